This design comes from an exercise in tuning for small area, a short achievable clock period and few clock cycles on the open sky130 flow, not from production work.
RTL that was checked went through simulation tests only; none was proved equivalent to the original.
The runs stand in the order in which they began. Some may have run side by side, so a run need not build on the results above it, and the first need not be the original design.
Not every run is shown, and edits may drop behaviour that the tests do not exercise.
For runs 2 to 5, 13 to 15, 20, 22 and 26, only the layout was checked, not whether the RTL still works.
Power is estimated from default activity; no workload was simulated.

### design/flow/design.v
`default_nettype none
module mac_array_32x32 #(
    parameter int ROWS = 32,
    parameter int COLS = 32
) (
    input  logic        clk,
    input  logic        rst_n,
    input  logic        valid,            
    input  logic        clear_acc,        
    input  wire  [COLS*8-1:0]  act_in_flat,       
    input  wire  [ROWS*COLS*8-1:0] w_in_flat,    
    output wire  [ROWS*32-1:0] acc_out_flat,          
    output logic        done                          
);
    reg signed [31:0] acc [0:ROWS-1];
    integer r, c;
    logic signed [31:0] partial;
    logic signed [15:0] prod16;
    always_ff @(posedge clk or negedge rst_n) begin
        if (!rst_n) begin
            for (r = 0; r < ROWS; r = r + 1)
                acc[r] <= 32'sd0;
            done <= 1'b0;
        end else begin
            done <= valid;
            if (valid) begin
                for (r = 0; r < ROWS; r = r + 1) begin
                    partial = 32'sd0;
                    for (c = 0; c < COLS; c = c + 1) begin
                        prod16 = $signed(w_in_flat[(r * COLS + c)*8 +: 8]) * $signed(act_in_flat[c*8 +: 8]);
                        partial = partial + {{16{prod16[15]}}, prod16};
                    end
                    if (clear_acc)
                        acc[r] <= partial;
                    else
                        acc[r] <= acc[r] + partial;
                end
            end
        end
    end
    genvar gi;
    generate
        for (gi = 0; gi < ROWS; gi = gi + 1) begin : gen_pack
            assign acc_out_flat[gi*32 +: 32] = acc[gi];
        end
    endgenerate
endmodule
`default_nettype wire
`default_nettype none
module post_process_array #(
    parameter int LANES   = 32,
    parameter int SCALE_Q = 16
) (
    input  logic        clk,
    input  logic        rst_n,
    input  logic        valid,
    input  wire  [LANES*32-1:0] acc_in_flat,    
    input  wire  [LANES*32-1:0] bias_flat,      
    input  logic [15:0]        scale,
    input  logic               skip_relu,       
    output wire  [LANES*8-1:0] result_flat,     
    output wire  [LANES*32-1:0] result_int32_flat,  
    output reg                 done
);
    reg v1, v2, v3;
    reg signed [31:0] biased_r [0:LANES-1];
    reg signed [31:0] relu_r [0:LANES-1];
    reg signed [7:0] result_int [0:LANES-1];
    wire signed [47:0] prod_w  [0:LANES-1];
    wire signed [31:0] rnd_w   [0:LANES-1];
    wire signed [7:0]  clamp_w [0:LANES-1];
    genvar gi;
    generate
        for (gi = 0; gi < LANES; gi = gi + 1) begin : gen_pp
            assign prod_w[gi]  = relu_r[gi] * $signed({1'b0, scale});
            assign rnd_w[gi]   = prod_w[gi] >>> SCALE_Q;
            assign clamp_w[gi] = (rnd_w[gi] > 32'sd127)  ? 8'sd127  :
                                 (rnd_w[gi] < -32'sd128) ? -8'sd128 :
                                 rnd_w[gi][7:0];
            assign result_flat[gi*8 +: 8] = result_int[gi];
            assign result_int32_flat[gi*32 +: 32] = relu_r[gi];
        end
    endgenerate
    integer i;
    always @(posedge clk or negedge rst_n) begin
        if (!rst_n) begin
            v1 <= 1'b0;
            v2 <= 1'b0;
            v3 <= 1'b0;
            done <= 1'b0;
            for (i = 0; i < LANES; i = i + 1) begin
                biased_r[i]   <= 32'sd0;
                relu_r[i]     <= 32'sd0;
                result_int[i] <= 8'sd0;
            end
        end else begin
            v1 <= valid;
            v2 <= v1;
            v3 <= v2;
            done <= v3;
            if (valid) begin
                for (i = 0; i < LANES; i = i + 1)
                    biased_r[i] <= $signed(acc_in_flat[i*32 +: 32]) + $signed(bias_flat[i*32 +: 32]);
            end
            if (v1) begin
                for (i = 0; i < LANES; i = i + 1)
                    relu_r[i] <= skip_relu ? biased_r[i] :
                                 ((biased_r[i][31] == 1'b0) ? biased_r[i] : ((biased_r[i] >>> 3) - (biased_r[i] >>> 5)));
            end
            if (v2) begin
                for (i = 0; i < LANES; i = i + 1)
                    result_int[i] <= clamp_w[i];
            end
        end
    end
endmodule
`default_nettype wire
`default_nettype none
module conv_engine_array #(
    parameter int ROWS    = 4,
    parameter int COLS    = 4,
    parameter int SCALE_Q = 16
) (
    input  logic        clk,
    input  logic        rst_n,
    input  logic        start,
    input  logic [10:0] c_in,
    input  logic [10:0] c_out,
    input  logic [3:0]  kernel_size,      
    output logic [12:0] patch_rd_addr,
    input  logic [COLS*8-1:0] patch_rd_data_wide,   
    output logic [21:0] weight_rd_addr,
    input  logic [COLS*8-1:0] weight_rd_data_wide,  
    output logic [8:0]  bias_rd_ch,
    input  logic signed [31:0] bias_rd_data,
    input  logic [15:0] scale,
    input  logic        skip_relu,      
    output logic        out_valid,
    output logic [8:0]  out_ch_base,
    output logic [5:0]  out_count,        
    output wire  [ROWS*8-1:0] out_data_flat,    
    output wire  [ROWS*32-1:0] out_int32_flat,  
    output logic        done
);
    reg signed [7:0] act_reg  [0:COLS-1];
    reg signed [7:0] w_reg    [0:ROWS*COLS-1];    
    reg signed [31:0] bias_reg [0:ROWS-1];
    logic        arr_valid, arr_clear, arr_done;
    wire [ROWS*32-1:0] acc_flat;
    wire [COLS*8-1:0]  act_flat;
    wire [ROWS*COLS*8-1:0] w_flat;
    wire [ROWS*32-1:0] bias_flat;
    wire [ROWS*32-1:0] arr_acc_flat;
    mac_array_32x32 #(.ROWS(ROWS), .COLS(COLS)) u_mac_array (
        .clk(clk), .rst_n(rst_n),
        .valid(arr_valid), .clear_acc(arr_clear),
        .act_in_flat(act_flat), .w_in_flat(w_flat),
        .acc_out_flat(acc_flat), .done(arr_done)
    );
    reg signed [31:0] arr_acc [0:ROWS-1];
    logic        pp_valid, pp_done;
    wire [ROWS*8-1:0] pp_result_flat;
    wire [ROWS*32-1:0] pp_result_int32_flat;
    post_process_array #(.LANES(ROWS), .SCALE_Q(SCALE_Q)) u_post (
        .clk(clk), .rst_n(rst_n),
        .valid(pp_valid),
        .acc_in_flat(arr_acc_flat), .bias_flat(bias_flat), .scale(scale),
        .skip_relu(skip_relu),
        .result_flat(pp_result_flat),
        .result_int32_flat(pp_result_int32_flat),
        .done(pp_done)
    );
    reg signed [7:0] pp_result [0:ROWS-1];
    reg signed [31:0] pp_result_int32 [0:ROWS-1];
    reg signed [7:0] out_data_int [0:ROWS-1];
    reg signed [31:0] out_data_int32 [0:ROWS-1];
    genvar gk;
    generate
        for (gk = 0; gk < COLS; gk = gk + 1) begin : gen_act_pack
            assign act_flat[gk*8 +: 8] = act_reg[gk];
        end
        for (gk = 0; gk < ROWS*COLS; gk = gk + 1) begin : gen_w_pack
            assign w_flat[gk*8 +: 8] = w_reg[gk];
        end
        for (gk = 0; gk < ROWS; gk = gk + 1) begin : gen_acc_pack
            assign bias_flat[gk*32 +: 32] = bias_reg[gk];
            assign arr_acc_flat[gk*32 +: 32] = arr_acc[gk];
        end
        for (gk = 0; gk < ROWS; gk = gk + 1) begin : gen_out_pack
            assign out_data_flat[gk*8 +: 8] = out_data_int[gk];
            assign out_int32_flat[gk*32 +: 32] = out_data_int32[gk];
        end
    endgenerate
    logic [10:0] k_sq;            
    logic [20:0] macs_per_ch;     
    typedef enum logic [3:0] {
        S_IDLE,
        S_INIT,
        S_BIAS_REQ,
        S_BIAS_LATCH,
        S_WLOAD_ROW,
        S_WLOAD_LATCH,
        S_ALOAD,
        S_ALOAD_LATCH,
        S_MAC_FIRE,
        S_MAC_WAIT,
        S_POST_PROCESS,
        S_PP_WAIT,
        S_OUTPUT,
        S_DONE
    } state_t;
    state_t state;
    integer cout_base;
    integer cin_base;
    integer kpos;
    logic   first_mac;            
    integer ld_r;                
    integer ld_b;                
    integer active_rows;         
    integer cin_actual;          
    integer ii, jj;              
    always_ff @(posedge clk or negedge rst_n) begin
        if (!rst_n) begin
            state       <= S_IDLE;
            arr_valid   <= 1'b0;
            arr_clear   <= 1'b0;
            pp_valid    <= 1'b0;
            out_valid   <= 1'b0;
            done        <= 1'b0;
            patch_rd_addr  <= 13'd0;
            weight_rd_addr <= 22'd0;
            bias_rd_ch     <= 9'd0;
            out_ch_base    <= 9'd0;
            out_count      <= 6'd0;
            cout_base <= 0; cin_base <= 0; kpos <= 0;
            first_mac <= 1'b0;
            ld_r <= 0; ld_b <= 0;
            for (ii = 0; ii < ROWS; ii = ii + 1) begin
                arr_acc[ii]          <= 32'sd0;
                pp_result[ii]        <= 8'sd0;
                pp_result_int32[ii]  <= 32'sd0;
                out_data_int[ii]     <= 8'sd0;
                out_data_int32[ii]   <= 32'sd0;
            end
        end else begin
            arr_valid <= 1'b0;
            pp_valid  <= 1'b0;
            out_valid <= 1'b0;
            done      <= 1'b0;
            case (state)
                S_IDLE: begin
                    if (start) state <= S_INIT;
                end
                S_INIT: begin
                    k_sq        <= (kernel_size == 4'd3) ? 11'd9 : 11'd1;
                    macs_per_ch <= (kernel_size == 4'd3) ? (c_in * 21'd9) : {10'd0, c_in};
                    cout_base   <= 0;
                    for (ii = 0; ii < ROWS; ii = ii + 1) begin
                        act_reg[ii]  <= 8'sd0;
                        bias_reg[ii] <= 32'sd0;
                        for (jj = 0; jj < COLS; jj = jj + 1)
                            w_reg[ii*COLS+jj] <= 8'sd0;
                    end
                    ld_b  <= 0;
                    state <= S_BIAS_REQ;
                end
                S_BIAS_REQ: begin
                    active_rows = (cout_base + ROWS <= c_out) ? ROWS : (c_out - cout_base);
                    if (ld_b < active_rows) begin
                        bias_rd_ch <= (cout_base + ld_b);
                        state      <= S_BIAS_LATCH;
                    end else begin
                        for (ii = 0; ii < ROWS; ii = ii + 1)
                            if (ii >= active_rows) bias_reg[ii] <= 32'sd0;
                        kpos      <= 0;
                        cin_base  <= 0;
                        first_mac <= 1'b1;
                        ld_r      <= 0;
                        for (ii = 0; ii < ROWS; ii = ii + 1) begin
                            act_reg[ii] <= 8'sd0;
                            for (jj = 0; jj < COLS; jj = jj + 1)
                                w_reg[ii*COLS+jj] <= 8'sd0;
                        end
                        state <= S_WLOAD_ROW;
                    end
                end
                S_BIAS_LATCH: begin
                    bias_reg[ld_b] <= bias_rd_data;
                    ld_b  <= ld_b + 1;
                    state <= S_BIAS_REQ;
                end
                S_WLOAD_ROW: begin
                    active_rows = (cout_base + ROWS <= c_out) ? ROWS : (c_out - cout_base);
                    if (ld_r < active_rows) begin
                        weight_rd_addr <= (cout_base + ld_r) * macs_per_ch +
                                         kpos * c_in + cin_base;
                        state <= S_WLOAD_LATCH;
                    end else begin
                        state <= S_ALOAD;
                    end
                end
                S_WLOAD_LATCH: begin
                    cin_actual = (cin_base + COLS <= c_in) ? COLS : (c_in - cin_base);
                    for (jj = 0; jj < COLS; jj = jj + 1) begin
                        if (jj < cin_actual)
                            w_reg[ld_r*COLS+jj] <= $signed(weight_rd_data_wide[jj*8 +: 8]);
                        else
                            w_reg[ld_r*COLS+jj] <= 8'sd0;
                    end
                    ld_r  <= ld_r + 1;
                    state <= S_WLOAD_ROW;
                end
                S_ALOAD: begin
                    patch_rd_addr <= kpos * c_in + cin_base;
                    state <= S_ALOAD_LATCH;
                end
                S_ALOAD_LATCH: begin
                    cin_actual = (cin_base + COLS <= c_in) ? COLS : (c_in - cin_base);
                    for (jj = 0; jj < COLS; jj = jj + 1) begin
                        if (jj < cin_actual)
                            act_reg[jj] <= $signed(patch_rd_data_wide[jj*8 +: 8]);
                        else
                            act_reg[jj] <= 8'sd0;
                    end
                    state <= S_MAC_FIRE;
                end
                S_MAC_FIRE: begin
                    arr_valid <= 1'b1;
                    arr_clear <= first_mac;
                    first_mac <= 1'b0;
                    state     <= S_MAC_WAIT;
                end
                S_MAC_WAIT: begin
                    if (arr_done) begin
                        if (cin_base + COLS < c_in) begin
                            cin_base <= cin_base + COLS;
                            ld_r <= 0;
                            state <= S_WLOAD_ROW;
                        end
                        else if (kpos + 1 < k_sq) begin
                            kpos     <= kpos + 1;
                            cin_base <= 0;
                            ld_r <= 0;
                            state <= S_WLOAD_ROW;
                        end
                        else begin
                            for (ii = 0; ii < ROWS; ii = ii + 1)
                                arr_acc[ii] <= $signed(acc_flat[ii*32 +: 32]);
                            state <= S_POST_PROCESS;
                        end
                    end
                end
                S_POST_PROCESS: begin
                    pp_valid <= 1'b1;
                    state    <= S_PP_WAIT;
                end
                S_PP_WAIT: begin
                    if (pp_done) begin
                        for (ii = 0; ii < ROWS; ii = ii + 1) begin
                            pp_result[ii] <= $signed(pp_result_flat[ii*8 +: 8]);
                            pp_result_int32[ii] <= $signed(pp_result_int32_flat[ii*32 +: 32]);
                        end
                        state <= S_OUTPUT;
                    end
                end
                S_OUTPUT: begin
                    active_rows = (cout_base + ROWS <= c_out) ? ROWS : (c_out - cout_base);
                    out_valid   <= 1'b1;
                    out_ch_base <= cout_base[8:0];
                    out_count   <= active_rows[5:0];
                    for (ii = 0; ii < ROWS; ii = ii + 1) begin
                        out_data_int[ii]   <= pp_result[ii];
                        out_data_int32[ii] <= pp_result_int32[ii];
                    end
                    if (cout_base + ROWS < c_out) begin
                        cout_base <= cout_base + ROWS;
                        ld_b      <= 0;
                        state     <= S_BIAS_REQ;
                    end else begin
                        state <= S_DONE;
                    end
                end
                S_DONE: begin
                    done  <= 1'b1;
                    state <= S_IDLE;
                end
                default: state <= S_IDLE;
            endcase
        end
    end
endmodule
`default_nettype wire
### design/flow/run.sh
#!/bin/bash
# synth_recipe.tcl (not shown) runs the flow's synth.tcl, then flattens the netlist and writes it again
# the make line also repeats each setting of config.mk as NAME=value (left out here)
make -C /OpenROAD-flow-scripts/flow DESIGN_CONFIG=/design/flow/config.mk WORK_HOME=/design/flow/orfs CLKGATE_MAP_FILE= SYNTH_SCRIPT=/design/flow/synth_recipe.tcl finish
### design/flow/config.mk
export PLATFORM = sky130hd
export DESIGN_NAME = conv_engine_array
export DESIGN_NICKNAME = conv_engine_array
export VERILOG_FILES = /design/flow/design.v
export SDC_FILE = /design/flow/constraint.sdc
export NUM_CORES = 4
export LEC_CHECK = 0
export CAP_MARGIN = 20
export CORE_MARGIN = 2
export CORE_UTILIZATION = 45
export PLACE_DENSITY = 0.6
export SLEW_MARGIN = 20
### design/flow/constraint.sdc
create_clock -name core_clock -period 13.5 [get_ports {clk}]
set_input_delay 2.7000 -clock core_clock [delete_from_list [all_inputs] [get_ports {clk}]]
set_output_delay 2.7000 -clock core_clock [all_outputs]
set_load 0.01 [all_outputs]
==> results of run 1 <==
## metrics by stage
stage	util	hold slack, ns	total power (W)	area, sq um	setup slack (ns)
CTS	0.488	0.424	0.0322	219000	0.121
floorplan	-	0.331	0.0216	202000	0.150
global placement	0.475	0.445	0.0266	213000	-0.876
finish	0.489	0.430	0.0321	219000	0.595
global route	0.488	0.467	0.0353	219000	0.0586
detailed placement	0.475	0.448	0.0268	213000	-0.883
## layer usage
metal | global-route usage | vias up
met4 | 0.0667 | 12
met5 | 0 | -
met2 | 0.416 | 3419
met3 | 0.0311 | 693
met1 | 0.344 | 74165
li1 | - | 67578
## Yosys cell counts (39+ instances only)
master / n
inv_1: 4190
fa_1: 3352
nand2_1: 2862
and2_1: 1704
ha_1: 1581
dfrtp_1: 1092
a21oi_1: 939
nor2_1: 826
clkbuf_1: 805
xnor2_1: 674
o21ai_0: 497
edfxtp_1: 304
mux2_2: 259
xor2_1: 232
a21o_1: 229
nor3_1: 204
nand3_1: 200
o21bai_1: 188
nand2b_1: 183
nor2b_1: 101
and3_1: 94
a31oi_1: 92
nand4_1: 90
o21a_1: 87
mux2_1: 78
or3_1: 78
mux2i_1: 73
o211ai_1: 61
a211oi_1: 58
buf_1: 52
o31ai_1: 49
nor4_1: 39
## worst register-to-register path, delay by kind of cell, from the launching register on
kind / cells / cell delay, ns
AOI/OAI and AO/OA: 15 / 3.23
xor gates and xnor gates: 3 / 1.17
and+or+nand+nor: 6 / 1.62
adders and majority gates: 10 / 4.60
buffers and inverters: 5 / 0.38
DFF: 1 / 0.94
## cells by family after synthesis
group,count (synthesis),synth area share
AND/OR/NAND/NOR,6529,0.155
buffers and inverters,5079,0.0946
adder cells (fa/ha/maj),4933,0.430
AO/OA/AOI/OAI,2539,0.0775
flip-flops,1396,0.180
XOR/XNOR,912,0.0400
multiplexers,411,0.0225
other,2,0.0000372
## layout make-up
type	instances	area, sq um
tap	5952	7450
inverter	4195	15800
timing repair buffer	711	6340
sequential	1396	36500
multi-input combinational	15333	147000
fill	42756	229000
antenna	16	40.0
clock inverter	78	1050
clock buffer	251	5140
## report_power, final
group          internal [W]  switching, W
Clock               0.00299       0.00214
Sequential          0.00430    0.00000398
Combinational       0.00965        0.0130
Total                0.0169        0.0151
## worst paths after layout
path | to | slack, ns | from
setup / recovery | weight_rd_addr[21] | 0.59 | c_in[5]
hold / removal | out_data_int32[3][17] | 0.43 | pp_result_int32[3][17]
setup reg to reg | u_mac_array.acc[1][29] | 1.42 | act_reg[1][0]
hold reg to reg | out_data_int32[3][17] | 0.43 | pp_result_int32[3][17]
max in group asynchronous | out_data_int32[3][2] | 8.15 | rst_n
min in group asynchronous | patch_rd_addr[5] | 1.70 | rst_n
## what timing repair did
action | in CTS | in global routing
hold endpoints to repair | 0 | 0
gates resized for setup | 0 | 11
setup buffers | 0 | 0
setup endpoints to repair | 0 | 1
hold buffers | 0 | 0
==> results.json, run 1 <==
{
  "outcome": "complete, no violations",
  "h-tree-depth": 4,
  "drc": 0,
  "finalCritPeriodShare": 0.956,
  "initial_core_util": 0.451,
  "cp.buffers_inverters": 9,
  "cts_tree": "built",
  "yosys_warnings": 15,
  "layout_common_cells": "4189 x inv_1, 3352 x fa_1, 2862 x nand2_1",
  "syn_inst": 21801,
  "setup_violations": 0,
  "layout-drive-gt1-share": 0.0464,
  "cpPeakStageDelay_ns": 0.62,
  "cp.required_ns": 14.30,
  "die_w_um": 674,
  "clock.fmax_mhz": 77.5,
  "critical_path_arrival_ns": 13.70,
  "globalRouteOverflowTotal": 0,
  "final-hold-violation-count": 0,
  "die_height_um": 674,
  "drt-met1-wl_mm": 247,
  "drt_iter0_drc": 9116,
  "antenna_found_initial": 36,
  "synth_edf_count": 304,
  "finalWirelength_mm": 555,
  "power_density_nw_per_um2": 147,
  "ys_seq_area_frac": 0.180,
  "min_path_cells": 2,
  "ys.flop_type": "dfrtp_1",
  "slew_headroom": 0.201,
  "rows": 246,
  "routed.top_layer": "met5",
  "clock_path_buffers": 4,
  "wl_per_cell_um": 19.9,
  "crit_slowest_cell": "a2111oi_0",
  "cts_sinks": 1396,
  "yosys.area.top_type_share": 0.332,
  "worstSetupPathType": "in2reg",
  "gp_congestion": 0.888,
  "drtAntennaViolNets": 0,
  "clk_pin_slew_ns": 0.06,
  "syn2layout_area_growth_pct": 8.36,
  "period_minus_slack_ns": 12.91,
  "finalClockSkew_ns": 0.0900,
  "grt_setup_unrepaired": "false",
  "grt_usage": 0.249,
  "maxCapViolations": 0,
  "dpl.cell_count": 27586,
  "worstSetupPathDepth": 41,
  "async_flop_share": 0.782,
  "slew_violations": 0,
  "cts_buffers": 181,
  "grt_pass1_wl_mm": 885,
  "clockRootBuffer": "clkbuf_16",
  "crit_family": "adder cells",
  "vias": 145867,
  "tns_ns": 0,
  "dp_hpwl_mm": 440,
  "wl_met3_mm": 29.5,
  "synth.avg_cell_area_sq_um": 9.27,
  "yosysTopAreaCell": "fa_1",
  "first_pass_iters": 6,
  "layout.cells.non_filler": 27932,
  "viasPerCell": 5.22,
  "worstSetupStartpointType": "input pin",
  "crit_path_max_fanout": 6,
  "p_leak_nw": 108,
  "ys_ff_latch": 1396,
  "ios": 363,
  "io_buffers": 360,
  "die_area_sq_um": 454000,
  "worstHoldPathType": "reg2reg",
  "layout_commonest_cell": "inv_1",
  "worstRegToRegCells": 39,
  "core_sq_um": 448000,
  "netlist_area_sq_um": 202000,
  "peakVddDrop_mv": 0.433,
  "worst_pin_slew_ns": 1.20,
  "grt_max_degree": 167,
  "route.met2.wl_mm": 262,
  "clk_latency_ns": 0.95,
  "synth_area_leaders": "fa_1 33%, dfrtp_1 14%, ha_1 9.8%",
  "first_global_vias": 151674,
  "nets": 26893,
  "ys_types": 105,
  "cp-end-kind": "flop"
}
Testbench counts, summed over its fixed seeds: cycles 56,830.
==> inputs of run 2 (changes only) <==
==> design/flow/design.v (replaced) <==
`default_nettype none
module mac_array_32x32 (
    input  wire [31:0]        w,
    input  wire [31:0]        a,
    output wire signed [17:0] y
);
    assign y = $signed(w[7:0])   * $signed(a[7:0])   +
               $signed(w[15:8])  * $signed(a[15:8])  +
               $signed(w[23:16]) * $signed(a[23:16]) +
               $signed(w[31:24]) * $signed(a[31:24]);
endmodule
`default_nettype wire
`default_nettype none
module post_process_array (
    input  wire signed [31:0] r,
    input  wire        [15:0] scale,
    output wire signed [7:0]  q
);
    wire big_pos = ~r[31] & (|r[30:23]);
    wire big_neg =  r[31] & ~(&r[30:23]);
    wire snz     = |scale;
    wire signed [39:0] p = $signed(r[23:0]) * $signed({1'b0, scale});
    wire signed [23:0] m = p[39:16];
    wire hi = ~m[23] & (|m[22:7]);
    wire lo =  m[23] & ~(&m[22:7]);
    wire big     = big_pos | big_neg;
    assign q = (snz & big_pos) | (~big & hi) ? 8'sd127  :
               (snz & big_neg) | (~big & lo) ? -8'sd128 :
               big ? 8'sd0 : m[7:0];
endmodule
`default_nettype wire
`default_nettype none
module conv_engine_array #(
    parameter int ROWS    = 4,
    parameter int COLS    = 4,
    parameter int SCALE_Q = 16
) (
    input  logic        clk,
    input  logic        rst_n,
    input  logic        start,
    input  logic [10:0] c_in,
    input  logic [10:0] c_out,
    input  logic [3:0]  kernel_size,
    output logic [12:0] patch_rd_addr,
    input  logic [COLS*8-1:0] patch_rd_data_wide,
    output logic [21:0] weight_rd_addr,
    input  logic [COLS*8-1:0] weight_rd_data_wide,
    output logic [8:0]  bias_rd_ch,
    input  logic signed [31:0] bias_rd_data,
    input  logic [15:0] scale,
    input  logic        skip_relu,
    output logic        out_valid,
    output logic [8:0]  out_ch_base,
    output logic [5:0]  out_count,
    output wire  [ROWS*8-1:0] out_data_flat,
    output wire  [ROWS*32-1:0] out_int32_flat,
    output logic        done
);
    logic [8:0]  cin_q;
    logic        k3_q;
    logic [8:0]  coutm1_q;       
    logic [15:0] scale_q;
    logic        skip_q;
    logic [10:0] lastq_q;        
    logic [1:0]  rlast_q;        
    wire  [13:0] nm1 = (k3_q ? ({cin_q, 3'b000} + {5'd0, cin_q}) : {5'd0, cin_q}) - 14'd1;
    always_ff @(posedge clk) begin
        cin_q    <= c_in[8:0];
        k3_q     <= (kernel_size == 4'd3);
        coutm1_q <= c_out[8:0] - 9'd1;
        scale_q  <= scale;
        skip_q   <= skip_relu;
        lastq_q  <= nm1[12:2];
        rlast_q  <= nm1[1:0];
    end
    logic        st1, run;
    logic [10:0] pos;            
    logic [8:0]  och;            
    logic [21:0] waddr;
    wire f_last   = (pos == lastq_q);
    wire f_lastch = (och == coutm1_q);
    assign weight_rd_addr = waddr;
    assign patch_rd_addr  = {pos, 2'b00};
    always_ff @(posedge clk or negedge rst_n) begin
        if (!rst_n) begin
            st1 <= 1'b0;
            run <= 1'b0;
        end else begin
            st1 <= start;
            if (st1)
                run <= 1'b1;
            else if (run && f_last && f_lastch)
                run <= 1'b0;
        end
    end
    always_ff @(posedge clk) begin
        if (st1) begin
            pos   <= 11'd0;
            och   <= 9'd0;
            waddr <= 22'd0;
        end else if (run) begin
            if (f_last) begin
                pos   <= 11'd0;
                och   <= och + 9'd1;
                waddr <= waddr + {19'd0, {1'b0, rlast_q} + 3'd1};
            end else begin
                pos   <= pos + 11'd1;
                waddr <= waddr + 22'd4;
            end
        end
    end
    logic        d_v, d_first, d_last, d_end;
    logic [31:0] d_w, d_a;
    always_ff @(posedge clk or negedge rst_n) begin
        if (!rst_n) d_v <= 1'b0;
        else        d_v <= run;
    end
    always_ff @(posedge clk) begin
        d_first <= (pos == 11'd0);
        d_last  <= f_last;
        d_end   <= f_last & f_lastch;
        d_w     <= weight_rd_data_wide;
        for (int j = 0; j < 4; j++)
            d_a[j*8 +: 8] <= (!f_last || j <= rlast_q) ? patch_rd_data_wide[j*8 +: 8] : 8'd0;
    end
    logic        s_v, s_first, s_last, s_end;
    logic signed [17:0] s_sum;
    wire  signed [17:0] dot;
    mac_array_32x32 u_dot (.w(d_w), .a(d_a), .y(dot));
    always_ff @(posedge clk or negedge rst_n) begin
        if (!rst_n) s_v <= 1'b0;
        else        s_v <= d_v;
    end
    always_ff @(posedge clk) begin
        s_first <= d_first;
        s_last  <= d_last;
        s_end   <= d_end;
        s_sum   <= dot;
    end
    logic        a_v, a_end;
    logic [8:0]  ach;            
    logic [1:0]  a_lane;
    logic signed [31:0] acc;
    assign bias_rd_ch = ach;
    always_ff @(posedge clk or negedge rst_n) begin
        if (!rst_n) a_v <= 1'b0;
        else        a_v <= s_v & s_last;
    end
    always_ff @(posedge clk) begin
        if (st1)
            ach <= 9'd0;
        else if (s_v && s_last)
            ach <= ach + 9'd1;
        a_end  <= s_end;
        a_lane <= ach[1:0];
        if (s_v)
            acc <= (s_first ? bias_rd_data : acc) + {{14{s_sum[17]}}, s_sum};
    end
    logic        r_v, r_end;
    logic [1:0]  r_lane;
    logic signed [31:0] r;
    always_ff @(posedge clk or negedge rst_n) begin
        if (!rst_n) r_v <= 1'b0;
        else        r_v <= a_v;
    end
    always_ff @(posedge clk) begin
        r_end  <= a_end;
        r_lane <= a_lane;
        r      <= (skip_q || !acc[31]) ? acc : ((acc >>> 3) - (acc >>> 5));
    end
    wire signed [7:0] q;
    post_process_array u_q (.r(r), .scale(scale_q), .q(q));
    logic [7:0]  o8  [0:ROWS-1];
    logic [31:0] o32 [0:ROWS-1];
    logic [6:0]  tile;
    always_ff @(posedge clk or negedge rst_n) begin
        if (!rst_n) begin
            out_valid <= 1'b0;
            done      <= 1'b0;
        end else begin
            out_valid <= r_v & (r_end | (r_lane == 2'd3));
            done      <= r_v & r_end;
        end
    end
    always_ff @(posedge clk) begin
        if (start)
            tile <= 7'd0;
        else if (out_valid)
            tile <= tile + 7'd1;
        out_count <= r_end ? {3'd0, {1'b0, coutm1_q[1:0]} + 3'd1} : 6'd4;
        if (r_v)
            for (int l = 0; l < ROWS; l++)
                if (r_lane == l[1:0]) begin
                    o8[l]  <= q;
                    o32[l] <= r;
                end
    end
    assign out_ch_base = {tile, 2'b00};
    genvar gl;
    generate
        for (gl = 0; gl < ROWS; gl++) begin : g_out
            assign out_data_flat[gl*8 +: 8]   = o8[gl];
            assign out_int32_flat[gl*32 +: 32] = o32[gl];
        end
    endgenerate
endmodule
`default_nettype wire
==> run 2 against run 1 <==
- still clean
- core utilization up 3.9 points
- global-route usage decreased by 3.3 points
- final area is 78% lower
- synthesized cell count shrank 81%
- setup slack improved by 4.5 ns
- non-clock buffer count shrank 320
- clock-buffer cell count shrank 183
- clock skew is 0.041 ns lower
- flip-flop and latch count fell by 960
- critical endpoint is now o8[3][4]
==> results.json, run 2 <==
{
  "yosys-top-cells-count": "850 x inv_1, 627 x fa_1, 447 x nand2_1",
  "viasPerCell": 5.00,
  "finalClockSkew_ns": 0.0492,
  "vias": 28828,
  "dp_hpwl_mm": 76.7,
  "ctsHoldBuffers": 0,
  "dpl.cell_count": 5676,
  "post_cts_buffers": 0,
  "finalWirelength_mm": 99.5,
  "yosys.area_share.simple": 0.144,
  "worst_pin_slew_ns": 1.14,
  "h-tree-depth": 2,
  "synth_compound_area_frac": 0.0669,
  "setup_violations": 0,
  "cts_tree": "built",
  "ios": 363,
  "ys.flop_type": "dfxtp_1",
  "worstSetupStartpointType": "flop",
  "syn_inst": 4186,
  "largest_register": "o32",
  "grt_max_degree": 66,
  "grt_usage": 0.216,
  "min_path_cells": 0,
  "yosysMostFrequentCell": "inv_1",
  "clockRootBuffer": "clkbuf_16",
  "synthAdderAreaFrac": 0.394,
  "ys_ff_latch": 436,
  "first_global_vias": 30380,
  "finalCritPeriodShare": 0.621,
  "layout_common_cells": "850 x inv_1, 627 x fa_1, 447 x nand2_1",
  "slew_violations": 0,
  "worstSetupPathType": "reg2reg",
  "cp.required_ns": 13.90,
  "io_buffers": 351,
  "cts_buffers": 49,
  "cts_resized": 0,
  "clk_latency_ns": 0.66,
  "synth_edf_count": 192,
  "clock.fmax_mhz": 119,
  "final-hold-violation-count": 0,
  "grt_setup_unrepaired": "false",
  "layout.cells.non_filler": 5770,
  "yosys_warnings": 3,
  "largest_reg_flops": 128,
  "die_height_um": 308,
  "worstHoldPathType": "reg2reg",
  "critical_path_arrival_ns": 8.78,
  "synth_top_family_by_area": "adder cells",
  "period_minus_slack_ns": 8.38,
  "first_pass_iters": 5,
  "die_area_sq_um": 94800,
  "core_sq_um": 91500,
  "layout-drive-gt1-share": 0.0336,
  "clock_path_buffers": 3,
  "antenna_found_initial": 9,
  "ys_types": 79,
  "tns_ns": 0,
  "synth_mux_area_frac": 0.00373,
  "drt_iter0_drc": 1479,
  "cts_sinks": 436,
  "crit_path_max_fanout": 20,
  "slew_headroom": 0.236,
  "die_w_um": 308,
  "outcome": "complete, no violations",
  "gp_congestion": 0.856,
  "nets": 5615,
  "synth_xor_area_frac": 0.0483,
  "netlist_area_sq_um": 41600,
  "synth.avg_cell_area_sq_um": 9.93,
  "drtAntennaViolNets": 0,
  "initial_core_util": 0.454,
  "yosys.area.top_type_share": 0.302,
  "drc": 0,
  "ys_seq_area_frac": 0.257,
  "layout_commonest_cell": "inv_1",
  "async_flop_share": 0.0183,
  "yosysTopAreaCell": "fa_1",
  "syn2layout_area_growth_pct": 16.2,
  "globalRouteOverflowTotal": 0,
  "cp-end-kind": "flop",
  "worstRegToRegCells": 23,
  "maxCapViolations": 0,
  "rows": 111,
  "wl_per_cell_um": 17.2,
  "synth_area_leaders": "fa_1 30%, edfxtp_1 14%, dfxtp_1 11%",
  "rrSetupSlack_ns": 5.12,
  "grt_pass1_wl_mm": 162,
  "clk_pin_slew_ns": 0.06
}
## run 2: layout make-up
class / count / area, sq um
well taps: 1186 / 1480
clock buffers: 68 / 1460
diodes: 3 / 7.51
inverters: 850 / 3190
flip-flops and latches: 436 / 10700
fillers: 8351 / 43300
clock inverters: 23 / 295
multi-input cells: 2813 / 27300
repair buffers: 391 / 3810
## run 2: kinds of logic (layout without fill, tap and decap cells)
family                     count (synthesis)  in the layout
adders and majority gates                932            932
muxes                                     15             15
buffers and inverters                    943           1332
other                                      1             10
AOI/OAI and AO/OA                        438            438
xor gates and xnor gates                 229            229
DFF                                      436            436
and+or+nand+nor                         1192           1192
## run 2: worst paths after layout
kind                              to       from
hold / removal             r_lane[1]  a_lane[1]
min in group asynchronous        st1      rst_n
max in group asynchronous        s_v      rst_n
setup reg to reg            o8[3][4]       r[4]
setup / recovery            o8[3][4]       r[4]
hold reg to reg            r_lane[1]  a_lane[1]
## run 2: metrics by stage
step	utilization	worst slack, ns	hold slack, ns	cell area [sq um]
after global routing	0.527	4.87	0.334	48300
after floorplan	-	6.49	0.310	41600
after detailed placement	0.508	5.17	0.312	46500
after CTS	0.527	5.15	0.326	48300
after global placement	0.508	5.18	0.311	46500
final	0.527	5.12	0.325	48300
## run 2: metal layers
| layer | up-vias | global-route usage | wire length (um) |
|---|---|---|---|
| met5 | - | 0 | 64 |
| met4 | 12 | 0.0649 | 3080 |
| met3 | 162 | 0.0438 | 5740 |
| met2 | 633 | 0.365 | 47400 |
| met1 | 14263 | 0.281 | 43200 |
| li1 | 13758 | - | - |
## run 2: worst max-delay path, stage by stage (launching register included)
cell and delay [ns]:
dfxtp_1 1.00, nand2_1 0.17, fa_1 0.54, inv_1 0.06, fa_1 0.39, inv_1 0.09, fa_1 0.39, inv_1 0.08
fa_1 0.44, fa_1 0.56, inv_1 0.07, fa_1 0.54, inv_1 0.05, ha_1 0.31, o21ai_0 0.78, nor2_1 0.17
o211ai_2 0.27, a21oi_1 0.17, o311ai_1 0.52, nand2_1 0.12, or4_4 0.45, nor4_4 0.32, a41oi_4 0.21, o211ai_1 0.46
Power of run 2 is left out: the tool's default activity adds up to more than one toggle a clock period on the data nets, which glitch-free logic cannot reach.
==> inputs of run 3 (changes only) <==
==> design/flow/design.v (replaced) <==
`default_nettype none
module mac_array_32x32 (
    input  wire [31:0] w,
    input  wire [31:0] a,
    output wire [17:0] s,
    output wire [17:0] c
);
    dot4_csa u_csa (.w(w), .a(a), .s(s), .c(c));
endmodule
module dot4_csa (
    input  wire [31:0] w,
    input  wire [31:0] a,
    output wire [17:0] s,
    output wire [17:0] c
);
    wire pp0_0_0 = a[0] & w[0];
    wire pp0_0_1 = a[0] & w[1];
    wire pp0_0_2 = a[0] & w[2];
    wire pp0_0_3 = a[0] & w[3];
    wire pp0_0_4 = a[0] & w[4];
    wire pp0_0_5 = a[0] & w[5];
    wire pp0_0_6 = a[0] & w[6];
    wire pp0_0_7 = ~(a[0] & w[7]);
    wire pp0_1_0 = a[1] & w[0];
    wire pp0_1_1 = a[1] & w[1];
    wire pp0_1_2 = a[1] & w[2];
    wire pp0_1_3 = a[1] & w[3];
    wire pp0_1_4 = a[1] & w[4];
    wire pp0_1_5 = a[1] & w[5];
    wire pp0_1_6 = a[1] & w[6];
    wire pp0_1_7 = ~(a[1] & w[7]);
    wire pp0_2_0 = a[2] & w[0];
    wire pp0_2_1 = a[2] & w[1];
    wire pp0_2_2 = a[2] & w[2];
    wire pp0_2_3 = a[2] & w[3];
    wire pp0_2_4 = a[2] & w[4];
    wire pp0_2_5 = a[2] & w[5];
    wire pp0_2_6 = a[2] & w[6];
    wire pp0_2_7 = ~(a[2] & w[7]);
    wire pp0_3_0 = a[3] & w[0];
    wire pp0_3_1 = a[3] & w[1];
    wire pp0_3_2 = a[3] & w[2];
    wire pp0_3_3 = a[3] & w[3];
    wire pp0_3_4 = a[3] & w[4];
    wire pp0_3_5 = a[3] & w[5];
    wire pp0_3_6 = a[3] & w[6];
    wire pp0_3_7 = ~(a[3] & w[7]);
    wire pp0_4_0 = a[4] & w[0];
    wire pp0_4_1 = a[4] & w[1];
    wire pp0_4_2 = a[4] & w[2];
    wire pp0_4_3 = a[4] & w[3];
    wire pp0_4_4 = a[4] & w[4];
    wire pp0_4_5 = a[4] & w[5];
    wire pp0_4_6 = a[4] & w[6];
    wire pp0_4_7 = ~(a[4] & w[7]);
    wire pp0_5_0 = a[5] & w[0];
    wire pp0_5_1 = a[5] & w[1];
    wire pp0_5_2 = a[5] & w[2];
    wire pp0_5_3 = a[5] & w[3];
    wire pp0_5_4 = a[5] & w[4];
    wire pp0_5_5 = a[5] & w[5];
    wire pp0_5_6 = a[5] & w[6];
    wire pp0_5_7 = ~(a[5] & w[7]);
    wire pp0_6_0 = a[6] & w[0];
    wire pp0_6_1 = a[6] & w[1];
    wire pp0_6_2 = a[6] & w[2];
    wire pp0_6_3 = a[6] & w[3];
    wire pp0_6_4 = a[6] & w[4];
    wire pp0_6_5 = a[6] & w[5];
    wire pp0_6_6 = a[6] & w[6];
    wire pp0_6_7 = ~(a[6] & w[7]);
    wire pp0_7_0 = ~(a[7] & w[0]);
    wire pp0_7_1 = ~(a[7] & w[1]);
    wire pp0_7_2 = ~(a[7] & w[2]);
    wire pp0_7_3 = ~(a[7] & w[3]);
    wire pp0_7_4 = ~(a[7] & w[4]);
    wire pp0_7_5 = ~(a[7] & w[5]);
    wire pp0_7_6 = ~(a[7] & w[6]);
    wire pp0_7_7 = a[7] & w[7];
    wire pp1_0_0 = a[8] & w[8];
    wire pp1_0_1 = a[8] & w[9];
    wire pp1_0_2 = a[8] & w[10];
    wire pp1_0_3 = a[8] & w[11];
    wire pp1_0_4 = a[8] & w[12];
    wire pp1_0_5 = a[8] & w[13];
    wire pp1_0_6 = a[8] & w[14];
    wire pp1_0_7 = ~(a[8] & w[15]);
    wire pp1_1_0 = a[9] & w[8];
    wire pp1_1_1 = a[9] & w[9];
    wire pp1_1_2 = a[9] & w[10];
    wire pp1_1_3 = a[9] & w[11];
    wire pp1_1_4 = a[9] & w[12];
    wire pp1_1_5 = a[9] & w[13];
    wire pp1_1_6 = a[9] & w[14];
    wire pp1_1_7 = ~(a[9] & w[15]);
    wire pp1_2_0 = a[10] & w[8];
    wire pp1_2_1 = a[10] & w[9];
    wire pp1_2_2 = a[10] & w[10];
    wire pp1_2_3 = a[10] & w[11];
    wire pp1_2_4 = a[10] & w[12];
    wire pp1_2_5 = a[10] & w[13];
    wire pp1_2_6 = a[10] & w[14];
    wire pp1_2_7 = ~(a[10] & w[15]);
    wire pp1_3_0 = a[11] & w[8];
    wire pp1_3_1 = a[11] & w[9];
    wire pp1_3_2 = a[11] & w[10];
    wire pp1_3_3 = a[11] & w[11];
    wire pp1_3_4 = a[11] & w[12];
    wire pp1_3_5 = a[11] & w[13];
    wire pp1_3_6 = a[11] & w[14];
    wire pp1_3_7 = ~(a[11] & w[15]);
    wire pp1_4_0 = a[12] & w[8];
    wire pp1_4_1 = a[12] & w[9];
    wire pp1_4_2 = a[12] & w[10];
    wire pp1_4_3 = a[12] & w[11];
    wire pp1_4_4 = a[12] & w[12];
    wire pp1_4_5 = a[12] & w[13];
    wire pp1_4_6 = a[12] & w[14];
    wire pp1_4_7 = ~(a[12] & w[15]);
    wire pp1_5_0 = a[13] & w[8];
    wire pp1_5_1 = a[13] & w[9];
    wire pp1_5_2 = a[13] & w[10];
    wire pp1_5_3 = a[13] & w[11];
    wire pp1_5_4 = a[13] & w[12];
    wire pp1_5_5 = a[13] & w[13];
    wire pp1_5_6 = a[13] & w[14];
    wire pp1_5_7 = ~(a[13] & w[15]);
    wire pp1_6_0 = a[14] & w[8];
    wire pp1_6_1 = a[14] & w[9];
    wire pp1_6_2 = a[14] & w[10];
    wire pp1_6_3 = a[14] & w[11];
    wire pp1_6_4 = a[14] & w[12];
    wire pp1_6_5 = a[14] & w[13];
    wire pp1_6_6 = a[14] & w[14];
    wire pp1_6_7 = ~(a[14] & w[15]);
    wire pp1_7_0 = ~(a[15] & w[8]);
    wire pp1_7_1 = ~(a[15] & w[9]);
    wire pp1_7_2 = ~(a[15] & w[10]);
    wire pp1_7_3 = ~(a[15] & w[11]);
    wire pp1_7_4 = ~(a[15] & w[12]);
    wire pp1_7_5 = ~(a[15] & w[13]);
    wire pp1_7_6 = ~(a[15] & w[14]);
    wire pp1_7_7 = a[15] & w[15];
    wire pp2_0_0 = a[16] & w[16];
    wire pp2_0_1 = a[16] & w[17];
    wire pp2_0_2 = a[16] & w[18];
    wire pp2_0_3 = a[16] & w[19];
    wire pp2_0_4 = a[16] & w[20];
    wire pp2_0_5 = a[16] & w[21];
    wire pp2_0_6 = a[16] & w[22];
    wire pp2_0_7 = ~(a[16] & w[23]);
    wire pp2_1_0 = a[17] & w[16];
    wire pp2_1_1 = a[17] & w[17];
    wire pp2_1_2 = a[17] & w[18];
    wire pp2_1_3 = a[17] & w[19];
    wire pp2_1_4 = a[17] & w[20];
    wire pp2_1_5 = a[17] & w[21];
    wire pp2_1_6 = a[17] & w[22];
    wire pp2_1_7 = ~(a[17] & w[23]);
    wire pp2_2_0 = a[18] & w[16];
    wire pp2_2_1 = a[18] & w[17];
    wire pp2_2_2 = a[18] & w[18];
    wire pp2_2_3 = a[18] & w[19];
    wire pp2_2_4 = a[18] & w[20];
    wire pp2_2_5 = a[18] & w[21];
    wire pp2_2_6 = a[18] & w[22];
    wire pp2_2_7 = ~(a[18] & w[23]);
    wire pp2_3_0 = a[19] & w[16];
    wire pp2_3_1 = a[19] & w[17];
    wire pp2_3_2 = a[19] & w[18];
    wire pp2_3_3 = a[19] & w[19];
    wire pp2_3_4 = a[19] & w[20];
    wire pp2_3_5 = a[19] & w[21];
    wire pp2_3_6 = a[19] & w[22];
    wire pp2_3_7 = ~(a[19] & w[23]);
    wire pp2_4_0 = a[20] & w[16];
    wire pp2_4_1 = a[20] & w[17];
    wire pp2_4_2 = a[20] & w[18];
    wire pp2_4_3 = a[20] & w[19];
    wire pp2_4_4 = a[20] & w[20];
    wire pp2_4_5 = a[20] & w[21];
    wire pp2_4_6 = a[20] & w[22];
    wire pp2_4_7 = ~(a[20] & w[23]);
    wire pp2_5_0 = a[21] & w[16];
    wire pp2_5_1 = a[21] & w[17];
    wire pp2_5_2 = a[21] & w[18];
    wire pp2_5_3 = a[21] & w[19];
    wire pp2_5_4 = a[21] & w[20];
    wire pp2_5_5 = a[21] & w[21];
    wire pp2_5_6 = a[21] & w[22];
    wire pp2_5_7 = ~(a[21] & w[23]);
    wire pp2_6_0 = a[22] & w[16];
    wire pp2_6_1 = a[22] & w[17];
    wire pp2_6_2 = a[22] & w[18];
    wire pp2_6_3 = a[22] & w[19];
    wire pp2_6_4 = a[22] & w[20];
    wire pp2_6_5 = a[22] & w[21];
    wire pp2_6_6 = a[22] & w[22];
    wire pp2_6_7 = ~(a[22] & w[23]);
    wire pp2_7_0 = ~(a[23] & w[16]);
    wire pp2_7_1 = ~(a[23] & w[17]);
    wire pp2_7_2 = ~(a[23] & w[18]);
    wire pp2_7_3 = ~(a[23] & w[19]);
    wire pp2_7_4 = ~(a[23] & w[20]);
    wire pp2_7_5 = ~(a[23] & w[21]);
    wire pp2_7_6 = ~(a[23] & w[22]);
    wire pp2_7_7 = a[23] & w[23];
    wire pp3_0_0 = a[24] & w[24];
    wire pp3_0_1 = a[24] & w[25];
    wire pp3_0_2 = a[24] & w[26];
    wire pp3_0_3 = a[24] & w[27];
    wire pp3_0_4 = a[24] & w[28];
    wire pp3_0_5 = a[24] & w[29];
    wire pp3_0_6 = a[24] & w[30];
    wire pp3_0_7 = ~(a[24] & w[31]);
    wire pp3_1_0 = a[25] & w[24];
    wire pp3_1_1 = a[25] & w[25];
    wire pp3_1_2 = a[25] & w[26];
    wire pp3_1_3 = a[25] & w[27];
    wire pp3_1_4 = a[25] & w[28];
    wire pp3_1_5 = a[25] & w[29];
    wire pp3_1_6 = a[25] & w[30];
    wire pp3_1_7 = ~(a[25] & w[31]);
    wire pp3_2_0 = a[26] & w[24];
    wire pp3_2_1 = a[26] & w[25];
    wire pp3_2_2 = a[26] & w[26];
    wire pp3_2_3 = a[26] & w[27];
    wire pp3_2_4 = a[26] & w[28];
    wire pp3_2_5 = a[26] & w[29];
    wire pp3_2_6 = a[26] & w[30];
    wire pp3_2_7 = ~(a[26] & w[31]);
    wire pp3_3_0 = a[27] & w[24];
    wire pp3_3_1 = a[27] & w[25];
    wire pp3_3_2 = a[27] & w[26];
    wire pp3_3_3 = a[27] & w[27];
    wire pp3_3_4 = a[27] & w[28];
    wire pp3_3_5 = a[27] & w[29];
    wire pp3_3_6 = a[27] & w[30];
    wire pp3_3_7 = ~(a[27] & w[31]);
    wire pp3_4_0 = a[28] & w[24];
    wire pp3_4_1 = a[28] & w[25];
    wire pp3_4_2 = a[28] & w[26];
    wire pp3_4_3 = a[28] & w[27];
    wire pp3_4_4 = a[28] & w[28];
    wire pp3_4_5 = a[28] & w[29];
    wire pp3_4_6 = a[28] & w[30];
    wire pp3_4_7 = ~(a[28] & w[31]);
    wire pp3_5_0 = a[29] & w[24];
    wire pp3_5_1 = a[29] & w[25];
    wire pp3_5_2 = a[29] & w[26];
    wire pp3_5_3 = a[29] & w[27];
    wire pp3_5_4 = a[29] & w[28];
    wire pp3_5_5 = a[29] & w[29];
    wire pp3_5_6 = a[29] & w[30];
    wire pp3_5_7 = ~(a[29] & w[31]);
    wire pp3_6_0 = a[30] & w[24];
    wire pp3_6_1 = a[30] & w[25];
    wire pp3_6_2 = a[30] & w[26];
    wire pp3_6_3 = a[30] & w[27];
    wire pp3_6_4 = a[30] & w[28];
    wire pp3_6_5 = a[30] & w[29];
    wire pp3_6_6 = a[30] & w[30];
    wire pp3_6_7 = ~(a[30] & w[31]);
    wire pp3_7_0 = ~(a[31] & w[24]);
    wire pp3_7_1 = ~(a[31] & w[25]);
    wire pp3_7_2 = ~(a[31] & w[26]);
    wire pp3_7_3 = ~(a[31] & w[27]);
    wire pp3_7_4 = ~(a[31] & w[28]);
    wire pp3_7_5 = ~(a[31] & w[29]);
    wire pp3_7_6 = ~(a[31] & w[30]);
    wire pp3_7_7 = a[31] & w[31];
    wire fs0 = pp0_0_7 ^ pp0_1_6 ^ pp0_2_5;
    wire fc0 = (pp0_0_7 & pp0_1_6) | (pp0_0_7 & pp0_2_5) | (pp0_1_6 & pp0_2_5);
    wire fs1 = pp0_3_4 ^ pp0_4_3 ^ pp0_5_2;
    wire fc1 = (pp0_3_4 & pp0_4_3) | (pp0_3_4 & pp0_5_2) | (pp0_4_3 & pp0_5_2);
    wire fs2 = pp0_1_7 ^ pp0_2_6 ^ pp0_3_5;
    wire fc2 = (pp0_1_7 & pp0_2_6) | (pp0_1_7 & pp0_3_5) | (pp0_2_6 & pp0_3_5);
    wire hs3 = pp0_0_4 ^ pp0_1_3;
    wire hc3 = pp0_0_4 & pp0_1_3;
    wire fs4 = pp0_0_5 ^ pp0_1_4 ^ pp0_2_3;
    wire fc4 = (pp0_0_5 & pp0_1_4) | (pp0_0_5 & pp0_2_3) | (pp0_1_4 & pp0_2_3);
    wire fs5 = pp0_3_2 ^ pp0_4_1 ^ pp0_5_0;
    wire fc5 = (pp0_3_2 & pp0_4_1) | (pp0_3_2 & pp0_5_0) | (pp0_4_1 & pp0_5_0);
    wire fs6 = pp1_0_5 ^ pp1_1_4 ^ pp1_2_3;
    wire fc6 = (pp1_0_5 & pp1_1_4) | (pp1_0_5 & pp1_2_3) | (pp1_1_4 & pp1_2_3);
    wire fs7 = pp0_0_6 ^ pp0_1_5 ^ pp0_2_4;
    wire fc7 = (pp0_0_6 & pp0_1_5) | (pp0_0_6 & pp0_2_4) | (pp0_1_5 & pp0_2_4);
    wire fs8 = pp0_3_3 ^ pp0_4_2 ^ pp0_5_1;
    wire fc8 = (pp0_3_3 & pp0_4_2) | (pp0_3_3 & pp0_5_1) | (pp0_4_2 & pp0_5_1);
    wire fs9 = pp0_6_0 ^ pp1_0_6 ^ pp1_1_5;
    wire fc9 = (pp0_6_0 & pp1_0_6) | (pp0_6_0 & pp1_1_5) | (pp1_0_6 & pp1_1_5);
    wire fs10 = pp1_2_4 ^ pp1_3_3 ^ pp1_4_2;
    wire fc10 = (pp1_2_4 & pp1_3_3) | (pp1_2_4 & pp1_4_2) | (pp1_3_3 & pp1_4_2);
    wire fs11 = pp1_5_1 ^ pp1_6_0 ^ pp2_0_6;
    wire fc11 = (pp1_5_1 & pp1_6_0) | (pp1_5_1 & pp2_0_6) | (pp1_6_0 & pp2_0_6);
    wire fs12 = pp2_1_5 ^ pp2_2_4 ^ pp2_3_3;
    wire fc12 = (pp2_1_5 & pp2_2_4) | (pp2_1_5 & pp2_3_3) | (pp2_2_4 & pp2_3_3);
    wire fs13 = fs0 ^ fs1 ^ pp0_6_1;
    wire fc13 = (fs0 & fs1) | (fs0 & pp0_6_1) | (fs1 & pp0_6_1);
    wire fs14 = pp0_7_0 ^ pp1_0_7 ^ pp1_1_6;
    wire fc14 = (pp0_7_0 & pp1_0_7) | (pp0_7_0 & pp1_1_6) | (pp1_0_7 & pp1_1_6);
    wire fs15 = pp1_2_5 ^ pp1_3_4 ^ pp1_4_3;
    wire fc15 = (pp1_2_5 & pp1_3_4) | (pp1_2_5 & pp1_4_3) | (pp1_3_4 & pp1_4_3);
    wire fs16 = pp1_5_2 ^ pp1_6_1 ^ pp1_7_0;
    wire fc16 = (pp1_5_2 & pp1_6_1) | (pp1_5_2 & pp1_7_0) | (pp1_6_1 & pp1_7_0);
    wire fs17 = pp2_0_7 ^ pp2_1_6 ^ pp2_2_5;
    wire fc17 = (pp2_0_7 & pp2_1_6) | (pp2_0_7 & pp2_2_5) | (pp2_1_6 & pp2_2_5);
    wire fs18 = pp2_3_4 ^ pp2_4_3 ^ pp2_5_2;
    wire fc18 = (pp2_3_4 & pp2_4_3) | (pp2_3_4 & pp2_5_2) | (pp2_4_3 & pp2_5_2);
    wire fs19 = pp2_6_1 ^ pp2_7_0 ^ pp3_0_7;
    wire fc19 = (pp2_6_1 & pp2_7_0) | (pp2_6_1 & pp3_0_7) | (pp2_7_0 & pp3_0_7);
    wire hs20 = pp3_1_6 ^ pp3_2_5;
    wire hc20 = pp3_1_6 & pp3_2_5;
    wire fs21 = fc0 ^ fc1 ^ fs2;
    wire fc21 = (fc0 & fc1) | (fc0 & fs2) | (fc1 & fs2);
    wire fs22 = pp0_4_4 ^ pp0_5_3 ^ pp0_6_2;
    wire fc22 = (pp0_4_4 & pp0_5_3) | (pp0_4_4 & pp0_6_2) | (pp0_5_3 & pp0_6_2);
    wire fs23 = pp0_7_1 ^ pp1_1_7 ^ pp1_2_6;
    wire fc23 = (pp0_7_1 & pp1_1_7) | (pp0_7_1 & pp1_2_6) | (pp1_1_7 & pp1_2_6);
    wire fs24 = pp1_3_5 ^ pp1_4_4 ^ pp1_5_3;
    wire fc24 = (pp1_3_5 & pp1_4_4) | (pp1_3_5 & pp1_5_3) | (pp1_4_4 & pp1_5_3);
    wire fs25 = pp1_6_2 ^ pp1_7_1 ^ pp2_1_7;
    wire fc25 = (pp1_6_2 & pp1_7_1) | (pp1_6_2 & pp2_1_7) | (pp1_7_1 & pp2_1_7);
    wire fs26 = pp2_2_6 ^ pp2_3_5 ^ pp2_4_4;
    wire fc26 = (pp2_2_6 & pp2_3_5) | (pp2_2_6 & pp2_4_4) | (pp2_3_5 & pp2_4_4);
    wire fs27 = pp2_5_3 ^ pp2_6_2 ^ pp2_7_1;
    wire fc27 = (pp2_5_3 & pp2_6_2) | (pp2_5_3 & pp2_7_1) | (pp2_6_2 & pp2_7_1);
    wire fs28 = pp3_1_7 ^ pp3_2_6 ^ pp3_3_5;
    wire fc28 = (pp3_1_7 & pp3_2_6) | (pp3_1_7 & pp3_3_5) | (pp3_2_6 & pp3_3_5);
    wire hs29 = pp3_4_4 ^ pp3_5_3;
    wire hc29 = pp3_4_4 & pp3_5_3;
    wire fs30 = fc2 ^ pp0_2_7 ^ pp0_3_6;
    wire fc30 = (fc2 & pp0_2_7) | (fc2 & pp0_3_6) | (pp0_2_7 & pp0_3_6);
    wire fs31 = pp0_4_5 ^ pp0_5_4 ^ pp0_6_3;
    wire fc31 = (pp0_4_5 & pp0_5_4) | (pp0_4_5 & pp0_6_3) | (pp0_5_4 & pp0_6_3);
    wire fs32 = pp0_7_2 ^ pp1_2_7 ^ pp1_3_6;
    wire fc32 = (pp0_7_2 & pp1_2_7) | (pp0_7_2 & pp1_3_6) | (pp1_2_7 & pp1_3_6);
    wire fs33 = pp1_4_5 ^ pp1_5_4 ^ pp1_6_3;
    wire fc33 = (pp1_4_5 & pp1_5_4) | (pp1_4_5 & pp1_6_3) | (pp1_5_4 & pp1_6_3);
    wire fs34 = pp1_7_2 ^ pp2_2_7 ^ pp2_3_6;
    wire fc34 = (pp1_7_2 & pp2_2_7) | (pp1_7_2 & pp2_3_6) | (pp2_2_7 & pp2_3_6);
    wire fs35 = pp2_4_5 ^ pp2_5_4 ^ pp2_6_3;
    wire fc35 = (pp2_4_5 & pp2_5_4) | (pp2_4_5 & pp2_6_3) | (pp2_5_4 & pp2_6_3);
    wire fs36 = pp2_7_2 ^ pp3_2_7 ^ pp3_3_6;
    wire fc36 = (pp2_7_2 & pp3_2_7) | (pp2_7_2 & pp3_3_6) | (pp3_2_7 & pp3_3_6);
    wire hs37 = pp3_4_5 ^ pp3_5_4;
    wire hc37 = pp3_4_5 & pp3_5_4;
    wire fs38 = pp0_3_7 ^ pp0_4_6 ^ pp0_5_5;
    wire fc38 = (pp0_3_7 & pp0_4_6) | (pp0_3_7 & pp0_5_5) | (pp0_4_6 & pp0_5_5);
    wire fs39 = pp0_6_4 ^ pp0_7_3 ^ pp1_3_7;
    wire fc39 = (pp0_6_4 & pp0_7_3) | (pp0_6_4 & pp1_3_7) | (pp0_7_3 & pp1_3_7);
    wire fs40 = pp1_4_6 ^ pp1_5_5 ^ pp1_6_4;
    wire fc40 = (pp1_4_6 & pp1_5_5) | (pp1_4_6 & pp1_6_4) | (pp1_5_5 & pp1_6_4);
    wire fs41 = pp1_7_3 ^ pp2_3_7 ^ pp2_4_6;
    wire fc41 = (pp1_7_3 & pp2_3_7) | (pp1_7_3 & pp2_4_6) | (pp2_3_7 & pp2_4_6);
    wire fs42 = pp2_5_5 ^ pp2_6_4 ^ pp2_7_3;
    wire fc42 = (pp2_5_5 & pp2_6_4) | (pp2_5_5 & pp2_7_3) | (pp2_6_4 & pp2_7_3);
    wire fs43 = pp0_4_7 ^ pp0_5_6 ^ pp0_6_5;
    wire fc43 = (pp0_4_7 & pp0_5_6) | (pp0_4_7 & pp0_6_5) | (pp0_5_6 & pp0_6_5);
    wire fs44 = pp0_0_3 ^ pp0_1_2 ^ pp0_2_1;
    wire fc44 = (pp0_0_3 & pp0_1_2) | (pp0_0_3 & pp0_2_1) | (pp0_1_2 & pp0_2_1);
    wire hs45 = pp0_3_0 ^ pp1_0_3;
    wire hc45 = pp0_3_0 & pp1_0_3;
    wire fs46 = hs3 ^ pp0_2_2 ^ pp0_3_1;
    wire fc46 = (hs3 & pp0_2_2) | (hs3 & pp0_3_1) | (pp0_2_2 & pp0_3_1);
    wire fs47 = pp0_4_0 ^ pp1_0_4 ^ pp1_1_3;
    wire fc47 = (pp0_4_0 & pp1_0_4) | (pp0_4_0 & pp1_1_3) | (pp1_0_4 & pp1_1_3);
    wire fs48 = pp1_2_2 ^ pp1_3_1 ^ pp1_4_0;
    wire fc48 = (pp1_2_2 & pp1_3_1) | (pp1_2_2 & pp1_4_0) | (pp1_3_1 & pp1_4_0);
    wire fs49 = pp2_0_4 ^ pp2_1_3 ^ pp2_2_2;
    wire fc49 = (pp2_0_4 & pp2_1_3) | (pp2_0_4 & pp2_2_2) | (pp2_1_3 & pp2_2_2);
    wire fs50 = hc3 ^ fs4 ^ fs5;
    wire fc50 = (hc3 & fs4) | (hc3 & fs5) | (fs4 & fs5);
    wire fs51 = fs6 ^ pp1_3_2 ^ pp1_4_1;
    wire fc51 = (fs6 & pp1_3_2) | (fs6 & pp1_4_1) | (pp1_3_2 & pp1_4_1);
    wire fs52 = pp1_5_0 ^ pp2_0_5 ^ pp2_1_4;
    wire fc52 = (pp1_5_0 & pp2_0_5) | (pp1_5_0 & pp2_1_4) | (pp2_0_5 & pp2_1_4);
    wire fs53 = pp2_2_3 ^ pp2_3_2 ^ pp2_4_1;
    wire fc53 = (pp2_2_3 & pp2_3_2) | (pp2_2_3 & pp2_4_1) | (pp2_3_2 & pp2_4_1);
    wire fs54 = pp2_5_0 ^ pp3_0_5 ^ pp3_1_4;
    wire fc54 = (pp2_5_0 & pp3_0_5) | (pp2_5_0 & pp3_1_4) | (pp3_0_5 & pp3_1_4);
    wire fs55 = fc4 ^ fc5 ^ fc6;
    wire fc55 = (fc4 & fc5) | (fc4 & fc6) | (fc5 & fc6);
    wire fs56 = fs7 ^ fs8 ^ fs9;
    wire fc56 = (fs7 & fs8) | (fs7 & fs9) | (fs8 & fs9);
    wire fs57 = fs10 ^ fs11 ^ fs12;
    wire fc57 = (fs10 & fs11) | (fs10 & fs12) | (fs11 & fs12);
    wire fs58 = pp2_4_2 ^ pp2_5_1 ^ pp2_6_0;
    wire fc58 = (pp2_4_2 & pp2_5_1) | (pp2_4_2 & pp2_6_0) | (pp2_5_1 & pp2_6_0);
    wire fs59 = pp3_0_6 ^ pp3_1_5 ^ pp3_2_4;
    wire fc59 = (pp3_0_6 & pp3_1_5) | (pp3_0_6 & pp3_2_4) | (pp3_1_5 & pp3_2_4);
    wire hs60 = pp3_3_3 ^ pp3_4_2;
    wire hc60 = pp3_3_3 & pp3_4_2;
    wire fs61 = fc7 ^ fc8 ^ fc9;
    wire fc61 = (fc7 & fc8) | (fc7 & fc9) | (fc8 & fc9);
    wire fs62 = fc10 ^ fc11 ^ fc12;
    wire fc62 = (fc10 & fc11) | (fc10 & fc12) | (fc11 & fc12);
    wire fs63 = fs13 ^ fs14 ^ fs15;
    wire fc63 = (fs13 & fs14) | (fs13 & fs15) | (fs14 & fs15);
    wire fs64 = fs16 ^ fs17 ^ fs18;
    wire fc64 = (fs16 & fs17) | (fs16 & fs18) | (fs17 & fs18);
    wire fs65 = fs19 ^ hs20 ^ pp3_3_4;
    wire fc65 = (fs19 & hs20) | (fs19 & pp3_3_4) | (hs20 & pp3_3_4);
    wire fs66 = pp3_4_3 ^ pp3_5_2 ^ pp3_6_1;
    wire fc66 = (pp3_4_3 & pp3_5_2) | (pp3_4_3 & pp3_6_1) | (pp3_5_2 & pp3_6_1);
    wire fs67 = fc13 ^ fc14 ^ fc15;
    wire fc67 = (fc13 & fc14) | (fc13 & fc15) | (fc14 & fc15);
    wire fs68 = fc16 ^ fc17 ^ fc18;
    wire fc68 = (fc16 & fc17) | (fc16 & fc18) | (fc17 & fc18);
    wire fs69 = fc19 ^ hc20 ^ fs21;
    wire fc69 = (fc19 & hc20) | (fc19 & fs21) | (hc20 & fs21);
    wire fs70 = fs22 ^ fs23 ^ fs24;
    wire fc70 = (fs22 & fs23) | (fs22 & fs24) | (fs23 & fs24);
    wire fs71 = fs25 ^ fs26 ^ fs27;
    wire fc71 = (fs25 & fs26) | (fs25 & fs27) | (fs26 & fs27);
    wire fs72 = fs28 ^ hs29 ^ pp3_6_2;
    wire fc72 = (fs28 & hs29) | (fs28 & pp3_6_2) | (hs29 & pp3_6_2);
    wire fs73 = fc21 ^ fc22 ^ fc23;
    wire fc73 = (fc21 & fc22) | (fc21 & fc23) | (fc22 & fc23);
    wire fs74 = fc24 ^ fc25 ^ fc26;
    wire fc74 = (fc24 & fc25) | (fc24 & fc26) | (fc25 & fc26);
    wire fs75 = fc27 ^ fc28 ^ hc29;
    wire fc75 = (fc27 & fc28) | (fc27 & hc29) | (fc28 & hc29);
    wire fs76 = fs30 ^ fs31 ^ fs32;
    wire fc76 = (fs30 & fs31) | (fs30 & fs32) | (fs31 & fs32);
    wire fs77 = fs33 ^ fs34 ^ fs35;
    wire fc77 = (fs33 & fs34) | (fs33 & fs35) | (fs34 & fs35);
    wire fs78 = fs36 ^ hs37 ^ pp3_6_3;
    wire fc78 = (fs36 & hs37) | (fs36 & pp3_6_3) | (hs37 & pp3_6_3);
    wire fs79 = fc30 ^ fc31 ^ fc32;
    wire fc79 = (fc30 & fc31) | (fc30 & fc32) | (fc31 & fc32);
    wire fs80 = fc33 ^ fc34 ^ fc35;
    wire fc80 = (fc33 & fc34) | (fc33 & fc35) | (fc34 & fc35);
    wire fs81 = fc36 ^ hc37 ^ fs38;
    wire fc81 = (fc36 & hc37) | (fc36 & fs38) | (hc37 & fs38);
    wire fs82 = fs39 ^ fs40 ^ fs41;
    wire fc82 = (fs39 & fs40) | (fs39 & fs41) | (fs40 & fs41);
    wire fs83 = fs42 ^ pp3_3_7 ^ pp3_4_6;
    wire fc83 = (fs42 & pp3_3_7) | (fs42 & pp3_4_6) | (pp3_3_7 & pp3_4_6);
    wire fs84 = pp3_5_5 ^ pp3_6_4 ^ pp3_7_3;
    wire fc84 = (pp3_5_5 & pp3_6_4) | (pp3_5_5 & pp3_7_3) | (pp3_6_4 & pp3_7_3);
    wire fs85 = fc38 ^ fc39 ^ fc40;
    wire fc85 = (fc38 & fc39) | (fc38 & fc40) | (fc39 & fc40);
    wire fs86 = fc41 ^ fc42 ^ fs43;
    wire fc86 = (fc41 & fc42) | (fc41 & fs43) | (fc42 & fs43);
    wire fs87 = pp0_7_4 ^ pp1_4_7 ^ pp1_5_6;
    wire fc87 = (pp0_7_4 & pp1_4_7) | (pp0_7_4 & pp1_5_6) | (pp1_4_7 & pp1_5_6);
    wire fs88 = pp1_6_5 ^ pp1_7_4 ^ pp2_4_7;
    wire fc88 = (pp1_6_5 & pp1_7_4) | (pp1_6_5 & pp2_4_7) | (pp1_7_4 & pp2_4_7);
    wire fs89 = pp2_5_6 ^ pp2_6_5 ^ pp2_7_4;
    wire fc89 = (pp2_5_6 & pp2_6_5) | (pp2_5_6 & pp2_7_4) | (pp2_6_5 & pp2_7_4);
    wire fs90 = pp3_4_7 ^ pp3_5_6 ^ pp3_6_5;
    wire fc90 = (pp3_4_7 & pp3_5_6) | (pp3_4_7 & pp3_6_5) | (pp3_5_6 & pp3_6_5);
    wire fs91 = fc43 ^ pp0_5_7 ^ pp0_6_6;
    wire fc91 = (fc43 & pp0_5_7) | (fc43 & pp0_6_6) | (pp0_5_7 & pp0_6_6);
    wire fs92 = pp0_7_5 ^ pp1_5_7 ^ pp1_6_6;
    wire fc92 = (pp0_7_5 & pp1_5_7) | (pp0_7_5 & pp1_6_6) | (pp1_5_7 & pp1_6_6);
    wire fs93 = pp1_7_5 ^ pp2_5_7 ^ pp2_6_6;
    wire fc93 = (pp1_7_5 & pp2_5_7) | (pp1_7_5 & pp2_6_6) | (pp2_5_7 & pp2_6_6);
    wire fs94 = pp0_0_2 ^ pp0_1_1 ^ pp0_2_0;
    wire fc94 = (pp0_0_2 & pp0_1_1) | (pp0_0_2 & pp0_2_0) | (pp0_1_1 & pp0_2_0);
    wire hs95 = pp1_0_2 ^ pp1_1_1;
    wire hc95 = pp1_0_2 & pp1_1_1;
    wire fs96 = fs44 ^ hs45 ^ pp1_1_2;
    wire fc96 = (fs44 & hs45) | (fs44 & pp1_1_2) | (hs45 & pp1_1_2);
    wire fs97 = pp1_2_1 ^ pp1_3_0 ^ pp2_0_3;
    wire fc97 = (pp1_2_1 & pp1_3_0) | (pp1_2_1 & pp2_0_3) | (pp1_3_0 & pp2_0_3);
    wire fs98 = pp2_1_2 ^ pp2_2_1 ^ pp2_3_0;
    wire fc98 = (pp2_1_2 & pp2_2_1) | (pp2_1_2 & pp2_3_0) | (pp2_2_1 & pp2_3_0);
    wire fs99 = fc44 ^ hc45 ^ fs46;
    wire fc99 = (fc44 & hc45) | (fc44 & fs46) | (hc45 & fs46);
    wire fs100 = fs47 ^ fs48 ^ fs49;
    wire fc100 = (fs47 & fs48) | (fs47 & fs49) | (fs48 & fs49);
    wire fs101 = pp2_3_1 ^ pp2_4_0 ^ pp3_0_4;
    wire fc101 = (pp2_3_1 & pp2_4_0) | (pp2_3_1 & pp3_0_4) | (pp2_4_0 & pp3_0_4);
    wire hs102 = pp3_1_3 ^ pp3_2_2;
    wire hc102 = pp3_1_3 & pp3_2_2;
    wire fs103 = fc46 ^ fc47 ^ fc48;
    wire fc103 = (fc46 & fc47) | (fc46 & fc48) | (fc47 & fc48);
    wire fs104 = fc49 ^ fs50 ^ fs51;
    wire fc104 = (fc49 & fs50) | (fc49 & fs51) | (fs50 & fs51);
    wire fs105 = fs52 ^ fs53 ^ fs54;
    wire fc105 = (fs52 & fs53) | (fs52 & fs54) | (fs53 & fs54);
    wire fs106 = pp3_2_3 ^ pp3_3_2 ^ pp3_4_1;
    wire fc106 = (pp3_2_3 & pp3_3_2) | (pp3_2_3 & pp3_4_1) | (pp3_3_2 & pp3_4_1);
    wire fs107 = fc50 ^ fc51 ^ fc52;
    wire fc107 = (fc50 & fc51) | (fc50 & fc52) | (fc51 & fc52);
    wire fs108 = fc53 ^ fc54 ^ fs55;
    wire fc108 = (fc53 & fc54) | (fc53 & fs55) | (fc54 & fs55);
    wire fs109 = fs56 ^ fs57 ^ fs58;
    wire fc109 = (fs56 & fs57) | (fs56 & fs58) | (fs57 & fs58);
    wire fs110 = fs59 ^ hs60 ^ pp3_5_1;
    wire fc110 = (fs59 & hs60) | (fs59 & pp3_5_1) | (hs60 & pp3_5_1);
    wire fs111 = fc55 ^ fc56 ^ fc57;
    wire fc111 = (fc55 & fc56) | (fc55 & fc57) | (fc56 & fc57);
    wire fs112 = fc58 ^ fc59 ^ hc60;
    wire fc112 = (fc58 & fc59) | (fc58 & hc60) | (fc59 & hc60);
    wire fs113 = fs61 ^ fs62 ^ fs63;
    wire fc113 = (fs61 & fs62) | (fs61 & fs63) | (fs62 & fs63);
    wire fs114 = fs64 ^ fs65 ^ fs66;
    wire fc114 = (fs64 & fs65) | (fs64 & fs66) | (fs65 & fs66);
    wire fs115 = fc61 ^ fc62 ^ fc63;
    wire fc115 = (fc61 & fc62) | (fc61 & fc63) | (fc62 & fc63);
    wire fs116 = fc64 ^ fc65 ^ fc66;
    wire fc116 = (fc64 & fc65) | (fc64 & fc66) | (fc65 & fc66);
    wire fs117 = fs67 ^ fs68 ^ fs69;
    wire fc117 = (fs67 & fs68) | (fs67 & fs69) | (fs68 & fs69);
    wire fs118 = fs70 ^ fs71 ^ fs72;
    wire fc118 = (fs70 & fs71) | (fs70 & fs72) | (fs71 & fs72);
    wire fs119 = fc67 ^ fc68 ^ fc69;
    wire fc119 = (fc67 & fc68) | (fc67 & fc69) | (fc68 & fc69);
    wire fs120 = fc70 ^ fc71 ^ fc72;
    wire fc120 = (fc70 & fc71) | (fc70 & fc72) | (fc71 & fc72);
    wire fs121 = fs73 ^ fs74 ^ fs75;
    wire fc121 = (fs73 & fs74) | (fs73 & fs75) | (fs74 & fs75);
    wire fs122 = fs76 ^ fs77 ^ fs78;
    wire fc122 = (fs76 & fs77) | (fs76 & fs78) | (fs77 & fs78);
    wire fs123 = fc73 ^ fc74 ^ fc75;
    wire fc123 = (fc73 & fc74) | (fc73 & fc75) | (fc74 & fc75);
    wire fs124 = fc76 ^ fc77 ^ fc78;
    wire fc124 = (fc76 & fc77) | (fc76 & fc78) | (fc77 & fc78);
    wire fs125 = fs79 ^ fs80 ^ fs81;
    wire fc125 = (fs79 & fs80) | (fs79 & fs81) | (fs80 & fs81);
    wire fs126 = fs82 ^ fs83 ^ fs84;
    wire fc126 = (fs82 & fs83) | (fs82 & fs84) | (fs83 & fs84);
    wire fs127 = fc79 ^ fc80 ^ fc81;
    wire fc127 = (fc79 & fc80) | (fc79 & fc81) | (fc80 & fc81);
    wire fs128 = fc82 ^ fc83 ^ fc84;
    wire fc128 = (fc82 & fc83) | (fc82 & fc84) | (fc83 & fc84);
    wire fs129 = fs85 ^ fs86 ^ fs87;
    wire fc129 = (fs85 & fs86) | (fs85 & fs87) | (fs86 & fs87);
    wire fs130 = fs88 ^ fs89 ^ fs90;
    wire fc130 = (fs88 & fs89) | (fs88 & fs90) | (fs89 & fs90);
    wire fs131 = fc85 ^ fc86 ^ fc87;
    wire fc131 = (fc85 & fc86) | (fc85 & fc87) | (fc86 & fc87);
    wire fs132 = fc88 ^ fc89 ^ fc90;
    wire fc132 = (fc88 & fc89) | (fc88 & fc90) | (fc89 & fc90);
    wire fs133 = fs91 ^ fs92 ^ fs93;
    wire fc133 = (fs91 & fs92) | (fs91 & fs93) | (fs92 & fs93);
    wire fs134 = pp2_7_5 ^ pp3_5_7 ^ pp3_6_6;
    wire fc134 = (pp2_7_5 & pp3_5_7) | (pp2_7_5 & pp3_6_6) | (pp3_5_7 & pp3_6_6);
    wire fs135 = fc91 ^ fc92 ^ fc93;
    wire fc135 = (fc91 & fc92) | (fc91 & fc93) | (fc92 & fc93);
    wire fs136 = pp0_6_7 ^ pp0_7_6 ^ pp1_6_7;
    wire fc136 = (pp0_6_7 & pp0_7_6) | (pp0_6_7 & pp1_6_7) | (pp0_7_6 & pp1_6_7);
    wire fs137 = pp1_7_6 ^ pp2_6_7 ^ pp2_7_6;
    wire fc137 = (pp1_7_6 & pp2_6_7) | (pp1_7_6 & pp2_7_6) | (pp2_6_7 & pp2_7_6);
    wire fs138 = pp0_0_1 ^ pp0_1_0 ^ pp1_0_1;
    wire fc138 = (pp0_0_1 & pp0_1_0) | (pp0_0_1 & pp1_0_1) | (pp0_1_0 & pp1_0_1);
    wire fs139 = fs94 ^ hs95 ^ pp1_2_0;
    wire fc139 = (fs94 & hs95) | (fs94 & pp1_2_0) | (hs95 & pp1_2_0);
    wire fs140 = pp2_0_2 ^ pp2_1_1 ^ pp2_2_0;
    wire fc140 = (pp2_0_2 & pp2_1_1) | (pp2_0_2 & pp2_2_0) | (pp2_1_1 & pp2_2_0);
    wire fs141 = fc94 ^ hc95 ^ fs96;
    wire fc141 = (fc94 & hc95) | (fc94 & fs96) | (hc95 & fs96);
    wire fs142 = fs97 ^ fs98 ^ pp3_0_3;
    wire fc142 = (fs97 & fs98) | (fs97 & pp3_0_3) | (fs98 & pp3_0_3);
    wire hs143 = pp3_1_2 ^ pp3_2_1;
    wire hc143 = pp3_1_2 & pp3_2_1;
    wire fs144 = fc96 ^ fc97 ^ fc98;
    wire fc144 = (fc96 & fc97) | (fc96 & fc98) | (fc97 & fc98);
    wire fs145 = fs99 ^ fs100 ^ fs101;
    wire fc145 = (fs99 & fs100) | (fs99 & fs101) | (fs100 & fs101);
    wire fs146 = hs102 ^ pp3_3_1 ^ pp3_4_0;
    wire fc146 = (hs102 & pp3_3_1) | (hs102 & pp3_4_0) | (pp3_3_1 & pp3_4_0);
    wire fs147 = fc99 ^ fc100 ^ fc101;
    wire fc147 = (fc99 & fc100) | (fc99 & fc101) | (fc100 & fc101);
    wire fs148 = hc102 ^ fs103 ^ fs104;
    wire fc148 = (hc102 & fs103) | (hc102 & fs104) | (fs103 & fs104);
    wire fs149 = fs105 ^ fs106 ^ pp3_5_0;
    wire fc149 = (fs105 & fs106) | (fs105 & pp3_5_0) | (fs106 & pp3_5_0);
    wire fs150 = fc103 ^ fc104 ^ fc105;
    wire fc150 = (fc103 & fc104) | (fc103 & fc105) | (fc104 & fc105);
    wire fs151 = fc106 ^ fs107 ^ fs108;
    wire fc151 = (fc106 & fs107) | (fc106 & fs108) | (fs107 & fs108);
    wire fs152 = fs109 ^ fs110 ^ pp3_6_0;
    wire fc152 = (fs109 & fs110) | (fs109 & pp3_6_0) | (fs110 & pp3_6_0);
    wire fs153 = fc107 ^ fc108 ^ fc109;
    wire fc153 = (fc107 & fc108) | (fc107 & fc109) | (fc108 & fc109);
    wire fs154 = fc110 ^ fs111 ^ fs112;
    wire fc154 = (fc110 & fs111) | (fc110 & fs112) | (fs111 & fs112);
    wire fs155 = fs113 ^ fs114 ^ pp3_7_0;
    wire fc155 = (fs113 & fs114) | (fs113 & pp3_7_0) | (fs114 & pp3_7_0);
    wire fs156 = fc111 ^ fc112 ^ fc113;
    wire fc156 = (fc111 & fc112) | (fc111 & fc113) | (fc112 & fc113);
    wire fs157 = fc114 ^ fs115 ^ fs116;
    wire fc157 = (fc114 & fs115) | (fc114 & fs116) | (fs115 & fs116);
    wire fs158 = fs117 ^ fs118 ^ pp3_7_1;
    wire fc158 = (fs117 & fs118) | (fs117 & pp3_7_1) | (fs118 & pp3_7_1);
    wire fs159 = fc115 ^ fc116 ^ fc117;
    wire fc159 = (fc115 & fc116) | (fc115 & fc117) | (fc116 & fc117);
    wire fs160 = fc118 ^ fs119 ^ fs120;
    wire fc160 = (fc118 & fs119) | (fc118 & fs120) | (fs119 & fs120);
    wire fs161 = fs121 ^ fs122 ^ pp3_7_2;
    wire fc161 = (fs121 & fs122) | (fs121 & pp3_7_2) | (fs122 & pp3_7_2);
    wire fs162 = fc119 ^ fc120 ^ fc121;
    wire fc162 = (fc119 & fc120) | (fc119 & fc121) | (fc120 & fc121);
    wire fs163 = fc122 ^ fs123 ^ fs124;
    wire fc163 = (fc122 & fs123) | (fc122 & fs124) | (fs123 & fs124);
    wire fs164 = fs125 ^ fs126 ^ 1'b1;
    wire fc164 = (fs125 & fs126) | (fs125 & 1'b1) | (fs126 & 1'b1);
    wire fs165 = fc123 ^ fc124 ^ fc125;
    wire fc165 = (fc123 & fc124) | (fc123 & fc125) | (fc124 & fc125);
    wire fs166 = fc126 ^ fs127 ^ fs128;
    wire fc166 = (fc126 & fs127) | (fc126 & fs128) | (fs127 & fs128);
    wire fs167 = fs129 ^ fs130 ^ pp3_7_4;
    wire fc167 = (fs129 & fs130) | (fs129 & pp3_7_4) | (fs130 & pp3_7_4);
    wire fs168 = fc127 ^ fc128 ^ fc129;
    wire fc168 = (fc127 & fc128) | (fc127 & fc129) | (fc128 & fc129);
    wire fs169 = fc130 ^ fs131 ^ fs132;
    wire fc169 = (fc130 & fs131) | (fc130 & fs132) | (fs131 & fs132);
    wire fs170 = fs133 ^ fs134 ^ pp3_7_5;
    wire fc170 = (fs133 & fs134) | (fs133 & pp3_7_5) | (fs134 & pp3_7_5);
    wire fs171 = fc131 ^ fc132 ^ fc133;
    wire fc171 = (fc131 & fc132) | (fc131 & fc133) | (fc132 & fc133);
    wire fs172 = fc134 ^ fs135 ^ fs136;
    wire fc172 = (fc134 & fs135) | (fc134 & fs136) | (fs135 & fs136);
    wire fs173 = fs137 ^ pp3_6_7 ^ pp3_7_6;
    wire fc173 = (fs137 & pp3_6_7) | (fs137 & pp3_7_6) | (pp3_6_7 & pp3_7_6);
    wire fs174 = fc135 ^ fc136 ^ fc137;
    wire fc174 = (fc135 & fc136) | (fc135 & fc137) | (fc136 & fc137);
    wire fs175 = pp0_7_7 ^ pp1_7_7 ^ pp2_7_7;
    wire fc175 = (pp0_7_7 & pp1_7_7) | (pp0_7_7 & pp2_7_7) | (pp1_7_7 & pp2_7_7);
    wire fs176 = fs138 ^ pp1_1_0 ^ pp2_0_1;
    wire fc176 = (fs138 & pp1_1_0) | (fs138 & pp2_0_1) | (pp1_1_0 & pp2_0_1);
    wire fs177 = fc138 ^ fs139 ^ fs140;
    wire fc177 = (fc138 & fs139) | (fc138 & fs140) | (fs139 & fs140);
    wire hs178 = pp3_0_2 ^ pp3_1_1;
    wire hc178 = pp3_0_2 & pp3_1_1;
    wire fs179 = fc139 ^ fc140 ^ fs141;
    wire fc179 = (fc139 & fc140) | (fc139 & fs141) | (fc140 & fs141);
    wire fs180 = fs142 ^ hs143 ^ pp3_3_0;
    wire fc180 = (fs142 & hs143) | (fs142 & pp3_3_0) | (hs143 & pp3_3_0);
    wire fs181 = fc141 ^ fc142 ^ hc143;
    wire fc181 = (fc141 & fc142) | (fc141 & hc143) | (fc142 & hc143);
    wire fs182 = fs144 ^ fs145 ^ fs146;
    wire fc182 = (fs144 & fs145) | (fs144 & fs146) | (fs145 & fs146);
    wire fs183 = fc144 ^ fc145 ^ fc146;
    wire fc183 = (fc144 & fc145) | (fc144 & fc146) | (fc145 & fc146);
    wire fs184 = fs147 ^ fs148 ^ fs149;
    wire fc184 = (fs147 & fs148) | (fs147 & fs149) | (fs148 & fs149);
    wire fs185 = fc147 ^ fc148 ^ fc149;
    wire fc185 = (fc147 & fc148) | (fc147 & fc149) | (fc148 & fc149);
    wire fs186 = fs150 ^ fs151 ^ fs152;
    wire fc186 = (fs150 & fs151) | (fs150 & fs152) | (fs151 & fs152);
    wire fs187 = fc150 ^ fc151 ^ fc152;
    wire fc187 = (fc150 & fc151) | (fc150 & fc152) | (fc151 & fc152);
    wire fs188 = fs153 ^ fs154 ^ fs155;
    wire fc188 = (fs153 & fs154) | (fs153 & fs155) | (fs154 & fs155);
    wire fs189 = fc153 ^ fc154 ^ fc155;
    wire fc189 = (fc153 & fc154) | (fc153 & fc155) | (fc154 & fc155);
    wire fs190 = fs156 ^ fs157 ^ fs158;
    wire fc190 = (fs156 & fs157) | (fs156 & fs158) | (fs157 & fs158);
    wire fs191 = fc156 ^ fc157 ^ fc158;
    wire fc191 = (fc156 & fc157) | (fc156 & fc158) | (fc157 & fc158);
    wire fs192 = fs159 ^ fs160 ^ fs161;
    wire fc192 = (fs159 & fs160) | (fs159 & fs161) | (fs160 & fs161);
    wire fs193 = fc159 ^ fc160 ^ fc161;
    wire fc193 = (fc159 & fc160) | (fc159 & fc161) | (fc160 & fc161);
    wire fs194 = fs162 ^ fs163 ^ fs164;
    wire fc194 = (fs162 & fs163) | (fs162 & fs164) | (fs163 & fs164);
    wire fs195 = fc162 ^ fc163 ^ fc164;
    wire fc195 = (fc162 & fc163) | (fc162 & fc164) | (fc163 & fc164);
    wire fs196 = fs165 ^ fs166 ^ fs167;
    wire fc196 = (fs165 & fs166) | (fs165 & fs167) | (fs166 & fs167);
    wire fs197 = fc165 ^ fc166 ^ fc167;
    wire fc197 = (fc165 & fc166) | (fc165 & fc167) | (fc166 & fc167);
    wire fs198 = fs168 ^ fs169 ^ fs170;
    wire fc198 = (fs168 & fs169) | (fs168 & fs170) | (fs169 & fs170);
    wire fs199 = fc168 ^ fc169 ^ fc170;
    wire fc199 = (fc168 & fc169) | (fc168 & fc170) | (fc169 & fc170);
    wire fs200 = fs171 ^ fs172 ^ fs173;
    wire fc200 = (fs171 & fs172) | (fs171 & fs173) | (fs172 & fs173);
    wire fs201 = fc171 ^ fc172 ^ fc173;
    wire fc201 = (fc171 & fc172) | (fc171 & fc173) | (fc172 & fc173);
    wire fs202 = fs174 ^ fs175 ^ pp3_7_7;
    wire fc202 = (fs174 & fs175) | (fs174 & pp3_7_7) | (fs175 & pp3_7_7);
    wire hs203 = pp0_0_0 ^ pp1_0_0;
    wire hc203 = pp0_0_0 & pp1_0_0;
    wire fs204 = fs176 ^ pp2_1_0 ^ pp3_0_1;
    wire fc204 = (fs176 & pp2_1_0) | (fs176 & pp3_0_1) | (pp2_1_0 & pp3_0_1);
    wire fs205 = fc176 ^ fs177 ^ hs178;
    wire fc205 = (fc176 & fs177) | (fc176 & hs178) | (fs177 & hs178);
    wire fs206 = fc177 ^ hc178 ^ fs179;
    wire fc206 = (fc177 & hc178) | (fc177 & fs179) | (hc178 & fs179);
    wire fs207 = fc179 ^ fc180 ^ fs181;
    wire fc207 = (fc179 & fc180) | (fc179 & fs181) | (fc180 & fs181);
    wire fs208 = fc181 ^ fc182 ^ fs183;
    wire fc208 = (fc181 & fc182) | (fc181 & fs183) | (fc182 & fs183);
    wire fs209 = fc183 ^ fc184 ^ fs185;
    wire fc209 = (fc183 & fc184) | (fc183 & fs185) | (fc184 & fs185);
    wire fs210 = fc185 ^ fc186 ^ fs187;
    wire fc210 = (fc185 & fc186) | (fc185 & fs187) | (fc186 & fs187);
    wire fs211 = fc187 ^ fc188 ^ fs189;
    wire fc211 = (fc187 & fc188) | (fc187 & fs189) | (fc188 & fs189);
    wire fs212 = fc189 ^ fc190 ^ fs191;
    wire fc212 = (fc189 & fc190) | (fc189 & fs191) | (fc190 & fs191);
    wire fs213 = fc191 ^ fc192 ^ fs193;
    wire fc213 = (fc191 & fc192) | (fc191 & fs193) | (fc192 & fs193);
    wire fs214 = fc193 ^ fc194 ^ fs195;
    wire fc214 = (fc193 & fc194) | (fc193 & fs195) | (fc194 & fs195);
    wire fs215 = fc195 ^ fc196 ^ fs197;
    wire fc215 = (fc195 & fc196) | (fc195 & fs197) | (fc196 & fs197);
    wire fs216 = fc197 ^ fc198 ^ fs199;
    wire fc216 = (fc197 & fc198) | (fc197 & fs199) | (fc198 & fs199);
    wire fs217 = fc199 ^ fc200 ^ fs201;
    wire fc217 = (fc199 & fc200) | (fc199 & fs201) | (fc200 & fs201);
    wire fs218 = fc201 ^ fc202 ^ fc174;
    wire fc218 = (fc201 & fc202) | (fc201 & fc174) | (fc202 & fc174);
    wire hs219 = hs203 ^ pp2_0_0;
    wire hc219 = hs203 & pp2_0_0;
    wire fs220 = hc203 ^ fs204 ^ pp3_1_0;
    wire fc220 = (hc203 & fs204) | (hc203 & pp3_1_0) | (fs204 & pp3_1_0);
    wire fs221 = fc204 ^ fs205 ^ pp3_2_0;
    wire fc221 = (fc204 & fs205) | (fc204 & pp3_2_0) | (fs205 & pp3_2_0);
    wire fs222 = fc205 ^ fs206 ^ fs180;
    wire fc222 = (fc205 & fs206) | (fc205 & fs180) | (fs206 & fs180);
    wire fs223 = fc206 ^ fs207 ^ fs182;
    wire fc223 = (fc206 & fs207) | (fc206 & fs182) | (fs207 & fs182);
    wire fs224 = fc207 ^ fs208 ^ fs184;
    wire fc224 = (fc207 & fs208) | (fc207 & fs184) | (fs208 & fs184);
    wire fs225 = fc208 ^ fs209 ^ fs186;
    wire fc225 = (fc208 & fs209) | (fc208 & fs186) | (fs209 & fs186);
    wire fs226 = fc209 ^ fs210 ^ fs188;
    wire fc226 = (fc209 & fs210) | (fc209 & fs188) | (fs210 & fs188);
    wire fs227 = fc210 ^ fs211 ^ fs190;
    wire fc227 = (fc210 & fs211) | (fc210 & fs190) | (fs211 & fs190);
    wire fs228 = fc211 ^ fs212 ^ fs192;
    wire fc228 = (fc211 & fs212) | (fc211 & fs192) | (fs212 & fs192);
    wire fs229 = fc212 ^ fs213 ^ fs194;
    wire fc229 = (fc212 & fs213) | (fc212 & fs194) | (fs213 & fs194);
    wire fs230 = fc213 ^ fs214 ^ fs196;
    wire fc230 = (fc213 & fs214) | (fc213 & fs196) | (fs214 & fs196);
    wire fs231 = fc214 ^ fs215 ^ fs198;
    wire fc231 = (fc214 & fs215) | (fc214 & fs198) | (fs215 & fs198);
    wire fs232 = fc215 ^ fs216 ^ fs200;
    wire fc232 = (fc215 & fs216) | (fc215 & fs200) | (fs216 & fs200);
    wire fs233 = fc216 ^ fs217 ^ fs202;
    wire fc233 = (fc216 & fs217) | (fc216 & fs202) | (fs217 & fs202);
    wire fs234 = fc217 ^ fs218 ^ fc175;
    wire fc234 = (fc217 & fs218) | (fc217 & fc175) | (fs218 & fc175);
    assign s = {1'b0, fc234, fc233, fc232, fc231, fc230, fc229, fc228, fc227, fc226, fc225, fc224, fc223, fc222, fc221, fc220, hc219, hs219};
    assign c = {1'b0, fc218, fs234, fs233, fs232, fs231, fs230, fs229, fs228, fs227, fs226, fs225, fs224, fs223, fs222, fs221, fs220, pp3_0_0};
endmodule
`default_nettype wire
`default_nettype none
module post_process_array (
    input  wire               clk,
    input  wire        [3:0]  qs,
    input  wire signed [31:0] r,
    input  wire        [15:0] scale,
    output wire signed [7:0]  q
);
    logic signed [23:0] t;
    wire [3:0] dig = ({4{qs[0]}} & scale[3:0])  | ({4{qs[1]}} & scale[7:4]) |
                     ({4{qs[2]}} & scale[11:8]) | ({4{qs[3]}} & scale[15:12]);
    wire [23:0] tin = qs[0] ? 24'd0 : t;
    wire [27:0] ps, pc;
    qmul_csa u_csa (.r(r[23:0]), .d(dig), .t(tin), .s(ps), .c(pc));
    wire [27:0] sum = ps + pc;       
    wire big_pos = ~r[31] & (|r[30:23]);
    wire big_neg =  r[31] & ~(&r[30:23]);
    logic bp, bn;
    always_ff @(posedge clk) begin
        t <= sum[27:4];
        if (qs[3]) begin
            bp <= big_pos;
            bn <= big_neg;
        end
    end
    wire signed [23:0] m = t;
    wire big     = bp | bn;
    wire snz     = |scale;
    wire hi = ~m[23] & (|m[22:7]);
    wire lo =  m[23] & ~(&m[22:7]);
    assign q = (snz & bp) | (~big & hi) ? 8'sd127  :
               (snz & bn) | (~big & lo) ? -8'sd128 :
               big ? 8'sd0 : m[7:0];
endmodule
module qmul_csa (
    input  wire [23:0] r,
    input  wire [3:0]  d,
    input  wire [23:0] t,
    output wire [27:0] s,
    output wire [27:0] c
);
    wire pq0_0 = d[0] & r[0];
    wire pq0_1 = d[0] & r[1];
    wire pq0_2 = d[0] & r[2];
    wire pq0_3 = d[0] & r[3];
    wire pq0_4 = d[0] & r[4];
    wire pq0_5 = d[0] & r[5];
    wire pq0_6 = d[0] & r[6];
    wire pq0_7 = d[0] & r[7];
    wire pq0_8 = d[0] & r[8];
    wire pq0_9 = d[0] & r[9];
    wire pq0_10 = d[0] & r[10];
    wire pq0_11 = d[0] & r[11];
    wire pq0_12 = d[0] & r[12];
    wire pq0_13 = d[0] & r[13];
    wire pq0_14 = d[0] & r[14];
    wire pq0_15 = d[0] & r[15];
    wire pq0_16 = d[0] & r[16];
    wire pq0_17 = d[0] & r[17];
    wire pq0_18 = d[0] & r[18];
    wire pq0_19 = d[0] & r[19];
    wire pq0_20 = d[0] & r[20];
    wire pq0_21 = d[0] & r[21];
    wire pq0_22 = d[0] & r[22];
    wire pq0_23 = ~(d[0] & r[23]);
    wire pq1_0 = d[1] & r[0];
    wire pq1_1 = d[1] & r[1];
    wire pq1_2 = d[1] & r[2];
    wire pq1_3 = d[1] & r[3];
    wire pq1_4 = d[1] & r[4];
    wire pq1_5 = d[1] & r[5];
    wire pq1_6 = d[1] & r[6];
    wire pq1_7 = d[1] & r[7];
    wire pq1_8 = d[1] & r[8];
    wire pq1_9 = d[1] & r[9];
    wire pq1_10 = d[1] & r[10];
    wire pq1_11 = d[1] & r[11];
    wire pq1_12 = d[1] & r[12];
    wire pq1_13 = d[1] & r[13];
    wire pq1_14 = d[1] & r[14];
    wire pq1_15 = d[1] & r[15];
    wire pq1_16 = d[1] & r[16];
    wire pq1_17 = d[1] & r[17];
    wire pq1_18 = d[1] & r[18];
    wire pq1_19 = d[1] & r[19];
    wire pq1_20 = d[1] & r[20];
    wire pq1_21 = d[1] & r[21];
    wire pq1_22 = d[1] & r[22];
    wire pq1_23 = ~(d[1] & r[23]);
    wire pq2_0 = d[2] & r[0];
    wire pq2_1 = d[2] & r[1];
    wire pq2_2 = d[2] & r[2];
    wire pq2_3 = d[2] & r[3];
    wire pq2_4 = d[2] & r[4];
    wire pq2_5 = d[2] & r[5];
    wire pq2_6 = d[2] & r[6];
    wire pq2_7 = d[2] & r[7];
    wire pq2_8 = d[2] & r[8];
    wire pq2_9 = d[2] & r[9];
    wire pq2_10 = d[2] & r[10];
    wire pq2_11 = d[2] & r[11];
    wire pq2_12 = d[2] & r[12];
    wire pq2_13 = d[2] & r[13];
    wire pq2_14 = d[2] & r[14];
    wire pq2_15 = d[2] & r[15];
    wire pq2_16 = d[2] & r[16];
    wire pq2_17 = d[2] & r[17];
    wire pq2_18 = d[2] & r[18];
    wire pq2_19 = d[2] & r[19];
    wire pq2_20 = d[2] & r[20];
    wire pq2_21 = d[2] & r[21];
    wire pq2_22 = d[2] & r[22];
    wire pq2_23 = ~(d[2] & r[23]);
    wire pq3_0 = d[3] & r[0];
    wire pq3_1 = d[3] & r[1];
    wire pq3_2 = d[3] & r[2];
    wire pq3_3 = d[3] & r[3];
    wire pq3_4 = d[3] & r[4];
    wire pq3_5 = d[3] & r[5];
    wire pq3_6 = d[3] & r[6];
    wire pq3_7 = d[3] & r[7];
    wire pq3_8 = d[3] & r[8];
    wire pq3_9 = d[3] & r[9];
    wire pq3_10 = d[3] & r[10];
    wire pq3_11 = d[3] & r[11];
    wire pq3_12 = d[3] & r[12];
    wire pq3_13 = d[3] & r[13];
    wire pq3_14 = d[3] & r[14];
    wire pq3_15 = d[3] & r[15];
    wire pq3_16 = d[3] & r[16];
    wire pq3_17 = d[3] & r[17];
    wire pq3_18 = d[3] & r[18];
    wire pq3_19 = d[3] & r[19];
    wire pq3_20 = d[3] & r[20];
    wire pq3_21 = d[3] & r[21];
    wire pq3_22 = d[3] & r[22];
    wire pq3_23 = ~(d[3] & r[23]);
    wire hs0 = pq0_3 ^ pq1_2;
    wire hc0 = pq0_3 & pq1_2;
    wire fs1 = pq0_4 ^ pq1_3 ^ pq2_2;
    wire fc1 = (pq0_4 & pq1_3) | (pq0_4 & pq2_2) | (pq1_3 & pq2_2);
    wire fs2 = pq0_5 ^ pq1_4 ^ pq2_3;
    wire fc2 = (pq0_5 & pq1_4) | (pq0_5 & pq2_3) | (pq1_4 & pq2_3);
    wire fs3 = pq0_6 ^ pq1_5 ^ pq2_4;
    wire fc3 = (pq0_6 & pq1_5) | (pq0_6 & pq2_4) | (pq1_5 & pq2_4);
    wire fs4 = pq0_7 ^ pq1_6 ^ pq2_5;
    wire fc4 = (pq0_7 & pq1_6) | (pq0_7 & pq2_5) | (pq1_6 & pq2_5);
    wire fs5 = pq0_8 ^ pq1_7 ^ pq2_6;
    wire fc5 = (pq0_8 & pq1_7) | (pq0_8 & pq2_6) | (pq1_7 & pq2_6);
    wire fs6 = pq0_9 ^ pq1_8 ^ pq2_7;
    wire fc6 = (pq0_9 & pq1_8) | (pq0_9 & pq2_7) | (pq1_8 & pq2_7);
    wire fs7 = pq0_10 ^ pq1_9 ^ pq2_8;
    wire fc7 = (pq0_10 & pq1_9) | (pq0_10 & pq2_8) | (pq1_9 & pq2_8);
    wire fs8 = pq0_11 ^ pq1_10 ^ pq2_9;
    wire fc8 = (pq0_11 & pq1_10) | (pq0_11 & pq2_9) | (pq1_10 & pq2_9);
    wire fs9 = pq0_12 ^ pq1_11 ^ pq2_10;
    wire fc9 = (pq0_12 & pq1_11) | (pq0_12 & pq2_10) | (pq1_11 & pq2_10);
    wire fs10 = pq0_13 ^ pq1_12 ^ pq2_11;
    wire fc10 = (pq0_13 & pq1_12) | (pq0_13 & pq2_11) | (pq1_12 & pq2_11);
    wire fs11 = pq0_14 ^ pq1_13 ^ pq2_12;
    wire fc11 = (pq0_14 & pq1_13) | (pq0_14 & pq2_12) | (pq1_13 & pq2_12);
    wire fs12 = pq0_15 ^ pq1_14 ^ pq2_13;
    wire fc12 = (pq0_15 & pq1_14) | (pq0_15 & pq2_13) | (pq1_14 & pq2_13);
    wire fs13 = pq0_16 ^ pq1_15 ^ pq2_14;
    wire fc13 = (pq0_16 & pq1_15) | (pq0_16 & pq2_14) | (pq1_15 & pq2_14);
    wire fs14 = pq0_17 ^ pq1_16 ^ pq2_15;
    wire fc14 = (pq0_17 & pq1_16) | (pq0_17 & pq2_15) | (pq1_16 & pq2_15);
    wire fs15 = pq0_18 ^ pq1_17 ^ pq2_16;
    wire fc15 = (pq0_18 & pq1_17) | (pq0_18 & pq2_16) | (pq1_17 & pq2_16);
    wire fs16 = pq0_19 ^ pq1_18 ^ pq2_17;
    wire fc16 = (pq0_19 & pq1_18) | (pq0_19 & pq2_17) | (pq1_18 & pq2_17);
    wire fs17 = pq0_20 ^ pq1_19 ^ pq2_18;
    wire fc17 = (pq0_20 & pq1_19) | (pq0_20 & pq2_18) | (pq1_19 & pq2_18);
    wire fs18 = pq0_21 ^ pq1_20 ^ pq2_19;
    wire fc18 = (pq0_21 & pq1_20) | (pq0_21 & pq2_19) | (pq1_20 & pq2_19);
    wire fs19 = pq0_22 ^ pq1_21 ^ pq2_20;
    wire fc19 = (pq0_22 & pq1_21) | (pq0_22 & pq2_20) | (pq1_21 & pq2_20);
    wire fs20 = pq0_23 ^ pq1_22 ^ pq2_21;
    wire fc20 = (pq0_23 & pq1_22) | (pq0_23 & pq2_21) | (pq1_22 & pq2_21);
    wire hs21 = pq0_2 ^ pq1_1;
    wire hc21 = pq0_2 & pq1_1;
    wire fs22 = hs0 ^ pq2_1 ^ pq3_0;
    wire fc22 = (hs0 & pq2_1) | (hs0 & pq3_0) | (pq2_1 & pq3_0);
    wire fs23 = hc0 ^ fs1 ^ pq3_1;
    wire fc23 = (hc0 & fs1) | (hc0 & pq3_1) | (fs1 & pq3_1);
    wire fs24 = fc1 ^ fs2 ^ pq3_2;
    wire fc24 = (fc1 & fs2) | (fc1 & pq3_2) | (fs2 & pq3_2);
    wire fs25 = fc2 ^ fs3 ^ pq3_3;
    wire fc25 = (fc2 & fs3) | (fc2 & pq3_3) | (fs3 & pq3_3);
    wire fs26 = fc3 ^ fs4 ^ pq3_4;
    wire fc26 = (fc3 & fs4) | (fc3 & pq3_4) | (fs4 & pq3_4);
    wire fs27 = fc4 ^ fs5 ^ pq3_5;
    wire fc27 = (fc4 & fs5) | (fc4 & pq3_5) | (fs5 & pq3_5);
    wire fs28 = fc5 ^ fs6 ^ pq3_6;
    wire fc28 = (fc5 & fs6) | (fc5 & pq3_6) | (fs6 & pq3_6);
    wire fs29 = fc6 ^ fs7 ^ pq3_7;
    wire fc29 = (fc6 & fs7) | (fc6 & pq3_7) | (fs7 & pq3_7);
    wire fs30 = fc7 ^ fs8 ^ pq3_8;
    wire fc30 = (fc7 & fs8) | (fc7 & pq3_8) | (fs8 & pq3_8);
    wire fs31 = fc8 ^ fs9 ^ pq3_9;
    wire fc31 = (fc8 & fs9) | (fc8 & pq3_9) | (fs9 & pq3_9);
    wire fs32 = fc9 ^ fs10 ^ pq3_10;
    wire fc32 = (fc9 & fs10) | (fc9 & pq3_10) | (fs10 & pq3_10);
    wire fs33 = fc10 ^ fs11 ^ pq3_11;
    wire fc33 = (fc10 & fs11) | (fc10 & pq3_11) | (fs11 & pq3_11);
    wire fs34 = fc11 ^ fs12 ^ pq3_12;
    wire fc34 = (fc11 & fs12) | (fc11 & pq3_12) | (fs12 & pq3_12);
    wire fs35 = fc12 ^ fs13 ^ pq3_13;
    wire fc35 = (fc12 & fs13) | (fc12 & pq3_13) | (fs13 & pq3_13);
    wire fs36 = fc13 ^ fs14 ^ pq3_14;
    wire fc36 = (fc13 & fs14) | (fc13 & pq3_14) | (fs14 & pq3_14);
    wire fs37 = fc14 ^ fs15 ^ pq3_15;
    wire fc37 = (fc14 & fs15) | (fc14 & pq3_15) | (fs15 & pq3_15);
    wire fs38 = fc15 ^ fs16 ^ pq3_16;
    wire fc38 = (fc15 & fs16) | (fc15 & pq3_16) | (fs16 & pq3_16);
    wire fs39 = fc16 ^ fs17 ^ pq3_17;
    wire fc39 = (fc16 & fs17) | (fc16 & pq3_17) | (fs17 & pq3_17);
    wire fs40 = fc17 ^ fs18 ^ pq3_18;
    wire fc40 = (fc17 & fs18) | (fc17 & pq3_18) | (fs18 & pq3_18);
    wire fs41 = fc18 ^ fs19 ^ pq3_19;
    wire fc41 = (fc18 & fs19) | (fc18 & pq3_19) | (fs19 & pq3_19);
    wire fs42 = fc19 ^ fs20 ^ pq3_20;
    wire fc42 = (fc19 & fs20) | (fc19 & pq3_20) | (fs20 & pq3_20);
    wire fs43 = fc20 ^ pq1_23 ^ pq2_22;
    wire fc43 = (fc20 & pq1_23) | (fc20 & pq2_22) | (pq1_23 & pq2_22);
    wire hs44 = pq0_1 ^ pq1_0;
    wire hc44 = pq0_1 & pq1_0;
    wire fs45 = hs21 ^ pq2_0 ^ t[2];
    wire fc45 = (hs21 & pq2_0) | (hs21 & t[2]) | (pq2_0 & t[2]);
    wire fs46 = hc21 ^ fs22 ^ t[3];
    wire fc46 = (hc21 & fs22) | (hc21 & t[3]) | (fs22 & t[3]);
    wire fs47 = fc22 ^ fs23 ^ t[4];
    wire fc47 = (fc22 & fs23) | (fc22 & t[4]) | (fs23 & t[4]);
    wire fs48 = fc23 ^ fs24 ^ t[5];
    wire fc48 = (fc23 & fs24) | (fc23 & t[5]) | (fs24 & t[5]);
    wire fs49 = fc24 ^ fs25 ^ t[6];
    wire fc49 = (fc24 & fs25) | (fc24 & t[6]) | (fs25 & t[6]);
    wire fs50 = fc25 ^ fs26 ^ t[7];
    wire fc50 = (fc25 & fs26) | (fc25 & t[7]) | (fs26 & t[7]);
    wire fs51 = fc26 ^ fs27 ^ t[8];
    wire fc51 = (fc26 & fs27) | (fc26 & t[8]) | (fs27 & t[8]);
    wire fs52 = fc27 ^ fs28 ^ t[9];
    wire fc52 = (fc27 & fs28) | (fc27 & t[9]) | (fs28 & t[9]);
    wire fs53 = fc28 ^ fs29 ^ t[10];
    wire fc53 = (fc28 & fs29) | (fc28 & t[10]) | (fs29 & t[10]);
    wire fs54 = fc29 ^ fs30 ^ t[11];
    wire fc54 = (fc29 & fs30) | (fc29 & t[11]) | (fs30 & t[11]);
    wire fs55 = fc30 ^ fs31 ^ t[12];
    wire fc55 = (fc30 & fs31) | (fc30 & t[12]) | (fs31 & t[12]);
    wire fs56 = fc31 ^ fs32 ^ t[13];
    wire fc56 = (fc31 & fs32) | (fc31 & t[13]) | (fs32 & t[13]);
    wire fs57 = fc32 ^ fs33 ^ t[14];
    wire fc57 = (fc32 & fs33) | (fc32 & t[14]) | (fs33 & t[14]);
    wire fs58 = fc33 ^ fs34 ^ t[15];
    wire fc58 = (fc33 & fs34) | (fc33 & t[15]) | (fs34 & t[15]);
    wire fs59 = fc34 ^ fs35 ^ t[16];
    wire fc59 = (fc34 & fs35) | (fc34 & t[16]) | (fs35 & t[16]);
    wire fs60 = fc35 ^ fs36 ^ t[17];
    wire fc60 = (fc35 & fs36) | (fc35 & t[17]) | (fs36 & t[17]);
    wire fs61 = fc36 ^ fs37 ^ t[18];
    wire fc61 = (fc36 & fs37) | (fc36 & t[18]) | (fs37 & t[18]);
    wire fs62 = fc37 ^ fs38 ^ t[19];
    wire fc62 = (fc37 & fs38) | (fc37 & t[19]) | (fs38 & t[19]);
    wire fs63 = fc38 ^ fs39 ^ t[20];
    wire fc63 = (fc38 & fs39) | (fc38 & t[20]) | (fs39 & t[20]);
    wire fs64 = fc39 ^ fs40 ^ t[21];
    wire fc64 = (fc39 & fs40) | (fc39 & t[21]) | (fs40 & t[21]);
    wire fs65 = fc40 ^ fs41 ^ t[22];
    wire fc65 = (fc40 & fs41) | (fc40 & t[22]) | (fs41 & t[22]);
    wire fs66 = fc41 ^ fs42 ^ ~t[23];
    wire fc66 = (fc41 & fs42) | (fc41 & ~t[23]) | (fs42 & ~t[23]);
    wire fs67 = fc42 ^ fs43 ^ pq3_21;
    wire fc67 = (fc42 & fs43) | (fc42 & pq3_21) | (fs43 & pq3_21);
    wire fs68 = fc43 ^ pq2_23 ^ pq3_22;
    wire fc68 = (fc43 & pq2_23) | (fc43 & pq3_22) | (pq2_23 & pq3_22);
    assign s = {1'b1, fc68, fc67, fc66, fc65, fc64, fc63, fc62, fc61, fc60, fc59, fc58, fc57, fc56, fc55, fc54, fc53, fc52, fc51, fc50, fc49, fc48, fc47, fc46, fc45, hc44, hs44, pq0_0};
    assign c = {1'b0, pq3_23, fs68, fs67, fs66, fs65, fs64, fs63, fs62, fs61, fs60, fs59, fs58, fs57, fs56, fs55, fs54, fs53, fs52, fs51, fs50, fs49, fs48, fs47, fs46, fs45, t[1], t[0]};
endmodule
`default_nettype wire
`default_nettype none
module conv_engine_array #(
    parameter int ROWS    = 4,
    parameter int COLS    = 4,
    parameter int SCALE_Q = 16
) (
    input  logic        clk,
    input  logic        rst_n,
    input  logic        start,
    input  logic [10:0] c_in,
    input  logic [10:0] c_out,
    input  logic [3:0]  kernel_size,
    output logic [12:0] patch_rd_addr,
    input  logic [COLS*8-1:0] patch_rd_data_wide,
    output logic [21:0] weight_rd_addr,
    input  logic [COLS*8-1:0] weight_rd_data_wide,
    output logic [8:0]  bias_rd_ch,
    input  logic signed [31:0] bias_rd_data,
    input  logic [15:0] scale,
    input  logic        skip_relu,
    output logic        out_valid,
    output logic [8:0]  out_ch_base,
    output logic [5:0]  out_count,
    output wire  [ROWS*8-1:0] out_data_flat,
    output wire  [ROWS*32-1:0] out_int32_flat,
    output logic        done
);
    logic [8:0]  cin_q;
    logic        k3_q;
    logic [8:0]  coutm1_q;       
    logic [15:0] scale_q;
    logic        skip_q;
    logic [10:0] lastq_q;        
    logic [1:0]  rlast_q;        
    wire  [13:0] nm1 = (k3_q ? ({cin_q, 3'b000} + {5'd0, cin_q}) : {5'd0, cin_q}) - 14'd1;
    always_ff @(posedge clk) begin
        cin_q    <= c_in[8:0];
        k3_q     <= (kernel_size == 4'd3);
        coutm1_q <= c_out[8:0] - 9'd1;
        scale_q  <= scale;
        skip_q   <= skip_relu;
        lastq_q  <= nm1[12:2];
        rlast_q  <= nm1[1:0];
    end
    logic        run;
    logic [10:0] pos;            
    logic [8:0]  och;            
    logic [21:0] waddr;
    logic [1:0]  gcnt;           
    logic        first_cyc;      
    wire f_last   = first_cyc ? (~k3_q & (cin_q <= 9'd4)) : (pos == lastq_q);
    wire f_lastch = (och == coutm1_q);
    wire f_go     = run & (~f_last | (&gcnt));    
    assign weight_rd_addr = waddr;
    assign patch_rd_addr  = {pos, 2'b00};
    always_ff @(posedge clk or negedge rst_n) begin
        if (!rst_n) begin
            run       <= 1'b0;
            first_cyc <= 1'b0;
        end else begin
            first_cyc <= start;
            if (start)
                run <= 1'b1;
            else if (f_go && f_last && f_lastch)
                run <= 1'b0;
        end
    end
    always_ff @(posedge clk) begin
        if (start) begin
            pos   <= 11'd0;
            och   <= 9'd0;
            waddr <= 22'd0;
            gcnt  <= 2'd0;
        end else if (f_go) begin
            if (f_last) begin
                pos   <= 11'd0;
                och   <= och + 9'd1;
                waddr <= waddr + {19'd0, {1'b0, rlast_q} + 3'd1};
                gcnt  <= 2'd0;
            end else begin
                pos   <= pos + 11'd1;
                waddr <= waddr + 22'd4;
                if (~&gcnt) gcnt <= gcnt + 2'd1;
            end
        end else if (~&gcnt) begin
            gcnt <= gcnt + 2'd1;
        end
    end
    logic        d_v, d_first, d_last, d_end;
    logic [31:0] d_w, d_a;
    always_ff @(posedge clk or negedge rst_n) begin
        if (!rst_n) d_v <= 1'b0;
        else        d_v <= f_go;
    end
    always_ff @(posedge clk) begin
        d_first <= f_go & (pos == 11'd0);
        d_last  <= f_last;
        d_end   <= f_last & f_lastch;
        d_w     <= weight_rd_data_wide;
        for (int j = 0; j < 4; j++)
            d_a[j*8 +: 8] <= (f_go && (!f_last || j <= rlast_q)) ? patch_rd_data_wide[j*8 +: 8] : 8'd0;
    end
    logic        s_v, s_first, s_last, s_end;
    logic [17:0] s_s, s_c;
    logic [8:0]  dch;            
    logic [31:0] bias_q;
    wire  [17:0] dot_s, dot_c;
    mac_array_32x32 u_dot (.w(d_w), .a(d_a), .s(dot_s), .c(dot_c));
    assign bias_rd_ch = dch;
    always_ff @(posedge clk or negedge rst_n) begin
        if (!rst_n) s_v <= 1'b0;
        else        s_v <= d_v;
    end
    always_ff @(posedge clk) begin
        if (start)
            dch <= 9'd0;
        else if (d_v && d_last)
            dch <= dch + 9'd1;
        s_first <= d_first;
        s_last  <= d_last;
        s_end   <= d_end;
        s_s     <= dot_s;
        s_c     <= dot_c;
        bias_q  <= bias_rd_data;
    end
    logic        a_v, a_end;
    logic [1:0]  alane, a_lane;
    logic signed [31:0] acc;
    always_ff @(posedge clk or negedge rst_n) begin
        if (!rst_n) a_v <= 1'b0;
        else        a_v <= s_v & s_last;
    end
    always_ff @(posedge clk) begin
        if (start)
            alane <= 2'd0;
        else if (s_v && s_last)
            alane <= alane + 2'd1;
        a_end  <= s_end;
        a_lane <= alane;
        acc <= (s_first ? bias_q : acc) + {14'd0, s_s} + {14'd0, s_c} - 32'd131072;
    end
    logic        r_end;
    logic [1:0]  r_lane;
    logic signed [31:0] r;
    logic [4:0]  qs;             
    always_ff @(posedge clk or negedge rst_n) begin
        if (!rst_n) qs <= 4'd0;
        else        qs <= {qs[3:0], a_v};
    end
    always_ff @(posedge clk) begin
        if (a_v) begin
            r_end  <= a_end;
            r_lane <= a_lane;
            r      <= (skip_q || !acc[31]) ? acc : ((acc >>> 3) - (acc >>> 5));
        end
    end
    wire signed [7:0] q;
    post_process_array u_q (.clk(clk), .qs(qs[3:0]), .r(r), .scale(scale_q), .q(q));
    logic [7:0]  o8  [0:ROWS-1];
    logic [31:0] o32 [0:ROWS-1];
    logic [6:0]  tile;
    logic        q_end;
    logic [1:0]  q_lane;
    always_ff @(posedge clk or negedge rst_n) begin
        if (!rst_n) begin
            out_valid <= 1'b0;
            done      <= 1'b0;
        end else begin
            out_valid <= qs[4] & (q_end | (q_lane == 2'd3));
            done      <= qs[4] & q_end;
        end
    end
    always_ff @(posedge clk) begin
        if (start)
            tile <= 7'd0;
        else if (out_valid)
            tile <= tile + 7'd1;
        if (qs[3]) begin
            q_end  <= r_end;
            q_lane <= r_lane;
        end
        out_count <= q_end ? {3'd0, {1'b0, coutm1_q[1:0]} + 3'd1} : 6'd4;
        for (int l = 0; l < ROWS; l++) begin
            if (qs[3] && r_lane == l[1:0]) o32[l] <= r;
            if (qs[4] && q_lane == l[1:0]) o8[l]  <= q;
        end
    end
    assign out_ch_base = {tile, 2'b00};
    genvar gl;
    generate
        for (gl = 0; gl < ROWS; gl++) begin : g_out
            assign out_data_flat[gl*8 +: 8]   = o8[gl];
            assign out_int32_flat[gl*32 +: 32] = o32[gl];
        end
    endgenerate
endmodule
`default_nettype wire
==> design/flow/flow/run.sh (new file) <==
#!/bin/bash
# The standard layout (standard.sh: unchanged synthesis, floorplan, place,
# CTS, route), with repair_timing asked for extra setup slack so that the
# achieved period is pushed below the constraint.
set -euo pipefail
bash standard.sh SETUP_SLACK_MARGIN=9 finish > standard_flow.log 2>&1
==> design/flow/standard.sh (new file) <==
#!/bin/bash
# synth_recipe.tcl (not shown) runs the flow's synth.tcl, then flattens the netlist and writes it again
# the make line also repeats each setting of config.mk as NAME=value (left out here)
make -C /OpenROAD-flow-scripts/flow DESIGN_CONFIG=/design/flow/config.mk WORK_HOME=/design/flow/orfs CLKGATE_MAP_FILE= SYNTH_SCRIPT=/design/flow/synth_recipe.tcl "${@:-finish}"
--- a/design/flow/config.mk
+++ b/design/flow/config.mk
@@ -8,5 +8,5 @@
 export CAP_MARGIN = 20
 export CORE_MARGIN = 2
-export CORE_UTILIZATION = 45
+export CORE_UTILIZATION = 35
 export PLACE_DENSITY = 0.6
 export SLEW_MARGIN = 20
removed: design/flow/run.sh
==> run 3 against run 2 <==
- worst hold slack got worse by 0.0011 ns
- sequential share of layout area increased by 11 points
- via count decreased by 32%
- final area decreased by 22%
- final cell count decreased by 27%
- synthesized area decreased by 29%
- first-iteration DRC count decreased by 42%
- die area decreased by 8.8%
- flip-flop and latch count increased by 85
- clock skew decreased by 0.015 ns
- setup slack improved by 3.6 ns
- synthesized cell count decreased by 37%
==> results.json, run 3 <==
{
  "outcome": "complete, no violations",
  "wl_per_cell_um": 17.6,
  "min_to": "a_end",
  "netlist_area_sq_um": 29500,
  "clk_pin_slew_ns": 0.06,
  "timing.rr.end": "u_q.t[21]",
  "total_power_w": 0.00721,
  "worstSetupPathType": "reg2reg",
  "ios": 363,
  "h-tree-depth": 2,
  "synth_area_leaders": "dfxtp_1 21%, fa_1 21%, edfxtp_1 20%",
  "clockRootBuffer": "clkbuf_16",
  "drtAntennaViolNets": 0,
  "die_height_um": 294,
  "rrSetupSlack_ns": 8.71,
  "worst_pin_slew_ns": 1.03,
  "fillCellCount": 7770,
  "synth_edf_count": 200,
  "cts_tree": "built",
  "largest_reg_flops": 128,
  "tns_ns": 0,
  "die_area_sq_um": 86500,
  "yosys-top-cells-count": "326 x inv_1, 309 x dfxtp_1, 309 x fa_1",
  "core_sq_um": 83400,
  "clock.fmax_mhz": 209,
  "initial_core_util": 0.353,
  "viasPerCell": 4.64,
  "slew_violations": 0,
  "drc": 0,
  "seqCellArea_sq_um": 12600,
  "dp_hpwl_mm": 56.1,
  "drt_iter0_drc": 859,
  "p_leak_nw": 15.6,
  "layout_commonest_cell": "clkdlybuf4s50_1",
  "min_path_cells": 0,
  "power_density_nw_per_um2": 193,
  "finalCritPeriodShare": 0.355,
  "finalWirelength_mm": 73.9,
  "layout_common_cells": "350 x clkdlybuf4s50_1, 311 x inv_1, 274 x fa_1",
  "r2r_start": "qs[0]",
  "ys_ff_latch": 521,
  "finalClockSkew_ns": 0.0339,
  "setup_violations": 0,
  "worstSetupStartpointType": "flop",
  "gp_congestion": 0.850,
  "layout-drive-gt1-share": 0.109,
  "period_minus_slack_ns": 4.79,
  "grt_usage": 0.171,
  "crit_chain": "a22oi_2, nand2_4, buf_12, and2_4, fa_2, fa_2, fa_1, ha_2, a21o_1, a21o_1, o211ai_1, o22ai_2, a31o_4, a41o_1, o211ai_1, buf_4, mux2i_1, nand2_1",
  "cts_sinks": 521,
  "ys_types": 69,
  "worstHoldStart": "s_end",
  "yosys_warnings": 4,
  "syn_inst": 2636,
  "first_global_vias": 20027,
  "yosysMostFrequentCell": "inv_1",
  "cp-end-kind": "flop",
  "crit_path_max_fanout": 7,
  "rows": 106,
  "slew_headroom": 0.317,
  "multi_input_area_sq_um": 16000,
  "critical_path_arrival_ns": 5.30,
  "final-hold-violation-count": 0,
  "cp.required_ns": 14.01,
  "maxCapViolations": 0,
  "ys.flop_type": "dfxtp_1",
  "worstHoldPathType": "reg2reg",
  "final_core_util": 0.449,
  "vias": 19495,
  "syn2layout_area_growth_pct": 27.1,
  "async_flop_share": 0.0230,
  "die_w_um": 294,
  "io_buffers": 351,
  "peakVddDrop_mv": 0.161,
  "clk_latency_ns": 0.64,
  "nets": 3636,
  "crit_slowest_cell": "fa_2",
  "cts_buffers": 60,
  "yosysTopAreaCell": "dfxtp_1",
  "cpPeakStageDelay_ns": 0.57,
  "grt_pass1_wl_mm": 114,
  "grt_setup_unrepaired": "true",
  "first_pass_iters": 5,
  "synth.avg_cell_area_sq_um": 11.2,
  "antenna_found_initial": 2,
  "worstRegToRegCells": 18,
  "largest_register": "o32",
  "clock_path_buffers": 3,
  "ys_seq_area_frac": 0.424,
  "globalRouteOverflowTotal": 0,
  "yosys.area.top_type_share": 0.210,
  "grt_max_degree": 66
}
run 3: logic make-up (layout without fill, tap and decap cells):
kind of cell    Yosys count  count (layout)  synth area share
other cells               1               9          0.000127
simple gates            836             839             0.149
fa+ha+maj               427             427             0.260
buf+inv                 373             846            0.0485
compound gates          322             322            0.0703
mux                      17              17           0.00591
flops                   521             521             0.424
xor+xnor                139             139            0.0413
run 3: area by class of cell:
cell class	count	area share
Antenna cell	2	0.000134
Clock inverter	33	0.0122
Tap cell	1080	0.0361
Clock buffer	80	0.0474
Sequential cell	521	0.336
Multi-Input combinational cell	1751	0.429
Inverter	326	0.0327
Timing Repair Buffer	407	0.106
run 3: power by group:
group	internal [W]	total, W	switching (W)	leakage [nW]
registers	0.00189	0.00203	0.000144	4.52
clock network	0.00110	0.00180	0.000699	1.10
logic	0.00152	0.00338	0.00185	9.94
total	0.00452	0.00721	0.00270	15.6
run 3: routing by layer:
metal	GRT usage	wire [um]
met5	0	0
met4	0.0528	1770
met3	0.0264	2990
met2	0.299	37100
met1	0.217	32000
run 3: how the worst max path moves through the flow:
stage	slack, ns	cells after the start	to	start
global route	8.53	18	u_q.t[21]	qs[0]
CTS	8.64	19	u_q.t[22]	qs[0]
floorplan	8.77	20	u_q.t[9]	qs[0]
finish	8.71	18	u_q.t[21]	qs[0]
global placement	7.41	16	u_q.t[22]	qs[0]
detailed placement	7.42	16	u_q.t[22]	qs[0]
run 3: critical path: cells and delay by family, from the launching register on:
family	cells	cell delay (ns)
AO/OA/AOI/OAI	8	1.59
adder cells (fa/ha/maj)	4	1.72
buffers and inverters	2	0.32
flip-flops	1	0.51
multiplexers	1	0.18
AND/OR/NAND/NOR	3	0.34
run 3: what timing repair did:
item,4_1_cts,5_1_grt
pin swaps,62,63
setup endpoints to repair,37,32
resized for setup,76,89
gates cloned,3,0
hold buffers,0,0
buffers inserted,41,6
run 3: through the flow:
stage	cells	hold slack [ns]	area [sq um]	setup slack (ns)
final	4200	0.324	37400	8.71
after global routing	4200	0.337	37400	8.53
after CTS	4192	0.330	37100	8.64
after detailed placement	4035	0.312	34300	7.42
after global placement	4035	0.313	34300	7.41
after floorplan	2642	0.310	29600	8.77
==> inputs of run 4 (changes only) <==
==> design/flow/run.sh (new file) <==
#!/bin/bash
# synth_recipe.tcl (not shown) runs the flow's synth.tcl, then flattens the netlist and writes it again
# the make line also repeats each setting of config.mk as NAME=value (left out here)
make -C /OpenROAD-flow-scripts/flow DESIGN_CONFIG=/design/flow/config.mk WORK_HOME=/design/flow/orfs CLKGATE_MAP_FILE= SYNTH_SCRIPT=/design/flow/synth_recipe.tcl finish
--- a/design/flow/config.mk
+++ b/design/flow/config.mk
@@ -10,3 +10,4 @@
 export CORE_UTILIZATION = 35
 export PLACE_DENSITY = 0.6
+export SETUP_SLACK_MARGIN = 5
 export SLEW_MARGIN = 20
removed: design/flow/flow/run.sh
removed: design/flow/standard.sh
==> run 4 against run 3 <==
- global-route usage fell by 0.79 points
- clock skew is 0.0047 ns higher
- via count is 0.88% lower
- synthesized area stayed put
- combinational power down 5%
- first-iteration DRC count shrank 4.4%
- sequential power about the same
- critical path depth stayed put
- non-clock buffer count down 47
- critical path type unchanged
- largest cell class unchanged
==> results.json, run 4 <==
{
  "largest_reg_flops": 128,
  "tns_ns": 0,
  "total_power_w": 0.00687,
  "antenna_found_initial": 3,
  "finalCritPeriodShare": 0.484,
  "yosys-top-cells-count": "326 x inv_1, 309 x dfxtp_1, 309 x fa_1",
  "cp.required_ns": 14.05,
  "yosys.area.top_type_share": 0.210,
  "finalClockSkew_ns": 0.0385,
  "h-tree-depth": 2,
  "power.share.clock": 0.238,
  "clk_pin_slew_ns": 0.06,
  "rows": 106,
  "crit_slowest_cell": "dfrtp_1",
  "cts_sinks": 521,
  "nets": 3584,
  "ys_types": 69,
  "first_global_vias": 19678,
  "crit_path_max_fanout": 29,
  "setup_violations": 0,
  "drtAntennaViolNets": 0,
  "globalRouteOverflowTotal": 0,
  "initial_core_util": 0.353,
  "crit_family": "compound AO/OA/AOI/OAI gates",
  "crit_chain": "a22oi_1, nand2_1, and2_1, fa_1, inv_1, fa_1, inv_1, fa_1, ha_1, o2111ai_1, a2111oi_2, a211oi_1, o22ai_1, a31o_2, a41o_1, o211ai_1, a21oi_1, xor2_1",
  "grt_pass1_wl_mm": 111,
  "netlist_area_sq_um": 29500,
  "ys.flop_type": "dfxtp_1",
  "yosysTopAreaCell": "dfxtp_1",
  "cts_resized": 0,
  "peakVddDrop_mv": 0.137,
  "yosysMostFrequentCell": "inv_1",
  "period_minus_slack_ns": 6.53,
  "io_buffers": 351,
  "power_density_nw_per_um2": 190,
  "cp.buffers_inverters": 2,
  "syn2layout_area_growth_pct": 23.0,
  "largest_register": "o32",
  "gp_congestion": 0.859,
  "ys_ff_latch": 521,
  "yosys_warnings": 4,
  "grt_max_degree": 66,
  "die_w_um": 294,
  "cp-end-kind": "flop",
  "worst_pin_slew_ns": 1.08,
  "clk_latency_ns": 0.63,
  "cpMostUsedCell": "fa_1",
  "synth.avg_cell_area_sq_um": 11.2,
  "die_area_sq_um": 86500,
  "post_cts_buffers": 0,
  "clock_path_buffers": 3,
  "slew_headroom": 0.280,
  "outcome": "complete, no violations",
  "worstSetupPathType": "reg2reg",
  "cts_buffers": 58,
  "cts_tree": "built",
  "wl_per_cell_um": 17.1,
  "layout_commonest_cell": "clkdlybuf4s50_1",
  "grt_setup_unrepaired": "false",
  "layout_common_cells": "350 x clkdlybuf4s50_1, 326 x inv_1, 309 x fa_1",
  "vias": 19324,
  "dp_hpwl_mm": 55.6,
  "clock.fmax_mhz": 153,
  "synth_edf_count": 200,
  "drt_iter0_drc": 821,
  "worstHoldPathType": "reg2reg",
  "internal-power_w": 0.00427,
  "critical_path_arrival_ns": 7.08,
  "p_switching_w": 0.00260,
  "final_core_util": 0.434,
  "slew_violations": 0,
  "maxCapViolations": 0,
  "final-hold-violation-count": 0,
  "first_pass_iters": 5,
  "finalWirelength_mm": 70.9,
  "ys_seq_area_frac": 0.424,
  "layout-drive-gt1-share": 0.0428,
  "core_sq_um": 83400,
  "viasPerCell": 4.66,
  "ctsHoldBuffers": 0,
  "cpPeakStageDelay_ns": 0.77,
  "async_flop_share": 0.0230,
  "seqPwrFrac": 0.296,
  "combPwrFrac": 0.466,
  "syn_inst": 2636,
  "drc": 0,
  "ios": 363,
  "grt_usage": 0.163,
  "p_leak_nw": 15.2,
  "switching_share": 0.378,
  "synth_area_leaders": "dfxtp_1 21%, fa_1 21%, edfxtp_1 20%",
  "clockRootBuffer": "clkbuf_16",
  "die_height_um": 294,
  "worstSetupStartpointType": "flop"
}
==> run 4: changes by cell type in the layout (fill, tap and decap cells not counted), sizes merged <==
cell      before  now
buf           57   10
bufinv         9    4
clkbuf        80   79
clkinv        14   16
clkinvlp       2    3
inv          334  333
nand2        219  216
==> run 4: area by class of cell <==
class / count / area, sq um
inverter: 326 / 1220
sequential: 521 / 12500
fill: 7981 / 47200
multi-input combinational: 1748 / 15600
antenna: 2 / 5.00
clock inverter: 30 / 329
tap: 1080 / 1350
clock buffer: 79 / 1680
timing repair buffer: 360 / 3580
==> run 4: power by group through the flow <==
stage	clock (W)	sequential, W	combinational [W]
6_report	0.00163	0.00203	0.00320
5_1_grt	0.00175	0.00206	0.00377
4_1_cts	0.00169	0.00204	0.00325
3_5_place_dp	0	0.00207	0.00324
3_3_place_gp	0	0.00207	0.00318
2_1_floorplan	0	0.00201	0.00252
==> run 4: cells by family after synthesis <==
| family | share of synthesized area |
|---|---|
| and+or+nand+nor | 0.149 |
| DFF | 0.424 |
| adders and majority gates | 0.260 |
| buffers and inverters | 0.0485 |
| AOI/OAI and AO/OA | 0.0703 |
| xor gates and xnor gates | 0.0413 |
| muxes | 0.00591 |
| other | 0.000127 |
==> run 4: worst paths after layout <==
path                            slack [ns]   endpoint   from  cells after the start
worst min-delay path                  0.33      a_end  s_end                      0
worst min register to register        0.33      a_end  s_end                      0
min in group asynchronous             2.49        run  rst_n                      1
max in group asynchronous            10.58      qs[0]  rst_n                      1
worst max-delay path                  6.97  u_q.t[22]  qs[0]                     18
worst max register to register        6.97  u_q.t[22]  qs[0]                     18
==> run 4: layer usage <==
layer / part of all wire / track usage / vias up / wire (um)
li1: - / - / 9385 / -
met3: 0.042 / 0.0230 / 94 / 2990
met4: 0.022 / 0.0441 / 0 / 1570
met1: 0.45 / 0.216 / 9437 / 31900
met5: 0 / 0 / - / 0
met2: 0.49 / 0.279 / 408 / 34500
==> run 4: worst reg2reg max path: cells and delay by family (launching register included) <==
kind	cells	cell delay (ns)
simple gates	2	1.02
buf+inv	2	0.12
flops	1	0.77
compound gates	9	2.55
fa+ha+maj	4	1.85
xor+xnor	1	0.16
==> run 4: through the flow <==
stage,std cells,cell area (sq um),hold slack [ns],setup slack (ns)
2_1_floorplan,2642,29500,0.310,8.48
3_3_place_gp,4035,34200,0.310,6.91
3_5_place_dp,4035,34200,0.314,6.79
4_1_cts,4144,36200,0.327,6.75
5_1_grt,4146,36200,0.337,6.56
6_report,4146,36200,0.327,6.97
## Run 5: large edit since run 4, in outline
design/flow/design.v: 1221 -> 1039 lines; modules unchanged: 0
  booth_enc4: new, 20 lines
  mac_array_32x32: edited, 8 -> 10 lines
  dot4_csa: edited, 735 -> 451 lines, shown in part
  post_process_array: edited, 33 -> 38 lines
  qmul_csa: edited, 244 -> 302 lines, not shown
  conv_engine_array: edited, 195 -> 212 lines
==> module booth_enc4 as of run 5 <==
module booth_enc4 (
    input  wire [31:0] a,
    output wire [15:0] one,
    output wire [15:0] two,
    output wire [15:0] neg
);
    genvar p, k;
    generate
        for (p = 0; p < 4; p++) begin : g_p
            for (k = 0; k < 4; k++) begin : g_k
                wire a2 = a[p*8 + 2*k + 1];
                wire a1 = a[p*8 + 2*k];
                wire a0 = (k == 0) ? 1'b0 : a[p*8 + 2*k - 1];
                assign one[p*4 + k] = a1 ^ a0;
                assign two[p*4 + k] = (a2 & ~a1 & ~a0) | (~a2 & a1 & a0);
                assign neg[p*4 + k] = a2;
            end
        end
    endgenerate
endmodule
==> module mac_array_32x32 as of run 5 <==
module mac_array_32x32 (
    input  wire [31:0] w,
    input  wire [15:0] one,
    input  wire [15:0] two,
    input  wire [15:0] neg,
    output wire [17:0] s,
    output wire [17:0] c
);
    dot4_csa u_csa (.w(w), .one(one), .two(two), .neg(neg), .s(s), .c(c));
endmodule
==> module dot4_csa as of run 5, first 34 of 451 lines <==
module dot4_csa (
    input  wire [31:0] w,
    input  wire [15:0] one,
    input  wire [15:0] two,
    input  wire [15:0] neg,
    output wire [17:0] s,
    output wire [17:0] c
);
    wire x0_0 = ((one[0] & w[0]) | (two[0] & 1'b0)) ^ neg[0];
    wire x0_1 = ((one[0] & w[1]) | (two[0] & w[0])) ^ neg[0];
    wire x0_2 = ((one[0] & w[2]) | (two[0] & w[1])) ^ neg[0];
    wire x0_3 = ((one[0] & w[3]) | (two[0] & w[2])) ^ neg[0];
    wire x0_4 = ((one[0] & w[4]) | (two[0] & w[3])) ^ neg[0];
    wire x0_5 = ((one[0] & w[5]) | (two[0] & w[4])) ^ neg[0];
    wire x0_6 = ((one[0] & w[6]) | (two[0] & w[5])) ^ neg[0];
    wire x0_7 = ((one[0] & w[7]) | (two[0] & w[6])) ^ neg[0];
    wire x0_8 = ((one[0] & w[7]) | (two[0] & w[7])) ^ neg[0];
    wire x1_0 = ((one[1] & w[0]) | (two[1] & 1'b0)) ^ neg[1];
    wire x1_1 = ((one[1] & w[1]) | (two[1] & w[0])) ^ neg[1];
    wire x1_2 = ((one[1] & w[2]) | (two[1] & w[1])) ^ neg[1];
    wire x1_3 = ((one[1] & w[3]) | (two[1] & w[2])) ^ neg[1];
    wire x1_4 = ((one[1] & w[4]) | (two[1] & w[3])) ^ neg[1];
    wire x1_5 = ((one[1] & w[5]) | (two[1] & w[4])) ^ neg[1];
    wire x1_6 = ((one[1] & w[6]) | (two[1] & w[5])) ^ neg[1];
    wire x1_7 = ((one[1] & w[7]) | (two[1] & w[6])) ^ neg[1];
    wire x1_8 = ((one[1] & w[7]) | (two[1] & w[7])) ^ neg[1];
    wire x2_0 = ((one[2] & w[0]) | (two[2] & 1'b0)) ^ neg[2];
    wire x2_1 = ((one[2] & w[1]) | (two[2] & w[0])) ^ neg[2];
    wire x2_2 = ((one[2] & w[2]) | (two[2] & w[1])) ^ neg[2];
    wire x2_3 = ((one[2] & w[3]) | (two[2] & w[2])) ^ neg[2];
    wire x2_4 = ((one[2] & w[4]) | (two[2] & w[3])) ^ neg[2];
    wire x2_5 = ((one[2] & w[5]) | (two[2] & w[4])) ^ neg[2];
    wire x2_6 = ((one[2] & w[6]) | (two[2] & w[5])) ^ neg[2];
    wire x2_7 = ((one[2] & w[7]) | (two[2] & w[6])) ^ neg[2];
==> module post_process_array as of run 5 <==
module post_process_array (
    input  wire               clk,
    input  wire        [3:0]  qs,
    input  wire        [3:0]  dig,
    input  wire signed [31:0] r,
    input  wire        [15:0] scale,
    output wire signed [7:0]  q
);
    logic [23:0] us, uc;
    logic        ui;
    wire [23:0] us_in = qs[0] ? 24'h800000 : us;
    wire [23:0] uc_in = qs[0] ? 24'h000000 : uc;
    wire        ui_in = ~qs[0] & ui;
    wire [27:0] ps, pc;
    qmul_csa u_csa (.r(r[23:0]), .d(dig), .us(us_in), .uc(uc_in), .ui(ui_in), .s(ps), .c(pc));
    wire [4:0] lo = {1'b0, ps[3:0]} + {1'b0, pc[3:0]};
    wire big_pos = ~r[31] & (|r[30:23]);
    wire big_neg =  r[31] & ~(&r[30:23]);
    logic bp, bn;
    always_ff @(posedge clk) begin
        us <= ps[27:4];
        uc <= pc[27:4];
        ui <= lo[4];
        if (qs[3]) begin
            bp <= big_pos;
            bn <= big_neg;
        end
    end
    wire [23:0] u = us + uc + {23'd0, ui};
    wire signed [23:0] m = {~u[23], u[22:0]};      
    wire big     = bp | bn;
    wire snz     = |scale;
    wire hi = ~m[23] & (|m[22:7]);
    wire lo_ = m[23] & ~(&m[22:7]);
    assign q = (snz & bp) | (~big & hi)  ? 8'sd127  :
               (snz & bn) | (~big & lo_) ? -8'sd128 :
               big ? 8'sd0 : m[7:0];
endmodule
==> module conv_engine_array, changes in run 5 <==
@@ -87,5 +87,16 @@
     end
     logic        d_v, d_first, d_last, d_end;
-    logic [31:0] d_w, d_a;
+    logic [31:0] d_w;
+    logic [15:0] d_one, d_two, d_neg;    
+    wire  [31:0] a_m;
+    wire  [15:0] e_one, e_two, e_neg;
+    genvar gj;
+    generate
+        for (gj = 0; gj < 4; gj++) begin : g_am
+            assign a_m[gj*8 +: 8] = (f_go && (!f_last || gj <= rlast_q)) ?
+                                    patch_rd_data_wide[gj*8 +: 8] : 8'd0;
+        end
+    endgenerate
+    booth_enc4 u_enc (.a(a_m), .one(e_one), .two(e_two), .neg(e_neg));
     always_ff @(posedge clk or negedge rst_n) begin
         if (!rst_n) d_v <= 1'b0;
@@ -97,6 +108,7 @@
         d_end   <= f_last & f_lastch;
         d_w     <= weight_rd_data_wide;
-        for (int j = 0; j < 4; j++)
-            d_a[j*8 +: 8] <= (f_go && (!f_last || j <= rlast_q)) ? patch_rd_data_wide[j*8 +: 8] : 8'd0;
+        d_one   <= e_one;
+        d_two   <= e_two;
+        d_neg   <= e_neg;
     end
     logic        s_v, s_first, s_last, s_end;
@@ -105,5 +117,5 @@
     logic [31:0] bias_q;
     wire  [17:0] dot_s, dot_c;
-    mac_array_32x32 u_dot (.w(d_w), .a(d_a), .s(dot_s), .c(dot_c));
+    mac_array_32x32 u_dot (.w(d_w), .one(d_one), .two(d_two), .neg(d_neg), .s(dot_s), .c(dot_c));
     assign bias_rd_ch = dch;
     always_ff @(posedge clk or negedge rst_n) begin
@@ -121,5 +133,5 @@
         s_s     <= dot_s;
         s_c     <= dot_c;
-        bias_q  <= bias_rd_data;
+        bias_q  <= bias_rd_data + {4'hf, ~lastq_q, 17'd0};
     end
     logic        a_v, a_end;
@@ -137,5 +149,5 @@
         a_end  <= s_end;
         a_lane <= alane;
-        acc <= (s_first ? bias_q : acc) + {14'd0, s_s} + {14'd0, s_c} - 32'd131072;
+        acc <= (s_first ? bias_q : acc) + {14'd0, s_s & {18{s_v}}} + {14'd0, s_c & {18{s_v}}};
     end
     logic        r_end;
@@ -155,5 +167,10 @@
     end
     wire signed [7:0] q;
-    post_process_array u_q (.clk(clk), .qs(qs[3:0]), .r(r), .scale(scale_q), .q(q));
+    logic [3:0]  dig;            
+    always_ff @(posedge clk)
+        dig <= a_v   ? scale_q[3:0]   :
+               qs[0] ? scale_q[7:4]   :
+               qs[1] ? scale_q[11:8]  : scale_q[15:12];
+    post_process_array u_q (.clk(clk), .qs(qs[3:0]), .dig(dig), .r(r), .scale(scale_q), .q(q));
     logic [7:0]  o8  [0:ROWS-1];
     logic [31:0] o32 [0:ROWS-1];
removed: design/flow/run.sh
==> design/flow/flow/run.sh (new file) <==
#!/bin/bash
# The standard layout (standard.sh: unchanged synthesis, floorplan, place,
# CTS, route), with repair_timing asked for extra setup slack so that the
# achieved period is pushed below the constraint.
set -euo pipefail
bash standard.sh SETUP_SLACK_MARGIN=9.5 finish > standard_flow.log 2>&1
==> design/flow/standard.sh (new file) <==
#!/bin/bash
# synth_recipe.tcl (not shown) runs the flow's synth.tcl, then flattens the netlist and writes it again
# the make line also repeats each setting of config.mk as NAME=value (left out here)
make -C /OpenROAD-flow-scripts/flow DESIGN_CONFIG=/design/flow/config.mk WORK_HOME=/design/flow/orfs CLKGATE_MAP_FILE= SYNTH_SCRIPT=/design/flow/synth_recipe.tcl "${@:-finish}"
--- a/design/flow/config.mk
+++ b/design/flow/config.mk
@@ -10,4 +10,3 @@
 export CORE_UTILIZATION = 35
 export PLACE_DENSITY = 0.6
-export SETUP_SLACK_MARGIN = 5
 export SLEW_MARGIN = 20
==> run 5 against run 4 <==
- register-to-register slack improved by 2.7 ns
- flip-flop and latch count rose by 44
- total power rose by 21%
- global-route usage rose by 0.68 points
- setup slack improved by 2.4 ns
- critical endpoint is now bias_q[27]
==> results.json, run 5 <==
{
  "wl_per_cell_um": 17.5,
  "yosysTopAreaCell": "dfxtp_1",
  "clock.fmax_mhz": 241,
  "die_w_um": 303,
  "worstSetupStartpointType": "input pin",
  "grt_setup_unrepaired": "true",
  "outcome": "complete, no violations",
  "worstHoldPathType": "reg2reg",
  "synth_compound_area_frac": 0.100,
  "critical_path_arrival_ns": 4.66,
  "antenna_found_initial": 10,
  "synthAdderAreaFrac": 0.201,
  "worst_pin_slew_ns": 1.07,
  "yosys.area.top_type_share": 0.226,
  "rrSetupSlack_ns": 9.62,
  "power_density_nw_per_um2": 214,
  "yosys-top-cells-count": "353 x dfxtp_1, 295 x inv_1, 234 x fa_1",
  "crit_path_max_fanout": 2,
  "largest_reg_flops": 128,
  "peakVddDrop_mv": 0.153,
  "synth_mux_area_frac": 0.0111,
  "die_height_um": 303,
  "ys_seq_area_frac": 0.427,
  "grt_max_degree": 68,
  "yosys.area_share.simple": 0.119,
  "antenna_cells": 0,
  "cts_tree": "built",
  "synth_top_family_by_area": "adder cells",
  "p_leak_nw": 15.7,
  "io_buffers": 351,
  "tns_ns": 0,
  "cts_buffers": 66,
  "finalClockSkew_ns": 0.0477,
  "vias": 21386,
  "initial_core_util": 0.354,
  "layout_common_cells": "290 x inv_1, 256 x dfxtp_1, 221 x fa_1",
  "synth.avg_cell_area_sq_um": 10.7,
  "setup_violations": 0,
  "clock_path_buffers": 3,
  "drt_iter0_drc": 823,
  "ios": 363,
  "globalRouteOverflowTotal": 0,
  "slew_violations": 0,
  "syn_inst": 2935,
  "synth_edf_count": 200,
  "ys_ff_latch": 565,
  "yosys_warnings": 4,
  "grt_usage": 0.170,
  "stdcell_area_sq_um": 38900,
  "clk_pin_slew_ns": 0.06,
  "synth_area_leaders": "dfxtp_1 23%, edfxtp_1 19%, fa_1 15%",
  "synth_xor_area_frac": 0.0884,
  "layout_commonest_cell": "inv_1",
  "dp_hpwl_mm": 60.6,
  "gp_congestion": 0.919,
  "maxCapViolations": 0,
  "placed_cell_area_sq_um": 35900,
  "first_global_vias": 21803,
  "core_sq_um": 88500,
  "drc": 0,
  "clockRootBuffer": "clkbuf_16",
  "yosysMostFrequentCell": "dfxtp_1",
  "slew_headroom": 0.286,
  "final-hold-violation-count": 0,
  "ctsHoldBuffers": 0,
  "syn2layout_area_growth_pct": 24.3,
  "rows": 109,
  "h-tree-depth": 3,
  "final_core_util": 0.440,
  "nets": 3777,
  "first_pass_iters": 5,
  "worstSetupPathType": "in2reg",
  "grt_pass1_wl_mm": 122,
  "finalCritPeriodShare": 0.307,
  "cts_sinks": 565,
  "async_flop_share": 0.0212,
  "ys_types": 85,
  "drtAntennaViolNets": 0,
  "die_area_sq_um": 91800,
  "cp.required_ns": 14.01,
  "largest_register": "o32",
  "layout-drive-gt1-share": 0.133,
  "clk_latency_ns": 0.63,
  "netlist_area_sq_um": 31300,
  "period_minus_slack_ns": 4.15,
  "finalWirelength_mm": 78.6,
  "ys.flop_type": "dfxtp_1",
  "viasPerCell": 4.76,
  "cp-end-kind": "flop"
}
-- run 5: cell count changes after synthesis, sizes merged, moves of 37 or more --
cell and delta:
a22oi +104, and2 -188, clkbuf +77, dfxtp +44, fa -75, nor2 +37
o21ai +38, xnor2 +92, xor2 +85
-- run 5: metrics by stage --
step | hold slack, ns | setup slack, ns | cells | power (W)
after global routing | 0.318 | 9.24 | 4489 | 0.00916
after global placement | 0.311 | 8.23 | 4337 | 0.00634
after CTS | 0.302 | 9.36 | 4476 | 0.00836
after detailed placement | 0.312 | 8.19 | 4337 | 0.00647
after floorplan | 0.310 | 8.84 | 2941 | 0.00540
final | 0.309 | 9.35 | 4489 | 0.00831
-- run 5: logic make-up after synthesis --
| kind of cell | Yosys count |
|---|---|
| other | 1 |
| DFF | 565 |
| buffers and inverters | 429 |
| muxes | 34 |
| and+or+nand+nor | 741 |
| AOI/OAI and AO/OA | 486 |
| adders and majority gates | 363 |
| xor gates and xnor gates | 316 |
-- run 5: path summary, 6_finish.rpt --
kind	cells past startpoint	end	start
worst max-delay path	15	bias_q[27]	bias_rd_data[17]
worst min-delay path	0	s_end	d_end
worst max register to register	9	s_c[5]	d_w[4]
worst min register to register	0	s_end	d_end
max in group asynchronous	1	s_v	rst_n
min in group asynchronous	1	qs[3]	rst_n
-- run 5: power breakdown --
| group | internal, W | total [W] | switching (W) |
|---|---|---|---|
| logic | 0.00188 | 0.00426 | 0.00238 |
| registers | 0.00207 | 0.00225 | 0.000181 |
| clock network | 0.00104 | 0.00180 | 0.000759 |
| total | 0.00499 | 0.00831 | 0.00332 |
-- run 5: per-layer routing --
| metal | global-route usage | part of all wire |
|---|---|---|
| met1 | 0.200 | 0.41 |
| met2 | 0.313 | 0.52 |
| met3 | 0.0305 | 0.051 |
| met4 | 0.0513 | 0.025 |
| met5 | 0 | 0.00088 |
-- run 5: timing repair --
item / 4_1_cts / 5_1_grt
endpoints found under the setup margin: 270 / 139
setup buffers: 18 / 12
cloned: 1 / 1
gates resized for setup: 556 / 173
pin swaps: 26 / 50
-- run 5: area by class of cell --
| class | count | area [sq um] |
|---|---|---|
| clock buffer | 84 | 1790 |
| multi-input combinational | 1947 | 16700 |
| sequential | 565 | 13600 |
| tap | 1165 | 1460 |
| clock inverter | 36 | 437 |
| fill | 8326 | 49600 |
| inverter | 297 | 1120 |
| timing repair buffer | 395 | 3780 |
-- run 5: worst max-delay path, cell delays in order --
cell and delay [ns]:
buf_6 0.09, ha_4 0.15, fa_2 0.34, a21o_1 0.17, a21oi_2 0.14, o21bai_1 0.11, a21oi_2 0.15, o21bai_1 0.10
a21oi_2 0.14, buf_4 0.13, buf_6 0.08, buf_6 0.10, nor2_4 0.03, o21ai_2 0.16, a21oi_2 0.07
==> inputs of run 6 (changes only) <==
--- a/design/flow/design.v
+++ b/design/flow/design.v
@@ -940,9 +940,8 @@
     logic        s_v, s_first, s_last, s_end;
     logic [17:0] s_s, s_c;
-    logic [8:0]  dch;            
-    logic [31:0] bias_q;
+    logic [31:0] bias_d, bias_q;
     wire  [17:0] dot_s, dot_c;
     mac_array_32x32 u_dot (.w(d_w), .one(d_one), .two(d_two), .neg(d_neg), .s(dot_s), .c(dot_c));
-    assign bias_rd_ch = dch;
+    assign bias_rd_ch = och;
     always_ff @(posedge clk or negedge rst_n) begin
         if (!rst_n) s_v <= 1'b0;
@@ -950,8 +949,4 @@
     end
     always_ff @(posedge clk) begin
-        if (start)
-            dch <= 9'd0;
-        else if (d_v && d_last)
-            dch <= dch + 9'd1;
         s_first <= d_first;
         s_last  <= d_last;
@@ -959,5 +954,6 @@
         s_s     <= dot_s;
         s_c     <= dot_c;
-        bias_q  <= bias_rd_data + {4'hf, ~lastq_q, 17'd0};
+        bias_d  <= bias_rd_data;
+        bias_q  <= bias_d + {4'hf, ~lastq_q, 17'd0};
     end
     logic        a_v, a_end;
==> design/flow/flow/run.sh (replaced) <==
#!/bin/bash
# The standard layout (standard.sh: unchanged synthesis, floorplan, place,
# CTS, route) with two changes to how it is made:
#  - repair_timing is asked for extra setup slack, so that the achieved period
#    is pushed below the constraint;
#  - the port buffers that buffer_ports inserts are plain buffers (buf_1,
#    which repair may upsize) rather than the delay cells it picks by default.
set -euo pipefail
bash standard.sh SETUP_SLACK_MARGIN=9.7 \
  "BUFFER_PORTS_ARGS=-buffer_cell sky130_fd_sc_hd__buf_1" finish > standard_flow.log 2>&1
--- a/design/flow/config.mk
+++ b/design/flow/config.mk
@@ -9,4 +9,5 @@
 export CORE_MARGIN = 2
 export CORE_UTILIZATION = 35
+export CTS_BUF_LIST = sky130_fd_sc_hd__clkbuf_4 sky130_fd_sc_hd__clkbuf_8
 export PLACE_DENSITY = 0.6
 export SLEW_MARGIN = 20
==> run 6 against run 5 <==
- synthesized cell count is 0.20% lower
- routed wire length is 3.5% higher
- final area is 0.12% higher
- combinational power is 6.3% higher
- critical path depth is 14 lower
- total power is 5.6% higher
- register-to-register slack worse by 0.06 ns
- clock-buffer cell count is 57 higher
==> results.json, run 6 <==
{
  "outcome": "complete, no violations",
  "layout-drive-gt1-share": 0.226,
  "p_leak_nw": 16.0,
  "clk_pin_slew_ns": 0.07,
  "globalRouteOverflowTotal": 0,
  "drc": 0,
  "synth_edf_count": 200,
  "finalWirelength_mm": 81.4,
  "ys_ff_latch": 588,
  "netlist_area_sq_um": 31600,
  "initial_core_util": 0.352,
  "grt_max_degree": 72,
  "core_sq_um": 89700,
  "syn2layout_area_growth_pct": 23.2,
  "ys_seq_area_frac": 0.437,
  "clock_path_buffers": 3,
  "clockRootBuffer": "clkbuf_8",
  "yosys.area.top_type_share": 0.238,
  "power_density_nw_per_um2": 225,
  "fillCellCount": 8558,
  "yosysMostFrequentCell": "dfxtp_1",
  "viasPerCell": 4.80,
  "ios": 363,
  "holdWs_ns": 0.305,
  "largest_register": "o32",
  "synth.avg_cell_area_sq_um": 10.8,
  "largest_reg_flops": 128,
  "worstHoldPathType": "reg2reg",
  "clk_latency_ns": 0.79,
  "finalCritPeriodShare": 0.299,
  "layout_common_cells": "283 x inv_1, 260 x dfxtp_1, 200 x edfxtp_1",
  "worst_pin_slew_ns": 1.09,
  "slew_violations": 0,
  "gp_congestion": 0.882,
  "cp-end-kind": "output pin",
  "r2r_start": "d_one[5]",
  "peakVddDrop_mv": 0.120,
  "first_pass_iters": 5,
  "rows": 110,
  "setup_violations": 0,
  "vias": 22186,
  "io_buffers": 351,
  "maxCapViolations": 0,
  "cp.buffers_inverters": 1,
  "drtAntennaViolNets": 0,
  "worstHoldStart": "d_last",
  "crit_slowest_cell": "edfxtp_1",
  "cts_sinks": 588,
  "clock.fmax_mhz": 248,
  "ys.flop_type": "dfxtp_1",
  "die_w_um": 305,
  "grt_setup_unrepaired": "true",
  "wl_per_cell_um": 17.6,
  "worstSetupStartpointType": "flop",
  "worstSetupPathType": "reg2out",
  "cp.required_ns": 10.80,
  "async_flop_share": 0.0204,
  "die_area_sq_um": 92800,
  "final_core_util": 0.434,
  "h-tree-depth": 3,
  "grt_pass1_wl_mm": 126,
  "cts_buffers": 103,
  "die_height_um": 305,
  "syn_inst": 2929,
  "yosys_warnings": 4,
  "drt_iter0_drc": 927,
  "crit_chain": "buf_1",
  "finalClockSkew_ns": 0.0870,
  "grt_usage": 0.173,
  "tns_ns": 0,
  "dp_hpwl_mm": 60.5,
  "yosysTopAreaCell": "dfxtp_1",
  "cp-startpoint": "o8[0][6]",
  "nets": 3864,
  "cpPeakStageDelay_ns": 0.42,
  "period_minus_slack_ns": 4.03,
  "first_global_vias": 22869,
  "layout_commonest_cell": "inv_1",
  "crit_family": "flip-flops",
  "yosys-top-cells-count": "376 x dfxtp_1, 302 x inv_1, 234 x fa_1",
  "slew_headroom": 0.271,
  "synth_area_leaders": "dfxtp_1 24%, edfxtp_1 19%, fa_1 15%",
  "cts_tree": "built",
  "ys_types": 84,
  "critical_path_arrival_ns": 1.33,
  "antenna_found_initial": 12,
  "crit_path_max_fanout": 1,
  "final-hold-violation-count": 0
}
[run 6: repair_timing]
item	4_1_cts	5_1_grt
hold buffers	0	0
resized for setup	381	216
buffers inserted	73	21
cloned	2	0
endpoints found under the setup margin	280	275
pin swaps	67	70
[run 6: per-stage QoR]
stage	instances	instance area [sq um]	worst slack (ns)	power, W
2_1_floorplan	2935	31800	9.69	0.00546
3_3_place_gp	4335	34100	8.74	0.00637
3_5_place_dp	4335	34100	8.71	0.00648
4_1_cts	4601	38200	9.36	0.00869
5_1_grt	4624	39000	9.39	0.00961
6_report	4624	39000	9.47	0.00878
[run 6: layout make-up]
type,count,area [sq um],share of cell area
multi-input cells,1904,16900,0.434
flip-flops and latches,588,14200,0.364
repair buffers,458,2810,0.0721
clock buffers,141,1780,0.0458
well taps,1176,1470,0.0378
inverters,305,1150,0.0295
clock inverters,50,661,0.0170
diodes,2,5.00,0.000128
[run 6: logic make-up after synthesis]
kind of cell,Yosys count,share of synthesized area
buffers and inverters,443,0.0535
flip-flops,588,0.437
XOR/XNOR,315,0.0873
multiplexers,31,0.0101
AND/OR/NAND/NOR,736,0.117
other,1,0.000119
adder cells (fa/ha/maj),362,0.199
AO/OA/AOI/OAI,453,0.0955
[run 6: final timing paths]
kind,end,slack (ns),cells after the start
worst max-delay path,out_data_flat[6],9.47,1
worst min-delay path,s_last,0.30,0
worst max register to register,s_c[8],9.56,10
worst min register to register,s_last,0.30,0
max in group asynchronous,s_v,10.79,1
min in group asynchronous,run,2.03,1
[run 6: power by group]
group,total (W),internal [W],switching [W]
combinational,0.00453,0.00202,0.00251
clock,0.00192,0.00113,0.000796
sequential,0.00233,0.00214,0.000184
total,0.00878,0.00529,0.00349
[run 6: layer usage]
layer	vias up	GRT usage	wire, um
met5	-	0	77
met4	12	0.0650	2430
met3	174	0.0332	3990
met2	580	0.312	42100
met1	10771	0.202	32800
li1	10649	-	-
Testbench counts for the RTL of run 6, summed over its fixed seeds: cycles 14,425.
==> inputs of run 7 (changes only) <==
--- a/design/flow/config.mk
+++ b/design/flow/config.mk
@@ -9,5 +9,4 @@
 export CORE_MARGIN = 2
 export CORE_UTILIZATION = 35
-export CTS_BUF_LIST = sky130_fd_sc_hd__clkbuf_4 sky130_fd_sc_hd__clkbuf_8
 export PLACE_DENSITY = 0.6
 export SLEW_MARGIN = 20
==> run 7 against run 6 <==
- final area decreased by 0.26%
- total power grew 0.62%
- largest power group unchanged
- core utilization is 0.11 points lower
- worst hold slack gained 0.020 ns
- maximum frequency grew 3.4%
- critical path type is now reg2reg
- largest cell class unchanged
- synthesized cell count is the same
- critical endpoint is now s_c[11]
==> results.json, run 7 <==
{
  "outcome": "complete, no violations",
  "critical_path_arrival_ns": 4.45,
  "rows": 110,
  "yosys-top-cells-count": "376 x dfxtp_1, 302 x inv_1, 234 x fa_1",
  "maxCapViolations": 0,
  "finalClockSkew_ns": 0.0280,
  "route.met2.wl_mm": 41.1,
  "die_w_um": 305,
  "dp_hpwl_mm": 60.5,
  "async_flop_share": 0.0204,
  "yosys_warnings": 4,
  "crit_path_max_fanout": 6,
  "period_minus_slack_ns": 3.90,
  "gp_congestion": 0.882,
  "cp-end-kind": "flop",
  "clk_pin_slew_ns": 0.06,
  "h-tree-depth": 3,
  "ys.flop_type": "dfxtp_1",
  "drtAntennaViolNets": 0,
  "layout_commonest_cell": "inv_1",
  "drt-met1-wl_mm": 32.9,
  "worstSetupPathType": "reg2reg",
  "largest_reg_flops": 128,
  "syn2layout_area_growth_pct": 22.9,
  "synth.avg_cell_area_sq_um": 10.8,
  "drc": 0,
  "layout-drive-gt1-share": 0.207,
  "clock.fmax_mhz": 257,
  "ys_seq_area_frac": 0.437,
  "initial_core_util": 0.352,
  "routed.top_layer": "met5",
  "ys_ff_latch": 588,
  "die_area_sq_um": 92800,
  "clock_path_buffers": 3,
  "yosys.area.top_type_share": 0.238,
  "first_global_vias": 22544,
  "vias": 21887,
  "finalWirelength_mm": 80.5,
  "antenna_found_initial": 12,
  "layout_common_cells": "279 x inv_1, 260 x dfxtp_1, 202 x fa_1",
  "netlist_area_sq_um": 31600,
  "final-hold-violation-count": 0,
  "grt_pass1_wl_mm": 125,
  "worstHoldPathType": "reg2reg",
  "rrSetupSlack_ns": 9.60,
  "globalRouteOverflowTotal": 0,
  "worst_pin_slew_ns": 1.07,
  "ios": 363,
  "p_leak_nw": 15.9,
  "cts_tree": "built",
  "synth_area_leaders": "dfxtp_1 24%, edfxtp_1 19%, fa_1 15%",
  "worstSetupStartpointType": "flop",
  "first_pass_iters": 5,
  "syn_inst": 2929,
  "grt_max_degree": 72,
  "core_sq_um": 89700,
  "io_buffers": 351,
  "nets": 3828,
  "synth_edf_count": 200,
  "largest_register": "o32",
  "wl_per_cell_um": 17.7,
  "cts_sinks": 588,
  "clk_latency_ns": 0.63,
  "power_density_nw_per_um2": 227,
  "slew_violations": 0,
  "die_height_um": 305,
  "holdWs_ns": 0.325,
  "slew_headroom": 0.289,
  "wl_met3_mm": 3.51,
  "cp.required_ns": 14.06,
  "viasPerCell": 4.80,
  "peakVddDrop_mv": 0.134,
  "yosysTopAreaCell": "dfxtp_1",
  "finalCritPeriodShare": 0.289,
  "drt_iter0_drc": 856,
  "ctsHoldBuffers": 0,
  "cts_buffers": 69,
  "grt_setup_unrepaired": "true",
  "yosysMostFrequentCell": "dfxtp_1",
  "ys_types": 84,
  "clockRootBuffer": "clkbuf_16",
  "tns_ns": 0,
  "setup_violations": 0,
  "grt_usage": 0.172
}
[run 7: timing repair]
item                       4_1_cts  5_1_grt
resized for setup              393      194
pin swaps                       75       59
setup endpoints to repair      281      274
buffers inserted                71       21
cloned                           2        0
[run 7: cells by family (layout without fill, tap and decap cells)]
family	count (synthesis)	count (layout)	synth area share
XOR/XNOR	315	315	0.0873
AO/OA/AOI/OAI	453	453	0.0955
AND/OR/NAND/NOR	736	736	0.117
multiplexers	31	31	0.0101
adder cells (fa/ha/maj)	362	362	0.199
flip-flops	588	588	0.437
other	1	10	0.000119
buffers and inverters	443	885	0.0535
[run 7: final timing paths]
check / startpoint / endpoint / depth (start not counted)
worst max-delay path: d_one[2] / s_c[11] / 12
worst min-delay path: bias_d[9] / bias_q[9] / 0
worst max register to register: d_one[2] / s_c[11] / 12
worst min register to register: bias_d[9] / bias_q[9] / 0
max in group asynchronous: rst_n / s_v / 1
min in group asynchronous: rst_n / s_v / 1
[run 7: power breakdown]
group          internal [W]  total [W]  switching [W]
Combinational       0.00201    0.00452        0.00251
Clock               0.00123    0.00199       0.000754
Sequential          0.00214    0.00233       0.000183
Total               0.00539    0.00883        0.00345
[run 7: critical path: stages (launching register included)]
cell and delay, ns:
dfxtp_4 0.37, buf_6 0.13, a22oi_2 0.17, xor2_1 0.20
fa_2 0.47, inv_2 0.07, fa_2 0.46, fa_2 0.56
inv_2 0.04, fa_2 0.33, fa_1 0.48, inv_1 0.05
fa_2 0.50
[run 7: layout make-up]
| class | instances | area [sq um] |
|---|---|---|
| antenna | 3 | 7.51 |
| timing repair buffer | 456 | 2780 |
| clock buffer | 94 | 2000 |
| inverter | 305 | 1150 |
| clock inverter | 30 | 444 |
| multi-input combinational | 1904 | 16800 |
| tap | 1176 | 1470 |
| fill | 8551 | 50900 |
| sequential | 588 | 14200 |
[run 7: per-layer routing]
layer	GRT usage	vias to the layer above
met1	0.202	10630
met5	0	-
met2	0.306	515
li1	-	10558
met3	0.0316	172
met4	0.0738	12
[run 7: per-stage QoR]
step                instances  cell area [sq um]  total power, W  utilization  worst slack (ns)
global route             4555              38800         0.00964        0.433              9.52
global placement         4335              34100         0.00637        0.379              8.74
detailed placement       4335              34100         0.00648        0.379              8.71
finish                   4556              38900         0.00883        0.433              9.60
floorplan                2935              31800         0.00546            -              9.69
CTS                      4532              38200         0.00878        0.426              9.55
==> inputs of run 8 (changes only) <==
--- a/design/flow/flow/run.sh
+++ b/design/flow/flow/run.sh
@@ -7,4 +7,4 @@
 #    which repair may upsize) rather than the delay cells it picks by default.
 set -euo pipefail
-bash standard.sh SETUP_SLACK_MARGIN=9.7 \
+bash standard.sh SETUP_SLACK_MARGIN=9.3 \
   "BUFFER_PORTS_ARGS=-buffer_cell sky130_fd_sc_hd__buf_1" finish > standard_flow.log 2>&1
==> run 8 against run 7 <==
- maximum frequency is 5.0% lower
- register-to-register slack lost 0.21 ns
- flip-flop and latch count did not move
- non-clock buffer count is 87 lower
==> results.json, run 8 <==
{
  "outcome": "complete, no violations",
  "synth.avg_cell_area_sq_um": 10.8,
  "globalRouteOverflowTotal": 0,
  "largest_register": "o32",
  "vias": 21352,
  "grt_setup_unrepaired": "true",
  "synth_edf_count": 200,
  "layout-drive-gt1-share": 0.0718,
  "yosys-top-cells-count": "376 x dfxtp_1, 302 x inv_1, 234 x fa_1",
  "worstHoldPathType": "reg2reg",
  "drt_iter0_drc": 1025,
  "io_buffers": 351,
  "wl_per_cell_um": 17.5,
  "fillCellCount": 8795,
  "drtAntennaViolNets": 0,
  "dp_hpwl_mm": 60.7,
  "ios": 363,
  "maxCapViolations": 0,
  "period_minus_slack_ns": 4.10,
  "cp-end-kind": "flop",
  "syn_inst": 2929,
  "clockRootBuffer": "clkbuf_16",
  "cts_sinks": 588,
  "ys_ff_latch": 588,
  "viasPerCell": 4.78,
  "seqPwrFrac": 0.279,
  "peakVddDrop_mv": 0.127,
  "slew_headroom": 0.200,
  "drc": 0,
  "power.share.clock": 0.224,
  "die_w_um": 305,
  "largest_reg_flops": 128,
  "first_global_vias": 21935,
  "switching_share": 0.395,
  "finalWirelength_mm": 78.3,
  "core_sq_um": 89700,
  "layout_common_cells": "349 x buf_1, 325 x dfxtp_1, 302 x inv_1",
  "netlist_area_sq_um": 31600,
  "die_height_um": 305,
  "worst_pin_slew_ns": 1.20,
  "ys_seq_area_frac": 0.437,
  "yosys_warnings": 4,
  "rows": 110,
  "p_leak_nw": 14.5,
  "power_density_nw_per_um2": 229,
  "clock.fmax_mhz": 244,
  "final-hold-violation-count": 0,
  "clk_pin_slew_ns": 0.06,
  "critical_path_arrival_ns": 4.47,
  "crit_path_max_fanout": 7,
  "synth_area_leaders": "dfxtp_1 24%, edfxtp_1 19%, fa_1 15%",
  "ys.flop_type": "dfxtp_1",
  "ctsHoldBuffers": 0,
  "grt_pass1_wl_mm": 122,
  "slew_violations": 0,
  "multi_input_area_sq_um": 16300,
  "die_area_sq_um": 92800,
  "clk_latency_ns": 0.63,
  "internal-power_w": 0.00506,
  "yosys.area.top_type_share": 0.238,
  "yosysMostFrequentCell": "dfxtp_1",
  "combPwrFrac": 0.497,
  "worstSetupStartpointType": "flop",
  "first_pass_iters": 5,
  "clock_path_buffers": 3,
  "antenna_found_initial": 13,
  "finalClockSkew_ns": 0.0386,
  "yosysTopAreaCell": "dfxtp_1",
  "layout_commonest_cell": "buf_1",
  "async_flop_share": 0.0204,
  "h-tree-depth": 3,
  "grt_usage": 0.167,
  "grt_max_degree": 72,
  "cp-startpoint": "u_q.ui",
  "ys_types": 84,
  "setup_violations": 0,
  "syn2layout_area_growth_pct": 15.6,
  "cts_buffers": 69,
  "worstHoldStart": "bias_d[10]",
  "final_core_util": 0.407,
  "gp_congestion": 0.893,
  "r2r_start": "u_q.ui",
  "cts_tree": "built",
  "finalCritPeriodShare": 0.304,
  "nets": 3741,
  "tns_ns": 0,
  "cp.required_ns": 13.87,
  "seqCellArea_sq_um": 13900,
  "p_switching_w": 0.00330,
  "initial_core_util": 0.352,
  "worstSetupPathType": "reg2reg"
}
[run 8: cell counts after synthesis]
Identical to the previous run, type by type.
[run 8: metal layers]
metal | vias to the layer above | GRT usage | routed length, um
met2 | 491 | 0.303 | 39900
met4 | 10 | 0.0558 | 2430
met5 | - | 0 | 54
met3 | 149 | 0.0323 | 3430
met1 | 10316 | 0.198 | 32500
li1 | 10386 | - | -
[run 8: power by group through the flow]
stage	combinational [W]	sequential [W]	clock [W]
2_1_floorplan	0.00317	0.00226	0
3_3_place_gp	0.00398	0.00237	0
3_5_place_dp	0.00410	0.00237	0
4_1_cts	0.00417	0.00233	0.00194
5_1_grt	0.00481	0.00236	0.00200
6_report	0.00416	0.00233	0.00187
[run 8: path summary, 6_finish.rpt]
path                               to  slack [ns]  cells past startpoint
max in group asynchronous         s_v       11.08                      1
min                        bias_q[10]        0.30                      0
min reg2reg                bias_q[10]        0.30                      0
max reg2reg                  o8[0][0]        9.40                     14
max                          o8[0][0]        9.40                     14
min in group asynchronous   out_valid        2.04                      1
[run 8: cell type report]
cell class	count	area share
clock inverter	32	0.0103
antenna	1	0.0000685
timing repair buffer	369	0.0410
clock buffer	89	0.0518
multi-input combinational	1904	0.445
tap	1176	0.0403
sequential	588	0.380
inverter	305	0.0314
[run 8: logic make-up (layout without fill, tap and decap cells)]
kind of cell,count (synthesis),in the layout,share of synthesized area
AOI/OAI and AO/OA,453,453,0.0955
xor gates and xnor gates,315,315,0.0873
adders and majority gates,362,362,0.199
buffers and inverters,443,795,0.0535
DFF,588,588,0.437
muxes,31,31,0.0101
other,1,8,0.000119
and+or+nand+nor,736,736,0.117
[run 8: per-stage QoR]
step | total power (W) | hold WS (ns) | instances | setup slack (ns) | instance area [sq um]
floorplan | 0.00543 | 0.310 | 2935 | 9.36 | 31600
global placement | 0.00634 | 0.312 | 4336 | 8.59 | 34000
detailed placement | 0.00646 | 0.312 | 4336 | 8.56 | 34000
CTS | 0.00844 | 0.303 | 4460 | 9.30 | 36400
global route | 0.00918 | 0.304 | 4464 | 9.24 | 36600
finish | 0.00836 | 0.305 | 4464 | 9.40 | 36600
[run 8: critical path, stage by stage (launching register included)]
cell	delay (ns)
dfxtp_1	0.33
inv_1	0.06
fa_1	0.47
fa_1	0.46
nand2b_1	0.19
a21o_1	0.21
a21o_2	0.22
mux2i_1	0.14
a2111oi_2	0.29
buf_4	0.18
nor4b_1	0.04
and4_1	0.26
a31oi_2	0.59
o32ai_2	0.18
buf_4	0.22
[run 8: what timing repair did]
| item | CTS | global route |
|---|---|---|
| setup endpoints to repair | 48 | 50 |
| cloned | 0 | 1 |
| gates resized for setup | 18 | 56 |
| pin swaps | 4 | 5 |
| setup buffers | 3 | 2 |
==> inputs of run 9 (changes only) <==
--- a/design/flow/flow/run.sh
+++ b/design/flow/flow/run.sh
@@ -7,4 +7,4 @@
 #    which repair may upsize) rather than the delay cells it picks by default.
 set -euo pipefail
-bash standard.sh SETUP_SLACK_MARGIN=9.3 \
+bash standard.sh SETUP_SLACK_MARGIN=9.5 \
   "BUFFER_PORTS_ARGS=-buffer_cell sky130_fd_sc_hd__buf_1" finish > standard_flow.log 2>&1
==> run 9 against run 8 <==
- critical path type is now reg2out
- maximum frequency grew 3.9%
- total power grew 3.2%
- largest power group unchanged
- die area is the same
- final cell count increased by 0.36%
- final area rose by 2.2%
- via count up 0.44%
- clock-buffer cell count down 8
- critical endpoint is now bias_rd_ch[1]
- combinational power is 2% higher
- first-iteration DRC count rose by 9.1%
- largest cell class unchanged
==> results.json, run 9 <==
{
  "outcome": "complete, no violations",
  "finalWirelength_mm": 78.9,
  "worstSetupStartpointType": "flop",
  "min_path_cells": 0,
  "crit_slowest_cell": "dfxtp_1",
  "vias": 21445,
  "worstSetupPathDepth": 1,
  "drc": 0,
  "yosysTopAreaCell": "dfxtp_1",
  "syn_inst": 2929,
  "grt_max_degree": 72,
  "antenna_found_initial": 12,
  "yosys.area.top_type_share": 0.238,
  "tns_ns": 0,
  "clock_path_buffers": 3,
  "syn2layout_area_growth_pct": 18.1,
  "rows": 110,
  "fillCellCount": 8702,
  "crit_path_max_fanout": 5,
  "nets": 3750,
  "ys_seq_area_frac": 0.437,
  "worstRegToRegCells": 11,
  "io_buffers": 351,
  "power_density_nw_per_um2": 231,
  "initial_core_util": 0.352,
  "cts_sinks": 588,
  "clock.fmax_mhz": 253,
  "clk_latency_ns": 0.65,
  "setup_violations": 0,
  "worstHoldPathType": "reg2reg",
  "period_minus_slack_ns": 3.95,
  "worst_pin_slew_ns": 1.06,
  "slew_headroom": 0.292,
  "cts_buffers": 69,
  "largest_reg_flops": 128,
  "finalClockSkew_ns": 0.0375,
  "cp.required_ns": 10.80,
  "p_leak_nw": 14.9,
  "cts_tree": "built",
  "core_sq_um": 89700,
  "layout_commonest_cell": "buf_1",
  "worstSetupPathType": "reg2out",
  "synth_top_family_by_area": "adder cells",
  "synth_area_leaders": "dfxtp_1 24%, edfxtp_1 19%, fa_1 15%",
  "synth_compound_area_frac": 0.0955,
  "yosys-top-cells-count": "376 x dfxtp_1, 302 x inv_1, 234 x fa_1",
  "stdcell_area_sq_um": 37300,
  "maxCapViolations": 0,
  "globalRouteOverflowTotal": 0,
  "drtAntennaViolNets": 0,
  "synth_xor_area_frac": 0.0873,
  "die_height_um": 305,
  "ys_types": 84,
  "cp.buffers_inverters": 1,
  "first_pass_iters": 5,
  "crit_family": "flip-flops",
  "layout-drive-gt1-share": 0.105,
  "layout_common_cells": "337 x buf_1, 298 x inv_1, 296 x dfxtp_1",
  "synth_mux_area_frac": 0.0101,
  "dp_hpwl_mm": 60.8,
  "wl_per_cell_um": 17.6,
  "async_flop_share": 0.0204,
  "final-hold-violation-count": 0,
  "grt_usage": 0.170,
  "cpPeakStageDelay_ns": 0.43,
  "crit_chain": "buf_1",
  "yosys.area_share.simple": 0.117,
  "clk_pin_slew_ns": 0.06,
  "grt_pass1_wl_mm": 124,
  "ys.flop_type": "dfxtp_1",
  "synth.avg_cell_area_sq_um": 10.8,
  "finalCritPeriodShare": 0.293,
  "netlist_area_sq_um": 31600,
  "yosys_warnings": 4,
  "seqCellArea_sq_um": 14000,
  "drt_iter0_drc": 1118,
  "cp-end-kind": "output pin",
  "largest_register": "o32",
  "slew_violations": 0,
  "multi_input_area_sq_um": 16500,
  "first_global_vias": 21925,
  "synth_edf_count": 200,
  "grt_setup_unrepaired": "true",
  "placed_cell_area_sq_um": 34000,
  "yosysMostFrequentCell": "dfxtp_1",
  "gp_congestion": 0.878,
  "viasPerCell": 4.79,
  "ys_ff_latch": 588,
  "die_area_sq_um": 92800,
  "ios": 363,
  "critical_path_arrival_ns": 1.25,
  "h-tree-depth": 3,
  "die_w_um": 305,
  "clockRootBuffer": "clkbuf_16",
  "ctsHoldBuffers": 0,
  "peakVddDrop_mv": 0.156,
  "synthAdderAreaFrac": 0.199
}
==> run 9: cell counts after synthesis <==
Identical to the previous run, type by type.
==> run 9: power by group <==
part	internal (W)	switching [W]	total (W)
Sequential	0.00215	0.000184	0.00233
Combinational	0.00185	0.00240	0.00425
Clock	0.00125	0.000796	0.00204
Total	0.00525	0.00338	0.00863
==> run 9: metrics by stage <==
stage	power, W	util	std cells	hold WS, ns	setup slack, ns
floorplan	0.00543	-	2935	0.310	9.50
global placement	0.00635	0.379	4337	0.313	8.58
detailed placement	0.00645	0.379	4337	0.312	8.60
CTS	0.00864	0.412	4469	0.326	9.50
global route	0.00945	0.416	4479	0.330	9.48
finish	0.00863	0.416	4480	0.317	9.55
==> run 9: worst paths after layout <==
path	startpoint	endpoint	slack, ns
max reg2reg	d_one[1]	s_c[12]	9.61
min	bias_d[14]	bias_q[14]	0.32
min in group asynchronous	rst_n	run	2.00
min reg2reg	bias_d[14]	bias_q[14]	0.32
max in group asynchronous	rst_n	s_v	11.14
max	och[1]	bias_rd_ch[1]	9.55
==> run 9: metal layers <==
metal | GRT usage | share of wire | up-vias | wire [um]
li1 | - | - | 10404 | -
met2 | 0.302 | 0.50 | 512 | 39700
met5 | 0 | 0.00086 | - | 68
met4 | 0.0664 | 0.030 | 10 | 2390
met3 | 0.0331 | 0.051 | 140 | 4030
met1 | 0.202 | 0.41 | 10379 | 32700
==> run 9: area by class of cell <==
cell class | count | share of cell area
Clock inverter | 45 | 0.0184
Tap cell | 1176 | 0.0394
Clock buffer | 81 | 0.0496
Sequential cell | 588 | 0.375
Timing Repair Buffer | 378 | 0.0430
Inverter | 305 | 0.0308
Antenna cell | 3 | 0.000201
Multi-Input combinational cell | 1904 | 0.443
==> run 9: cell families after synthesis <==
kind of cell	count (synthesis)
muxes	31
and+or+nand+nor	736
buffers and inverters	443
other	1
AOI/OAI and AO/OA	453
adders and majority gates	362
DFF	588
xor gates and xnor gates	315
==> run 9: repair_timing <==
| item | 4_1_cts | 5_1_grt |
|---|---|---|
| gates cloned | 1 | 1 |
| pin swaps | 7 | 33 |
| resized for setup | 123 | 81 |
| buffers inserted | 5 | 7 |
| endpoints found under the setup margin | 86 | 64 |
==> inputs of run 10 (changes only) <==
==> design/flow/flow/run.sh (replaced) <==
#!/bin/bash
# The standard layout (standard.sh: unchanged synthesis, floorplan, place,
# CTS, route) with these changes to how it is made:
#  - repair_timing is asked for extra setup slack, so that the achieved period
#    is pushed below the constraint;
#  - the port buffers that buffer_ports inserts are plain buffers (buf_1,
#    which repair may upsize) rather than the delay cells it picks by default;
#  - CTS inserts no dummy load cells.
set -euo pipefail
bash standard.sh SETUP_SLACK_MARGIN=9.5 \
  "BUFFER_PORTS_ARGS=-buffer_cell sky130_fd_sc_hd__buf_1" \
  "CTS_ARGS=-sink_clustering_enable -repair_clock_nets -dont_use_dummy_load" \
  finish > standard_flow.log 2>&1
==> run 10 against run 9 <==
- register-to-register slack about the same
- clock skew increased by 0.049 ns
- non-clock buffer count unchanged
==> results.json, run 10 <==
{
  "drc": 0,
  "viasPerCell": 4.82,
  "seqCellArea_sq_um": 14000,
  "async_flop_share": 0.0204,
  "layout.cells.non_filler": 4423,
  "dpl.cell_count": 4337,
  "ys_seq_area_frac": 0.437,
  "grt_setup_unrepaired": "true",
  "largest_register": "o32",
  "yosys.area.top_type_share": 0.238,
  "multi_input_area_sq_um": 16500,
  "cts_sinks": 588,
  "first_global_vias": 21783,
  "finalClockSkew_ns": 0.0868,
  "dp_worst_setup_slack_ns": 8.60,
  "layout_commonest_cell": "buf_1",
  "final.setup.worst_slack_ns": 9.54,
  "nets": 3750,
  "fillCellCount": 8767,
  "ctsHoldBuffers": 0,
  "initial_core_util": 0.352,
  "ys_types": 84,
  "syn_inst": 2929,
  "setup_violations": 0,
  "clock_path_buffers": 3,
  "tns_ns": 0,
  "worstSetupPathType": "reg2out",
  "final-hold-violation-count": 0,
  "critical_path_arrival_ns": 1.26,
  "layout_common_cells": "339 x buf_1, 301 x inv_1, 299 x dfxtp_1",
  "p_leak_nw": 14.5,
  "cts_tree": "built",
  "ys.flop_type": "dfxtp_1",
  "worst_pin_slew_ns": 1.01,
  "layout-drive-gt1-share": 0.0894,
  "grt_usage": 0.169,
  "cp.required_ns": 10.80,
  "final_core_util": 0.407,
  "die_w_um": 305,
  "cp-end-kind": "output pin",
  "io_buffers": 351,
  "dp_hpwl_mm": 60.8,
  "grt_pass1_wl_mm": 123,
  "die_height_um": 305,
  "finalWirelength_mm": 78.3,
  "yosysTopAreaCell": "dfxtp_1",
  "ys_ff_latch": 588,
  "worstSetupStartpointType": "flop",
  "wl_per_cell_um": 17.7,
  "crit_family": "flip-flops",
  "slew_headroom": 0.325,
  "synth_area_leaders": "dfxtp_1 24%, edfxtp_1 19%, fa_1 15%",
  "crit_chain": "buf_1",
  "netlist_area_sq_um": 31600,
  "clock.fmax_mhz": 253,
  "crit_path_max_fanout": 4,
  "synth_edf_count": 200,
  "cp.buffers_inverters": 1,
  "globalRouteOverflowTotal": 0,
  "ios": 363,
  "vias": 21308,
  "core_sq_um": 89700,
  "antenna_found_initial": 12,
  "period_minus_slack_ns": 3.96,
  "clk_latency_ns": 0.64,
  "crit_slowest_cell": "dfxtp_1",
  "cpPeakStageDelay_ns": 0.40,
  "drt_iter0_drc": 1037,
  "h-tree-depth": 3,
  "peakVddDrop_mv": 0.154,
  "synth.avg_cell_area_sq_um": 10.8,
  "clockRootBuffer": "clkbuf_16",
  "outcome": "complete, no violations",
  "cts_buffers": 69,
  "first_pass_iters": 6,
  "gp_congestion": 0.878,
  "die_area_sq_um": 92800,
  "yosys_warnings": 4,
  "drtAntennaViolNets": 0,
  "yosys-top-cells-count": "376 x dfxtp_1, 302 x inv_1, 234 x fa_1",
  "slew_violations": 0,
  "clk_pin_slew_ns": 0.05,
  "largest_reg_flops": 128,
  "maxCapViolations": 0,
  "rows": 110,
  "grt_max_degree": 72,
  "syn2layout_area_growth_pct": 15.5,
  "power_density_nw_per_um2": 223,
  "yosysMostFrequentCell": "dfxtp_1",
  "finalCritPeriodShare": 0.293,
  "worstHoldPathType": "reg2reg"
}
[run 10: cell counts after synthesis]
No cell type changed its count.
[run 10: power by group]
group / switching [W] / internal, W / total, W
Sequential: 0.000183 / 0.00215 / 0.00233
Combinational: 0.00240 / 0.00185 / 0.00425
Clock: 0.000661 / 0.000893 / 0.00155
Total: 0.00324 / 0.00489 / 0.00813
[run 10: what timing repair did]
| action | 4_1_cts | 5_1_grt |
|---|---|---|
| gates cloned | 1 | 1 |
| setup endpoints to repair | 84 | 64 |
| pin swaps | 8 | 25 |
| resized for setup | 115 | 80 |
| setup buffers | 5 | 7 |
[run 10: worst paths after layout]
| check | depth (start not counted) | end | start | slack, ns |
|---|---|---|---|---|
| max | 1 | patch_rd_addr[11] | pos[9] | 9.54 |
| min | 0 | bias_q[12] | bias_d[12] | 0.32 |
| max reg2reg | 11 | s_c[12] | d_w[3] | 9.60 |
| min reg2reg | 0 | bias_q[12] | bias_d[12] | 0.32 |
| max in group asynchronous | 1 | s_v | rst_n | 11.11 |
| min in group asynchronous | 1 | run | rst_n | 2.01 |
[run 10: cell families after synthesis]
family,synth area share
simple gates,0.117
mux,0.0101
other cells,0.000119
xor+xnor,0.0873
fa+ha+maj,0.199
compound gates,0.0955
buf+inv,0.0535
flops,0.437
[run 10: final cells by class]
| type | count | area share |
|---|---|---|
| inverter | 305 | 0.0315 |
| tap | 1176 | 0.0403 |
| sequential | 588 | 0.384 |
| antenna | 3 | 0.000206 |
| multi-input combinational | 1904 | 0.453 |
| timing repair buffer | 378 | 0.0439 |
| clock buffer | 69 | 0.0473 |
[run 10: stage by stage]
| step | instance area [sq um] | total power, W | hold slack, ns |
|---|---|---|---|
| finish | 36500 | 0.00813 | 0.317 |
| global placement | 34000 | 0.00635 | 0.313 |
| detailed placement | 34000 | 0.00645 | 0.312 |
| global route | 36500 | 0.00895 | 0.328 |
| CTS | 36100 | 0.00815 | 0.325 |
| floorplan | 31700 | 0.00543 | 0.310 |
[run 10: layer usage]
metal / global-route usage / up-vias / routed length (um)
met3: 0.0328 / 133 / 3830
li1: - / 10346 / -
met4: 0.0611 / 10 / 2230
met2: 0.302 / 502 / 39600
met5: 0 / - / 68
met1: 0.200 / 10317 / 32600
==> inputs of run 11 (changes only) <==
--- a/design/flow/flow/run.sh
+++ b/design/flow/flow/run.sh
@@ -6,8 +6,8 @@
 #  - the port buffers that buffer_ports inserts are plain buffers (buf_1,
 #    which repair may upsize) rather than the delay cells it picks by default;
-#  - CTS inserts no dummy load cells.
+#  - CTS inserts no dummy load cells and clusters up to 30 sinks per leaf buffer.
 set -euo pipefail
 bash standard.sh SETUP_SLACK_MARGIN=9.5 \
   "BUFFER_PORTS_ARGS=-buffer_cell sky130_fd_sc_hd__buf_1" \
-  "CTS_ARGS=-sink_clustering_enable -repair_clock_nets -dont_use_dummy_load" \
+  "CTS_ARGS=-sink_clustering_enable -repair_clock_nets -dont_use_dummy_load -sink_clustering_size 30 -sink_clustering_max_diameter 80 -buf_list {sky130_fd_sc_hd__clkbuf_8 sky130_fd_sc_hd__clkbuf_16}" \
   finish > standard_flow.log 2>&1
==> run 11 against run 10 <==
- still clean on timing, DRC and antenna
- setup slack gained 0.019 ns
- highest routed layer unchanged
- worst hold slack got worse by 0.013 ns
- final cell count down 0.70%
==> results.json, run 11 <==
{
  "drtAntennaViolNets": 0,
  "outcome": "complete, no violations",
  "die_height_um": 305,
  "final_core_util": 0.398,
  "yosys.area.top_type_share": 0.238,
  "rows": 110,
  "cp-end-kind": "output pin",
  "dp_hpwl_mm": 60.8,
  "cts_sinks": 588,
  "die_area_sq_um": 92800,
  "worstSetupStartpointType": "flop",
  "slew_headroom": 0.345,
  "finalCritPeriodShare": 0.292,
  "period_minus_slack_ns": 3.94,
  "cp.buffers_inverters": 1,
  "core_sq_um": 89700,
  "synth_edf_count": 200,
  "ys.flop_type": "dfxtp_1",
  "peakVddDrop_mv": 0.134,
  "grt_max_degree": 72,
  "yosysTopAreaCell": "dfxtp_1",
  "placed_cell_area_sq_um": 34000,
  "async_flop_share": 0.0204,
  "yosys-top-cells-count": "376 x dfxtp_1, 302 x inv_1, 234 x fa_1",
  "die_w_um": 305,
  "first_global_vias": 21468,
  "final-hold-violation-count": 0,
  "synth_area_leaders": "dfxtp_1 24%, edfxtp_1 19%, fa_1 15%",
  "cpPeakStageDelay_ns": 0.45,
  "yosysMostFrequentCell": "dfxtp_1",
  "syn_inst": 2929,
  "crit_family": "flip-flops",
  "globalRouteOverflowTotal": 0,
  "grt_setup_unrepaired": "true",
  "internal-power_w": 0.00453,
  "nets": 3719,
  "setup_violations": 0,
  "layout-drive-gt1-share": 0.0787,
  "power.share.clock": 0.144,
  "cp.required_ns": 10.80,
  "switching_share": 0.412,
  "gp_congestion": 0.878,
  "io_buffers": 351,
  "finalWirelength_mm": 77.7,
  "layout_commonest_cell": "buf_1",
  "grt_usage": 0.166,
  "ys_seq_area_frac": 0.437,
  "power_density_nw_per_um2": 215,
  "first_pass_iters": 5,
  "yosys_warnings": 4,
  "cts_buffers": 40,
  "antenna_found_initial": 12,
  "initial_core_util": 0.352,
  "drt_iter0_drc": 999,
  "ios": 363,
  "h-tree-depth": 2,
  "cts_tree": "built",
  "ctsHoldBuffers": 0,
  "worstSetupPathType": "reg2out",
  "ys_types": 84,
  "synth.avg_cell_area_sq_um": 10.8,
  "worstHoldPathType": "reg2reg",
  "crit_chain": "buf_1",
  "crit_slowest_cell": "dfxtp_1",
  "largest_reg_flops": 128,
  "p_leak_nw": 14.1,
  "tns_ns": 0,
  "ys_ff_latch": 588,
  "layout_common_cells": "346 x buf_1, 299 x inv_1, 298 x dfxtp_1",
  "drc": 0,
  "clk_latency_ns": 0.64,
  "maxCapViolations": 0,
  "largest_register": "o32",
  "viasPerCell": 4.80,
  "seqPwrFrac": 0.303,
  "worst_pin_slew_ns": 0.983,
  "holdWs_ns": 0.304,
  "wl_per_cell_um": 17.7,
  "clock_path_buffers": 3,
  "netlist_area_sq_um": 31600,
  "finalClockSkew_ns": 0.117,
  "p_switching_w": 0.00317,
  "slew_violations": 0,
  "syn2layout_area_growth_pct": 13.1,
  "clk_pin_slew_ns": 0.09,
  "critical_path_arrival_ns": 1.24,
  "crit_path_max_fanout": 6,
  "combPwrFrac": 0.553,
  "stdcell_area_sq_um": 35800,
  "grt_pass1_wl_mm": 122,
  "clock.fmax_mhz": 254,
  "vias": 21076,
  "clockRootBuffer": "clkbuf_16"
}
-- run 11: cell types whose count changed in the layout (fill, tap and decap cells not counted), sizes merged --
cell	previous run	this run
clkbuf	73	44
buf	373	371
inv	304	305
clkinv	1	0
-- run 11: final cells by class --
| class | instances | area (sq um) |
|---|---|---|
| antenna | 3 | 7.51 |
| inverter | 305 | 1150 |
| clock buffer | 40 | 1000 |
| fill | 8831 | 54000 |
| sequential | 588 | 14000 |
| multi-input combinational | 1904 | 16500 |
| timing repair buffer | 376 | 1580 |
| tap | 1176 | 1470 |
-- run 11: per-stage QoR --
stage,instances,worst slack (ns),total power (W)
4_1_cts,4383,9.50,0.00770
5_1_grt,4390,9.49,0.00850
6_report,4392,9.56,0.00769
3_3_place_gp,4337,8.58,0.00635
2_1_floorplan,2935,9.50,0.00543
3_5_place_dp,4337,8.60,0.00645
-- run 11: timing repair --
| action | CTS | global route |
|---|---|---|
| buffers inserted | 5 | 5 |
| hold endpoints to repair | 0 | 0 |
| setup endpoints to repair | 73 | 66 |
| cloned | 1 | 1 |
| gates resized for setup | 98 | 89 |
| pin swaps | 8 | 26 |
-- run 11: cells by family (layout without fill, tap and decap cells) --
group / Yosys count / after routing / synth area share
buffers and inverters: 443 / 721 / 0.0535
AO/OA/AOI/OAI: 453 / 453 / 0.0955
adder cells (fa/ha/maj): 362 / 362 / 0.199
other: 1 / 10 / 0.000119
AND/OR/NAND/NOR: 736 / 736 / 0.117
multiplexers: 31 / 31 / 0.0101
XOR/XNOR: 315 / 315 / 0.0873
flip-flops: 588 / 588 / 0.437
-- run 11: power by group through the flow --
stage | clock [W] | combinational [W] | sequential [W]
after floorplan | 0 | 0.00317 | 0.00226
after global placement | 0 | 0.00399 | 0.00237
after detailed placement | 0 | 0.00408 | 0.00237
after CTS | 0.00116 | 0.00421 | 0.00233
after global routing | 0.00122 | 0.00492 | 0.00236
final | 0.00111 | 0.00426 | 0.00233
-- run 11: final timing paths --
check	startpoint	to	slack (ns)	cells after the start
worst min-delay path	d_last	s_last	0.30	0
worst min register to register	d_last	s_last	0.30	0
worst max-delay path	pos[8]	patch_rd_addr[10]	9.56	1
max in group asynchronous	rst_n	s_v	11.10	1
min in group asynchronous	rst_n	qs[2]	2.00	1
worst max register to register	d_w[18]	s_c[8]	9.63	11
-- run 11: worst reg2reg max path: stages, from the launching register on --
cell and delay, ns:
dfxtp_2 0.45, a22oi_1 0.14, xor2_1 0.17, fa_1 0.51, inv_1 0.05, fa_1 0.53, inv_1 0.07, fa_1 0.49
fa_2 0.36, fa_1 0.51, inv_1 0.05, fa_1 0.43
-- run 11: layer usage --
metal / track usage / part of all wire / wire length, um
met2: 0.306 / 0.51 / 39900
met5: 0 / 0.00073 / 57
met1: 0.201 / 0.42 / 32700
met4: 0.0421 / 0.023 / 1820
met3: 0.0262 / 0.042 / 3280
==> inputs of run 12 (changes only) <==
--- a/design/flow/flow/run.sh
+++ b/design/flow/flow/run.sh
@@ -10,4 +10,4 @@
 bash standard.sh SETUP_SLACK_MARGIN=9.5 \
   "BUFFER_PORTS_ARGS=-buffer_cell sky130_fd_sc_hd__buf_1" \
-  "CTS_ARGS=-sink_clustering_enable -repair_clock_nets -dont_use_dummy_load -sink_clustering_size 30 -sink_clustering_max_diameter 80 -buf_list {sky130_fd_sc_hd__clkbuf_8 sky130_fd_sc_hd__clkbuf_16}" \
+  "CTS_ARGS=-sink_clustering_enable -repair_clock_nets -dont_use_dummy_load -sink_clustering_size 30 -sink_clustering_max_diameter 80" \
   finish > standard_flow.log 2>&1
==> run 12 against run 11 <==
- critical endpoint unchanged
- routed wire length unchanged
- total power unchanged
- synthesized cell count unchanged
- non-clock buffer count stayed put
- highest routed layer unchanged
- setup slack unchanged
- first-iteration DRC count did not move
- still clean on timing, DRC and antenna
- sequential share of layout area stayed put
==> results.json, run 12 <==
{
  "h-tree-depth": 2,
  "finalCritPeriodShare": 0.292,
  "layout.cells.non_filler": 4392,
  "cp-end-kind": "output pin",
  "final_core_util": 0.398,
  "grt_setup_unrepaired": "true",
  "drt_iter0_drc": 999,
  "period_minus_slack_ns": 3.94,
  "p_leak_nw": 14.1,
  "drtAntennaViolNets": 0,
  "syn_inst": 2929,
  "ys_types": 84,
  "cts_sinks": 588,
  "layout_commonest_cell": "buf_1",
  "first_global_vias": 21468,
  "viasPerCell": 4.80,
  "finalWirelength_mm": 77.7,
  "gp_congestion": 0.878,
  "globalRouteOverflowTotal": 0,
  "grt_usage": 0.166,
  "total_power_w": 0.00769,
  "final-hold-violation-count": 0,
  "tns_ns": 0,
  "ys.flop_type": "dfxtp_1",
  "crit_family": "flip-flops",
  "cp.buffers_inverters": 1,
  "worst_pin_slew_ns": 0.983,
  "ys_ff_latch": 588,
  "multi_input_area_sq_um": 16500,
  "die_w_um": 305,
  "ys_seq_area_frac": 0.437,
  "drc": 0,
  "outcome": "complete, no violations",
  "grt_pass1_wl_mm": 122,
  "grt_max_degree": 72,
  "cts_buffers": 40,
  "clock_path_buffers": 3,
  "clk_latency_ns": 0.64,
  "syn2layout_area_growth_pct": 13.1,
  "power_density_nw_per_um2": 215,
  "io_buffers": 351,
  "dpl.cell_count": 4337,
  "core_sq_um": 89700,
  "synth_edf_count": 200,
  "cpPeakStageDelay_ns": 0.45,
  "yosysTopAreaCell": "dfxtp_1",
  "slew_violations": 0,
  "rows": 110,
  "largest_reg_flops": 128,
  "fillCellCount": 8831,
  "crit_path_max_fanout": 6,
  "worstSetupStartpointType": "flop",
  "yosys-top-cells-count": "376 x dfxtp_1, 302 x inv_1, 234 x fa_1",
  "dp_hpwl_mm": 60.8,
  "largest_register": "o32",
  "synth_area_leaders": "dfxtp_1 24%, edfxtp_1 19%, fa_1 15%",
  "die_height_um": 305,
  "crit_slowest_cell": "dfxtp_1",
  "stdcell_area_sq_um": 35800,
  "yosysMostFrequentCell": "dfxtp_1",
  "slew_headroom": 0.345,
  "nets": 3719,
  "cp.required_ns": 10.80,
  "maxCapViolations": 0,
  "clk_pin_slew_ns": 0.09,
  "antenna_found_initial": 12,
  "worstHoldPathType": "reg2reg",
  "clock.fmax_mhz": 254,
  "layout_common_cells": "346 x buf_1, 299 x inv_1, 298 x dfxtp_1",
  "seqCellArea_sq_um": 14000,
  "cts_tree": "built",
  "clockRootBuffer": "clkbuf_16",
  "layout-drive-gt1-share": 0.0787,
  "crit_chain": "buf_1",
  "die_area_sq_um": 92800,
  "peakVddDrop_mv": 0.134,
  "placed_cell_area_sq_um": 34000,
  "finalClockSkew_ns": 0.117,
  "initial_core_util": 0.352,
  "critical_path_arrival_ns": 1.24,
  "ios": 363,
  "netlist_area_sq_um": 31600,
  "wl_per_cell_um": 17.7,
  "first_pass_iters": 5,
  "synth.avg_cell_area_sq_um": 10.8,
  "ctsHoldBuffers": 0,
  "vias": 21076,
  "worstSetupPathType": "reg2out",
  "yosys.area.top_type_share": 0.238,
  "yosys_warnings": 4,
  "setup_violations": 0,
  "async_flop_share": 0.0204
}
==> run 12: logic make-up after synthesis <==
kind of cell,after synthesis,share of synthesized area
DFF,588,0.437
adders and majority gates,362,0.199
muxes,31,0.0101
AOI/OAI and AO/OA,453,0.0955
xor gates and xnor gates,315,0.0873
other,1,0.000119
buffers and inverters,443,0.0535
and+or+nand+nor,736,0.117
==> run 12: cell type report <==
cell class / instances / share of cell area
multi-input combinational: 1904 / 0.463
sequential: 588 / 0.392
timing repair buffer: 376 / 0.0442
tap: 1176 / 0.0412
inverter: 305 / 0.0321
clock buffer: 40 / 0.0280
antenna: 3 / 0.000210
==> run 12: worst paths after layout <==
kind                          from                end  slack, ns  cells past startpoint
max in group asynchronous    rst_n                s_v      11.10                      1
max                         pos[8]  patch_rd_addr[10]       9.56                      1
min                         d_last             s_last       0.30                      0
min in group asynchronous    rst_n              qs[2]       2.00                      1
min reg2reg                 d_last             s_last       0.30                      0
max reg2reg                d_w[18]             s_c[8]       9.63                     11
==> run 12: power breakdown <==
group | switching [W] | total (W) | internal, W | leakage (nW)
sequential | 0.000185 | 0.00233 | 0.00215 | 5.11
combinational | 0.00240 | 0.00426 | 0.00186 | 8.46
clock | 0.000581 | 0.00111 | 0.000524 | 0.493
total | 0.00317 | 0.00769 | 0.00453 | 14.1
==> run 12: per-stage QoR <==
stage,hold slack [ns],worst slack [ns]
final,0.304,9.56
after global routing,0.311,9.49
after CTS,0.308,9.50
after detailed placement,0.312,8.60
after global placement,0.313,8.58
after floorplan,0.310,9.50
==> run 12: metal layers <==
metal	vias up	wire length, um	share of wire	global-route usage
met4	8	1820	0.023	0.0421
met1	10237	32700	0.42	0.201
met3	104	3280	0.042	0.0262
li1	10273	-	-	-
met2	454	39900	0.51	0.306
met5	-	57	0.00073	0
==> run 12: timing repair <==
| item | CTS | global route |
|---|---|---|
| pin swaps | 8 | 26 |
| buffers inserted | 5 | 5 |
| resized for setup | 98 | 89 |
| gates cloned | 1 | 1 |
| endpoints found under the setup margin | 73 | 66 |
==> inputs of run 13 (changes only) <==
--- a/design/flow/design.v
+++ b/design/flow/design.v
@@ -854,6 +854,4 @@
     logic        k3_q;
     logic [8:0]  coutm1_q;       
-    logic [15:0] scale_q;
-    logic        skip_q;
     logic [10:0] lastq_q;        
     logic [1:0]  rlast_q;        
@@ -863,6 +861,4 @@
         k3_q     <= (kernel_size == 4'd3);
         coutm1_q <= c_out[8:0] - 9'd1;
-        scale_q  <= scale;
-        skip_q   <= skip_relu;
         lastq_q  <= nm1[12:2];
         rlast_q  <= nm1[1:0];
@@ -872,9 +868,10 @@
     logic [8:0]  och;            
     logic [21:0] waddr;
-    logic [1:0]  gcnt;           
+    logic [2:0]  gcnt;           
     logic        first_cyc;      
     wire f_last   = first_cyc ? (~k3_q & (cin_q <= 9'd4)) : (pos == lastq_q);
     wire f_lastch = (och == coutm1_q);
-    wire f_go     = run & (~f_last | (&gcnt));    
+    wire f_space  = (och[1:0] == 2'd0 && och != 9'd0) ? (gcnt == 3'd5) : (gcnt >= 3'd3);
+    wire f_go     = run & (~f_last | f_space);    
     assign weight_rd_addr = waddr;
     assign patch_rd_addr  = {pos, 2'b00};
@@ -896,5 +893,5 @@
             och   <= 9'd0;
             waddr <= 22'd0;
-            gcnt  <= 2'd0;
+            gcnt  <= 3'd0;
         end else if (f_go) begin
             if (f_last) begin
@@ -902,12 +899,12 @@
                 och   <= och + 9'd1;
                 waddr <= waddr + {19'd0, {1'b0, rlast_q} + 3'd1};
-                gcnt  <= 2'd0;
+                gcnt  <= 3'd0;
             end else begin
                 pos   <= pos + 11'd1;
                 waddr <= waddr + 22'd4;
-                if (~&gcnt) gcnt <= gcnt + 2'd1;
+                if (gcnt != 3'd5) gcnt <= gcnt + 3'd1;
             end
-        end else if (~&gcnt) begin
-            gcnt <= gcnt + 2'd1;
+        end else if (gcnt != 3'd5) begin
+            gcnt <= gcnt + 3'd1;
         end
     end
@@ -985,5 +982,5 @@
             r_end  <= a_end;
             r_lane <= a_lane;
-            r      <= (skip_q || !acc[31]) ? acc : ((acc >>> 3) - (acc >>> 5));
+            r      <= (skip_relu || !acc[31]) ? acc : ((acc >>> 3) - (acc >>> 5));
         end
     end
@@ -991,10 +988,10 @@
     logic [3:0]  dig;            
     always_ff @(posedge clk)
-        dig <= a_v   ? scale_q[3:0]   :
-               qs[0] ? scale_q[7:4]   :
-               qs[1] ? scale_q[11:8]  : scale_q[15:12];
-    post_process_array u_q (.clk(clk), .qs(qs[3:0]), .dig(dig), .r(r), .scale(scale_q), .q(q));
+        dig <= a_v   ? scale[3:0]   :
+               qs[0] ? scale[7:4]   :
+               qs[1] ? scale[11:8]  : scale[15:12];
+    post_process_array u_q (.clk(clk), .qs(qs[3:0]), .dig(dig), .r(r), .scale(scale), .q(q));
     logic [7:0]  o8  [0:ROWS-1];
-    logic [31:0] o32 [0:ROWS-1];
+    logic [31:0] o32 [0:ROWS-2];     
     logic [6:0]  tile;
     logic        q_end;
@@ -1020,7 +1017,8 @@
         out_count <= q_end ? {3'd0, {1'b0, coutm1_q[1:0]} + 3'd1} : 6'd4;
         for (int l = 0; l < ROWS; l++) begin
-            if (qs[3] && r_lane == l[1:0]) o32[l] <= r;
-            if (qs[4] && q_lane == l[1:0]) o8[l]  <= q;
+            if (l < ROWS-1 && qs[3] && r_lane == l[1:0]) o32[l] <= r;
+            if (l < ROWS-1 && qs[4] && q_lane == l[1:0]) o8[l]  <= q;
         end
+        o8[ROWS-1] <= q;         
     end
     assign out_ch_base = {tile, 2'b00};
@@ -1029,5 +1027,9 @@
         for (gl = 0; gl < ROWS; gl++) begin : g_out
             assign out_data_flat[gl*8 +: 8]   = o8[gl];
-            assign out_int32_flat[gl*32 +: 32] = o32[gl];
+            if (gl < ROWS-1) begin : g_o32
+                assign out_int32_flat[gl*32 +: 32] = o32[gl];
+            end else begin : g_r
+                assign out_int32_flat[gl*32 +: 32] = r;
+            end
         end
     endgenerate
==> run 13 against run 12 <==
- still clean
- synthesized area decreased by 2.9%
- total power about the same
- sequential share of layout area decreased by 3.4 points
- sequential power decreased by 7%
- die area decreased by 2.9%
- setup slack got worse by 1.1 ns
- combinational power increased by 5.9%
- clock skew decreased by 0.046 ns
- routed wire length increased by 0.72%
- critical path type is now in2reg
- largest cell class unchanged
- largest power group unchanged
==> results.json, run 13 <==
{
  "outcome": "complete, no violations",
  "yosys-top-cells-count": "368 x dfxtp_1, 307 x inv_1, 234 x fa_1",
  "drt_iter0_drc": 1092,
  "rrSetupSlack_ns": 9.52,
  "synth_edf_count": 160,
  "dp_hpwl_mm": 59.5,
  "ys_seq_area_frac": 0.406,
  "period_minus_slack_ns": 5.04,
  "syn_inst": 2944,
  "fillCellCount": 8552,
  "cts_sinks": 540,
  "timing.rr.end": "acc[28]",
  "clockRootBuffer": "clkbuf_16",
  "io_buffers": 351,
  "clk_pin_slew_ns": 0.10,
  "drtAntennaViolNets": 0,
  "maxCapViolations": 0,
  "synth.avg_cell_area_sq_um": 10.4,
  "layout-drive-gt1-share": 0.109,
  "finalClockSkew_ns": 0.0708,
  "globalRouteOverflowTotal": 0,
  "grt_setup_unrepaired": "true",
  "initial_core_util": 0.353,
  "ys_ff_latch": 540,
  "yosysTopAreaCell": "dfxtp_1",
  "vias": 21456,
  "cts_tree": "built",
  "grt_usage": 0.170,
  "die_w_um": 300,
  "ctsHoldBuffers": 0,
  "synth_area_leaders": "dfxtp_1 24%, edfxtp_1 16%, fa_1 15%",
  "power_density_nw_per_um2": 217,
  "cpPeakStageDelay_ns": 0.47,
  "worstHoldPathType": "reg2reg",
  "slew_headroom": 0.323,
  "ys.flop_type": "dfxtp_1",
  "syn2layout_area_growth_pct": 15.3,
  "critical_path_arrival_ns": 5.33,
  "r2r_start": "s_first",
  "stdcell_area_sq_um": 35400,
  "yosys.area.top_type_share": 0.240,
  "placed_cell_area_sq_um": 33100,
  "rows": 108,
  "ys_types": 96,
  "viasPerCell": 4.83,
  "yosysMostFrequentCell": "dfxtp_1",
  "worstSetupStartpointType": "input pin",
  "largest_register": "o32",
  "worstRegToRegCells": 16,
  "finalCritPeriodShare": 0.374,
  "netlist_area_sq_um": 30700,
  "layout_common_cells": "339 x buf_1, 299 x inv_1, 294 x dfxtp_1",
  "largest_reg_flops": 96,
  "crit_chain": "buf_6, nor4_4, nand4_1, and2_4, a21oi_2, nand3_1, or4b_1, or4_4, nor4_4, buf_4, a2111o_1, a21oi_2",
  "cp-end-kind": "flop",
  "peakVddDrop_mv": 0.131,
  "cts_buffers": 37,
  "worstHoldStart": "s_end",
  "slew_violations": 0,
  "finalWirelength_mm": 78.3,
  "grt_max_degree": 55,
  "clock.fmax_mhz": 198,
  "yosys_warnings": 4,
  "die_height_um": 300,
  "die_area_sq_um": 90100,
  "p_leak_nw": 14.1,
  "h-tree-depth": 2,
  "clock_path_buffers": 3,
  "final_core_util": 0.407,
  "nets": 3790,
  "crit_path_max_fanout": 4,
  "worst_pin_slew_ns": 1.02,
  "crit_slowest_cell": "or4b_1",
  "gp_congestion": 0.920,
  "tns_ns": 0,
  "core_sq_um": 86900,
  "drc": 0,
  "final-hold-violation-count": 0,
  "wl_per_cell_um": 17.6,
  "async_flop_share": 0.0222,
  "clk_latency_ns": 0.60,
  "setup_violations": 0,
  "ios": 363,
  "min_path_cells": 0,
  "first_global_vias": 21222,
  "total_power_w": 0.00770,
  "worstSetupPathType": "in2reg",
  "cp.required_ns": 13.79,
  "layout_commonest_cell": "buf_1",
  "grt_pass1_wl_mm": 120,
  "antenna_found_initial": 6,
  "first_pass_iters": 5,
  "min_to": "a_end"
}
-- run 13: cell types whose count changed after synthesis, sizes merged, moves of 7 or more --
cell,before,now
edfxtp,200,160
dfxtp,376,368
a21o,27,38
nand3,56,32
a21oi,93,112
o211ai,11,4
o21ai,101,115
nor3,27,34
and2,88,102
xor2,142,130
or3,10,23
-- run 13: cells by family after synthesis --
kind of cell	share of synthesized area
XOR/XNOR	0.0865
adder cells (fa/ha/maj)	0.206
other	0.000122
AO/OA/AOI/OAI	0.111
buffers and inverters	0.0567
multiplexers	0.00974
flip-flops	0.406
AND/OR/NAND/NOR	0.123
-- run 13: worst max-delay path by stage --
stage / start / end / depth (start not counted) / slack (ns)
global placement: scale[2] / o8[1][0] / 11 / 7.06
floorplan: scale[12] / o8[0][0] / 10 / 8.55
CTS: scale[5] / o8[0][7] / 12 / 8.40
global route: scale[13] / o8[0][7] / 12 / 8.32
detailed placement: scale[2] / o8[1][4] / 11 / 7.07
finish: scale[13] / o8[0][7] / 12 / 8.46
-- run 13: what timing repair did --
action / in CTS / in global routing
resized for setup: 84 / 154
buffers inserted: 41 / 24
gates cloned: 2 / 1
endpoints found under the setup margin: 105 / 72
pin swaps: 11 / 71
-- run 13: metal layers --
metal,vias to the layer above,part of all wire,track usage
met1,10467,0.43,0.216
met4,2,0.032,0.0519
met5,-,0.00020,0
li1,10430,-,-
met2,447,0.50,0.301
met3,110,0.039,0.0214
-- run 13: area by class of cell --
cell class                 count  area [sq um]  area share
inverter                     309          1160      0.0328
sequential                   540         12700       0.357
timing repair buffer         435          2150      0.0607
antenna                        3          7.51    0.000212
tap                         1155          1450      0.0408
multi-input combinational   1959         17100       0.482
clock buffer                  37           926      0.0262
-- run 13: stage by stage --
stage	std cells	hold slack [ns]	worst slack (ns)
2_1_floorplan	2950	0.310	8.55
4_1_cts	4410	0.323	8.40
6_report	4438	0.322	8.46
5_1_grt	4437	0.330	8.32
3_3_place_gp	4330	0.310	7.06
3_5_place_dp	4330	0.313	7.07
-- run 13: power by group --
part	leakage, nW	total, W	switching (W)	internal, W
Sequential	4.68	0.00216	0.000174	0.00198
Combinational	9.01	0.00451	0.00251	0.00201
Clock	0.456	0.00103	0.000541	0.000486
Total	14.1	0.00770	0.00322	0.00448
-- run 13: worst max-delay path: cells and delay by family --
kind                   cells  cell delay, ns
buffers and inverters      2            0.26
AOI/OAI and AO/OA          3            0.34
and+or+nand+nor            7            2.03
==> inputs of run 14 (changes only) <==
--- a/design/flow/design.v
+++ b/design/flow/design.v
@@ -488,5 +488,5 @@
     input  wire        [3:0]  dig,
     input  wire signed [31:0] r,
-    input  wire        [15:0] scale,
+    input  wire               snz,       
     output wire signed [7:0]  q
 );
@@ -501,5 +501,5 @@
     wire big_pos = ~r[31] & (|r[30:23]);
     wire big_neg =  r[31] & ~(&r[30:23]);
-    logic bp, bn;
+    logic bp, bn, bz;                
     always_ff @(posedge clk) begin
         us <= ps[27:4];
@@ -507,16 +507,16 @@
         ui <= lo[4];
         if (qs[3]) begin
-            bp <= big_pos;
-            bn <= big_neg;
+            bp <= big_pos & snz;
+            bn <= big_neg & snz;
+            bz <= (big_pos | big_neg) & ~snz;
         end
     end
     wire [23:0] u = us + uc + {23'd0, ui};
     wire signed [23:0] m = {~u[23], u[22:0]};      
-    wire big     = bp | bn;
-    wire snz     = |scale;
+    wire big     = bp | bn | bz;
     wire hi = ~m[23] & (|m[22:7]);
     wire lo_ = m[23] & ~(&m[22:7]);
-    assign q = (snz & bp) | (~big & hi)  ? 8'sd127  :
-               (snz & bn) | (~big & lo_) ? -8'sd128 :
+    assign q = bp | (~big & hi)  ? 8'sd127  :
+               bn | (~big & lo_) ? -8'sd128 :
                big ? 8'sd0 : m[7:0];
 endmodule
@@ -991,5 +991,5 @@
                qs[0] ? scale[7:4]   :
                qs[1] ? scale[11:8]  : scale[15:12];
-    post_process_array u_q (.clk(clk), .qs(qs[3:0]), .dig(dig), .r(r), .scale(scale), .q(q));
+    post_process_array u_q (.clk(clk), .qs(qs[3:0]), .dig(dig), .r(r), .snz(|scale), .q(q));
     logic [7:0]  o8  [0:ROWS-1];
     logic [31:0] o32 [0:ROWS-2];     
==> run 14 against run 13 <==
- still clean
- first-iteration DRC count shrank 2.0%
- final area down 1.8%
- clock skew grew 0.017 ns
- clock power is essentially flat
- combinational power is 6.2% lower
- sequential share of layout area up 0.64 points
- synthesized area fell by 0.35%
- largest cell class unchanged
==> results.json, run 14 <==
{
  "outcome": "complete, no violations",
  "worstSetupStartpointType": "flop",
  "clock_path_buffers": 3,
  "grt_pass1_wl_mm": 119,
  "finalCritPeriodShare": 0.298,
  "layout-drive-gt1-share": 0.0794,
  "die_height_um": 300,
  "cp.required_ns": 10.80,
  "ys_types": 81,
  "grt_usage": 0.169,
  "crit_family": "flip-flops",
  "multi_input_area_sq_um": 16700,
  "synth_edf_count": 161,
  "worstSetupPathType": "reg2out",
  "crit_path_max_fanout": 4,
  "yosysTopAreaCell": "dfxtp_1",
  "rows": 108,
  "nets": 3771,
  "period_minus_slack_ns": 4.03,
  "initial_core_util": 0.353,
  "yosys-top-cells-count": "368 x dfxtp_1, 297 x inv_1, 237 x nand2_1",
  "min_to": "bias_q[15]",
  "ios": 363,
  "ys_seq_area_frac": 0.409,
  "clk_latency_ns": 0.60,
  "ys_ff_latch": 541,
  "drc": 0,
  "yosys_warnings": 4,
  "core_sq_um": 86800,
  "layout_commonest_cell": "buf_1",
  "dp_worst_setup_slack_ns": 9.08,
  "largest_reg_flops": 96,
  "gp_congestion": 0.885,
  "internal-power_w": 0.00430,
  "layout_common_cells": "337 x buf_1, 294 x inv_1, 291 x dfxtp_1",
  "cpPeakStageDelay_ns": 0.54,
  "h-tree-depth": 2,
  "final.setup.worst_slack_ns": 9.47,
  "viasPerCell": 4.84,
  "rrSetupSlack_ns": 9.52,
  "r2r_start": "u_q.us[0]",
  "synth_area_leaders": "dfxtp_1 24%, edfxtp_1 16%, fa_1 15%",
  "critical_path_arrival_ns": 1.33,
  "maxCapViolations": 0,
  "cts_tree": "built",
  "largest_register": "o32",
  "p_switching_w": 0.00315,
  "cts_buffers": 39,
  "holdWs_ns": 0.298,
  "clk_pin_slew_ns": 0.07,
  "cts_sinks": 541,
  "clock.fmax_mhz": 248,
  "async_flop_share": 0.0222,
  "drtAntennaViolNets": 0,
  "die_area_sq_um": 89800,
  "final-hold-violation-count": 0,
  "power.share.clock": 0.141,
  "die_w_um": 300,
  "wl_per_cell_um": 17.4,
  "syn2layout_area_growth_pct": 13.7,
  "cp.buffers_inverters": 1,
  "switching_share": 0.423,
  "yosysMostFrequentCell": "dfxtp_1",
  "vias": 21402,
  "finalClockSkew_ns": 0.0875,
  "p_leak_nw": 13.9,
  "worstRegToRegCells": 12,
  "ys.flop_type": "dfxtp_1",
  "netlist_area_sq_um": 30600,
  "finalWirelength_mm": 77.1,
  "crit_slowest_cell": "edfxtp_1",
  "total_power_w": 0.00745,
  "setup_violations": 0,
  "power_density_nw_per_um2": 214,
  "grt_max_degree": 69,
  "peakVddDrop_mv": 0.134,
  "worstHoldPathType": "reg2reg",
  "placed_cell_area_sq_um": 33000,
  "worstHoldStart": "bias_d[15]",
  "synth.avg_cell_area_sq_um": 10.4,
  "first_global_vias": 21031,
  "stdcell_area_sq_um": 34800,
  "drt_iter0_drc": 1070,
  "clockRootBuffer": "clkbuf_16",
  "syn_inst": 2949,
  "worst_pin_slew_ns": 1.01,
  "yosys.area.top_type_share": 0.241,
  "io_buffers": 351,
  "globalRouteOverflowTotal": 0,
  "seqCellArea_sq_um": 12600,
  "antenna_found_initial": 5,
  "cp-end-kind": "output pin",
  "first_pass_iters": 5,
  "slew_headroom": 0.326,
  "dp_hpwl_mm": 58.7,
  "combPwrFrac": 0.568,
  "min_path_cells": 0,
  "slew_violations": 0,
  "tns_ns": 0,
  "timing.rr.end": "o8[1][2]",
  "crit_chain": "buf_6",
  "fillCellCount": 8592,
  "grt_setup_unrepaired": "true",
  "seqPwrFrac": 0.291
}
run 14: changes by cell type after synthesis, moves of 10 or more:
| cell | previous run | this run |
|---|---|---|
| inv_1 | 307 | 297 |
| o21ai_0 | 104 | 129 |
| nand2b_1 | 21 | 10 |
| nand2_1 | 205 | 237 |
run 14: per-layer routing:
layer / global-route usage / part of all wire
met2: 0.299 / 0.50
met1: 0.214 / 0.43
met3: 0.0220 / 0.044
met5: 0 / 0.00014
met4: 0.0517 / 0.026
run 14: power by group through the flow:
stage               Combinational [W]  Sequential (W)  Clock, W
CTS                           0.00421         0.00216   0.00110
global route                  0.00489         0.00219   0.00116
detailed placement            0.00416         0.00220         0
finish                        0.00423         0.00216   0.00105
floorplan                     0.00324         0.00209         0
global placement              0.00405         0.00220         0
run 14: logic make-up (layout without fill, tap and decap cells):
logic type / Yosys count / count (layout) / share of synthesized area
and+or+nand+nor: 750 / 750 / 0.121
DFF: 541 / 541 / 0.409
AOI/OAI and AO/OA: 520 / 520 / 0.111
buffers and inverters: 436 / 742 / 0.0546
adders and majority gates: 366 / 366 / 0.207
xor gates and xnor gates: 307 / 307 / 0.0879
muxes: 28 / 28 / 0.00941
other: 1 / 11 / 0.000123
run 14: per-stage QoR:
step	cells	util
finish	4420	0.401
global route	4420	0.401
CTS	4408	0.396
detailed placement	4339	0.380
global placement	4339	0.380
floorplan	2955	-
run 14: area by class of cell:
| class | instances | area share |
|---|---|---|
| Antenna cell | 4 | 0.000288 |
| Inverter | 301 | 0.0326 |
| Sequential cell | 541 | 0.364 |
| Clock buffer | 39 | 0.0281 |
| Tap cell | 1155 | 0.0416 |
| Multi-Input combinational cell | 1978 | 0.480 |
| Timing Repair Buffer | 402 | 0.0539 |
run 14: worst max-delay path by stage:
| stage | start | end | slack [ns] | cells after the start |
|---|---|---|---|---|
| 2_1_floorplan | d_neg[2] | s_c[10] | 9.52 | 12 |
| 3_5_place_dp | s_first | acc[25] | 9.08 | 15 |
| 6_report | r[22] | out_int32_flat[118] | 9.47 | 1 |
| 3_3_place_gp | s_first | acc[25] | 9.14 | 15 |
| 4_1_cts | s_first | acc[25] | 9.42 | 15 |
| 5_1_grt | u_q.us[0] | o8[2][2] | 9.38 | 12 |
run 14: what timing repair did:
action,4_1_cts,5_1_grt
endpoints found under the setup margin,72,72
hold buffers,0,0
gates cloned,1,1
buffers inserted,29,7
gates resized for setup,86,99
pin swaps,2,22
==> inputs of run 15 (changes only) <==
==> design/flow/design.v (replaced) <==
`default_nettype none
module booth_enc4 (
    input  wire [31:0] a,
    output wire [15:0] one,
    output wire [15:0] two,
    output wire [15:0] neg
);
    genvar p, k;
    generate
        for (p = 0; p < 4; p++) begin : g_p
            for (k = 0; k < 4; k++) begin : g_k
                wire a2 = a[p*8 + 2*k + 1];
                wire a1 = a[p*8 + 2*k];
                wire a0 = (k == 0) ? 1'b0 : a[p*8 + 2*k - 1];
                assign one[p*4 + k] = a1 ^ a0;
                assign two[p*4 + k] = (a2 & ~a1 & ~a0) | (~a2 & a1 & a0);
                assign neg[p*4 + k] = a2;
            end
        end
    endgenerate
endmodule
module mac_array_32x32 (
    input  wire [31:0] w,
    input  wire [15:0] one,
    input  wire [15:0] two,
    input  wire [15:0] neg,
    output wire [17:0] s,
    output wire [17:0] c
);
    dot4_csa u_csa (.w(w), .one(one), .two(two), .neg(neg), .s(s), .c(c));
endmodule
module dot4_csa (
    input  wire [31:0] w,
    input  wire [15:0] one,
    input  wire [15:0] two,
    input  wire [15:0] neg,
    output wire [17:0] s,
    output wire [17:0] c
);
    wire x0_0 = ((one[0] & w[0]) | (two[0] & 1'b0)) ^ neg[0];
    wire x0_1 = ((one[0] & w[1]) | (two[0] & w[0])) ^ neg[0];
    wire x0_2 = ((one[0] & w[2]) | (two[0] & w[1])) ^ neg[0];
    wire x0_3 = ((one[0] & w[3]) | (two[0] & w[2])) ^ neg[0];
    wire x0_4 = ((one[0] & w[4]) | (two[0] & w[3])) ^ neg[0];
    wire x0_5 = ((one[0] & w[5]) | (two[0] & w[4])) ^ neg[0];
    wire x0_6 = ((one[0] & w[6]) | (two[0] & w[5])) ^ neg[0];
    wire x0_7 = ((one[0] & w[7]) | (two[0] & w[6])) ^ neg[0];
    wire x0_8 = ((one[0] & w[7]) | (two[0] & w[7])) ^ neg[0];
    wire x1_0 = ((one[1] & w[0]) | (two[1] & 1'b0)) ^ neg[1];
    wire x1_1 = ((one[1] & w[1]) | (two[1] & w[0])) ^ neg[1];
    wire x1_2 = ((one[1] & w[2]) | (two[1] & w[1])) ^ neg[1];
    wire x1_3 = ((one[1] & w[3]) | (two[1] & w[2])) ^ neg[1];
    wire x1_4 = ((one[1] & w[4]) | (two[1] & w[3])) ^ neg[1];
    wire x1_5 = ((one[1] & w[5]) | (two[1] & w[4])) ^ neg[1];
    wire x1_6 = ((one[1] & w[6]) | (two[1] & w[5])) ^ neg[1];
    wire x1_7 = ((one[1] & w[7]) | (two[1] & w[6])) ^ neg[1];
    wire x1_8 = ((one[1] & w[7]) | (two[1] & w[7])) ^ neg[1];
    wire x2_0 = ((one[2] & w[0]) | (two[2] & 1'b0)) ^ neg[2];
    wire x2_1 = ((one[2] & w[1]) | (two[2] & w[0])) ^ neg[2];
    wire x2_2 = ((one[2] & w[2]) | (two[2] & w[1])) ^ neg[2];
    wire x2_3 = ((one[2] & w[3]) | (two[2] & w[2])) ^ neg[2];
    wire x2_4 = ((one[2] & w[4]) | (two[2] & w[3])) ^ neg[2];
    wire x2_5 = ((one[2] & w[5]) | (two[2] & w[4])) ^ neg[2];
    wire x2_6 = ((one[2] & w[6]) | (two[2] & w[5])) ^ neg[2];
    wire x2_7 = ((one[2] & w[7]) | (two[2] & w[6])) ^ neg[2];
    wire x2_8 = ((one[2] & w[7]) | (two[2] & w[7])) ^ neg[2];
    wire x3_0 = ((one[3] & w[0]) | (two[3] & 1'b0)) ^ neg[3];
    wire x3_1 = ((one[3] & w[1]) | (two[3] & w[0])) ^ neg[3];
    wire x3_2 = ((one[3] & w[2]) | (two[3] & w[1])) ^ neg[3];
    wire x3_3 = ((one[3] & w[3]) | (two[3] & w[2])) ^ neg[3];
    wire x3_4 = ((one[3] & w[4]) | (two[3] & w[3])) ^ neg[3];
    wire x3_5 = ((one[3] & w[5]) | (two[3] & w[4])) ^ neg[3];
    wire x3_6 = ((one[3] & w[6]) | (two[3] & w[5])) ^ neg[3];
    wire x3_7 = ((one[3] & w[7]) | (two[3] & w[6])) ^ neg[3];
    wire x3_8 = ((one[3] & w[7]) | (two[3] & w[7])) ^ neg[3];
    wire x4_0 = ((one[4] & w[8]) | (two[4] & 1'b0)) ^ neg[4];
    wire x4_1 = ((one[4] & w[9]) | (two[4] & w[8])) ^ neg[4];
    wire x4_2 = ((one[4] & w[10]) | (two[4] & w[9])) ^ neg[4];
    wire x4_3 = ((one[4] & w[11]) | (two[4] & w[10])) ^ neg[4];
    wire x4_4 = ((one[4] & w[12]) | (two[4] & w[11])) ^ neg[4];
    wire x4_5 = ((one[4] & w[13]) | (two[4] & w[12])) ^ neg[4];
    wire x4_6 = ((one[4] & w[14]) | (two[4] & w[13])) ^ neg[4];
    wire x4_7 = ((one[4] & w[15]) | (two[4] & w[14])) ^ neg[4];
    wire x4_8 = ((one[4] & w[15]) | (two[4] & w[15])) ^ neg[4];
    wire x5_0 = ((one[5] & w[8]) | (two[5] & 1'b0)) ^ neg[5];
    wire x5_1 = ((one[5] & w[9]) | (two[5] & w[8])) ^ neg[5];
    wire x5_2 = ((one[5] & w[10]) | (two[5] & w[9])) ^ neg[5];
    wire x5_3 = ((one[5] & w[11]) | (two[5] & w[10])) ^ neg[5];
    wire x5_4 = ((one[5] & w[12]) | (two[5] & w[11])) ^ neg[5];
    wire x5_5 = ((one[5] & w[13]) | (two[5] & w[12])) ^ neg[5];
    wire x5_6 = ((one[5] & w[14]) | (two[5] & w[13])) ^ neg[5];
    wire x5_7 = ((one[5] & w[15]) | (two[5] & w[14])) ^ neg[5];
    wire x5_8 = ((one[5] & w[15]) | (two[5] & w[15])) ^ neg[5];
    wire x6_0 = ((one[6] & w[8]) | (two[6] & 1'b0)) ^ neg[6];
    wire x6_1 = ((one[6] & w[9]) | (two[6] & w[8])) ^ neg[6];
    wire x6_2 = ((one[6] & w[10]) | (two[6] & w[9])) ^ neg[6];
    wire x6_3 = ((one[6] & w[11]) | (two[6] & w[10])) ^ neg[6];
    wire x6_4 = ((one[6] & w[12]) | (two[6] & w[11])) ^ neg[6];
    wire x6_5 = ((one[6] & w[13]) | (two[6] & w[12])) ^ neg[6];
    wire x6_6 = ((one[6] & w[14]) | (two[6] & w[13])) ^ neg[6];
    wire x6_7 = ((one[6] & w[15]) | (two[6] & w[14])) ^ neg[6];
    wire x6_8 = ((one[6] & w[15]) | (two[6] & w[15])) ^ neg[6];
    wire x7_0 = ((one[7] & w[8]) | (two[7] & 1'b0)) ^ neg[7];
    wire x7_1 = ((one[7] & w[9]) | (two[7] & w[8])) ^ neg[7];
    wire x7_2 = ((one[7] & w[10]) | (two[7] & w[9])) ^ neg[7];
    wire x7_3 = ((one[7] & w[11]) | (two[7] & w[10])) ^ neg[7];
    wire x7_4 = ((one[7] & w[12]) | (two[7] & w[11])) ^ neg[7];
    wire x7_5 = ((one[7] & w[13]) | (two[7] & w[12])) ^ neg[7];
    wire x7_6 = ((one[7] & w[14]) | (two[7] & w[13])) ^ neg[7];
    wire x7_7 = ((one[7] & w[15]) | (two[7] & w[14])) ^ neg[7];
    wire x7_8 = ((one[7] & w[15]) | (two[7] & w[15])) ^ neg[7];
    wire x8_0 = ((one[8] & w[16]) | (two[8] & 1'b0)) ^ neg[8];
    wire x8_1 = ((one[8] & w[17]) | (two[8] & w[16])) ^ neg[8];
    wire x8_2 = ((one[8] & w[18]) | (two[8] & w[17])) ^ neg[8];
    wire x8_3 = ((one[8] & w[19]) | (two[8] & w[18])) ^ neg[8];
    wire x8_4 = ((one[8] & w[20]) | (two[8] & w[19])) ^ neg[8];
    wire x8_5 = ((one[8] & w[21]) | (two[8] & w[20])) ^ neg[8];
    wire x8_6 = ((one[8] & w[22]) | (two[8] & w[21])) ^ neg[8];
    wire x8_7 = ((one[8] & w[23]) | (two[8] & w[22])) ^ neg[8];
    wire x8_8 = ((one[8] & w[23]) | (two[8] & w[23])) ^ neg[8];
    wire x9_0 = ((one[9] & w[16]) | (two[9] & 1'b0)) ^ neg[9];
    wire x9_1 = ((one[9] & w[17]) | (two[9] & w[16])) ^ neg[9];
    wire x9_2 = ((one[9] & w[18]) | (two[9] & w[17])) ^ neg[9];
    wire x9_3 = ((one[9] & w[19]) | (two[9] & w[18])) ^ neg[9];
    wire x9_4 = ((one[9] & w[20]) | (two[9] & w[19])) ^ neg[9];
    wire x9_5 = ((one[9] & w[21]) | (two[9] & w[20])) ^ neg[9];
    wire x9_6 = ((one[9] & w[22]) | (two[9] & w[21])) ^ neg[9];
    wire x9_7 = ((one[9] & w[23]) | (two[9] & w[22])) ^ neg[9];
    wire x9_8 = ((one[9] & w[23]) | (two[9] & w[23])) ^ neg[9];
    wire x10_0 = ((one[10] & w[16]) | (two[10] & 1'b0)) ^ neg[10];
    wire x10_1 = ((one[10] & w[17]) | (two[10] & w[16])) ^ neg[10];
    wire x10_2 = ((one[10] & w[18]) | (two[10] & w[17])) ^ neg[10];
    wire x10_3 = ((one[10] & w[19]) | (two[10] & w[18])) ^ neg[10];
    wire x10_4 = ((one[10] & w[20]) | (two[10] & w[19])) ^ neg[10];
    wire x10_5 = ((one[10] & w[21]) | (two[10] & w[20])) ^ neg[10];
    wire x10_6 = ((one[10] & w[22]) | (two[10] & w[21])) ^ neg[10];
    wire x10_7 = ((one[10] & w[23]) | (two[10] & w[22])) ^ neg[10];
    wire x10_8 = ((one[10] & w[23]) | (two[10] & w[23])) ^ neg[10];
    wire x11_0 = ((one[11] & w[16]) | (two[11] & 1'b0)) ^ neg[11];
    wire x11_1 = ((one[11] & w[17]) | (two[11] & w[16])) ^ neg[11];
    wire x11_2 = ((one[11] & w[18]) | (two[11] & w[17])) ^ neg[11];
    wire x11_3 = ((one[11] & w[19]) | (two[11] & w[18])) ^ neg[11];
    wire x11_4 = ((one[11] & w[20]) | (two[11] & w[19])) ^ neg[11];
    wire x11_5 = ((one[11] & w[21]) | (two[11] & w[20])) ^ neg[11];
    wire x11_6 = ((one[11] & w[22]) | (two[11] & w[21])) ^ neg[11];
    wire x11_7 = ((one[11] & w[23]) | (two[11] & w[22])) ^ neg[11];
    wire x11_8 = ((one[11] & w[23]) | (two[11] & w[23])) ^ neg[11];
    wire x12_0 = ((one[12] & w[24]) | (two[12] & 1'b0)) ^ neg[12];
    wire x12_1 = ((one[12] & w[25]) | (two[12] & w[24])) ^ neg[12];
    wire x12_2 = ((one[12] & w[26]) | (two[12] & w[25])) ^ neg[12];
    wire x12_3 = ((one[12] & w[27]) | (two[12] & w[26])) ^ neg[12];
    wire x12_4 = ((one[12] & w[28]) | (two[12] & w[27])) ^ neg[12];
    wire x12_5 = ((one[12] & w[29]) | (two[12] & w[28])) ^ neg[12];
    wire x12_6 = ((one[12] & w[30]) | (two[12] & w[29])) ^ neg[12];
    wire x12_7 = ((one[12] & w[31]) | (two[12] & w[30])) ^ neg[12];
    wire x12_8 = ((one[12] & w[31]) | (two[12] & w[31])) ^ neg[12];
    wire x13_0 = ((one[13] & w[24]) | (two[13] & 1'b0)) ^ neg[13];
    wire x13_1 = ((one[13] & w[25]) | (two[13] & w[24])) ^ neg[13];
    wire x13_2 = ((one[13] & w[26]) | (two[13] & w[25])) ^ neg[13];
    wire x13_3 = ((one[13] & w[27]) | (two[13] & w[26])) ^ neg[13];
    wire x13_4 = ((one[13] & w[28]) | (two[13] & w[27])) ^ neg[13];
    wire x13_5 = ((one[13] & w[29]) | (two[13] & w[28])) ^ neg[13];
    wire x13_6 = ((one[13] & w[30]) | (two[13] & w[29])) ^ neg[13];
    wire x13_7 = ((one[13] & w[31]) | (two[13] & w[30])) ^ neg[13];
    wire x13_8 = ((one[13] & w[31]) | (two[13] & w[31])) ^ neg[13];
    wire x14_0 = ((one[14] & w[24]) | (two[14] & 1'b0)) ^ neg[14];
    wire x14_1 = ((one[14] & w[25]) | (two[14] & w[24])) ^ neg[14];
    wire x14_2 = ((one[14] & w[26]) | (two[14] & w[25])) ^ neg[14];
    wire x14_3 = ((one[14] & w[27]) | (two[14] & w[26])) ^ neg[14];
    wire x14_4 = ((one[14] & w[28]) | (two[14] & w[27])) ^ neg[14];
    wire x14_5 = ((one[14] & w[29]) | (two[14] & w[28])) ^ neg[14];
    wire x14_6 = ((one[14] & w[30]) | (two[14] & w[29])) ^ neg[14];
    wire x14_7 = ((one[14] & w[31]) | (two[14] & w[30])) ^ neg[14];
    wire x14_8 = ((one[14] & w[31]) | (two[14] & w[31])) ^ neg[14];
    wire x15_0 = ((one[15] & w[24]) | (two[15] & 1'b0)) ^ neg[15];
    wire x15_1 = ((one[15] & w[25]) | (two[15] & w[24])) ^ neg[15];
    wire x15_2 = ((one[15] & w[26]) | (two[15] & w[25])) ^ neg[15];
    wire x15_3 = ((one[15] & w[27]) | (two[15] & w[26])) ^ neg[15];
    wire x15_4 = ((one[15] & w[28]) | (two[15] & w[27])) ^ neg[15];
    wire x15_5 = ((one[15] & w[29]) | (two[15] & w[28])) ^ neg[15];
    wire x15_6 = ((one[15] & w[30]) | (two[15] & w[29])) ^ neg[15];
    wire x15_7 = ((one[15] & w[31]) | (two[15] & w[30])) ^ neg[15];
    wire x15_8 = ((one[15] & w[31]) | (two[15] & w[31])) ^ neg[15];
    wire hn_s = neg[3] ^ neg[7];
    wire hn_c = neg[3] & neg[7];
    wire fs0, fc0;
    assign {fc0, fs0} = {x0_4} + {x1_2} + {x2_0};
    wire hs1, hc1;
    assign {hc1, hs1} = {neg[2]} + {x4_4};
    wire hs2, hc2;
    assign {hc2, hs2} = {x0_5} + {x1_3};
    wire fs3, fc3;
    assign {fc3, fs3} = {x0_6} + {x1_4} + {x2_2};
    wire fs4, fc4;
    assign {fc4, fs4} = {x3_0} + {x4_6} + {x5_4};
    wire fs5, fc5;
    assign {fc5, fs5} = {x6_2} + {x7_0} + {x8_6};
    wire hs6, hc6;
    assign {hc6, hs6} = {x9_4} + {x10_2};
    wire fs7, fc7;
    assign {fc7, fs7} = {x0_7} + {x1_5} + {x2_3};
    wire fs8, fc8;
    assign {fc8, fs8} = {x3_1} + {x4_7} + {x5_5};
    wire fs9, fc9;
    assign {fc9, fs9} = {x6_3} + {x7_1} + {x8_7};
    wire fs10, fc10;
    assign {fc10, fs10} = {x9_5} + {x10_3} + {x11_1};
    wire fs11, fc11;
    assign {fc11, fs11} = {~x0_8} + {x1_6} + {x2_4};
    wire fs12, fc12;
    assign {fc12, fs12} = {x3_2} + {~x4_8} + {x5_6};
    wire fs13, fc13;
    assign {fc13, fs13} = {x6_4} + {x7_2} + {~x8_8};
    wire hs14, hc14;
    assign {hc14, hs14} = {x9_6} + {x10_4};
    wire fs15, fc15;
    assign {fc15, fs15} = {x1_7} + {x2_5} + {x3_3};
    wire hs16, hc16;
    assign {hc16, hs16} = {x5_7} + {x6_5};
    wire fs17, fc17;
    assign {fc17, fs17} = {~x1_8} + {x2_6} + {x3_4};
    wire fs18, fc18;
    assign {fc18, fs18} = {x0_2} + {x1_0} + {neg[1]};
    wire hs19, hc19;
    assign {hc19, hs19} = {x4_2} + {x5_0};
    wire hs20, hc20;
    assign {hc20, hs20} = {x0_3} + {x1_1};
    wire fs21, fc21;
    assign {fc21, fs21} = {fs0} + {hs1} + {x5_2};
    wire fs22, fc22;
    assign {fc22, fs22} = {x6_0} + {neg[6]} + {x8_4};
    wire hs23, hc23;
    assign {hc23, hs23} = {x9_2} + {x10_0};
    wire fs24, fc24;
    assign {fc24, fs24} = {fc0} + {hc1} + {hs2};
    wire fs25, fc25;
    assign {fc25, fs25} = {x2_1} + {x4_5} + {x5_3};
    wire fs26, fc26;
    assign {fc26, fs26} = {x6_1} + {x8_5} + {x9_3};
    wire hs27, hc27;
    assign {hc27, hs27} = {x10_1} + {x12_5};
    wire fs28, fc28;
    assign {fc28, fs28} = {hc2} + {fs3} + {fs4};
    wire fs29, fc29;
    assign {fc29, fs29} = {fs5} + {hs6} + {x11_0};
    wire fs30, fc30;
    assign {fc30, fs30} = {neg[11]} + {x12_6} + {x13_4};
    wire fs31, fc31;
    assign {fc31, fs31} = {x14_2} + {x15_0} + {neg[15]};
    wire fs32, fc32;
    assign {fc32, fs32} = {fc3} + {fc4} + {fc5};
    wire fs33, fc33;
    assign {fc33, fs33} = {hc6} + {fs7} + {fs8};
    wire fs34, fc34;
    assign {fc34, fs34} = {fs9} + {fs10} + {x12_7};
    wire fs35, fc35;
    assign {fc35, fs35} = {x13_5} + {x14_3} + {x15_1};
    wire fs36, fc36;
    assign {fc36, fs36} = {fc7} + {fc8} + {fc9};
    wire fs37, fc37;
    assign {fc37, fs37} = {fc10} + {fs11} + {fs12};
    wire fs38, fc38;
    assign {fc38, fs38} = {fs13} + {hs14} + {x11_2};
    wire fs39, fc39;
    assign {fc39, fs39} = {~x12_8} + {x13_6} + {x14_4};
    wire fs40, fc40;
    assign {fc40, fs40} = {fc11} + {fc12} + {fc13};
    wire fs41, fc41;
    assign {fc41, fs41} = {hc14} + {fs15} + {hs16};
    wire fs42, fc42;
    assign {fc42, fs42} = {x7_3} + {x9_7} + {x10_5};
    wire fs43, fc43;
    assign {fc43, fs43} = {x11_3} + {x13_7} + {x14_5};
    wire fs44, fc44;
    assign {fc44, fs44} = {fc15} + {hc16} + {fs17};
    wire fs45, fc45;
    assign {fc45, fs45} = {~x5_8} + {x6_6} + {x7_4};
    wire fs46, fc46;
    assign {fc46, fs46} = {~x9_8} + {x10_6} + {x11_4};
    wire fs47, fc47;
    assign {fc47, fs47} = {~x13_8} + {x14_6} + {x15_4};
    wire fs48, fc48;
    assign {fc48, fs48} = {fc17} + {x2_7} + {x3_5};
    wire fs49, fc49;
    assign {fc49, fs49} = {x6_7} + {x7_5} + {x10_7};
    wire hs50, hc50;
    assign {hc50, hs50} = {x11_5} + {x14_7};
    wire fs51, fc51;
    assign {fc51, fs51} = {~x2_8} + {x3_6} + {~x6_8};
    wire fs52, fc52;
    assign {fc52, fs52} = {x0_0} + {neg[0]} + {x4_0};
    wire fs53, fc53;
    assign {fc53, fs53} = {fs18} + {hs19} + {neg[5]};
    wire hs54, hc54;
    assign {hc54, hs54} = {x8_2} + {x9_0};
    wire fs55, fc55;
    assign {fc55, fs55} = {fc18} + {hc19} + {hs20};
    wire fs56, fc56;
    assign {fc56, fs56} = {x4_3} + {x5_1} + {x8_3};
    wire hs57, hc57;
    assign {hc57, hs57} = {x9_1} + {x12_3};
    wire fs58, fc58;
    assign {fc58, fs58} = {hc20} + {fs21} + {fs22};
    wire fs59, fc59;
    assign {fc59, fs59} = {hs23} + {neg[10]} + {x12_4};
    wire fs60, fc60;
    assign {fc60, fs60} = {x13_2} + {x14_0} + {neg[14]};
    wire fs61, fc61;
    assign {fc61, fs61} = {fc21} + {fc22} + {hc23};
    wire fs62, fc62;
    assign {fc62, fs62} = {fs24} + {fs25} + {fs26};
    wire fs63, fc63;
    assign {fc63, fs63} = {hs27} + {x13_3} + {x14_1};
    wire fs64, fc64;
    assign {fc64, fs64} = {fc24} + {fc25} + {fc26};
    wire fs65, fc65;
    assign {fc65, fs65} = {hc27} + {fs28} + {fs29};
    wire fs66, fc66;
    assign {fc66, fs66} = {fs30} + {fs31} + {hn_s};
    wire fs67, fc67;
    assign {fc67, fs67} = {fc28} + {fc29} + {fc30};
    wire fs68, fc68;
    assign {fc68, fs68} = {fc31} + {fs32} + {fs33};
    wire fs69, fc69;
    assign {fc69, fs69} = {fs34} + {fs35} + {hn_c};
    wire fs70, fc70;
    assign {fc70, fs70} = {fc32} + {fc33} + {fc34};
    wire fs71, fc71;
    assign {fc71, fs71} = {fc35} + {fs36} + {fs37};
    wire fs72, fc72;
    assign {fc72, fs72} = {fs38} + {fs39} + {x15_2};
    wire fs73, fc73;
    assign {fc73, fs73} = {fc36} + {fc37} + {fc38};
    wire fs74, fc74;
    assign {fc74, fs74} = {fc39} + {fs40} + {fs41};
    wire fs75, fc75;
    assign {fc75, fs75} = {fs42} + {fs43} + {x15_3};
    wire fs76, fc76;
    assign {fc76, fs76} = {fc40} + {fc41} + {fc42};
    wire fs77, fc77;
    assign {fc77, fs77} = {fc43} + {fs44} + {fs45};
    wire fs78, fc78;
    assign {fc78, fs78} = {fs46} + {fs47} + {1'b1};
    wire fs79, fc79;
    assign {fc79, fs79} = {fc44} + {fc45} + {fc46};
    wire fs80, fc80;
    assign {fc80, fs80} = {fc47} + {fs48} + {fs49};
    wire fs81, fc81;
    assign {fc81, fs81} = {hs50} + {x15_5} + {1'b1};
    wire fs82, fc82;
    assign {fc82, fs82} = {fc48} + {fc49} + {hc50};
    wire fs83, fc83;
    assign {fc83, fs83} = {fs51} + {x7_6} + {~x10_8};
    wire fs84, fc84;
    assign {fc84, fs84} = {x11_6} + {~x14_8} + {x15_6};
    wire fs85, fc85;
    assign {fc85, fs85} = {fc51} + {x3_7} + {x7_7};
    wire hs86, hc86;
    assign {hc86, hs86} = {x11_7} + {x15_7};
    wire fs87, fc87;
    assign {fc87, fs87} = {fs52} + {neg[4]} + {x8_0};
    wire fs88, fc88;
    assign {fc88, fs88} = {fc52} + {x0_1} + {x4_1};
    wire fs89, fc89;
    assign {fc89, fs89} = {fs53} + {hs54} + {neg[9]};
    wire hs90, hc90;
    assign {hc90, hs90} = {x12_2} + {x13_0};
    wire fs91, fc91;
    assign {fc91, fs91} = {fc53} + {hc54} + {fs55};
    wire fs92, fc92;
    assign {fc92, fs92} = {fs56} + {hs57} + {x13_1};
    wire fs93, fc93;
    assign {fc93, fs93} = {fc55} + {fc56} + {hc57};
    wire fs94, fc94;
    assign {fc94, fs94} = {fs58} + {fs59} + {fs60};
    wire fs95, fc95;
    assign {fc95, fs95} = {fc58} + {fc59} + {fc60};
    wire fs96, fc96;
    assign {fc96, fs96} = {fs61} + {fs62} + {fs63};
    wire fs97, fc97;
    assign {fc97, fs97} = {fc61} + {fc62} + {fc63};
    wire fs98, fc98;
    assign {fc98, fs98} = {fs64} + {fs65} + {fs66};
    wire fs99, fc99;
    assign {fc99, fs99} = {fc64} + {fc65} + {fc66};
    wire fs100, fc100;
    assign {fc100, fs100} = {fs67} + {fs68} + {fs69};
    wire fs101, fc101;
    assign {fc101, fs101} = {fc67} + {fc68} + {fc69};
    wire fs102, fc102;
    assign {fc102, fs102} = {fs70} + {fs71} + {fs72};
    wire fs103, fc103;
    assign {fc103, fs103} = {fc70} + {fc71} + {fc72};
    wire fs104, fc104;
    assign {fc104, fs104} = {fs73} + {fs74} + {fs75};
    wire fs105, fc105;
    assign {fc105, fs105} = {fc73} + {fc74} + {fc75};
    wire fs106, fc106;
    assign {fc106, fs106} = {fs76} + {fs77} + {fs78};
    wire fs107, fc107;
    assign {fc107, fs107} = {fc76} + {fc77} + {fc78};
    wire fs108, fc108;
    assign {fc108, fs108} = {fs79} + {fs80} + {fs81};
    wire fs109, fc109;
    assign {fc109, fs109} = {fc79} + {fc80} + {fc81};
    wire fs110, fc110;
    assign {fc110, fs110} = {fs82} + {fs83} + {fs84};
    wire fs111, fc111;
    assign {fc111, fs111} = {fc82} + {fc83} + {fc84};
    wire fs112, fc112;
    assign {fc112, fs112} = {fs85} + {hs86} + {1'b1};
    wire fs113, fc113;
    assign {fc113, fs113} = {fc85} + {hc86} + {~x3_8};
    wire fs114, fc114;
    assign {fc114, fs114} = {~x7_8} + {~x11_8} + {~x15_8};
    wire hs115, hc115;
    assign {hc115, hs115} = {fs87} + {neg[8]};
    wire fs116, fc116;
    assign {fc116, fs116} = {fc87} + {fs88} + {x8_1};
    wire fs117, fc117;
    assign {fc117, fs117} = {fc88} + {fs89} + {hs90};
    wire fs118, fc118;
    assign {fc118, fs118} = {fc89} + {hc90} + {fs91};
    wire fs119, fc119;
    assign {fc119, fs119} = {fc91} + {fc92} + {fs93};
    wire fs120, fc120;
    assign {fc120, fs120} = {fc93} + {fc94} + {fs95};
    wire fs121, fc121;
    assign {fc121, fs121} = {fc95} + {fc96} + {fs97};
    wire fs122, fc122;
    assign {fc122, fs122} = {fc97} + {fc98} + {fs99};
    wire fs123, fc123;
    assign {fc123, fs123} = {fc99} + {fc100} + {fs101};
    wire fs124, fc124;
    assign {fc124, fs124} = {fc101} + {fc102} + {fs103};
    wire fs125, fc125;
    assign {fc125, fs125} = {fc103} + {fc104} + {fs105};
    wire fs126, fc126;
    assign {fc126, fs126} = {fc105} + {fc106} + {fs107};
    wire fs127, fc127;
    assign {fc127, fs127} = {fc107} + {fc108} + {fs109};
    wire fs128, fc128;
    assign {fc128, fs128} = {fc109} + {fc110} + {fs111};
    wire fs129, fc129;
    assign {fc129, fs129} = {fc111} + {fc112} + {fs113};
    wire hs130, hc130;
    assign {hc130, hs130} = {fc113} + {fc114};
    wire hs131, hc131;
    assign {hc131, hs131} = {hs115} + {x12_0};
    wire fs132, fc132;
    assign {fc132, fs132} = {hc115} + {fs116} + {x12_1};
    wire fs133, fc133;
    assign {fc133, fs133} = {fc116} + {fs117} + {neg[13]};
    wire fs134, fc134;
    assign {fc134, fs134} = {fc117} + {fs118} + {fs92};
    wire fs135, fc135;
    assign {fc135, fs135} = {fc118} + {fs119} + {fs94};
    wire fs136, fc136;
    assign {fc136, fs136} = {fc119} + {fs120} + {fs96};
    wire fs137, fc137;
    assign {fc137, fs137} = {fc120} + {fs121} + {fs98};
    wire fs138, fc138;
    assign {fc138, fs138} = {fc121} + {fs122} + {fs100};
    wire fs139, fc139;
    assign {fc139, fs139} = {fc122} + {fs123} + {fs102};
    wire fs140, fc140;
    assign {fc140, fs140} = {fc123} + {fs124} + {fs104};
    wire fs141, fc141;
    assign {fc141, fs141} = {fc124} + {fs125} + {fs106};
    wire fs142, fc142;
    assign {fc142, fs142} = {fc125} + {fs126} + {fs108};
    wire fs143, fc143;
    assign {fc143, fs143} = {fc126} + {fs127} + {fs110};
    wire fs144, fc144;
    assign {fc144, fs144} = {fc127} + {fs128} + {fs112};
    wire fs145, fc145;
    assign {fc145, fs145} = {fc128} + {fs129} + {fs114};
    wire fs146, fc146;
    assign {fc146, fs146} = {fc129} + {hs130} + {1'b1};
    assign s = {1'b0, fc146, fc145, fc144, fc143, fc142, fc141, fc140, fc139, fc138, fc137, fc136, fc135, fc134, fc133, fc132, hc131, hs131};
    assign c = {1'b0, hc130, fs146, fs145, fs144, fs143, fs142, fs141, fs140, fs139, fs138, fs137, fs136, fs135, fs134, fs133, fs132, neg[12]};
endmodule
`default_nettype wire
`default_nettype none
module post_process_array (
    input  wire               clk,
    input  wire        [3:0]  qs,
    input  wire        [3:0]  dig,
    input  wire signed [31:0] r,
    input  wire               snz,       
    output wire signed [7:0]  q
);
    logic [23:0] us, uc;
    logic        ui;
    wire [23:0] us_in = qs[0] ? 24'h800000 : us;
    wire [23:0] uc_in = qs[0] ? 24'h000000 : uc;
    wire        ui_in = ~qs[0] & ui;
    wire [27:0] ps, pc;
    qmul_csa u_csa (.r(r[23:0]), .d(dig), .us(us_in), .uc(uc_in), .ui(ui_in), .s(ps), .c(pc));
    wire [4:0] lo = {1'b0, ps[3:0]} + {1'b0, pc[3:0]};
    wire big_pos = ~r[31] & (|r[30:23]);
    wire big_neg =  r[31] & ~(&r[30:23]);
    logic bp, bn, bz;                
    always_ff @(posedge clk) begin
        us <= ps[27:4];
        uc <= pc[27:4];
        ui <= lo[4];
        if (qs[3]) begin
            bp <= big_pos & snz;
            bn <= big_neg & snz;
            bz <= (big_pos | big_neg) & ~snz;
        end
    end
    wire [24:0] u2 = {us, ui} + {uc, ui};
    wire [23:0] u  = u2[24:1];
    wire signed [23:0] m = {~u[23], u[22:0]};      
    wire big     = bp | bn | bz;
    wire hi = ~m[23] & (|m[22:7]);
    wire lo_ = m[23] & ~(&m[22:7]);
    assign q = bp | (~big & hi)  ? 8'sd127  :
               bn | (~big & lo_) ? -8'sd128 :
               big ? 8'sd0 : m[7:0];
endmodule
module qmul_csa (
    input  wire [23:0] r,
    input  wire [3:0]  d,
    input  wire [23:0] us,
    input  wire [23:0] uc,
    input  wire        ui,
    output wire [27:0] s,
    output wire [27:0] c
);
    wire pq0_0 = d[0] & r[0];
    wire pq0_1 = d[0] & r[1];
    wire pq0_2 = d[0] & r[2];
    wire pq0_3 = d[0] & r[3];
    wire pq0_4 = d[0] & r[4];
    wire pq0_5 = d[0] & r[5];
    wire pq0_6 = d[0] & r[6];
    wire pq0_7 = d[0] & r[7];
    wire pq0_8 = d[0] & r[8];
    wire pq0_9 = d[0] & r[9];
    wire pq0_10 = d[0] & r[10];
    wire pq0_11 = d[0] & r[11];
    wire pq0_12 = d[0] & r[12];
    wire pq0_13 = d[0] & r[13];
    wire pq0_14 = d[0] & r[14];
    wire pq0_15 = d[0] & r[15];
    wire pq0_16 = d[0] & r[16];
    wire pq0_17 = d[0] & r[17];
    wire pq0_18 = d[0] & r[18];
    wire pq0_19 = d[0] & r[19];
    wire pq0_20 = d[0] & r[20];
    wire pq0_21 = d[0] & r[21];
    wire pq0_22 = d[0] & r[22];
    wire pq0_23 = ~(d[0] & r[23]);
    wire pq1_0 = d[1] & r[0];
    wire pq1_1 = d[1] & r[1];
    wire pq1_2 = d[1] & r[2];
    wire pq1_3 = d[1] & r[3];
    wire pq1_4 = d[1] & r[4];
    wire pq1_5 = d[1] & r[5];
    wire pq1_6 = d[1] & r[6];
    wire pq1_7 = d[1] & r[7];
    wire pq1_8 = d[1] & r[8];
    wire pq1_9 = d[1] & r[9];
    wire pq1_10 = d[1] & r[10];
    wire pq1_11 = d[1] & r[11];
    wire pq1_12 = d[1] & r[12];
    wire pq1_13 = d[1] & r[13];
    wire pq1_14 = d[1] & r[14];
    wire pq1_15 = d[1] & r[15];
    wire pq1_16 = d[1] & r[16];
    wire pq1_17 = d[1] & r[17];
    wire pq1_18 = d[1] & r[18];
    wire pq1_19 = d[1] & r[19];
    wire pq1_20 = d[1] & r[20];
    wire pq1_21 = d[1] & r[21];
    wire pq1_22 = d[1] & r[22];
    wire pq1_23 = ~(d[1] & r[23]);
    wire pq2_0 = d[2] & r[0];
    wire pq2_1 = d[2] & r[1];
    wire pq2_2 = d[2] & r[2];
    wire pq2_3 = d[2] & r[3];
    wire pq2_4 = d[2] & r[4];
    wire pq2_5 = d[2] & r[5];
    wire pq2_6 = d[2] & r[6];
    wire pq2_7 = d[2] & r[7];
    wire pq2_8 = d[2] & r[8];
    wire pq2_9 = d[2] & r[9];
    wire pq2_10 = d[2] & r[10];
    wire pq2_11 = d[2] & r[11];
    wire pq2_12 = d[2] & r[12];
    wire pq2_13 = d[2] & r[13];
    wire pq2_14 = d[2] & r[14];
    wire pq2_15 = d[2] & r[15];
    wire pq2_16 = d[2] & r[16];
    wire pq2_17 = d[2] & r[17];
    wire pq2_18 = d[2] & r[18];
    wire pq2_19 = d[2] & r[19];
    wire pq2_20 = d[2] & r[20];
    wire pq2_21 = d[2] & r[21];
    wire pq2_22 = d[2] & r[22];
    wire pq2_23 = ~(d[2] & r[23]);
    wire pq3_0 = d[3] & r[0];
    wire pq3_1 = d[3] & r[1];
    wire pq3_2 = d[3] & r[2];
    wire pq3_3 = d[3] & r[3];
    wire pq3_4 = d[3] & r[4];
    wire pq3_5 = d[3] & r[5];
    wire pq3_6 = d[3] & r[6];
    wire pq3_7 = d[3] & r[7];
    wire pq3_8 = d[3] & r[8];
    wire pq3_9 = d[3] & r[9];
    wire pq3_10 = d[3] & r[10];
    wire pq3_11 = d[3] & r[11];
    wire pq3_12 = d[3] & r[12];
    wire pq3_13 = d[3] & r[13];
    wire pq3_14 = d[3] & r[14];
    wire pq3_15 = d[3] & r[15];
    wire pq3_16 = d[3] & r[16];
    wire pq3_17 = d[3] & r[17];
    wire pq3_18 = d[3] & r[18];
    wire pq3_19 = d[3] & r[19];
    wire pq3_20 = d[3] & r[20];
    wire pq3_21 = d[3] & r[21];
    wire pq3_22 = d[3] & r[22];
    wire pq3_23 = ~(d[3] & r[23]);
    wire hs0, hc0;
    assign {hc0, hs0} = {pq0_2} + {pq1_1};
    wire fs1, fc1;
    assign {fc1, fs1} = {pq0_3} + {pq1_2} + {pq2_1};
    wire hs2, hc2;
    assign {hc2, hs2} = {pq3_0} + {us[3]};
    wire fs3, fc3;
    assign {fc3, fs3} = {pq0_4} + {pq1_3} + {pq2_2};
    wire fs4, fc4;
    assign {fc4, fs4} = {pq3_1} + {us[4]} + {uc[4]};
    wire fs5, fc5;
    assign {fc5, fs5} = {pq0_5} + {pq1_4} + {pq2_3};
    wire fs6, fc6;
    assign {fc6, fs6} = {pq3_2} + {us[5]} + {uc[5]};
    wire fs7, fc7;
    assign {fc7, fs7} = {pq0_6} + {pq1_5} + {pq2_4};
    wire fs8, fc8;
    assign {fc8, fs8} = {pq3_3} + {us[6]} + {uc[6]};
    wire fs9, fc9;
    assign {fc9, fs9} = {pq0_7} + {pq1_6} + {pq2_5};
    wire fs10, fc10;
    assign {fc10, fs10} = {pq3_4} + {us[7]} + {uc[7]};
    wire fs11, fc11;
    assign {fc11, fs11} = {pq0_8} + {pq1_7} + {pq2_6};
    wire fs12, fc12;
    assign {fc12, fs12} = {pq3_5} + {us[8]} + {uc[8]};
    wire fs13, fc13;
    assign {fc13, fs13} = {pq0_9} + {pq1_8} + {pq2_7};
    wire fs14, fc14;
    assign {fc14, fs14} = {pq3_6} + {us[9]} + {uc[9]};
    wire fs15, fc15;
    assign {fc15, fs15} = {pq0_10} + {pq1_9} + {pq2_8};
    wire fs16, fc16;
    assign {fc16, fs16} = {pq3_7} + {us[10]} + {uc[10]};
    wire fs17, fc17;
    assign {fc17, fs17} = {pq0_11} + {pq1_10} + {pq2_9};
    wire fs18, fc18;
    assign {fc18, fs18} = {pq3_8} + {us[11]} + {uc[11]};
    wire fs19, fc19;
    assign {fc19, fs19} = {pq0_12} + {pq1_11} + {pq2_10};
    wire fs20, fc20;
    assign {fc20, fs20} = {pq3_9} + {us[12]} + {uc[12]};
    wire fs21, fc21;
    assign {fc21, fs21} = {pq0_13} + {pq1_12} + {pq2_11};
    wire fs22, fc22;
    assign {fc22, fs22} = {pq3_10} + {us[13]} + {uc[13]};
    wire fs23, fc23;
    assign {fc23, fs23} = {pq0_14} + {pq1_13} + {pq2_12};
    wire fs24, fc24;
    assign {fc24, fs24} = {pq3_11} + {us[14]} + {uc[14]};
    wire fs25, fc25;
    assign {fc25, fs25} = {pq0_15} + {pq1_14} + {pq2_13};
    wire fs26, fc26;
    assign {fc26, fs26} = {pq3_12} + {us[15]} + {uc[15]};
    wire fs27, fc27;
    assign {fc27, fs27} = {pq0_16} + {pq1_15} + {pq2_14};
    wire fs28, fc28;
    assign {fc28, fs28} = {pq3_13} + {us[16]} + {uc[16]};
    wire fs29, fc29;
    assign {fc29, fs29} = {pq0_17} + {pq1_16} + {pq2_15};
    wire fs30, fc30;
    assign {fc30, fs30} = {pq3_14} + {us[17]} + {uc[17]};
    wire fs31, fc31;
    assign {fc31, fs31} = {pq0_18} + {pq1_17} + {pq2_16};
    wire fs32, fc32;
    assign {fc32, fs32} = {pq3_15} + {us[18]} + {uc[18]};
    wire fs33, fc33;
    assign {fc33, fs33} = {pq0_19} + {pq1_18} + {pq2_17};
    wire fs34, fc34;
    assign {fc34, fs34} = {pq3_16} + {us[19]} + {uc[19]};
    wire fs35, fc35;
    assign {fc35, fs35} = {pq0_20} + {pq1_19} + {pq2_18};
    wire fs36, fc36;
    assign {fc36, fs36} = {pq3_17} + {us[20]} + {uc[20]};
    wire fs37, fc37;
    assign {fc37, fs37} = {pq0_21} + {pq1_20} + {pq2_19};
    wire fs38, fc38;
    assign {fc38, fs38} = {pq3_18} + {us[21]} + {uc[21]};
    wire fs39, fc39;
    assign {fc39, fs39} = {pq0_22} + {pq1_21} + {pq2_20};
    wire fs40, fc40;
    assign {fc40, fs40} = {pq3_19} + {us[22]} + {uc[22]};
    wire fs41, fc41;
    assign {fc41, fs41} = {pq0_23} + {pq1_22} + {pq2_21};
    wire fs42, fc42;
    assign {fc42, fs42} = {pq3_20} + {us[23]} + {uc[23]};
    wire hs43, hc43;
    assign {hc43, hs43} = {pq1_23} + {pq2_22};
    wire hs44, hc44;
    assign {hc44, hs44} = {pq0_0} + {us[0]};
    wire fs45, fc45;
    assign {fc45, fs45} = {pq0_1} + {pq1_0} + {us[1]};
    wire fs46, fc46;
    assign {fc46, fs46} = {hs0} + {pq2_0} + {us[2]};
    wire fs47, fc47;
    assign {fc47, fs47} = {hc0} + {fs1} + {hs2};
    wire fs48, fc48;
    assign {fc48, fs48} = {fc1} + {hc2} + {fs3};
    wire fs49, fc49;
    assign {fc49, fs49} = {fc3} + {fc4} + {fs5};
    wire fs50, fc50;
    assign {fc50, fs50} = {fc5} + {fc6} + {fs7};
    wire fs51, fc51;
    assign {fc51, fs51} = {fc7} + {fc8} + {fs9};
    wire fs52, fc52;
    assign {fc52, fs52} = {fc9} + {fc10} + {fs11};
    wire fs53, fc53;
    assign {fc53, fs53} = {fc11} + {fc12} + {fs13};
    wire fs54, fc54;
    assign {fc54, fs54} = {fc13} + {fc14} + {fs15};
    wire fs55, fc55;
    assign {fc55, fs55} = {fc15} + {fc16} + {fs17};
    wire fs56, fc56;
    assign {fc56, fs56} = {fc17} + {fc18} + {fs19};
    wire fs57, fc57;
    assign {fc57, fs57} = {fc19} + {fc20} + {fs21};
    wire fs58, fc58;
    assign {fc58, fs58} = {fc21} + {fc22} + {fs23};
    wire fs59, fc59;
    assign {fc59, fs59} = {fc23} + {fc24} + {fs25};
    wire fs60, fc60;
    assign {fc60, fs60} = {fc25} + {fc26} + {fs27};
    wire fs61, fc61;
    assign {fc61, fs61} = {fc27} + {fc28} + {fs29};
    wire fs62, fc62;
    assign {fc62, fs62} = {fc29} + {fc30} + {fs31};
    wire fs63, fc63;
    assign {fc63, fs63} = {fc31} + {fc32} + {fs33};
    wire fs64, fc64;
    assign {fc64, fs64} = {fc33} + {fc34} + {fs35};
    wire fs65, fc65;
    assign {fc65, fs65} = {fc35} + {fc36} + {fs37};
    wire fs66, fc66;
    assign {fc66, fs66} = {fc37} + {fc38} + {fs39};
    wire fs67, fc67;
    assign {fc67, fs67} = {fc39} + {fc40} + {fs41};
    wire fs68, fc68;
    assign {fc68, fs68} = {fc41} + {fc42} + {hs43};
    wire hs69, hc69;
    assign {hc69, hs69} = {hc43} + {pq2_23};
    wire hs70, hc70;
    assign {hc70, hs70} = {hs44} + {uc[0]};
    wire fs71, fc71;
    assign {fc71, fs71} = {hc44} + {fs45} + {uc[1]};
    wire fs72, fc72;
    assign {fc72, fs72} = {fc45} + {fs46} + {uc[2]};
    wire fs73, fc73;
    assign {fc73, fs73} = {fc46} + {fs47} + {uc[3]};
    wire fs74, fc74;
    assign {fc74, fs74} = {fc47} + {fs48} + {fs4};
    wire fs75, fc75;
    assign {fc75, fs75} = {fc48} + {fs49} + {fs6};
    wire fs76, fc76;
    assign {fc76, fs76} = {fc49} + {fs50} + {fs8};
    wire fs77, fc77;
    assign {fc77, fs77} = {fc50} + {fs51} + {fs10};
    wire fs78, fc78;
    assign {fc78, fs78} = {fc51} + {fs52} + {fs12};
    wire fs79, fc79;
    assign {fc79, fs79} = {fc52} + {fs53} + {fs14};
    wire fs80, fc80;
    assign {fc80, fs80} = {fc53} + {fs54} + {fs16};
    wire fs81, fc81;
    assign {fc81, fs81} = {fc54} + {fs55} + {fs18};
    wire fs82, fc82;
    assign {fc82, fs82} = {fc55} + {fs56} + {fs20};
    wire fs83, fc83;
    assign {fc83, fs83} = {fc56} + {fs57} + {fs22};
    wire fs84, fc84;
    assign {fc84, fs84} = {fc57} + {fs58} + {fs24};
    wire fs85, fc85;
    assign {fc85, fs85} = {fc58} + {fs59} + {fs26};
    wire fs86, fc86;
    assign {fc86, fs86} = {fc59} + {fs60} + {fs28};
    wire fs87, fc87;
    assign {fc87, fs87} = {fc60} + {fs61} + {fs30};
    wire fs88, fc88;
    assign {fc88, fs88} = {fc61} + {fs62} + {fs32};
    wire fs89, fc89;
    assign {fc89, fs89} = {fc62} + {fs63} + {fs34};
    wire fs90, fc90;
    assign {fc90, fs90} = {fc63} + {fs64} + {fs36};
    wire fs91, fc91;
    assign {fc91, fs91} = {fc64} + {fs65} + {fs38};
    wire fs92, fc92;
    assign {fc92, fs92} = {fc65} + {fs66} + {fs40};
    wire fs93, fc93;
    assign {fc93, fs93} = {fc66} + {fs67} + {fs42};
    wire fs94, fc94;
    assign {fc94, fs94} = {fc67} + {fs68} + {pq3_21};
    wire fs95, fc95;
    assign {fc95, fs95} = {fc68} + {hs69} + {pq3_22};
    wire hs96, hc96;
    assign {hc96, hs96} = {hc69} + {pq3_23};
    assign s = {hc96, fc95, fc94, fc93, fc92, fc91, fc90, fc89, fc88, fc87, fc86, fc85, fc84, fc83, fc82, fc81, fc80, fc79, fc78, fc77, fc76, fc75, fc74, fc73, fc72, fc71, hc70, hs70};
    assign c = {1'b0, hs96, fs95, fs94, fs93, fs92, fs91, fs90, fs89, fs88, fs87, fs86, fs85, fs84, fs83, fs82, fs81, fs80, fs79, fs78, fs77, fs76, fs75, fs74, fs73, fs72, fs71, ui};
endmodule
`default_nettype wire
`default_nettype none
module conv_engine_array #(
    parameter int ROWS    = 4,
    parameter int COLS    = 4,
    parameter int SCALE_Q = 16
) (
    input  logic        clk,
    input  logic        rst_n,
    input  logic        start,
    input  logic [10:0] c_in,
    input  logic [10:0] c_out,
    input  logic [3:0]  kernel_size,
    output logic [12:0] patch_rd_addr,
    input  logic [COLS*8-1:0] patch_rd_data_wide,
    output logic [21:0] weight_rd_addr,
    input  logic [COLS*8-1:0] weight_rd_data_wide,
    output logic [8:0]  bias_rd_ch,
    input  logic signed [31:0] bias_rd_data,
    input  logic [15:0] scale,
    input  logic        skip_relu,
    output logic        out_valid,
    output logic [8:0]  out_ch_base,
    output logic [5:0]  out_count,
    output wire  [ROWS*8-1:0] out_data_flat,
    output wire  [ROWS*32-1:0] out_int32_flat,
    output logic        done
);
    logic [8:0]  cin_q;
    logic        k3_q;
    logic [8:0]  coutm1_q;       
    logic [10:0] lastq_q;        
    logic [1:0]  rlast_q;        
    wire  [13:0] nm1 = (k3_q ? ({cin_q, 3'b000} + {5'd0, cin_q}) : {5'd0, cin_q}) - 14'd1;
    always_ff @(posedge clk) begin
        cin_q    <= c_in[8:0];
        k3_q     <= (kernel_size == 4'd3);
        coutm1_q <= c_out[8:0] - 9'd1;
        lastq_q  <= nm1[12:2];
        rlast_q  <= nm1[1:0];
    end
    logic        run;
    logic [10:0] pos;            
    logic [8:0]  och;            
    logic [21:0] waddr;
    logic [2:0]  gcnt;           
    logic        first_cyc;      
    wire f_last   = first_cyc ? (~k3_q & (cin_q <= 9'd4)) : (pos == lastq_q);
    wire f_lastch = (och == coutm1_q);
    wire f_space  = (och[1:0] == 2'd0 && och != 9'd0) ? (gcnt == 3'd5) : (gcnt >= 3'd3);
    wire f_go     = run & (~f_last | f_space);    
    assign weight_rd_addr = waddr;
    assign patch_rd_addr  = {pos, 2'b00};
    always_ff @(posedge clk or negedge rst_n) begin
        if (!rst_n) begin
            run       <= 1'b0;
            first_cyc <= 1'b0;
        end else begin
            first_cyc <= start;
            if (start)
                run <= 1'b1;
            else if (f_go && f_last && f_lastch)
                run <= 1'b0;
        end
    end
    always_ff @(posedge clk) begin
        if (start) begin
            pos   <= 11'd0;
            och   <= 9'd0;
            waddr <= 22'd0;
            gcnt  <= 3'd0;
        end else if (f_go) begin
            if (f_last) begin
                pos   <= 11'd0;
                och   <= och + 9'd1;
                waddr <= waddr + {19'd0, {1'b0, rlast_q} + 3'd1};
                gcnt  <= 3'd0;
            end else begin
                pos   <= pos + 11'd1;
                waddr <= waddr + 22'd4;
                if (gcnt != 3'd5) gcnt <= gcnt + 3'd1;
            end
        end else if (gcnt != 3'd5) begin
            gcnt <= gcnt + 3'd1;
        end
    end
    logic        d_v, d_first, d_last, d_end;
    logic [31:0] d_w;
    logic [15:0] d_one, d_two, d_neg;    
    wire  [31:0] a_m;
    wire  [15:0] e_one, e_two, e_neg;
    genvar gj;
    generate
        for (gj = 0; gj < 4; gj++) begin : g_am
            assign a_m[gj*8 +: 8] = (f_go && (!f_last || gj <= rlast_q)) ?
                                    patch_rd_data_wide[gj*8 +: 8] : 8'd0;
        end
    endgenerate
    booth_enc4 u_enc (.a(a_m), .one(e_one), .two(e_two), .neg(e_neg));
    always_ff @(posedge clk or negedge rst_n) begin
        if (!rst_n) d_v <= 1'b0;
        else        d_v <= f_go;
    end
    always_ff @(posedge clk) begin
        d_first <= f_go & (pos == 11'd0);
        d_last  <= f_last;
        d_end   <= f_last & f_lastch;
        d_w     <= weight_rd_data_wide;
        d_one   <= e_one;
        d_two   <= e_two;
        d_neg   <= e_neg;
    end
    logic        s_v, s_first, s_last, s_end;
    logic [17:0] s_s, s_c;
    logic [31:0] bias_d, bias_q;
    wire  [17:0] dot_s, dot_c;
    mac_array_32x32 u_dot (.w(d_w), .one(d_one), .two(d_two), .neg(d_neg), .s(dot_s), .c(dot_c));
    assign bias_rd_ch = och;
    always_ff @(posedge clk or negedge rst_n) begin
        if (!rst_n) s_v <= 1'b0;
        else        s_v <= d_v;
    end
    always_ff @(posedge clk) begin
        s_first <= d_first;
        s_last  <= d_last;
        s_end   <= d_end;
        s_s     <= dot_s;
        s_c     <= dot_c;
        bias_d  <= bias_rd_data;
        bias_q  <= bias_d + {4'hf, ~lastq_q, 17'd0};
    end
    logic        a_v, a_end;
    logic [1:0]  alane, a_lane;
    logic signed [31:0] acc;
    always_ff @(posedge clk or negedge rst_n) begin
        if (!rst_n) a_v <= 1'b0;
        else        a_v <= s_v & s_last;
    end
    always_ff @(posedge clk) begin
        if (start)
            alane <= 2'd0;
        else if (s_v && s_last)
            alane <= alane + 2'd1;
        a_end  <= s_end;
        a_lane <= alane;
        acc <= (s_first ? bias_q : acc) + {14'd0, s_s & {18{s_v}}} + {14'd0, s_c & {18{s_v}}};
    end
    logic        r_end;
    logic [1:0]  r_lane;
    logic signed [31:0] r;
    logic [4:0]  qs;             
    always_ff @(posedge clk or negedge rst_n) begin
        if (!rst_n) qs <= 4'd0;
        else        qs <= {qs[3:0], a_v};
    end
    always_ff @(posedge clk) begin
        if (a_v) begin
            r_end  <= a_end;
            r_lane <= a_lane;
            r      <= (skip_relu || !acc[31]) ? acc : ((acc >>> 3) - (acc >>> 5));
        end
    end
    wire signed [7:0] q;
    logic [3:0]  dig;            
    always_ff @(posedge clk)
        dig <= a_v   ? scale[3:0]   :
               qs[0] ? scale[7:4]   :
               qs[1] ? scale[11:8]  : scale[15:12];
    post_process_array u_q (.clk(clk), .qs(qs[3:0]), .dig(dig), .r(r), .snz(|scale), .q(q));
    logic [7:0]  o8  [0:ROWS-1];
    logic [31:0] o32 [0:ROWS-2];     
    logic [6:0]  tile;
    logic        q_end;
    logic [1:0]  q_lane;
    always_ff @(posedge clk or negedge rst_n) begin
        if (!rst_n) begin
            out_valid <= 1'b0;
            done      <= 1'b0;
        end else begin
            out_valid <= qs[4] & (q_end | (q_lane == 2'd3));
            done      <= qs[4] & q_end;
        end
    end
    always_ff @(posedge clk) begin
        if (start)
            tile <= 7'd0;
        else if (out_valid)
            tile <= tile + 7'd1;
        if (qs[3]) begin
            q_end  <= r_end;
            q_lane <= r_lane;
        end
        out_count <= q_end ? {3'd0, {1'b0, coutm1_q[1:0]} + 3'd1} : 6'd4;
        for (int l = 0; l < ROWS; l++) begin
            if (l < ROWS-1 && qs[3] && r_lane == l[1:0]) o32[l] <= r;
            if (l < ROWS-1 && qs[4] && q_lane == l[1:0]) o8[l]  <= q;
        end
        o8[ROWS-1] <= q;         
    end
    assign out_ch_base = {tile, 2'b00};
    genvar gl;
    generate
        for (gl = 0; gl < ROWS; gl++) begin : g_out
            assign out_data_flat[gl*8 +: 8]   = o8[gl];
            if (gl < ROWS-1) begin : g_o32
                assign out_int32_flat[gl*32 +: 32] = o32[gl];
            end else begin : g_r
                assign out_int32_flat[gl*32 +: 32] = r;
            end
        end
    endgenerate
endmodule
`default_nettype wire
==> run 15 against run 14 <==
- still clean
- non-clock buffer count grew 1
- clock power is essentially flat
- flip-flop and latch count is the same
- register-to-register slack gained 0.06 ns
- critical path depth is the same
- critical endpoint is now out_int32_flat[113]
- largest cell class unchanged
==> results.json, run 15 <==
{
  "outcome": "complete, no violations",
  "placed_cell_area_sq_um": 33100,
  "largest_reg_flops": 96,
  "fillCellCount": 8661,
  "slew_violations": 0,
  "r2r_start": "d_w[10]",
  "min_to": "bias_q[13]",
  "antenna_found_initial": 5,
  "slew_headroom": 0.299,
  "layout-drive-gt1-share": 0.0763,
  "ys_ff_latch": 541,
  "cts_tree": "built",
  "yosysTopAreaCell": "dfxtp_1",
  "seqCellArea_sq_um": 12600,
  "clk_pin_slew_ns": 0.10,
  "grt_setup_unrepaired": "true",
  "clk_latency_ns": 0.59,
  "first_pass_iters": 5,
  "yosys_warnings": 4,
  "timing.rr.end": "s_c[9]",
  "power_density_nw_per_um2": 220,
  "internal-power_w": 0.00445,
  "core_sq_um": 87000,
  "synth_top_family_by_area": "adder cells",
  "die_height_um": 301,
  "syn2layout_area_growth_pct": 13.0,
  "yosys.area_share.simple": 0.127,
  "syn_inst": 2943,
  "ctsHoldBuffers": 0,
  "cp.required_ns": 10.80,
  "worstSetupStartpointType": "flop",
  "grt_max_degree": 64,
  "cp.buffers_inverters": 1,
  "combPwrFrac": 0.579,
  "worstHoldPathType": "reg2reg",
  "drt_iter0_drc": 986,
  "first_global_vias": 21016,
  "period_minus_slack_ns": 4.00,
  "tns_ns": 0,
  "yosys-top-cells-count": "368 x dfxtp_1, 308 x inv_1, 233 x fa_1",
  "finalCritPeriodShare": 0.296,
  "cts_sinks": 541,
  "synth_compound_area_frac": 0.106,
  "multi_input_area_sq_um": 16800,
  "switching_share": 0.419,
  "seqPwrFrac": 0.284,
  "cp-end-kind": "output pin",
  "ys.flop_type": "dfxtp_1",
  "holdWs_ns": 0.326,
  "wl_per_cell_um": 17.8,
  "crit_slowest_cell": "edfxtp_1",
  "critical_path_arrival_ns": 1.30,
  "yosysMostFrequentCell": "dfxtp_1",
  "layout_commonest_cell": "buf_1",
  "synth_edf_count": 161,
  "p_switching_w": 0.00321,
  "synth_xor_area_frac": 0.0887,
  "io_buffers": 351,
  "grt_usage": 0.172,
  "vias": 21187,
  "stdcell_area_sq_um": 34800,
  "viasPerCell": 4.80,
  "crit_family": "flip-flops",
  "final-hold-violation-count": 0,
  "cts_buffers": 38,
  "ios": 363,
  "drtAntennaViolNets": 0,
  "rows": 108,
  "finalClockSkew_ns": 0.0515,
  "worstSetupPathDepth": 1,
  "min_path_cells": 0,
  "gp_congestion": 0.873,
  "power.share.clock": 0.137,
  "largest_register": "o32",
  "yosys.area.top_type_share": 0.239,
  "finalWirelength_mm": 78.6,
  "crit_chain": "buf_1",
  "worstHoldStart": "bias_d[13]",
  "nets": 3762,
  "initial_core_util": 0.354,
  "setup_violations": 0,
  "maxCapViolations": 0,
  "clockRootBuffer": "clkbuf_16",
  "worstRegToRegCells": 9,
  "clock_path_buffers": 3,
  "netlist_area_sq_um": 30800,
  "synth_area_leaders": "dfxtp_1 24%, edfxtp_1 16%, fa_1 15%",
  "grt_pass1_wl_mm": 121,
  "peakVddDrop_mv": 0.143,
  "h-tree-depth": 2,
  "clock.fmax_mhz": 250,
  "layout_common_cells": "339 x buf_1, 308 x inv_1, 295 x dfxtp_1",
  "die_w_um": 301,
  "ys_types": 87,
  "synthAdderAreaFrac": 0.205,
  "async_flop_share": 0.0222,
  "ys_seq_area_frac": 0.406,
  "crit_path_max_fanout": 2,
  "worst_pin_slew_ns": 1.05,
  "globalRouteOverflowTotal": 0,
  "die_area_sq_um": 90400,
  "dp_hpwl_mm": 59.5,
  "worstSetupPathType": "reg2out",
  "synth.avg_cell_area_sq_um": 10.5,
  "synth_mux_area_frac": 0.0115,
  "cpPeakStageDelay_ns": 0.53,
  "p_leak_nw": 14.0,
  "drc": 0,
  "rrSetupSlack_ns": 9.58
}
[run 15: worst max path at each step]
| stage | startpoint | end | slack (ns) |
|---|---|---|---|
| final | r[17] | out_int32_flat[113] | 9.50 |
| after global routing | r[1] | out_int32_flat[97] | 9.45 |
| after CTS | r[1] | out_int32_flat[97] | 9.45 |
| after detailed placement | s_first | acc[28] | 8.86 |
| after global placement | s_first | acc[28] | 8.94 |
| after floorplan | s_first | acc[27] | 9.48 |
[run 15: kinds of logic (layout without fill, tap and decap cells)]
group / count (synthesis) / in the layout
xor+xnor: 312 / 312
fa+ha+maj: 366 / 366
buf+inv: 449 / 752
other cells: 1 / 11
compound gates: 491 / 491
simple gates: 748 / 748
mux: 35 / 35
flops: 541 / 541
[run 15: layout make-up]
class	count	area share
multi-input cells	1959	0.483
inverters	311	0.0335
flip-flops and latches	541	0.362
diodes	4	0.000287
repair buffers	403	0.0520
well taps	1155	0.0415
clock buffers	38	0.0273
[run 15: repair_timing]
action	4_1_cts	5_1_grt
gates resized for setup	65	74
setup endpoints to repair	70	43
pin swaps	4	12
buffers inserted	36	4
cloned	2	0
[run 15: power by group through the flow]
| stage | sequential [W] | combinational (W) | clock [W] |
|---|---|---|---|
| 5_1_grt | 0.00220 | 0.00511 | 0.00115 |
| 3_5_place_dp | 0.00221 | 0.00439 | 0 |
| 3_3_place_gp | 0.00221 | 0.00429 | 0 |
| 4_1_cts | 0.00217 | 0.00447 | 0.00110 |
| 2_1_floorplan | 0.00210 | 0.00343 | 0 |
| 6_report | 0.00217 | 0.00444 | 0.00105 |
[run 15: per-layer routing]
metal / part of all wire / track usage / up-vias
met1: 0.44 / 0.221 / 10248
met3: 0.045 / 0.0255 / 97
li1: - / - / 10405
met4: 0.023 / 0.0462 / 6
met5: 0.00051 / 0 / -
met2: 0.49 / 0.300 / 431
[run 15: per-stage QoR]
step | utilization | power [W] | setup WS (ns) | cells
2_1_floorplan | - | 0.00553 | 9.48 | 2949
5_1_grt | 0.400 | 0.00846 | 9.45 | 4407
3_3_place_gp | 0.381 | 0.00649 | 8.94 | 4327
4_1_cts | 0.397 | 0.00774 | 9.45 | 4403
6_report | 0.400 | 0.00766 | 9.50 | 4411
3_5_place_dp | 0.381 | 0.00659 | 8.86 | 4327
[run 15: worst register-to-register path: cells and delay by family (launching register included)]
family	cells	cell delay (ns)
buffers and inverters	1	0.04
adders and majority gates	6	3.01
AOI/OAI and AO/OA	1	0.13
DFF	1	0.45
xor gates and xnor gates	1	0.18
==> inputs of run 16 (changes only) <==
--- a/design/flow/design.v
+++ b/design/flow/design.v
@@ -184,298 +184,298 @@
     wire hn_s = neg[3] ^ neg[7];
     wire hn_c = neg[3] & neg[7];
-    wire fs0, fc0;
-    assign {fc0, fs0} = {x0_4} + {x1_2} + {x2_0};
-    wire hs1, hc1;
-    assign {hc1, hs1} = {neg[2]} + {x4_4};
-    wire hs2, hc2;
-    assign {hc2, hs2} = {x0_5} + {x1_3};
-    wire fs3, fc3;
-    assign {fc3, fs3} = {x0_6} + {x1_4} + {x2_2};
-    wire fs4, fc4;
-    assign {fc4, fs4} = {x3_0} + {x4_6} + {x5_4};
-    wire fs5, fc5;
-    assign {fc5, fs5} = {x6_2} + {x7_0} + {x8_6};
-    wire hs6, hc6;
-    assign {hc6, hs6} = {x9_4} + {x10_2};
-    wire fs7, fc7;
-    assign {fc7, fs7} = {x0_7} + {x1_5} + {x2_3};
-    wire fs8, fc8;
-    assign {fc8, fs8} = {x3_1} + {x4_7} + {x5_5};
-    wire fs9, fc9;
-    assign {fc9, fs9} = {x6_3} + {x7_1} + {x8_7};
-    wire fs10, fc10;
-    assign {fc10, fs10} = {x9_5} + {x10_3} + {x11_1};
-    wire fs11, fc11;
-    assign {fc11, fs11} = {~x0_8} + {x1_6} + {x2_4};
-    wire fs12, fc12;
-    assign {fc12, fs12} = {x3_2} + {~x4_8} + {x5_6};
-    wire fs13, fc13;
-    assign {fc13, fs13} = {x6_4} + {x7_2} + {~x8_8};
-    wire hs14, hc14;
-    assign {hc14, hs14} = {x9_6} + {x10_4};
-    wire fs15, fc15;
-    assign {fc15, fs15} = {x1_7} + {x2_5} + {x3_3};
-    wire hs16, hc16;
-    assign {hc16, hs16} = {x5_7} + {x6_5};
-    wire fs17, fc17;
-    assign {fc17, fs17} = {~x1_8} + {x2_6} + {x3_4};
-    wire fs18, fc18;
-    assign {fc18, fs18} = {x0_2} + {x1_0} + {neg[1]};
-    wire hs19, hc19;
-    assign {hc19, hs19} = {x4_2} + {x5_0};
-    wire hs20, hc20;
-    assign {hc20, hs20} = {x0_3} + {x1_1};
-    wire fs21, fc21;
-    assign {fc21, fs21} = {fs0} + {hs1} + {x5_2};
-    wire fs22, fc22;
-    assign {fc22, fs22} = {x6_0} + {neg[6]} + {x8_4};
-    wire hs23, hc23;
-    assign {hc23, hs23} = {x9_2} + {x10_0};
-    wire fs24, fc24;
-    assign {fc24, fs24} = {fc0} + {hc1} + {hs2};
-    wire fs25, fc25;
-    assign {fc25, fs25} = {x2_1} + {x4_5} + {x5_3};
-    wire fs26, fc26;
-    assign {fc26, fs26} = {x6_1} + {x8_5} + {x9_3};
-    wire hs27, hc27;
-    assign {hc27, hs27} = {x10_1} + {x12_5};
-    wire fs28, fc28;
-    assign {fc28, fs28} = {hc2} + {fs3} + {fs4};
-    wire fs29, fc29;
-    assign {fc29, fs29} = {fs5} + {hs6} + {x11_0};
-    wire fs30, fc30;
-    assign {fc30, fs30} = {neg[11]} + {x12_6} + {x13_4};
-    wire fs31, fc31;
-    assign {fc31, fs31} = {x14_2} + {x15_0} + {neg[15]};
-    wire fs32, fc32;
-    assign {fc32, fs32} = {fc3} + {fc4} + {fc5};
-    wire fs33, fc33;
-    assign {fc33, fs33} = {hc6} + {fs7} + {fs8};
-    wire fs34, fc34;
-    assign {fc34, fs34} = {fs9} + {fs10} + {x12_7};
-    wire fs35, fc35;
-    assign {fc35, fs35} = {x13_5} + {x14_3} + {x15_1};
-    wire fs36, fc36;
-    assign {fc36, fs36} = {fc7} + {fc8} + {fc9};
-    wire fs37, fc37;
-    assign {fc37, fs37} = {fc10} + {fs11} + {fs12};
-    wire fs38, fc38;
-    assign {fc38, fs38} = {fs13} + {hs14} + {x11_2};
-    wire fs39, fc39;
-    assign {fc39, fs39} = {~x12_8} + {x13_6} + {x14_4};
-    wire fs40, fc40;
-    assign {fc40, fs40} = {fc11} + {fc12} + {fc13};
-    wire fs41, fc41;
-    assign {fc41, fs41} = {hc14} + {fs15} + {hs16};
-    wire fs42, fc42;
-    assign {fc42, fs42} = {x7_3} + {x9_7} + {x10_5};
-    wire fs43, fc43;
-    assign {fc43, fs43} = {x11_3} + {x13_7} + {x14_5};
-    wire fs44, fc44;
-    assign {fc44, fs44} = {fc15} + {hc16} + {fs17};
-    wire fs45, fc45;
-    assign {fc45, fs45} = {~x5_8} + {x6_6} + {x7_4};
-    wire fs46, fc46;
-    assign {fc46, fs46} = {~x9_8} + {x10_6} + {x11_4};
-    wire fs47, fc47;
-    assign {fc47, fs47} = {~x13_8} + {x14_6} + {x15_4};
-    wire fs48, fc48;
-    assign {fc48, fs48} = {fc17} + {x2_7} + {x3_5};
-    wire fs49, fc49;
-    assign {fc49, fs49} = {x6_7} + {x7_5} + {x10_7};
-    wire hs50, hc50;
-    assign {hc50, hs50} = {x11_5} + {x14_7};
-    wire fs51, fc51;
-    assign {fc51, fs51} = {~x2_8} + {x3_6} + {~x6_8};
-    wire fs52, fc52;
-    assign {fc52, fs52} = {x0_0} + {neg[0]} + {x4_0};
-    wire fs53, fc53;
-    assign {fc53, fs53} = {fs18} + {hs19} + {neg[5]};
-    wire hs54, hc54;
-    assign {hc54, hs54} = {x8_2} + {x9_0};
-    wire fs55, fc55;
-    assign {fc55, fs55} = {fc18} + {hc19} + {hs20};
-    wire fs56, fc56;
-    assign {fc56, fs56} = {x4_3} + {x5_1} + {x8_3};
-    wire hs57, hc57;
-    assign {hc57, hs57} = {x9_1} + {x12_3};
-    wire fs58, fc58;
-    assign {fc58, fs58} = {hc20} + {fs21} + {fs22};
-    wire fs59, fc59;
-    assign {fc59, fs59} = {hs23} + {neg[10]} + {x12_4};
-    wire fs60, fc60;
-    assign {fc60, fs60} = {x13_2} + {x14_0} + {neg[14]};
-    wire fs61, fc61;
-    assign {fc61, fs61} = {fc21} + {fc22} + {hc23};
-    wire fs62, fc62;
-    assign {fc62, fs62} = {fs24} + {fs25} + {fs26};
-    wire fs63, fc63;
-    assign {fc63, fs63} = {hs27} + {x13_3} + {x14_1};
-    wire fs64, fc64;
-    assign {fc64, fs64} = {fc24} + {fc25} + {fc26};
-    wire fs65, fc65;
-    assign {fc65, fs65} = {hc27} + {fs28} + {fs29};
-    wire fs66, fc66;
-    assign {fc66, fs66} = {fs30} + {fs31} + {hn_s};
-    wire fs67, fc67;
-    assign {fc67, fs67} = {fc28} + {fc29} + {fc30};
-    wire fs68, fc68;
-    assign {fc68, fs68} = {fc31} + {fs32} + {fs33};
-    wire fs69, fc69;
-    assign {fc69, fs69} = {fs34} + {fs35} + {hn_c};
-    wire fs70, fc70;
-    assign {fc70, fs70} = {fc32} + {fc33} + {fc34};
-    wire fs71, fc71;
-    assign {fc71, fs71} = {fc35} + {fs36} + {fs37};
-    wire fs72, fc72;
-    assign {fc72, fs72} = {fs38} + {fs39} + {x15_2};
-    wire fs73, fc73;
-    assign {fc73, fs73} = {fc36} + {fc37} + {fc38};
-    wire fs74, fc74;
-    assign {fc74, fs74} = {fc39} + {fs40} + {fs41};
-    wire fs75, fc75;
-    assign {fc75, fs75} = {fs42} + {fs43} + {x15_3};
-    wire fs76, fc76;
-    assign {fc76, fs76} = {fc40} + {fc41} + {fc42};
-    wire fs77, fc77;
-    assign {fc77, fs77} = {fc43} + {fs44} + {fs45};
-    wire fs78, fc78;
-    assign {fc78, fs78} = {fs46} + {fs47} + {1'b1};
-    wire fs79, fc79;
-    assign {fc79, fs79} = {fc44} + {fc45} + {fc46};
-    wire fs80, fc80;
-    assign {fc80, fs80} = {fc47} + {fs48} + {fs49};
-    wire fs81, fc81;
-    assign {fc81, fs81} = {hs50} + {x15_5} + {1'b1};
-    wire fs82, fc82;
-    assign {fc82, fs82} = {fc48} + {fc49} + {hc50};
-    wire fs83, fc83;
-    assign {fc83, fs83} = {fs51} + {x7_6} + {~x10_8};
-    wire fs84, fc84;
-    assign {fc84, fs84} = {x11_6} + {~x14_8} + {x15_6};
-    wire fs85, fc85;
-    assign {fc85, fs85} = {fc51} + {x3_7} + {x7_7};
-    wire hs86, hc86;
-    assign {hc86, hs86} = {x11_7} + {x15_7};
-    wire fs87, fc87;
-    assign {fc87, fs87} = {fs52} + {neg[4]} + {x8_0};
-    wire fs88, fc88;
-    assign {fc88, fs88} = {fc52} + {x0_1} + {x4_1};
-    wire fs89, fc89;
-    assign {fc89, fs89} = {fs53} + {hs54} + {neg[9]};
-    wire hs90, hc90;
-    assign {hc90, hs90} = {x12_2} + {x13_0};
-    wire fs91, fc91;
-    assign {fc91, fs91} = {fc53} + {hc54} + {fs55};
-    wire fs92, fc92;
-    assign {fc92, fs92} = {fs56} + {hs57} + {x13_1};
-    wire fs93, fc93;
-    assign {fc93, fs93} = {fc55} + {fc56} + {hc57};
-    wire fs94, fc94;
-    assign {fc94, fs94} = {fs58} + {fs59} + {fs60};
-    wire fs95, fc95;
-    assign {fc95, fs95} = {fc58} + {fc59} + {fc60};
-    wire fs96, fc96;
-    assign {fc96, fs96} = {fs61} + {fs62} + {fs63};
-    wire fs97, fc97;
-    assign {fc97, fs97} = {fc61} + {fc62} + {fc63};
-    wire fs98, fc98;
-    assign {fc98, fs98} = {fs64} + {fs65} + {fs66};
-    wire fs99, fc99;
-    assign {fc99, fs99} = {fc64} + {fc65} + {fc66};
-    wire fs100, fc100;
-    assign {fc100, fs100} = {fs67} + {fs68} + {fs69};
-    wire fs101, fc101;
-    assign {fc101, fs101} = {fc67} + {fc68} + {fc69};
-    wire fs102, fc102;
-    assign {fc102, fs102} = {fs70} + {fs71} + {fs72};
-    wire fs103, fc103;
-    assign {fc103, fs103} = {fc70} + {fc71} + {fc72};
-    wire fs104, fc104;
-    assign {fc104, fs104} = {fs73} + {fs74} + {fs75};
-    wire fs105, fc105;
-    assign {fc105, fs105} = {fc73} + {fc74} + {fc75};
-    wire fs106, fc106;
-    assign {fc106, fs106} = {fs76} + {fs77} + {fs78};
-    wire fs107, fc107;
-    assign {fc107, fs107} = {fc76} + {fc77} + {fc78};
-    wire fs108, fc108;
-    assign {fc108, fs108} = {fs79} + {fs80} + {fs81};
-    wire fs109, fc109;
-    assign {fc109, fs109} = {fc79} + {fc80} + {fc81};
-    wire fs110, fc110;
-    assign {fc110, fs110} = {fs82} + {fs83} + {fs84};
-    wire fs111, fc111;
-    assign {fc111, fs111} = {fc82} + {fc83} + {fc84};
-    wire fs112, fc112;
-    assign {fc112, fs112} = {fs85} + {hs86} + {1'b1};
-    wire fs113, fc113;
-    assign {fc113, fs113} = {fc85} + {hc86} + {~x3_8};
-    wire fs114, fc114;
-    assign {fc114, fs114} = {~x7_8} + {~x11_8} + {~x15_8};
-    wire hs115, hc115;
-    assign {hc115, hs115} = {fs87} + {neg[8]};
-    wire fs116, fc116;
-    assign {fc116, fs116} = {fc87} + {fs88} + {x8_1};
-    wire fs117, fc117;
-    assign {fc117, fs117} = {fc88} + {fs89} + {hs90};
-    wire fs118, fc118;
-    assign {fc118, fs118} = {fc89} + {hc90} + {fs91};
-    wire fs119, fc119;
-    assign {fc119, fs119} = {fc91} + {fc92} + {fs93};
-    wire fs120, fc120;
-    assign {fc120, fs120} = {fc93} + {fc94} + {fs95};
-    wire fs121, fc121;
-    assign {fc121, fs121} = {fc95} + {fc96} + {fs97};
-    wire fs122, fc122;
-    assign {fc122, fs122} = {fc97} + {fc98} + {fs99};
-    wire fs123, fc123;
-    assign {fc123, fs123} = {fc99} + {fc100} + {fs101};
-    wire fs124, fc124;
-    assign {fc124, fs124} = {fc101} + {fc102} + {fs103};
-    wire fs125, fc125;
-    assign {fc125, fs125} = {fc103} + {fc104} + {fs105};
-    wire fs126, fc126;
-    assign {fc126, fs126} = {fc105} + {fc106} + {fs107};
-    wire fs127, fc127;
-    assign {fc127, fs127} = {fc107} + {fc108} + {fs109};
-    wire fs128, fc128;
-    assign {fc128, fs128} = {fc109} + {fc110} + {fs111};
-    wire fs129, fc129;
-    assign {fc129, fs129} = {fc111} + {fc112} + {fs113};
-    wire hs130, hc130;
-    assign {hc130, hs130} = {fc113} + {fc114};
-    wire hs131, hc131;
-    assign {hc131, hs131} = {hs115} + {x12_0};
-    wire fs132, fc132;
-    assign {fc132, fs132} = {hc115} + {fs116} + {x12_1};
-    wire fs133, fc133;
-    assign {fc133, fs133} = {fc116} + {fs117} + {neg[13]};
-    wire fs134, fc134;
-    assign {fc134, fs134} = {fc117} + {fs118} + {fs92};
-    wire fs135, fc135;
-    assign {fc135, fs135} = {fc118} + {fs119} + {fs94};
-    wire fs136, fc136;
-    assign {fc136, fs136} = {fc119} + {fs120} + {fs96};
-    wire fs137, fc137;
-    assign {fc137, fs137} = {fc120} + {fs121} + {fs98};
-    wire fs138, fc138;
-    assign {fc138, fs138} = {fc121} + {fs122} + {fs100};
-    wire fs139, fc139;
-    assign {fc139, fs139} = {fc122} + {fs123} + {fs102};
-    wire fs140, fc140;
-    assign {fc140, fs140} = {fc123} + {fs124} + {fs104};
-    wire fs141, fc141;
-    assign {fc141, fs141} = {fc124} + {fs125} + {fs106};
-    wire fs142, fc142;
-    assign {fc142, fs142} = {fc125} + {fs126} + {fs108};
-    wire fs143, fc143;
-    assign {fc143, fs143} = {fc126} + {fs127} + {fs110};
-    wire fs144, fc144;
-    assign {fc144, fs144} = {fc127} + {fs128} + {fs112};
-    wire fs145, fc145;
-    assign {fc145, fs145} = {fc128} + {fs129} + {fs114};
-    wire fs146, fc146;
-    assign {fc146, fs146} = {fc129} + {hs130} + {1'b1};
+    wire fs0 = x0_4 ^ x1_2 ^ x2_0;
+    wire fc0 = (x0_4 & x1_2) | (x0_4 & x2_0) | (x1_2 & x2_0);
+    wire hs1 = neg[2] ^ x4_4;
+    wire hc1 = neg[2] & x4_4;
+    wire hs2 = x0_5 ^ x1_3;
+    wire hc2 = x0_5 & x1_3;
+    wire fs3 = x0_6 ^ x1_4 ^ x2_2;
+    wire fc3 = (x0_6 & x1_4) | (x0_6 & x2_2) | (x1_4 & x2_2);
+    wire fs4 = x3_0 ^ x4_6 ^ x5_4;
+    wire fc4 = (x3_0 & x4_6) | (x3_0 & x5_4) | (x4_6 & x5_4);
+    wire fs5 = x6_2 ^ x7_0 ^ x8_6;
+    wire fc5 = (x6_2 & x7_0) | (x6_2 & x8_6) | (x7_0 & x8_6);
+    wire hs6 = x9_4 ^ x10_2;
+    wire hc6 = x9_4 & x10_2;
+    wire fs7 = x0_7 ^ x1_5 ^ x2_3;
+    wire fc7 = (x0_7 & x1_5) | (x0_7 & x2_3) | (x1_5 & x2_3);
+    wire fs8 = x3_1 ^ x4_7 ^ x5_5;
+    wire fc8 = (x3_1 & x4_7) | (x3_1 & x5_5) | (x4_7 & x5_5);
+    wire fs9 = x6_3 ^ x7_1 ^ x8_7;
+    wire fc9 = (x6_3 & x7_1) | (x6_3 & x8_7) | (x7_1 & x8_7);
+    wire fs10 = x9_5 ^ x10_3 ^ x11_1;
+    wire fc10 = (x9_5 & x10_3) | (x9_5 & x11_1) | (x10_3 & x11_1);
+    wire fs11 = ~x0_8 ^ x1_6 ^ x2_4;
+    wire fc11 = (~x0_8 & x1_6) | (~x0_8 & x2_4) | (x1_6 & x2_4);
+    wire fs12 = x3_2 ^ ~x4_8 ^ x5_6;
+    wire fc12 = (x3_2 & ~x4_8) | (x3_2 & x5_6) | (~x4_8 & x5_6);
+    wire fs13 = x6_4 ^ x7_2 ^ ~x8_8;
+    wire fc13 = (x6_4 & x7_2) | (x6_4 & ~x8_8) | (x7_2 & ~x8_8);
+    wire hs14 = x9_6 ^ x10_4;
+    wire hc14 = x9_6 & x10_4;
+    wire fs15 = x1_7 ^ x2_5 ^ x3_3;
+    wire fc15 = (x1_7 & x2_5) | (x1_7 & x3_3) | (x2_5 & x3_3);
+    wire hs16 = x5_7 ^ x6_5;
+    wire hc16 = x5_7 & x6_5;
+    wire fs17 = ~x1_8 ^ x2_6 ^ x3_4;
+    wire fc17 = (~x1_8 & x2_6) | (~x1_8 & x3_4) | (x2_6 & x3_4);
+    wire fs18 = x0_2 ^ x1_0 ^ neg[1];
+    wire fc18 = (x0_2 & x1_0) | (x0_2 & neg[1]) | (x1_0 & neg[1]);
+    wire hs19 = x4_2 ^ x5_0;
+    wire hc19 = x4_2 & x5_0;
+    wire hs20 = x0_3 ^ x1_1;
+    wire hc20 = x0_3 & x1_1;
+    wire fs21 = fs0 ^ hs1 ^ x5_2;
+    wire fc21 = (fs0 & hs1) | (fs0 & x5_2) | (hs1 & x5_2);
+    wire fs22 = x6_0 ^ neg[6] ^ x8_4;
+    wire fc22 = (x6_0 & neg[6]) | (x6_0 & x8_4) | (neg[6] & x8_4);
+    wire hs23 = x9_2 ^ x10_0;
+    wire hc23 = x9_2 & x10_0;
+    wire fs24 = fc0 ^ hc1 ^ hs2;
+    wire fc24 = (fc0 & hc1) | (fc0 & hs2) | (hc1 & hs2);
+    wire fs25 = x2_1 ^ x4_5 ^ x5_3;
+    wire fc25 = (x2_1 & x4_5) | (x2_1 & x5_3) | (x4_5 & x5_3);
+    wire fs26 = x6_1 ^ x8_5 ^ x9_3;
+    wire fc26 = (x6_1 & x8_5) | (x6_1 & x9_3) | (x8_5 & x9_3);
+    wire hs27 = x10_1 ^ x12_5;
+    wire hc27 = x10_1 & x12_5;
+    wire fs28 = hc2 ^ fs3 ^ fs4;
+    wire fc28 = (hc2 & fs3) | (hc2 & fs4) | (fs3 & fs4);
+    wire fs29 = fs5 ^ hs6 ^ x11_0;
+    wire fc29 = (fs5 & hs6) | (fs5 & x11_0) | (hs6 & x11_0);
+    wire fs30 = neg[11] ^ x12_6 ^ x13_4;
+    wire fc30 = (neg[11] & x12_6) | (neg[11] & x13_4) | (x12_6 & x13_4);
+    wire fs31 = x14_2 ^ x15_0 ^ neg[15];
+    wire fc31 = (x14_2 & x15_0) | (x14_2 & neg[15]) | (x15_0 & neg[15]);
+    wire fs32 = fc3 ^ fc4 ^ fc5;
+    wire fc32 = (fc3 & fc4) | (fc3 & fc5) | (fc4 & fc5);
+    wire fs33 = hc6 ^ fs7 ^ fs8;
+    wire fc33 = (hc6 & fs7) | (hc6 & fs8) | (fs7 & fs8);
+    wire fs34 = fs9 ^ fs10 ^ x12_7;
+    wire fc34 = (fs9 & fs10) | (fs9 & x12_7) | (fs10 & x12_7);
+    wire fs35 = x13_5 ^ x14_3 ^ x15_1;
+    wire fc35 = (x13_5 & x14_3) | (x13_5 & x15_1) | (x14_3 & x15_1);
+    wire fs36 = fc7 ^ fc8 ^ fc9;
+    wire fc36 = (fc7 & fc8) | (fc7 & fc9) | (fc8 & fc9);
+    wire fs37 = fc10 ^ fs11 ^ fs12;
+    wire fc37 = (fc10 & fs11) | (fc10 & fs12) | (fs11 & fs12);
+    wire fs38 = fs13 ^ hs14 ^ x11_2;
+    wire fc38 = (fs13 & hs14) | (fs13 & x11_2) | (hs14 & x11_2);
+    wire fs39 = ~x12_8 ^ x13_6 ^ x14_4;
+    wire fc39 = (~x12_8 & x13_6) | (~x12_8 & x14_4) | (x13_6 & x14_4);
+    wire fs40 = fc11 ^ fc12 ^ fc13;
+    wire fc40 = (fc11 & fc12) | (fc11 & fc13) | (fc12 & fc13);
+    wire fs41 = hc14 ^ fs15 ^ hs16;
+    wire fc41 = (hc14 & fs15) | (hc14 & hs16) | (fs15 & hs16);
+    wire fs42 = x7_3 ^ x9_7 ^ x10_5;
+    wire fc42 = (x7_3 & x9_7) | (x7_3 & x10_5) | (x9_7 & x10_5);
+    wire fs43 = x11_3 ^ x13_7 ^ x14_5;
+    wire fc43 = (x11_3 & x13_7) | (x11_3 & x14_5) | (x13_7 & x14_5);
+    wire fs44 = fc15 ^ hc16 ^ fs17;
+    wire fc44 = (fc15 & hc16) | (fc15 & fs17) | (hc16 & fs17);
+    wire fs45 = ~x5_8 ^ x6_6 ^ x7_4;
+    wire fc45 = (~x5_8 & x6_6) | (~x5_8 & x7_4) | (x6_6 & x7_4);
+    wire fs46 = ~x9_8 ^ x10_6 ^ x11_4;
+    wire fc46 = (~x9_8 & x10_6) | (~x9_8 & x11_4) | (x10_6 & x11_4);
+    wire fs47 = ~x13_8 ^ x14_6 ^ x15_4;
+    wire fc47 = (~x13_8 & x14_6) | (~x13_8 & x15_4) | (x14_6 & x15_4);
+    wire fs48 = fc17 ^ x2_7 ^ x3_5;
+    wire fc48 = (fc17 & x2_7) | (fc17 & x3_5) | (x2_7 & x3_5);
+    wire fs49 = x6_7 ^ x7_5 ^ x10_7;
+    wire fc49 = (x6_7 & x7_5) | (x6_7 & x10_7) | (x7_5 & x10_7);
+    wire hs50 = x11_5 ^ x14_7;
+    wire hc50 = x11_5 & x14_7;
+    wire fs51 = ~x2_8 ^ x3_6 ^ ~x6_8;
+    wire fc51 = (~x2_8 & x3_6) | (~x2_8 & ~x6_8) | (x3_6 & ~x6_8);
+    wire fs52 = x0_0 ^ neg[0] ^ x4_0;
+    wire fc52 = (x0_0 & neg[0]) | (x0_0 & x4_0) | (neg[0] & x4_0);
+    wire fs53 = fs18 ^ hs19 ^ neg[5];
+    wire fc53 = (fs18 & hs19) | (fs18 & neg[5]) | (hs19 & neg[5]);
+    wire hs54 = x8_2 ^ x9_0;
+    wire hc54 = x8_2 & x9_0;
+    wire fs55 = fc18 ^ hc19 ^ hs20;
+    wire fc55 = (fc18 & hc19) | (fc18 & hs20) | (hc19 & hs20);
+    wire fs56 = x4_3 ^ x5_1 ^ x8_3;
+    wire fc56 = (x4_3 & x5_1) | (x4_3 & x8_3) | (x5_1 & x8_3);
+    wire hs57 = x9_1 ^ x12_3;
+    wire hc57 = x9_1 & x12_3;
+    wire fs58 = hc20 ^ fs21 ^ fs22;
+    wire fc58 = (hc20 & fs21) | (hc20 & fs22) | (fs21 & fs22);
+    wire fs59 = hs23 ^ neg[10] ^ x12_4;
+    wire fc59 = (hs23 & neg[10]) | (hs23 & x12_4) | (neg[10] & x12_4);
+    wire fs60 = x13_2 ^ x14_0 ^ neg[14];
+    wire fc60 = (x13_2 & x14_0) | (x13_2 & neg[14]) | (x14_0 & neg[14]);
+    wire fs61 = fc21 ^ fc22 ^ hc23;
+    wire fc61 = (fc21 & fc22) | (fc21 & hc23) | (fc22 & hc23);
+    wire fs62 = fs24 ^ fs25 ^ fs26;
+    wire fc62 = (fs24 & fs25) | (fs24 & fs26) | (fs25 & fs26);
+    wire fs63 = hs27 ^ x13_3 ^ x14_1;
+    wire fc63 = (hs27 & x13_3) | (hs27 & x14_1) | (x13_3 & x14_1);
+    wire fs64 = fc24 ^ fc25 ^ fc26;
+    wire fc64 = (fc24 & fc25) | (fc24 & fc26) | (fc25 & fc26);
+    wire fs65 = hc27 ^ fs28 ^ fs29;
+    wire fc65 = (hc27 & fs28) | (hc27 & fs29) | (fs28 & fs29);
+    wire fs66 = fs30 ^ fs31 ^ hn_s;
+    wire fc66 = (fs30 & fs31) | (fs30 & hn_s) | (fs31 & hn_s);
+    wire fs67 = fc28 ^ fc29 ^ fc30;
+    wire fc67 = (fc28 & fc29) | (fc28 & fc30) | (fc29 & fc30);
+    wire fs68 = fc31 ^ fs32 ^ fs33;
+    wire fc68 = (fc31 & fs32) | (fc31 & fs33) | (fs32 & fs33);
+    wire fs69 = fs34 ^ fs35 ^ hn_c;
+    wire fc69 = (fs34 & fs35) | (fs34 & hn_c) | (fs35 & hn_c);
+    wire fs70 = fc32 ^ fc33 ^ fc34;
+    wire fc70 = (fc32 & fc33) | (fc32 & fc34) | (fc33 & fc34);
+    wire fs71 = fc35 ^ fs36 ^ fs37;
+    wire fc71 = (fc35 & fs36) | (fc35 & fs37) | (fs36 & fs37);
+    wire fs72 = fs38 ^ fs39 ^ x15_2;
+    wire fc72 = (fs38 & fs39) | (fs38 & x15_2) | (fs39 & x15_2);
+    wire fs73 = fc36 ^ fc37 ^ fc38;
+    wire fc73 = (fc36 & fc37) | (fc36 & fc38) | (fc37 & fc38);
+    wire fs74 = fc39 ^ fs40 ^ fs41;
+    wire fc74 = (fc39 & fs40) | (fc39 & fs41) | (fs40 & fs41);
+    wire fs75 = fs42 ^ fs43 ^ x15_3;
+    wire fc75 = (fs42 & fs43) | (fs42 & x15_3) | (fs43 & x15_3);
+    wire fs76 = fc40 ^ fc41 ^ fc42;
+    wire fc76 = (fc40 & fc41) | (fc40 & fc42) | (fc41 & fc42);
+    wire fs77 = fc43 ^ fs44 ^ fs45;
+    wire fc77 = (fc43 & fs44) | (fc43 & fs45) | (fs44 & fs45);
+    wire fs78 = fs46 ^ fs47 ^ 1'b1;
+    wire fc78 = (fs46 & fs47) | (fs46 & 1'b1) | (fs47 & 1'b1);
+    wire fs79 = fc44 ^ fc45 ^ fc46;
+    wire fc79 = (fc44 & fc45) | (fc44 & fc46) | (fc45 & fc46);
+    wire fs80 = fc47 ^ fs48 ^ fs49;
+    wire fc80 = (fc47 & fs48) | (fc47 & fs49) | (fs48 & fs49);
+    wire fs81 = hs50 ^ x15_5 ^ 1'b1;
+    wire fc81 = (hs50 & x15_5) | (hs50 & 1'b1) | (x15_5 & 1'b1);
+    wire fs82 = fc48 ^ fc49 ^ hc50;
+    wire fc82 = (fc48 & fc49) | (fc48 & hc50) | (fc49 & hc50);
+    wire fs83 = fs51 ^ x7_6 ^ ~x10_8;
+    wire fc83 = (fs51 & x7_6) | (fs51 & ~x10_8) | (x7_6 & ~x10_8);
+    wire fs84 = x11_6 ^ ~x14_8 ^ x15_6;
+    wire fc84 = (x11_6 & ~x14_8) | (x11_6 & x15_6) | (~x14_8 & x15_6);
+    wire fs85 = fc51 ^ x3_7 ^ x7_7;
+    wire fc85 = (fc51 & x3_7) | (fc51 & x7_7) | (x3_7 & x7_7);
+    wire hs86 = x11_7 ^ x15_7;
+    wire hc86 = x11_7 & x15_7;
+    wire fs87 = fs52 ^ neg[4] ^ x8_0;
+    wire fc87 = (fs52 & neg[4]) | (fs52 & x8_0) | (neg[4] & x8_0);
+    wire fs88 = fc52 ^ x0_1 ^ x4_1;
+    wire fc88 = (fc52 & x0_1) | (fc52 & x4_1) | (x0_1 & x4_1);
+    wire fs89 = fs53 ^ hs54 ^ neg[9];
+    wire fc89 = (fs53 & hs54) | (fs53 & neg[9]) | (hs54 & neg[9]);
+    wire hs90 = x12_2 ^ x13_0;
+    wire hc90 = x12_2 & x13_0;
+    wire fs91 = fc53 ^ hc54 ^ fs55;
+    wire fc91 = (fc53 & hc54) | (fc53 & fs55) | (hc54 & fs55);
+    wire fs92 = fs56 ^ hs57 ^ x13_1;
+    wire fc92 = (fs56 & hs57) | (fs56 & x13_1) | (hs57 & x13_1);
+    wire fs93 = fc55 ^ fc56 ^ hc57;
+    wire fc93 = (fc55 & fc56) | (fc55 & hc57) | (fc56 & hc57);
+    wire fs94 = fs58 ^ fs59 ^ fs60;
+    wire fc94 = (fs58 & fs59) | (fs58 & fs60) | (fs59 & fs60);
+    wire fs95 = fc58 ^ fc59 ^ fc60;
+    wire fc95 = (fc58 & fc59) | (fc58 & fc60) | (fc59 & fc60);
+    wire fs96 = fs61 ^ fs62 ^ fs63;
+    wire fc96 = (fs61 & fs62) | (fs61 & fs63) | (fs62 & fs63);
+    wire fs97 = fc61 ^ fc62 ^ fc63;
+    wire fc97 = (fc61 & fc62) | (fc61 & fc63) | (fc62 & fc63);
+    wire fs98 = fs64 ^ fs65 ^ fs66;
+    wire fc98 = (fs64 & fs65) | (fs64 & fs66) | (fs65 & fs66);
+    wire fs99 = fc64 ^ fc65 ^ fc66;
+    wire fc99 = (fc64 & fc65) | (fc64 & fc66) | (fc65 & fc66);
+    wire fs100 = fs67 ^ fs68 ^ fs69;
+    wire fc100 = (fs67 & fs68) | (fs67 & fs69) | (fs68 & fs69);
+    wire fs101 = fc67 ^ fc68 ^ fc69;
+    wire fc101 = (fc67 & fc68) | (fc67 & fc69) | (fc68 & fc69);
+    wire fs102 = fs70 ^ fs71 ^ fs72;
+    wire fc102 = (fs70 & fs71) | (fs70 & fs72) | (fs71 & fs72);
+    wire fs103 = fc70 ^ fc71 ^ fc72;
+    wire fc103 = (fc70 & fc71) | (fc70 & fc72) | (fc71 & fc72);
+    wire fs104 = fs73 ^ fs74 ^ fs75;
+    wire fc104 = (fs73 & fs74) | (fs73 & fs75) | (fs74 & fs75);
+    wire fs105 = fc73 ^ fc74 ^ fc75;
+    wire fc105 = (fc73 & fc74) | (fc73 & fc75) | (fc74 & fc75);
+    wire fs106 = fs76 ^ fs77 ^ fs78;
+    wire fc106 = (fs76 & fs77) | (fs76 & fs78) | (fs77 & fs78);
+    wire fs107 = fc76 ^ fc77 ^ fc78;
+    wire fc107 = (fc76 & fc77) | (fc76 & fc78) | (fc77 & fc78);
+    wire fs108 = fs79 ^ fs80 ^ fs81;
+    wire fc108 = (fs79 & fs80) | (fs79 & fs81) | (fs80 & fs81);
+    wire fs109 = fc79 ^ fc80 ^ fc81;
+    wire fc109 = (fc79 & fc80) | (fc79 & fc81) | (fc80 & fc81);
+    wire fs110 = fs82 ^ fs83 ^ fs84;
+    wire fc110 = (fs82 & fs83) | (fs82 & fs84) | (fs83 & fs84);
+    wire fs111 = fc82 ^ fc83 ^ fc84;
+    wire fc111 = (fc82 & fc83) | (fc82 & fc84) | (fc83 & fc84);
+    wire fs112 = fs85 ^ hs86 ^ 1'b1;
+    wire fc112 = (fs85 & hs86) | (fs85 & 1'b1) | (hs86 & 1'b1);
+    wire fs113 = fc85 ^ hc86 ^ ~x3_8;
+    wire fc113 = (fc85 & hc86) | (fc85 & ~x3_8) | (hc86 & ~x3_8);
+    wire fs114 = ~x7_8 ^ ~x11_8 ^ ~x15_8;
+    wire fc114 = (~x7_8 & ~x11_8) | (~x7_8 & ~x15_8) | (~x11_8 & ~x15_8);
+    wire hs115 = fs87 ^ neg[8];
+    wire hc115 = fs87 & neg[8];
+    wire fs116 = fc87 ^ fs88 ^ x8_1;
+    wire fc116 = (fc87 & fs88) | (fc87 & x8_1) | (fs88 & x8_1);
+    wire fs117 = fc88 ^ fs89 ^ hs90;
+    wire fc117 = (fc88 & fs89) | (fc88 & hs90) | (fs89 & hs90);
+    wire fs118 = fc89 ^ hc90 ^ fs91;
+    wire fc118 = (fc89 & hc90) | (fc89 & fs91) | (hc90 & fs91);
+    wire fs119 = fc91 ^ fc92 ^ fs93;
+    wire fc119 = (fc91 & fc92) | (fc91 & fs93) | (fc92 & fs93);
+    wire fs120 = fc93 ^ fc94 ^ fs95;
+    wire fc120 = (fc93 & fc94) | (fc93 & fs95) | (fc94 & fs95);
+    wire fs121 = fc95 ^ fc96 ^ fs97;
+    wire fc121 = (fc95 & fc96) | (fc95 & fs97) | (fc96 & fs97);
+    wire fs122 = fc97 ^ fc98 ^ fs99;
+    wire fc122 = (fc97 & fc98) | (fc97 & fs99) | (fc98 & fs99);
+    wire fs123 = fc99 ^ fc100 ^ fs101;
+    wire fc123 = (fc99 & fc100) | (fc99 & fs101) | (fc100 & fs101);
+    wire fs124 = fc101 ^ fc102 ^ fs103;
+    wire fc124 = (fc101 & fc102) | (fc101 & fs103) | (fc102 & fs103);
+    wire fs125 = fc103 ^ fc104 ^ fs105;
+    wire fc125 = (fc103 & fc104) | (fc103 & fs105) | (fc104 & fs105);
+    wire fs126 = fc105 ^ fc106 ^ fs107;
+    wire fc126 = (fc105 & fc106) | (fc105 & fs107) | (fc106 & fs107);
+    wire fs127 = fc107 ^ fc108 ^ fs109;
+    wire fc127 = (fc107 & fc108) | (fc107 & fs109) | (fc108 & fs109);
+    wire fs128 = fc109 ^ fc110 ^ fs111;
+    wire fc128 = (fc109 & fc110) | (fc109 & fs111) | (fc110 & fs111);
+    wire fs129 = fc111 ^ fc112 ^ fs113;
+    wire fc129 = (fc111 & fc112) | (fc111 & fs113) | (fc112 & fs113);
+    wire hs130 = fc113 ^ fc114;
+    wire hc130 = fc113 & fc114;
+    wire hs131 = hs115 ^ x12_0;
+    wire hc131 = hs115 & x12_0;
+    wire fs132 = hc115 ^ fs116 ^ x12_1;
+    wire fc132 = (hc115 & fs116) | (hc115 & x12_1) | (fs116 & x12_1);
+    wire fs133 = fc116 ^ fs117 ^ neg[13];
+    wire fc133 = (fc116 & fs117) | (fc116 & neg[13]) | (fs117 & neg[13]);
+    wire fs134 = fc117 ^ fs118 ^ fs92;
+    wire fc134 = (fc117 & fs118) | (fc117 & fs92) | (fs118 & fs92);
+    wire fs135 = fc118 ^ fs119 ^ fs94;
+    wire fc135 = (fc118 & fs119) | (fc118 & fs94) | (fs119 & fs94);
+    wire fs136 = fc119 ^ fs120 ^ fs96;
+    wire fc136 = (fc119 & fs120) | (fc119 & fs96) | (fs120 & fs96);
+    wire fs137 = fc120 ^ fs121 ^ fs98;
+    wire fc137 = (fc120 & fs121) | (fc120 & fs98) | (fs121 & fs98);
+    wire fs138 = fc121 ^ fs122 ^ fs100;
+    wire fc138 = (fc121 & fs122) | (fc121 & fs100) | (fs122 & fs100);
+    wire fs139 = fc122 ^ fs123 ^ fs102;
+    wire fc139 = (fc122 & fs123) | (fc122 & fs102) | (fs123 & fs102);
+    wire fs140 = fc123 ^ fs124 ^ fs104;
+    wire fc140 = (fc123 & fs124) | (fc123 & fs104) | (fs124 & fs104);
+    wire fs141 = fc124 ^ fs125 ^ fs106;
+    wire fc141 = (fc124 & fs125) | (fc124 & fs106) | (fs125 & fs106);
+    wire fs142 = fc125 ^ fs126 ^ fs108;
+    wire fc142 = (fc125 & fs126) | (fc125 & fs108) | (fs126 & fs108);
+    wire fs143 = fc126 ^ fs127 ^ fs110;
+    wire fc143 = (fc126 & fs127) | (fc126 & fs110) | (fs127 & fs110);
+    wire fs144 = fc127 ^ fs128 ^ fs112;
+    wire fc144 = (fc127 & fs128) | (fc127 & fs112) | (fs128 & fs112);
+    wire fs145 = fc128 ^ fs129 ^ fs114;
+    wire fc145 = (fc128 & fs129) | (fc128 & fs114) | (fs129 & fs114);
+    wire fs146 = fc129 ^ hs130 ^ 1'b1;
+    wire fc146 = (fc129 & hs130) | (fc129 & 1'b1) | (hs130 & 1'b1);
     assign s = {1'b0, fc146, fc145, fc144, fc143, fc142, fc141, fc140, fc139, fc138, fc137, fc136, fc135, fc134, fc133, fc132, hc131, hs131};
     assign c = {1'b0, hc130, fs146, fs145, fs144, fs143, fs142, fs141, fs140, fs139, fs138, fs137, fs136, fs135, fs134, fs133, fs132, neg[12]};
@@ -627,198 +627,198 @@
     wire pq3_22 = d[3] & r[22];
     wire pq3_23 = ~(d[3] & r[23]);
-    wire hs0, hc0;
-    assign {hc0, hs0} = {pq0_2} + {pq1_1};
-    wire fs1, fc1;
-    assign {fc1, fs1} = {pq0_3} + {pq1_2} + {pq2_1};
-    wire hs2, hc2;
-    assign {hc2, hs2} = {pq3_0} + {us[3]};
-    wire fs3, fc3;
-    assign {fc3, fs3} = {pq0_4} + {pq1_3} + {pq2_2};
-    wire fs4, fc4;
-    assign {fc4, fs4} = {pq3_1} + {us[4]} + {uc[4]};
-    wire fs5, fc5;
-    assign {fc5, fs5} = {pq0_5} + {pq1_4} + {pq2_3};
-    wire fs6, fc6;
-    assign {fc6, fs6} = {pq3_2} + {us[5]} + {uc[5]};
-    wire fs7, fc7;
-    assign {fc7, fs7} = {pq0_6} + {pq1_5} + {pq2_4};
-    wire fs8, fc8;
-    assign {fc8, fs8} = {pq3_3} + {us[6]} + {uc[6]};
-    wire fs9, fc9;
-    assign {fc9, fs9} = {pq0_7} + {pq1_6} + {pq2_5};
-    wire fs10, fc10;
-    assign {fc10, fs10} = {pq3_4} + {us[7]} + {uc[7]};
-    wire fs11, fc11;
-    assign {fc11, fs11} = {pq0_8} + {pq1_7} + {pq2_6};
-    wire fs12, fc12;
-    assign {fc12, fs12} = {pq3_5} + {us[8]} + {uc[8]};
-    wire fs13, fc13;
-    assign {fc13, fs13} = {pq0_9} + {pq1_8} + {pq2_7};
-    wire fs14, fc14;
-    assign {fc14, fs14} = {pq3_6} + {us[9]} + {uc[9]};
-    wire fs15, fc15;
-    assign {fc15, fs15} = {pq0_10} + {pq1_9} + {pq2_8};
-    wire fs16, fc16;
-    assign {fc16, fs16} = {pq3_7} + {us[10]} + {uc[10]};
-    wire fs17, fc17;
-    assign {fc17, fs17} = {pq0_11} + {pq1_10} + {pq2_9};
-    wire fs18, fc18;
-    assign {fc18, fs18} = {pq3_8} + {us[11]} + {uc[11]};
-    wire fs19, fc19;
-    assign {fc19, fs19} = {pq0_12} + {pq1_11} + {pq2_10};
-    wire fs20, fc20;
-    assign {fc20, fs20} = {pq3_9} + {us[12]} + {uc[12]};
-    wire fs21, fc21;
-    assign {fc21, fs21} = {pq0_13} + {pq1_12} + {pq2_11};
-    wire fs22, fc22;
-    assign {fc22, fs22} = {pq3_10} + {us[13]} + {uc[13]};
-    wire fs23, fc23;
-    assign {fc23, fs23} = {pq0_14} + {pq1_13} + {pq2_12};
-    wire fs24, fc24;
-    assign {fc24, fs24} = {pq3_11} + {us[14]} + {uc[14]};
-    wire fs25, fc25;
-    assign {fc25, fs25} = {pq0_15} + {pq1_14} + {pq2_13};
-    wire fs26, fc26;
-    assign {fc26, fs26} = {pq3_12} + {us[15]} + {uc[15]};
-    wire fs27, fc27;
-    assign {fc27, fs27} = {pq0_16} + {pq1_15} + {pq2_14};
-    wire fs28, fc28;
-    assign {fc28, fs28} = {pq3_13} + {us[16]} + {uc[16]};
-    wire fs29, fc29;
-    assign {fc29, fs29} = {pq0_17} + {pq1_16} + {pq2_15};
-    wire fs30, fc30;
-    assign {fc30, fs30} = {pq3_14} + {us[17]} + {uc[17]};
-    wire fs31, fc31;
-    assign {fc31, fs31} = {pq0_18} + {pq1_17} + {pq2_16};
-    wire fs32, fc32;
-    assign {fc32, fs32} = {pq3_15} + {us[18]} + {uc[18]};
-    wire fs33, fc33;
-    assign {fc33, fs33} = {pq0_19} + {pq1_18} + {pq2_17};
-    wire fs34, fc34;
-    assign {fc34, fs34} = {pq3_16} + {us[19]} + {uc[19]};
-    wire fs35, fc35;
-    assign {fc35, fs35} = {pq0_20} + {pq1_19} + {pq2_18};
-    wire fs36, fc36;
-    assign {fc36, fs36} = {pq3_17} + {us[20]} + {uc[20]};
-    wire fs37, fc37;
-    assign {fc37, fs37} = {pq0_21} + {pq1_20} + {pq2_19};
-    wire fs38, fc38;
-    assign {fc38, fs38} = {pq3_18} + {us[21]} + {uc[21]};
-    wire fs39, fc39;
-    assign {fc39, fs39} = {pq0_22} + {pq1_21} + {pq2_20};
-    wire fs40, fc40;
-    assign {fc40, fs40} = {pq3_19} + {us[22]} + {uc[22]};
-    wire fs41, fc41;
-    assign {fc41, fs41} = {pq0_23} + {pq1_22} + {pq2_21};
-    wire fs42, fc42;
-    assign {fc42, fs42} = {pq3_20} + {us[23]} + {uc[23]};
-    wire hs43, hc43;
-    assign {hc43, hs43} = {pq1_23} + {pq2_22};
-    wire hs44, hc44;
-    assign {hc44, hs44} = {pq0_0} + {us[0]};
-    wire fs45, fc45;
-    assign {fc45, fs45} = {pq0_1} + {pq1_0} + {us[1]};
-    wire fs46, fc46;
-    assign {fc46, fs46} = {hs0} + {pq2_0} + {us[2]};
-    wire fs47, fc47;
-    assign {fc47, fs47} = {hc0} + {fs1} + {hs2};
-    wire fs48, fc48;
-    assign {fc48, fs48} = {fc1} + {hc2} + {fs3};
-    wire fs49, fc49;
-    assign {fc49, fs49} = {fc3} + {fc4} + {fs5};
-    wire fs50, fc50;
-    assign {fc50, fs50} = {fc5} + {fc6} + {fs7};
-    wire fs51, fc51;
-    assign {fc51, fs51} = {fc7} + {fc8} + {fs9};
-    wire fs52, fc52;
-    assign {fc52, fs52} = {fc9} + {fc10} + {fs11};
-    wire fs53, fc53;
-    assign {fc53, fs53} = {fc11} + {fc12} + {fs13};
-    wire fs54, fc54;
-    assign {fc54, fs54} = {fc13} + {fc14} + {fs15};
-    wire fs55, fc55;
-    assign {fc55, fs55} = {fc15} + {fc16} + {fs17};
-    wire fs56, fc56;
-    assign {fc56, fs56} = {fc17} + {fc18} + {fs19};
-    wire fs57, fc57;
-    assign {fc57, fs57} = {fc19} + {fc20} + {fs21};
-    wire fs58, fc58;
-    assign {fc58, fs58} = {fc21} + {fc22} + {fs23};
-    wire fs59, fc59;
-    assign {fc59, fs59} = {fc23} + {fc24} + {fs25};
-    wire fs60, fc60;
-    assign {fc60, fs60} = {fc25} + {fc26} + {fs27};
-    wire fs61, fc61;
-    assign {fc61, fs61} = {fc27} + {fc28} + {fs29};
-    wire fs62, fc62;
-    assign {fc62, fs62} = {fc29} + {fc30} + {fs31};
-    wire fs63, fc63;
-    assign {fc63, fs63} = {fc31} + {fc32} + {fs33};
-    wire fs64, fc64;
-    assign {fc64, fs64} = {fc33} + {fc34} + {fs35};
-    wire fs65, fc65;
-    assign {fc65, fs65} = {fc35} + {fc36} + {fs37};
-    wire fs66, fc66;
-    assign {fc66, fs66} = {fc37} + {fc38} + {fs39};
-    wire fs67, fc67;
-    assign {fc67, fs67} = {fc39} + {fc40} + {fs41};
-    wire fs68, fc68;
-    assign {fc68, fs68} = {fc41} + {fc42} + {hs43};
-    wire hs69, hc69;
-    assign {hc69, hs69} = {hc43} + {pq2_23};
-    wire hs70, hc70;
-    assign {hc70, hs70} = {hs44} + {uc[0]};
-    wire fs71, fc71;
-    assign {fc71, fs71} = {hc44} + {fs45} + {uc[1]};
-    wire fs72, fc72;
-    assign {fc72, fs72} = {fc45} + {fs46} + {uc[2]};
-    wire fs73, fc73;
-    assign {fc73, fs73} = {fc46} + {fs47} + {uc[3]};
-    wire fs74, fc74;
-    assign {fc74, fs74} = {fc47} + {fs48} + {fs4};
-    wire fs75, fc75;
-    assign {fc75, fs75} = {fc48} + {fs49} + {fs6};
-    wire fs76, fc76;
-    assign {fc76, fs76} = {fc49} + {fs50} + {fs8};
-    wire fs77, fc77;
-    assign {fc77, fs77} = {fc50} + {fs51} + {fs10};
-    wire fs78, fc78;
-    assign {fc78, fs78} = {fc51} + {fs52} + {fs12};
-    wire fs79, fc79;
-    assign {fc79, fs79} = {fc52} + {fs53} + {fs14};
-    wire fs80, fc80;
-    assign {fc80, fs80} = {fc53} + {fs54} + {fs16};
-    wire fs81, fc81;
-    assign {fc81, fs81} = {fc54} + {fs55} + {fs18};
-    wire fs82, fc82;
-    assign {fc82, fs82} = {fc55} + {fs56} + {fs20};
-    wire fs83, fc83;
-    assign {fc83, fs83} = {fc56} + {fs57} + {fs22};
-    wire fs84, fc84;
-    assign {fc84, fs84} = {fc57} + {fs58} + {fs24};
-    wire fs85, fc85;
-    assign {fc85, fs85} = {fc58} + {fs59} + {fs26};
-    wire fs86, fc86;
-    assign {fc86, fs86} = {fc59} + {fs60} + {fs28};
-    wire fs87, fc87;
-    assign {fc87, fs87} = {fc60} + {fs61} + {fs30};
-    wire fs88, fc88;
-    assign {fc88, fs88} = {fc61} + {fs62} + {fs32};
-    wire fs89, fc89;
-    assign {fc89, fs89} = {fc62} + {fs63} + {fs34};
-    wire fs90, fc90;
-    assign {fc90, fs90} = {fc63} + {fs64} + {fs36};
-    wire fs91, fc91;
-    assign {fc91, fs91} = {fc64} + {fs65} + {fs38};
-    wire fs92, fc92;
-    assign {fc92, fs92} = {fc65} + {fs66} + {fs40};
-    wire fs93, fc93;
-    assign {fc93, fs93} = {fc66} + {fs67} + {fs42};
-    wire fs94, fc94;
-    assign {fc94, fs94} = {fc67} + {fs68} + {pq3_21};
-    wire fs95, fc95;
-    assign {fc95, fs95} = {fc68} + {hs69} + {pq3_22};
-    wire hs96, hc96;
-    assign {hc96, hs96} = {hc69} + {pq3_23};
+    wire hs0 = pq0_2 ^ pq1_1;
+    wire hc0 = pq0_2 & pq1_1;
+    wire fs1 = pq0_3 ^ pq1_2 ^ pq2_1;
+    wire fc1 = (pq0_3 & pq1_2) | (pq0_3 & pq2_1) | (pq1_2 & pq2_1);
+    wire hs2 = pq3_0 ^ us[3];
+    wire hc2 = pq3_0 & us[3];
+    wire fs3 = pq0_4 ^ pq1_3 ^ pq2_2;
+    wire fc3 = (pq0_4 & pq1_3) | (pq0_4 & pq2_2) | (pq1_3 & pq2_2);
+    wire fs4 = pq3_1 ^ us[4] ^ uc[4];
+    wire fc4 = (pq3_1 & us[4]) | (pq3_1 & uc[4]) | (us[4] & uc[4]);
+    wire fs5 = pq0_5 ^ pq1_4 ^ pq2_3;
+    wire fc5 = (pq0_5 & pq1_4) | (pq0_5 & pq2_3) | (pq1_4 & pq2_3);
+    wire fs6 = pq3_2 ^ us[5] ^ uc[5];
+    wire fc6 = (pq3_2 & us[5]) | (pq3_2 & uc[5]) | (us[5] & uc[5]);
+    wire fs7 = pq0_6 ^ pq1_5 ^ pq2_4;
+    wire fc7 = (pq0_6 & pq1_5) | (pq0_6 & pq2_4) | (pq1_5 & pq2_4);
+    wire fs8 = pq3_3 ^ us[6] ^ uc[6];
+    wire fc8 = (pq3_3 & us[6]) | (pq3_3 & uc[6]) | (us[6] & uc[6]);
+    wire fs9 = pq0_7 ^ pq1_6 ^ pq2_5;
+    wire fc9 = (pq0_7 & pq1_6) | (pq0_7 & pq2_5) | (pq1_6 & pq2_5);
+    wire fs10 = pq3_4 ^ us[7] ^ uc[7];
+    wire fc10 = (pq3_4 & us[7]) | (pq3_4 & uc[7]) | (us[7] & uc[7]);
+    wire fs11 = pq0_8 ^ pq1_7 ^ pq2_6;
+    wire fc11 = (pq0_8 & pq1_7) | (pq0_8 & pq2_6) | (pq1_7 & pq2_6);
+    wire fs12 = pq3_5 ^ us[8] ^ uc[8];
+    wire fc12 = (pq3_5 & us[8]) | (pq3_5 & uc[8]) | (us[8] & uc[8]);
+    wire fs13 = pq0_9 ^ pq1_8 ^ pq2_7;
+    wire fc13 = (pq0_9 & pq1_8) | (pq0_9 & pq2_7) | (pq1_8 & pq2_7);
+    wire fs14 = pq3_6 ^ us[9] ^ uc[9];
+    wire fc14 = (pq3_6 & us[9]) | (pq3_6 & uc[9]) | (us[9] & uc[9]);
+    wire fs15 = pq0_10 ^ pq1_9 ^ pq2_8;
+    wire fc15 = (pq0_10 & pq1_9) | (pq0_10 & pq2_8) | (pq1_9 & pq2_8);
+    wire fs16 = pq3_7 ^ us[10] ^ uc[10];
+    wire fc16 = (pq3_7 & us[10]) | (pq3_7 & uc[10]) | (us[10] & uc[10]);
+    wire fs17 = pq0_11 ^ pq1_10 ^ pq2_9;
+    wire fc17 = (pq0_11 & pq1_10) | (pq0_11 & pq2_9) | (pq1_10 & pq2_9);
+    wire fs18 = pq3_8 ^ us[11] ^ uc[11];
+    wire fc18 = (pq3_8 & us[11]) | (pq3_8 & uc[11]) | (us[11] & uc[11]);
+    wire fs19 = pq0_12 ^ pq1_11 ^ pq2_10;
+    wire fc19 = (pq0_12 & pq1_11) | (pq0_12 & pq2_10) | (pq1_11 & pq2_10);
+    wire fs20 = pq3_9 ^ us[12] ^ uc[12];
+    wire fc20 = (pq3_9 & us[12]) | (pq3_9 & uc[12]) | (us[12] & uc[12]);
+    wire fs21 = pq0_13 ^ pq1_12 ^ pq2_11;
+    wire fc21 = (pq0_13 & pq1_12) | (pq0_13 & pq2_11) | (pq1_12 & pq2_11);
+    wire fs22 = pq3_10 ^ us[13] ^ uc[13];
+    wire fc22 = (pq3_10 & us[13]) | (pq3_10 & uc[13]) | (us[13] & uc[13]);
+    wire fs23 = pq0_14 ^ pq1_13 ^ pq2_12;
+    wire fc23 = (pq0_14 & pq1_13) | (pq0_14 & pq2_12) | (pq1_13 & pq2_12);
+    wire fs24 = pq3_11 ^ us[14] ^ uc[14];
+    wire fc24 = (pq3_11 & us[14]) | (pq3_11 & uc[14]) | (us[14] & uc[14]);
+    wire fs25 = pq0_15 ^ pq1_14 ^ pq2_13;
+    wire fc25 = (pq0_15 & pq1_14) | (pq0_15 & pq2_13) | (pq1_14 & pq2_13);
+    wire fs26 = pq3_12 ^ us[15] ^ uc[15];
+    wire fc26 = (pq3_12 & us[15]) | (pq3_12 & uc[15]) | (us[15] & uc[15]);
+    wire fs27 = pq0_16 ^ pq1_15 ^ pq2_14;
+    wire fc27 = (pq0_16 & pq1_15) | (pq0_16 & pq2_14) | (pq1_15 & pq2_14);
+    wire fs28 = pq3_13 ^ us[16] ^ uc[16];
+    wire fc28 = (pq3_13 & us[16]) | (pq3_13 & uc[16]) | (us[16] & uc[16]);
+    wire fs29 = pq0_17 ^ pq1_16 ^ pq2_15;
+    wire fc29 = (pq0_17 & pq1_16) | (pq0_17 & pq2_15) | (pq1_16 & pq2_15);
+    wire fs30 = pq3_14 ^ us[17] ^ uc[17];
+    wire fc30 = (pq3_14 & us[17]) | (pq3_14 & uc[17]) | (us[17] & uc[17]);
+    wire fs31 = pq0_18 ^ pq1_17 ^ pq2_16;
+    wire fc31 = (pq0_18 & pq1_17) | (pq0_18 & pq2_16) | (pq1_17 & pq2_16);
+    wire fs32 = pq3_15 ^ us[18] ^ uc[18];
+    wire fc32 = (pq3_15 & us[18]) | (pq3_15 & uc[18]) | (us[18] & uc[18]);
+    wire fs33 = pq0_19 ^ pq1_18 ^ pq2_17;
+    wire fc33 = (pq0_19 & pq1_18) | (pq0_19 & pq2_17) | (pq1_18 & pq2_17);
+    wire fs34 = pq3_16 ^ us[19] ^ uc[19];
+    wire fc34 = (pq3_16 & us[19]) | (pq3_16 & uc[19]) | (us[19] & uc[19]);
+    wire fs35 = pq0_20 ^ pq1_19 ^ pq2_18;
+    wire fc35 = (pq0_20 & pq1_19) | (pq0_20 & pq2_18) | (pq1_19 & pq2_18);
+    wire fs36 = pq3_17 ^ us[20] ^ uc[20];
+    wire fc36 = (pq3_17 & us[20]) | (pq3_17 & uc[20]) | (us[20] & uc[20]);
+    wire fs37 = pq0_21 ^ pq1_20 ^ pq2_19;
+    wire fc37 = (pq0_21 & pq1_20) | (pq0_21 & pq2_19) | (pq1_20 & pq2_19);
+    wire fs38 = pq3_18 ^ us[21] ^ uc[21];
+    wire fc38 = (pq3_18 & us[21]) | (pq3_18 & uc[21]) | (us[21] & uc[21]);
+    wire fs39 = pq0_22 ^ pq1_21 ^ pq2_20;
+    wire fc39 = (pq0_22 & pq1_21) | (pq0_22 & pq2_20) | (pq1_21 & pq2_20);
+    wire fs40 = pq3_19 ^ us[22] ^ uc[22];
+    wire fc40 = (pq3_19 & us[22]) | (pq3_19 & uc[22]) | (us[22] & uc[22]);
+    wire fs41 = pq0_23 ^ pq1_22 ^ pq2_21;
+    wire fc41 = (pq0_23 & pq1_22) | (pq0_23 & pq2_21) | (pq1_22 & pq2_21);
+    wire fs42 = pq3_20 ^ us[23] ^ uc[23];
+    wire fc42 = (pq3_20 & us[23]) | (pq3_20 & uc[23]) | (us[23] & uc[23]);
+    wire hs43 = pq1_23 ^ pq2_22;
+    wire hc43 = pq1_23 & pq2_22;
+    wire hs44 = pq0_0 ^ us[0];
+    wire hc44 = pq0_0 & us[0];
+    wire fs45 = pq0_1 ^ pq1_0 ^ us[1];
+    wire fc45 = (pq0_1 & pq1_0) | (pq0_1 & us[1]) | (pq1_0 & us[1]);
+    wire fs46 = hs0 ^ pq2_0 ^ us[2];
+    wire fc46 = (hs0 & pq2_0) | (hs0 & us[2]) | (pq2_0 & us[2]);
+    wire fs47 = hc0 ^ fs1 ^ hs2;
+    wire fc47 = (hc0 & fs1) | (hc0 & hs2) | (fs1 & hs2);
+    wire fs48 = fc1 ^ hc2 ^ fs3;
+    wire fc48 = (fc1 & hc2) | (fc1 & fs3) | (hc2 & fs3);
+    wire fs49 = fc3 ^ fc4 ^ fs5;
+    wire fc49 = (fc3 & fc4) | (fc3 & fs5) | (fc4 & fs5);
+    wire fs50 = fc5 ^ fc6 ^ fs7;
+    wire fc50 = (fc5 & fc6) | (fc5 & fs7) | (fc6 & fs7);
+    wire fs51 = fc7 ^ fc8 ^ fs9;
+    wire fc51 = (fc7 & fc8) | (fc7 & fs9) | (fc8 & fs9);
+    wire fs52 = fc9 ^ fc10 ^ fs11;
+    wire fc52 = (fc9 & fc10) | (fc9 & fs11) | (fc10 & fs11);
+    wire fs53 = fc11 ^ fc12 ^ fs13;
+    wire fc53 = (fc11 & fc12) | (fc11 & fs13) | (fc12 & fs13);
+    wire fs54 = fc13 ^ fc14 ^ fs15;
+    wire fc54 = (fc13 & fc14) | (fc13 & fs15) | (fc14 & fs15);
+    wire fs55 = fc15 ^ fc16 ^ fs17;
+    wire fc55 = (fc15 & fc16) | (fc15 & fs17) | (fc16 & fs17);
+    wire fs56 = fc17 ^ fc18 ^ fs19;
+    wire fc56 = (fc17 & fc18) | (fc17 & fs19) | (fc18 & fs19);
+    wire fs57 = fc19 ^ fc20 ^ fs21;
+    wire fc57 = (fc19 & fc20) | (fc19 & fs21) | (fc20 & fs21);
+    wire fs58 = fc21 ^ fc22 ^ fs23;
+    wire fc58 = (fc21 & fc22) | (fc21 & fs23) | (fc22 & fs23);
+    wire fs59 = fc23 ^ fc24 ^ fs25;
+    wire fc59 = (fc23 & fc24) | (fc23 & fs25) | (fc24 & fs25);
+    wire fs60 = fc25 ^ fc26 ^ fs27;
+    wire fc60 = (fc25 & fc26) | (fc25 & fs27) | (fc26 & fs27);
+    wire fs61 = fc27 ^ fc28 ^ fs29;
+    wire fc61 = (fc27 & fc28) | (fc27 & fs29) | (fc28 & fs29);
+    wire fs62 = fc29 ^ fc30 ^ fs31;
+    wire fc62 = (fc29 & fc30) | (fc29 & fs31) | (fc30 & fs31);
+    wire fs63 = fc31 ^ fc32 ^ fs33;
+    wire fc63 = (fc31 & fc32) | (fc31 & fs33) | (fc32 & fs33);
+    wire fs64 = fc33 ^ fc34 ^ fs35;
+    wire fc64 = (fc33 & fc34) | (fc33 & fs35) | (fc34 & fs35);
+    wire fs65 = fc35 ^ fc36 ^ fs37;
+    wire fc65 = (fc35 & fc36) | (fc35 & fs37) | (fc36 & fs37);
+    wire fs66 = fc37 ^ fc38 ^ fs39;
+    wire fc66 = (fc37 & fc38) | (fc37 & fs39) | (fc38 & fs39);
+    wire fs67 = fc39 ^ fc40 ^ fs41;
+    wire fc67 = (fc39 & fc40) | (fc39 & fs41) | (fc40 & fs41);
+    wire fs68 = fc41 ^ fc42 ^ hs43;
+    wire fc68 = (fc41 & fc42) | (fc41 & hs43) | (fc42 & hs43);
+    wire hs69 = hc43 ^ pq2_23;
+    wire hc69 = hc43 & pq2_23;
+    wire hs70 = hs44 ^ uc[0];
+    wire hc70 = hs44 & uc[0];
+    wire fs71 = hc44 ^ fs45 ^ uc[1];
+    wire fc71 = (hc44 & fs45) | (hc44 & uc[1]) | (fs45 & uc[1]);
+    wire fs72 = fc45 ^ fs46 ^ uc[2];
+    wire fc72 = (fc45 & fs46) | (fc45 & uc[2]) | (fs46 & uc[2]);
+    wire fs73 = fc46 ^ fs47 ^ uc[3];
+    wire fc73 = (fc46 & fs47) | (fc46 & uc[3]) | (fs47 & uc[3]);
+    wire fs74 = fc47 ^ fs48 ^ fs4;
+    wire fc74 = (fc47 & fs48) | (fc47 & fs4) | (fs48 & fs4);
+    wire fs75 = fc48 ^ fs49 ^ fs6;
+    wire fc75 = (fc48 & fs49) | (fc48 & fs6) | (fs49 & fs6);
+    wire fs76 = fc49 ^ fs50 ^ fs8;
+    wire fc76 = (fc49 & fs50) | (fc49 & fs8) | (fs50 & fs8);
+    wire fs77 = fc50 ^ fs51 ^ fs10;
+    wire fc77 = (fc50 & fs51) | (fc50 & fs10) | (fs51 & fs10);
+    wire fs78 = fc51 ^ fs52 ^ fs12;
+    wire fc78 = (fc51 & fs52) | (fc51 & fs12) | (fs52 & fs12);
+    wire fs79 = fc52 ^ fs53 ^ fs14;
+    wire fc79 = (fc52 & fs53) | (fc52 & fs14) | (fs53 & fs14);
+    wire fs80 = fc53 ^ fs54 ^ fs16;
+    wire fc80 = (fc53 & fs54) | (fc53 & fs16) | (fs54 & fs16);
+    wire fs81 = fc54 ^ fs55 ^ fs18;
+    wire fc81 = (fc54 & fs55) | (fc54 & fs18) | (fs55 & fs18);
+    wire fs82 = fc55 ^ fs56 ^ fs20;
+    wire fc82 = (fc55 & fs56) | (fc55 & fs20) | (fs56 & fs20);
+    wire fs83 = fc56 ^ fs57 ^ fs22;
+    wire fc83 = (fc56 & fs57) | (fc56 & fs22) | (fs57 & fs22);
+    wire fs84 = fc57 ^ fs58 ^ fs24;
+    wire fc84 = (fc57 & fs58) | (fc57 & fs24) | (fs58 & fs24);
+    wire fs85 = fc58 ^ fs59 ^ fs26;
+    wire fc85 = (fc58 & fs59) | (fc58 & fs26) | (fs59 & fs26);
+    wire fs86 = fc59 ^ fs60 ^ fs28;
+    wire fc86 = (fc59 & fs60) | (fc59 & fs28) | (fs60 & fs28);
+    wire fs87 = fc60 ^ fs61 ^ fs30;
+    wire fc87 = (fc60 & fs61) | (fc60 & fs30) | (fs61 & fs30);
+    wire fs88 = fc61 ^ fs62 ^ fs32;
+    wire fc88 = (fc61 & fs62) | (fc61 & fs32) | (fs62 & fs32);
+    wire fs89 = fc62 ^ fs63 ^ fs34;
+    wire fc89 = (fc62 & fs63) | (fc62 & fs34) | (fs63 & fs34);
+    wire fs90 = fc63 ^ fs64 ^ fs36;
+    wire fc90 = (fc63 & fs64) | (fc63 & fs36) | (fs64 & fs36);
+    wire fs91 = fc64 ^ fs65 ^ fs38;
+    wire fc91 = (fc64 & fs65) | (fc64 & fs38) | (fs65 & fs38);
+    wire fs92 = fc65 ^ fs66 ^ fs40;
+    wire fc92 = (fc65 & fs66) | (fc65 & fs40) | (fs66 & fs40);
+    wire fs93 = fc66 ^ fs67 ^ fs42;
+    wire fc93 = (fc66 & fs67) | (fc66 & fs42) | (fs67 & fs42);
+    wire fs94 = fc67 ^ fs68 ^ pq3_21;
+    wire fc94 = (fc67 & fs68) | (fc67 & pq3_21) | (fs68 & pq3_21);
+    wire fs95 = fc68 ^ hs69 ^ pq3_22;
+    wire fc95 = (fc68 & hs69) | (fc68 & pq3_22) | (hs69 & pq3_22);
+    wire hs96 = hc69 ^ pq3_23;
+    wire hc96 = hc69 & pq3_23;
     assign s = {hc96, fc95, fc94, fc93, fc92, fc91, fc90, fc89, fc88, fc87, fc86, fc85, fc84, fc83, fc82, fc81, fc80, fc79, fc78, fc77, fc76, fc75, fc74, fc73, fc72, fc71, hc70, hs70};
     assign c = {1'b0, hs96, fs95, fs94, fs93, fs92, fs91, fs90, fs89, fs88, fs87, fs86, fs85, fs84, fs83, fs82, fs81, fs80, fs79, fs78, fs77, fs76, fs75, fs74, fs73, fs72, fs71, ui};
==> run 16 against run 15 <==
- sequential share of layout area is 0.27 points higher
- first-iteration DRC count rose by 3.9%
- critical path depth is the same
- largest cell class unchanged
- critical endpoint is now out_int32_flat[98]
- setup slack improved by 0.00096 ns
- still clean
- critical path type unchanged
- routed wire length down 1.7%
- flip-flop and latch count stayed put
- synthesized cell count is 0.99% lower
- core utilization is essentially flat
- clock skew rose by 0.028 ns
- synthesized area is 0.82% lower
- via count down 1.3%
==> results.json, run 16 <==
{
  "outcome": "complete, no violations",
  "peakVddDrop_mv": 0.117,
  "netlist_area_sq_um": 30600,
  "syn2layout_area_growth_pct": 13.5,
  "synth_edf_count": 161,
  "first_pass_iters": 7,
  "grt_setup_unrepaired": "true",
  "cp-end-kind": "output pin",
  "period_minus_slack_ns": 4.00,
  "cts_sinks": 541,
  "cts_tree": "built",
  "finalClockSkew_ns": 0.0792,
  "largest_register": "o32",
  "gp_congestion": 0.880,
  "dp_worst_setup_slack_ns": 8.97,
  "r2r_start": "d_one[1]",
  "timing.rr.end": "s_c[9]",
  "crit_slowest_cell": "edfxtp_1",
  "final_core_util": 0.400,
  "multi_input_area_sq_um": 16600,
  "finalCritPeriodShare": 0.296,
  "clock_path_buffers": 3,
  "ys_seq_area_frac": 0.409,
  "holdWs_ns": 0.316,
  "maxCapViolations": 0,
  "clk_pin_slew_ns": 0.08,
  "yosys-top-cells-count": "368 x dfxtp_1, 306 x inv_1, 233 x fa_1",
  "vias": 20901,
  "yosysMostFrequentCell": "dfxtp_1",
  "drtAntennaViolNets": 0,
  "setup_violations": 0,
  "ys_types": 83,
  "switching_share": 0.415,
  "cts_buffers": 37,
  "cp.required_ns": 10.80,
  "synth.avg_cell_area_sq_um": 10.5,
  "internal-power_w": 0.00437,
  "core_sq_um": 86600,
  "clk_latency_ns": 0.60,
  "cpPeakStageDelay_ns": 0.53,
  "final-hold-violation-count": 0,
  "first_global_vias": 21095,
  "slew_headroom": 0.278,
  "layout_commonest_cell": "buf_1",
  "slew_violations": 0,
  "worstHoldPathType": "reg2reg",
  "drt_iter0_drc": 1024,
  "worstSetupPathDepth": 1,
  "worstHoldStart": "bias_d[12]",
  "min_to": "bias_q[12]",
  "worstSetupStartpointType": "flop",
  "crit_chain": "clkbuf_2",
  "nets": 3739,
  "initial_core_util": 0.353,
  "viasPerCell": 4.77,
  "ios": 363,
  "power.share.clock": 0.137,
  "layout_common_cells": "337 x buf_1, 305 x inv_1, 290 x dfxtp_1",
  "combPwrFrac": 0.573,
  "grt_max_degree": 63,
  "dp_hpwl_mm": 59.4,
  "die_w_um": 299,
  "rows": 108,
  "ys_ff_latch": 541,
  "synth_area_leaders": "dfxtp_1 24%, edfxtp_1 16%, fa_1 15%",
  "yosysTopAreaCell": "dfxtp_1",
  "clock.fmax_mhz": 250,
  "yosys_warnings": 4,
  "rrSetupSlack_ns": 9.55,
  "power_density_nw_per_um2": 216,
  "syn_inst": 2914,
  "p_leak_nw": 14.1,
  "crit_family": "flip-flops",
  "worstRegToRegCells": 12,
  "wl_per_cell_um": 17.6,
  "critical_path_arrival_ns": 1.30,
  "largest_reg_flops": 96,
  "worst_pin_slew_ns": 1.08,
  "drc": 0,
  "grt_usage": 0.169,
  "grt_pass1_wl_mm": 119,
  "h-tree-depth": 2,
  "worstSetupPathType": "reg2out",
  "fillCellCount": 8534,
  "final.setup.worst_slack_ns": 9.50,
  "layout-drive-gt1-share": 0.0836,
  "clockRootBuffer": "clkbuf_16",
  "globalRouteOverflowTotal": 0,
  "min_path_cells": 0,
  "die_area_sq_um": 89700,
  "async_flop_share": 0.0222,
  "finalWirelength_mm": 77.3,
  "yosys.area.top_type_share": 0.241,
  "io_buffers": 351,
  "die_height_um": 299,
  "ys.flop_type": "dfxtp_1",
  "seqCellArea_sq_um": 12700,
  "cp.buffers_inverters": 1,
  "p_switching_w": 0.00310,
  "tns_ns": 0,
  "seqPwrFrac": 0.290,
  "crit_path_max_fanout": 2,
  "total_power_w": 0.00748,
  "antenna_found_initial": 5
}
run 16: worst max-delay path by stage:
stage            start                   to
2_1_floorplan  s_first              acc[23]
3_3_place_gp   s_first              acc[31]
3_5_place_dp   s_first              acc[23]
4_1_cts           r[4]  out_int32_flat[100]
5_1_grt           r[4]  out_int32_flat[100]
6_report          r[2]   out_int32_flat[98]
run 16: routing by layer:
metal  global-route usage  vias up  share of wire
li1                     -    10273              -
met1                0.205    10101           0.42
met2                0.309      424           0.51
met3               0.0243       99          0.041
met4               0.0500        4          0.028
met5                    0        -        0.00031
run 16: power groups by stage:
stage,sequential [W],combinational [W],clock (W)
6_report,0.00217,0.00429,0.00102
5_1_grt,0.00220,0.00494,0.00112
4_1_cts,0.00217,0.00426,0.00107
3_5_place_dp,0.00221,0.00419,0
3_3_place_gp,0.00221,0.00410,0
2_1_floorplan,0.00210,0.00329,0
run 16: cell families after synthesis:
family,after synthesis,share of synthesized area
other,1,0.000123
multiplexers,40,0.0134
AND/OR/NAND/NOR,718,0.117
XOR/XNOR,317,0.0909
adder cells (fa/ha/maj),366,0.207
buffers and inverters,443,0.0561
AO/OA/AOI/OAI,488,0.106
flip-flops,541,0.409
run 16: through the flow:
stage                     area, sq um  cells
after global routing            34700   4385
after global placement          32900   4305
after detailed placement        32900   4305
final                           34700   4386
after floorplan                 30600   2920
after CTS                       34300   4375
run 16: area by class of cell:
type,count,share of cell area
diodes,2,0.000144
clock buffers,37,0.0267
inverters,309,0.0336
multi-input cells,1936,0.479
flip-flops and latches,541,0.365
well taps,1155,0.0417
repair buffers,406,0.0536
run 16: what timing repair did:
action / CTS / global route
pin swaps: 4 / 13
setup endpoints to repair: 66 / 52
hold buffers: 0 / 0
buffers inserted: 31 / 9
gates cloned: 2 / 0
resized for setup: 97 / 78
Testbench counts for the RTL of run 16, summed over its fixed seeds: cycles 14,476.
==> inputs of run 17 (changes only) <==
--- a/design/flow/config.mk
+++ b/design/flow/config.mk
@@ -8,5 +8,5 @@
 export CAP_MARGIN = 20
 export CORE_MARGIN = 2
-export CORE_UTILIZATION = 35
+export CORE_UTILIZATION = 42
 export PLACE_DENSITY = 0.6
 export SLEW_MARGIN = 20
==> run 17 against run 16 <==
- worst hold slack better by 0.015 ns
- core utilization up 8.4 points
- sequential power about the same
- via count rose by 1.7%
- largest cell class unchanged
==> results.json, run 17 <==
{
  "cts_tree": "built",
  "first_pass_iters": 5,
  "clock.fmax_mhz": 247,
  "dp_hpwl_mm": 58.7,
  "timing.rr.end": "s_c[9]",
  "grt_setup_unrepaired": "true",
  "crit_slowest_cell": "edfxtp_1",
  "largest_reg_flops": 96,
  "cp.buffers_inverters": 1,
  "r2r_start": "d_two[7]",
  "drc": 0,
  "viasPerCell": 5.04,
  "critical_path_arrival_ns": 1.35,
  "clockRootBuffer": "clkbuf_16",
  "layout.cells.non_filler": 4214,
  "yosys-top-cells-count": "368 x dfxtp_1, 306 x inv_1, 233 x fa_1",
  "syn_inst": 2914,
  "ys_ff_latch": 541,
  "grt_max_degree": 63,
  "worstSetupPathDepth": 1,
  "synth.avg_cell_area_sq_um": 10.5,
  "crit_end": "out_int32_flat[96]",
  "netlist_area_sq_um": 30600,
  "grt_usage": 0.202,
  "finalClockSkew_ns": 0.103,
  "grt_pass1_wl_mm": 117,
  "p_leak_nw": 14.2,
  "finalCritPeriodShare": 0.300,
  "final-hold-violation-count": 0,
  "cp.required_ns": 10.80,
  "vias": 21248,
  "peakVddDrop_mv": 0.138,
  "synth_edf_count": 161,
  "stdcell_area_sq_um": 34800,
  "clk_latency_ns": 0.65,
  "dpl.cell_count": 4098,
  "layout-drive-gt1-share": 0.108,
  "layout_common_cells": "319 x buf_1, 297 x inv_1, 281 x dfxtp_1",
  "total_power_w": 0.00747,
  "worstHoldPathType": "reg2reg",
  "h-tree-depth": 1,
  "largest_register": "o32",
  "nets": 3773,
  "power_density_nw_per_um2": 215,
  "die_w_um": 274,
  "placed_cell_area_sq_um": 32700,
  "worstSetupStartpointType": "flop",
  "worstRegToRegCells": 9,
  "gp_congestion": 0.900,
  "cts_buffers": 31,
  "setup_violations": 0,
  "initial_core_util": 0.426,
  "finalWirelength_mm": 77.9,
  "crit_chain": "buf_1",
  "cpPeakStageDelay_ns": 0.52,
  "cp-startpoint": "r[0]",
  "wl_per_cell_um": 18.5,
  "worstSetupPathType": "reg2out",
  "first_global_vias": 20547,
  "drt_iter0_drc": 1489,
  "core_sq_um": 71700,
  "slew_headroom": 0.258,
  "fillCellCount": 6728,
  "layout_commonest_cell": "buf_1",
  "antenna_found_initial": 5,
  "io_buffers": 351,
  "syn2layout_area_growth_pct": 13.7,
  "ios": 363,
  "cts_sinks": 541,
  "worst_pin_slew_ns": 1.11,
  "rows": 98,
  "rrSetupSlack_ns": 9.57,
  "ys.flop_type": "dfxtp_1",
  "drtAntennaViolNets": 0,
  "tns_ns": 0,
  "die_area_sq_um": 74900,
  "crit_family": "flip-flops",
  "clk_pin_slew_ns": 0.11,
  "cp-end-kind": "output pin",
  "ys_types": 83,
  "maxCapViolations": 0,
  "clock_path_buffers": 3,
  "globalRouteOverflowTotal": 0,
  "ys_seq_area_frac": 0.409,
  "synth_area_leaders": "dfxtp_1 24%, edfxtp_1 16%, fa_1 15%",
  "die_height_um": 274,
  "yosysTopAreaCell": "dfxtp_1",
  "yosysMostFrequentCell": "dfxtp_1",
  "async_flop_share": 0.0222,
  "yosys.area.top_type_share": 0.241,
  "crit_path_max_fanout": 2,
  "period_minus_slack_ns": 4.05,
  "outcome": "complete, no violations",
  "yosys_warnings": 4,
  "slew_violations": 0
}
run 17: cell counts after synthesis:
No cell type changed its count.
run 17: what timing repair did:
| action | in CTS | in global routing |
|---|---|---|
| hold buffers | 0 | 0 |
| endpoints found under the hold margin | 0 | 0 |
| resized for setup | 140 | 108 |
| setup endpoints to repair | 85 | 69 |
| gates cloned | 1 | 1 |
| buffers inserted | 45 | 37 |
| pin swaps | 13 | 52 |
run 17: how the worst min path moves through the flow:
stage	cells after the start	to	slack (ns)	from
after floorplan	0	a_end	0.31	s_end
after global placement	0	s_end	0.31	d_end
after detailed placement	0	bias_q[1]	0.31	bias_d[1]
after CTS	0	bias_q[2]	0.33	bias_d[2]
after global routing	0	a_end	0.34	s_end
final	0	bias_q[1]	0.33	bias_d[1]
run 17: metal layers:
metal,vias up,part of all wire,track usage
met3,97,0.056,0.0365
met2,536,0.48,0.344
met1,10277,0.43,0.262
li1,10334,-,-
met5,-,0.00032,0
met4,4,0.028,0.0555
run 17: per-stage QoR:
stage          hold WS [ns]  utilization  worst slack (ns)
2_1_floorplan         0.310            -              9.52
3_3_place_gp          0.312        0.455              9.03
3_5_place_dp          0.312        0.455              9.05
4_1_cts               0.331        0.476              9.40
5_1_grt               0.335        0.485              9.40
6_report              0.331        0.485              9.45
run 17: cells by family after synthesis:
group | share of synthesized area
simple gates | 0.117
xor+xnor | 0.0909
fa+ha+maj | 0.207
buf+inv | 0.0561
compound gates | 0.106
other cells | 0.000123
mux | 0.0134
flops | 0.409
run 17: power breakdown:
| group | leakage, nW | switching (W) | internal [W] | total [W] |
|---|---|---|---|---|
| registers | 4.70 | 0.000189 | 0.00198 | 0.00217 |
| clock network | 0.382 | 0.000511 | 0.000404 | 0.000915 |
| logic | 9.17 | 0.00245 | 0.00194 | 0.00438 |
run 17: layout make-up:
| type | count | area [sq um] | share of cell area |
|---|---|---|---|
| sequential | 541 | 12700 | 0.366 |
| inverter | 309 | 1160 | 0.0335 |
| multi-input combinational | 1936 | 16700 | 0.480 |
| clock buffer | 31 | 776 | 0.0223 |
| timing repair buffer | 446 | 2230 | 0.0641 |
| antenna | 1 | 2.50 | 0.0000720 |
| tap | 950 | 1190 | 0.0342 |
==> inputs of run 18 (changes only) <==
--- a/design/flow/flow/run.sh
+++ b/design/flow/flow/run.sh
@@ -8,5 +8,5 @@
 #  - CTS inserts no dummy load cells and clusters up to 30 sinks per leaf buffer.
 set -euo pipefail
-bash standard.sh SETUP_SLACK_MARGIN=9.5 \
+bash standard.sh SETUP_SLACK_MARGIN=9.6 \
   "BUFFER_PORTS_ARGS=-buffer_cell sky130_fd_sc_hd__buf_1" \
   "CTS_ARGS=-sink_clustering_enable -repair_clock_nets -dont_use_dummy_load -sink_clustering_size 30 -sink_clustering_max_diameter 80" \
--- a/design/flow/config.mk
+++ b/design/flow/config.mk
@@ -8,5 +8,5 @@
 export CAP_MARGIN = 20
 export CORE_MARGIN = 2
-export CORE_UTILIZATION = 42
+export CORE_UTILIZATION = 35
 export PLACE_DENSITY = 0.6
 export SLEW_MARGIN = 20
==> run 18 against run 17 <==
- still clean
- final area is 1.8% higher
- die area is 20% higher
- sequential power hardly changed
- final cell count is 5.1% higher
- via count is 0.22% lower
- combinational power hardly changed
- global-route usage is 2.6 points lower
- sequential share of layout area is 0.61 points lower
- total power is 1.8% higher
- clock-buffer cell count is 7 higher
- clock power is 15% higher
- synthesized area stayed put
- largest cell class unchanged
==> results.json, run 18 <==
{
  "outcome": "complete, no violations",
  "core_sq_um": 86600,
  "synth_area_leaders": "dfxtp_1 24%, edfxtp_1 16%, fa_1 15%",
  "worst_pin_slew_ns": 1.06,
  "final-hold-violation-count": 0,
  "largest_reg_flops": 96,
  "finalWirelength_mm": 80.8,
  "synth.avg_cell_area_sq_um": 10.5,
  "cts_tree": "built",
  "async_flop_share": 0.0222,
  "die_height_um": 299,
  "yosysMostFrequentCell": "dfxtp_1",
  "crit_slowest_cell": "fa_1",
  "cp.required_ns": 13.94,
  "initial_core_util": 0.353,
  "cts_buffers": 38,
  "h-tree-depth": 2,
  "syn2layout_area_growth_pct": 15.8,
  "die_area_sq_um": 89700,
  "cpMostUsedCell": "fa_1",
  "worstSetupPathType": "reg2reg",
  "dp_worst_setup_slack_ns": 9.04,
  "ys_ff_latch": 541,
  "wl_per_cell_um": 18.3,
  "first_pass_iters": 5,
  "cp-end-kind": "flop",
  "finalCritPeriodShare": 0.299,
  "vias": 21201,
  "clock_path_buffers": 3,
  "synth_edf_count": 161,
  "power.share.clock": 0.138,
  "power_density_nw_per_um2": 215,
  "grt_use_met1": 0.225,
  "tns_ns": 0,
  "slew_violations": 0,
  "yosys_warnings": 4,
  "worstSetupStartpointType": "flop",
  "grt_setup_unrepaired": "true",
  "switching_share": 0.417,
  "yosysTopAreaCell": "dfxtp_1",
  "final.setup.worst_slack_ns": 9.46,
  "p_switching_w": 0.00317,
  "gp_congestion": 0.887,
  "clk_latency_ns": 0.59,
  "drc": 0,
  "ios": 363,
  "maxCapViolations": 0,
  "die_w_um": 299,
  "io_buffers": 351,
  "drt_iter0_drc": 1010,
  "p_leak_nw": 14.5,
  "grt_usage": 0.175,
  "combPwrFrac": 0.578,
  "internal-power_w": 0.00443,
  "crit_chain": "buf_6, a22oi_2, xnor2_2, fa_1, inv_2, fa_1, inv_2, fa_2, inv_2, fa_2, fa_1, inv_1, fa_1",
  "seqPwrFrac": 0.284,
  "drtAntennaViolNets": 0,
  "ys_types": 83,
  "crit_path_max_fanout": 5,
  "rows": 108,
  "clockRootBuffer": "clkbuf_16",
  "viasPerCell": 4.79,
  "ys.flop_type": "dfxtp_1",
  "largest_register": "o32",
  "crit_family": "adder cells",
  "holdWs_ns": 0.301,
  "grt_pass1_wl_mm": 122,
  "netlist_area_sq_um": 30600,
  "antenna_found_initial": 9,
  "first_global_vias": 21087,
  "ys_seq_area_frac": 0.409,
  "finalClockSkew_ns": 0.0697,
  "period_minus_slack_ns": 4.04,
  "cp.buffers_inverters": 5,
  "slew_headroom": 0.293,
  "met2_usage": 0.309,
  "busiest_layer": "met2",
  "clock.fmax_mhz": 247,
  "dp_hpwl_mm": 59.8,
  "worstHoldPathType": "reg2reg",
  "peakVddDrop_mv": 0.131,
  "setup_violations": 0,
  "grt_use_met3": 0.0276,
  "grt_max_degree": 63,
  "yosys.area.top_type_share": 0.241,
  "layout-drive-gt1-share": 0.127,
  "critical_path_arrival_ns": 4.48,
  "yosys-top-cells-count": "368 x dfxtp_1, 306 x inv_1, 233 x fa_1",
  "cpPeakStageDelay_ns": 0.57,
  "syn_inst": 2914,
  "layout_common_cells": "292 x inv_1, 292 x buf_1, 268 x dfxtp_1",
  "nets": 3783,
  "clk_pin_slew_ns": 0.09,
  "ctsHoldBuffers": 0,
  "globalRouteOverflowTotal": 0,
  "cts_sinks": 541
}
-- run 18: cell counts after synthesis --
No cell type changed its count.
-- run 18: timing repair --
| item | CTS | global route |
|---|---|---|
| resized for setup | 249 | 83 |
| pin swaps | 39 | 30 |
| buffers inserted | 53 | 27 |
| gates cloned | 2 | 0 |
| endpoints found under the setup margin | 110 | 89 |
-- run 18: power groups by stage --
stage	sequential, W	combinational, W	clock [W]
after floorplan	0.00210	0.00329	0
after global placement	0.00220	0.00413	0
after detailed placement	0.00220	0.00423	0
after CTS	0.00216	0.00432	0.00110
after global routing	0.00219	0.00505	0.00115
final	0.00216	0.00439	0.00105
-- run 18: cell families (layout without fill, tap and decap cells) --
kind of cell / after synthesis / in the layout / synth area share
AOI/OAI and AO/OA: 488 / 488 / 0.106
xor gates and xnor gates: 317 / 317 / 0.0909
adders and majority gates: 366 / 366 / 0.207
buffers and inverters: 443 / 796 / 0.0561
DFF: 541 / 541 / 0.409
muxes: 40 / 40 / 0.0134
other: 1 / 8 / 0.000123
and+or+nand+nor: 718 / 718 / 0.117
-- run 18: per-stage QoR --
step | cells | instance area, sq um | utilization | total power [W]
2_1_floorplan | 2920 | 30700 | - | 0.00539
3_5_place_dp | 4308 | 33000 | 0.380 | 0.00643
3_3_place_gp | 4308 | 33000 | 0.380 | 0.00633
5_1_grt | 4429 | 35400 | 0.408 | 0.00840
4_1_cts | 4401 | 35000 | 0.404 | 0.00759
6_report | 4429 | 35400 | 0.408 | 0.00760
-- run 18: final timing paths --
path / from / end / slack (ns) / cells after the start
setup / recovery: d_one[1] / s_c[9] / 9.46 / 13
hold / removal: bias_d[11] / bias_q[11] / 0.30 / 0
setup reg to reg: d_one[1] / s_c[9] / 9.46 / 13
hold reg to reg: bias_d[11] / bias_q[11] / 0.30 / 0
max in group asynchronous: rst_n / s_v / 10.54 / 1
min in group asynchronous: rst_n / first_cyc / 2.23 / 1
-- run 18: cell type report --
| class | instances | area, sq um |
|---|---|---|
| Antenna cell | 1 | 2.50 |
| Timing Repair Buffer | 449 | 2380 |
| Tap cell | 1155 | 1450 |
| Inverter | 309 | 1160 |
| Fill cell | 8509 | 51200 |
| Clock buffer | 38 | 951 |
| Multi-Input combinational cell | 1936 | 16700 |
| Sequential cell | 541 | 12700 |
-- run 18: per-layer routing --
| metal | vias up | routed length (um) |
|---|---|---|
| li1 | 10369 | - |
| met1 | 10228 | 34600 |
| met2 | 507 | 40600 |
| met3 | 89 | 3890 |
| met4 | 8 | 1770 |
| met5 | - | 50 |
==> inputs of run 19 (changes only) <==
--- a/design/flow/flow/run.sh
+++ b/design/flow/flow/run.sh
@@ -8,5 +8,5 @@
 #  - CTS inserts no dummy load cells and clusters up to 30 sinks per leaf buffer.
 set -euo pipefail
-bash standard.sh SETUP_SLACK_MARGIN=9.6 \
+bash standard.sh SETUP_SLACK_MARGIN=9.5 \
   "BUFFER_PORTS_ARGS=-buffer_cell sky130_fd_sc_hd__buf_1" \
   "CTS_ARGS=-sink_clustering_enable -repair_clock_nets -dont_use_dummy_load -sink_clustering_size 30 -sink_clustering_max_diameter 80" \
--- a/design/flow/config.mk
+++ b/design/flow/config.mk
@@ -8,5 +8,5 @@
 export CAP_MARGIN = 20
 export CORE_MARGIN = 2
-export CORE_UTILIZATION = 35
+export CORE_UTILIZATION = 30
 export PLACE_DENSITY = 0.6
 export SLEW_MARGIN = 20
==> run 19 against run 18 <==
- first-iteration DRC count grew 9.7%
- via count increased by 0.24%
- critical path depth down 12
- clock skew is 0.027 ns higher
- die area increased by 16%
- flip-flop and latch count is the same
- combinational power shrank 2%
- synthesized cell count stayed put
==> results.json, run 19 <==
{
  "die_area_sq_um": 104000,
  "h-tree-depth": 2,
  "cp-end-kind": "output pin",
  "layout-drive-gt1-share": 0.0977,
  "nets": 3755,
  "cp.required_ns": 10.80,
  "drtAntennaViolNets": 0,
  "first_global_vias": 21278,
  "ys.flop_type": "dfxtp_1",
  "slew_violations": 0,
  "tns_ns": 0,
  "wl_per_cell_um": 17.6,
  "cpPeakStageDelay_ns": 0.54,
  "async_flop_share": 0.0222,
  "grt_max_degree": 63,
  "rows": 117,
  "yosysTopAreaCell": "dfxtp_1",
  "clock_path_buffers": 3,
  "finalCritPeriodShare": 0.300,
  "final_core_util": 0.347,
  "cts_tree": "built",
  "outcome": "complete, no violations",
  "dp_hpwl_mm": 61.4,
  "clockRootBuffer": "clkbuf_16",
  "worstSetupPathType": "reg2out",
  "peakVddDrop_mv": 0.116,
  "dp_worst_setup_slack_ns": 8.99,
  "worstSetupStartpointType": "flop",
  "crit_path_max_fanout": 2,
  "initial_core_util": 0.301,
  "seqCellArea_sq_um": 12700,
  "vias": 21251,
  "globalRouteOverflowTotal": 0,
  "first_pass_iters": 5,
  "ios": 363,
  "cp.buffers_inverters": 1,
  "ys_ff_latch": 541,
  "cts_sinks": 541,
  "ys_seq_area_frac": 0.409,
  "period_minus_slack_ns": 4.05,
  "crit_chain": "clkbuf_2",
  "die_height_um": 323,
  "netlist_area_sq_um": 30600,
  "slew_headroom": 0.253,
  "final.setup.worst_slack_ns": 9.45,
  "io_buffers": 351,
  "syn_inst": 2914,
  "yosys_warnings": 4,
  "multi_input_area_sq_um": 16600,
  "finalWirelength_mm": 81.1,
  "crit_slowest_cell": "edfxtp_1",
  "layout_common_cells": "318 x buf_1, 299 x inv_1, 283 x dfxtp_1",
  "setup_violations": 0,
  "finalClockSkew_ns": 0.0963,
  "synth_edf_count": 161,
  "grt_usage": 0.154,
  "p_leak_nw": 14.2,
  "clk_latency_ns": 0.62,
  "grt_pass1_wl_mm": 123,
  "antenna_found_initial": 15,
  "worst_pin_slew_ns": 1.12,
  "fillCellCount": 10329,
  "drc": 0,
  "largest_reg_flops": 96,
  "synth.avg_cell_area_sq_um": 10.5,
  "viasPerCell": 4.60,
  "ys_types": 83,
  "gp_congestion": 0.903,
  "maxCapViolations": 0,
  "synth_area_leaders": "dfxtp_1 24%, edfxtp_1 16%, fa_1 15%",
  "core_sq_um": 101000,
  "final-hold-violation-count": 0,
  "syn2layout_area_growth_pct": 15.3,
  "clk_pin_slew_ns": 0.09,
  "clock.fmax_mhz": 247,
  "power_density_nw_per_um2": 214,
  "largest_register": "o32",
  "die_w_um": 323,
  "layout_commonest_cell": "buf_1",
  "cts_buffers": 39,
  "yosys-top-cells-count": "368 x dfxtp_1, 306 x inv_1, 233 x fa_1",
  "yosys.area.top_type_share": 0.241,
  "yosysMostFrequentCell": "dfxtp_1",
  "worstHoldPathType": "reg2reg",
  "drt_iter0_drc": 1108,
  "grt_setup_unrepaired": "true",
  "critical_path_arrival_ns": 1.35,
  "crit_family": "flip-flops"
}
run 19: changes by cell type in the layout (fill, tap and decap cells not counted), sizes merged:
cell and change:
clkbuf -3, diode +3, buf -25
run 19: cell families (layout without fill, tap and decap cells):
family          Yosys count  count (layout)  share of synthesized area
fa+ha+maj               366             366                      0.207
other cells               1              11                   0.000123
mux                      40              40                     0.0134
buf+inv                 443             768                     0.0561
flops                   541             541                      0.409
xor+xnor                317             317                     0.0909
compound gates          488             488                      0.106
simple gates            718             718                      0.117
run 19: metrics by stage:
| step | instances | power (W) | cell area (sq um) | hold slack, ns |
|---|---|---|---|---|
| 2_1_floorplan | 2920 | 0.00539 | 30600 | 0.310 |
| 3_3_place_gp | 4521 | 0.00629 | 33200 | 0.311 |
| 3_5_place_dp | 4521 | 0.00640 | 33200 | 0.312 |
| 4_1_cts | 4603 | 0.00758 | 34900 | 0.306 |
| 5_1_grt | 4616 | 0.00834 | 35200 | 0.313 |
| 6_report | 4617 | 0.00754 | 35200 | 0.300 |
run 19: power breakdown:
part           switching [W]  total, W  leakage (nW)  internal (W)
combinational        0.00240   0.00431          9.06       0.00190
clock               0.000553   0.00106         0.481      0.000510
sequential          0.000187   0.00217          4.69       0.00198
run 19: layer usage:
layer / vias up / GRT usage / wire length (um)
met5: - / 0 / 70
met3: 124 / 0.0258 / 3990
met2: 501 / 0.276 / 40800
met1: 10324 / 0.187 / 33800
li1: 10292 / - / -
met4: 10 / 0.0495 / 2500
run 19: timing repair:
item,4_1_cts,5_1_grt
gates resized for setup,129,101
setup buffers,41,9
pin swaps,5,28
endpoints found under the setup margin,85,69
hold buffers,0,0
cloned,2,0
run 19: area by class of cell:
class                      instances  share of cell area
antenna                            4            0.000284
inverter                         309              0.0331
tap                             1368              0.0486
multi-input combinational       1936               0.471
clock buffer                      39              0.0277
timing repair buffer             420              0.0585
sequential                       541               0.360
run 19: final timing paths:
check | startpoint | endpoint | slack (ns) | cells past startpoint
max | r[0] | out_int32_flat[96] | 9.45 | 1
min | bias_d[13] | bias_q[13] | 0.30 | 0
max reg2reg | d_w[9] | s_c[9] | 9.58 | 9
min reg2reg | bias_d[13] | bias_q[13] | 0.30 | 0
max in group asynchronous | rst_n | a_v | 11.01 | 2
min in group asynchronous | rst_n | done | 2.04 | 1
==> inputs of run 20 (changes only) <==
--- a/design/flow/design.v
+++ b/design/flow/design.v
@@ -956,5 +956,4 @@
     end
     logic        a_v, a_end;
-    logic [1:0]  alane, a_lane;
     logic signed [31:0] acc;
     always_ff @(posedge clk or negedge rst_n) begin
@@ -963,14 +962,8 @@
     end
     always_ff @(posedge clk) begin
-        if (start)
-            alane <= 2'd0;
-        else if (s_v && s_last)
-            alane <= alane + 2'd1;
         a_end  <= s_end;
-        a_lane <= alane;
         acc <= (s_first ? bias_q : acc) + {14'd0, s_s & {18{s_v}}} + {14'd0, s_c & {18{s_v}}};
     end
     logic        r_end;
-    logic [1:0]  r_lane;
     logic signed [31:0] r;
     logic [4:0]  qs;             
@@ -982,5 +975,4 @@
         if (a_v) begin
             r_end  <= a_end;
-            r_lane <= a_lane;
             r      <= (skip_relu || !acc[31]) ? acc : ((acc >>> 3) - (acc >>> 5));
         end
@@ -997,5 +989,5 @@
     logic [6:0]  tile;
     logic        q_end;
-    logic [1:0]  q_lane;
+    logic [1:0]  qlane;          
     always_ff @(posedge clk or negedge rst_n) begin
         if (!rst_n) begin
@@ -1003,5 +995,5 @@
             done      <= 1'b0;
         end else begin
-            out_valid <= qs[4] & (q_end | (q_lane == 2'd3));
+            out_valid <= qs[4] & (q_end | (qlane == 2'd3));
             done      <= qs[4] & q_end;
         end
@@ -1009,4 +1001,8 @@
     always_ff @(posedge clk) begin
         if (start)
+            qlane <= 2'd0;
+        else if (qs[4])
+            qlane <= qlane + 2'd1;
+        if (start)
             tile <= 7'd0;
         else if (out_valid)
@@ -1014,10 +1010,9 @@
         if (qs[3]) begin
             q_end  <= r_end;
-            q_lane <= r_lane;
         end
         out_count <= q_end ? {3'd0, {1'b0, coutm1_q[1:0]} + 3'd1} : 6'd4;
         for (int l = 0; l < ROWS; l++) begin
-            if (l < ROWS-1 && qs[3] && r_lane == l[1:0]) o32[l] <= r;
-            if (l < ROWS-1 && qs[4] && q_lane == l[1:0]) o8[l]  <= q;
+            if (l < ROWS-1 && qs[3] && qlane == l[1:0]) o32[l] <= r;
+            if (l < ROWS-1 && qs[4] && qlane == l[1:0]) o8[l]  <= q;
         end
         o8[ROWS-1] <= q;         
--- a/design/flow/config.mk
+++ b/design/flow/config.mk
@@ -8,5 +8,5 @@
 export CAP_MARGIN = 20
 export CORE_MARGIN = 2
-export CORE_UTILIZATION = 30
+export CORE_UTILIZATION = 35
 export PLACE_DENSITY = 0.6
 export SLEW_MARGIN = 20
==> run 20 against run 19 <==
- clock-buffer cell count shrank 2
- sequential share of layout area up 0.23 points
- flip-flop and latch count down 6
- clock power fell by 4%
- routed wire length down 5.3%
- final cell count shrank 5.3%
- maximum frequency up 0.82%
- critical path depth is 10 higher
- combinational power is 1% lower
- core utilization rose by 5.2 points
- register-to-register slack lost 0.099 ns
- critical path type is now reg2reg
- critical endpoint is now o8[2][6]
- highest routed layer unchanged
==> results.json, run 20 <==
{
  "yosysTopAreaCell": "dfxtp_1",
  "die_w_um": 299,
  "final-hold-violation-count": 0,
  "async_flop_share": 0.0224,
  "grt_use_met3": 0.0279,
  "worstSetupPathType": "reg2reg",
  "synth.avg_cell_area_sq_um": 10.5,
  "finalClockSkew_ns": 0.0770,
  "holdWs_ns": 0.327,
  "period_minus_slack_ns": 4.02,
  "p_leak_nw": 14.0,
  "crit_path_max_fanout": 7,
  "die_area_sq_um": 89100,
  "r2r_start": "u_q.ui",
  "rrSetupSlack_ns": 9.48,
  "layout.cells.non_filler": 4372,
  "drtAntennaViolNets": 0,
  "slew_headroom": 0.250,
  "stdcell_area_sq_um": 34500,
  "first_pass_iters": 8,
  "synth_edf_count": 157,
  "min_path_cells": 0,
  "clockRootBuffer": "clkbuf_16",
  "synth_compound_area_frac": 0.103,
  "netlist_area_sq_um": 30400,
  "clock_path_buffers": 3,
  "yosysMostFrequentCell": "dfxtp_1",
  "setup_violations": 0,
  "syn2layout_area_growth_pct": 13.7,
  "ys.flop_type": "dfxtp_1",
  "clk_pin_slew_ns": 0.07,
  "clk_latency_ns": 0.60,
  "finalWirelength_mm": 76.8,
  "largest_reg_flops": 96,
  "synth_xor_area_frac": 0.0909,
  "yosys_warnings": 4,
  "tns_ns": 0,
  "syn_inst": 2897,
  "clock.fmax_mhz": 249,
  "drc": 0,
  "globalRouteOverflowTotal": 0,
  "cts_tree": "built",
  "worstSetupStartpointType": "flop",
  "core_sq_um": 86300,
  "layout-drive-gt1-share": 0.0843,
  "finalCritPeriodShare": 0.298,
  "ys_types": 82,
  "worstHoldPathType": "reg2reg",
  "placed_cell_area_sq_um": 32700,
  "cp-end-kind": "flop",
  "fillCellCount": 8510,
  "layout_commonest_cell": "buf_1",
  "h-tree-depth": 2,
  "first_global_vias": 21040,
  "timing.rr.end": "o8[2][6]",
  "power_density_nw_per_um2": 215,
  "antenna_found_initial": 10,
  "critical_path_arrival_ns": 4.32,
  "vias": 20971,
  "cp.required_ns": 13.80,
  "synthAdderAreaFrac": 0.210,
  "ys_seq_area_frac": 0.407,
  "maxCapViolations": 0,
  "outcome": "complete, no violations",
  "drt_iter0_drc": 1122,
  "worst_pin_slew_ns": 1.12,
  "nets": 3730,
  "grt_use_met1": 0.208,
  "dpl.cell_count": 4285,
  "worstRegToRegCells": 11,
  "wl_per_cell_um": 17.6,
  "cts_buffers": 37,
  "grt_pass1_wl_mm": 119,
  "synth_mux_area_frac": 0.0130,
  "grt_max_degree": 62,
  "worstHoldStart": "bias_d[15]",
  "busiest_layer": "met2",
  "cts_sinks": 535,
  "slew_violations": 0,
  "grt_usage": 0.168,
  "io_buffers": 351,
  "synth_area_leaders": "dfxtp_1 24%, edfxtp_1 16%, fa_1 15%",
  "final_core_util": 0.400,
  "die_height_um": 299,
  "min_to": "bias_q[15]",
  "yosys-top-cells-count": "366 x dfxtp_1, 303 x inv_1, 233 x fa_1",
  "met2_usage": 0.304,
  "ys_ff_latch": 535,
  "gp_congestion": 0.881,
  "peakVddDrop_mv": 0.136,
  "dp_hpwl_mm": 58.5,
  "viasPerCell": 4.80,
  "ios": 363,
  "synth_top_family_by_area": "adder cells",
  "grt_setup_unrepaired": "true",
  "largest_register": "o32",
  "initial_core_util": 0.352,
  "layout_common_cells": "337 x buf_1, 300 x inv_1, 294 x dfxtp_1",
  "rows": 108,
  "ctsHoldBuffers": 0,
  "yosys.area.top_type_share": 0.241,
  "yosys.area_share.simple": 0.120
}
## run 20: logic make-up after synthesis
| kind of cell | after synthesis |
|---|---|
| buffers and inverters | 442 |
| XOR/XNOR | 315 |
| multiplexers | 38 |
| AO/OA/AOI/OAI | 471 |
| adder cells (fa/ha/maj) | 370 |
| flip-flops | 535 |
| other | 1 |
| AND/OR/NAND/NOR | 725 |
## run 20: per-stage QoR
stage / setup slack, ns / power, W
after floorplan: 9.51 / 0.00533
after global placement: 8.98 / 0.00628
after detailed placement: 8.97 / 0.00638
after CTS: 9.43 / 0.00748
after global routing: 9.35 / 0.00818
final: 9.48 / 0.00743
## run 20: per-layer routing
layer | wire [um] | share of wire
met1 | 32300 | 0.42
met3 | 3860 | 0.050
met5 | 95 | 0.0012
met4 | 2000 | 0.026
met2 | 38500 | 0.50
## run 20: timing repair
action,in CTS,in global routing
resized for setup,91,100
endpoints found under the setup margin,82,78
buffers inserted,35,13
cloned,0,1
pin swaps,4,27
## run 20: power breakdown
group	total (W)	switching [W]	internal (W)
Sequential	0.00215	0.000181	0.00197
Clock	0.00102	0.000535	0.000486
Combinational	0.00425	0.00240	0.00185
Total	0.00743	0.00312	0.00431
## run 20: worst max-delay path by stage
stage,from,end,slack (ns)
after global routing,u_q.ui,o8[2][6],9.35
after detailed placement,s_first,acc[30],8.97
after global placement,s_first,acc[30],8.98
after CTS,r[20],out_int32_flat[116],9.43
final,u_q.ui,o8[2][6],9.48
after floorplan,s_first,acc[21],9.51
## run 20: area by class of cell
| cell class | count | area (sq um) | share of cell area |
|---|---|---|---|
| multi-input combinational | 1926 | 16500 | 0.479 |
| antenna | 1 | 2.50 | 0.0000725 |
| clock buffer | 37 | 926 | 0.0268 |
| inverter | 305 | 1150 | 0.0333 |
| sequential | 535 | 12500 | 0.363 |
| timing repair buffer | 413 | 1920 | 0.0558 |
| tap | 1155 | 1450 | 0.0419 |
## run 20: worst max-delay path: stages, from the launching register on
cell and delay (ns):
dfxtp_1 0.36, inv_1 0.09, fa_1 0.45, nand2b_1 0.18
a21o_1 0.22, a21oi_2 0.29, mux2i_1 0.12, a2111oi_1 0.61
o2111ai_1 0.24, nor4_2 0.24, a41oi_2 0.36, o31ai_1 0.57
==> inputs of run 21 (changes only) <==
--- a/design/flow/design.v
+++ b/design/flow/design.v
@@ -938,8 +938,9 @@
     logic        s_v, s_first, s_last, s_end;
     logic [17:0] s_s, s_c;
-    logic [31:0] bias_d, bias_q;
+    logic [8:0]  dch;            
+    logic [31:0] bias_q;
     wire  [17:0] dot_s, dot_c;
     mac_array_32x32 u_dot (.w(d_w), .one(d_one), .two(d_two), .neg(d_neg), .s(dot_s), .c(dot_c));
-    assign bias_rd_ch = och;
+    assign bias_rd_ch = dch;
     always_ff @(posedge clk or negedge rst_n) begin
         if (!rst_n) s_v <= 1'b0;
@@ -947,4 +948,5 @@
     end
     always_ff @(posedge clk) begin
+        dch     <= och;
         s_first <= d_first;
         s_last  <= d_last;
@@ -952,9 +954,9 @@
         s_s     <= dot_s;
         s_c     <= dot_c;
-        bias_d  <= bias_rd_data;
-        bias_q  <= bias_d + {4'hf, ~lastq_q, 17'd0};
+        bias_q  <= bias_rd_data;
     end
     logic        a_v, a_end;
     logic signed [31:0] acc;
+    wire  [14:0] corr = s_first ? {4'hf, ~lastq_q} : 15'd0;
     always_ff @(posedge clk or negedge rst_n) begin
         if (!rst_n) a_v <= 1'b0;
@@ -963,5 +965,5 @@
     always_ff @(posedge clk) begin
         a_end  <= s_end;
-        acc <= (s_first ? bias_q : acc) + {14'd0, s_s & {18{s_v}}} + {14'd0, s_c & {18{s_v}}};
+        acc <= (s_first ? bias_q : acc) + {corr, s_s[16:0] & {17{s_v}}} + {14'd0, s_c & {18{s_v}}};
     end
     logic        r_end;
==> run 21 against run 20 <==
- synthesized cell count decreased by 3.2%
- first-iteration DRC count decreased by 22%
- maximum frequency increased by 0.64%
- final area decreased by 2.5%
- synthesized area decreased by 2.8%
- setup slack improved by 0.025 ns
- critical path depth decreased by 10
- core utilization increased by 0.30 points
- sequential share of layout area decreased by 0.52 points
- largest power group unchanged
- highest routed layer unchanged
==> results.json, run 21 <==
{
  "first_pass_iters": 5,
  "timing.rr.end": "acc[31]",
  "worstRegToRegCells": 14,
  "die_w_um": 294,
  "core_sq_um": 83600,
  "syn_inst": 2805,
  "worstSetupPathDepth": 1,
  "holdWs_ns": 0.295,
  "drc": 0,
  "die_area_sq_um": 86600,
  "layout-drive-gt1-share": 0.0867,
  "netlist_area_sq_um": 29500,
  "period_minus_slack_ns": 3.99,
  "grt_max_degree": 61,
  "outcome": "complete, no violations",
  "cts_sinks": 512,
  "slew_violations": 0,
  "first_global_vias": 20485,
  "antenna_found_initial": 13,
  "worstSetupStartpointType": "flop",
  "largest_register": "o32",
  "ios": 363,
  "synth.avg_cell_area_sq_um": 10.5,
  "crit_slowest_cell": "edfxtp_1",
  "clk_latency_ns": 0.59,
  "layout_commonest_cell": "buf_1",
  "io_buffers": 351,
  "finalClockSkew_ns": 0.0810,
  "setup_violations": 0,
  "worstHoldStart": "d_v",
  "cpPeakStageDelay_ns": 0.53,
  "grt_usage": 0.173,
  "dp_hpwl_mm": 58.4,
  "layout_common_cells": "339 x buf_1, 279 x dfxtp_1, 272 x inv_1",
  "drt_iter0_drc": 871,
  "yosys-top-cells-count": "343 x dfxtp_1, 280 x inv_1, 232 x fa_1",
  "syn2layout_area_growth_pct": 14.1,
  "crit_chain": "buf_1",
  "die_height_um": 294,
  "crit_family": "flip-flops",
  "peakVddDrop_mv": 0.122,
  "worstSetupPathType": "reg2out",
  "final-hold-violation-count": 0,
  "cp-end-kind": "output pin",
  "largest_reg_flops": 96,
  "initial_core_util": 0.353,
  "clock_path_buffers": 3,
  "worst_pin_slew_ns": 0.966,
  "grt_setup_unrepaired": "true",
  "yosysMostFrequentCell": "dfxtp_1",
  "ys_seq_area_frac": 0.403,
  "grt_pass1_wl_mm": 116,
  "finalCritPeriodShare": 0.296,
  "critical_path_arrival_ns": 1.29,
  "cts_tree": "built",
  "viasPerCell": 4.80,
  "slew_headroom": 0.356,
  "cp.required_ns": 10.80,
  "synth_edf_count": 157,
  "ys_types": 72,
  "h-tree-depth": 2,
  "power_density_nw_per_um2": 218,
  "p_leak_nw": 13.8,
  "cts_buffers": 35,
  "ys.flop_type": "dfxtp_1",
  "drtAntennaViolNets": 0,
  "wl_per_cell_um": 18.1,
  "ctsHoldBuffers": 0,
  "crit_path_max_fanout": 2,
  "clock.fmax_mhz": 250,
  "globalRouteOverflowTotal": 0,
  "ys_ff_latch": 512,
  "yosys.area.top_type_share": 0.233,
  "vias": 20277,
  "yosysTopAreaCell": "dfxtp_1",
  "tns_ns": 0,
  "cp.buffers_inverters": 1,
  "rrSetupSlack_ns": 9.55,
  "clk_pin_slew_ns": 0.10,
  "yosys_warnings": 4,
  "min_to": "s_v",
  "synth_area_leaders": "dfxtp_1 23%, edfxtp_1 16%, fa_1 16%",
  "total_power_w": 0.00733,
  "rows": 106,
  "r2r_start": "s_v",
  "clockRootBuffer": "clkbuf_16",
  "nets": 3665,
  "worstHoldPathType": "reg2reg",
  "finalWirelength_mm": 76.4,
  "async_flop_share": 0.0234,
  "maxCapViolations": 0,
  "gp_congestion": 0.914,
  "min_path_cells": 0
}
run 21: cell types whose count changed in the layout (fill, tap and decap cells not counted), sizes merged, moves of 11 or more:
cell   delta
o31ai    -11
nor2     -15
inv      -21
or3      -13
dfxtp    -23
o21ai    +19
mux2i    -12
nand2    +13
a21oi    -13
ha       +16
run 21: how the worst max path moves through the flow:
stage	startpoint	end	slack [ns]
finish	r[1]	out_int32_flat[97]	9.51
global route	s_v	acc[31]	9.38
CTS	s_v	acc[31]	9.34
detailed placement	s_first	acc[31]	8.66
global placement	s_first	acc[31]	8.68
floorplan	d_neg[2]	s_c[10]	9.52
run 21: final cells by class:
class	instances	area, sq um
repair buffers	421	1980
multi-input cells	1884	16300
inverters	284	1070
clock buffers	35	876
fillers	8255	49900
diodes	4	10.0
flip-flops and latches	512	12000
well taps	1080	1350
run 21: worst reg2reg max path: cells and delay by family (launching register included):
family | cells | cell delay, ns
AO/OA/AOI/OAI | 9 | 2.08
adder cells (fa/ha/maj) | 2 | 0.84
buffers and inverters | 1 | 0.15
flip-flops | 1 | 0.52
AND/OR/NAND/NOR | 1 | 0.14
XOR/XNOR | 1 | 0.13
run 21: what timing repair did:
action | 4_1_cts | 5_1_grt
resized for setup | 103 | 82
endpoints found under the hold margin | 0 | 0
pin swaps | 6 | 29
setup endpoints to repair | 79 | 75
setup buffers | 34 | 19
cloned | 1 | 0
run 21: cells by family after synthesis:
family / share of synthesized area
flops: 0.403
compound gates: 0.103
other cells: 0.000127
buf+inv: 0.0538
xor+xnor: 0.0924
simple gates: 0.117
fa+ha+maj: 0.222
mux: 0.00878
run 21: through the flow:
step / std cells / setup slack [ns] / cell area (sq um) / util
after floorplan: 2811 / 9.52 / 29500 / -
after global placement: 4126 / 8.68 / 31800 / 0.381
after detailed placement: 4126 / 8.66 / 31800 / 0.381
after CTS: 4196 / 9.34 / 33200 / 0.397
after global routing: 4219 / 9.38 / 33600 / 0.403
final: 4220 / 9.51 / 33600 / 0.403
run 21: per-layer routing:
| metal | global-route usage | routed length, um |
|---|---|---|
| met4 | 0.0462 | 1840 |
| met1 | 0.208 | 31600 |
| met2 | 0.315 | 39000 |
| met5 | 0 | 112 |
| met3 | 0.0311 | 3830 |
run 21: where the power goes:
group	internal (W)	switching, W	total [W]
Clock	0.000460	0.000513	0.000973
Combinational	0.00189	0.00239	0.00428
Sequential	0.00191	0.000172	0.00208
Testbench counts for the RTL of run 21, summed over its fixed seeds: cycles 14,476.
==> inputs of run 22 (changes only) <==
--- a/design/flow/design.v
+++ b/design/flow/design.v
@@ -910,5 +910,5 @@
         end
     end
-    logic        d_v, d_first, d_last, d_end;
+    logic        d_v, d_first, d_last;
     logic [31:0] d_w;
     logic [15:0] d_one, d_two, d_neg;    
@@ -930,5 +930,4 @@
         d_first <= f_go & (pos == 11'd0);
         d_last  <= f_last;
-        d_end   <= f_last & f_lastch;
         d_w     <= weight_rd_data_wide;
         d_one   <= e_one;
@@ -936,5 +935,5 @@
         d_neg   <= e_neg;
     end
-    logic        s_v, s_first, s_last, s_end;
+    logic        s_v, s_first, s_last;
     logic [17:0] s_s, s_c;
     logic [8:0]  dch;            
@@ -951,10 +950,9 @@
         s_first <= d_first;
         s_last  <= d_last;
-        s_end   <= d_end;
         s_s     <= dot_s;
         s_c     <= dot_c;
         bias_q  <= bias_rd_data;
     end
-    logic        a_v, a_end;
+    logic        a_v;
     logic signed [31:0] acc;
     wire  [14:0] corr = s_first ? {4'hf, ~lastq_q} : 15'd0;
@@ -964,17 +962,16 @@
     end
     always_ff @(posedge clk) begin
-        a_end  <= s_end;
         acc <= (s_first ? bias_q : acc) + {corr, s_s[16:0] & {17{s_v}}} + {14'd0, s_c & {18{s_v}}};
     end
     logic        r_end;
     logic signed [31:0] r;
-    logic [4:0]  qs;             
+    logic [5:0]  qs;             
     always_ff @(posedge clk or negedge rst_n) begin
-        if (!rst_n) qs <= 4'd0;
-        else        qs <= {qs[3:0], a_v};
+        if (!rst_n) qs <= 6'd0;
+        else        qs <= {qs[4:0], a_v};
     end
     always_ff @(posedge clk) begin
         if (a_v) begin
-            r_end  <= a_end;
+            r_end  <= ~run;
             r      <= (skip_relu || !acc[31]) ? acc : ((acc >>> 3) - (acc >>> 5));
         end
@@ -997,6 +994,6 @@
             done      <= 1'b0;
         end else begin
-            out_valid <= qs[4] & (q_end | (qlane == 2'd3));
-            done      <= qs[4] & q_end;
+            out_valid <= (qs[4] & (qlane == 2'd3)) | (qs[5] & q_end & (qlane != 2'd3));
+            done      <= q_end & ((qs[4] & (qlane == 2'd3)) | (qs[5] & (qlane != 2'd3)));
         end
     end
@@ -1004,5 +1001,5 @@
         if (start)
             qlane <= 2'd0;
-        else if (qs[4])
+        else if (qs[5])
             qlane <= qlane + 2'd1;
         if (start)
@@ -1016,5 +1013,5 @@
         for (int l = 0; l < ROWS; l++) begin
             if (l < ROWS-1 && qs[3] && qlane == l[1:0]) o32[l] <= r;
-            if (l < ROWS-1 && qs[4] && qlane == l[1:0]) o8[l]  <= q;
+            if (l < ROWS-1 && qs[5] && qlane == l[1:0]) o8[l]  <= o8[ROWS-1];
         end
         o8[ROWS-1] <= q;         
==> run 22 against run 21 <==
- die area grew 1.1%
- synthesized cell count is 3.1% higher
- via count increased by 2.7%
- clock power about the same
- flip-flop and latch count fell by 2
- core utilization fell by 0.21 points
- final cell count is 3.3% higher
- clock-buffer cell count is the same
- combinational power increased by 3%
- critical path depth stayed put
- critical path type unchanged
- critical endpoint is now out_int32_flat[114]
==> results.json, run 22 <==
{
  "cp.buffers_inverters": 1,
  "drt_iter0_drc": 1061,
  "holdWs_ns": 0.315,
  "crit_family": "flip-flops",
  "yosys-top-cells-count": "340 x dfxtp_1, 292 x inv_1, 240 x nand2_1",
  "route.met2.wl_mm": 39.9,
  "tns_ns": 0,
  "ys.flop_type": "dfxtp_1",
  "synth_edf_count": 157,
  "worstHoldPathType": "reg2reg",
  "final-hold-violation-count": 0,
  "netlist_area_sq_um": 29800,
  "crit_path_max_fanout": 2,
  "wl_per_cell_um": 17.9,
  "gp_congestion": 0.914,
  "cts_tree": "built",
  "antenna_found_initial": 12,
  "cts_buffers": 35,
  "yosys.area.top_type_share": 0.228,
  "internal-power_w": 0.00425,
  "die_height_um": 296,
  "drtAntennaViolNets": 0,
  "core_sq_um": 84700,
  "outcome": "complete, no violations",
  "rows": 107,
  "drc": 0,
  "layout-drive-gt1-share": 0.0835,
  "slew_violations": 0,
  "yosysTopAreaCell": "dfxtp_1",
  "wl_met3_mm": 3.79,
  "syn_inst": 2892,
  "clk_pin_slew_ns": 0.08,
  "die_area_sq_um": 87600,
  "setup_violations": 0,
  "largest_register": "o32",
  "worst_pin_slew_ns": 1.05,
  "finalClockSkew_ns": 0.0907,
  "vias": 20821,
  "ys_ff_latch": 510,
  "grt_setup_unrepaired": "true",
  "seqPwrFrac": 0.278,
  "grt_usage": 0.174,
  "die_w_um": 296,
  "cp-end-kind": "output pin",
  "p_switching_w": 0.00319,
  "routed.top_layer": "met5",
  "combPwrFrac": 0.591,
  "switching_share": 0.429,
  "cpPeakStageDelay_ns": 0.53,
  "critical_path_arrival_ns": 1.30,
  "async_flop_share": 0.0255,
  "period_minus_slack_ns": 4.00,
  "power.share.clock": 0.131,
  "layout_common_cells": "347 x buf_1, 285 x inv_1, 272 x dfxtp_1",
  "slew_headroom": 0.284,
  "first_global_vias": 20815,
  "globalRouteOverflowTotal": 0,
  "grt_pass1_wl_mm": 118,
  "drt-met1-wl_mm": 32.1,
  "ys_types": 75,
  "worstSetupStartpointType": "flop",
  "grt_max_degree": 66,
  "dp_hpwl_mm": 59.6,
  "cts_sinks": 510,
  "crit_slowest_cell": "edfxtp_1",
  "worstSetupPathType": "reg2out",
  "cp.required_ns": 10.80,
  "largest_reg_flops": 96,
  "maxCapViolations": 0,
  "power_density_nw_per_um2": 219,
  "clockRootBuffer": "clkbuf_16",
  "p_leak_nw": 13.7,
  "synth_area_leaders": "dfxtp_1 23%, edfxtp_1 16%, fa_1 16%",
  "ys_seq_area_frac": 0.397,
  "peakVddDrop_mv": 0.141,
  "yosys_warnings": 4,
  "finalCritPeriodShare": 0.296,
  "clock_path_buffers": 3,
  "clk_latency_ns": 0.59,
  "crit_chain": "clkbuf_2",
  "first_pass_iters": 5,
  "viasPerCell": 4.78,
  "ios": 363,
  "syn2layout_area_growth_pct": 13.8,
  "dpl.cell_count": 4265,
  "io_buffers": 351,
  "layout_commonest_cell": "buf_1",
  "h-tree-depth": 2,
  "yosysMostFrequentCell": "dfxtp_1",
  "finalWirelength_mm": 77.8,
  "synth.avg_cell_area_sq_um": 10.3,
  "clock.fmax_mhz": 250,
  "layout.cells.non_filler": 4359,
  "fillCellCount": 8310,
  "initial_core_util": 0.352,
  "ctsHoldBuffers": 0,
  "nets": 3738
}
## run 22: power by group through the flow
stage	combinational [W]	clock (W)	sequential (W)
2_1_floorplan	0.00333	0	0.00201
3_3_place_gp	0.00421	0	0.00211
3_5_place_dp	0.00430	0	0.00211
4_1_cts	0.00437	0.00102	0.00207
5_1_grt	0.00509	0.00106	0.00210
6_report	0.00440	0.000973	0.00207
## run 22: area by class of cell
type	instances	area [sq um]	area share
multi-input combinational	1954	16700	0.491
clock buffer	35	876	0.0258
antenna	6	15.0	0.000442
sequential	510	12000	0.354
timing repair buffer	416	1850	0.0544
inverter	294	1110	0.0327
tap	1144	1430	0.0422
## run 22: worst paths after layout
kind	from	to	slack, ns	cells past startpoint
worst max-delay path	r[18]	out_int32_flat[114]	9.50	1
min in group asynchronous	rst_n	done	2.26	1
max in group asynchronous	rst_n	s_v	10.48	1
worst min register to register	d_v	s_v	0.31	0
worst min-delay path	d_v	s_v	0.31	0
worst max register to register	d_one[1]	s_c[6]	9.59	12
## run 22: kinds of logic after synthesis
group	Yosys count	synth area share
fa+ha+maj	385	0.220
buf+inv	434	0.0556
compound gates	494	0.109
simple gates	752	0.124
flops	510	0.397
xor+xnor	292	0.0857
mux	24	0.00826
other cells	1	0.000126
## run 22: routing by layer
layer	up-vias	track usage
li1	10244	-
met2	462	0.318
met5	-	0
met1	10009	0.210
met3	98	0.0247
met4	8	0.0546
## run 22: stage by stage
| step | worst slack [ns] | util | cell area, sq um | power [W] |
|---|---|---|---|---|
| 2_1_floorplan | 9.46 | - | 29900 | 0.00534 |
| 3_5_place_dp | 8.63 | 0.379 | 32200 | 0.00641 |
| 6_report | 9.50 | 0.401 | 33900 | 0.00744 |
| 4_1_cts | 9.37 | 0.395 | 33500 | 0.00745 |
| 3_3_place_gp | 8.66 | 0.379 | 32200 | 0.00632 |
| 5_1_grt | 9.44 | 0.401 | 33900 | 0.00825 |
## run 22: repair_timing
| action | CTS | global route |
|---|---|---|
| gates resized for setup | 86 | 101 |
| setup buffers | 36 | 17 |
| endpoints found under the setup margin | 61 | 31 |
| pin swaps | 2 | 49 |
==> inputs of run 23 (changes only) <==
==> design/flow/design.v: back to that of run 21 <==
--- a/design/flow/flow/run.sh
+++ b/design/flow/flow/run.sh
@@ -8,5 +8,5 @@
 #  - CTS inserts no dummy load cells and clusters up to 30 sinks per leaf buffer.
 set -euo pipefail
-bash standard.sh SETUP_SLACK_MARGIN=9.5 \
+bash standard.sh SETUP_SLACK_MARGIN=9.6 \
   "BUFFER_PORTS_ARGS=-buffer_cell sky130_fd_sc_hd__buf_1" \
   "CTS_ARGS=-sink_clustering_enable -repair_clock_nets -dont_use_dummy_load -sink_clustering_size 30 -sink_clustering_max_diameter 80" \
==> run 23 against run 22 <==
- still clean on timing, DRC and antenna
- sequential share of layout area increased by 0.16 points
- clock skew decreased by 0.020 ns
- non-clock buffer count increased by 13
- final cell count decreased by 3.1%
- global-route usage about the same
- flip-flop and latch count increased by 2
- total power increased by 0.46%
- core utilization increased by 0.69 points
- combinational power about the same
- final area increased by 0.30%
- clock power increased by 1%
- synthesized cell count decreased by 3.0%
- largest power group unchanged
==> results.json, run 23 <==
{
  "synth_mux_area_frac": 0.00878,
  "drt_iter0_drc": 968,
  "yosys.area.top_type_share": 0.233,
  "first_global_vias": 20424,
  "synth_edf_count": 157,
  "synth_compound_area_frac": 0.103,
  "rows": 106,
  "worstHoldPathType": "reg2reg",
  "largest_register": "o32",
  "synthAdderAreaFrac": 0.222,
  "synth_top_family_by_area": "adder cells",
  "clock_path_buffers": 3,
  "tns_ns": 0,
  "layout-drive-gt1-share": 0.119,
  "dp_hpwl_mm": 57.8,
  "ys_seq_area_frac": 0.403,
  "maxCapViolations": 0,
  "ys_types": 72,
  "cp.buffers_inverters": 1,
  "finalClockSkew_ns": 0.0708,
  "yosysTopAreaCell": "dfxtp_1",
  "die_height_um": 294,
  "ys.flop_type": "dfxtp_1",
  "crit_path_max_fanout": 2,
  "ctsHoldBuffers": 0,
  "grt_usage": 0.174,
  "cts_tree": "built",
  "min_path_cells": 0,
  "critical_path_arrival_ns": 1.32,
  "cp.required_ns": 10.80,
  "peakVddDrop_mv": 0.122,
  "h-tree-depth": 2,
  "cts_sinks": 512,
  "crit_family": "flip-flops",
  "p_leak_nw": 14.0,
  "async_flop_share": 0.0234,
  "worstSetupStartpointType": "flop",
  "synth_xor_area_frac": 0.0924,
  "synth_area_leaders": "dfxtp_1 23%, edfxtp_1 16%, fa_1 16%",
  "finalCritPeriodShare": 0.298,
  "syn_inst": 2805,
  "largest_reg_flops": 96,
  "drc": 0,
  "clock.fmax_mhz": 249,
  "clk_latency_ns": 0.60,
  "io_buffers": 351,
  "grt_pass1_wl_mm": 117,
  "route.met2.wl_mm": 39.3,
  "finalWirelength_mm": 76.5,
  "synth.avg_cell_area_sq_um": 10.5,
  "slew_headroom": 0.238,
  "cts_buffers": 36,
  "netlist_area_sq_um": 29500,
  "nets": 3674,
  "die_w_um": 294,
  "yosys-top-cells-count": "343 x dfxtp_1, 280 x inv_1, 232 x fa_1",
  "drt-met1-wl_mm": 32.5,
  "yosysMostFrequentCell": "dfxtp_1",
  "crit_slowest_cell": "edfxtp_1",
  "gp_congestion": 0.914,
  "outcome": "complete, no violations",
  "first_pass_iters": 5,
  "worst_pin_slew_ns": 1.14,
  "ys_ff_latch": 512,
  "grt_max_degree": 61,
  "period_minus_slack_ns": 4.02,
  "clockRootBuffer": "clkbuf_16",
  "die_area_sq_um": 86600,
  "grt_setup_unrepaired": "true",
  "setup_violations": 0,
  "routed.top_layer": "met5",
  "core_sq_um": 83600,
  "initial_core_util": 0.353,
  "wl_per_cell_um": 18.1,
  "layout_common_cells": "308 x buf_1, 266 x dfxtp_1, 263 x inv_1",
  "cp-end-kind": "output pin",
  "drtAntennaViolNets": 0,
  "globalRouteOverflowTotal": 0,
  "worstRegToRegCells": 9,
  "final_core_util": 0.407,
  "yosys.area_share.simple": 0.117,
  "clk_pin_slew_ns": 0.11,
  "wl_met3_mm": 3.24,
  "worstSetupPathType": "reg2out",
  "slew_violations": 0,
  "viasPerCell": 4.81,
  "crit_chain": "clkbuf_2",
  "cpPeakStageDelay_ns": 0.53,
  "ios": 363,
  "antenna_found_initial": 11,
  "final-hold-violation-count": 0,
  "syn2layout_area_growth_pct": 15.4,
  "yosys_warnings": 4,
  "vias": 20319,
  "layout_commonest_cell": "buf_1",
  "worstSetupPathDepth": 1,
  "power_density_nw_per_um2": 220
}
[run 23: kinds of logic (layout without fill, tap and decap cells)]
| family | after synthesis | count (layout) |
|---|---|---|
| adders and majority gates | 385 | 385 |
| DFF | 512 | 512 |
| xor gates and xnor gates | 311 | 311 |
| buffers and inverters | 415 | 749 |
| and+or+nand+nor | 694 | 694 |
| other | 1 | 8 |
| muxes | 25 | 25 |
| AOI/OAI and AO/OA | 462 | 462 |
[run 23: timing repair]
item / 4_1_cts / 5_1_grt
gates resized for setup: 182 / 128
setup endpoints to repair: 110 / 106
setup buffers: 50 / 14
pin swaps: 26 / 67
cloned: 0 / 0
[run 23: area by class of cell]
cell class                 count  area, sq um
fill                        8192        49500
multi-input combinational   1884        16500
sequential                   512        12100
timing repair buffer         429         2070
tap                         1080         1350
inverter                     284         1070
clock buffer                  36          901
antenna                        1         2.50
[run 23: final timing paths]
kind | startpoint | to | slack (ns)
max | r[1] | out_int32_flat[97] | 9.48
min | s_end | a_end | 0.29
max reg2reg | d_one[8] | s_c[9] | 9.60
min reg2reg | s_end | a_end | 0.29
max in group asynchronous | rst_n | out_valid | 10.99
min in group asynchronous | rst_n | d_v | 2.03
[run 23: where the power goes]
part           internal (W)  switching, W  leakage, nW
Sequential          0.00190      0.000172         4.44
Clock              0.000473      0.000513        0.444
Combinational       0.00196       0.00246         9.07
[run 23: worst reg2reg max path, delay by kind of cell, from the launching register on]
| kind | cells | cell delay [ns] |
|---|---|---|
| AO/OA/AOI/OAI | 1 | 0.22 |
| XOR/XNOR | 1 | 0.12 |
| adder cells (fa/ha/maj) | 6 | 3.05 |
| buffers and inverters | 1 | 0.04 |
| flip-flops | 1 | 0.38 |
[run 23: metrics by stage]
step	std cells	worst slack (ns)	area [sq um]	total power (W)	hold WS [ns]
2_1_floorplan	2811	9.60	29600	0.00526	0.310
3_3_place_gp	4124	8.94	31800	0.00622	0.313
3_5_place_dp	4124	8.97	31800	0.00631	0.312
4_1_cts	4210	9.47	33500	0.00738	0.295
5_1_grt	4225	9.45	34000	0.00828	0.301
6_report	4226	9.48	34000	0.00747	0.294
[run 23: metal layers]
layer | GRT usage | vias up
met5 | 0 | -
met4 | 0.0361 | 14
li1 | - | 9943
met3 | 0.0279 | 97
met2 | 0.319 | 386
met1 | 0.214 | 9879
Testbench counts for the RTL of run 23, summed over its fixed seeds: cycles 14,476.
==> inputs of run 24 (changes only) <==
--- a/design/flow/flow/run.sh
+++ b/design/flow/flow/run.sh
@@ -8,5 +8,5 @@
 #  - CTS inserts no dummy load cells and clusters up to 30 sinks per leaf buffer.
 set -euo pipefail
-bash standard.sh SETUP_SLACK_MARGIN=9.6 \
+bash standard.sh SETUP_SLACK_MARGIN=9.4 \
   "BUFFER_PORTS_ARGS=-buffer_cell sky130_fd_sc_hd__buf_1" \
   "CTS_ARGS=-sink_clustering_enable -repair_clock_nets -dont_use_dummy_load -sink_clustering_size 30 -sink_clustering_max_diameter 80" \
==> run 24 against run 23 <==
- maximum frequency decreased by 0.18%
- global-route usage decreased by 0.29 points
- sequential share of layout area increased by 0.59 points
- total power decreased by 2.4%
- final area decreased by 2.6%
- die area unchanged
==> results.json, run 24 <==
{
  "worst_pin_slew_ns": 1.05,
  "synth_area_leaders": "dfxtp_1 23%, edfxtp_1 16%, fa_1 16%",
  "layout_commonest_cell": "buf_1",
  "finalWirelength_mm": 74.9,
  "synth.avg_cell_area_sq_um": 10.5,
  "final-hold-violation-count": 0,
  "antenna_found_initial": 12,
  "die_area_sq_um": 86600,
  "setup_violations": 0,
  "first_pass_iters": 5,
  "p_leak_nw": 13.6,
  "ys.flop_type": "dfxtp_1",
  "cts_buffers": 35,
  "clockRootBuffer": "clkbuf_16",
  "async_flop_share": 0.0234,
  "grt_usage": 0.171,
  "cts_sinks": 512,
  "worstRegToRegCells": 11,
  "yosys_warnings": 4,
  "viasPerCell": 4.79,
  "syn2layout_area_growth_pct": 12.4,
  "min_path_cells": 0,
  "maxCapViolations": 0,
  "grt_setup_unrepaired": "true",
  "layout.cells.non_filler": 4191,
  "total_power_w": 0.00730,
  "period_minus_slack_ns": 4.02,
  "syn_inst": 2805,
  "ys_ff_latch": 512,
  "drtAntennaViolNets": 0,
  "worstSetupPathType": "reg2reg",
  "tns_ns": 0,
  "rows": 106,
  "finalClockSkew_ns": 0.0860,
  "worstSetupStartpointType": "flop",
  "ctsHoldBuffers": 0,
  "critical_path_arrival_ns": 4.46,
  "ys_seq_area_frac": 0.403,
  "die_height_um": 294,
  "r2r_start": "d_w[10]",
  "largest_reg_flops": 96,
  "power_density_nw_per_um2": 220,
  "timing.rr.end": "s_c[8]",
  "ys_types": 72,
  "grt_max_degree": 61,
  "wl_per_cell_um": 17.9,
  "die_w_um": 294,
  "worstHoldPathType": "reg2reg",
  "synth_edf_count": 157,
  "initial_core_util": 0.353,
  "clk_latency_ns": 0.60,
  "worstHoldStart": "d_end",
  "yosysMostFrequentCell": "dfxtp_1",
  "vias": 20072,
  "largest_register": "o32",
  "outcome": "complete, no violations",
  "yosys-top-cells-count": "343 x dfxtp_1, 280 x inv_1, 232 x fa_1",
  "min_to": "s_end",
  "core_sq_um": 83600,
  "clock.fmax_mhz": 248,
  "finalCritPeriodShare": 0.298,
  "rrSetupSlack_ns": 9.48,
  "nets": 3638,
  "stdcell_area_sq_um": 33200,
  "cts_tree": "built",
  "slew_headroom": 0.300,
  "dpl.cell_count": 4123,
  "clock_path_buffers": 3,
  "cp.required_ns": 13.93,
  "cp-end-kind": "flop",
  "layout_common_cells": "350 x buf_1, 285 x dfxtp_1, 280 x inv_1",
  "h-tree-depth": 2,
  "drt_iter0_drc": 938,
  "netlist_area_sq_um": 29500,
  "clk_pin_slew_ns": 0.11,
  "fillCellCount": 8225,
  "gp_congestion": 0.916,
  "grt_pass1_wl_mm": 115,
  "dp_hpwl_mm": 58.2,
  "peakVddDrop_mv": 0.126,
  "yosysTopAreaCell": "dfxtp_1",
  "layout-drive-gt1-share": 0.0627,
  "drc": 0,
  "first_global_vias": 20285,
  "placed_cell_area_sq_um": 31800,
  "slew_violations": 0,
  "crit_path_max_fanout": 8,
  "yosys.area.top_type_share": 0.233,
  "globalRouteOverflowTotal": 0,
  "io_buffers": 351,
  "ios": 363,
  "holdWs_ns": 0.310
}
run 24: changes by cell type in the layout (fill, tap and decap cells not counted), sizes merged:
cell	previous run	this run
inv	282	283
clkinv	2	1
clkbuf	56	37
diode	1	2
buf	409	392
run 24: what timing repair did:
action                     4_1_cts  5_1_grt
setup endpoints to repair       41       61
setup buffers                   23        6
gates cloned                     0        1
pin swaps                        1        7
resized for setup               33       70
run 24: where the power goes:
part / leakage (nW) / total [W] / switching [W] / internal (W)
registers: 4.43 / 0.00207 / 0.000167 / 0.00191
clock network: 0.431 / 0.000971 / 0.000510 / 0.000460
logic: 8.71 / 0.00425 / 0.00239 / 0.00186
run 24: logic make-up after synthesis:
family,Yosys count,share of synthesized area
AOI/OAI and AO/OA,462,0.103
xor gates and xnor gates,311,0.0924
adders and majority gates,385,0.222
buffers and inverters,415,0.0538
DFF,512,0.403
muxes,25,0.00878
other,1,0.000127
and+or+nand+nor,694,0.117
run 24: worst max-delay path, stage by stage, from the launching register on:
cell and delay [ns]:
dfxtp_2 0.43, a22oi_1 0.12, xor2_1 0.17, fa_1 0.59, inv_1 0.07, fa_1 0.56, inv_1 0.07, fa_1 0.49
fa_1 0.41, fa_1 0.51, inv_1 0.05, fa_1 0.43
run 24: layout make-up:
type                    count  area, sq um  share of cell area
multi-input cells        1884        16200               0.488
flip-flops and latches    512        12000               0.361
repair buffers            394         1680              0.0506
well taps                1080         1350              0.0408
inverters                 284         1070              0.0322
clock buffers              35          876              0.0264
diodes                      2         5.00            0.000151
run 24: per-layer routing:
| metal | routed length [um] | up-vias | track usage |
|---|---|---|---|
| met1 | 31800 | 9703 | 0.211 |
| met3 | 3680 | 84 | 0.0313 |
| met2 | 38100 | 413 | 0.311 |
| met4 | 1250 | 18 | 0.0345 |
| met5 | 112 | - | 0 |
| li1 | - | 9854 | - |
run 24: stage by stage:
stage,utilization,setup slack [ns]
5_1_grt,0.397,9.25
3_3_place_gp,0.380,8.68
4_1_cts,0.394,9.27
2_1_floorplan,-,9.42
6_report,0.397,9.48
3_5_place_dp,0.380,8.69
run 24: how the worst max path moves through the flow:
stage            start       to  slack [ns]  depth (start not counted)
2_1_floorplan  s_first  acc[31]        9.42                         17
3_3_place_gp   s_first  acc[31]        8.68                         14
3_5_place_dp   s_first  acc[31]        8.69                         14
4_1_cts        s_first  acc[31]        9.27                         15
5_1_grt        s_first  acc[31]        9.25                         16
6_report       d_w[10]   s_c[8]        9.48                         11
==> inputs of run 25 (changes only) <==
==> design/flow/flow/run.sh (replaced) <==
#!/bin/bash
# The standard layout (standard.sh: unchanged synthesis, floorplan, place,
# CTS, route) with these changes to how it is made:
#  - repair_timing is asked for extra setup slack, so that the achieved period
#    is pushed below the constraint;
#  - the port buffers that buffer_ports inserts are plain buffers (buf_1,
#    which repair may upsize) rather than the delay cells it picks by default;
#  - CTS inserts no dummy load cells and clusters up to 36 sinks per leaf buffer.
set -euo pipefail
bash standard.sh SETUP_SLACK_MARGIN=9.5 \
  "BUFFER_PORTS_ARGS=-buffer_cell sky130_fd_sc_hd__buf_1" \
  "CTS_ARGS=-sink_clustering_enable -repair_clock_nets -dont_use_dummy_load -sink_clustering_size 36 -sink_clustering_max_diameter 90" \
  finish > standard_flow.log 2>&1
==> run 25 against run 24 <==
- clock-buffer cell count shrank 5
- clock skew up 0.0029 ns
- routed wire length up 2.1%
- flip-flop and latch count stayed put
- critical path type is now reg2out
- synthesized area unchanged
==> results.json, run 25 <==
{
  "rrSetupSlack_ns": 9.52,
  "ctsHoldBuffers": 0,
  "ys_ff_latch": 512,
  "yosysMostFrequentCell": "dfxtp_1",
  "viasPerCell": 4.83,
  "power.share.clock": 0.123,
  "synth_mux_area_frac": 0.00878,
  "netlist_area_sq_um": 29500,
  "final-hold-violation-count": 0,
  "period_minus_slack_ns": 4.05,
  "synth_top_family_by_area": "adder cells",
  "initial_core_util": 0.353,
  "grt_max_degree": 61,
  "worstHoldPathType": "reg2reg",
  "yosysTopAreaCell": "dfxtp_1",
  "slew_violations": 0,
  "cpPeakStageDelay_ns": 0.52,
  "setup_violations": 0,
  "grt_pass1_wl_mm": 117,
  "switching_share": 0.423,
  "crit_path_max_fanout": 2,
  "grt_usage": 0.173,
  "gp_congestion": 0.914,
  "p_switching_w": 0.00305,
  "worstSetupPathType": "reg2out",
  "dpl.cell_count": 4126,
  "clock.fmax_mhz": 247,
  "crit_family": "flip-flops",
  "synthAdderAreaFrac": 0.222,
  "rows": 106,
  "synth_area_leaders": "dfxtp_1 23%, edfxtp_1 16%, fa_1 16%",
  "dp_hpwl_mm": 58.4,
  "final.setup.worst_slack_ns": 9.45,
  "yosys.area.top_type_share": 0.233,
  "async_flop_share": 0.0234,
  "clk_pin_slew_ns": 0.09,
  "tns_ns": 0,
  "first_pass_iters": 5,
  "seqPwrFrac": 0.287,
  "cp.buffers_inverters": 1,
  "combPwrFrac": 0.590,
  "ys.flop_type": "dfxtp_1",
  "cp-end-kind": "output pin",
  "total_power_w": 0.00722,
  "cts_sinks": 512,
  "layout-drive-gt1-share": 0.0884,
  "first_global_vias": 20536,
  "drc": 0,
  "io_buffers": 351,
  "cts_buffers": 30,
  "worst_pin_slew_ns": 0.968,
  "clock_path_buffers": 3,
  "cts_tree": "built",
  "dp_worst_setup_slack_ns": 8.66,
  "clockRootBuffer": "clkbuf_16",
  "maxCapViolations": 0,
  "yosys.area_share.simple": 0.117,
  "vias": 20379,
  "antenna_found_initial": 13,
  "finalClockSkew_ns": 0.0889,
  "peakVddDrop_mv": 0.142,
  "layout_common_cells": "321 x buf_1, 278 x inv_1, 271 x dfxtp_1",
  "internal-power_w": 0.00417,
  "globalRouteOverflowTotal": 0,
  "power_density_nw_per_um2": 216,
  "yosys_warnings": 4,
  "drt_iter0_drc": 894,
  "synth_xor_area_frac": 0.0924,
  "grt_setup_unrepaired": "true",
  "critical_path_arrival_ns": 1.35,
  "die_height_um": 294,
  "holdWs_ns": 0.333,
  "core_sq_um": 83600,
  "ys_types": 72,
  "die_area_sq_um": 86600,
  "ios": 363,
  "synth_edf_count": 157,
  "clk_latency_ns": 0.66,
  "syn2layout_area_growth_pct": 13.6,
  "worstRegToRegCells": 9,
  "syn_inst": 2805,
  "finalCritPeriodShare": 0.300,
  "outcome": "complete, no violations",
  "layout_commonest_cell": "buf_1",
  "ys_seq_area_frac": 0.403,
  "nets": 3662,
  "worstSetupPathDepth": 1,
  "finalWirelength_mm": 76.4,
  "fillCellCount": 8293,
  "crit_chain": "clkbuf_2",
  "p_leak_nw": 13.8,
  "largest_reg_flops": 96,
  "cp.required_ns": 10.80,
  "crit_slowest_cell": "edfxtp_1",
  "wl_per_cell_um": 18.1,
  "min_path_cells": 0,
  "slew_headroom": 0.355,
  "largest_register": "o32",
  "h-tree-depth": 1,
  "worstSetupStartpointType": "flop",
  "drtAntennaViolNets": 0,
  "synth.avg_cell_area_sq_um": 10.5,
  "yosys-top-cells-count": "343 x dfxtp_1, 280 x inv_1, 232 x fa_1",
  "die_w_um": 294,
  "layout.cells.non_filler": 4217,
  "synth_compound_area_frac": 0.103
}
## run 25: cell counts after synthesis
Identical to the previous run, type by type.
## run 25: cell families after synthesis
group                    count (synthesis)
XOR/XNOR                               311
multiplexers                            25
buffers and inverters                  415
AO/OA/AOI/OAI                          462
flip-flops                             512
adder cells (fa/ha/maj)                385
other                                    1
AND/OR/NAND/NOR                        694
## run 25: worst paths after layout
| check | from | endpoint |
|---|---|---|
| setup reg to reg | d_w[1] | s_c[5] |
| setup / recovery | r[3] | out_int32_flat[99] |
| max in group asynchronous | rst_n | first_cyc |
| hold reg to reg | d_first | s_first |
| min in group asynchronous | rst_n | qs[1] |
| hold / removal | d_first | s_first |
## run 25: through the flow
| step | cell area, sq um | utilization |
|---|---|---|
| finish | 33500 | 0.401 |
| global route | 33500 | 0.401 |
| CTS | 33200 | 0.397 |
| detailed placement | 31800 | 0.381 |
| global placement | 31800 | 0.381 |
| floorplan | 29500 | - |
## run 25: worst reg2reg max path, delay by kind of cell (launching register included)
family,cells,cell delay [ns]
AO/OA/AOI/OAI,1,0.24
XOR/XNOR,1,0.24
flip-flops,1,0.38
buffers and inverters,1,0.05
adder cells (fa/ha/maj),6,2.95
## run 25: power groups by stage
| stage | Sequential [W] | Clock (W) | Combinational, W |
|---|---|---|---|
| after floorplan | 0.00202 | 0 | 0.00324 |
| after global placement | 0.00211 | 0 | 0.00411 |
| after detailed placement | 0.00211 | 0 | 0.00418 |
| after CTS | 0.00208 | 0.000929 | 0.00425 |
| after global routing | 0.00210 | 0.000975 | 0.00492 |
| final | 0.00207 | 0.000890 | 0.00426 |
## run 25: per-layer routing
metal / global-route usage / part of all wire / up-vias
li1: - / - / 9902
met1: 0.209 / 0.41 / 9907
met2: 0.318 / 0.52 / 451
met3: 0.0299 / 0.048 / 101
met4: 0.0436 / 0.024 / 18
met5: 0 / 0.0015 / -
## run 25: area by class of cell
class | instances | area [sq um] | share of cell area
tap | 1080 | 1350 | 0.0403
sequential | 512 | 12000 | 0.359
timing repair buffer | 423 | 2040 | 0.0609
multi-input combinational | 1884 | 16200 | 0.485
antenna | 4 | 10.0 | 0.000299
inverter | 284 | 1070 | 0.0320
clock buffer | 30 | 751 | 0.0224
## run 25: timing repair
action / CTS / global route
buffers inserted: 45 / 10
pin swaps: 5 / 12
resized for setup: 123 / 79
endpoints found under the setup margin: 97 / 100
cloned: 1 / 0
==> inputs of run 26 (changes only) <==
--- a/design/flow/design.v
+++ b/design/flow/design.v
@@ -856,5 +856,5 @@
     logic [8:0]  coutm1_q;       
     logic [10:0] lastq_q;        
-    logic [1:0]  rlast_q;        
+    wire  [1:0]  rlast = cin_q[1:0] - 2'd1;
     wire  [13:0] nm1 = (k3_q ? ({cin_q, 3'b000} + {5'd0, cin_q}) : {5'd0, cin_q}) - 14'd1;
     always_ff @(posedge clk) begin
@@ -863,5 +863,4 @@
         coutm1_q <= c_out[8:0] - 9'd1;
         lastq_q  <= nm1[12:2];
-        rlast_q  <= nm1[1:0];
     end
     logic        run;
@@ -899,5 +898,5 @@
                 pos   <= 11'd0;
                 och   <= och + 9'd1;
-                waddr <= waddr + {19'd0, {1'b0, rlast_q} + 3'd1};
+                waddr <= waddr + {19'd0, {1'b0, rlast} + 3'd1};
                 gcnt  <= 3'd0;
             end else begin
@@ -910,5 +909,5 @@
         end
     end
-    logic        d_v, d_first, d_last, d_end;
+    logic        d_v, d_first, d_last;
     logic [31:0] d_w;
     logic [15:0] d_one, d_two, d_neg;    
@@ -918,5 +917,5 @@
     generate
         for (gj = 0; gj < 4; gj++) begin : g_am
-            assign a_m[gj*8 +: 8] = (f_go && (!f_last || gj <= rlast_q)) ?
+            assign a_m[gj*8 +: 8] = (f_go && (!f_last || gj <= rlast)) ?
                                     patch_rd_data_wide[gj*8 +: 8] : 8'd0;
         end
@@ -930,5 +929,4 @@
         d_first <= f_go & (pos == 11'd0);
         d_last  <= f_last;
-        d_end   <= f_last & f_lastch;
         d_w     <= weight_rd_data_wide;
         d_one   <= e_one;
@@ -936,5 +934,5 @@
         d_neg   <= e_neg;
     end
-    logic        s_v, s_first, s_last, s_end;
+    logic        s_v, s_first, s_last;
     logic [17:0] s_s, s_c;
     logic [8:0]  dch;            
@@ -951,10 +949,9 @@
         s_first <= d_first;
         s_last  <= d_last;
-        s_end   <= d_end;
         s_s     <= dot_s;
         s_c     <= dot_c;
         bias_q  <= bias_rd_data;
     end
-    logic        a_v, a_end;
+    logic        a_v;
     logic signed [31:0] acc;
     wire  [14:0] corr = s_first ? {4'hf, ~lastq_q} : 15'd0;
@@ -964,5 +961,4 @@
     end
     always_ff @(posedge clk) begin
-        a_end  <= s_end;
         acc <= (s_first ? bias_q : acc) + {corr, s_s[16:0] & {17{s_v}}} + {14'd0, s_c & {18{s_v}}};
     end
@@ -976,5 +972,5 @@
     always_ff @(posedge clk) begin
         if (a_v) begin
-            r_end  <= a_end;
+            r_end  <= ~run;
             r      <= (skip_relu || !acc[31]) ? acc : ((acc >>> 3) - (acc >>> 5));
         end
==> design/flow/flow/run.sh (replaced) <==
#!/bin/bash
# The standard layout (standard.sh: unchanged synthesis, floorplan, place,
# CTS, route) with these changes to how it is made:
#  - repair_timing is asked for extra setup slack, so that the achieved period
#    is pushed below the constraint;
#  - the port buffers that buffer_ports inserts are plain buffers (buf_1,
#    which repair may upsize) rather than the delay cells it picks by default;
#  - CTS inserts no dummy load cells and clusters up to 30 sinks per leaf buffer.
set -euo pipefail
bash standard.sh SETUP_SLACK_MARGIN=9.5 \
  "BUFFER_PORTS_ARGS=-buffer_cell sky130_fd_sc_hd__buf_1" \
  "CTS_ARGS=-sink_clustering_enable -repair_clock_nets -dont_use_dummy_load -sink_clustering_size 30 -sink_clustering_max_diameter 80" \
  finish > standard_flow.log 2>&1
==> run 26 against run 25 <==
- synthesized area increased by 1.3%
- critical path depth unchanged
- die area increased by 1.3%
- worst hold slack improved by 0.00056 ns
- clock-buffer cell count increased by 8
- final cell count increased by 3.1%
- flip-flop and latch count decreased by 5
- critical path type unchanged
- critical endpoint is now out_int32_flat[97]
==> results.json, run 26 <==
{
  "outcome": "complete, no violations",
  "cp.buffers_inverters": 1,
  "yosys_warnings": 4,
  "synth_area_leaders": "dfxtp_1 23%, edfxtp_1 16%, fa_1 16%",
  "antenna_found_initial": 9,
  "clock_path_buffers": 3,
  "yosysMostFrequentCell": "dfxtp_1",
  "layout_common_cells": "338 x buf_1, 284 x inv_1, 271 x dfxtp_1",
  "crit_family": "flip-flops",
  "viasPerCell": 4.83,
  "ios": 363,
  "first_pass_iters": 7,
  "power_density_nw_per_um2": 219,
  "fillCellCount": 8418,
  "internal-power_w": 0.00430,
  "dp_hpwl_mm": 58.7,
  "crit_path_max_fanout": 3,
  "switching_share": 0.426,
  "largest_reg_flops": 96,
  "clockRootBuffer": "clkbuf_16",
  "rows": 107,
  "clock.fmax_mhz": 248,
  "wl_per_cell_um": 17.8,
  "die_w_um": 296,
  "die_height_um": 296,
  "synth_mux_area_frac": 0.00766,
  "period_minus_slack_ns": 4.02,
  "cp-end-kind": "output pin",
  "netlist_area_sq_um": 29900,
  "ctsHoldBuffers": 0,
  "cts_buffers": 38,
  "cts_sinks": 507,
  "dp_worst_setup_slack_ns": 8.64,
  "yosysTopAreaCell": "dfxtp_1",
  "grt_usage": 0.173,
  "io_buffers": 351,
  "clk_latency_ns": 0.62,
  "finalWirelength_mm": 77.2,
  "final.setup.worst_slack_ns": 9.48,
  "grt_max_degree": 62,
  "finalCritPeriodShare": 0.298,
  "grt_setup_unrepaired": "true",
  "seqCellArea_sq_um": 11900,
  "syn_inst": 2887,
  "gp_congestion": 0.887,
  "synth_compound_area_frac": 0.114,
  "ys_seq_area_frac": 0.394,
  "crit_slowest_cell": "edfxtp_1",
  "setup_violations": 0,
  "async_flop_share": 0.0237,
  "cp.required_ns": 10.80,
  "final_core_util": 0.402,
  "critical_path_arrival_ns": 1.32,
  "worstSetupPathType": "reg2out",
  "first_global_vias": 20823,
  "yosys-top-cells-count": "338 x dfxtp_1, 285 x inv_1, 237 x nand2_1",
  "worstSetupStartpointType": "flop",
  "multi_input_area_sq_um": 16800,
  "vias": 21016,
  "peakVddDrop_mv": 0.144,
  "core_sq_um": 84900,
  "maxCapViolations": 0,
  "cpPeakStageDelay_ns": 0.56,
  "synthAdderAreaFrac": 0.220,
  "globalRouteOverflowTotal": 0,
  "final-hold-violation-count": 0,
  "drtAntennaViolNets": 0,
  "layout-drive-gt1-share": 0.0874,
  "worst_pin_slew_ns": 1.04,
  "worstHoldPathType": "reg2reg",
  "p_leak_nw": 13.8,
  "clk_pin_slew_ns": 0.10,
  "crit_chain": "buf_1",
  "seqPwrFrac": 0.273,
  "ys_types": 81,
  "finalClockSkew_ns": 0.129,
  "ys_ff_latch": 507,
  "yosys.area_share.simple": 0.122,
  "nets": 3732,
  "slew_violations": 0,
  "power.share.clock": 0.135,
  "grt_pass1_wl_mm": 118,
  "synth_edf_count": 157,
  "holdWs_ns": 0.333,
  "syn2layout_area_growth_pct": 14.2,
  "initial_core_util": 0.352,
  "total_power_w": 0.00748,
  "h-tree-depth": 2,
  "synth_top_family_by_area": "adder cells",
  "drt_iter0_drc": 1063,
  "yosys.area.top_type_share": 0.226,
  "slew_headroom": 0.304,
  "combPwrFrac": 0.592,
  "synth.avg_cell_area_sq_um": 10.3,
  "die_area_sq_um": 87700,
  "drc": 0,
  "tns_ns": 0,
  "ys.flop_type": "dfxtp_1",
  "synth_xor_area_frac": 0.0859,
  "layout_commonest_cell": "buf_1",
  "p_switching_w": 0.00319,
  "largest_register": "o32",
  "cts_tree": "built"
}
[run 26: changes by cell type in the layout (fill, tap and decap cells not counted), sizes merged, moves of 8 or more]
| cell | previous run | this run |
|---|---|---|
| nand2 | 215 | 238 |
| and2 | 97 | 80 |
| nor2b | 72 | 88 |
| nor3 | 20 | 33 |
| a211oi | 6 | 18 |
| a21oi | 88 | 100 |
| xor2 | 140 | 128 |
| o31ai | 6 | 17 |
| or3 | 7 | 16 |
| a21o | 42 | 34 |
| o21a | 17 | 25 |
| xnor2 | 171 | 163 |
[run 26: cell type report]
class / count / area share
Antenna cell: 1 / 0.0000733
Timing Repair Buffer: 417 / 0.0574
Sequential cell: 507 / 0.350
Tap cell: 1144 / 0.0419
Multi-Input combinational cell: 1953 / 0.491
Clock buffer: 38 / 0.0279
Inverter: 287 / 0.0317
[run 26: final timing paths]
check,start,end,cells after the start,slack (ns)
min in group asynchronous,rst_n,out_valid,1,2.18
worst min-delay path,d_first,s_first,0,0.33
max in group asynchronous,rst_n,s_v,1,10.71
worst max-delay path,r[1],out_int32_flat[97],1,9.48
worst max register to register,d_w[4],s_c[5],9,9.58
worst min register to register,d_first,s_first,0,0.33
[run 26: what timing repair did]
item | 4_1_cts | 5_1_grt
endpoints found under the setup margin | 65 | 66
resized for setup | 75 | 114
setup buffers | 29 | 18
pin swaps | 3 | 15
cloned | 1 | 1
[run 26: per-layer routing]
metal,vias up,GRT usage,part of all wire,wire (um)
li1,10227,-,-,-
met1,10200,0.215,0.42,32700
met2,468,0.305,0.49,38100
met3,117,0.0286,0.049,3770
met4,4,0.0556,0.033,2530
met5,-,0,0.00032,25
[run 26: cells by family (layout without fill, tap and decap cells)]
| group | count (synthesis) | count (layout) |
|---|---|---|
| simple gates | 734 | 734 |
| compound gates | 513 | 513 |
| flops | 507 | 507 |
| buf+inv | 433 | 742 |
| fa+ha+maj | 386 | 386 |
| xor+xnor | 291 | 291 |
| mux | 22 | 22 |
| other cells | 1 | 8 |
[run 26: power groups by stage]
stage               clock, W  sequential (W)  combinational, W
floorplan                  0         0.00199           0.00338
CTS                  0.00105         0.00204           0.00438
finish               0.00101         0.00204           0.00443
detailed placement         0         0.00207           0.00432
global placement           0         0.00207           0.00423
global route         0.00110         0.00207           0.00512
[run 26: per-stage QoR]
step | cell area [sq um] | std cells
global placement | 32200 | 4259
floorplan | 29900 | 2893
CTS | 33600 | 4327
global route | 34100 | 4346
detailed placement | 32200 | 4259
finish | 34100 | 4347
==> inputs of run 27 (changes only) <==
--- a/design/flow/design.v
+++ b/design/flow/design.v
@@ -856,5 +856,5 @@
     logic [8:0]  coutm1_q;       
     logic [10:0] lastq_q;        
-    wire  [1:0]  rlast = cin_q[1:0] - 2'd1;
+    logic [1:0]  rlast_q;        
     wire  [13:0] nm1 = (k3_q ? ({cin_q, 3'b000} + {5'd0, cin_q}) : {5'd0, cin_q}) - 14'd1;
     always_ff @(posedge clk) begin
@@ -863,4 +863,5 @@
         coutm1_q <= c_out[8:0] - 9'd1;
         lastq_q  <= nm1[12:2];
+        rlast_q  <= nm1[1:0];
     end
     logic        run;
@@ -898,5 +899,5 @@
                 pos   <= 11'd0;
                 och   <= och + 9'd1;
-                waddr <= waddr + {19'd0, {1'b0, rlast} + 3'd1};
+                waddr <= waddr + {19'd0, {1'b0, rlast_q} + 3'd1};
                 gcnt  <= 3'd0;
             end else begin
@@ -909,5 +910,5 @@
         end
     end
-    logic        d_v, d_first, d_last;
+    logic        d_v, d_first, d_last, d_end;
     logic [31:0] d_w;
     logic [15:0] d_one, d_two, d_neg;    
@@ -917,5 +918,5 @@
     generate
         for (gj = 0; gj < 4; gj++) begin : g_am
-            assign a_m[gj*8 +: 8] = (f_go && (!f_last || gj <= rlast)) ?
+            assign a_m[gj*8 +: 8] = (f_go && (!f_last || gj <= rlast_q)) ?
                                     patch_rd_data_wide[gj*8 +: 8] : 8'd0;
         end
@@ -929,4 +930,5 @@
         d_first <= f_go & (pos == 11'd0);
         d_last  <= f_last;
+        d_end   <= f_last & f_lastch;
         d_w     <= weight_rd_data_wide;
         d_one   <= e_one;
@@ -934,5 +936,5 @@
         d_neg   <= e_neg;
     end
-    logic        s_v, s_first, s_last;
+    logic        s_v, s_first, s_last, s_end;
     logic [17:0] s_s, s_c;
     logic [8:0]  dch;            
@@ -949,9 +951,10 @@
         s_first <= d_first;
         s_last  <= d_last;
+        s_end   <= d_end;
         s_s     <= dot_s;
         s_c     <= dot_c;
         bias_q  <= bias_rd_data;
     end
-    logic        a_v;
+    logic        a_v, a_end;
     logic signed [31:0] acc;
     wire  [14:0] corr = s_first ? {4'hf, ~lastq_q} : 15'd0;
@@ -961,4 +964,5 @@
     end
     always_ff @(posedge clk) begin
+        a_end  <= s_end;
         acc <= (s_first ? bias_q : acc) + {corr, s_s[16:0] & {17{s_v}}} + {14'd0, s_c & {18{s_v}}};
     end
@@ -972,5 +976,5 @@
     always_ff @(posedge clk) begin
         if (a_v) begin
-            r_end  <= ~run;
+            r_end  <= a_end;
             r      <= (skip_relu || !acc[31]) ? acc : ((acc >>> 3) - (acc >>> 5));
         end
--- a/design/flow/config.mk
+++ b/design/flow/config.mk
@@ -9,4 +9,4 @@
 export CORE_MARGIN = 2
 export CORE_UTILIZATION = 35
-export PLACE_DENSITY = 0.6
+export PLACE_DENSITY = 0.5
 export SLEW_MARGIN = 20
==> run 27 against run 26 <==
- largest power group unchanged
- worst hold slack worse by 0.021 ns
- maximum frequency about the same
- sequential power up 2%
- highest routed layer unchanged
- sequential share of layout area up 1.0 points
- final area down 1.9%
- non-clock buffer count down 15
- routed wire length up 4.6%
- largest cell class unchanged
- clock-buffer cell count down 2
==> results.json, run 27 <==
{
  "layout-drive-gt1-share": 0.0811,
  "initial_core_util": 0.353,
  "vias": 20473,
  "fillCellCount": 8234,
  "syn_inst": 2805,
  "grt_max_degree": 61,
  "globalRouteOverflowTotal": 0,
  "async_flop_share": 0.0234,
  "grt_usage": 0.184,
  "ys.flop_type": "dfxtp_1",
  "h-tree-depth": 2,
  "p_leak_nw": 13.7,
  "die_height_um": 294,
  "ys_ff_latch": 512,
  "peakVddDrop_mv": 0.118,
  "clock.fmax_mhz": 249,
  "nets": 3647,
  "synth.avg_cell_area_sq_um": 10.5,
  "crit_chain": "clkbuf_2",
  "ys_seq_area_frac": 0.403,
  "crit_family": "flip-flops",
  "clock_path_buffers": 3,
  "first_pass_iters": 7,
  "grt_pass1_wl_mm": 123,
  "setup_violations": 0,
  "die_area_sq_um": 86600,
  "placed_cell_area_sq_um": 31700,
  "yosys_warnings": 4,
  "cp-end-kind": "output pin",
  "crit_slowest_cell": "edfxtp_1",
  "largest_reg_flops": 96,
  "final-hold-violation-count": 0,
  "critical_path_arrival_ns": 1.32,
  "dp_hpwl_mm": 62.1,
  "synth_area_leaders": "dfxtp_1 23%, edfxtp_1 16%, fa_1 16%",
  "worstHoldStart": "s_end",
  "antenna_found_initial": 7,
  "stdcell_area_sq_um": 33500,
  "slew_headroom": 0.276,
  "outcome": "complete, no violations",
  "die_w_um": 294,
  "layout.cells.non_filler": 4201,
  "rows": 106,
  "worstHoldPathType": "reg2reg",
  "finalClockSkew_ns": 0.107,
  "cp-startpoint": "r[3]",
  "maxCapViolations": 0,
  "cts_tree": "built",
  "crit_path_max_fanout": 2,
  "wl_per_cell_um": 19.2,
  "final_core_util": 0.401,
  "syn2layout_area_growth_pct": 13.6,
  "gp_congestion": 0.888,
  "ios": 363,
  "yosys-top-cells-count": "343 x dfxtp_1, 280 x inv_1, 232 x fa_1",
  "dpl.cell_count": 4118,
  "clk_latency_ns": 0.61,
  "cp.buffers_inverters": 1,
  "synth_edf_count": 157,
  "drc": 0,
  "clockRootBuffer": "clkbuf_16",
  "worstSetupStartpointType": "flop",
  "power_density_nw_per_um2": 223,
  "netlist_area_sq_um": 29500,
  "tns_ns": 0,
  "largest_register": "o32",
  "first_global_vias": 21183,
  "finalWirelength_mm": 80.7,
  "layout_common_cells": "343 x buf_1, 278 x inv_1, 272 x dfxtp_1",
  "ys_types": 72,
  "layout_commonest_cell": "buf_1",
  "core_sq_um": 83600,
  "grt_setup_unrepaired": "true",
  "yosys.area.top_type_share": 0.233,
  "yosysMostFrequentCell": "dfxtp_1",
  "slew_violations": 0,
  "cpPeakStageDelay_ns": 0.53,
  "period_minus_slack_ns": 4.02,
  "worst_pin_slew_ns": 1.09,
  "drt_iter0_drc": 904,
  "clk_pin_slew_ns": 0.09,
  "worstSetupPathType": "reg2out",
  "yosysTopAreaCell": "dfxtp_1",
  "viasPerCell": 4.87,
  "cts_buffers": 36,
  "finalCritPeriodShare": 0.298,
  "cp.required_ns": 10.80,
  "drtAntennaViolNets": 0,
  "r2r_start": "d_two[3]",
  "io_buffers": 351,
  "cts_sinks": 512
}
## run 27: cell types whose count changed after synthesis, sizes merged, moves of 12 or more
cell / before / now
a21oi: 100 / 88
clkbuf: 132 / 120
xor2: 128 / 140
a211oi: 18 / 6
nand2: 238 / 215
nor3: 33 / 20
nor2b: 88 / 72
and2: 80 / 97
## run 27: kinds of logic after synthesis
| family | after synthesis | synth area share |
|---|---|---|
| AO/OA/AOI/OAI | 462 | 0.103 |
| XOR/XNOR | 311 | 0.0924 |
| adder cells (fa/ha/maj) | 385 | 0.222 |
| buffers and inverters | 415 | 0.0538 |
| flip-flops | 512 | 0.403 |
| multiplexers | 25 | 0.00878 |
| other | 1 | 0.000127 |
| AND/OR/NAND/NOR | 694 | 0.117 |
## run 27: cell type report
type / count / area (sq um) / area share
inverter: 284 / 1070 / 0.0319
sequential: 512 / 12000 / 0.360
antenna: 3 / 7.51 / 0.000224
tap: 1080 / 1350 / 0.0403
clock buffer: 36 / 901 / 0.0269
timing repair buffer: 402 / 1790 / 0.0533
multi-input combinational: 1884 / 16300 / 0.488
## run 27: worst register-to-register path, delay by kind of cell, from the launching register on
| family | cells | cell delay (ns) |
|---|---|---|
| fa+ha+maj | 6 | 2.92 |
| flops | 1 | 0.38 |
| xor+xnor | 1 | 0.26 |
| compound gates | 1 | 0.23 |
| buf+inv | 1 | 0.08 |
## run 27: what timing repair did
action                                  in CTS  in global routing
setup buffers                               33                 10
resized for setup                           86                 94
hold endpoints to repair                     0                  0
endpoints found under the setup margin      71                 75
hold buffers                                 0                  0
pin swaps                                    2                 26
## run 27: per-stage QoR
stage / power [W] / hold slack, ns / worst slack [ns]
finish: 0.00748 / 0.313 / 9.48
global route: 0.00826 / 0.319 / 9.40
CTS: 0.00751 / 0.317 / 9.43
detailed placement: 0.00646 / 0.312 / 8.98
global placement: 0.00641 / 0.315 / 8.96
floorplan: 0.00526 / 0.310 / 9.52
## run 27: power breakdown
part	total, W	switching [W]	leakage [nW]	internal [W]
Combinational	0.00441	0.00250	8.80	0.00191
Sequential	0.00208	0.000179	4.44	0.00191
Clock	0.000988	0.000515	0.444	0.000473
## run 27: path summary, 6_finish.rpt
path                       slack [ns]            endpoint  cells past startpoint
max                              9.48  out_int32_flat[99]                      1
min                              0.31               a_end                      0
max reg2reg                      9.53             s_c[11]                      9
min reg2reg                      0.31               a_end                      0
max in group asynchronous       11.00           out_valid                      2
min in group asynchronous        2.04                 run                      1
## run 27: routing by layer
| metal | track usage | up-vias | part of all wire |
|---|---|---|---|
| met4 | 0.0464 | 6 | 0.024 |
| met2 | 0.346 | 409 | 0.53 |
| met3 | 0.0243 | 102 | 0.038 |
| li1 | - | 9867 | - |
| met5 | 0 | - | 0.00050 |
| met1 | 0.218 | 10089 | 0.41 |
Testbench counts for the RTL of run 27, summed over its fixed seeds: cycles 14,476.
==> inputs of run 28 (changes only) <==
--- a/design/flow/config.mk
+++ b/design/flow/config.mk
@@ -9,4 +9,4 @@
 export CORE_MARGIN = 2
 export CORE_UTILIZATION = 35
-export PLACE_DENSITY = 0.5
+export PLACE_DENSITY = 0.7
 export SLEW_MARGIN = 20
==> run 28 against run 27 <==
- setup slack improved by 0.012 ns
- critical path depth stayed put
- die area stayed put
- maximum frequency is 0.31% higher
- clock-buffer cell count decreased by 1
- clock power down 2%
- global-route usage fell by 1.2 points
- first-iteration DRC count increased by 12%
- flip-flop and latch count is the same
- via count rose by 0.52%
- critical path type unchanged
- largest cell class unchanged
==> results.json, run 28 <==
{
  "outcome": "complete, no violations",
  "layout-drive-gt1-share": 0.0853,
  "globalRouteOverflowTotal": 0,
  "vias": 20579,
  "rows": 106,
  "cpPeakStageDelay_ns": 0.53,
  "slew_violations": 0,
  "ios": 363,
  "clockRootBuffer": "clkbuf_16",
  "tns_ns": 0,
  "layout.cells.non_filler": 4212,
  "cts_tree": "built",
  "h-tree-depth": 2,
  "yosys_warnings": 4,
  "cts_buffers": 35,
  "critical_path_arrival_ns": 1.31,
  "grt_max_degree": 61,
  "core_sq_um": 83600,
  "viasPerCell": 4.89,
  "crit_path_max_fanout": 2,
  "p_switching_w": 0.00309,
  "ctsHoldBuffers": 0,
  "yosys.area.top_type_share": 0.233,
  "finalWirelength_mm": 75.1,
  "cts_sinks": 512,
  "synth_area_leaders": "dfxtp_1 23%, edfxtp_1 16%, fa_1 16%",
  "power_density_nw_per_um2": 219,
  "period_minus_slack_ns": 4.01,
  "setup_violations": 0,
  "clock.fmax_mhz": 249,
  "yosysMostFrequentCell": "dfxtp_1",
  "ys_types": 72,
  "final.setup.worst_slack_ns": 9.49,
  "wl_per_cell_um": 17.8,
  "io_buffers": 351,
  "worstHoldPathType": "reg2reg",
  "drc": 0,
  "die_height_um": 294,
  "combPwrFrac": 0.586,
  "synth.avg_cell_area_sq_um": 10.5,
  "dpl.cell_count": 4124,
  "dp_worst_setup_slack_ns": 8.87,
  "peakVddDrop_mv": 0.128,
  "crit_slowest_cell": "edfxtp_1",
  "layout_commonest_cell": "buf_1",
  "seqPwrFrac": 0.282,
  "netlist_area_sq_um": 29500,
  "syn2layout_area_growth_pct": 14.0,
  "clock_path_buffers": 3,
  "rrSetupSlack_ns": 9.54,
  "cp.buffers_inverters": 1,
  "worst_pin_slew_ns": 1.09,
  "grt_pass1_wl_mm": 115,
  "finalCritPeriodShare": 0.297,
  "initial_core_util": 0.353,
  "ys_seq_area_frac": 0.403,
  "multi_input_area_sq_um": 16300,
  "clk_pin_slew_ns": 0.11,
  "worstSetupPathType": "reg2out",
  "clk_latency_ns": 0.59,
  "syn_inst": 2805,
  "yosys-top-cells-count": "343 x dfxtp_1, 280 x inv_1, 232 x fa_1",
  "die_w_um": 294,
  "nets": 3659,
  "crit_chain": "buf_1",
  "finalClockSkew_ns": 0.0902,
  "synth_edf_count": 157,
  "yosysTopAreaCell": "dfxtp_1",
  "crit_family": "flip-flops",
  "total_power_w": 0.00736,
  "seqCellArea_sq_um": 12000,
  "dp_hpwl_mm": 56.8,
  "cp-end-kind": "output pin",
  "worstSetupStartpointType": "flop",
  "layout_common_cells": "342 x buf_1, 276 x inv_1, 274 x dfxtp_1",
  "ys.flop_type": "dfxtp_1",
  "internal-power_w": 0.00427,
  "holdWs_ns": 0.319,
  "ys_ff_latch": 512,
  "p_leak_nw": 13.8,
  "final-hold-violation-count": 0,
  "drt_iter0_drc": 1009,
  "switching_share": 0.420,
  "maxCapViolations": 0,
  "first_global_vias": 20473,
  "power.share.clock": 0.132,
  "async_flop_share": 0.0234,
  "cp.required_ns": 10.80,
  "largest_reg_flops": 96,
  "fillCellCount": 8060,
  "slew_headroom": 0.269,
  "grt_usage": 0.171,
  "antenna_found_initial": 12,
  "die_area_sq_um": 86600,
  "first_pass_iters": 5,
  "gp_congestion": 0.932,
  "largest_register": "o32",
  "drtAntennaViolNets": 0,
  "grt_setup_unrepaired": "true"
}
run 28: routing by layer:
layer,part of all wire,wire (um),GRT usage,up-vias
met4,0.030,2220,0.0534,12
met1,0.41,31200,0.212,9941
met2,0.49,36800,0.299,596
met3,0.065,4910,0.0339,124
li1,-,-,-,9906
met5,0.0011,81,0,-
run 28: area by class of cell:
type | instances | share of cell area
clock buffers | 35 | 0.0261
well taps | 1080 | 0.0402
multi-input cells | 1884 | 0.486
inverters | 284 | 0.0318
repair buffers | 415 | 0.0577
flip-flops and latches | 512 | 0.358
diodes | 2 | 0.000149
run 28: logic make-up (layout without fill, tap and decap cells):
kind of cell | after synthesis | in the layout | share of synthesized area
multiplexers | 25 | 25 | 0.00878
AND/OR/NAND/NOR | 694 | 694 | 0.117
other | 1 | 9 | 0.000127
adder cells (fa/ha/maj) | 385 | 385 | 0.222
AO/OA/AOI/OAI | 462 | 462 | 0.103
XOR/XNOR | 311 | 311 | 0.0924
buffers and inverters | 415 | 734 | 0.0538
flip-flops | 512 | 512 | 0.403
run 28: power by group through the flow:
stage | clock (W) | combinational (W) | sequential [W]
CTS | 0.00101 | 0.00425 | 0.00208
floorplan | 0 | 0.00324 | 0.00202
global placement | 0 | 0.00406 | 0.00211
detailed placement | 0 | 0.00417 | 0.00211
finish | 0.000972 | 0.00431 | 0.00208
global route | 0.00106 | 0.00499 | 0.00210
run 28: path summary, 6_finish.rpt:
check | from | end | cells after the start
hold reg to reg | d_first | s_first | 0
hold / removal | d_first | s_first | 0
max in group asynchronous | rst_n | a_v | 1
setup / recovery | r[5] | out_int32_flat[101] | 1
min in group asynchronous | rst_n | qs[0] | 1
setup reg to reg | d_one[1] | s_c[10] | 12
run 28: stage by stage:
stage           util  cell area, sq um
2_1_floorplan      -             29500
3_5_place_dp   0.380             31800
5_1_grt        0.402             33600
3_3_place_gp   0.380             31800
4_1_cts        0.397             33200
6_report       0.402             33600
run 28: timing repair:
item                                    4_1_cts  5_1_grt
resized for setup                            94       94
cloned                                        2        0
buffers inserted                             36       13
pin swaps                                     6       26
endpoints found under the setup margin       74       77
==> inputs of run 29 (changes only) <==
--- a/design/flow/config.mk
+++ b/design/flow/config.mk
@@ -6,7 +6,7 @@
 export NUM_CORES = 4
 export LEC_CHECK = 0
-export CAP_MARGIN = 20
+export CAP_MARGIN = 5
 export CORE_MARGIN = 2
 export CORE_UTILIZATION = 35
-export PLACE_DENSITY = 0.7
-export SLEW_MARGIN = 20
+export PLACE_DENSITY = 0.6
+export SLEW_MARGIN = 5
==> run 29 against run 28 <==
- die area is the same
- register-to-register slack barely moved
- clock power about the same
- synthesized cell count did not move
- combinational power about the same
- global-route usage increased by 0.17 points
- total power shrank 0.35%
- critical path depth unchanged
- final area barely moved
- routed wire length grew 1.6%
- critical endpoint is now out_int32_flat[99]
- highest routed layer unchanged
==> results.json, run 29 <==
{
  "outcome": "complete, no violations",
  "clk_pin_slew_ns": 0.10,
  "syn2layout_area_growth_pct": 14.0,
  "finalWirelength_mm": 76.3,
  "cp.buffers_inverters": 1,
  "tns_ns": 0,
  "first_pass_iters": 5,
  "crit_chain": "clkbuf_2",
  "dp_hpwl_mm": 58.4,
  "maxCapViolations": 0,
  "cpPeakStageDelay_ns": 0.52,
  "ys_types": 72,
  "cts_tree": "built",
  "layout_common_cells": "339 x buf_1, 280 x dfxtp_1, 272 x inv_1",
  "clockRootBuffer": "clkbuf_16",
  "crit_end": "out_int32_flat[99]",
  "vias": 20234,
  "core_sq_um": 83600,
  "cp.required_ns": 10.80,
  "cts_sinks": 512,
  "gp_congestion": 0.914,
  "first_global_vias": 20485,
  "rows": 106,
  "critical_path_arrival_ns": 1.29,
  "worstHoldPathType": "reg2reg",
  "cts_buffers": 35,
  "clock_path_buffers": 3,
  "netlist_area_sq_um": 29500,
  "yosys-top-cells-count": "343 x dfxtp_1, 280 x inv_1, 232 x fa_1",
  "power_density_nw_per_um2": 218,
  "clock.fmax_mhz": 251,
  "crit_slowest_cell": "edfxtp_1",
  "yosys_warnings": 4,
  "slew_headroom": 0.241,
  "viasPerCell": 4.80,
  "cp-startpoint": "r[3]",
  "largest_register": "o32",
  "timing.rr.end": "acc[31]",
  "die_w_um": 294,
  "total_power_w": 0.00734,
  "worstSetupPathType": "reg2out",
  "drc": 0,
  "cp-end-kind": "output pin",
  "finalClockSkew_ns": 0.0816,
  "layout_commonest_cell": "buf_1",
  "stdcell_area_sq_um": 33600,
  "h-tree-depth": 2,
  "die_area_sq_um": 86600,
  "synth_edf_count": 157,
  "grt_pass1_wl_mm": 116,
  "drtAntennaViolNets": 0,
  "io_buffers": 351,
  "crit_family": "flip-flops",
  "synth_area_leaders": "dfxtp_1 23%, edfxtp_1 16%, fa_1 16%",
  "grt_usage": 0.173,
  "layout-drive-gt1-share": 0.0861,
  "worstRegToRegCells": 14,
  "wl_per_cell_um": 18.1,
  "synth.avg_cell_area_sq_um": 10.5,
  "async_flop_share": 0.0234,
  "grt_setup_unrepaired": "true",
  "yosysTopAreaCell": "dfxtp_1",
  "largest_reg_flops": 96,
  "p_leak_nw": 13.8,
  "ys.flop_type": "dfxtp_1",
  "ctsHoldBuffers": 0,
  "die_height_um": 294,
  "worstSetupStartpointType": "flop",
  "yosys.area.top_type_share": 0.233,
  "setup_violations": 0,
  "placed_cell_area_sq_um": 31800,
  "worst_pin_slew_ns": 1.14,
  "period_minus_slack_ns": 3.99,
  "globalRouteOverflowTotal": 0,
  "grt_max_degree": 61,
  "finalCritPeriodShare": 0.295,
  "antenna_found_initial": 13,
  "rrSetupSlack_ns": 9.55,
  "peakVddDrop_mv": 0.122,
  "final-hold-violation-count": 0,
  "r2r_start": "s_v",
  "clk_latency_ns": 0.59,
  "ys_seq_area_frac": 0.403,
  "drt_iter0_drc": 917,
  "worstSetupPathDepth": 1,
  "initial_core_util": 0.353,
  "ys_ff_latch": 512,
  "yosysMostFrequentCell": "dfxtp_1",
  "slew_violations": 0,
  "ios": 363,
  "nets": 3664,
  "syn_inst": 2805,
  "crit_path_max_fanout": 2
}
-- run 29: area by class of cell --
| type | count | area, sq um |
|---|---|---|
| diodes | 3 | 7.51 |
| clock buffers | 35 | 876 |
| fillers | 8255 | 49900 |
| inverters | 284 | 1070 |
| multi-input cells | 1884 | 16300 |
| flip-flops and latches | 512 | 12000 |
| well taps | 1080 | 1350 |
| repair buffers | 420 | 1970 |
-- run 29: kinds of logic after synthesis --
| logic type | Yosys count | synth area share |
|---|---|---|
| compound gates | 462 | 0.103 |
| fa+ha+maj | 385 | 0.222 |
| flops | 512 | 0.403 |
| simple gates | 694 | 0.117 |
| mux | 25 | 0.00878 |
| other cells | 1 | 0.000127 |
| xor+xnor | 311 | 0.0924 |
| buf+inv | 415 | 0.0538 |
-- run 29: power by group --
part / leakage (nW) / internal, W / switching (W)
Sequential: 4.43 / 0.00191 / 0.000172
Clock: 0.431 / 0.000460 / 0.000512
Combinational: 8.91 / 0.00189 / 0.00239
Total: 13.8 / 0.00426 / 0.00308
-- run 29: routing by layer --
metal / global-route usage / wire length, um / up-vias
li1: - / - / 9915
met1: 0.208 / 31500 / 9749
met2: 0.315 / 39100 / 444
met3: 0.0311 / 3830 / 108
met4: 0.0462 / 1820 / 18
met5: 0 / 112 / -
-- run 29: timing repair --
| action | in CTS | in global routing |
|---|---|---|
| hold endpoints to repair | 0 | 0 |
| endpoints found under the setup margin | 79 | 75 |
| buffers inserted | 34 | 19 |
| pin swaps | 6 | 29 |
| gates cloned | 1 | 0 |
| resized for setup | 103 | 82 |
-- run 29: per-stage QoR --
step,worst slack [ns],hold WS (ns),instances,utilization
global placement,8.68,0.312,4126,0.381
global route,9.38,0.319,4218,0.402
detailed placement,8.66,0.312,4126,0.381
CTS,9.34,0.297,4196,0.397
finish,9.51,0.295,4218,0.402
floorplan,9.52,0.310,2811,-
-- run 29: how the worst min path moves through the flow --
stage                 start  slack (ns)       to  cells after the start
CTS                     d_v        0.30      s_v                      0
floorplan             s_end        0.31    a_end                      0
global placement    d_first        0.31  s_first                      0
global route            d_v        0.32      s_v                      0
detailed placement    s_end        0.31    a_end                      0
finish                  d_v        0.29      s_v                      0
==> inputs of run 30 (changes only) <==
--- a/design/flow/flow/run.sh
+++ b/design/flow/flow/run.sh
@@ -10,4 +10,4 @@
 bash standard.sh SETUP_SLACK_MARGIN=9.5 \
   "BUFFER_PORTS_ARGS=-buffer_cell sky130_fd_sc_hd__buf_1" \
-  "CTS_ARGS=-sink_clustering_enable -repair_clock_nets -dont_use_dummy_load -sink_clustering_size 30 -sink_clustering_max_diameter 80" \
+  "CTS_ARGS=-sink_clustering_enable -repair_clock_nets -dont_use_dummy_load -sink_clustering_size 30 -sink_clustering_max_diameter 80 -distance_between_buffers 400 -branching_point_buffers_distance 400" \
   finish > standard_flow.log 2>&1
--- a/design/flow/config.mk
+++ b/design/flow/config.mk
@@ -6,7 +6,7 @@
 export NUM_CORES = 4
 export LEC_CHECK = 0
-export CAP_MARGIN = 5
+export CAP_MARGIN = 20
 export CORE_MARGIN = 2
 export CORE_UTILIZATION = 35
 export PLACE_DENSITY = 0.6
-export SLEW_MARGIN = 5
+export SLEW_MARGIN = 20
==> run 30 against run 29 <==
- global-route usage unchanged
- core utilization about the same
- clock power about the same
- final cell count barely moved
- maximum frequency decreased by 0.19%
- final area about the same
- critical path depth is the same
- first-iteration DRC count fell by 5.0%
- sequential power about the same
- still clean on timing, DRC and antenna
==> results.json, run 30 <==
{
  "nets": 3665,
  "final-hold-violation-count": 0,
  "total_power_w": 0.00733,
  "core_sq_um": 83600,
  "die_area_sq_um": 86600,
  "crit_family": "flip-flops",
  "h-tree-depth": 2,
  "grt_max_degree": 61,
  "cp-end-kind": "output pin",
  "grt_setup_unrepaired": "true",
  "viasPerCell": 4.80,
  "maxCapViolations": 0,
  "layout.cells.non_filler": 4220,
  "async_flop_share": 0.0234,
  "synth_xor_area_frac": 0.0924,
  "synth_compound_area_frac": 0.103,
  "ys_ff_latch": 512,
  "finalCritPeriodShare": 0.296,
  "ios": 363,
  "yosysTopAreaCell": "dfxtp_1",
  "outcome": "complete, no violations",
  "p_leak_nw": 13.8,
  "layout_commonest_cell": "buf_1",
  "clk_pin_slew_ns": 0.10,
  "yosys_warnings": 4,
  "first_global_vias": 20485,
  "antenna_found_initial": 13,
  "layout-drive-gt1-share": 0.0867,
  "syn_inst": 2805,
  "cp.buffers_inverters": 1,
  "ctsHoldBuffers": 0,
  "synthAdderAreaFrac": 0.222,
  "holdWs_ns": 0.295,
  "yosys-top-cells-count": "343 x dfxtp_1, 280 x inv_1, 232 x fa_1",
  "drt_iter0_drc": 871,
  "gp_congestion": 0.914,
  "io_buffers": 351,
  "wl_per_cell_um": 18.1,
  "die_height_um": 294,
  "cts_buffers": 35,
  "crit_slowest_cell": "edfxtp_1",
  "synth_area_leaders": "dfxtp_1 23%, edfxtp_1 16%, fa_1 16%",
  "ys_types": 72,
  "largest_reg_flops": 96,
  "ys.flop_type": "dfxtp_1",
  "period_minus_slack_ns": 3.99,
  "worstSetupPathType": "reg2out",
  "synth_edf_count": 157,
  "crit_path_max_fanout": 2,
  "cpPeakStageDelay_ns": 0.53,
  "setup_violations": 0,
  "worstSetupStartpointType": "flop",
  "largest_register": "o32",
  "clk_latency_ns": 0.59,
  "clock.fmax_mhz": 250,
  "netlist_area_sq_um": 29500,
  "clock_path_buffers": 3,
  "tns_ns": 0,
  "finalWirelength_mm": 76.4,
  "synth_mux_area_frac": 0.00878,
  "synth_top_family_by_area": "adder cells",
  "cp.required_ns": 10.80,
  "critical_path_arrival_ns": 1.29,
  "clockRootBuffer": "clkbuf_16",
  "drc": 0,
  "dpl.cell_count": 4126,
  "cts_tree": "built",
  "peakVddDrop_mv": 0.122,
  "finalClockSkew_ns": 0.0810,
  "synth.avg_cell_area_sq_um": 10.5,
  "worstHoldPathType": "reg2reg",
  "slew_headroom": 0.356,
  "dp_hpwl_mm": 58.4,
  "ys_seq_area_frac": 0.403,
  "worst_pin_slew_ns": 0.966,
  "cts_sinks": 512,
  "crit_chain": "buf_1",
  "drtAntennaViolNets": 0,
  "syn2layout_area_growth_pct": 14.1,
  "yosysMostFrequentCell": "dfxtp_1",
  "vias": 20277,
  "slew_violations": 0,
  "rows": 106,
  "grt_pass1_wl_mm": 116,
  "power_density_nw_per_um2": 218,
  "die_w_um": 294,
  "yosys.area.top_type_share": 0.233,
  "yosys.area_share.simple": 0.117,
  "grt_usage": 0.173,
  "layout_common_cells": "339 x buf_1, 279 x dfxtp_1, 272 x inv_1",
  "initial_core_util": 0.353,
  "globalRouteOverflowTotal": 0,
  "first_pass_iters": 5
}
run 30: cell counts after synthesis:
No cell type changed its count.
run 30: power by group:
group / switching, W / internal, W / total, W
Sequential: 0.000172 / 0.00191 / 0.00208
Clock: 0.000513 / 0.000460 / 0.000973
Combinational: 0.00239 / 0.00189 / 0.00428
Total: 0.00308 / 0.00426 / 0.00733
run 30: kinds of logic after synthesis:
family                   Yosys count
buffers and inverters            415
multiplexers                      25
adder cells (fa/ha/maj)          385
flip-flops                       512
AO/OA/AOI/OAI                    462
XOR/XNOR                         311
AND/OR/NAND/NOR                  694
other                              1
run 30: final timing paths:
path | startpoint | end | slack (ns) | cells after the start
setup reg to reg | s_v | acc[31] | 9.55 | 14
max in group asynchronous | rst_n | first_cyc | 10.87 | 2
hold / removal | d_v | s_v | 0.29 | 0
setup / recovery | r[1] | out_int32_flat[97] | 9.51 | 1
hold reg to reg | d_v | s_v | 0.29 | 0
min in group asynchronous | rst_n | done | 2.09 | 1
run 30: timing repair:
item	CTS	global route
setup buffers	34	19
resized for setup	103	82
setup endpoints to repair	79	75
cloned	1	0
pin swaps	6	29
run 30: area by class of cell:
type | instances | area, sq um
timing repair buffer | 421 | 1980
sequential | 512 | 12000
fill | 8255 | 49900
antenna | 4 | 10.0
inverter | 284 | 1070
multi-input combinational | 1884 | 16300
tap | 1080 | 1350
clock buffer | 35 | 876
run 30: per-layer routing:
layer | wire length (um) | share of wire | track usage
met1 | 31600 | 0.41 | 0.208
met5 | 112 | 0.0015 | 0
met2 | 39000 | 0.51 | 0.315
met3 | 3830 | 0.050 | 0.0311
met4 | 1840 | 0.024 | 0.0462
run 30: stage by stage:
step            util  setup WS [ns]  cell area, sq um
5_1_grt        0.403           9.38             33600
2_1_floorplan      -           9.52             29500
3_3_place_gp   0.381           8.68             31800
3_5_place_dp   0.381           8.66             31800
6_report       0.403           9.51             33600
4_1_cts        0.397           9.34             33200

## separate check: timing with driven ports
Ports are ideal in the flow. The routed layouts listed here were re-timed in OpenROAD. Step 1: set_driving_cell puts a clkbuf_16 on clk and a buf_2 on each other input, an assumption about the parent block. Step 2 adds t to the input delays and takes it off the output delays; t is the mean of the earliest and latest rising clock arrival at the registers after step 1. Input paths then give back, and output paths get back, about the clock's delay inside the block. Three values: no drivers, after step 1, after step 2; two values: the first two.
run | t, ns | slack for setup (ns) | hold slack, ns | cell pins on the clock port's net
run 1 | 1.026 | 0.595 / 0.686 / -0.341 | 0.430 / 0.430 / 0.430 | 1
run 2 | 0.707 | 5.122 / 5.122 / 5.122 | 0.325 / 0.325 / 0.325 | 1
run 3 | 0.699 | 8.712 / 8.712 / 8.712 | 0.324 / 0.324 / 0.324 | 1
run 4 | 0.675 | 6.967 / 6.967 / 6.967 | 0.327 / 0.327 / 0.327 | 1
run 5 | 0.670 | 9.349 / 9.336 / 8.666 | 0.309 / 0.309 / 0.309 | 1
run 6 | 0.809 | 9.467 / 9.404 / 9.393 | 0.305 / 0.305 / 0.305 | 1
run 7 | 0.681 | 9.601 / 9.544 / 9.329 | 0.325 / 0.325 / 0.325 | 1
run 8 | 0.671 | 9.396 / 9.396 / 9.371 | 0.305 / 0.305 / 0.305 | 1
run 9 | 0.688 | 9.549 / 9.486 / 9.408 | 0.317 / 0.317 / 0.317 | 1
run 10 | 0.661 | 9.544 / 9.482 / 9.398 | 0.317 / 0.317 / 0.317 | 1
run 11 | 0.640 | 9.564 / 9.502 / 9.395 | 0.304 / 0.304 / 0.304 | 1
run 12 | 0.640 | 9.564 / 9.502 / 9.395 | 0.304 / 0.304 / 0.304 | 1
run 13 | 0.627 | 8.456 / 8.488 / 7.860 | 0.322 / 0.322 / 0.322 | 1
run 14 | 0.628 | 9.474 / 9.406 / 9.129 | 0.298 / 0.298 / 0.298 | 1
run 15 | 0.629 | 9.499 / 9.432 / 9.228 | 0.326 / 0.326 / 0.326 | 1
run 16 | 0.623 | 9.500 / 9.437 / 9.361 | 0.316 / 0.316 / 0.316 | 1
run 17 | 0.672 | 9.448 / 9.383 / 9.364 | 0.331 / 0.331 / 0.331 | 1
run 18 | 0.627 | 9.459 / 9.459 / 9.447 | 0.301 / 0.301 / 0.301 | 1
run 19 | 0.644 | 9.448 / 9.385 / 9.397 | 0.300 / 0.300 / 0.300 | 1
run 20 | 0.613 | 9.481 / 9.440 / 9.423 | 0.327 / 0.327 / 0.327 | 1
run 21 | 0.609 | 9.506 / 9.444 / 9.348 | 0.295 / 0.295 / 0.295 | 1
run 22 | 0.616 | 9.504 / 9.441 / 9.233 | 0.315 / 0.315 / 0.315 | 1
run 23 | 0.632 | 9.483 / 9.419 / 9.266 | 0.294 / 0.294 / 0.294 | 1
run 24 | 0.621 | 9.476 / 9.414 / 9.301 | 0.310 / 0.310 / 0.310 | 1
run 25 | 0.678 | 9.449 / 9.387 / 9.359 | 0.333 / 0.333 / 0.333 | 1
run 26 | 0.613 | 9.475 / 9.415 / 9.288 | 0.333 / 0.333 / 0.333 | 1
run 27 | 0.621 | 9.478 / 9.414 / 9.246 | 0.313 / 0.313 / 0.313 | 1
run 28 | 0.607 | 9.491 / 9.432 / 9.216 | 0.319 / 0.319 / 0.319 | 1
run 29 | 0.608 | 9.514 / 9.452 / 9.338 | 0.295 / 0.295 / 0.295 | 1
run 30 | 0.609 | 9.506 / 9.444 / 9.348 | 0.295 / 0.295 / 0.295 | 1
Met with ideal ports but missed after step 2: setup timing in run 1. The setup slack of run 1, which loses most, moves by +0.091 ns with the drivers and by -0.936 ns with both steps.
